From an optimization exercise on the open Yosys and OpenROAD flow, aimed at small area and few clock cycles per item; shortcuts taken in it are not production practice.
RTL that was checked went through simulation tests only; none was proved equivalent to the original.
The runs stand in the order in which they began. Some may have run side by side, so a run need not build on the results above it, and the first need not be the original design.
The series may have gaps, and a smaller design here may also do less where the tests do not look.
Function not checked in run 2: the RTL went through the layout flow alone.
Power figures rest on the tool's default switching activity, not on a simulated workload.

==> flow/design.v <==
`timescale 1ns / 1ps
module twiddle_rom (
    input      [7:0]  index,
    output reg [15:0] w_real,
    output reg [15:0] w_imag
);
    always @(*) begin
        case (index)
            8'd0: begin w_real = 16'h7FFF; w_imag = 16'h0000; end
            8'd1: begin w_real = 16'h7FF6; w_imag = 16'hFCDC; end
            8'd2: begin w_real = 16'h7FD8; w_imag = 16'hF9B9; end
            8'd3: begin w_real = 16'h7FA7; w_imag = 16'hF696; end
            8'd4: begin w_real = 16'h7F62; w_imag = 16'hF375; end
            8'd5: begin w_real = 16'h7F09; w_imag = 16'hF055; end
            8'd6: begin w_real = 16'h7E9D; w_imag = 16'hED38; end
            8'd7: begin w_real = 16'h7E1D; w_imag = 16'hEA1E; end
            8'd8: begin w_real = 16'h7D8A; w_imag = 16'hE708; end
            8'd9: begin w_real = 16'h7CE3; w_imag = 16'hE3F5; end
            8'd10: begin w_real = 16'h7C29; w_imag = 16'hE0E7; end
            8'd11: begin w_real = 16'h7B5D; w_imag = 16'hDDDD; end
            8'd12: begin w_real = 16'h7A7D; w_imag = 16'hDAD8; end
            8'd13: begin w_real = 16'h798A; w_imag = 16'hD7DA; end
            8'd14: begin w_real = 16'h7884; w_imag = 16'hD4E1; end
            8'd15: begin w_real = 16'h776C; w_imag = 16'hD1EF; end
            8'd16: begin w_real = 16'h7641; w_imag = 16'hCF05; end
            8'd17: begin w_real = 16'h7504; w_imag = 16'hCC22; end
            8'd18: begin w_real = 16'h73B5; w_imag = 16'hC946; end
            8'd19: begin w_real = 16'h7255; w_imag = 16'hC674; end
            8'd20: begin w_real = 16'h70E2; w_imag = 16'hC3AA; end
            8'd21: begin w_real = 16'h6F5F; w_imag = 16'hC0E9; end
            8'd22: begin w_real = 16'h6DCA; w_imag = 16'hBE32; end
            8'd23: begin w_real = 16'h6C24; w_imag = 16'hBB86; end
            8'd24: begin w_real = 16'h6A6D; w_imag = 16'hB8E4; end
            8'd25: begin w_real = 16'h68A6; w_imag = 16'hB64C; end
            8'd26: begin w_real = 16'h66CF; w_imag = 16'hB3C1; end
            8'd27: begin w_real = 16'h64E8; w_imag = 16'hB141; end
            8'd28: begin w_real = 16'h62F2; w_imag = 16'hAECD; end
            8'd29: begin w_real = 16'h60EC; w_imag = 16'hAC65; end
            8'd30: begin w_real = 16'h5ED7; w_imag = 16'hAA0B; end
            8'd31: begin w_real = 16'h5CB4; w_imag = 16'hA7BE; end
            8'd32: begin w_real = 16'h5A82; w_imag = 16'hA57E; end
            8'd33: begin w_real = 16'h5842; w_imag = 16'hA34C; end
            8'd34: begin w_real = 16'h55F5; w_imag = 16'hA129; end
            8'd35: begin w_real = 16'h539B; w_imag = 16'h9F14; end
            8'd36: begin w_real = 16'h5133; w_imag = 16'h9D0E; end
            8'd37: begin w_real = 16'h4EBF; w_imag = 16'h9B18; end
            8'd38: begin w_real = 16'h4C3F; w_imag = 16'h9931; end
            8'd39: begin w_real = 16'h49B4; w_imag = 16'h975A; end
            8'd40: begin w_real = 16'h471C; w_imag = 16'h9593; end
            8'd41: begin w_real = 16'h447A; w_imag = 16'h93DC; end
            8'd42: begin w_real = 16'h41CE; w_imag = 16'h9236; end
            8'd43: begin w_real = 16'h3F17; w_imag = 16'h90A1; end
            8'd44: begin w_real = 16'h3C56; w_imag = 16'h8F1E; end
            8'd45: begin w_real = 16'h398C; w_imag = 16'h8DAB; end
            8'd46: begin w_real = 16'h36BA; w_imag = 16'h8C4B; end
            8'd47: begin w_real = 16'h33DE; w_imag = 16'h8AFC; end
            8'd48: begin w_real = 16'h30FB; w_imag = 16'h89BF; end
            8'd49: begin w_real = 16'h2E11; w_imag = 16'h8894; end
            8'd50: begin w_real = 16'h2B1F; w_imag = 16'h877C; end
            8'd51: begin w_real = 16'h2826; w_imag = 16'h8676; end
            8'd52: begin w_real = 16'h2528; w_imag = 16'h8583; end
            8'd53: begin w_real = 16'h2223; w_imag = 16'h84A3; end
            8'd54: begin w_real = 16'h1F19; w_imag = 16'h83D7; end
            8'd55: begin w_real = 16'h1C0B; w_imag = 16'h831D; end
            8'd56: begin w_real = 16'h18F8; w_imag = 16'h8276; end
            8'd57: begin w_real = 16'h15E2; w_imag = 16'h81E3; end
            8'd58: begin w_real = 16'h12C8; w_imag = 16'h8163; end
            8'd59: begin w_real = 16'h0FAB; w_imag = 16'h80F7; end
            8'd60: begin w_real = 16'h0C8B; w_imag = 16'h809E; end
            8'd61: begin w_real = 16'h096A; w_imag = 16'h8059; end
            8'd62: begin w_real = 16'h0647; w_imag = 16'h8028; end
            8'd63: begin w_real = 16'h0324; w_imag = 16'h800A; end
            8'd64: begin w_real = 16'h0000; w_imag = 16'h8000; end
            8'd65: begin w_real = 16'hFCDC; w_imag = 16'h800A; end
            8'd66: begin w_real = 16'hF9B9; w_imag = 16'h8028; end
            8'd67: begin w_real = 16'hF696; w_imag = 16'h8059; end
            8'd68: begin w_real = 16'hF375; w_imag = 16'h809E; end
            8'd69: begin w_real = 16'hF055; w_imag = 16'h80F7; end
            8'd70: begin w_real = 16'hED38; w_imag = 16'h8163; end
            8'd71: begin w_real = 16'hEA1E; w_imag = 16'h81E3; end
            8'd72: begin w_real = 16'hE708; w_imag = 16'h8276; end
            8'd73: begin w_real = 16'hE3F5; w_imag = 16'h831D; end
            8'd74: begin w_real = 16'hE0E7; w_imag = 16'h83D7; end
            8'd75: begin w_real = 16'hDDDD; w_imag = 16'h84A3; end
            8'd76: begin w_real = 16'hDAD8; w_imag = 16'h8583; end
            8'd77: begin w_real = 16'hD7DA; w_imag = 16'h8676; end
            8'd78: begin w_real = 16'hD4E1; w_imag = 16'h877C; end
            8'd79: begin w_real = 16'hD1EF; w_imag = 16'h8894; end
            8'd80: begin w_real = 16'hCF05; w_imag = 16'h89BF; end
            8'd81: begin w_real = 16'hCC22; w_imag = 16'h8AFC; end
            8'd82: begin w_real = 16'hC946; w_imag = 16'h8C4B; end
            8'd83: begin w_real = 16'hC674; w_imag = 16'h8DAB; end
            8'd84: begin w_real = 16'hC3AA; w_imag = 16'h8F1E; end
            8'd85: begin w_real = 16'hC0E9; w_imag = 16'h90A1; end
            8'd86: begin w_real = 16'hBE32; w_imag = 16'h9236; end
            8'd87: begin w_real = 16'hBB86; w_imag = 16'h93DC; end
            8'd88: begin w_real = 16'hB8E4; w_imag = 16'h9593; end
            8'd89: begin w_real = 16'hB64C; w_imag = 16'h975A; end
            8'd90: begin w_real = 16'hB3C1; w_imag = 16'h9931; end
            8'd91: begin w_real = 16'hB141; w_imag = 16'h9B18; end
            8'd92: begin w_real = 16'hAECD; w_imag = 16'h9D0E; end
            8'd93: begin w_real = 16'hAC65; w_imag = 16'h9F14; end
            8'd94: begin w_real = 16'hAA0B; w_imag = 16'hA129; end
            8'd95: begin w_real = 16'hA7BE; w_imag = 16'hA34C; end
            8'd96: begin w_real = 16'hA57E; w_imag = 16'hA57E; end
            8'd97: begin w_real = 16'hA34C; w_imag = 16'hA7BE; end
            8'd98: begin w_real = 16'hA129; w_imag = 16'hAA0B; end
            8'd99: begin w_real = 16'h9F14; w_imag = 16'hAC65; end
            8'd100: begin w_real = 16'h9D0E; w_imag = 16'hAECD; end
            8'd101: begin w_real = 16'h9B18; w_imag = 16'hB141; end
            8'd102: begin w_real = 16'h9931; w_imag = 16'hB3C1; end
            8'd103: begin w_real = 16'h975A; w_imag = 16'hB64C; end
            8'd104: begin w_real = 16'h9593; w_imag = 16'hB8E4; end
            8'd105: begin w_real = 16'h93DC; w_imag = 16'hBB86; end
            8'd106: begin w_real = 16'h9236; w_imag = 16'hBE32; end
            8'd107: begin w_real = 16'h90A1; w_imag = 16'hC0E9; end
            8'd108: begin w_real = 16'h8F1E; w_imag = 16'hC3AA; end
            8'd109: begin w_real = 16'h8DAB; w_imag = 16'hC674; end
            8'd110: begin w_real = 16'h8C4B; w_imag = 16'hC946; end
            8'd111: begin w_real = 16'h8AFC; w_imag = 16'hCC22; end
            8'd112: begin w_real = 16'h89BF; w_imag = 16'hCF05; end
            8'd113: begin w_real = 16'h8894; w_imag = 16'hD1EF; end
            8'd114: begin w_real = 16'h877C; w_imag = 16'hD4E1; end
            8'd115: begin w_real = 16'h8676; w_imag = 16'hD7DA; end
            8'd116: begin w_real = 16'h8583; w_imag = 16'hDAD8; end
            8'd117: begin w_real = 16'h84A3; w_imag = 16'hDDDD; end
            8'd118: begin w_real = 16'h83D7; w_imag = 16'hE0E7; end
            8'd119: begin w_real = 16'h831D; w_imag = 16'hE3F5; end
            8'd120: begin w_real = 16'h8276; w_imag = 16'hE708; end
            8'd121: begin w_real = 16'h81E3; w_imag = 16'hEA1E; end
            8'd122: begin w_real = 16'h8163; w_imag = 16'hED38; end
            8'd123: begin w_real = 16'h80F7; w_imag = 16'hF055; end
            8'd124: begin w_real = 16'h809E; w_imag = 16'hF375; end
            8'd125: begin w_real = 16'h8059; w_imag = 16'hF696; end
            8'd126: begin w_real = 16'h8028; w_imag = 16'hF9B9; end
            8'd127: begin w_real = 16'h800A; w_imag = 16'hFCDC; end
            8'd128: begin w_real = 16'h8000; w_imag = 16'h0000; end
            8'd129: begin w_real = 16'h800A; w_imag = 16'h0324; end
            8'd130: begin w_real = 16'h8028; w_imag = 16'h0647; end
            8'd131: begin w_real = 16'h8059; w_imag = 16'h096A; end
            8'd132: begin w_real = 16'h809E; w_imag = 16'h0C8B; end
            8'd133: begin w_real = 16'h80F7; w_imag = 16'h0FAB; end
            8'd134: begin w_real = 16'h8163; w_imag = 16'h12C8; end
            8'd135: begin w_real = 16'h81E3; w_imag = 16'h15E2; end
            8'd136: begin w_real = 16'h8276; w_imag = 16'h18F8; end
            8'd137: begin w_real = 16'h831D; w_imag = 16'h1C0B; end
            8'd138: begin w_real = 16'h83D7; w_imag = 16'h1F19; end
            8'd139: begin w_real = 16'h84A3; w_imag = 16'h2223; end
            8'd140: begin w_real = 16'h8583; w_imag = 16'h2528; end
            8'd141: begin w_real = 16'h8676; w_imag = 16'h2826; end
            8'd142: begin w_real = 16'h877C; w_imag = 16'h2B1F; end
            8'd143: begin w_real = 16'h8894; w_imag = 16'h2E11; end
            8'd144: begin w_real = 16'h89BF; w_imag = 16'h30FB; end
            8'd145: begin w_real = 16'h8AFC; w_imag = 16'h33DE; end
            8'd146: begin w_real = 16'h8C4B; w_imag = 16'h36BA; end
            8'd147: begin w_real = 16'h8DAB; w_imag = 16'h398C; end
            8'd148: begin w_real = 16'h8F1E; w_imag = 16'h3C56; end
            8'd149: begin w_real = 16'h90A1; w_imag = 16'h3F17; end
            8'd150: begin w_real = 16'h9236; w_imag = 16'h41CE; end
            8'd151: begin w_real = 16'h93DC; w_imag = 16'h447A; end
            8'd152: begin w_real = 16'h9593; w_imag = 16'h471C; end
            8'd153: begin w_real = 16'h975A; w_imag = 16'h49B4; end
            8'd154: begin w_real = 16'h9931; w_imag = 16'h4C3F; end
            8'd155: begin w_real = 16'h9B18; w_imag = 16'h4EBF; end
            8'd156: begin w_real = 16'h9D0E; w_imag = 16'h5133; end
            8'd157: begin w_real = 16'h9F14; w_imag = 16'h539B; end
            8'd158: begin w_real = 16'hA129; w_imag = 16'h55F5; end
            8'd159: begin w_real = 16'hA34C; w_imag = 16'h5842; end
            8'd160: begin w_real = 16'hA57E; w_imag = 16'h5A82; end
            8'd161: begin w_real = 16'hA7BE; w_imag = 16'h5CB4; end
            8'd162: begin w_real = 16'hAA0B; w_imag = 16'h5ED7; end
            8'd163: begin w_real = 16'hAC65; w_imag = 16'h60EC; end
            8'd164: begin w_real = 16'hAECD; w_imag = 16'h62F2; end
            8'd165: begin w_real = 16'hB141; w_imag = 16'h64E8; end
            8'd166: begin w_real = 16'hB3C1; w_imag = 16'h66CF; end
            8'd167: begin w_real = 16'hB64C; w_imag = 16'h68A6; end
            8'd168: begin w_real = 16'hB8E4; w_imag = 16'h6A6D; end
            8'd169: begin w_real = 16'hBB86; w_imag = 16'h6C24; end
            8'd170: begin w_real = 16'hBE32; w_imag = 16'h6DCA; end
            8'd171: begin w_real = 16'hC0E9; w_imag = 16'h6F5F; end
            8'd172: begin w_real = 16'hC3AA; w_imag = 16'h70E2; end
            8'd173: begin w_real = 16'hC674; w_imag = 16'h7255; end
            8'd174: begin w_real = 16'hC946; w_imag = 16'h73B5; end
            8'd175: begin w_real = 16'hCC22; w_imag = 16'h7504; end
            8'd176: begin w_real = 16'hCF05; w_imag = 16'h7641; end
            8'd177: begin w_real = 16'hD1EF; w_imag = 16'h776C; end
            8'd178: begin w_real = 16'hD4E1; w_imag = 16'h7884; end
            8'd179: begin w_real = 16'hD7DA; w_imag = 16'h798A; end
            8'd180: begin w_real = 16'hDAD8; w_imag = 16'h7A7D; end
            8'd181: begin w_real = 16'hDDDD; w_imag = 16'h7B5D; end
            8'd182: begin w_real = 16'hE0E7; w_imag = 16'h7C29; end
            8'd183: begin w_real = 16'hE3F5; w_imag = 16'h7CE3; end
            8'd184: begin w_real = 16'hE708; w_imag = 16'h7D8A; end
            8'd185: begin w_real = 16'hEA1E; w_imag = 16'h7E1D; end
            8'd186: begin w_real = 16'hED38; w_imag = 16'h7E9D; end
            8'd187: begin w_real = 16'hF055; w_imag = 16'h7F09; end
            8'd188: begin w_real = 16'hF375; w_imag = 16'h7F62; end
            8'd189: begin w_real = 16'hF696; w_imag = 16'h7FA7; end
            8'd190: begin w_real = 16'hF9B9; w_imag = 16'h7FD8; end
            8'd191: begin w_real = 16'hFCDC; w_imag = 16'h7FF6; end
            8'd192: begin w_real = 16'h0000; w_imag = 16'h7FFF; end
            8'd193: begin w_real = 16'h0324; w_imag = 16'h7FF6; end
            8'd194: begin w_real = 16'h0647; w_imag = 16'h7FD8; end
            8'd195: begin w_real = 16'h096A; w_imag = 16'h7FA7; end
            8'd196: begin w_real = 16'h0C8B; w_imag = 16'h7F62; end
            8'd197: begin w_real = 16'h0FAB; w_imag = 16'h7F09; end
            8'd198: begin w_real = 16'h12C8; w_imag = 16'h7E9D; end
            8'd199: begin w_real = 16'h15E2; w_imag = 16'h7E1D; end
            8'd200: begin w_real = 16'h18F8; w_imag = 16'h7D8A; end
            8'd201: begin w_real = 16'h1C0B; w_imag = 16'h7CE3; end
            8'd202: begin w_real = 16'h1F19; w_imag = 16'h7C29; end
            8'd203: begin w_real = 16'h2223; w_imag = 16'h7B5D; end
            8'd204: begin w_real = 16'h2528; w_imag = 16'h7A7D; end
            8'd205: begin w_real = 16'h2826; w_imag = 16'h798A; end
            8'd206: begin w_real = 16'h2B1F; w_imag = 16'h7884; end
            8'd207: begin w_real = 16'h2E11; w_imag = 16'h776C; end
            8'd208: begin w_real = 16'h30FB; w_imag = 16'h7641; end
            8'd209: begin w_real = 16'h33DE; w_imag = 16'h7504; end
            8'd210: begin w_real = 16'h36BA; w_imag = 16'h73B5; end
            8'd211: begin w_real = 16'h398C; w_imag = 16'h7255; end
            8'd212: begin w_real = 16'h3C56; w_imag = 16'h70E2; end
            8'd213: begin w_real = 16'h3F17; w_imag = 16'h6F5F; end
            8'd214: begin w_real = 16'h41CE; w_imag = 16'h6DCA; end
            8'd215: begin w_real = 16'h447A; w_imag = 16'h6C24; end
            8'd216: begin w_real = 16'h471C; w_imag = 16'h6A6D; end
            8'd217: begin w_real = 16'h49B4; w_imag = 16'h68A6; end
            8'd218: begin w_real = 16'h4C3F; w_imag = 16'h66CF; end
            8'd219: begin w_real = 16'h4EBF; w_imag = 16'h64E8; end
            8'd220: begin w_real = 16'h5133; w_imag = 16'h62F2; end
            8'd221: begin w_real = 16'h539B; w_imag = 16'h60EC; end
            8'd222: begin w_real = 16'h55F5; w_imag = 16'h5ED7; end
            8'd223: begin w_real = 16'h5842; w_imag = 16'h5CB4; end
            8'd224: begin w_real = 16'h5A82; w_imag = 16'h5A82; end
            8'd225: begin w_real = 16'h5CB4; w_imag = 16'h5842; end
            8'd226: begin w_real = 16'h5ED7; w_imag = 16'h55F5; end
            8'd227: begin w_real = 16'h60EC; w_imag = 16'h539B; end
            8'd228: begin w_real = 16'h62F2; w_imag = 16'h5133; end
            8'd229: begin w_real = 16'h64E8; w_imag = 16'h4EBF; end
            8'd230: begin w_real = 16'h66CF; w_imag = 16'h4C3F; end
            8'd231: begin w_real = 16'h68A6; w_imag = 16'h49B4; end
            8'd232: begin w_real = 16'h6A6D; w_imag = 16'h471C; end
            8'd233: begin w_real = 16'h6C24; w_imag = 16'h447A; end
            8'd234: begin w_real = 16'h6DCA; w_imag = 16'h41CE; end
            8'd235: begin w_real = 16'h6F5F; w_imag = 16'h3F17; end
            8'd236: begin w_real = 16'h70E2; w_imag = 16'h3C56; end
            8'd237: begin w_real = 16'h7255; w_imag = 16'h398C; end
            8'd238: begin w_real = 16'h73B5; w_imag = 16'h36BA; end
            8'd239: begin w_real = 16'h7504; w_imag = 16'h33DE; end
            8'd240: begin w_real = 16'h7641; w_imag = 16'h30FB; end
            8'd241: begin w_real = 16'h776C; w_imag = 16'h2E11; end
            8'd242: begin w_real = 16'h7884; w_imag = 16'h2B1F; end
            8'd243: begin w_real = 16'h798A; w_imag = 16'h2826; end
            8'd244: begin w_real = 16'h7A7D; w_imag = 16'h2528; end
            8'd245: begin w_real = 16'h7B5D; w_imag = 16'h2223; end
            8'd246: begin w_real = 16'h7C29; w_imag = 16'h1F19; end
            8'd247: begin w_real = 16'h7CE3; w_imag = 16'h1C0B; end
            8'd248: begin w_real = 16'h7D8A; w_imag = 16'h18F8; end
            8'd249: begin w_real = 16'h7E1D; w_imag = 16'h15E2; end
            8'd250: begin w_real = 16'h7E9D; w_imag = 16'h12C8; end
            8'd251: begin w_real = 16'h7F09; w_imag = 16'h0FAB; end
            8'd252: begin w_real = 16'h7F62; w_imag = 16'h0C8B; end
            8'd253: begin w_real = 16'h7FA7; w_imag = 16'h096A; end
            8'd254: begin w_real = 16'h7FD8; w_imag = 16'h0647; end
            8'd255: begin w_real = 16'h7FF6; w_imag = 16'h0324; end
        endcase
    end
endmodule
`timescale 1ns/1ps
module butterfly #(
    parameter   WIDTH = 32
)(
    input signed [WIDTH-1:0] ar, ai, br, bi,
    input signed [WIDTH/2-1:0] wr, wi,
    output signed [WIDTH-1:0] out1r, out1i, out2r, out2i
);
    wire signed [2*WIDTH-1:0] mr = br * wr - bi * wi;
    wire signed [2*WIDTH-1:0] mi = br * wi + bi * wr;
    assign out1r = ar + mr[WIDTH/2 + WIDTH-2 : WIDTH/2-1];
    assign out1i = ai + mi[WIDTH/2 + WIDTH-2 : WIDTH/2-1];
    assign out2r = ar - mr[WIDTH/2 + WIDTH-2 : WIDTH/2-1];
    assign out2i = ai - mi[WIDTH/2 + WIDTH-2 : WIDTH/2-1];
endmodule
module DelayBuffer #(
    parameter   DEPTH = 32,
    parameter   WIDTH = 32
)(
    input               clock,  
    input   [WIDTH-1:0] input_real,  
    input   [WIDTH-1:0] input_imag,  
    output  [WIDTH-1:0] out_real, 
    output  [WIDTH-1:0] out_imag   
);
reg [WIDTH-1:0] buf_re[0:DEPTH-1];
reg [WIDTH-1:0] buf_im[0:DEPTH-1];
integer n;
always @(posedge clock) begin
    for (n = DEPTH-1; n > 0; n = n - 1) begin
        buf_re[n] <= buf_re[n-1];
        buf_im[n] <= buf_im[n-1];
    end
    buf_re[0] <= input_real;
    buf_im[0] <= input_imag; 
end
assign  out_real = buf_re[DEPTH-1];
assign  out_imag = buf_im[DEPTH-1];
endmodule
module SdfUnit2 #(
    parameter   WIDTH = 32,  
    parameter   STAGE_NUM = 1,    
    parameter   N = 16  
)(
    input                   clock,   
    input                   reset,   
    input                   input_en,   
    input       [WIDTH-1:0] input_real,   
    input       [WIDTH-1:0] input_imag,   
    output  reg             output_en,   
    output  reg [WIDTH-1:0] output_real,   
    output  reg [WIDTH-1:0] output_imag    
);
localparam M = (1 << STAGE_NUM)/2;  
wire [$clog2(N)-1:0] twiddle_index;
reg [STAGE_NUM-1:0] butterfly_en;
reg [STAGE_NUM-1:0] flush_count;
wire [WIDTH-1:0] x0_re, x0_im, y0_re, y0_im;
wire [WIDTH-1:0] x1_re, x1_im, y1_re, y1_im;
wire [WIDTH-1:0] delay_in_real, delay_in_imag, delay_out_real, delay_out_imag;
wire [WIDTH-1:0] output_real_reg, output_imag_reg;
wire [WIDTH/2 - 1:0] w_real, w_imag;
reg start_out;
twiddle_rom rom0 (.index(twiddle_index), .w_real(w_real), .w_imag(w_imag));
always @(posedge clock or posedge reset) begin
    if (reset) begin
        butterfly_en <= 1'b0;
        flush_count <= 1'b0;
    end else begin
        if(input_en) begin
            butterfly_en <= butterfly_en + 1'b1;
            flush_count <= M;
        end else begin
            butterfly_en <=  1'b0;
            if (flush_count == 0) begin
                flush_count <= 0;
            end else begin
                flush_count <= flush_count - 1'b1;
            end
        end
    end
end
assign twiddle_index = (STAGE_NUM == 1) ? 3'b0 : (butterfly_en[STAGE_NUM-2:0] * (N/(2 * M)));
assign x0_re = delay_out_real;  
assign x0_im = delay_out_imag;  
assign x1_re = input_real;  
assign x1_im = input_imag;  
butterfly #(
    .WIDTH(WIDTH)
) b0 (
    .ar(x0_re), .ai(x0_im),
    .br(x1_re), .bi(x1_im),
    .wr(w_real), .wi(w_imag),
    .out1r(y0_re), .out1i(y0_im),
    .out2r(y1_re), .out2i(y1_im)
);
DelayBuffer #(
    .DEPTH(M),
    .WIDTH(WIDTH)
) db0 (
    .clock(clock),
    .input_real(delay_in_real),
    .input_imag(delay_in_imag),
    .out_real(delay_out_real),
    .out_imag(delay_out_imag)
);
assign delay_in_real = (butterfly_en[STAGE_NUM-1] == 1'b1) ? y1_re : input_real;
assign delay_in_imag = (butterfly_en[STAGE_NUM-1] == 1'b1) ? y1_im : input_imag;
assign output_real_reg = (butterfly_en[STAGE_NUM-1] == 1'b1) ? y0_re : delay_out_real;
assign output_imag_reg = (butterfly_en[STAGE_NUM-1] == 1'b1) ? y0_im : delay_out_imag;
always @(posedge clock or posedge reset) begin
    if (reset) begin
        output_en <= 1'b0;
        start_out <= 1'b0;
    end else begin
        if(input_en && (butterfly_en[STAGE_NUM-1] == 1'b1)) begin
            output_en <= 1'b1;
            start_out <= 1'b1;
        end else if(!input_en && flush_count > 0) begin
            output_en <= 1'b1;
            start_out <= 1'b0;
        end else if (input_en && start_out) begin
            output_en <= 1'b1;
            start_out <= 1'b1;
        end else begin
            output_en <= 1'b0;
            start_out <= 1'b0;
        end
    end
end
always @(posedge clock or posedge reset) begin
    if (reset) begin
        output_real <= {WIDTH{1'b0}};
        output_imag <= {WIDTH{1'b0}};
    end else begin
        output_real <= output_real_reg;
        output_imag <= output_imag_reg;
    end
end
endmodule
module fft_256_top #(
    parameter WIDTH = 32,
    parameter N = 256
)(
    input                   clock,
    input                   reset,
    input                   input_en,
    input       [WIDTH-1:0] input_real,
    input       [WIDTH-1:0] input_imag,
    output                  output_en,
    output      [WIDTH-1:0] output_real,
    output      [WIDTH-1:0] output_imag
);
wire stage1_output_en;
wire [WIDTH-1:0] stage1_output_real;
wire [WIDTH-1:0] stage1_output_imag;
wire stage2_output_en;
wire [WIDTH-1:0] stage2_output_real;
wire [WIDTH-1:0] stage2_output_imag;
wire stage3_output_en;
wire [WIDTH-1:0] stage3_output_real;
wire [WIDTH-1:0] stage3_output_imag;
wire stage4_output_en;
wire [WIDTH-1:0] stage4_output_real;
wire [WIDTH-1:0] stage4_output_imag;
wire stage5_output_en;
wire [WIDTH-1:0] stage5_output_real;
wire [WIDTH-1:0] stage5_output_imag;
wire stage6_output_en;
wire [WIDTH-1:0] stage6_output_real;
wire [WIDTH-1:0] stage6_output_imag;
wire stage7_output_en;
wire [WIDTH-1:0] stage7_output_real;
wire [WIDTH-1:0] stage7_output_imag;
SdfUnit2 #(
    .WIDTH(WIDTH),
    .STAGE_NUM(1),
    .N(N)
) stage1 (
    .clock(clock),
    .reset(reset),
    .input_en(input_en),
    .input_real(input_real),
    .input_imag(input_imag),
    .output_en(stage1_output_en),
    .output_real(stage1_output_real),
    .output_imag(stage1_output_imag)
);
SdfUnit2 #(
    .WIDTH(WIDTH),
    .STAGE_NUM(2),
    .N(N)
) stage2 (
    .clock(clock),
    .reset(reset),
    .input_en(stage1_output_en),
    .input_real(stage1_output_real),
    .input_imag(stage1_output_imag),
    .output_en(stage2_output_en),
    .output_real(stage2_output_real),
    .output_imag(stage2_output_imag)
);
SdfUnit2 #(
    .WIDTH(WIDTH),
    .STAGE_NUM(3),
    .N(N)
) stage3 (
    .clock(clock),
    .reset(reset),
    .input_en(stage2_output_en),
    .input_real(stage2_output_real),
    .input_imag(stage2_output_imag),
    .output_en(stage3_output_en),
    .output_real(stage3_output_real),
    .output_imag(stage3_output_imag)
);
SdfUnit2 #(
    .WIDTH(WIDTH),
    .STAGE_NUM(4),
    .N(N)
) stage4 (
    .clock(clock),
    .reset(reset),
    .input_en(stage3_output_en),
    .input_real(stage3_output_real),
    .input_imag(stage3_output_imag),
    .output_en(stage4_output_en),
    .output_real(stage4_output_real),
    .output_imag(stage4_output_imag)
);
SdfUnit2 #(
    .WIDTH(WIDTH),
    .STAGE_NUM(5),
    .N(N)
) stage5 (
    .clock(clock),
    .reset(reset),
    .input_en(stage4_output_en),
    .input_real(stage4_output_real),
    .input_imag(stage4_output_imag),
    .output_en(stage5_output_en),
    .output_real(stage5_output_real),
    .output_imag(stage5_output_imag)
);
SdfUnit2 #(
    .WIDTH(WIDTH),
    .STAGE_NUM(6),
    .N(N)
) stage6 (
    .clock(clock),
    .reset(reset),
    .input_en(stage5_output_en),
    .input_real(stage5_output_real),
    .input_imag(stage5_output_imag),
    .output_en(stage6_output_en),
    .output_real(stage6_output_real),
    .output_imag(stage6_output_imag)
);
SdfUnit2 #(
    .WIDTH(WIDTH),
    .STAGE_NUM(7),
    .N(N)
) stage7 (
    .clock(clock),
    .reset(reset),
    .input_en(stage6_output_en),
    .input_real(stage6_output_real),
    .input_imag(stage6_output_imag),
    .output_en(stage7_output_en),
    .output_real(stage7_output_real),
    .output_imag(stage7_output_imag)
);
SdfUnit2 #(
    .WIDTH(WIDTH),
    .STAGE_NUM(8),
    .N(N)
) stage8 (
    .clock(clock),
    .reset(reset),
    .input_en(stage7_output_en),
    .input_real(stage7_output_real),
    .input_imag(stage7_output_imag),
    .output_en(output_en),
    .output_real(output_real),
    .output_imag(output_imag)
);
endmodule
==> flow/run.sh <==
#!/bin/bash
# synth_recipe.tcl (not shown) runs the flow's synth.tcl, then flattens the netlist and writes it again
# the make line also repeats each setting of config.mk as NAME=value (left out here)
make -C /OpenROAD-flow-scripts/flow DESIGN_CONFIG=/design/flow/config.mk WORK_HOME=/design/flow/orfs CLKGATE_MAP_FILE= SYNTH_SCRIPT=/design/flow/synth_recipe.tcl finish
==> flow/config.mk <==
export PLATFORM = sky130hd
export DESIGN_NAME = fft_256_top
export DESIGN_NICKNAME = fft_256_top
export VERILOG_FILES = /design/flow/design.v
export SDC_FILE = /design/flow/constraint.sdc
export NUM_CORES = 8
export LEC_CHECK = 0
export CAP_MARGIN = 20
export CORE_MARGIN = 2
export CORE_UTILIZATION = 40
export SLEW_MARGIN = 20
export SYNTH_MEMORY_MAX_BITS = 131072
==> flow/constraint.sdc <==
create_clock -name core_clock -period 14.0 [get_ports {clock}]
set_input_delay 2.8000 -clock core_clock [delete_from_list [all_inputs] [get_ports {clock}]]
set_output_delay 2.8000 -clock core_clock [all_outputs]
set_load 0.01 [all_outputs]
==> run summary, run 1 <==
Status
The run finished with no timing, DRC or antenna violations.

STA
Setup violations remaining at the end of the flow were counted as 0. The post-route fraction of the period consumed by the critical path is 0.967. Measured against its own limit, the worst slew margin works out to 0.187. Static timing analysis puts the maximum clock frequency at 73.8 MHz. For the finished layout, the period the worst path requires is 13.54 ns. The final max-slew violation count is 0. For the pin with the worst max-slew slack, the measured transition is 1.21 ns. The setup skew after layout is 0.153 ns. The final-report hold violation count is 0. After layout, the worst setup slack is 0.457 ns.

Drt
In the routed design, unresolved DRC markers number 0. The detail-routed net length per standard cell is 19.8 um. The iteration count of the initial detailed-routing pass is 6.

After the first detailed-routing iteration, the DRC count stood at 25821. The via total after detailed routing is 477083. The mean number of vias per cell is 4.58. The residual antenna-violating net count after detailed routing is 0. The final layout contains routed wiring with a total length of 2070000 um.

Layout
The layout overhead on the synthesized area is 12.5%. The largest registers in the layout are stage8.db0.buf_im (4096), stage8.db0.buf_re (4096). In the layout the commonest cells are sky130_fd_sc_hd__dfxtp_1, sky130_fd_sc_hd__inv_1, sky130_fd_sc_hd__fa_1, sky130_fd_sc_hd__nand2_1, sky130_fd_sc_hd__ha_1. The final net count is 92379. The final standard cell utilization of the core is 0.451. The fraction of layout cells with a size suffix above 1 is 0.0846. After routing the design area is 947000 um^2. Leaving out fill and tap cells, the most frequent cell in the layout is sky130_fd_sc_hd__dfxtp_1.

Critical path
The endpoint kind of the worst setup timing path is a flop. Tracing the worst setup path back leads to its startpoint at stage5.butterfly_en[2]$_DFF_PP0_. The buffer and inverter count on the worst path is 12. The worst reg2reg path startpoint is stage5.butterfly_en[2]$_DFF_PP0_.

The largest single stage delay on the critical path is 1.02 ns. The master of the slowest instance on the critical path is sky130_fd_sc_hd__dfrtp_2. The cell family contributing the most delay on the critical path is adder cells. The type of the worst setup path is reg -> reg.

The most used cell along the critical path is sky130_fd_sc_hd__fa_1. The worst setup path is launched from a flop. The maximum net fanout on the critical path is 56. The endpoint required time on the critical path is 15.27 ns. The worst endpoint data arrival time is 14.81 ns.

Global route
Entering global routing, the biggest net connects 122 pins. The aggregate global routing overflow is 0. The number of global-route vias before repair is 522911.

The number of antenna violations at the first check in global routing is 196. The first-pass GRT wire length is 3180000 um. In the global route stage, overall resource usage came out at 0.197.

Job
The max-capacitance violation count is 0.

Clock network
After clock tree synthesis, the flow added hold-fix buffers numbering 0. The clock tree from TritonCTS is yes. CTS built an H-tree with a depth of 7. The clock latency at the later pin of the worst-skew pair is 1.38 ns. The clock transition at the registers of the reported paths is 0.06 ns. The clock tree buffer depth is 6. The tree built by TritonCTS fans out to 16920 sinks.

The clock buffer count from CTS is 1580. The library cell used as clock root buffer is sky130_fd_sc_hd__clkbuf_16.

Synth
In this run the cell area of the synthesized design comes to 841000 um^2. The share of synthesized flip-flops with an asynchronous set or reset is 0.0355. The dominant synthesized flop cell is sky130_fd_sc_hd__dfxtp_1.

A synthesized cell averages 11.6 um^2. In this run, synthesis inferred 0 flip-flops with an integrated enable. The gate count after technology mapping is 72552. Counting distinct cell types in the post-synthesis netlist gives 103.

The part of the Yosys area used for sequential elements is 0.406. Yosys printed 33 warnings. Synthesis inferred 16920 register bits.

Floorplan
The core region is 2100000 um^2. The die extent in x is 1450 um. The die outline height is 1450 um. The overall die area is 2120000 um^2.

132 I/O pins were placed. After floorplanning, the core was divided into 532 placement rows. For this configuration, the core starts out at a cell density of 0.401.

Place
Before CTS, the worst setup slack after placement is -0.516 ns. The count of buffers added on input and output ports is 131. The HPWL after detailed placement is 1630000 um. Summing all placed instances gives a cell area of 891000 um^2. Routability-driven placement finished with a final weighted congestion of 0.922.

Worst hold path
The worst hold path belongs to the class reg -> reg. The hold path startpoint is stage7.db0.buf_re[38][30]$_DFF_P_.
through the flow:
stage          std cells  setup TNS (ns)  hold slack [ns]
2_1_floorplan      72553               0            0.310
3_3_place_gp      100958           -8.09            0.309
3_5_place_dp      100960           -3.86            0.312
4_1_cts           103826               0            0.196
5_1_grt           104002         -0.0271            0.209
6_report          104081               0            0.195
worst paths after layout:
kind                       cells after the start  slack [ns]                                end
setup / recovery                              48        0.46   stage5.db0.buf_re[0][29]$_DFF_P_
hold / removal                                 0        0.19  stage7.db0.buf_re[39][30]$_DFF_P_
setup reg to reg                              48        0.46   stage5.db0.buf_re[0][29]$_DFF_P_
hold reg to reg                                0        0.19  stage7.db0.buf_re[39][30]$_DFF_P_
max in group asynchronous                      5        9.35   stage1.output_real[19]$_DFF_PP0_
min in group asynchronous                      3        2.53    stage7.output_real[3]$_DFF_PP0_
area by class of cell:
cell class	instances	area, um^2
antenna	234	586
multi-input combinational	37827	435000
sequential	16920	342000
clock buffer	2243	45900
inverter	15331	57600
fill	193647	1150000
tap	28035	35100
timing repair buffer	2868	22900
clock inverter	623	8020
cell usage after synthesis, drive strengths merged (60+ instances only):
| cell | instances | area share |
|---|---|---|
| or2 | 237 | 0.0018 |
| o211ai | 95 | 0.00085 |
| a21o | 292 | 0.0026 |
| dfrtp | 600 | 0.018 |
| o21a | 136 | 0.0012 |
| o31ai | 89 | 0.00080 |
| a211oi | 107 | 0.00097 |
| nand2 | 6212 | 0.028 |
| nor2b | 402 | 0.0030 |
| and3 | 83 | 0.00062 |
| a21oi | 1711 | 0.010 |
| mux2i | 60 | 0.00071 |
| nor3 | 274 | 0.0016 |
| nand2b | 538 | 0.0040 |
| mux2 | 472 | 0.0063 |
| fa | 13209 | 0.31 |
| and2 | 3221 | 0.024 |
| xor2 | 362 | 0.0038 |
| or3 | 93 | 0.00069 |
| nand4 | 76 | 0.00057 |
| nor2 | 2155 | 0.0096 |
| o21ai | 663 | 0.0039 |
| o21bai | 270 | 0.0024 |
| ha | 4575 | 0.068 |
| a31oi | 132 | 0.00098 |
| xnor2 | 1525 | 0.016 |
| buf | 113 | 0.00054 |
| dfxtp | 16320 | 0.39 |
| nand3 | 205 | 0.0012 |
| clkbuf | 2364 | 0.011 |
| inv | 15324 | 0.068 |
cells by family (layout without fill, tap and decap cells):
logic type,count (synthesis),count (layout),share of synthesized area
buffers and inverters,17808,21065,0.0795
adder cells (fa/ha/maj),17785,17785,0.382
flip-flops,16920,16920,0.406
AND/OR/NAND/NOR,13623,13623,0.0759
AO/OA/AOI/OAI,3984,3986,0.0292
XOR/XNOR,1889,1889,0.0197
multiplexers,542,542,0.00730
other,1,236,0.00000446
timing repair:
item / CTS / global route
endpoints found under the hold margin: 0 / 0
setup buffers: 0 / 18
gates resized for setup: 8 / 93
endpoints found under the setup margin: 19 / 66
gates cloned: 0 / 2
pin swaps: 0 / 13
worst register-to-register path: cells and delay by family (launching register included):
| family | cells | cell delay [ns] |
|---|---|---|
| buf+inv | 12 | 1.61 |
| simple gates | 10 | 2.57 |
| compound gates | 13 | 2.50 |
| fa+ha+maj | 10 | 4.90 |
| mux | 1 | 0.30 |
| flops | 1 | 1.02 |
| xor+xnor | 2 | 0.60 |
metal layers:
layer	global-route usage	part of all wire	vias up
met5	0	0.00014	-
met4	0.0843	0.050	46
met3	0.0308	0.054	4386
met2	0.336	0.48	11899
met1	0.250	0.42	243516
li1	-	-	217236
Testbench counts, summed over its fixed seeds: cycles 18,480, frames 64.
Power of run 1 is left out: the tool's default activity adds up to more than one toggle a clock period on the data nets, which glitch-free logic cannot reach.
==> run 2: too many edits to list; what changed since run 1 <==
flow/design.v: 554 -> 10394 lines; modules unchanged: 0
  TwiddleDigits2: new, 16 lines
  TwiddleDigits3: new, 20 lines
  TwiddleDigits4: new, 28 lines
  TwiddleDigits5: new, 44 lines
  TwiddleDigits6: new, 76 lines
  TwiddleDigits7: new, 140 lines
  FA: new, 10 lines
  HA: new, 9 lines
  DelayBuffer: edited, 24 -> 24 lines
  SdfStage0: new, 587 lines, not shown
  SdfStage1: new, 625 lines, not shown
  SdfStage2: new, 1240 lines, not shown
  SdfStage3: new, 1392 lines, not shown
  SdfStage4: new, 1531 lines, not shown
  SdfStage5: new, 1531 lines, not shown
  SdfStage6: new, 1531 lines, not shown
  SdfStage7: new, 1531 lines, shown in part
  fft_256_top: edited, 147 -> 59 lines
  removed: twiddle_rom, butterfly, SdfUnit2
  code outside the modules changed too, not shown
==> module TwiddleDigits2 as of run 2 <==
module TwiddleDigits2 (
    input             en,
    input      [1:0] p,
    output reg [18:0] d
);
    always @(*) begin
        case (p)
            2'd0: d = 19'h805;
            2'd1: d = 19'h7e75a;
            2'd2: d = 19'h40000;
            2'd3: d = 19'h7faae;
            default: d = 19'h0;
        endcase
        if (!en) d = 19'h0;
    end
endmodule
==> module TwiddleDigits3 as of run 2 <==
module TwiddleDigits3 (
    input             en,
    input      [2:0] p,
    output reg [33:0] d
);
    always @(*) begin
        case (p)
            3'd0: d = 34'h40005;
            3'd1: d = 34'h154943621;
            3'd2: d = 34'h2ba62adc2;
            3'd3: d = 34'h22953411d;
            3'd4: d = 34'h200000000;
            3'd5: d = 34'h2295a4509;
            3'd6: d = 34'h2ba6b8946;
            3'd7: d = 34'h1549c12a5;
            default: d = 34'h0;
        endcase
        if (!en) d = 34'h0;
    end
endmodule
==> module TwiddleDigits4 as of run 2 <==
module TwiddleDigits4 (
    input             en,
    input      [3:0] p,
    output reg [43:0] d
);
    always @(*) begin
        case (p)
            4'd0: d = 44'h400005;
            4'd1: d = 44'h3d410406c12;
            4'd2: d = 44'h51409436201;
            4'd3: d = 44'h4c4c856dd69;
            4'd4: d = 44'h7da062adc02;
            4'd5: d = 44'h95a2d2150a8;
            4'd6: d = 44'h8490534102d;
            4'd7: d = 44'h836b6051030;
            4'd8: d = 44'h80000000000;
            4'd9: d = 44'h836b6175010;
            4'd10: d = 44'h84905a45009;
            4'd11: d = 44'h95a2da31188;
            4'd12: d = 44'h7da06b89406;
            4'd13: d = 44'h4c4c8c4944d;
            4'd14: d = 44'h51409c12a05;
            4'd15: d = 44'h3d410c02436;
            default: d = 44'h0;
        endcase
        if (!en) d = 44'h0;
    end
endmodule
==> module TwiddleDigits5 as of run 2 <==
module TwiddleDigits5 (
    input             en,
    input      [4:0] p,
    output reg [46:0] d
);
    always @(*) begin
        case (p)
            5'd0: d = 47'h400005;
            5'd1: d = 47'h148d49400d82;
            5'd2: d = 47'h175010406c12;
            5'd3: d = 47'h1ad1b042dc29;
            5'd4: d = 47'h245009436201;
            5'd5: d = 47'h208b6e541182;
            5'd6: d = 47'h23118856dd69;
            5'd7: d = 47'h345a6928d142;
            5'd8: d = 47'h3894062adc02;
            5'd9: d = 47'h3a904624134d;
            5'd10: d = 47'h44944d2150a8;
            5'd11: d = 47'h44508622824a;
            5'd12: d = 47'h412a0534102d;
            5'd13: d = 47'h40940d089090;
            5'd14: d = 47'h402436051030;
            5'd15: d = 47'h40048606846d;
            5'd16: d = 47'h400000000000;
            5'd17: d = 47'h400486148d49;
            5'd18: d = 47'h402436175010;
            5'd19: d = 47'h40940d1ad1b0;
            5'd20: d = 47'h412a05a45009;
            5'd21: d = 47'h445086a08b6e;
            5'd22: d = 47'h44944da31188;
            5'd23: d = 47'h3a9046b45a69;
            5'd24: d = 47'h389406b89406;
            5'd25: d = 47'h345a69ba9046;
            5'd26: d = 47'h231188c4944d;
            5'd27: d = 47'h208b6ec45086;
            5'd28: d = 47'h245009c12a05;
            5'd29: d = 47'h1ad1b0c0940d;
            5'd30: d = 47'h175010c02436;
            5'd31: d = 47'h148d49c00486;
            default: d = 47'h0;
        endcase
        if (!en) d = 47'h0;
    end
endmodule
==> module TwiddleDigits6 as of run 2 <==
module TwiddleDigits6 (
    input             en,
    input      [5:0] p,
    output reg [46:0] d
);
    always @(*) begin
        case (p)
            6'd0: d = 47'h400005;
            6'd1: d = 47'h2ea314001b0;
            6'd2: d = 47'h148d49400d82;
            6'd3: d = 47'h169230405ba9;
            6'd4: d = 47'h175010406c12;
            6'd5: d = 47'h181175428091;
            6'd6: d = 47'h1ad1b042dc29;
            6'd7: d = 47'h249181430408;
            6'd8: d = 47'h245009436201;
            6'd9: d = 47'h21120a548b49;
            6'd10: d = 47'h208b6e541182;
            6'd11: d = 47'h206342546a12;
            6'd12: d = 47'h23118856dd69;
            6'd13: d = 47'h348a01575a45;
            6'd14: d = 47'h345a6928d142;
            6'd15: d = 47'h36e06d2851b5;
            6'd16: d = 47'h3894062adc02;
            6'd17: d = 47'h38109124a149;
            6'd18: d = 47'h3a904624134d;
            6'd19: d = 47'h451341268205;
            6'd20: d = 47'h44944d2150a8;
            6'd21: d = 47'h442236202a46;
            6'd22: d = 47'h44508622824a;
            6'd23: d = 47'h46826d235a2e;
            6'd24: d = 47'h412a0534102d;
            6'd25: d = 47'h410c2836d085;
            6'd26: d = 47'h40940d089090;
            6'd27: d = 47'h4081b5085051;
            6'd28: d = 47'h402436051030;
            6'd29: d = 47'h40128d04da10;
            6'd30: d = 47'h40048606846d;
            6'd31: d = 47'h40009000a215;
            6'd32: d = 47'h400000000000;
            6'd33: d = 47'h40009002ea31;
            6'd34: d = 47'h400486148d49;
            6'd35: d = 47'h40128d169230;
            6'd36: d = 47'h402436175010;
            6'd37: d = 47'h4081b5181175;
            6'd38: d = 47'h40940d1ad1b0;
            6'd39: d = 47'h410c28a49181;
            6'd40: d = 47'h412a05a45009;
            6'd41: d = 47'h46826da1120a;
            6'd42: d = 47'h445086a08b6e;
            6'd43: d = 47'h442236a06342;
            6'd44: d = 47'h44944da31188;
            6'd45: d = 47'h451341b48a01;
            6'd46: d = 47'h3a9046b45a69;
            6'd47: d = 47'h381091b6e06d;
            6'd48: d = 47'h389406b89406;
            6'd49: d = 47'h36e06db81091;
            6'd50: d = 47'h345a69ba9046;
            6'd51: d = 47'h348a01c51341;
            6'd52: d = 47'h231188c4944d;
            6'd53: d = 47'h206342c42236;
            6'd54: d = 47'h208b6ec45086;
            6'd55: d = 47'h21120ac6826d;
            6'd56: d = 47'h245009c12a05;
            6'd57: d = 47'h249181c10c28;
            6'd58: d = 47'h1ad1b0c0940d;
            6'd59: d = 47'h181175c081b5;
            6'd60: d = 47'h175010c02436;
            6'd61: d = 47'h169230c0128d;
            6'd62: d = 47'h148d49c00486;
            6'd63: d = 47'h2ea31c00090;
            default: d = 47'h0;
        endcase
        if (!en) d = 47'h0;
    end
endmodule
==> module TwiddleDigits7 as of run 2 <==
module TwiddleDigits7 (
    input             en,
    input      [6:0] p,
    output reg [46:0] d
);
    always @(*) begin
        case (p)
            7'd0: d = 47'h400005;
            7'd1: d = 47'h291a8400036;
            7'd2: d = 47'h2ea314001b0;
            7'd3: d = 47'h35c4a400b75;
            7'd4: d = 47'h148d49400d82;
            7'd5: d = 47'h140249405011;
            7'd6: d = 47'h169230405ba9;
            7'd7: d = 47'h16e0864060a9;
            7'd8: d = 47'h175010406c12;
            7'd9: d = 47'h18814942918d;
            7'd10: d = 47'h181175428091;
            7'd11: d = 47'h1861a9428da9;
            7'd12: d = 47'h1ad1b042dc29;
            7'd13: d = 47'h1b01ae431412;
            7'd14: d = 47'h249181430408;
            7'd15: d = 47'h242145430d68;
            7'd16: d = 47'h245009436201;
            7'd17: d = 47'h268082549008;
            7'd18: d = 47'h21120a548b49;
            7'd19: d = 47'h215d48542249;
            7'd20: d = 47'h208b6e541182;
            7'd21: d = 47'h201171540d85;
            7'd22: d = 47'h206342546a12;
            7'd23: d = 47'h228c0a568088;
            7'd24: d = 47'h23118856dd69;
            7'd25: d = 47'h23626857048a;
            7'd26: d = 47'h348a01575a45;
            7'd27: d = 47'h341201289170;
            7'd28: d = 47'h345a6928d142;
            7'd29: d = 47'h368289281168;
            7'd30: d = 47'h36e06d2851b5;
            7'd31: d = 47'h370a062a9b48;
            7'd32: d = 47'h3894062adc02;
            7'd33: d = 47'h38d268250202;
            7'd34: d = 47'h38109124a149;
            7'd35: d = 47'h385048248bad;
            7'd36: d = 47'h3a904624134d;
            7'd37: d = 47'h3ad050245a05;
            7'd38: d = 47'h451341268205;
            7'd39: d = 47'h450dae212b48;
            7'd40: d = 47'h44944d2150a8;
            7'd41: d = 47'h4481a820842e;
            7'd42: d = 47'h442236202a46;
            7'd43: d = 47'h440481205055;
            7'd44: d = 47'h44508622824a;
            7'd45: d = 47'h446b6d231468;
            7'd46: d = 47'h46826d235a2e;
            7'd47: d = 47'h46d028348186;
            7'd48: d = 47'h412a0534102d;
            7'd49: d = 47'h410448346041;
            7'd50: d = 47'h410c2836d085;
            7'd51: d = 47'h415c3609008a;
            7'd52: d = 47'h40940d089090;
            7'd53: d = 47'h40848d08208d;
            7'd54: d = 47'h4081b5085051;
            7'd55: d = 47'h40d0a90a806d;
            7'd56: d = 47'h402436051030;
            7'd57: d = 47'h40218d04a182;
            7'd58: d = 47'h40128d04da10;
            7'd59: d = 47'h401035040b6d;
            7'd60: d = 47'h40048606846d;
            7'd61: d = 47'h40025101156e;
            7'd62: d = 47'h40009000a215;
            7'd63: d = 47'h40001200d088;
            7'd64: d = 47'h400000000000;
            7'd65: d = 47'h4000120291a8;
            7'd66: d = 47'h40009002ea31;
            7'd67: d = 47'h400251035c4a;
            7'd68: d = 47'h400486148d49;
            7'd69: d = 47'h401035140249;
            7'd70: d = 47'h40128d169230;
            7'd71: d = 47'h40218d16e086;
            7'd72: d = 47'h402436175010;
            7'd73: d = 47'h40d0a9188149;
            7'd74: d = 47'h4081b5181175;
            7'd75: d = 47'h40848d1861a9;
            7'd76: d = 47'h40940d1ad1b0;
            7'd77: d = 47'h415c361b01ae;
            7'd78: d = 47'h410c28a49181;
            7'd79: d = 47'h410448a42145;
            7'd80: d = 47'h412a05a45009;
            7'd81: d = 47'h46d028a68082;
            7'd82: d = 47'h46826da1120a;
            7'd83: d = 47'h446b6da15d48;
            7'd84: d = 47'h445086a08b6e;
            7'd85: d = 47'h440481a01171;
            7'd86: d = 47'h442236a06342;
            7'd87: d = 47'h4481a8a28c0a;
            7'd88: d = 47'h44944da31188;
            7'd89: d = 47'h450daea36268;
            7'd90: d = 47'h451341b48a01;
            7'd91: d = 47'h3ad050b41201;
            7'd92: d = 47'h3a9046b45a69;
            7'd93: d = 47'h385048b68289;
            7'd94: d = 47'h381091b6e06d;
            7'd95: d = 47'h38d268b70a06;
            7'd96: d = 47'h389406b89406;
            7'd97: d = 47'h370a06b8d268;
            7'd98: d = 47'h36e06db81091;
            7'd99: d = 47'h368289b85048;
            7'd100: d = 47'h345a69ba9046;
            7'd101: d = 47'h341201bad050;
            7'd102: d = 47'h348a01c51341;
            7'd103: d = 47'h236268c50dae;
            7'd104: d = 47'h231188c4944d;
            7'd105: d = 47'h228c0ac481a8;
            7'd106: d = 47'h206342c42236;
            7'd107: d = 47'h201171c40481;
            7'd108: d = 47'h208b6ec45086;
            7'd109: d = 47'h215d48c46b6d;
            7'd110: d = 47'h21120ac6826d;
            7'd111: d = 47'h268082c6d028;
            7'd112: d = 47'h245009c12a05;
            7'd113: d = 47'h242145c10448;
            7'd114: d = 47'h249181c10c28;
            7'd115: d = 47'h1b01aec15c36;
            7'd116: d = 47'h1ad1b0c0940d;
            7'd117: d = 47'h1861a9c0848d;
            7'd118: d = 47'h181175c081b5;
            7'd119: d = 47'h188149c0d0a9;
            7'd120: d = 47'h175010c02436;
            7'd121: d = 47'h16e086c0218d;
            7'd122: d = 47'h169230c0128d;
            7'd123: d = 47'h140249c01035;
            7'd124: d = 47'h148d49c00486;
            7'd125: d = 47'h35c4ac00251;
            7'd126: d = 47'h2ea31c00090;
            7'd127: d = 47'h291a8c00012;
            default: d = 47'h0;
        endcase
        if (!en) d = 47'h0;
    end
endmodule
==> module FA as of run 2 <==
module FA (
    input  a,
    input  b,
    input  c,
    output s,
    output co
);
    assign s  = a ^ b ^ c;
    assign co = (a & b) | (a & c) | (b & c);
endmodule
==> module HA as of run 2 <==
module HA (
    input  a,
    input  b,
    output s,
    output co
);
    assign s  = a ^ b;
    assign co = a & b;
endmodule
==> module DelayBuffer as of run 2 <==
module DelayBuffer #(
    parameter   DEPTH = 32,
    parameter   WIDTH = 32
)(
    input               clock,
    input   [WIDTH-1:0] input_real,
    input   [WIDTH-1:0] input_imag,
    output  [WIDTH-1:0] out_real,
    output  [WIDTH-1:0] out_imag
);
reg [WIDTH-1:0] buf_re[0:DEPTH-1];
reg [WIDTH-1:0] buf_im[0:DEPTH-1];
integer n;
always @(posedge clock) begin
    for (n = DEPTH-1; n > 0; n = n - 1) begin
        buf_re[n] <= buf_re[n-1];
        buf_im[n] <= buf_im[n-1];
    end
    buf_re[0] <= input_real;
    buf_im[0] <= input_imag;
end
assign  out_real = buf_re[DEPTH-1];
assign  out_imag = buf_im[DEPTH-1];
endmodule
==> module SdfStage7 as of run 2, first 58 of 1531 lines <==
module SdfStage7 (
    input             clock,
    input             reset,
    input             input_en,
    input      [31:0] input_real,
    input      [31:0] input_imag,
    output reg        output_en,
    output reg [31:0] output_real,
    output reg [31:0] output_imag
);
    reg [7:0] cnt;
    reg [7:0] flush_count;
    reg       start_out;
    always @(posedge clock or posedge reset) begin
        if (reset) begin
            cnt <= 0;
            flush_count <= 0;
        end else if (input_en) begin
            cnt <= cnt + 1'b1;
            flush_count <= 128;
        end else begin
            cnt <= 0;
            if (flush_count != 0)
                flush_count <= flush_count - 1'b1;
        end
    end
    always @(posedge clock or posedge reset) begin
        if (reset) begin
            output_en <= 1'b0;
            start_out <= 1'b0;
        end else if (input_en && cnt[7]) begin
            output_en <= 1'b1;
            start_out <= 1'b1;
        end else if (!input_en && flush_count != 0) begin
            output_en <= 1'b1;
            start_out <= 1'b0;
        end else if (input_en && start_out) begin
            output_en <= 1'b1;
            start_out <= 1'b1;
        end else begin
            output_en <= 1'b0;
            start_out <= 1'b0;
        end
    end
    wire        bf = cnt[7];
    reg         bfd;
    wire [7:0] cnt_next = input_en ? cnt + 1'b1 : 8'd0;
    wire [46:0] dg_next;
    reg  [46:0] dg;
    TwiddleDigits7 rom (.en(cnt_next[7]), .p(cnt_next[6:0]), .d(dg_next));
    wire [31:0] B_re = input_real;
    wire [31:0] B_im = input_imag;
    wire [31:0] A_re, A_im;
    wire [31:0] y1_re, y1_im;
    wire [31:0] d1_re, d1_im;
    reg  [31:0] d0_re, d0_im;
    always @(posedge clock) begin
        dg <= dg_next;
==> module fft_256_top as of run 2 <==
module fft_256_top (
    input         clock,
    input         reset,
    input         input_en,
    input  [31:0] input_real,
    input  [31:0] input_imag,
    output        output_en,
    output [31:0] output_real,
    output [31:0] output_imag
);
    wire        s0_en;
    wire [31:0] s0_re, s0_im;
    wire        s1_en;
    wire [31:0] s1_re, s1_im;
    wire        s2_en;
    wire [31:0] s2_re, s2_im;
    wire        s3_en;
    wire [31:0] s3_re, s3_im;
    wire        s4_en;
    wire [31:0] s4_re, s4_im;
    wire        s5_en;
    wire [31:0] s5_re, s5_im;
    wire        s6_en;
    wire [31:0] s6_re, s6_im;
    wire        s7_en;
    wire [31:0] s7_re, s7_im;
    wire        s8_en;
    wire [31:0] s8_re, s8_im;
    assign s0_en = input_en;
    assign s0_re = input_real;
    assign s0_im = input_imag;
    SdfStage0 stage1 (.clock(clock), .reset(reset),
        .input_en(s0_en), .input_real(s0_re), .input_imag(s0_im),
        .output_en(s1_en), .output_real(s1_re), .output_imag(s1_im));
    SdfStage1 stage2 (.clock(clock), .reset(reset),
        .input_en(s1_en), .input_real(s1_re), .input_imag(s1_im),
        .output_en(s2_en), .output_real(s2_re), .output_imag(s2_im));
    SdfStage2 stage3 (.clock(clock), .reset(reset),
        .input_en(s2_en), .input_real(s2_re), .input_imag(s2_im),
        .output_en(s3_en), .output_real(s3_re), .output_imag(s3_im));
    SdfStage3 stage4 (.clock(clock), .reset(reset),
        .input_en(s3_en), .input_real(s3_re), .input_imag(s3_im),
        .output_en(s4_en), .output_real(s4_re), .output_imag(s4_im));
    SdfStage4 stage5 (.clock(clock), .reset(reset),
        .input_en(s4_en), .input_real(s4_re), .input_imag(s4_im),
        .output_en(s5_en), .output_real(s5_re), .output_imag(s5_im));
    SdfStage5 stage6 (.clock(clock), .reset(reset),
        .input_en(s5_en), .input_real(s5_re), .input_imag(s5_im),
        .output_en(s6_en), .output_real(s6_re), .output_imag(s6_im));
    SdfStage6 stage7 (.clock(clock), .reset(reset),
        .input_en(s6_en), .input_real(s6_re), .input_imag(s6_im),
        .output_en(s7_en), .output_real(s7_re), .output_imag(s7_im));
    SdfStage7 stage8 (.clock(clock), .reset(reset),
        .input_en(s7_en), .input_real(s7_re), .input_imag(s7_im),
        .output_en(s8_en), .output_real(s8_re), .output_imag(s8_im));
    assign output_en = s8_en;
    assign output_real = s8_re;
    assign output_imag = s8_im;
endmodule
--- a/flow/config.mk
+++ b/flow/config.mk
@@ -9,4 +9,6 @@
 export CORE_MARGIN = 2
-export CORE_UTILIZATION = 40
+export CORE_UTILIZATION = 55
 export SLEW_MARGIN = 20
+export SYNTH_HIERARCHICAL = 1
 export SYNTH_MEMORY_MAX_BITS = 131072
+export SYNTH_MINIMUM_KEEP_SIZE = 0
==> run 2 against run 1 <==
Die area shrank 46%; routed wire length shrank 12%; global-route usage grew 12 points; non-clock buffer count decreased by 1633; sequential share of layout area rose by 14 points; sequential cell count is 245 higher; hold slack lost 0.015 ns; critical endpoint is now stage8.db0.buf_im[0][28]$_DFF_P_; largest cell class is now flip-flops and latches; highest routed layer unchanged.
==> run summary, run 2 <==
STA
For the final database, setup skew stands at 0.186 ns. The top achievable clock speed is 85.8 MHz. The final-report hold violation count is 0. Setup repair after global routing left no endpoint under its margin. The final-report setup violation count is 0. The final max-slew violation count is 0. The total negative slack for setup checks is 0 ns. After layout, the worst setup slack is 2.34 ns. The post-route fraction of the period consumed by the critical path is 0.833. The shortest clock period the worst path allows after layout is 11.66 ns. At the pin with the least slew margin, the transition time is 1.29 ns. The max-slew headroom at the worst pin is 0.141.

Critical path
The buffer and inverter count on the worst path is 1. The worst endpoint data arrival time is 12.81 ns. The worst setup path startpoint is stage8.bfd$_DFF_P_.

The worst setup slack for register-to-register paths is 2.34 ns. The most numerous cell type found on the critical path is sky130_fd_sc_hd__fa_1. The worst reg2reg path startpoint is stage8.bfd$_DFF_P_. The cell family contributing the most delay on the critical path is adder cells.

The endpoint kind of the worst setup timing path is a flop. In this run the worst setup path terminates at stage8.db0.buf_im[0][28]$_DFF_P_. The critical path is of the reg -> reg type. The endpoint required time on the critical path is 15.15 ns. The critical path launch point type is a flop. The maximum net fanout on the critical path is 35. The maximum single-stage delay on the critical path is 0.63 ns.

The number of cells on the worst reg-to-reg path is 26. The endpoint identified for the worst register-to-register timing path is stage8.db0.buf_im[0][28]$_DFF_P_. In this run the number of cells on the critical path is 26. The largest individual stage delay along the critical path comes from the cell sky130_fd_sc_hd__fa_1.

Floorplan
The floorplan core area is 1130000 um^2. The initial utilization of the core area, before any placement, comes to 0.551. The total number of placement rows is 390. The floorplan step set the die width to 1070 um. The overall die area is 1140000 um^2. Pin placement for this block handled 132 I/O pins. Measured along the y axis, the die boundary spans 1070 um.

Global route
The number of global-route vias before repair came to 361814. Summed over all layers, the global routing overflow is 0. The first global-routing pass estimated 2580000 um of wire. Entering global routing, the biggest net connects 88 pins. Across every metal layer, demand over resource in global routing totals 0.315. The number of antenna violations at the first check in global routing is 284.

Synth
The part of the Yosys area used for sequential elements is 0.554. During synthesis, Yosys emitted a total of 38 warnings. The leading area contributor after synthesis is sky130_fd_sc_hd__dfxtp_1.

The most frequently used cell type in the post-synthesis netlist is sky130_fd_sc_hd__dfxtp_1. The share of synthesized flip-flops with an asynchronous set or reset is 0.00513. The number of synthesized flops with an enable pin is 0. Synthesis produced 43572 cells. The count of distinct cell types in the synthesized netlist is 107. The total of flip-flops plus latches after synthesis is 17165. The commonest cells after synthesis are sky130_fd_sc_hd__dfxtp_1, sky130_fd_sc_hd__fa_1, sky130_fd_sc_hd__a22oi_1. The average instance in the mapped netlist occupies 14.3 um^2.

The share of synthesized area in the top cell type comes to 0.551. After synthesis, the cell types taking the most area are sky130_fd_sc_hd__dfxtp_1, sky130_fd_sc_hd__fa_1, sky130_fd_sc_hd__xnor2_1. Among all flip-flop cells after synthesis, the most frequent one is sky130_fd_sc_hd__dfxtp_1.

Summing every instance area after synthesis gives 621000 um^2.

Place
The post-placement setup slack is 2.23 ns. The placer's final routability congestion estimate is 0.949. Once detailed placement completed, the half-perimeter wirelength came to 1200000 um. The placed standard-cell area is 636000 um^2. The number of port buffers is 131.

Clock network
The tree built by TritonCTS fans out to 17165 sinks. The number of hold buffers added after CTS was 0. The tree is rooted in a sky130_fd_sc_hd__clkbuf_16. At the later pin of the worst-skew pair, clock insertion delay measures 1.33 ns. The clock buffer count from CTS is 1589.

The clock transition at the registers of the reported paths is 0.06 ns. The H-tree depth is 7. TritonCTS built the clock tree. The clock tree buffer depth is 6. The post-CTS setup repair buffer count is 0. The total of cells resized after clock tree synthesis is 0.

Worst hold path
The hold path startpoint is stage7.db0.buf_im[48][28]$_DFF_P_. The type of the tightest min-delay check is reg -> reg.

Drt
After detailed routing, the number of remaining DRC violations is 0. Dividing the detail-routed via count by the number of cells gives 5.79. In this run the remaining antenna-violating nets after routing total 0.

The detail-routed net length per standard cell is 30.5 um. The overall routed net length is 1820000 um. The count of routing violations after the opening detailed-route iteration is 38716. The iteration count of the initial detailed-routing pass is 7. Across all layers, the routed design uses 344409 vias.

Layout
Of the cells placed in the final design, the portion with a size suffix greater than 1 is 0.112. The finished cells cover 690000 um^2. The total of fill cells in the finished design is 84848.

The final net count is 50854. The largest registers in the layout are stage8.db0.buf_im (4064), stage8.db0.buf_re (4064). Leaving out fill and tap cells, the most frequent cells in the layout are sky130_fd_sc_hd__dfxtp_1, sky130_fd_sc_hd__fa_1, sky130_fd_sc_hd__a22oi_1, sky130_fd_sc_hd__xnor2_1, sky130_fd_sc_hd__clkbuf_16. The layout overhead on the synthesized area is 11.1%. The most common cell after layout, fill and taps aside is sky130_fd_sc_hd__dfxtp_1.

Pwr
The leakage power summed over all cells is 266 nW. Overall power consumption after layout is estimated at 171 mW. Dividing total power by cell area gives a power density of 248 nW/um^2.

IR analysis of the VDD net gives a maximum drop of 1.12 mV.

Status
The flow ran to the end and the layout has no timing, DRC or antenna violations.

Job
Max-cap violations in this run came to 0.
-- run 2: cells by family after synthesis --
logic type,synth area share
multiplexers,0.0188
XOR/XNOR,0.0656
AO/OA/AOI/OAI,0.0724
buffers and inverters,0.0282
AND/OR/NAND/NOR,0.0185
adder cells (fa/ha/maj),0.242
flip-flops,0.554
-- run 2: where the power goes --
group          total (mW)  internal, mW  switching (mW)
Combinational        68.5          28.2            40.4
Sequential           59.5          56.1            3.41
Clock                42.9          25.2            17.8
-- run 2: worst register-to-register path, delay by kind of cell, from the launching register on --
family | cells | cell delay [ns]
and+or+nand+nor | 1 | 0.19
adders and majority gates | 23 | 10.04
DFF | 1 | 0.42
buffers and inverters | 1 | 0.58
muxes | 1 | 0.39
-- run 2: layout make-up --
| type | count | area [um^2] | share of cell area |
|---|---|---|---|
| Sequential cell | 17165 | 345000 | 0.500 |
| Clock buffer | 2239 | 45900 | 0.0665 |
| Antenna cell | 400 | 1000 | 0.00145 |
| Timing Repair Buffer | 1235 | 9900 | 0.0143 |
| Clock inverter | 577 | 7000 | 0.0101 |
| Inverter | 931 | 3500 | 0.00508 |
| Multi-Input combinational cell | 22070 | 259000 | 0.376 |
| Tap cell | 14896 | 18600 | 0.0270 |
-- run 2: worst min path at each step --
| stage | endpoint | slack (ns) | depth (start not counted) |
|---|---|---|---|
| 2_1_floorplan | stage3.db0.buf_im[1][0]$_DFF_P_ | 0.31 | 0 |
| 3_3_place_gp | stage6.db0.buf_re[26][22]$_DFF_P_ | 0.31 | 0 |
| 3_5_place_dp | stage8.db0.buf_im[123][25]$_DFF_P_ | 0.31 | 0 |
| 4_1_cts | stage7.db0.buf_im[49][28]$_DFF_P_ | 0.14 | 0 |
| 5_1_grt | stage7.db0.buf_im[49][28]$_DFF_P_ | 0.14 | 0 |
| 6_report | stage7.db0.buf_im[49][28]$_DFF_P_ | 0.18 | 0 |
-- run 2: Yosys stat by module, one instance, submodules excluded, a selection --
module	cell area (um^2)	times used
SdfStage7	26100	1
SdfStage6	25900	1
SdfStage5	25900	1
SdfStage4	24100	1
SdfStage3	20000	1
SdfStage2	13600	1
SdfStage1	7070	1
TwiddleDigits7	4460	1
TwiddleDigits6	2820	1
TwiddleDigits5	1850	1
TwiddleDigits4	902	1
TwiddleDigits3	384	1
HA	12.5	524
-- run 2: metrics by stage --
| step | hold slack (ns) | std cells | utilization |
|---|---|---|---|
| floorplan | 0.310 | 43572 | - |
| global placement | 0.310 | 56292 | 0.564 |
| detailed placement | 0.312 | 56295 | 0.565 |
| CTS | 0.136 | 59111 | 0.612 |
| global route | 0.142 | 59186 | 0.612 |
| finish | 0.180 | 59513 | 0.612 |
-- run 2: routing by layer --
metal | up-vias | global-route usage | share of wire
met5 | - | 0.00899 | 0.0017
met4 | 178 | 0.149 | 0.054
met3 | 5885 | 0.131 | 0.13
met2 | 21826 | 0.431 | 0.40
met1 | 175193 | 0.433 | 0.42
li1 | 141327 | - | -
--- run 3: outline of the changes from run 2 ---
flow/design.v: 10394 -> 10128 lines; modules unchanged: 11
  SdfStage0: edited, 587 -> 451 lines
  SdfStage2: edited, 1240 -> 1222 lines, not shown
  SdfStage3: edited, 1392 -> 1371 lines, not shown
  SdfStage4: edited, 1531 -> 1506 lines, not shown
  SdfStage5: edited, 1531 -> 1509 lines, not shown
  SdfStage6: edited, 1531 -> 1509 lines, not shown
  SdfStage7: edited, 1531 -> 1509 lines, shown in part
==> module SdfStage0 as of run 3 <==
module SdfStage0 (
    input             clock,
    input             reset,
    input             input_en,
    input      [31:0] input_real,
    input      [31:0] input_imag,
    output reg        output_en,
    output reg [31:0] output_real,
    output reg [31:0] output_imag
);
    reg [0:0] cnt;
    reg [0:0] flush_count;
    reg       start_out;
    always @(posedge clock or posedge reset) begin
        if (reset) begin
            cnt <= 0;
            flush_count <= 0;
        end else if (input_en) begin
            cnt <= cnt + 1'b1;
            flush_count <= 1;
        end else begin
            cnt <= 0;
            if (flush_count != 0)
                flush_count <= flush_count - 1'b1;
        end
    end
    always @(posedge clock or posedge reset) begin
        if (reset) begin
            output_en <= 1'b0;
            start_out <= 1'b0;
        end else if (input_en && cnt[0]) begin
            output_en <= 1'b1;
            start_out <= 1'b1;
        end else if (!input_en && flush_count != 0) begin
            output_en <= 1'b1;
            start_out <= 1'b0;
        end else if (input_en && start_out) begin
            output_en <= 1'b1;
            start_out <= 1'b1;
        end else begin
            output_en <= 1'b0;
            start_out <= 1'b0;
        end
    end
    wire        bf = cnt[0];
    reg         bfd;
    wire [31:0] B_re = input_real;
    wire [31:0] B_im = input_imag;
    reg  [31:0] A_re, A_im;
    wire [31:0] y1_re, y1_im;
    always @(posedge clock) begin
        bfd <= bf;
        A_re <= bf ? {A_re[30:0], 1'b0} : B_re;
        A_im <= bf ? {A_im[30:0], 1'b0} : B_im;
        output_real <= y1_re;
        output_imag <= y1_im;
    end
wire [611:0] w;
assign w[0] = bf ? ~|B_re[14:0] : 1'b1;
assign w[1] = bf ? B_re[0] : ~(bfd & output_real[0]);
assign w[2] = bf & ~B_re[15];
assign w[3] = bf ? B_re[1] : ~(bfd & output_real[1]);
assign w[4] = bf & ~B_re[16];
assign w[5] = bf ? B_re[2] : ~(bfd & output_real[2]);
assign w[6] = bf & ~B_re[17];
assign w[7] = bf ? B_re[3] : ~(bfd & output_real[3]);
assign w[8] = bf & ~B_re[18];
assign w[9] = bf ? B_re[4] : ~(bfd & output_real[4]);
assign w[10] = bf & ~B_re[19];
assign w[11] = bf ? B_re[5] : ~(bfd & output_real[5]);
assign w[12] = bf & ~B_re[20];
assign w[13] = bf ? B_re[6] : ~(bfd & output_real[6]);
assign w[14] = bf & ~B_re[21];
assign w[15] = bf ? B_re[7] : ~(bfd & output_real[7]);
assign w[16] = bf & ~B_re[22];
assign w[17] = bf ? B_re[8] : ~(bfd & output_real[8]);
assign w[18] = bf & ~B_re[23];
assign w[19] = bf ? B_re[9] : ~(bfd & output_real[9]);
assign w[20] = bf & ~B_re[24];
assign w[21] = bf ? B_re[10] : ~(bfd & output_real[10]);
assign w[22] = bf & ~B_re[25];
assign w[23] = bf ? B_re[11] : ~(bfd & output_real[11]);
assign w[24] = bf & ~B_re[26];
assign w[25] = bf ? B_re[12] : ~(bfd & output_real[12]);
assign w[26] = bf & ~B_re[27];
assign w[27] = bf ? B_re[13] : ~(bfd & output_real[13]);
assign w[28] = bf & ~B_re[28];
assign w[29] = bf ? B_re[14] : ~(bfd & output_real[14]);
assign w[30] = bf & ~B_re[29];
assign w[31] = bf ? B_re[15] : ~(bfd & output_real[15]);
assign w[32] = bf & ~B_re[30];
assign w[33] = bf ? B_re[16] : ~(bfd & output_real[16]);
assign w[34] = bf & ~B_re[31];
assign w[35] = bf ? B_re[17] : ~(bfd & output_real[17]);
assign w[36] = bf & ~B_re[31];
assign w[37] = bf ? B_re[18] : ~(bfd & output_real[18]);
assign w[38] = bf & ~B_re[31];
assign w[39] = bf ? B_re[19] : ~(bfd & output_real[19]);
assign w[40] = bf & ~B_re[31];
assign w[41] = bf ? B_re[20] : ~(bfd & output_real[20]);
assign w[42] = bf & ~B_re[31];
assign w[43] = bf ? B_re[21] : ~(bfd & output_real[21]);
assign w[44] = bf & ~B_re[31];
assign w[45] = bf ? B_re[22] : ~(bfd & output_real[22]);
assign w[46] = bf & ~B_re[31];
assign w[47] = bf ? B_re[23] : ~(bfd & output_real[23]);
assign w[48] = bf & ~B_re[31];
assign w[49] = bf ? B_re[24] : ~(bfd & output_real[24]);
assign w[50] = bf & ~B_re[31];
assign w[51] = bf ? B_re[25] : ~(bfd & output_real[25]);
assign w[52] = bf & ~B_re[31];
assign w[53] = bf ? B_re[26] : ~(bfd & output_real[26]);
assign w[54] = bf & ~B_re[31];
assign w[55] = bf ? B_re[27] : ~(bfd & output_real[27]);
assign w[56] = bf & ~B_re[31];
assign w[57] = bf ? B_re[28] : ~(bfd & output_real[28]);
assign w[58] = bf & ~B_re[31];
assign w[59] = bf ? B_re[29] : ~(bfd & output_real[29]);
assign w[60] = bf & ~B_re[31];
assign w[61] = bf ? B_re[30] : ~(bfd & output_real[30]);
assign w[62] = bf & ~B_re[31];
assign w[63] = bf ? B_re[31] : ~(bfd & output_real[31]);
assign w[64] = bf & ~B_re[31];
HA h1(A_re[0],w[1],w[65],w[66]);
HA h2(A_re[1],w[3],w[67],w[68]);
HA h3(A_re[2],w[5],w[69],w[70]);
HA h4(A_re[3],w[7],w[71],w[72]);
HA h5(A_re[4],w[9],w[73],w[74]);
HA h6(A_re[5],w[11],w[75],w[76]);
HA h7(A_re[6],w[13],w[77],w[78]);
HA h8(A_re[7],w[15],w[79],w[80]);
HA h9(A_re[8],w[17],w[81],w[82]);
HA h10(A_re[9],w[19],w[83],w[84]);
HA h11(A_re[10],w[21],w[85],w[86]);
HA h12(A_re[11],w[23],w[87],w[88]);
HA h13(A_re[12],w[25],w[89],w[90]);
HA h14(A_re[13],w[27],w[91],w[92]);
HA h15(A_re[14],w[29],w[93],w[94]);
HA h16(A_re[15],w[31],w[95],w[96]);
HA h17(A_re[16],w[33],w[97],w[98]);
HA h18(A_re[17],w[35],w[99],w[100]);
HA h19(A_re[18],w[37],w[101],w[102]);
HA h20(A_re[19],w[39],w[103],w[104]);
HA h21(A_re[20],w[41],w[105],w[106]);
HA h22(A_re[21],w[43],w[107],w[108]);
HA h23(A_re[22],w[45],w[109],w[110]);
HA h24(A_re[23],w[47],w[111],w[112]);
HA h25(A_re[24],w[49],w[113],w[114]);
HA h26(A_re[25],w[51],w[115],w[116]);
HA h27(A_re[26],w[53],w[117],w[118]);
HA h28(A_re[27],w[55],w[119],w[120]);
HA h29(A_re[28],w[57],w[121],w[122]);
HA h30(A_re[29],w[59],w[123],w[124]);
HA h31(A_re[30],w[61],w[125],w[126]);
HA h32(A_re[31],w[63],w[127],w[128]);
HA h33(w[65],w[2],w[129],w[130]);
FA f34(w[67],w[4],w[66],w[131],w[132]);
FA f35(w[69],w[6],w[68],w[133],w[134]);
FA f36(w[71],w[8],w[70],w[135],w[136]);
FA f37(w[73],w[10],w[72],w[137],w[138]);
FA f38(w[75],w[12],w[74],w[139],w[140]);
FA f39(w[77],w[14],w[76],w[141],w[142]);
FA f40(w[79],w[16],w[78],w[143],w[144]);
FA f41(w[81],w[18],w[80],w[145],w[146]);
FA f42(w[83],w[20],w[82],w[147],w[148]);
FA f43(w[85],w[22],w[84],w[149],w[150]);
FA f44(w[87],w[24],w[86],w[151],w[152]);
FA f45(w[89],w[26],w[88],w[153],w[154]);
FA f46(w[91],w[28],w[90],w[155],w[156]);
FA f47(w[93],w[30],w[92],w[157],w[158]);
FA f48(w[95],w[32],w[94],w[159],w[160]);
FA f49(w[97],w[34],w[96],w[161],w[162]);
FA f50(w[99],w[36],w[98],w[163],w[164]);
FA f51(w[101],w[38],w[100],w[165],w[166]);
FA f52(w[103],w[40],w[102],w[167],w[168]);
FA f53(w[105],w[42],w[104],w[169],w[170]);
FA f54(w[107],w[44],w[106],w[171],w[172]);
FA f55(w[109],w[46],w[108],w[173],w[174]);
FA f56(w[111],w[48],w[110],w[175],w[176]);
FA f57(w[113],w[50],w[112],w[177],w[178]);
FA f58(w[115],w[52],w[114],w[179],w[180]);
FA f59(w[117],w[54],w[116],w[181],w[182]);
FA f60(w[119],w[56],w[118],w[183],w[184]);
FA f61(w[121],w[58],w[120],w[185],w[186]);
FA f62(w[123],w[60],w[122],w[187],w[188]);
FA f63(w[125],w[62],w[124],w[189],w[190]);
FA f64(w[127],w[64],w[126],w[191],w[192]);
HA h65(w[129],w[0],w[193],w[194]);
FA f66(w[131],w[130],w[194],w[195],w[196]);
FA f67(w[133],w[132],w[196],w[197],w[198]);
FA f68(w[135],w[134],w[198],w[199],w[200]);
FA f69(w[137],w[136],w[200],w[201],w[202]);
FA f70(w[139],w[138],w[202],w[203],w[204]);
FA f71(w[141],w[140],w[204],w[205],w[206]);
FA f72(w[143],w[142],w[206],w[207],w[208]);
FA f73(w[145],w[144],w[208],w[209],w[210]);
FA f74(w[147],w[146],w[210],w[211],w[212]);
FA f75(w[149],w[148],w[212],w[213],w[214]);
FA f76(w[151],w[150],w[214],w[215],w[216]);
FA f77(w[153],w[152],w[216],w[217],w[218]);
FA f78(w[155],w[154],w[218],w[219],w[220]);
FA f79(w[157],w[156],w[220],w[221],w[222]);
FA f80(w[159],w[158],w[222],w[223],w[224]);
HA h81(w[161],w[160],w[225],w[226]);
FA f82(w[163],w[162],w[226],w[227],w[228]);
FA f83(w[165],w[164],w[228],w[229],w[230]);
FA f84(w[167],w[166],w[230],w[231],w[232]);
FA f85(w[169],w[168],w[232],w[233],w[234]);
FA f86(w[171],w[170],w[234],w[235],w[236]);
FA f87(w[173],w[172],w[236],w[237],w[238]);
FA f88(w[175],w[174],w[238],w[239],w[240]);
FA f89(w[177],w[176],w[240],w[241],w[242]);
FA f90(w[179],w[178],w[242],w[243],w[244]);
FA f91(w[181],w[180],w[244],w[245],w[246]);
FA f92(w[183],w[182],w[246],w[247],w[248]);
FA f93(w[185],w[184],w[248],w[249],w[250]);
FA f94(w[187],w[186],w[250],w[251],w[252]);
FA f95(w[189],w[188],w[252],w[253],w[254]);
FA f96(w[191],w[190],w[254],w[255],w[256]);
assign w[257] = ~(w[161] ^ w[160]);
assign w[258] = w[161] | w[160];
FA f97(w[163],w[162],w[258],w[259],w[260]);
FA f98(w[165],w[164],w[260],w[261],w[262]);
FA f99(w[167],w[166],w[262],w[263],w[264]);
FA f100(w[169],w[168],w[264],w[265],w[266]);
FA f101(w[171],w[170],w[266],w[267],w[268]);
FA f102(w[173],w[172],w[268],w[269],w[270]);
FA f103(w[175],w[174],w[270],w[271],w[272]);
FA f104(w[177],w[176],w[272],w[273],w[274]);
FA f105(w[179],w[178],w[274],w[275],w[276]);
FA f106(w[181],w[180],w[276],w[277],w[278]);
FA f107(w[183],w[182],w[278],w[279],w[280]);
FA f108(w[185],w[184],w[280],w[281],w[282]);
FA f109(w[187],w[186],w[282],w[283],w[284]);
FA f110(w[189],w[188],w[284],w[285],w[286]);
FA f111(w[191],w[190],w[286],w[287],w[288]);
assign w[289] = w[224] ? w[257] : w[225];
assign w[290] = w[224] ? w[259] : w[227];
assign w[291] = w[224] ? w[261] : w[229];
assign w[292] = w[224] ? w[263] : w[231];
assign w[293] = w[224] ? w[265] : w[233];
assign w[294] = w[224] ? w[267] : w[235];
assign w[295] = w[224] ? w[269] : w[237];
assign w[296] = w[224] ? w[271] : w[239];
assign w[297] = w[224] ? w[273] : w[241];
assign w[298] = w[224] ? w[275] : w[243];
assign w[299] = w[224] ? w[277] : w[245];
assign w[300] = w[224] ? w[279] : w[247];
assign w[301] = w[224] ? w[281] : w[249];
assign w[302] = w[224] ? w[283] : w[251];
assign w[303] = w[224] ? w[285] : w[253];
assign w[304] = w[224] ? w[287] : w[255];
assign w[305] = w[224] ? w[288] : w[256];
assign y1_re = {w[304], w[303], w[302], w[301], w[300], w[299], w[298], w[297], w[296], w[295], w[294], w[293], w[292], w[291], w[290], w[289], w[223], w[221], w[219], w[217], w[215], w[213], w[211], w[209], w[207], w[205], w[203], w[201], w[199], w[197], w[195], w[193]};
assign w[306] = bf ? ~|B_im[14:0] : 1'b1;
assign w[307] = bf ? B_im[0] : ~(bfd & output_imag[0]);
assign w[308] = bf & ~B_im[15];
assign w[309] = bf ? B_im[1] : ~(bfd & output_imag[1]);
assign w[310] = bf & ~B_im[16];
assign w[311] = bf ? B_im[2] : ~(bfd & output_imag[2]);
assign w[312] = bf & ~B_im[17];
assign w[313] = bf ? B_im[3] : ~(bfd & output_imag[3]);
assign w[314] = bf & ~B_im[18];
assign w[315] = bf ? B_im[4] : ~(bfd & output_imag[4]);
assign w[316] = bf & ~B_im[19];
assign w[317] = bf ? B_im[5] : ~(bfd & output_imag[5]);
assign w[318] = bf & ~B_im[20];
assign w[319] = bf ? B_im[6] : ~(bfd & output_imag[6]);
assign w[320] = bf & ~B_im[21];
assign w[321] = bf ? B_im[7] : ~(bfd & output_imag[7]);
assign w[322] = bf & ~B_im[22];
assign w[323] = bf ? B_im[8] : ~(bfd & output_imag[8]);
assign w[324] = bf & ~B_im[23];
assign w[325] = bf ? B_im[9] : ~(bfd & output_imag[9]);
assign w[326] = bf & ~B_im[24];
assign w[327] = bf ? B_im[10] : ~(bfd & output_imag[10]);
assign w[328] = bf & ~B_im[25];
assign w[329] = bf ? B_im[11] : ~(bfd & output_imag[11]);
assign w[330] = bf & ~B_im[26];
assign w[331] = bf ? B_im[12] : ~(bfd & output_imag[12]);
assign w[332] = bf & ~B_im[27];
assign w[333] = bf ? B_im[13] : ~(bfd & output_imag[13]);
assign w[334] = bf & ~B_im[28];
assign w[335] = bf ? B_im[14] : ~(bfd & output_imag[14]);
assign w[336] = bf & ~B_im[29];
assign w[337] = bf ? B_im[15] : ~(bfd & output_imag[15]);
assign w[338] = bf & ~B_im[30];
assign w[339] = bf ? B_im[16] : ~(bfd & output_imag[16]);
assign w[340] = bf & ~B_im[31];
assign w[341] = bf ? B_im[17] : ~(bfd & output_imag[17]);
assign w[342] = bf & ~B_im[31];
assign w[343] = bf ? B_im[18] : ~(bfd & output_imag[18]);
assign w[344] = bf & ~B_im[31];
assign w[345] = bf ? B_im[19] : ~(bfd & output_imag[19]);
assign w[346] = bf & ~B_im[31];
assign w[347] = bf ? B_im[20] : ~(bfd & output_imag[20]);
assign w[348] = bf & ~B_im[31];
assign w[349] = bf ? B_im[21] : ~(bfd & output_imag[21]);
assign w[350] = bf & ~B_im[31];
assign w[351] = bf ? B_im[22] : ~(bfd & output_imag[22]);
assign w[352] = bf & ~B_im[31];
assign w[353] = bf ? B_im[23] : ~(bfd & output_imag[23]);
assign w[354] = bf & ~B_im[31];
assign w[355] = bf ? B_im[24] : ~(bfd & output_imag[24]);
assign w[356] = bf & ~B_im[31];
assign w[357] = bf ? B_im[25] : ~(bfd & output_imag[25]);
assign w[358] = bf & ~B_im[31];
assign w[359] = bf ? B_im[26] : ~(bfd & output_imag[26]);
assign w[360] = bf & ~B_im[31];
assign w[361] = bf ? B_im[27] : ~(bfd & output_imag[27]);
assign w[362] = bf & ~B_im[31];
assign w[363] = bf ? B_im[28] : ~(bfd & output_imag[28]);
assign w[364] = bf & ~B_im[31];
assign w[365] = bf ? B_im[29] : ~(bfd & output_imag[29]);
assign w[366] = bf & ~B_im[31];
assign w[367] = bf ? B_im[30] : ~(bfd & output_imag[30]);
assign w[368] = bf & ~B_im[31];
assign w[369] = bf ? B_im[31] : ~(bfd & output_imag[31]);
assign w[370] = bf & ~B_im[31];
HA h112(A_im[0],w[307],w[371],w[372]);
HA h113(A_im[1],w[309],w[373],w[374]);
HA h114(A_im[2],w[311],w[375],w[376]);
HA h115(A_im[3],w[313],w[377],w[378]);
HA h116(A_im[4],w[315],w[379],w[380]);
HA h117(A_im[5],w[317],w[381],w[382]);
HA h118(A_im[6],w[319],w[383],w[384]);
HA h119(A_im[7],w[321],w[385],w[386]);
HA h120(A_im[8],w[323],w[387],w[388]);
HA h121(A_im[9],w[325],w[389],w[390]);
HA h122(A_im[10],w[327],w[391],w[392]);
HA h123(A_im[11],w[329],w[393],w[394]);
HA h124(A_im[12],w[331],w[395],w[396]);
HA h125(A_im[13],w[333],w[397],w[398]);
HA h126(A_im[14],w[335],w[399],w[400]);
HA h127(A_im[15],w[337],w[401],w[402]);
HA h128(A_im[16],w[339],w[403],w[404]);
HA h129(A_im[17],w[341],w[405],w[406]);
HA h130(A_im[18],w[343],w[407],w[408]);
HA h131(A_im[19],w[345],w[409],w[410]);
HA h132(A_im[20],w[347],w[411],w[412]);
HA h133(A_im[21],w[349],w[413],w[414]);
HA h134(A_im[22],w[351],w[415],w[416]);
HA h135(A_im[23],w[353],w[417],w[418]);
HA h136(A_im[24],w[355],w[419],w[420]);
HA h137(A_im[25],w[357],w[421],w[422]);
HA h138(A_im[26],w[359],w[423],w[424]);
HA h139(A_im[27],w[361],w[425],w[426]);
HA h140(A_im[28],w[363],w[427],w[428]);
HA h141(A_im[29],w[365],w[429],w[430]);
HA h142(A_im[30],w[367],w[431],w[432]);
HA h143(A_im[31],w[369],w[433],w[434]);
HA h144(w[371],w[308],w[435],w[436]);
FA f145(w[373],w[310],w[372],w[437],w[438]);
FA f146(w[375],w[312],w[374],w[439],w[440]);
FA f147(w[377],w[314],w[376],w[441],w[442]);
FA f148(w[379],w[316],w[378],w[443],w[444]);
FA f149(w[381],w[318],w[380],w[445],w[446]);
FA f150(w[383],w[320],w[382],w[447],w[448]);
FA f151(w[385],w[322],w[384],w[449],w[450]);
FA f152(w[387],w[324],w[386],w[451],w[452]);
FA f153(w[389],w[326],w[388],w[453],w[454]);
FA f154(w[391],w[328],w[390],w[455],w[456]);
FA f155(w[393],w[330],w[392],w[457],w[458]);
FA f156(w[395],w[332],w[394],w[459],w[460]);
FA f157(w[397],w[334],w[396],w[461],w[462]);
FA f158(w[399],w[336],w[398],w[463],w[464]);
FA f159(w[401],w[338],w[400],w[465],w[466]);
FA f160(w[403],w[340],w[402],w[467],w[468]);
FA f161(w[405],w[342],w[404],w[469],w[470]);
FA f162(w[407],w[344],w[406],w[471],w[472]);
FA f163(w[409],w[346],w[408],w[473],w[474]);
FA f164(w[411],w[348],w[410],w[475],w[476]);
FA f165(w[413],w[350],w[412],w[477],w[478]);
FA f166(w[415],w[352],w[414],w[479],w[480]);
FA f167(w[417],w[354],w[416],w[481],w[482]);
FA f168(w[419],w[356],w[418],w[483],w[484]);
FA f169(w[421],w[358],w[420],w[485],w[486]);
FA f170(w[423],w[360],w[422],w[487],w[488]);
FA f171(w[425],w[362],w[424],w[489],w[490]);
FA f172(w[427],w[364],w[426],w[491],w[492]);
FA f173(w[429],w[366],w[428],w[493],w[494]);
FA f174(w[431],w[368],w[430],w[495],w[496]);
FA f175(w[433],w[370],w[432],w[497],w[498]);
HA h176(w[435],w[306],w[499],w[500]);
FA f177(w[437],w[436],w[500],w[501],w[502]);
FA f178(w[439],w[438],w[502],w[503],w[504]);
FA f179(w[441],w[440],w[504],w[505],w[506]);
FA f180(w[443],w[442],w[506],w[507],w[508]);
FA f181(w[445],w[444],w[508],w[509],w[510]);
FA f182(w[447],w[446],w[510],w[511],w[512]);
FA f183(w[449],w[448],w[512],w[513],w[514]);
FA f184(w[451],w[450],w[514],w[515],w[516]);
FA f185(w[453],w[452],w[516],w[517],w[518]);
FA f186(w[455],w[454],w[518],w[519],w[520]);
FA f187(w[457],w[456],w[520],w[521],w[522]);
FA f188(w[459],w[458],w[522],w[523],w[524]);
FA f189(w[461],w[460],w[524],w[525],w[526]);
FA f190(w[463],w[462],w[526],w[527],w[528]);
FA f191(w[465],w[464],w[528],w[529],w[530]);
HA h192(w[467],w[466],w[531],w[532]);
FA f193(w[469],w[468],w[532],w[533],w[534]);
FA f194(w[471],w[470],w[534],w[535],w[536]);
FA f195(w[473],w[472],w[536],w[537],w[538]);
FA f196(w[475],w[474],w[538],w[539],w[540]);
FA f197(w[477],w[476],w[540],w[541],w[542]);
FA f198(w[479],w[478],w[542],w[543],w[544]);
FA f199(w[481],w[480],w[544],w[545],w[546]);
FA f200(w[483],w[482],w[546],w[547],w[548]);
FA f201(w[485],w[484],w[548],w[549],w[550]);
FA f202(w[487],w[486],w[550],w[551],w[552]);
FA f203(w[489],w[488],w[552],w[553],w[554]);
FA f204(w[491],w[490],w[554],w[555],w[556]);
FA f205(w[493],w[492],w[556],w[557],w[558]);
FA f206(w[495],w[494],w[558],w[559],w[560]);
FA f207(w[497],w[496],w[560],w[561],w[562]);
assign w[563] = ~(w[467] ^ w[466]);
assign w[564] = w[467] | w[466];
FA f208(w[469],w[468],w[564],w[565],w[566]);
FA f209(w[471],w[470],w[566],w[567],w[568]);
FA f210(w[473],w[472],w[568],w[569],w[570]);
FA f211(w[475],w[474],w[570],w[571],w[572]);
FA f212(w[477],w[476],w[572],w[573],w[574]);
FA f213(w[479],w[478],w[574],w[575],w[576]);
FA f214(w[481],w[480],w[576],w[577],w[578]);
FA f215(w[483],w[482],w[578],w[579],w[580]);
FA f216(w[485],w[484],w[580],w[581],w[582]);
FA f217(w[487],w[486],w[582],w[583],w[584]);
FA f218(w[489],w[488],w[584],w[585],w[586]);
FA f219(w[491],w[490],w[586],w[587],w[588]);
FA f220(w[493],w[492],w[588],w[589],w[590]);
FA f221(w[495],w[494],w[590],w[591],w[592]);
FA f222(w[497],w[496],w[592],w[593],w[594]);
assign w[595] = w[530] ? w[563] : w[531];
assign w[596] = w[530] ? w[565] : w[533];
assign w[597] = w[530] ? w[567] : w[535];
assign w[598] = w[530] ? w[569] : w[537];
assign w[599] = w[530] ? w[571] : w[539];
assign w[600] = w[530] ? w[573] : w[541];
assign w[601] = w[530] ? w[575] : w[543];
assign w[602] = w[530] ? w[577] : w[545];
assign w[603] = w[530] ? w[579] : w[547];
assign w[604] = w[530] ? w[581] : w[549];
assign w[605] = w[530] ? w[583] : w[551];
assign w[606] = w[530] ? w[585] : w[553];
assign w[607] = w[530] ? w[587] : w[555];
assign w[608] = w[530] ? w[589] : w[557];
assign w[609] = w[530] ? w[591] : w[559];
assign w[610] = w[530] ? w[593] : w[561];
assign w[611] = w[530] ? w[594] : w[562];
assign y1_im = {w[610], w[609], w[608], w[607], w[606], w[605], w[604], w[603], w[602], w[601], w[600], w[599], w[598], w[597], w[596], w[595], w[529], w[527], w[525], w[523], w[521], w[519], w[517], w[515], w[513], w[511], w[509], w[507], w[505], w[503], w[501], w[499]};
endmodule
==> module SdfStage7 as of run 3, first 58 of 1509 lines <==
module SdfStage7 (
    input             clock,
    input             reset,
    input             input_en,
    input      [31:0] input_real,
    input      [31:0] input_imag,
    output reg        output_en,
    output reg [31:0] output_real,
    output reg [31:0] output_imag
);
    reg [7:0] cnt;
    reg [7:0] flush_count;
    reg       start_out;
    always @(posedge clock or posedge reset) begin
        if (reset) begin
            cnt <= 0;
            flush_count <= 0;
        end else if (input_en) begin
            cnt <= cnt + 1'b1;
            flush_count <= 128;
        end else begin
            cnt <= 0;
            if (flush_count != 0)
                flush_count <= flush_count - 1'b1;
        end
    end
    always @(posedge clock or posedge reset) begin
        if (reset) begin
            output_en <= 1'b0;
            start_out <= 1'b0;
        end else if (input_en && cnt[7]) begin
            output_en <= 1'b1;
            start_out <= 1'b1;
        end else if (!input_en && flush_count != 0) begin
            output_en <= 1'b1;
            start_out <= 1'b0;
        end else if (input_en && start_out) begin
            output_en <= 1'b1;
            start_out <= 1'b1;
        end else begin
            output_en <= 1'b0;
            start_out <= 1'b0;
        end
    end
    wire        bf = cnt[7];
    reg         bfd;
    wire [7:0] cnt_next = input_en ? cnt + 1'b1 : 8'd0;
    wire [46:0] dg_next;
    reg  [46:0] dg;
    TwiddleDigits7 rom (.en(cnt_next[7]), .p(cnt_next[6:0]), .d(dg_next));
    wire [31:0] B_re = input_real;
    wire [31:0] B_im = input_imag;
    wire [31:0] A_re, A_im;
    wire [31:0] y1_re, y1_im;
    wire [31:0] d1_re, d1_im;
    reg  [31:0] d0_re, d0_im;
    always @(posedge clock) begin
        dg <= dg_next;
--- a/flow/config.mk
+++ b/flow/config.mk
@@ -9,3 +9,6 @@
 export CORE_MARGIN = 2
-export CORE_UTILIZATION = 55
+export CORE_UTILIZATION = 50
+export CTS_BUF_LIST = sky130_fd_sc_hd__clkbuf_16
+export CTS_CLUSTER_DIAMETER = 100
+export CTS_CLUSTER_SIZE = 30
 export SLEW_MARGIN = 20
==> run 3 against run 2 <==
Still clean on timing, DRC and antenna; via count down 4.8%; critical path depth up 3; fmax down 6.9%; final cell count down 2.5%; critical path type unchanged; critical endpoint is now stage5.output_real[29]$_DFF_P_; largest cell class unchanged; largest power group is now registers; highest routed layer unchanged.
==> run summary, run 3 <==
Status
The run finished with no timing, DRC or antenna violations.

Critical path
The most used cell along the critical path is sky130_fd_sc_hd__fa_1. The endpoint kind of the worst setup timing path is a flop. Among cell families on the critical path, the largest total delay comes from adder cells. STA classifies the critical path startpoint as a flop. For this run, the slowest stage of the critical path takes 0.74 ns. The master of the slowest instance on the critical path is sky130_fd_sc_hd__dfrtp_1.

The capture instance of the worst register-to-register path is stage5.output_real[29]$_DFF_P_. In this run the worst path has a maximum fanout of 16. The logic depth of the worst register-to-register path is 29. The type of the worst setup path is reg -> reg. The endpoint required time on the critical path is 15.08 ns. Data arrives at the worst endpoint at 13.61 ns. The worst setup slack for register-to-register paths is 1.47 ns. The buffer and inverter count on the worst path is 1.

The worst reg2reg path startpoint is stage5.cnt[1]$_DFF_PP0_.

Drt
The count of nets left with antenna violations once routing finished came out at 0. The count of routing violations after the opening detailed-route iteration is 36423. The mean number of vias per cell is 5.65. The via total after detailed routing is 327927. The detail-routed net length per standard cell is 29.7 um. The overall routed net length is 1720000 um. The first detailed-routing pass took 12 iterations. For this run, design rule violations remaining after detail routing come to 0.

Place
Including well taps, the total number of placed cells is 56945. The placer's final routability congestion estimate is 0.923. The HPWL after detailed placement is 1130000 um. Buffers placed on the I/O ports in this run total 131. The post-placement setup slack is 1.57 ns.

Global route
The number of antenna violations at the first check in global routing is 197. The maximum number of pins on one net before global-route repair is 203. The number of global-route vias before repair came to 344929.

The first global-routing pass estimated 2460000 um of wire. In the global route stage, overall resource usage came out at 0.275. Summed over all layers, the global routing overflow is 0.

Layout
The final net count is 48847. In the final layout, the share of cells above drive strength 1 is 0.0807. The largest registers in the layout are stage8.db0.buf_im (4064), stage8.db0.buf_re (4064).

For this run, the number of standard cells in the final layout without fillers is 58010. The most common cell after layout, fill and taps aside is sky130_fd_sc_hd__dfxtp_1. From synthesis to final layout, the design area changed by 6.43%. Leaving out fill and tap cells, the most frequent cells in the layout are sky130_fd_sc_hd__dfxtp_1, sky130_fd_sc_hd__fa_1, sky130_fd_sc_hd__a22oi_1, sky130_fd_sc_hd__xnor2_1, sky130_fd_sc_hd__nand2_1.

Synth
After synthesis, the mean cell area works out to 14.3 um^2. The total of flip-flops plus latches after synthesis is 17069. The most frequently used cell type in the post-synthesis netlist is sky130_fd_sc_hd__dfxtp_1. The gate count after technology mapping is 42820. By area the synthesized netlist is led by sky130_fd_sc_hd__dfxtp_1, sky130_fd_sc_hd__fa_1, sky130_fd_sc_hd__xnor2_1. The count of distinct cell types in the synthesized netlist is 110. Counting instances in the post-synthesis netlist gives the leading cell types as sky130_fd_sc_hd__dfxtp_1, sky130_fd_sc_hd__fa_1, sky130_fd_sc_hd__a22oi_1.

The part of the Yosys area used for sequential elements is 0.560. The dominant synthesized flop cell is sky130_fd_sc_hd__dfxtp_1. sky130_fd_sc_hd__dfxtp_1 takes more of the synthesized area than any other cell.

During synthesis, Yosys emitted a total of 38 warnings. Of the post-synthesis cell area, the dominant cell type holds 0.556. The number of synthesized flops with an enable pin is 0. After synthesis, the share of flip-flops with an asynchronous set or reset is 0.00516. The cell area that synthesis handed to floorplanning was 611000 um^2.

Worst hold path
The path with the worst hold slack has its endpoint at stage4.db0.buf_im[5][29]$_DFF_P_. The cell depth of the worst min-delay path is 0. The type of the tightest min-delay check is reg -> reg. The hold path startpoint is stage4.db0.buf_im[4][29]$_DFF_P_.

Clock network
TritonCTS built the clock tree. The number of clock sinks is 17069. The clock transition at the registers of the reported paths is 0.11 ns. The number of setup buffers added after CTS is 0.

The cell sitting at the root of the clock tree is a sky130_fd_sc_hd__clkbuf_16. In this run the deepest clock path goes through 5 buffers. The H-tree depth is 6.

The clock buffer count from CTS is 725. The number of hold buffers added after CTS was 0. The later pin in the worst-skew pair is clocked with a latency of 1.22 ns. The total of cells resized after clock tree synthesis is 0.

STA
The final max-slew violation count was 0. The transition time at the pin with the least slew margin is 1.18 ns. The setup skew after layout is 0.153 ns.

The shortest clock period the worst path allows after layout is 12.53 ns. The final worst-path setup slack is 1.47 ns. Static timing analysis puts the maximum clock frequency at 79.8 MHz.

In this run the tightest slew margin relative to its limit is 0.212. In the finished design, the share of the clock period the worst path needs comes to 0.895. The final-report hold violation count is 0. For the final routed database, the setup TNS stands at 0 ns. Setup repair after global routing left no endpoint under its margin. Setup violations remaining at the end of the flow were counted as 0. The worst hold margin is 0.251 ns.

Pwr
Internal power comes to 91.3 mW. The completed layout was analyzed and its total power is 143 mW. Of the total power, combinational logic draws 0.411.

The share of total power dissipated in the clock network is 0.173. The net switching share of the total power is 0.361. The sequential group share of total power is 0.416. The power density normalized to cell area is 220 nW/um^2. The leakage power summed over all cells is 245 nW. The largest vdd supply drop is 0.853 mV.

In this run the power spent charging and discharging nets is 51.7 mW.

Floorplan
For this design the top-level I/O count stands at 132. The floorplan step set the die width to 1110 um. The die covers 1230000 um^2. The floorplan step set the die height to 1110 um. Row generation in the floorplan step produced 406 rows. For this configuration, the core starts out at a cell density of 0.501. The total area inside the core boundary comes to 1220000 um^2.

Job
Across the run, the number of max-cap violations was 0.
[run 3: worst max path at each step]
stage | endpoint | cells past startpoint | from
2_1_floorplan | stage1.output_real[31]$_DFF_P_ | 21 | input_real[31]
3_3_place_gp | stage5.output_real[29]$_DFF_P_ | 29 | stage5.cnt[1]$_DFF_PP0_
4_1_cts | stage5.output_real[29]$_DFF_P_ | 29 | stage5.cnt[1]$_DFF_PP0_
6_report | stage5.output_real[29]$_DFF_P_ | 29 | stage5.cnt[1]$_DFF_PP0_
5_1_grt | stage5.output_real[27]$_DFF_P_ | 29 | stage5.cnt[1]$_DFF_PP0_
3_5_place_dp | stage5.output_real[27]$_DFF_P_ | 29 | stage5.cnt[1]$_DFF_PP0_
[run 3: kinds of logic (layout without fill, tap and decap cells)]
kind of cell / Yosys count / count (layout) / synth area share
other: 0 / 139 / 0
AND/OR/NAND/NOR: 2431 / 2431 / 0.0187
buffers and inverters: 4108 / 2839 / 0.0271
flip-flops: 17069 / 17069 / 0.560
AO/OA/AOI/OAI: 6091 / 6091 / 0.0734
adder cells (fa/ha/maj): 7446 / 7446 / 0.235
multiplexers: 1010 / 1010 / 0.0193
XOR/XNOR: 4665 / 4665 / 0.0668
[run 3: per-module statistics from Yosys, one instance, submodules excluded, a selection]
module          flip-flops and latches  cells inside  copies in the design  area, um^2
SdfStage2                          137          1827                     1       13300
TwiddleDigits2                       0            25                     1         196
TwiddleDigits6                       0           444                     1        2820
SdfStage6                          192          3282                     1       25900
TwiddleDigits4                       0           137                     1         902
TwiddleDigits5                       0           289                     1        1850
SdfStage5                          190          3271                     1       25800
HA                                   0             1                   467        12.5
SdfStage1                          199           599                     1        7070
[run 3: power by group through the flow]
| stage | Sequential [mW] | Combinational [mW] | Clock, mW |
|---|---|---|---|
| 2_1_floorplan | 58.4 | 39.7 | 0 |
| 3_3_place_gp | 60.5 | 57.4 | 0 |
| 3_5_place_dp | 60.6 | 58.1 | 0 |
| 4_1_cts | 59.5 | 58.7 | 25.5 |
| 5_1_grt | 60.1 | 65.1 | 27.2 |
| 6_report | 59.5 | 58.8 | 24.8 |
[run 3: layout make-up]
type | instances | area [um^2]
well taps | 16320 | 20400
clock buffers | 730 | 18300
flip-flops and latches | 17069 | 343000
multi-input cells | 21643 | 253000
repair buffers | 1196 | 9600
diodes | 139 | 348
fillers | 100077 | 570000
inverters | 718 | 2710
clock inverters | 195 | 3460
[run 3: stage by stage]
step | instance area [um^2] | utilization
global route | 650000 | 0.533
detailed placement | 628000 | 0.515
floorplan | 611000 | -
global placement | 628000 | 0.515
CTS | 650000 | 0.533
finish | 651000 | 0.533
[run 3: per-layer routing]
| layer | vias to the layer above | GRT usage | routed length [um] |
|---|---|---|---|
| met3 | 5029 | 0.0985 | 203000 |
| met1 | 167896 | 0.390 | 747000 |
| met2 | 18920 | 0.381 | 687000 |
| met4 | 140 | 0.114 | 84600 |
| li1 | 135942 | - | - |
| met5 | - | 0.00166 | 1160 |
Testbench counts for the RTL of run 3, summed over its fixed seeds: cycles 18,480, frames 64.
==> inputs of run 4 (changes only) <==
--- a/flow/design.v
+++ b/flow/design.v
@@ -7,9 +7,9 @@
         case (p)
-            2'd0: d = 19'h805;
-            2'd1: d = 19'h7e75a;
-            2'd2: d = 19'h40000;
-            2'd3: d = 19'h7faae;
-            default: d = 19'h0;
+            2'd0: d = 19'h7e6fe;
+            2'd1: d = 19'h9a1;
+            2'd2: d = 19'h3eefb;
+            2'd3: d = 19'h1455;
+            default: d = 19'h7eefb;
         endcase
-        if (!en) d = 19'h0;
+        if (!en) d = 19'h7eefb;
     end
@@ -23,13 +23,13 @@
         case (p)
-            3'd0: d = 34'h40005;
-            3'd1: d = 34'h154943621;
-            3'd2: d = 34'h2ba62adc2;
-            3'd3: d = 34'h22953411d;
-            3'd4: d = 34'h200000000;
-            3'd5: d = 34'h2295a4509;
-            3'd6: d = 34'h2ba6b8946;
-            3'd7: d = 34'h1549c12a5;
-            default: d = 34'h0;
+            3'd0: d = 34'h3efb2db6e;
+            3'd1: d = 34'h2bb22ed4a;
+            3'd2: d = 34'h155d476a9;
+            3'd3: d = 34'h1c6e59a76;
+            3'd4: d = 34'h1efb6db6b;
+            3'd5: d = 34'h1c6ec9e62;
+            3'd6: d = 34'h155dd522d;
+            3'd7: d = 34'h2bb2ac9ce;
+            default: d = 34'h3efb6db6b;
         endcase
-        if (!en) d = 34'h0;
+        if (!en) d = 34'h3efb6db6b;
     end
@@ -43,21 +43,21 @@
         case (p)
-            4'd0: d = 44'h400005;
-            4'd1: d = 44'h3d410406c12;
-            4'd2: d = 44'h51409436201;
-            4'd3: d = 44'h4c4c856dd69;
-            4'd4: d = 44'h7da062adc02;
-            4'd5: d = 44'h95a2d2150a8;
-            4'd6: d = 44'h8490534102d;
-            4'd7: d = 44'h836b6051030;
-            4'd8: d = 44'h80000000000;
-            4'd9: d = 44'h836b6175010;
-            4'd10: d = 44'h84905a45009;
-            4'd11: d = 44'h95a2da31188;
-            4'd12: d = 44'h7da06b89406;
-            4'd13: d = 44'h4c4c8c4944d;
-            4'd14: d = 44'h51409c12a05;
-            4'd15: d = 44'h3d410c02436;
-            default: d = 44'h0;
+            4'd0: d = 44'hd6f7b2db6de;
+            4'd1: d = 44'hebb6b2ddac9;
+            4'd2: d = 44'h87b722ed4da;
+            4'd3: d = 44'h9abb33b6bb2;
+            4'd4: d = 44'hab57d476ad9;
+            4'd5: d = 44'h435564ce673;
+            4'd6: d = 44'h5267e59a6f6;
+            4'd7: d = 44'h559cd68a6eb;
+            4'd8: d = 44'h56f7b6db6db;
+            4'd9: d = 44'h559cd7ae6cb;
+            4'd10: d = 44'h5267ec9e6d2;
+            4'd11: d = 44'h43556cea753;
+            4'd12: d = 44'hab57dd522dd;
+            4'd13: d = 44'h9abb3a92296;
+            4'd14: d = 44'h87b72ac9cde;
+            4'd15: d = 44'hebb6bad92ed;
+            default: d = 44'hd6f7b6db6db;
         endcase
-        if (!en) d = 44'h0;
+        if (!en) d = 44'hd6f7b6db6db;
     end
@@ -65,260 +65,160 @@
 module TwiddleDigits5 (
-    input             en,
-    input      [4:0] p,
-    output reg [46:0] d
+    input         en,
+    input  [4:0] p,
+    output [46:0] d
 );
+    wire       flip = p[4] & |p[3:0];
+    wire [4:0] q = flip ? -p : p;
+    reg  [46:0] r;
     always @(*) begin
-        case (p)
-            5'd0: d = 47'h400005;
-            5'd1: d = 47'h148d49400d82;
-            5'd2: d = 47'h175010406c12;
-            5'd3: d = 47'h1ad1b042dc29;
-            5'd4: d = 47'h245009436201;
-            5'd5: d = 47'h208b6e541182;
-            5'd6: d = 47'h23118856dd69;
-            5'd7: d = 47'h345a6928d142;
-            5'd8: d = 47'h3894062adc02;
-            5'd9: d = 47'h3a904624134d;
-            5'd10: d = 47'h44944d2150a8;
-            5'd11: d = 47'h44508622824a;
-            5'd12: d = 47'h412a0534102d;
-            5'd13: d = 47'h40940d089090;
-            5'd14: d = 47'h402436051030;
-            5'd15: d = 47'h40048606846d;
-            5'd16: d = 47'h400000000000;
-            5'd17: d = 47'h400486148d49;
-            5'd18: d = 47'h402436175010;
-            5'd19: d = 47'h40940d1ad1b0;
-            5'd20: d = 47'h412a05a45009;
-            5'd21: d = 47'h445086a08b6e;
-            5'd22: d = 47'h44944da31188;
-            5'd23: d = 47'h3a9046b45a69;
-            5'd24: d = 47'h389406b89406;
-            5'd25: d = 47'h345a69ba9046;
-            5'd26: d = 47'h231188c4944d;
-            5'd27: d = 47'h208b6ec45086;
-            5'd28: d = 47'h245009c12a05;
-            5'd29: d = 47'h1ad1b0c0940d;
-            5'd30: d = 47'h175010c02436;
-            5'd31: d = 47'h148d49c00486;
-            default: d = 47'h0;
+        case (q)
+            5'd0: r = 47'h6db6db2db6de;
+            5'd1: r = 47'h793b922dbb59;
+            5'd2: r = 47'h7ae6cb2ddac9;
+            5'd3: r = 47'h77676b2f6af2;
+            5'd4: r = 47'h49e6d22ed4da;
+            5'd5: r = 47'h4d3db539a759;
+            5'd6: r = 47'h4ea7533b6bb2;
+            5'd7: r = 47'h59ecb2456799;
+            5'd8: r = 47'h5522dd476ad9;
+            5'd9: r = 47'h57269d49a596;
+            5'd10: r = 47'h2922964ce673;
+            5'd11: r = 47'h29e65d4f3491;
+            5'd12: r = 47'h2c9cde59a6f6;
+            5'd13: r = 47'h2d22d665264b;
+            5'd14: r = 47'h2d92ed68a6eb;
+            5'd15: r = 47'h2db25d6b32b6;
+            5'd16: r = 47'h2db6db6db6db;
+            default: r = 47'h6db6db6db6db;
         endcase
-        if (!en) d = 47'h0;
     end
+    assign d = en ? (r ^ (flip ? 47'h924924 : 47'h0)) : 47'h6db6db6db6db;
 endmodule
 module TwiddleDigits6 (
-    input             en,
-    input      [5:0] p,
-    output reg [46:0] d
+    input         en,
+    input  [5:0] p,
+    output [46:0] d
 );
+    wire       flip = p[5] & |p[4:0];
+    wire [5:0] q = flip ? -p : p;
+    reg  [46:0] r;
     always @(*) begin
-        case (p)
-            6'd0: d = 47'h400005;
-            6'd1: d = 47'h2ea314001b0;
-            6'd2: d = 47'h148d49400d82;
-            6'd3: d = 47'h169230405ba9;
-            6'd4: d = 47'h175010406c12;
-            6'd5: d = 47'h181175428091;
-            6'd6: d = 47'h1ad1b042dc29;
-            6'd7: d = 47'h249181430408;
-            6'd8: d = 47'h245009436201;
-            6'd9: d = 47'h21120a548b49;
-            6'd10: d = 47'h208b6e541182;
-            6'd11: d = 47'h206342546a12;
-            6'd12: d = 47'h23118856dd69;
-            6'd13: d = 47'h348a01575a45;
-            6'd14: d = 47'h345a6928d142;
-            6'd15: d = 47'h36e06d2851b5;
-            6'd16: d = 47'h3894062adc02;
-            6'd17: d = 47'h38109124a149;
-            6'd18: d = 47'h3a904624134d;
-            6'd19: d = 47'h451341268205;
-            6'd20: d = 47'h44944d2150a8;
-            6'd21: d = 47'h442236202a46;
-            6'd22: d = 47'h44508622824a;
-            6'd23: d = 47'h46826d235a2e;
-            6'd24: d = 47'h412a0534102d;
-            6'd25: d = 47'h410c2836d085;
-            6'd26: d = 47'h40940d089090;
-            6'd27: d = 47'h4081b5085051;
-            6'd28: d = 47'h402436051030;
-            6'd29: d = 47'h40128d04da10;
-            6'd30: d = 47'h40048606846d;
-            6'd31: d = 47'h40009000a215;
-            6'd32: d = 47'h400000000000;
-            6'd33: d = 47'h40009002ea31;
-            6'd34: d = 47'h400486148d49;
-            6'd35: d = 47'h40128d169230;
-            6'd36: d = 47'h402436175010;
-            6'd37: d = 47'h4081b5181175;
-            6'd38: d = 47'h40940d1ad1b0;
-            6'd39: d = 47'h410c28a49181;
-            6'd40: d = 47'h412a05a45009;
-            6'd41: d = 47'h46826da1120a;
-            6'd42: d = 47'h445086a08b6e;
-            6'd43: d = 47'h442236a06342;
-            6'd44: d = 47'h44944da31188;
-            6'd45: d = 47'h451341b48a01;
-            6'd46: d = 47'h3a9046b45a69;
-            6'd47: d = 47'h381091b6e06d;
-            6'd48: d = 47'h389406b89406;
-            6'd49: d = 47'h36e06db81091;
-            6'd50: d = 47'h345a69ba9046;
-            6'd51: d = 47'h348a01c51341;
-            6'd52: d = 47'h231188c4944d;
-            6'd53: d = 47'h206342c42236;
-            6'd54: d = 47'h208b6ec45086;
-            6'd55: d = 47'h21120ac6826d;
-            6'd56: d = 47'h245009c12a05;
-            6'd57: d = 47'h249181c10c28;
-            6'd58: d = 47'h1ad1b0c0940d;
-            6'd59: d = 47'h181175c081b5;
-            6'd60: d = 47'h175010c02436;
-            6'd61: d = 47'h169230c0128d;
-            6'd62: d = 47'h148d49c00486;
-            6'd63: d = 47'h2ea31c00090;
-            default: d = 47'h0;
+        case (q)
+            6'd0: r = 47'h6db6db2db6de;
+            6'd1: r = 47'h6f5cea2db76b;
+            6'd2: r = 47'h793b922dbb59;
+            6'd3: r = 47'h7b24eb2ded72;
+            6'd4: r = 47'h7ae6cb2ddac9;
+            6'd5: r = 47'h75a7ae2f364a;
+            6'd6: r = 47'h77676b2f6af2;
+            6'd7: r = 47'h49275a2eb2d3;
+            6'd8: r = 47'h49e6d22ed4da;
+            6'd9: r = 47'h4ca4d1393d92;
+            6'd10: r = 47'h4d3db539a759;
+            6'd11: r = 47'h4dd59939dcc9;
+            6'd12: r = 47'h4ea7533b6bb2;
+            6'd13: r = 47'h593cda3aec9e;
+            6'd14: r = 47'h59ecb2456799;
+            6'd15: r = 47'h5b56b645e76e;
+            6'd16: r = 47'h5522dd476ad9;
+            6'd17: r = 47'h55a64a491792;
+            6'd18: r = 47'h57269d49a596;
+            6'd19: r = 47'h28a59a4b34de;
+            6'd20: r = 47'h2922964ce673;
+            6'd21: r = 47'h2994ed4d9c9d;
+            6'd22: r = 47'h29e65d4f3491;
+            6'd23: r = 47'h2b34b64eecf5;
+            6'd24: r = 47'h2c9cde59a6f6;
+            6'd25: r = 47'h2cbaf35b665e;
+            6'd26: r = 47'h2d22d665264b;
+            6'd27: r = 47'h2d376e65e68a;
+            6'd28: r = 47'h2d92ed68a6eb;
+            6'd29: r = 47'h2da456696ccb;
+            6'd30: r = 47'h2db25d6b32b6;
+            6'd31: r = 47'h2db64b6d14ce;
+            6'd32: r = 47'h2db6db6db6db;
+            default: r = 47'h6db6db6db6db;
         endcase
-        if (!en) d = 47'h0;
     end
+    assign d = en ? (r ^ (flip ? 47'h924924 : 47'h0)) : 47'h6db6db6db6db;
 endmodule
 module TwiddleDigits7 (
-    input             en,
-    input      [6:0] p,
-    output reg [46:0] d
+    input         en,
+    input  [6:0] p,
+    output [46:0] d
 );
+    wire       flip = p[6] & |p[5:0];
+    wire [6:0] q = flip ? -p : p;
+    reg  [46:0] r;
     always @(*) begin
-        case (p)
-            7'd0: d = 47'h400005;
-            7'd1: d = 47'h291a8400036;
-            7'd2: d = 47'h2ea314001b0;
-            7'd3: d = 47'h35c4a400b75;
-            7'd4: d = 47'h148d49400d82;
-            7'd5: d = 47'h140249405011;
-            7'd6: d = 47'h169230405ba9;
-            7'd7: d = 47'h16e0864060a9;
-            7'd8: d = 47'h175010406c12;
-            7'd9: d = 47'h18814942918d;
-            7'd10: d = 47'h181175428091;
-            7'd11: d = 47'h1861a9428da9;
-            7'd12: d = 47'h1ad1b042dc29;
-            7'd13: d = 47'h1b01ae431412;
-            7'd14: d = 47'h249181430408;
-            7'd15: d = 47'h242145430d68;
-            7'd16: d = 47'h245009436201;
-            7'd17: d = 47'h268082549008;
-            7'd18: d = 47'h21120a548b49;
-            7'd19: d = 47'h215d48542249;
-            7'd20: d = 47'h208b6e541182;
-            7'd21: d = 47'h201171540d85;
-            7'd22: d = 47'h206342546a12;
-            7'd23: d = 47'h228c0a568088;
-            7'd24: d = 47'h23118856dd69;
-            7'd25: d = 47'h23626857048a;
-            7'd26: d = 47'h348a01575a45;
-            7'd27: d = 47'h341201289170;
-            7'd28: d = 47'h345a6928d142;
-            7'd29: d = 47'h368289281168;
-            7'd30: d = 47'h36e06d2851b5;
-            7'd31: d = 47'h370a062a9b48;
-            7'd32: d = 47'h3894062adc02;
-            7'd33: d = 47'h38d268250202;
-            7'd34: d = 47'h38109124a149;
-            7'd35: d = 47'h385048248bad;
-            7'd36: d = 47'h3a904624134d;
-            7'd37: d = 47'h3ad050245a05;
-            7'd38: d = 47'h451341268205;
-            7'd39: d = 47'h450dae212b48;
-            7'd40: d = 47'h44944d2150a8;
-            7'd41: d = 47'h4481a820842e;
-            7'd42: d = 47'h442236202a46;
-            7'd43: d = 47'h440481205055;
-            7'd44: d = 47'h44508622824a;
-            7'd45: d = 47'h446b6d231468;
-            7'd46: d = 47'h46826d235a2e;
-            7'd47: d = 47'h46d028348186;
-            7'd48: d = 47'h412a0534102d;
-            7'd49: d = 47'h410448346041;
-            7'd50: d = 47'h410c2836d085;
-            7'd51: d = 47'h415c3609008a;
-            7'd52: d = 47'h40940d089090;
-            7'd53: d = 47'h40848d08208d;
-            7'd54: d = 47'h4081b5085051;
-            7'd55: d = 47'h40d0a90a806d;
-            7'd56: d = 47'h402436051030;
-            7'd57: d = 47'h40218d04a182;
-            7'd58: d = 47'h40128d04da10;
-            7'd59: d = 47'h401035040b6d;
-            7'd60: d = 47'h40048606846d;
-            7'd61: d = 47'h40025101156e;
-            7'd62: d = 47'h40009000a215;
-            7'd63: d = 47'h40001200d088;
-            7'd64: d = 47'h400000000000;
-            7'd65: d = 47'h4000120291a8;
-            7'd66: d = 47'h40009002ea31;
-            7'd67: d = 47'h400251035c4a;
-            7'd68: d = 47'h400486148d49;
-            7'd69: d = 47'h401035140249;
-            7'd70: d = 47'h40128d169230;
-            7'd71: d = 47'h40218d16e086;
-            7'd72: d = 47'h402436175010;
-            7'd73: d = 47'h40d0a9188149;
-            7'd74: d = 47'h4081b5181175;
-            7'd75: d = 47'h40848d1861a9;
-            7'd76: d = 47'h40940d1ad1b0;
-            7'd77: d = 47'h415c361b01ae;
-            7'd78: d = 47'h410c28a49181;
-            7'd79: d = 47'h410448a42145;
-            7'd80: d = 47'h412a05a45009;
-            7'd81: d = 47'h46d028a68082;
-            7'd82: d = 47'h46826da1120a;
-            7'd83: d = 47'h446b6da15d48;
-            7'd84: d = 47'h445086a08b6e;
-            7'd85: d = 47'h440481a01171;
-            7'd86: d = 47'h442236a06342;
-            7'd87: d = 47'h4481a8a28c0a;
-            7'd88: d = 47'h44944da31188;
-            7'd89: d = 47'h450daea36268;
-            7'd90: d = 47'h451341b48a01;
-            7'd91: d = 47'h3ad050b41201;
-            7'd92: d = 47'h3a9046b45a69;
-            7'd93: d = 47'h385048b68289;
-            7'd94: d = 47'h381091b6e06d;
-            7'd95: d = 47'h38d268b70a06;
-            7'd96: d = 47'h389406b89406;
-            7'd97: d = 47'h370a06b8d268;
-            7'd98: d = 47'h36e06db81091;
-            7'd99: d = 47'h368289b85048;
-            7'd100: d = 47'h345a69ba9046;
-            7'd101: d = 47'h341201bad050;
-            7'd102: d = 47'h348a01c51341;
-            7'd103: d = 47'h236268c50dae;
-            7'd104: d = 47'h231188c4944d;
-            7'd105: d = 47'h228c0ac481a8;
-            7'd106: d = 47'h206342c42236;
-            7'd107: d = 47'h201171c40481;
-            7'd108: d = 47'h208b6ec45086;
-            7'd109: d = 47'h215d48c46b6d;
-            7'd110: d = 47'h21120ac6826d;
-            7'd111: d = 47'h268082c6d028;
-            7'd112: d = 47'h245009c12a05;
-            7'd113: d = 47'h242145c10448;
-            7'd114: d = 47'h249181c10c28;
-            7'd115: d = 47'h1b01aec15c36;
-            7'd116: d = 47'h1ad1b0c0940d;
-            7'd117: d = 47'h1861a9c0848d;
-            7'd118: d = 47'h181175c081b5;
-            7'd119: d = 47'h188149c0d0a9;
-            7'd120: d = 47'h175010c02436;
-            7'd121: d = 47'h16e086c0218d;
-            7'd122: d = 47'h169230c0128d;
-            7'd123: d = 47'h140249c01035;
-            7'd124: d = 47'h148d49c00486;
-            7'd125: d = 47'h35c4ac00251;
-            7'd126: d = 47'h2ea31c00090;
-            7'd127: d = 47'h291a8c00012;
-            default: d = 47'h0;
+        case (q)
+            7'd0: r = 47'h6db6db2db6de;
+            7'd1: r = 47'h6f27732db6ed;
+            7'd2: r = 47'h6f5cea2db76b;
+            7'd3: r = 47'h6eea912dbdae;
+            7'd4: r = 47'h793b922dbb59;
+            7'd5: r = 47'h79b4922de6ca;
+            7'd6: r = 47'h7b24eb2ded72;
+            7'd7: r = 47'h7b565d2dd672;
+            7'd8: r = 47'h7ae6cb2ddac9;
+            7'd9: r = 47'h7537922f2756;
+            7'd10: r = 47'h75a7ae2f364a;
+            7'd11: r = 47'h75d7722f3b72;
+            7'd12: r = 47'h77676b2f6af2;
+            7'd13: r = 47'h76b7752ea2c9;
+            7'd14: r = 47'h49275a2eb2d3;
+            7'd15: r = 47'h49979e2ebbb3;
+            7'd16: r = 47'h49e6d22ed4da;
+            7'd17: r = 47'h4b36593926d3;
+            7'd18: r = 47'h4ca4d1393d92;
+            7'd19: r = 47'h4ceb93399492;
+            7'd20: r = 47'h4d3db539a759;
+            7'd21: r = 47'h4da7aa39bb5e;
+            7'd22: r = 47'h4dd59939dcc9;
+            7'd23: r = 47'h4f3ad13b3653;
+            7'd24: r = 47'h4ea7533b6bb2;
+            7'd25: r = 47'h4ed4b33ab251;
+            7'd26: r = 47'h593cda3aec9e;
+            7'd27: r = 47'h59a4da4527ab;
+            7'd28: r = 47'h59ecb2456799;
+            7'd29: r = 47'h5b345245a7b3;
+            7'd30: r = 47'h5b56b645e76e;
+            7'd31: r = 47'h5abcdd472d93;
+            7'd32: r = 47'h5522dd476ad9;
+            7'd33: r = 47'h5564b348b4d9;
+            7'd34: r = 47'h55a64a491792;
+            7'd35: r = 47'h55e693493d76;
+            7'd36: r = 47'h57269d49a596;
+            7'd37: r = 47'h57668b49ecde;
+            7'd38: r = 47'h28a59a4b34de;
+            7'd39: r = 47'h28bb754c9d93;
+            7'd40: r = 47'h2922964ce673;
+            7'd41: r = 47'h2937734d32f5;
+            7'd42: r = 47'h2994ed4d9c9d;
+            7'd43: r = 47'h29b25a4de68e;
+            7'd44: r = 47'h29e65d4f3491;
+            7'd45: r = 47'h29ddb64ea2b3;
+            7'd46: r = 47'h2b34b64eecf5;
+            7'd47: r = 47'h2b66f359375d;
+            7'd48: r = 47'h2c9cde59a6f6;
+            7'd49: r = 47'h2cb29359d69a;
+            7'd50: r = 47'h2cbaf35b665e;
+            7'd51: r = 47'h2ceaed64b651;
+            7'd52: r = 47'h2d22d665264b;
+            7'd53: r = 47'h2d3256659656;
+            7'd54: r = 47'h2d376e65e68a;
+            7'd55: r = 47'h2d66726736b6;
+            7'd56: r = 47'h2d92ed68a6eb;
+            7'd57: r = 47'h2d9756691759;
+            7'd58: r = 47'h2da456696ccb;
+            7'd59: r = 47'h2da6ee69bdb6;
+            7'd60: r = 47'h2db25d6b32b6;
+            7'd61: r = 47'h2db48a6ca3b5;
+            7'd62: r = 47'h2db64b6d14ce;
+            7'd63: r = 47'h2db6c96d6653;
+            7'd64: r = 47'h2db6db6db6db;
+            default: r = 47'h6db6db6db6db;
         endcase
-        if (!en) d = 47'h0;
     end
+    assign d = en ? (r ^ (flip ? 47'h924924 : 47'h0)) : 47'h6db6db6db6db;
 endmodule
@@ -1493,2 +1393,4 @@
     wire [31:0] B_im = input_imag;
+    wire [31:0] B_re_n = ~input_real;
+    wire [31:0] B_im_n = ~input_imag;
     wire [31:0] A_re, A_im;
@@ -1510,14 +1412,14 @@
 wire [2017:0] w;
-wire [32:0] pp1 = (({33{dg[0]}} & {B_re[31], B_re}) | ({33{dg[1]}} & {B_re, 1'b0})) ^ {33{dg[2]}} ^ 33'h100000000;
-wire [32:0] pp2 = (({33{dg[3]}} & {B_re, 1'b0})) ^ 33'hffffffff;
-wire [32:0] pp3 = (({33{dg[4]}} & {B_re[31], B_re}) | ({33{dg[5]}} & {B_re, 1'b0})) ^ 33'hffffffff;
-wire [32:0] pp4 = (({33{dg[6]}} & {B_re[31], B_re}) | ({33{dg[7]}} & {B_re, 1'b0})) ^ {33{dg[8]}} ^ 33'h100000000;
-wire [32:0] pp5 = (({33{dg[9]}} & {B_re, 1'b0})) ^ 33'h100000000;
-wire [32:0] pp6 = (({33{dg[10]}} & {B_re[31], B_re}) | ({33{dg[11]}} & {B_re, 1'b0})) ^ {33{dg[12]}} ^ 33'h100000000;
-wire [32:0] pp7 = (({33{dg[13]}} & {B_im, 1'b0})) ^ 33'h100000000;
-wire [32:0] pp8 = (({33{dg[14]}} & {B_im, 1'b0})) ^ 33'h100000000;
-wire [32:0] pp9 = (({33{dg[15]}} & {B_im, 1'b0})) ^ 33'h100000000;
-wire [32:0] pp10 = (({33{dg[16]}} & {B_im, 1'b0})) ^ 33'hffffffff;
-wire [32:0] pp11 = (({33{dg[17]}} & {B_im, 1'b0})) ^ 33'hffffffff;
-wire [32:0] pp12 = (({33{dg[18]}} & {B_im, 1'b0})) ^ 33'h100000000;
+wire [32:0] pp1 = (~(({33{dg[0]}} | {B_re_n[31], B_re_n}) & ({33{dg[1]}} | {B_re_n, 1'b1}))) ^ {33{dg[2]}} ^ 33'h100000000;
+wire [32:0] pp2 = (~(({33{dg[3]}} | {B_re_n, 1'b1}))) ^ 33'hffffffff;
+wire [32:0] pp3 = (~(({33{dg[4]}} | {B_re_n[31], B_re_n}) & ({33{dg[5]}} | {B_re_n, 1'b1}))) ^ 33'hffffffff;
+wire [32:0] pp4 = (~(({33{dg[6]}} | {B_re_n[31], B_re_n}) & ({33{dg[7]}} | {B_re_n, 1'b1}))) ^ {33{dg[8]}} ^ 33'h100000000;
+wire [32:0] pp5 = (~(({33{dg[9]}} | {B_re_n, 1'b1}))) ^ 33'h100000000;
+wire [32:0] pp6 = (~(({33{dg[10]}} | {B_re_n[31], B_re_n}) & ({33{dg[11]}} | {B_re_n, 1'b1}))) ^ {33{dg[12]}} ^ 33'h100000000;
+wire [32:0] pp7 = (~(({33{dg[13]}} | {B_im_n, 1'b1}))) ^ 33'h100000000;
+wire [32:0] pp8 = (~(({33{dg[14]}} | {B_im_n, 1'b1}))) ^ 33'h100000000;
+wire [32:0] pp9 = (~(({33{dg[15]}} | {B_im_n, 1'b1}))) ^ 33'h100000000;
+wire [32:0] pp10 = (~(({33{dg[16]}} | {B_im_n, 1'b1}))) ^ 33'hffffffff;
+wire [32:0] pp11 = (~(({33{dg[17]}} | {B_im_n, 1'b1}))) ^ 33'hffffffff;
+wire [32:0] pp12 = (~(({33{dg[18]}} | {B_im_n, 1'b1}))) ^ 33'h100000000;
 FA f1(pp1[13],pp2[7],pp3[5],w[0],w[1]);
@@ -1991,14 +1893,14 @@
 assign w[864] = w[823] ? w[855] : w[839];
-wire [32:0] pp13 = (({33{dg[13]}} & {B_re, 1'b0})) ^ 33'hffffffff;
-wire [32:0] pp14 = (({33{dg[14]}} & {B_re, 1'b0})) ^ 33'hffffffff;
-wire [32:0] pp15 = (({33{dg[15]}} & {B_re, 1'b0})) ^ 33'hffffffff;
-wire [32:0] pp16 = (({33{dg[16]}} & {B_re, 1'b0})) ^ 33'h100000000;
-wire [32:0] pp17 = (({33{dg[17]}} & {B_re, 1'b0})) ^ 33'h100000000;
-wire [32:0] pp18 = (({33{dg[18]}} & {B_re, 1'b0})) ^ 33'hffffffff;
-wire [32:0] pp19 = (({33{dg[0]}} & {B_im[31], B_im}) | ({33{dg[1]}} & {B_im, 1'b0})) ^ {33{dg[2]}} ^ 33'h100000000;
-wire [32:0] pp20 = (({33{dg[3]}} & {B_im, 1'b0})) ^ 33'hffffffff;
-wire [32:0] pp21 = (({33{dg[4]}} & {B_im[31], B_im}) | ({33{dg[5]}} & {B_im, 1'b0})) ^ 33'hffffffff;
-wire [32:0] pp22 = (({33{dg[6]}} & {B_im[31], B_im}) | ({33{dg[7]}} & {B_im, 1'b0})) ^ {33{dg[8]}} ^ 33'h100000000;
-wire [32:0] pp23 = (({33{dg[9]}} & {B_im, 1'b0})) ^ 33'h100000000;
-wire [32:0] pp24 = (({33{dg[10]}} & {B_im[31], B_im}) | ({33{dg[11]}} & {B_im, 1'b0})) ^ {33{dg[12]}} ^ 33'h100000000;
+wire [32:0] pp13 = (~(({33{dg[13]}} | {B_re_n, 1'b1}))) ^ 33'hffffffff;
+wire [32:0] pp14 = (~(({33{dg[14]}} | {B_re_n, 1'b1}))) ^ 33'hffffffff;
+wire [32:0] pp15 = (~(({33{dg[15]}} | {B_re_n, 1'b1}))) ^ 33'hffffffff;
+wire [32:0] pp16 = (~(({33{dg[16]}} | {B_re_n, 1'b1}))) ^ 33'h100000000;
+wire [32:0] pp17 = (~(({33{dg[17]}} | {B_re_n, 1'b1}))) ^ 33'h100000000;
+wire [32:0] pp18 = (~(({33{dg[18]}} | {B_re_n, 1'b1}))) ^ 33'hffffffff;
+wire [32:0] pp19 = (~(({33{dg[0]}} | {B_im_n[31], B_im_n}) & ({33{dg[1]}} | {B_im_n, 1'b1}))) ^ {33{dg[2]}} ^ 33'h100000000;
+wire [32:0] pp20 = (~(({33{dg[3]}} | {B_im_n, 1'b1}))) ^ 33'hffffffff;
+wire [32:0] pp21 = (~(({33{dg[4]}} | {B_im_n[31], B_im_n}) & ({33{dg[5]}} | {B_im_n, 1'b1}))) ^ 33'hffffffff;
+wire [32:0] pp22 = (~(({33{dg[6]}} | {B_im_n[31], B_im_n}) & ({33{dg[7]}} | {B_im_n, 1'b1}))) ^ {33{dg[8]}} ^ 33'h100000000;
+wire [32:0] pp23 = (~(({33{dg[9]}} | {B_im_n, 1'b1}))) ^ 33'h100000000;
+wire [32:0] pp24 = (~(({33{dg[10]}} | {B_im_n[31], B_im_n}) & ({33{dg[11]}} | {B_im_n, 1'b1}))) ^ {33{dg[12]}} ^ 33'h100000000;
 HA h397(pp13[15],pp14[9],w[865],w[866]);
@@ -2715,2 +2617,4 @@
     wire [31:0] B_im = input_imag;
+    wire [31:0] B_re_n = ~input_real;
+    wire [31:0] B_im_n = ~input_imag;
     wire [31:0] A_re, A_im;
@@ -2732,16 +2636,16 @@
 wire [2311:0] w;
-wire [32:0] pp1 = (({33{dg[0]}} & {B_re[31], B_re}) | ({33{dg[1]}} & {B_re, 1'b0})) ^ {33{dg[2]}} ^ 33'h100000000;
-wire [32:0] pp2 = (({33{dg[3]}} & {B_re[31], B_re})) ^ {33{dg[4]}} ^ 33'h100000000;
-wire [32:0] pp3 = (({33{dg[5]}} & {B_re[31], B_re}) | ({33{dg[6]}} & {B_re, 1'b0})) ^ {33{dg[7]}} ^ 33'h100000000;
-wire [32:0] pp4 = (({33{dg[8]}} & {B_re[31], B_re}) | ({33{dg[9]}} & {B_re, 1'b0})) ^ {33{dg[10]}} ^ 33'h100000000;
-wire [32:0] pp5 = (({33{dg[11]}} & {B_re[31], B_re}) | ({33{dg[12]}} & {B_re, 1'b0})) ^ {33{dg[13]}} ^ 33'h100000000;
-wire [32:0] pp6 = (({33{dg[14]}} & {B_re[31], B_re}) | ({33{dg[15]}} & {B_re, 1'b0})) ^ {33{dg[16]}} ^ 33'h100000000;
-wire [32:0] pp7 = (({33{dg[17]}} & {B_re[31], B_re}) | ({33{dg[18]}} & {B_re, 1'b0})) ^ {33{dg[19]}} ^ 33'h100000000;
-wire [32:0] pp8 = (({33{dg[20]}} & {B_im[31], B_im}) | ({33{dg[21]}} & {B_im, 1'b0})) ^ {33{~dg[22]}} ^ 33'h100000000;
-wire [32:0] pp9 = (({33{dg[23]}} & {B_im[31], B_im})) ^ 33'hffffffff;
-wire [32:0] pp10 = (({33{dg[24]}} & {B_im[31], B_im}) | ({33{dg[25]}} & {B_im, 1'b0})) ^ 33'h100000000;
-wire [32:0] pp11 = (({33{dg[26]}} & {B_im[31], B_im}) | ({33{dg[27]}} & {B_im, 1'b0})) ^ {33{~dg[28]}} ^ 33'h100000000;
-wire [32:0] pp12 = (({33{dg[29]}} & {B_im, 1'b0})) ^ 33'hffffffff;
-wire [32:0] pp13 = (({33{dg[30]}} & {B_im[31], B_im}) | ({33{dg[31]}} & {B_im, 1'b0})) ^ 33'hffffffff;
-wire [32:0] pp14 = (({33{dg[32]}} & {B_im[31], B_im}) | ({33{dg[33]}} & {B_im, 1'b0})) ^ 33'h100000000;
+wire [32:0] pp1 = (~(({33{dg[0]}} | {B_re_n[31], B_re_n}) & ({33{dg[1]}} | {B_re_n, 1'b1}))) ^ {33{dg[2]}} ^ 33'h100000000;
+wire [32:0] pp2 = (~(({33{dg[3]}} | {B_re_n[31], B_re_n}))) ^ {33{dg[4]}} ^ 33'h100000000;
+wire [32:0] pp3 = (~(({33{dg[5]}} | {B_re_n[31], B_re_n}) & ({33{dg[6]}} | {B_re_n, 1'b1}))) ^ {33{dg[7]}} ^ 33'h100000000;
+wire [32:0] pp4 = (~(({33{dg[8]}} | {B_re_n[31], B_re_n}) & ({33{dg[9]}} | {B_re_n, 1'b1}))) ^ {33{dg[10]}} ^ 33'h100000000;
+wire [32:0] pp5 = (~(({33{dg[11]}} | {B_re_n[31], B_re_n}) & ({33{dg[12]}} | {B_re_n, 1'b1}))) ^ {33{dg[13]}} ^ 33'h100000000;
+wire [32:0] pp6 = (~(({33{dg[14]}} | {B_re_n[31], B_re_n}) & ({33{dg[15]}} | {B_re_n, 1'b1}))) ^ {33{dg[16]}} ^ 33'h100000000;
+wire [32:0] pp7 = (~(({33{dg[17]}} | {B_re_n[31], B_re_n}) & ({33{dg[18]}} | {B_re_n, 1'b1}))) ^ {33{dg[19]}} ^ 33'h100000000;
+wire [32:0] pp8 = (~(({33{dg[20]}} | {B_im_n[31], B_im_n}) & ({33{dg[21]}} | {B_im_n, 1'b1}))) ^ {33{~dg[22]}} ^ 33'h100000000;
+wire [32:0] pp9 = (~(({33{dg[23]}} | {B_im_n[31], B_im_n}))) ^ 33'hffffffff;
+wire [32:0] pp10 = (~(({33{dg[24]}} | {B_im_n[31], B_im_n}) & ({33{dg[25]}} | {B_im_n, 1'b1}))) ^ 33'h100000000;
+wire [32:0] pp11 = (~(({33{dg[26]}} | {B_im_n[31], B_im_n}) & ({33{dg[27]}} | {B_im_n, 1'b1}))) ^ {33{~dg[28]}} ^ 33'h100000000;
+wire [32:0] pp12 = (~(({33{dg[29]}} | {B_im_n, 1'b1}))) ^ 33'hffffffff;
+wire [32:0] pp13 = (~(({33{dg[30]}} | {B_im_n[31], B_im_n}) & ({33{dg[31]}} | {B_im_n, 1'b1}))) ^ 33'hffffffff;
+wire [32:0] pp14 = (~(({33{dg[32]}} | {B_im_n[31], B_im_n}) & ({33{dg[33]}} | {B_im_n, 1'b1}))) ^ 33'h100000000;
 HA h1(pp1[12],pp2[10],w[0],w[1]);
@@ -3300,16 +3204,16 @@
 assign w[1036] = w[995] ? w[1027] : w[1011];
-wire [32:0] pp15 = (({33{dg[20]}} & {B_re[31], B_re}) | ({33{dg[21]}} & {B_re, 1'b0})) ^ {33{dg[22]}} ^ 33'h100000000;
-wire [32:0] pp16 = (({33{dg[23]}} & {B_re[31], B_re})) ^ 33'h100000000;
-wire [32:0] pp17 = (({33{dg[24]}} & {B_re[31], B_re}) | ({33{dg[25]}} & {B_re, 1'b0})) ^ 33'hffffffff;
-wire [32:0] pp18 = (({33{dg[26]}} & {B_re[31], B_re}) | ({33{dg[27]}} & {B_re, 1'b0})) ^ {33{dg[28]}} ^ 33'h100000000;
-wire [32:0] pp19 = (({33{dg[29]}} & {B_re, 1'b0})) ^ 33'h100000000;
-wire [32:0] pp20 = (({33{dg[30]}} & {B_re[31], B_re}) | ({33{dg[31]}} & {B_re, 1'b0})) ^ 33'h100000000;
-wire [32:0] pp21 = (({33{dg[32]}} & {B_re[31], B_re}) | ({33{dg[33]}} & {B_re, 1'b0})) ^ 33'hffffffff;
-wire [32:0] pp22 = (({33{dg[0]}} & {B_im[31], B_im}) | ({33{dg[1]}} & {B_im, 1'b0})) ^ {33{dg[2]}} ^ 33'h100000000;
-wire [32:0] pp23 = (({33{dg[3]}} & {B_im[31], B_im})) ^ {33{dg[4]}} ^ 33'h100000000;
-wire [32:0] pp24 = (({33{dg[5]}} & {B_im[31], B_im}) | ({33{dg[6]}} & {B_im, 1'b0})) ^ {33{dg[7]}} ^ 33'h100000000;
-wire [32:0] pp25 = (({33{dg[8]}} & {B_im[31], B_im}) | ({33{dg[9]}} & {B_im, 1'b0})) ^ {33{dg[10]}} ^ 33'h100000000;
-wire [32:0] pp26 = (({33{dg[11]}} & {B_im[31], B_im}) | ({33{dg[12]}} & {B_im, 1'b0})) ^ {33{dg[13]}} ^ 33'h100000000;
-wire [32:0] pp27 = (({33{dg[14]}} & {B_im[31], B_im}) | ({33{dg[15]}} & {B_im, 1'b0})) ^ {33{dg[16]}} ^ 33'h100000000;
-wire [32:0] pp28 = (({33{dg[17]}} & {B_im[31], B_im}) | ({33{dg[18]}} & {B_im, 1'b0})) ^ {33{dg[19]}} ^ 33'h100000000;
+wire [32:0] pp15 = (~(({33{dg[20]}} | {B_re_n[31], B_re_n}) & ({33{dg[21]}} | {B_re_n, 1'b1}))) ^ {33{dg[22]}} ^ 33'h100000000;
+wire [32:0] pp16 = (~(({33{dg[23]}} | {B_re_n[31], B_re_n}))) ^ 33'h100000000;
+wire [32:0] pp17 = (~(({33{dg[24]}} | {B_re_n[31], B_re_n}) & ({33{dg[25]}} | {B_re_n, 1'b1}))) ^ 33'hffffffff;
+wire [32:0] pp18 = (~(({33{dg[26]}} | {B_re_n[31], B_re_n}) & ({33{dg[27]}} | {B_re_n, 1'b1}))) ^ {33{dg[28]}} ^ 33'h100000000;
+wire [32:0] pp19 = (~(({33{dg[29]}} | {B_re_n, 1'b1}))) ^ 33'h100000000;
+wire [32:0] pp20 = (~(({33{dg[30]}} | {B_re_n[31], B_re_n}) & ({33{dg[31]}} | {B_re_n, 1'b1}))) ^ 33'h100000000;
+wire [32:0] pp21 = (~(({33{dg[32]}} | {B_re_n[31], B_re_n}) & ({33{dg[33]}} | {B_re_n, 1'b1}))) ^ 33'hffffffff;
+wire [32:0] pp22 = (~(({33{dg[0]}} | {B_im_n[31], B_im_n}) & ({33{dg[1]}} | {B_im_n, 1'b1}))) ^ {33{dg[2]}} ^ 33'h100000000;
+wire [32:0] pp23 = (~(({33{dg[3]}} | {B_im_n[31], B_im_n}))) ^ {33{dg[4]}} ^ 33'h100000000;
+wire [32:0] pp24 = (~(({33{dg[5]}} | {B_im_n[31], B_im_n}) & ({33{dg[6]}} | {B_im_n, 1'b1}))) ^ {33{dg[7]}} ^ 33'h100000000;
+wire [32:0] pp25 = (~(({33{dg[8]}} | {B_im_n[31], B_im_n}) & ({33{dg[9]}} | {B_im_n, 1'b1}))) ^ {33{dg[10]}} ^ 33'h100000000;
+wire [32:0] pp26 = (~(({33{dg[11]}} | {B_im_n[31], B_im_n}) & ({33{dg[12]}} | {B_im_n, 1'b1}))) ^ {33{dg[13]}} ^ 33'h100000000;
+wire [32:0] pp27 = (~(({33{dg[14]}} | {B_im_n[31], B_im_n}) & ({33{dg[15]}} | {B_im_n, 1'b1}))) ^ {33{dg[16]}} ^ 33'h100000000;
+wire [32:0] pp28 = (~(({33{dg[17]}} | {B_im_n[31], B_im_n}) & ({33{dg[18]}} | {B_im_n, 1'b1}))) ^ {33{dg[19]}} ^ 33'h100000000;
 FA f484(pp15[14],pp16[12],pp17[8],w[1037],w[1038]);
@@ -4086,2 +3990,4 @@
     wire [31:0] B_im = input_imag;
+    wire [31:0] B_re_n = ~input_real;
+    wire [31:0] B_im_n = ~input_imag;
     wire [31:0] A_re, A_im;
@@ -4103,18 +4009,18 @@
 wire [2581:0] w;
-wire [32:0] pp1 = (({33{dg[0]}} & {B_re[31], B_re}) | ({33{dg[1]}} & {B_re, 1'b0})) ^ {33{dg[2]}} ^ 33'h100000000;
-wire [32:0] pp2 = (({33{dg[3]}} & {B_re[31], B_re}) | ({33{dg[4]}} & {B_re, 1'b0})) ^ {33{dg[5]}} ^ 33'h100000000;
-wire [32:0] pp3 = (({33{dg[6]}} & {B_re[31], B_re}) | ({33{dg[7]}} & {B_re, 1'b0})) ^ {33{dg[8]}} ^ 33'h100000000;
-wire [32:0] pp4 = (({33{dg[9]}} & {B_re[31], B_re}) | ({33{dg[10]}} & {B_re, 1'b0})) ^ {33{dg[11]}} ^ 33'h100000000;
-wire [32:0] pp5 = (({33{dg[12]}} & {B_re[31], B_re}) | ({33{dg[13]}} & {B_re, 1'b0})) ^ {33{dg[14]}} ^ 33'h100000000;
-wire [32:0] pp6 = (({33{dg[15]}} & {B_re[31], B_re}) | ({33{dg[16]}} & {B_re, 1'b0})) ^ {33{dg[17]}} ^ 33'h100000000;
-wire [32:0] pp7 = (({33{dg[18]}} & {B_re[31], B_re}) | ({33{dg[19]}} & {B_re, 1'b0})) ^ {33{dg[20]}} ^ 33'h100000000;
-wire [32:0] pp8 = (({33{dg[21]}} & {B_re[31], B_re}) | ({33{dg[22]}} & {B_re, 1'b0})) ^ {33{dg[23]}} ^ 33'h100000000;
-wire [32:0] pp9 = (({33{dg[24]}} & {B_im[31], B_im}) | ({33{dg[25]}} & {B_im, 1'b0})) ^ {33{~dg[26]}} ^ 33'h100000000;
-wire [32:0] pp10 = (({33{dg[27]}} & {B_im[31], B_im}) | ({33{dg[28]}} & {B_im, 1'b0})) ^ 33'hffffffff;
-wire [32:0] pp11 = (({33{dg[29]}} & {B_im[31], B_im}) | ({33{dg[30]}} & {B_im, 1'b0})) ^ {33{~dg[31]}} ^ 33'h100000000;
-wire [32:0] pp12 = (({33{dg[32]}} & {B_im[31], B_im}) | ({33{dg[33]}} & {B_im, 1'b0})) ^ 33'h100000000;
-wire [32:0] pp13 = (({33{dg[34]}} & {B_im[31], B_im}) | ({33{dg[35]}} & {B_im, 1'b0})) ^ {33{~dg[36]}} ^ 33'h100000000;
-wire [32:0] pp14 = (({33{dg[37]}} & {B_im[31], B_im}) | ({33{dg[38]}} & {B_im, 1'b0})) ^ {33{~dg[39]}} ^ 33'h100000000;
-wire [32:0] pp15 = (({33{dg[40]}} & {B_im[31], B_im})) ^ {33{~dg[41]}} ^ 33'h100000000;
-wire [32:0] pp16 = (({33{dg[42]}} & {B_im[31], B_im}) | ({33{dg[43]}} & {B_im, 1'b0})) ^ 33'h100000000;
+wire [32:0] pp1 = (~(({33{dg[0]}} | {B_re_n[31], B_re_n}) & ({33{dg[1]}} | {B_re_n, 1'b1}))) ^ {33{dg[2]}} ^ 33'h100000000;
+wire [32:0] pp2 = (~(({33{dg[3]}} | {B_re_n[31], B_re_n}) & ({33{dg[4]}} | {B_re_n, 1'b1}))) ^ {33{dg[5]}} ^ 33'h100000000;
+wire [32:0] pp3 = (~(({33{dg[6]}} | {B_re_n[31], B_re_n}) & ({33{dg[7]}} | {B_re_n, 1'b1}))) ^ {33{dg[8]}} ^ 33'h100000000;
+wire [32:0] pp4 = (~(({33{dg[9]}} | {B_re_n[31], B_re_n}) & ({33{dg[10]}} | {B_re_n, 1'b1}))) ^ {33{dg[11]}} ^ 33'h100000000;
+wire [32:0] pp5 = (~(({33{dg[12]}} | {B_re_n[31], B_re_n}) & ({33{dg[13]}} | {B_re_n, 1'b1}))) ^ {33{dg[14]}} ^ 33'h100000000;
+wire [32:0] pp6 = (~(({33{dg[15]}} | {B_re_n[31], B_re_n}) & ({33{dg[16]}} | {B_re_n, 1'b1}))) ^ {33{dg[17]}} ^ 33'h100000000;
+wire [32:0] pp7 = (~(({33{dg[18]}} | {B_re_n[31], B_re_n}) & ({33{dg[19]}} | {B_re_n, 1'b1}))) ^ {33{dg[20]}} ^ 33'h100000000;
+wire [32:0] pp8 = (~(({33{dg[21]}} | {B_re_n[31], B_re_n}) & ({33{dg[22]}} | {B_re_n, 1'b1}))) ^ {33{dg[23]}} ^ 33'h100000000;
+wire [32:0] pp9 = (~(({33{dg[24]}} | {B_im_n[31], B_im_n}) & ({33{dg[25]}} | {B_im_n, 1'b1}))) ^ {33{~dg[26]}} ^ 33'h100000000;
+wire [32:0] pp10 = (~(({33{dg[27]}} | {B_im_n[31], B_im_n}) & ({33{dg[28]}} | {B_im_n, 1'b1}))) ^ 33'hffffffff;
+wire [32:0] pp11 = (~(({33{dg[29]}} | {B_im_n[31], B_im_n}) & ({33{dg[30]}} | {B_im_n, 1'b1}))) ^ {33{~dg[31]}} ^ 33'h100000000;
+wire [32:0] pp12 = (~(({33{dg[32]}} | {B_im_n[31], B_im_n}) & ({33{dg[33]}} | {B_im_n, 1'b1}))) ^ 33'h100000000;
+wire [32:0] pp13 = (~(({33{dg[34]}} | {B_im_n[31], B_im_n}) & ({33{dg[35]}} | {B_im_n, 1'b1}))) ^ {33{~dg[36]}} ^ 33'h100000000;
+wire [32:0] pp14 = (~(({33{dg[37]}} | {B_im_n[31], B_im_n}) & ({33{dg[38]}} | {B_im_n, 1'b1}))) ^ {33{~dg[39]}} ^ 33'h100000000;
+wire [32:0] pp15 = (~(({33{dg[40]}} | {B_im_n[31], B_im_n}))) ^ {33{~dg[41]}} ^ 33'h100000000;
+wire [32:0] pp16 = (~(({33{dg[42]}} | {B_im_n[31], B_im_n}) & ({33{dg[43]}} | {B_im_n, 1'b1}))) ^ 33'h100000000;
 HA h1(pp1[10],pp2[8],w[0],w[1]);
@@ -4735,18 +4641,18 @@
 assign w[1166] = w[1125] ? w[1157] : w[1141];
-wire [32:0] pp17 = (({33{dg[24]}} & {B_re[31], B_re}) | ({33{dg[25]}} & {B_re, 1'b0})) ^ {33{dg[26]}} ^ 33'h100000000;
-wire [32:0] pp18 = (({33{dg[27]}} & {B_re[31], B_re}) | ({33{dg[28]}} & {B_re, 1'b0})) ^ 33'h100000000;
-wire [32:0] pp19 = (({33{dg[29]}} & {B_re[31], B_re}) | ({33{dg[30]}} & {B_re, 1'b0})) ^ {33{dg[31]}} ^ 33'h100000000;
-wire [32:0] pp20 = (({33{dg[32]}} & {B_re[31], B_re}) | ({33{dg[33]}} & {B_re, 1'b0})) ^ 33'hffffffff;
-wire [32:0] pp21 = (({33{dg[34]}} & {B_re[31], B_re}) | ({33{dg[35]}} & {B_re, 1'b0})) ^ {33{dg[36]}} ^ 33'h100000000;
-wire [32:0] pp22 = (({33{dg[37]}} & {B_re[31], B_re}) | ({33{dg[38]}} & {B_re, 1'b0})) ^ {33{dg[39]}} ^ 33'h100000000;
-wire [32:0] pp23 = (({33{dg[40]}} & {B_re[31], B_re})) ^ {33{dg[41]}} ^ 33'h100000000;
-wire [32:0] pp24 = (({33{dg[42]}} & {B_re[31], B_re}) | ({33{dg[43]}} & {B_re, 1'b0})) ^ 33'hffffffff;
-wire [32:0] pp25 = (({33{dg[0]}} & {B_im[31], B_im}) | ({33{dg[1]}} & {B_im, 1'b0})) ^ {33{dg[2]}} ^ 33'h100000000;
-wire [32:0] pp26 = (({33{dg[3]}} & {B_im[31], B_im}) | ({33{dg[4]}} & {B_im, 1'b0})) ^ {33{dg[5]}} ^ 33'h100000000;
-wire [32:0] pp27 = (({33{dg[6]}} & {B_im[31], B_im}) | ({33{dg[7]}} & {B_im, 1'b0})) ^ {33{dg[8]}} ^ 33'h100000000;
-wire [32:0] pp28 = (({33{dg[9]}} & {B_im[31], B_im}) | ({33{dg[10]}} & {B_im, 1'b0})) ^ {33{dg[11]}} ^ 33'h100000000;
-wire [32:0] pp29 = (({33{dg[12]}} & {B_im[31], B_im}) | ({33{dg[13]}} & {B_im, 1'b0})) ^ {33{dg[14]}} ^ 33'h100000000;
-wire [32:0] pp30 = (({33{dg[15]}} & {B_im[31], B_im}) | ({33{dg[16]}} & {B_im, 1'b0})) ^ {33{dg[17]}} ^ 33'h100000000;
-wire [32:0] pp31 = (({33{dg[18]}} & {B_im[31], B_im}) | ({33{dg[19]}} & {B_im, 1'b0})) ^ {33{dg[20]}} ^ 33'h100000000;
-wire [32:0] pp32 = (({33{dg[21]}} & {B_im[31], B_im}) | ({33{dg[22]}} & {B_im, 1'b0})) ^ {33{dg[23]}} ^ 33'h100000000;
+wire [32:0] pp17 = (~(({33{dg[24]}} | {B_re_n[31], B_re_n}) & ({33{dg[25]}} | {B_re_n, 1'b1}))) ^ {33{dg[26]}} ^ 33'h100000000;
+wire [32:0] pp18 = (~(({33{dg[27]}} | {B_re_n[31], B_re_n}) & ({33{dg[28]}} | {B_re_n, 1'b1}))) ^ 33'h100000000;
+wire [32:0] pp19 = (~(({33{dg[29]}} | {B_re_n[31], B_re_n}) & ({33{dg[30]}} | {B_re_n, 1'b1}))) ^ {33{dg[31]}} ^ 33'h100000000;
+wire [32:0] pp20 = (~(({33{dg[32]}} | {B_re_n[31], B_re_n}) & ({33{dg[33]}} | {B_re_n, 1'b1}))) ^ 33'hffffffff;
+wire [32:0] pp21 = (~(({33{dg[34]}} | {B_re_n[31], B_re_n}) & ({33{dg[35]}} | {B_re_n, 1'b1}))) ^ {33{dg[36]}} ^ 33'h100000000;
+wire [32:0] pp22 = (~(({33{dg[37]}} | {B_re_n[31], B_re_n}) & ({33{dg[38]}} | {B_re_n, 1'b1}))) ^ {33{dg[39]}} ^ 33'h100000000;
+wire [32:0] pp23 = (~(({33{dg[40]}} | {B_re_n[31], B_re_n}))) ^ {33{dg[41]}} ^ 33'h100000000;
+wire [32:0] pp24 = (~(({33{dg[42]}} | {B_re_n[31], B_re_n}) & ({33{dg[43]}} | {B_re_n, 1'b1}))) ^ 33'hffffffff;
+wire [32:0] pp25 = (~(({33{dg[0]}} | {B_im_n[31], B_im_n}) & ({33{dg[1]}} | {B_im_n, 1'b1}))) ^ {33{dg[2]}} ^ 33'h100000000;
+wire [32:0] pp26 = (~(({33{dg[3]}} | {B_im_n[31], B_im_n}) & ({33{dg[4]}} | {B_im_n, 1'b1}))) ^ {33{dg[5]}} ^ 33'h100000000;
+wire [32:0] pp27 = (~(({33{dg[6]}} | {B_im_n[31], B_im_n}) & ({33{dg[7]}} | {B_im_n, 1'b1}))) ^ {33{dg[8]}} ^ 33'h100000000;
+wire [32:0] pp28 = (~(({33{dg[9]}} | {B_im_n[31], B_im_n}) & ({33{dg[10]}} | {B_im_n, 1'b1}))) ^ {33{dg[11]}} ^ 33'h100000000;
+wire [32:0] pp29 = (~(({33{dg[12]}} | {B_im_n[31], B_im_n}) & ({33{dg[13]}} | {B_im_n, 1'b1}))) ^ {33{dg[14]}} ^ 33'h100000000;
+wire [32:0] pp30 = (~(({33{dg[15]}} | {B_im_n[31], B_im_n}) & ({33{dg[16]}} | {B_im_n, 1'b1}))) ^ {33{dg[17]}} ^ 33'h100000000;
+wire [32:0] pp31 = (~(({33{dg[18]}} | {B_im_n[31], B_im_n}) & ({33{dg[19]}} | {B_im_n, 1'b1}))) ^ {33{dg[20]}} ^ 33'h100000000;
+wire [32:0] pp32 = (~(({33{dg[21]}} | {B_im_n[31], B_im_n}) & ({33{dg[22]}} | {B_im_n, 1'b1}))) ^ {33{dg[23]}} ^ 33'h100000000;
 HA h552(pp17[10],pp18[8],w[1167],w[1168]);
@@ -5594,2 +5500,4 @@
     wire [31:0] B_im = input_imag;
+    wire [31:0] B_re_n = ~input_real;
+    wire [31:0] B_im_n = ~input_imag;
     wire [31:0] A_re, A_im;
@@ -5612,18 +5520,18 @@
 wire [2585:0] w;
-wire [32:0] pp1 = (({33{dg[0]}} & {B_re[31], B_re}) | ({33{dg[1]}} & {B_re, 1'b0})) ^ {33{dg[2]}} ^ 33'h100000000;
-wire [32:0] pp2 = (({33{dg[3]}} & {B_re[31], B_re}) | ({33{dg[4]}} & {B_re, 1'b0})) ^ {33{dg[5]}} ^ 33'h100000000;
-wire [32:0] pp3 = (({33{dg[6]}} & {B_re[31], B_re}) | ({33{dg[7]}} & {B_re, 1'b0})) ^ {33{dg[8]}} ^ 33'h100000000;
-wire [32:0] pp4 = (({33{dg[9]}} & {B_re[31], B_re}) | ({33{dg[10]}} & {B_re, 1'b0})) ^ {33{dg[11]}} ^ 33'h100000000;
-wire [32:0] pp5 = (({33{dg[12]}} & {B_re[31], B_re}) | ({33{dg[13]}} & {B_re, 1'b0})) ^ {33{dg[14]}} ^ 33'h100000000;
-wire [32:0] pp6 = (({33{dg[15]}} & {B_re[31], B_re}) | ({33{dg[16]}} & {B_re, 1'b0})) ^ {33{dg[17]}} ^ 33'h100000000;
-wire [32:0] pp7 = (({33{dg[18]}} & {B_re[31], B_re}) | ({33{dg[19]}} & {B_re, 1'b0})) ^ {33{dg[20]}} ^ 33'h100000000;
-wire [32:0] pp8 = (({33{dg[21]}} & {B_re[31], B_re}) | ({33{dg[22]}} & {B_re, 1'b0})) ^ {33{dg[23]}} ^ 33'h100000000;
-wire [32:0] pp9 = (({33{dg[24]}} & {B_im[31], B_im}) | ({33{dg[25]}} & {B_im, 1'b0})) ^ {33{~dg[26]}} ^ 33'h100000000;
-wire [32:0] pp10 = (({33{dg[27]}} & {B_im[31], B_im}) | ({33{dg[28]}} & {B_im, 1'b0})) ^ {33{~dg[29]}} ^ 33'h100000000;
-wire [32:0] pp11 = (({33{dg[30]}} & {B_im[31], B_im}) | ({33{dg[31]}} & {B_im, 1'b0})) ^ {33{~dg[32]}} ^ 33'h100000000;
-wire [32:0] pp12 = (({33{dg[33]}} & {B_im[31], B_im}) | ({33{dg[34]}} & {B_im, 1'b0})) ^ {33{~dg[35]}} ^ 33'h100000000;
-wire [32:0] pp13 = (({33{dg[36]}} & {B_im[31], B_im}) | ({33{dg[37]}} & {B_im, 1'b0})) ^ {33{~dg[38]}} ^ 33'h100000000;
-wire [32:0] pp14 = (({33{dg[39]}} & {B_im[31], B_im}) | ({33{dg[40]}} & {B_im, 1'b0})) ^ {33{~dg[41]}} ^ 33'h100000000;
-wire [32:0] pp15 = (({33{dg[42]}} & {B_im[31], B_im}) | ({33{dg[43]}} & {B_im, 1'b0})) ^ {33{~dg[44]}} ^ 33'h100000000;
-wire [32:0] pp16 = (({33{dg[45]}} & {B_im[31], B_im}) | ({33{dg[46]}} & {B_im, 1'b0})) ^ 33'h100000000;
+wire [32:0] pp1 = (~(({33{dg[0]}} | {B_re_n[31], B_re_n}) & ({33{dg[1]}} | {B_re_n, 1'b1}))) ^ {33{dg[2]}} ^ 33'h100000000;
+wire [32:0] pp2 = (~(({33{dg[3]}} | {B_re_n[31], B_re_n}) & ({33{dg[4]}} | {B_re_n, 1'b1}))) ^ {33{dg[5]}} ^ 33'h100000000;
+wire [32:0] pp3 = (~(({33{dg[6]}} | {B_re_n[31], B_re_n}) & ({33{dg[7]}} | {B_re_n, 1'b1}))) ^ {33{dg[8]}} ^ 33'h100000000;
+wire [32:0] pp4 = (~(({33{dg[9]}} | {B_re_n[31], B_re_n}) & ({33{dg[10]}} | {B_re_n, 1'b1}))) ^ {33{dg[11]}} ^ 33'h100000000;
+wire [32:0] pp5 = (~(({33{dg[12]}} | {B_re_n[31], B_re_n}) & ({33{dg[13]}} | {B_re_n, 1'b1}))) ^ {33{dg[14]}} ^ 33'h100000000;
+wire [32:0] pp6 = (~(({33{dg[15]}} | {B_re_n[31], B_re_n}) & ({33{dg[16]}} | {B_re_n, 1'b1}))) ^ {33{dg[17]}} ^ 33'h100000000;
+wire [32:0] pp7 = (~(({33{dg[18]}} | {B_re_n[31], B_re_n}) & ({33{dg[19]}} | {B_re_n, 1'b1}))) ^ {33{dg[20]}} ^ 33'h100000000;
+wire [32:0] pp8 = (~(({33{dg[21]}} | {B_re_n[31], B_re_n}) & ({33{dg[22]}} | {B_re_n, 1'b1}))) ^ {33{dg[23]}} ^ 33'h100000000;
+wire [32:0] pp9 = (~(({33{dg[24]}} | {B_im_n[31], B_im_n}) & ({33{dg[25]}} | {B_im_n, 1'b1}))) ^ {33{~dg[26]}} ^ 33'h100000000;
+wire [32:0] pp10 = (~(({33{dg[27]}} | {B_im_n[31], B_im_n}) & ({33{dg[28]}} | {B_im_n, 1'b1}))) ^ {33{~dg[29]}} ^ 33'h100000000;
+wire [32:0] pp11 = (~(({33{dg[30]}} | {B_im_n[31], B_im_n}) & ({33{dg[31]}} | {B_im_n, 1'b1}))) ^ {33{~dg[32]}} ^ 33'h100000000;
+wire [32:0] pp12 = (~(({33{dg[33]}} | {B_im_n[31], B_im_n}) & ({33{dg[34]}} | {B_im_n, 1'b1}))) ^ {33{~dg[35]}} ^ 33'h100000000;
+wire [32:0] pp13 = (~(({33{dg[36]}} | {B_im_n[31], B_im_n}) & ({33{dg[37]}} | {B_im_n, 1'b1}))) ^ {33{~dg[38]}} ^ 33'h100000000;
+wire [32:0] pp14 = (~(({33{dg[39]}} | {B_im_n[31], B_im_n}) & ({33{dg[40]}} | {B_im_n, 1'b1}))) ^ {33{~dg[41]}} ^ 33'h100000000;
+wire [32:0] pp15 = (~(({33{dg[42]}} | {B_im_n[31], B_im_n}) & ({33{dg[43]}} | {B_im_n, 1'b1}))) ^ {33{~dg[44]}} ^ 33'h100000000;
+wire [32:0] pp16 = (~(({33{dg[45]}} | {B_im_n[31], B_im_n}) & ({33{dg[46]}} | {B_im_n, 1'b1}))) ^ 33'h100000000;
 HA h1(pp1[10],pp2[8],w[0],w[1]);
@@ -6245,18 +6153,18 @@
 assign w[1170] = w[1129] ? w[1161] : w[1145];
-wire [32:0] pp17 = (({33{dg[24]}} & {B_re[31], B_re}) | ({33{dg[25]}} & {B_re, 1'b0})) ^ {33{dg[26]}} ^ 33'h100000000;
-wire [32:0] pp18 = (({33{dg[27]}} & {B_re[31], B_re}) | ({33{dg[28]}} & {B_re, 1'b0})) ^ {33{dg[29]}} ^ 33'h100000000;
-wire [32:0] pp19 = (({33{dg[30]}} & {B_re[31], B_re}) | ({33{dg[31]}} & {B_re, 1'b0})) ^ {33{dg[32]}} ^ 33'h100000000;
-wire [32:0] pp20 = (({33{dg[33]}} & {B_re[31], B_re}) | ({33{dg[34]}} & {B_re, 1'b0})) ^ {33{dg[35]}} ^ 33'h100000000;
-wire [32:0] pp21 = (({33{dg[36]}} & {B_re[31], B_re}) | ({33{dg[37]}} & {B_re, 1'b0})) ^ {33{dg[38]}} ^ 33'h100000000;
-wire [32:0] pp22 = (({33{dg[39]}} & {B_re[31], B_re}) | ({33{dg[40]}} & {B_re, 1'b0})) ^ {33{dg[41]}} ^ 33'h100000000;
-wire [32:0] pp23 = (({33{dg[42]}} & {B_re[31], B_re}) | ({33{dg[43]}} & {B_re, 1'b0})) ^ {33{dg[44]}} ^ 33'h100000000;
-wire [32:0] pp24 = (({33{dg[45]}} & {B_re[31], B_re}) | ({33{dg[46]}} & {B_re, 1'b0})) ^ 33'hffffffff;
-wire [32:0] pp25 = (({33{dg[0]}} & {B_im[31], B_im}) | ({33{dg[1]}} & {B_im, 1'b0})) ^ {33{dg[2]}} ^ 33'h100000000;
-wire [32:0] pp26 = (({33{dg[3]}} & {B_im[31], B_im}) | ({33{dg[4]}} & {B_im, 1'b0})) ^ {33{dg[5]}} ^ 33'h100000000;
-wire [32:0] pp27 = (({33{dg[6]}} & {B_im[31], B_im}) | ({33{dg[7]}} & {B_im, 1'b0})) ^ {33{dg[8]}} ^ 33'h100000000;
-wire [32:0] pp28 = (({33{dg[9]}} & {B_im[31], B_im}) | ({33{dg[10]}} & {B_im, 1'b0})) ^ {33{dg[11]}} ^ 33'h100000000;
-wire [32:0] pp29 = (({33{dg[12]}} & {B_im[31], B_im}) | ({33{dg[13]}} & {B_im, 1'b0})) ^ {33{dg[14]}} ^ 33'h100000000;
-wire [32:0] pp30 = (({33{dg[15]}} & {B_im[31], B_im}) | ({33{dg[16]}} & {B_im, 1'b0})) ^ {33{dg[17]}} ^ 33'h100000000;
-wire [32:0] pp31 = (({33{dg[18]}} & {B_im[31], B_im}) | ({33{dg[19]}} & {B_im, 1'b0})) ^ {33{dg[20]}} ^ 33'h100000000;
-wire [32:0] pp32 = (({33{dg[21]}} & {B_im[31], B_im}) | ({33{dg[22]}} & {B_im, 1'b0})) ^ {33{dg[23]}} ^ 33'h100000000;
+wire [32:0] pp17 = (~(({33{dg[24]}} | {B_re_n[31], B_re_n}) & ({33{dg[25]}} | {B_re_n, 1'b1}))) ^ {33{dg[26]}} ^ 33'h100000000;
+wire [32:0] pp18 = (~(({33{dg[27]}} | {B_re_n[31], B_re_n}) & ({33{dg[28]}} | {B_re_n, 1'b1}))) ^ {33{dg[29]}} ^ 33'h100000000;
+wire [32:0] pp19 = (~(({33{dg[30]}} | {B_re_n[31], B_re_n}) & ({33{dg[31]}} | {B_re_n, 1'b1}))) ^ {33{dg[32]}} ^ 33'h100000000;
+wire [32:0] pp20 = (~(({33{dg[33]}} | {B_re_n[31], B_re_n}) & ({33{dg[34]}} | {B_re_n, 1'b1}))) ^ {33{dg[35]}} ^ 33'h100000000;
+wire [32:0] pp21 = (~(({33{dg[36]}} | {B_re_n[31], B_re_n}) & ({33{dg[37]}} | {B_re_n, 1'b1}))) ^ {33{dg[38]}} ^ 33'h100000000;
+wire [32:0] pp22 = (~(({33{dg[39]}} | {B_re_n[31], B_re_n}) & ({33{dg[40]}} | {B_re_n, 1'b1}))) ^ {33{dg[41]}} ^ 33'h100000000;
+wire [32:0] pp23 = (~(({33{dg[42]}} | {B_re_n[31], B_re_n}) & ({33{dg[43]}} | {B_re_n, 1'b1}))) ^ {33{dg[44]}} ^ 33'h100000000;
+wire [32:0] pp24 = (~(({33{dg[45]}} | {B_re_n[31], B_re_n}) & ({33{dg[46]}} | {B_re_n, 1'b1}))) ^ 33'hffffffff;
+wire [32:0] pp25 = (~(({33{dg[0]}} | {B_im_n[31], B_im_n}) & ({33{dg[1]}} | {B_im_n, 1'b1}))) ^ {33{dg[2]}} ^ 33'h100000000;
+wire [32:0] pp26 = (~(({33{dg[3]}} | {B_im_n[31], B_im_n}) & ({33{dg[4]}} | {B_im_n, 1'b1}))) ^ {33{dg[5]}} ^ 33'h100000000;
+wire [32:0] pp27 = (~(({33{dg[6]}} | {B_im_n[31], B_im_n}) & ({33{dg[7]}} | {B_im_n, 1'b1}))) ^ {33{dg[8]}} ^ 33'h100000000;
+wire [32:0] pp28 = (~(({33{dg[9]}} | {B_im_n[31], B_im_n}) & ({33{dg[10]}} | {B_im_n, 1'b1}))) ^ {33{dg[11]}} ^ 33'h100000000;
+wire [32:0] pp29 = (~(({33{dg[12]}} | {B_im_n[31], B_im_n}) & ({33{dg[13]}} | {B_im_n, 1'b1}))) ^ {33{dg[14]}} ^ 33'h100000000;
+wire [32:0] pp30 = (~(({33{dg[15]}} | {B_im_n[31], B_im_n}) & ({33{dg[16]}} | {B_im_n, 1'b1}))) ^ {33{dg[17]}} ^ 33'h100000000;
+wire [32:0] pp31 = (~(({33{dg[18]}} | {B_im_n[31], B_im_n}) & ({33{dg[19]}} | {B_im_n, 1'b1}))) ^ {33{dg[20]}} ^ 33'h100000000;
+wire [32:0] pp32 = (~(({33{dg[21]}} | {B_im_n[31], B_im_n}) & ({33{dg[22]}} | {B_im_n, 1'b1}))) ^ {33{dg[23]}} ^ 33'h100000000;
 HA h555(pp17[10],pp18[8],w[1171],w[1172]);
@@ -7103,2 +7011,4 @@
     wire [31:0] B_im = input_imag;
+    wire [31:0] B_re_n = ~input_real;
+    wire [31:0] B_im_n = ~input_imag;
     wire [31:0] A_re, A_im;
@@ -7121,18 +7031,18 @@
 wire [2585:0] w;
-wire [32:0] pp1 = (({33{dg[0]}} & {B_re[31], B_re}) | ({33{dg[1]}} & {B_re, 1'b0})) ^ {33{dg[2]}} ^ 33'h100000000;
-wire [32:0] pp2 = (({33{dg[3]}} & {B_re[31], B_re}) | ({33{dg[4]}} & {B_re, 1'b0})) ^ {33{dg[5]}} ^ 33'h100000000;
-wire [32:0] pp3 = (({33{dg[6]}} & {B_re[31], B_re}) | ({33{dg[7]}} & {B_re, 1'b0})) ^ {33{dg[8]}} ^ 33'h100000000;
-wire [32:0] pp4 = (({33{dg[9]}} & {B_re[31], B_re}) | ({33{dg[10]}} & {B_re, 1'b0})) ^ {33{dg[11]}} ^ 33'h100000000;
-wire [32:0] pp5 = (({33{dg[12]}} & {B_re[31], B_re}) | ({33{dg[13]}} & {B_re, 1'b0})) ^ {33{dg[14]}} ^ 33'h100000000;
-wire [32:0] pp6 = (({33{dg[15]}} & {B_re[31], B_re}) | ({33{dg[16]}} & {B_re, 1'b0})) ^ {33{dg[17]}} ^ 33'h100000000;
-wire [32:0] pp7 = (({33{dg[18]}} & {B_re[31], B_re}) | ({33{dg[19]}} & {B_re, 1'b0})) ^ {33{dg[20]}} ^ 33'h100000000;
-wire [32:0] pp8 = (({33{dg[21]}} & {B_re[31], B_re}) | ({33{dg[22]}} & {B_re, 1'b0})) ^ {33{dg[23]}} ^ 33'h100000000;
-wire [32:0] pp9 = (({33{dg[24]}} & {B_im[31], B_im}) | ({33{dg[25]}} & {B_im, 1'b0})) ^ {33{~dg[26]}} ^ 33'h100000000;
-wire [32:0] pp10 = (({33{dg[27]}} & {B_im[31], B_im}) | ({33{dg[28]}} & {B_im, 1'b0})) ^ {33{~dg[29]}} ^ 33'h100000000;
-wire [32:0] pp11 = (({33{dg[30]}} & {B_im[31], B_im}) | ({33{dg[31]}} & {B_im, 1'b0})) ^ {33{~dg[32]}} ^ 33'h100000000;
-wire [32:0] pp12 = (({33{dg[33]}} & {B_im[31], B_im}) | ({33{dg[34]}} & {B_im, 1'b0})) ^ {33{~dg[35]}} ^ 33'h100000000;
-wire [32:0] pp13 = (({33{dg[36]}} & {B_im[31], B_im}) | ({33{dg[37]}} & {B_im, 1'b0})) ^ {33{~dg[38]}} ^ 33'h100000000;
-wire [32:0] pp14 = (({33{dg[39]}} & {B_im[31], B_im}) | ({33{dg[40]}} & {B_im, 1'b0})) ^ {33{~dg[41]}} ^ 33'h100000000;
-wire [32:0] pp15 = (({33{dg[42]}} & {B_im[31], B_im}) | ({33{dg[43]}} & {B_im, 1'b0})) ^ {33{~dg[44]}} ^ 33'h100000000;
-wire [32:0] pp16 = (({33{dg[45]}} & {B_im[31], B_im}) | ({33{dg[46]}} & {B_im, 1'b0})) ^ 33'h100000000;
+wire [32:0] pp1 = (~(({33{dg[0]}} | {B_re_n[31], B_re_n}) & ({33{dg[1]}} | {B_re_n, 1'b1}))) ^ {33{dg[2]}} ^ 33'h100000000;
+wire [32:0] pp2 = (~(({33{dg[3]}} | {B_re_n[31], B_re_n}) & ({33{dg[4]}} | {B_re_n, 1'b1}))) ^ {33{dg[5]}} ^ 33'h100000000;
+wire [32:0] pp3 = (~(({33{dg[6]}} | {B_re_n[31], B_re_n}) & ({33{dg[7]}} | {B_re_n, 1'b1}))) ^ {33{dg[8]}} ^ 33'h100000000;
+wire [32:0] pp4 = (~(({33{dg[9]}} | {B_re_n[31], B_re_n}) & ({33{dg[10]}} | {B_re_n, 1'b1}))) ^ {33{dg[11]}} ^ 33'h100000000;
+wire [32:0] pp5 = (~(({33{dg[12]}} | {B_re_n[31], B_re_n}) & ({33{dg[13]}} | {B_re_n, 1'b1}))) ^ {33{dg[14]}} ^ 33'h100000000;
+wire [32:0] pp6 = (~(({33{dg[15]}} | {B_re_n[31], B_re_n}) & ({33{dg[16]}} | {B_re_n, 1'b1}))) ^ {33{dg[17]}} ^ 33'h100000000;
+wire [32:0] pp7 = (~(({33{dg[18]}} | {B_re_n[31], B_re_n}) & ({33{dg[19]}} | {B_re_n, 1'b1}))) ^ {33{dg[20]}} ^ 33'h100000000;
+wire [32:0] pp8 = (~(({33{dg[21]}} | {B_re_n[31], B_re_n}) & ({33{dg[22]}} | {B_re_n, 1'b1}))) ^ {33{dg[23]}} ^ 33'h100000000;
+wire [32:0] pp9 = (~(({33{dg[24]}} | {B_im_n[31], B_im_n}) & ({33{dg[25]}} | {B_im_n, 1'b1}))) ^ {33{~dg[26]}} ^ 33'h100000000;
+wire [32:0] pp10 = (~(({33{dg[27]}} | {B_im_n[31], B_im_n}) & ({33{dg[28]}} | {B_im_n, 1'b1}))) ^ {33{~dg[29]}} ^ 33'h100000000;
+wire [32:0] pp11 = (~(({33{dg[30]}} | {B_im_n[31], B_im_n}) & ({33{dg[31]}} | {B_im_n, 1'b1}))) ^ {33{~dg[32]}} ^ 33'h100000000;
+wire [32:0] pp12 = (~(({33{dg[33]}} | {B_im_n[31], B_im_n}) & ({33{dg[34]}} | {B_im_n, 1'b1}))) ^ {33{~dg[35]}} ^ 33'h100000000;
+wire [32:0] pp13 = (~(({33{dg[36]}} | {B_im_n[31], B_im_n}) & ({33{dg[37]}} | {B_im_n, 1'b1}))) ^ {33{~dg[38]}} ^ 33'h100000000;
+wire [32:0] pp14 = (~(({33{dg[39]}} | {B_im_n[31], B_im_n}) & ({33{dg[40]}} | {B_im_n, 1'b1}))) ^ {33{~dg[41]}} ^ 33'h100000000;
+wire [32:0] pp15 = (~(({33{dg[42]}} | {B_im_n[31], B_im_n}) & ({33{dg[43]}} | {B_im_n, 1'b1}))) ^ {33{~dg[44]}} ^ 33'h100000000;
+wire [32:0] pp16 = (~(({33{dg[45]}} | {B_im_n[31], B_im_n}) & ({33{dg[46]}} | {B_im_n, 1'b1}))) ^ 33'h100000000;
 HA h1(pp1[10],pp2[8],w[0],w[1]);
@@ -7754,18 +7664,18 @@
 assign w[1170] = w[1129] ? w[1161] : w[1145];
-wire [32:0] pp17 = (({33{dg[24]}} & {B_re[31], B_re}) | ({33{dg[25]}} & {B_re, 1'b0})) ^ {33{dg[26]}} ^ 33'h100000000;
-wire [32:0] pp18 = (({33{dg[27]}} & {B_re[31], B_re}) | ({33{dg[28]}} & {B_re, 1'b0})) ^ {33{dg[29]}} ^ 33'h100000000;
-wire [32:0] pp19 = (({33{dg[30]}} & {B_re[31], B_re}) | ({33{dg[31]}} & {B_re, 1'b0})) ^ {33{dg[32]}} ^ 33'h100000000;
-wire [32:0] pp20 = (({33{dg[33]}} & {B_re[31], B_re}) | ({33{dg[34]}} & {B_re, 1'b0})) ^ {33{dg[35]}} ^ 33'h100000000;
-wire [32:0] pp21 = (({33{dg[36]}} & {B_re[31], B_re}) | ({33{dg[37]}} & {B_re, 1'b0})) ^ {33{dg[38]}} ^ 33'h100000000;
-wire [32:0] pp22 = (({33{dg[39]}} & {B_re[31], B_re}) | ({33{dg[40]}} & {B_re, 1'b0})) ^ {33{dg[41]}} ^ 33'h100000000;
-wire [32:0] pp23 = (({33{dg[42]}} & {B_re[31], B_re}) | ({33{dg[43]}} & {B_re, 1'b0})) ^ {33{dg[44]}} ^ 33'h100000000;
-wire [32:0] pp24 = (({33{dg[45]}} & {B_re[31], B_re}) | ({33{dg[46]}} & {B_re, 1'b0})) ^ 33'hffffffff;
-wire [32:0] pp25 = (({33{dg[0]}} & {B_im[31], B_im}) | ({33{dg[1]}} & {B_im, 1'b0})) ^ {33{dg[2]}} ^ 33'h100000000;
-wire [32:0] pp26 = (({33{dg[3]}} & {B_im[31], B_im}) | ({33{dg[4]}} & {B_im, 1'b0})) ^ {33{dg[5]}} ^ 33'h100000000;
-wire [32:0] pp27 = (({33{dg[6]}} & {B_im[31], B_im}) | ({33{dg[7]}} & {B_im, 1'b0})) ^ {33{dg[8]}} ^ 33'h100000000;
-wire [32:0] pp28 = (({33{dg[9]}} & {B_im[31], B_im}) | ({33{dg[10]}} & {B_im, 1'b0})) ^ {33{dg[11]}} ^ 33'h100000000;
-wire [32:0] pp29 = (({33{dg[12]}} & {B_im[31], B_im}) | ({33{dg[13]}} & {B_im, 1'b0})) ^ {33{dg[14]}} ^ 33'h100000000;
-wire [32:0] pp30 = (({33{dg[15]}} & {B_im[31], B_im}) | ({33{dg[16]}} & {B_im, 1'b0})) ^ {33{dg[17]}} ^ 33'h100000000;
-wire [32:0] pp31 = (({33{dg[18]}} & {B_im[31], B_im}) | ({33{dg[19]}} & {B_im, 1'b0})) ^ {33{dg[20]}} ^ 33'h100000000;
-wire [32:0] pp32 = (({33{dg[21]}} & {B_im[31], B_im}) | ({33{dg[22]}} & {B_im, 1'b0})) ^ {33{dg[23]}} ^ 33'h100000000;
+wire [32:0] pp17 = (~(({33{dg[24]}} | {B_re_n[31], B_re_n}) & ({33{dg[25]}} | {B_re_n, 1'b1}))) ^ {33{dg[26]}} ^ 33'h100000000;
+wire [32:0] pp18 = (~(({33{dg[27]}} | {B_re_n[31], B_re_n}) & ({33{dg[28]}} | {B_re_n, 1'b1}))) ^ {33{dg[29]}} ^ 33'h100000000;
+wire [32:0] pp19 = (~(({33{dg[30]}} | {B_re_n[31], B_re_n}) & ({33{dg[31]}} | {B_re_n, 1'b1}))) ^ {33{dg[32]}} ^ 33'h100000000;
+wire [32:0] pp20 = (~(({33{dg[33]}} | {B_re_n[31], B_re_n}) & ({33{dg[34]}} | {B_re_n, 1'b1}))) ^ {33{dg[35]}} ^ 33'h100000000;
+wire [32:0] pp21 = (~(({33{dg[36]}} | {B_re_n[31], B_re_n}) & ({33{dg[37]}} | {B_re_n, 1'b1}))) ^ {33{dg[38]}} ^ 33'h100000000;
+wire [32:0] pp22 = (~(({33{dg[39]}} | {B_re_n[31], B_re_n}) & ({33{dg[40]}} | {B_re_n, 1'b1}))) ^ {33{dg[41]}} ^ 33'h100000000;
+wire [32:0] pp23 = (~(({33{dg[42]}} | {B_re_n[31], B_re_n}) & ({33{dg[43]}} | {B_re_n, 1'b1}))) ^ {33{dg[44]}} ^ 33'h100000000;
+wire [32:0] pp24 = (~(({33{dg[45]}} | {B_re_n[31], B_re_n}) & ({33{dg[46]}} | {B_re_n, 1'b1}))) ^ 33'hffffffff;
+wire [32:0] pp25 = (~(({33{dg[0]}} | {B_im_n[31], B_im_n}) & ({33{dg[1]}} | {B_im_n, 1'b1}))) ^ {33{dg[2]}} ^ 33'h100000000;
+wire [32:0] pp26 = (~(({33{dg[3]}} | {B_im_n[31], B_im_n}) & ({33{dg[4]}} | {B_im_n, 1'b1}))) ^ {33{dg[5]}} ^ 33'h100000000;
+wire [32:0] pp27 = (~(({33{dg[6]}} | {B_im_n[31], B_im_n}) & ({33{dg[7]}} | {B_im_n, 1'b1}))) ^ {33{dg[8]}} ^ 33'h100000000;
+wire [32:0] pp28 = (~(({33{dg[9]}} | {B_im_n[31], B_im_n}) & ({33{dg[10]}} | {B_im_n, 1'b1}))) ^ {33{dg[11]}} ^ 33'h100000000;
+wire [32:0] pp29 = (~(({33{dg[12]}} | {B_im_n[31], B_im_n}) & ({33{dg[13]}} | {B_im_n, 1'b1}))) ^ {33{dg[14]}} ^ 33'h100000000;
+wire [32:0] pp30 = (~(({33{dg[15]}} | {B_im_n[31], B_im_n}) & ({33{dg[16]}} | {B_im_n, 1'b1}))) ^ {33{dg[17]}} ^ 33'h100000000;
+wire [32:0] pp31 = (~(({33{dg[18]}} | {B_im_n[31], B_im_n}) & ({33{dg[19]}} | {B_im_n, 1'b1}))) ^ {33{dg[20]}} ^ 33'h100000000;
+wire [32:0] pp32 = (~(({33{dg[21]}} | {B_im_n[31], B_im_n}) & ({33{dg[22]}} | {B_im_n, 1'b1}))) ^ {33{dg[23]}} ^ 33'h100000000;
 HA h555(pp17[10],pp18[8],w[1171],w[1172]);
@@ -8612,2 +8522,4 @@
     wire [31:0] B_im = input_imag;
+    wire [31:0] B_re_n = ~input_real;
+    wire [31:0] B_im_n = ~input_imag;
     wire [31:0] A_re, A_im;
@@ -8630,18 +8542,18 @@
 wire [2585:0] w;
-wire [32:0] pp1 = (({33{dg[0]}} & {B_re[31], B_re}) | ({33{dg[1]}} & {B_re, 1'b0})) ^ {33{dg[2]}} ^ 33'h100000000;
-wire [32:0] pp2 = (({33{dg[3]}} & {B_re[31], B_re}) | ({33{dg[4]}} & {B_re, 1'b0})) ^ {33{dg[5]}} ^ 33'h100000000;
-wire [32:0] pp3 = (({33{dg[6]}} & {B_re[31], B_re}) | ({33{dg[7]}} & {B_re, 1'b0})) ^ {33{dg[8]}} ^ 33'h100000000;
-wire [32:0] pp4 = (({33{dg[9]}} & {B_re[31], B_re}) | ({33{dg[10]}} & {B_re, 1'b0})) ^ {33{dg[11]}} ^ 33'h100000000;
-wire [32:0] pp5 = (({33{dg[12]}} & {B_re[31], B_re}) | ({33{dg[13]}} & {B_re, 1'b0})) ^ {33{dg[14]}} ^ 33'h100000000;
-wire [32:0] pp6 = (({33{dg[15]}} & {B_re[31], B_re}) | ({33{dg[16]}} & {B_re, 1'b0})) ^ {33{dg[17]}} ^ 33'h100000000;
-wire [32:0] pp7 = (({33{dg[18]}} & {B_re[31], B_re}) | ({33{dg[19]}} & {B_re, 1'b0})) ^ {33{dg[20]}} ^ 33'h100000000;
-wire [32:0] pp8 = (({33{dg[21]}} & {B_re[31], B_re}) | ({33{dg[22]}} & {B_re, 1'b0})) ^ {33{dg[23]}} ^ 33'h100000000;
-wire [32:0] pp9 = (({33{dg[24]}} & {B_im[31], B_im}) | ({33{dg[25]}} & {B_im, 1'b0})) ^ {33{~dg[26]}} ^ 33'h100000000;
-wire [32:0] pp10 = (({33{dg[27]}} & {B_im[31], B_im}) | ({33{dg[28]}} & {B_im, 1'b0})) ^ {33{~dg[29]}} ^ 33'h100000000;
-wire [32:0] pp11 = (({33{dg[30]}} & {B_im[31], B_im}) | ({33{dg[31]}} & {B_im, 1'b0})) ^ {33{~dg[32]}} ^ 33'h100000000;
-wire [32:0] pp12 = (({33{dg[33]}} & {B_im[31], B_im}) | ({33{dg[34]}} & {B_im, 1'b0})) ^ {33{~dg[35]}} ^ 33'h100000000;
-wire [32:0] pp13 = (({33{dg[36]}} & {B_im[31], B_im}) | ({33{dg[37]}} & {B_im, 1'b0})) ^ {33{~dg[38]}} ^ 33'h100000000;
-wire [32:0] pp14 = (({33{dg[39]}} & {B_im[31], B_im}) | ({33{dg[40]}} & {B_im, 1'b0})) ^ {33{~dg[41]}} ^ 33'h100000000;
-wire [32:0] pp15 = (({33{dg[42]}} & {B_im[31], B_im}) | ({33{dg[43]}} & {B_im, 1'b0})) ^ {33{~dg[44]}} ^ 33'h100000000;
-wire [32:0] pp16 = (({33{dg[45]}} & {B_im[31], B_im}) | ({33{dg[46]}} & {B_im, 1'b0})) ^ 33'h100000000;
+wire [32:0] pp1 = (~(({33{dg[0]}} | {B_re_n[31], B_re_n}) & ({33{dg[1]}} | {B_re_n, 1'b1}))) ^ {33{dg[2]}} ^ 33'h100000000;
+wire [32:0] pp2 = (~(({33{dg[3]}} | {B_re_n[31], B_re_n}) & ({33{dg[4]}} | {B_re_n, 1'b1}))) ^ {33{dg[5]}} ^ 33'h100000000;
+wire [32:0] pp3 = (~(({33{dg[6]}} | {B_re_n[31], B_re_n}) & ({33{dg[7]}} | {B_re_n, 1'b1}))) ^ {33{dg[8]}} ^ 33'h100000000;
+wire [32:0] pp4 = (~(({33{dg[9]}} | {B_re_n[31], B_re_n}) & ({33{dg[10]}} | {B_re_n, 1'b1}))) ^ {33{dg[11]}} ^ 33'h100000000;
+wire [32:0] pp5 = (~(({33{dg[12]}} | {B_re_n[31], B_re_n}) & ({33{dg[13]}} | {B_re_n, 1'b1}))) ^ {33{dg[14]}} ^ 33'h100000000;
+wire [32:0] pp6 = (~(({33{dg[15]}} | {B_re_n[31], B_re_n}) & ({33{dg[16]}} | {B_re_n, 1'b1}))) ^ {33{dg[17]}} ^ 33'h100000000;
+wire [32:0] pp7 = (~(({33{dg[18]}} | {B_re_n[31], B_re_n}) & ({33{dg[19]}} | {B_re_n, 1'b1}))) ^ {33{dg[20]}} ^ 33'h100000000;
+wire [32:0] pp8 = (~(({33{dg[21]}} | {B_re_n[31], B_re_n}) & ({33{dg[22]}} | {B_re_n, 1'b1}))) ^ {33{dg[23]}} ^ 33'h100000000;
+wire [32:0] pp9 = (~(({33{dg[24]}} | {B_im_n[31], B_im_n}) & ({33{dg[25]}} | {B_im_n, 1'b1}))) ^ {33{~dg[26]}} ^ 33'h100000000;
+wire [32:0] pp10 = (~(({33{dg[27]}} | {B_im_n[31], B_im_n}) & ({33{dg[28]}} | {B_im_n, 1'b1}))) ^ {33{~dg[29]}} ^ 33'h100000000;
+wire [32:0] pp11 = (~(({33{dg[30]}} | {B_im_n[31], B_im_n}) & ({33{dg[31]}} | {B_im_n, 1'b1}))) ^ {33{~dg[32]}} ^ 33'h100000000;
+wire [32:0] pp12 = (~(({33{dg[33]}} | {B_im_n[31], B_im_n}) & ({33{dg[34]}} | {B_im_n, 1'b1}))) ^ {33{~dg[35]}} ^ 33'h100000000;
+wire [32:0] pp13 = (~(({33{dg[36]}} | {B_im_n[31], B_im_n}) & ({33{dg[37]}} | {B_im_n, 1'b1}))) ^ {33{~dg[38]}} ^ 33'h100000000;
+wire [32:0] pp14 = (~(({33{dg[39]}} | {B_im_n[31], B_im_n}) & ({33{dg[40]}} | {B_im_n, 1'b1}))) ^ {33{~dg[41]}} ^ 33'h100000000;
+wire [32:0] pp15 = (~(({33{dg[42]}} | {B_im_n[31], B_im_n}) & ({33{dg[43]}} | {B_im_n, 1'b1}))) ^ {33{~dg[44]}} ^ 33'h100000000;
+wire [32:0] pp16 = (~(({33{dg[45]}} | {B_im_n[31], B_im_n}) & ({33{dg[46]}} | {B_im_n, 1'b1}))) ^ 33'h100000000;
 HA h1(pp1[10],pp2[8],w[0],w[1]);
@@ -9263,18 +9175,18 @@
 assign w[1170] = w[1129] ? w[1161] : w[1145];
-wire [32:0] pp17 = (({33{dg[24]}} & {B_re[31], B_re}) | ({33{dg[25]}} & {B_re, 1'b0})) ^ {33{dg[26]}} ^ 33'h100000000;
-wire [32:0] pp18 = (({33{dg[27]}} & {B_re[31], B_re}) | ({33{dg[28]}} & {B_re, 1'b0})) ^ {33{dg[29]}} ^ 33'h100000000;
-wire [32:0] pp19 = (({33{dg[30]}} & {B_re[31], B_re}) | ({33{dg[31]}} & {B_re, 1'b0})) ^ {33{dg[32]}} ^ 33'h100000000;
-wire [32:0] pp20 = (({33{dg[33]}} & {B_re[31], B_re}) | ({33{dg[34]}} & {B_re, 1'b0})) ^ {33{dg[35]}} ^ 33'h100000000;
-wire [32:0] pp21 = (({33{dg[36]}} & {B_re[31], B_re}) | ({33{dg[37]}} & {B_re, 1'b0})) ^ {33{dg[38]}} ^ 33'h100000000;
-wire [32:0] pp22 = (({33{dg[39]}} & {B_re[31], B_re}) | ({33{dg[40]}} & {B_re, 1'b0})) ^ {33{dg[41]}} ^ 33'h100000000;
-wire [32:0] pp23 = (({33{dg[42]}} & {B_re[31], B_re}) | ({33{dg[43]}} & {B_re, 1'b0})) ^ {33{dg[44]}} ^ 33'h100000000;
-wire [32:0] pp24 = (({33{dg[45]}} & {B_re[31], B_re}) | ({33{dg[46]}} & {B_re, 1'b0})) ^ 33'hffffffff;
-wire [32:0] pp25 = (({33{dg[0]}} & {B_im[31], B_im}) | ({33{dg[1]}} & {B_im, 1'b0})) ^ {33{dg[2]}} ^ 33'h100000000;
-wire [32:0] pp26 = (({33{dg[3]}} & {B_im[31], B_im}) | ({33{dg[4]}} & {B_im, 1'b0})) ^ {33{dg[5]}} ^ 33'h100000000;
-wire [32:0] pp27 = (({33{dg[6]}} & {B_im[31], B_im}) | ({33{dg[7]}} & {B_im, 1'b0})) ^ {33{dg[8]}} ^ 33'h100000000;
-wire [32:0] pp28 = (({33{dg[9]}} & {B_im[31], B_im}) | ({33{dg[10]}} & {B_im, 1'b0})) ^ {33{dg[11]}} ^ 33'h100000000;
-wire [32:0] pp29 = (({33{dg[12]}} & {B_im[31], B_im}) | ({33{dg[13]}} & {B_im, 1'b0})) ^ {33{dg[14]}} ^ 33'h100000000;
-wire [32:0] pp30 = (({33{dg[15]}} & {B_im[31], B_im}) | ({33{dg[16]}} & {B_im, 1'b0})) ^ {33{dg[17]}} ^ 33'h100000000;
-wire [32:0] pp31 = (({33{dg[18]}} & {B_im[31], B_im}) | ({33{dg[19]}} & {B_im, 1'b0})) ^ {33{dg[20]}} ^ 33'h100000000;
-wire [32:0] pp32 = (({33{dg[21]}} & {B_im[31], B_im}) | ({33{dg[22]}} & {B_im, 1'b0})) ^ {33{dg[23]}} ^ 33'h100000000;
+wire [32:0] pp17 = (~(({33{dg[24]}} | {B_re_n[31], B_re_n}) & ({33{dg[25]}} | {B_re_n, 1'b1}))) ^ {33{dg[26]}} ^ 33'h100000000;
+wire [32:0] pp18 = (~(({33{dg[27]}} | {B_re_n[31], B_re_n}) & ({33{dg[28]}} | {B_re_n, 1'b1}))) ^ {33{dg[29]}} ^ 33'h100000000;
+wire [32:0] pp19 = (~(({33{dg[30]}} | {B_re_n[31], B_re_n}) & ({33{dg[31]}} | {B_re_n, 1'b1}))) ^ {33{dg[32]}} ^ 33'h100000000;
+wire [32:0] pp20 = (~(({33{dg[33]}} | {B_re_n[31], B_re_n}) & ({33{dg[34]}} | {B_re_n, 1'b1}))) ^ {33{dg[35]}} ^ 33'h100000000;
+wire [32:0] pp21 = (~(({33{dg[36]}} | {B_re_n[31], B_re_n}) & ({33{dg[37]}} | {B_re_n, 1'b1}))) ^ {33{dg[38]}} ^ 33'h100000000;
+wire [32:0] pp22 = (~(({33{dg[39]}} | {B_re_n[31], B_re_n}) & ({33{dg[40]}} | {B_re_n, 1'b1}))) ^ {33{dg[41]}} ^ 33'h100000000;
+wire [32:0] pp23 = (~(({33{dg[42]}} | {B_re_n[31], B_re_n}) & ({33{dg[43]}} | {B_re_n, 1'b1}))) ^ {33{dg[44]}} ^ 33'h100000000;
+wire [32:0] pp24 = (~(({33{dg[45]}} | {B_re_n[31], B_re_n}) & ({33{dg[46]}} | {B_re_n, 1'b1}))) ^ 33'hffffffff;
+wire [32:0] pp25 = (~(({33{dg[0]}} | {B_im_n[31], B_im_n}) & ({33{dg[1]}} | {B_im_n, 1'b1}))) ^ {33{dg[2]}} ^ 33'h100000000;
+wire [32:0] pp26 = (~(({33{dg[3]}} | {B_im_n[31], B_im_n}) & ({33{dg[4]}} | {B_im_n, 1'b1}))) ^ {33{dg[5]}} ^ 33'h100000000;
+wire [32:0] pp27 = (~(({33{dg[6]}} | {B_im_n[31], B_im_n}) & ({33{dg[7]}} | {B_im_n, 1'b1}))) ^ {33{dg[8]}} ^ 33'h100000000;
+wire [32:0] pp28 = (~(({33{dg[9]}} | {B_im_n[31], B_im_n}) & ({33{dg[10]}} | {B_im_n, 1'b1}))) ^ {33{dg[11]}} ^ 33'h100000000;
+wire [32:0] pp29 = (~(({33{dg[12]}} | {B_im_n[31], B_im_n}) & ({33{dg[13]}} | {B_im_n, 1'b1}))) ^ {33{dg[14]}} ^ 33'h100000000;
+wire [32:0] pp30 = (~(({33{dg[15]}} | {B_im_n[31], B_im_n}) & ({33{dg[16]}} | {B_im_n, 1'b1}))) ^ {33{dg[17]}} ^ 33'h100000000;
+wire [32:0] pp31 = (~(({33{dg[18]}} | {B_im_n[31], B_im_n}) & ({33{dg[19]}} | {B_im_n, 1'b1}))) ^ {33{dg[20]}} ^ 33'h100000000;
+wire [32:0] pp32 = (~(({33{dg[21]}} | {B_im_n[31], B_im_n}) & ({33{dg[22]}} | {B_im_n, 1'b1}))) ^ {33{dg[23]}} ^ 33'h100000000;
 HA h555(pp17[10],pp18[8],w[1171],w[1172]);
==> run 4 against run 3 <==
Critical endpoint is now stage5.output_real[26]$_DFF_P_; combinational power is 14% higher; fmax rose by 2.0%; largest cell class unchanged; hold slack lost 0.0099 ns; setup slack better by 0.24 ns; first-iteration DRC count grew 2.1%; still clean; sequential power about the same; synthesized cell count rose by 0.92%.
==> run summary, run 4 <==
Global route
Entering global routing, the biggest net connects 151 pins. Across every metal layer, demand over resource in global routing totals 0.277. The number of antenna violations at the first check in global routing is 181. Global routing finished with a remaining overflow of 0. The first-pass GRT wire length is 2440000 um.

The number of global-route vias before repair is 343839.

Place
The placer's final routability congestion estimate is 0.957. Detailed placement finished with a half-perimeter wire length of 1170000 um. During placement, the flow inserted port buffers numbering 131. The placed standard-cell area is 622000 um^2.

Synth
The gate count after technology mapping is 43213. The total of flip-flops plus latches after synthesis is 17069. Of the synthesized area, sequential elements account for 0.567.

The combined area of all synthesized cells is 604000 um^2. Sorting the synthesized cells by how often they occur yields sky130_fd_sc_hd__dfxtp_1, sky130_fd_sc_hd__fa_1, sky130_fd_sc_hd__o22ai_1. The Yosys step of the flow raised 38 warnings. The count of distinct cell types in the synthesized netlist is 124. The dominant synthesized flop cell is sky130_fd_sc_hd__dfxtp_1.

The largest total area in the synthesized netlist belongs to sky130_fd_sc_hd__dfxtp_1. The number of synthesized flops with an enable pin is 0. The area fraction of the dominant cell type after synthesis is 0.563. By area the synthesized netlist is led by sky130_fd_sc_hd__dfxtp_1, sky130_fd_sc_hd__fa_1, sky130_fd_sc_hd__o22ai_1. The most frequently used cell type in the post-synthesis netlist is sky130_fd_sc_hd__dfxtp_1. In the synthesized netlist the async set-or-reset flop fraction comes to 0.00516. The mean cell area of the mapped netlist is 14.0 um^2.

Critical path
The cell that appears most often on the critical path is sky130_fd_sc_hd__fa_1. The worst endpoint data arrival time is 13.29 ns. The type of the worst setup path is reg -> reg.

Of all nets on the critical path, the largest fanout is 31. The critical path launch point type is a flop. For this run, the slowest stage of the critical path takes 0.73 ns. The master of the slowest instance on the critical path is sky130_fd_sc_hd__dfrtp_1.

STA puts the critical path data required time at 15.00 ns. STA classifies the critical path endpoint as a flop.

Worst hold path
In this run the worst hold path is classified as reg -> reg.

Clock network
The clock latency at the later pin of the worst-skew pair is 1.20 ns. The clock tree from TritonCTS is yes. The H-tree generated during clock tree synthesis spans 6 levels. For this design, the sink count on the clock tree is 17069. The total of cells resized after clock tree synthesis is 0. The clock transition at the registers of the reported paths is 0.10 ns. The library cell used as clock root buffer is sky130_fd_sc_hd__clkbuf_16.

The clock buffer count from CTS is 705. The clock tree buffer depth is 5. The post-CTS setup repair buffer count is 0. The number of hold buffers added after CTS was 0.

Floorplan
The total area inside the core boundary comes to 1200000 um^2. The total number of placement rows is 403. The I/O pin total is 132. The effective utilization at floorplan is 0.501. The floorplan step defined a die boundary enclosing 1220000 um^2. From bottom edge to top edge, the die measures 1100 um. The die is 1100 um wide.

STA
Between clock sinks in the finished design, the worst skew comes to 0.131 ns. Setup repair after global routing left no endpoint under its margin. The final max-slew violation count is 0. The top achievable clock speed is 81.4 MHz.

Setup violations remaining at the end of the flow were counted as 0. The total negative slack for setup checks is 0 ns. The post-route fraction of the period consumed by the critical path is 0.878.

The final-report hold violation count is 0. The max-slew headroom at the worst pin is 0.0338. The shortest clock period the worst path allows after layout is 12.29 ns. The transition time at the pin with the least slew margin is 1.45 ns.

Status
The flow ran to the end and the layout has no timing, DRC or antenna violations.

Drt
The post-route DRC violation count is 0. The count of routing violations after the opening detailed-route iteration is 37206. The overall routed net length is 1710000 um. The via total after detailed routing is 330736. In this run the remaining antenna-violating nets after routing total 0. Dividing the detail-routed wire length by the instance count gives 29.2 um.

For this run, the detailed router's first-pass iteration total came to 10. The mean number of vias per cell is 5.64.

Pwr
The leakage power summed over all cells is 264 nW. The power density normalized to cell area is 233 nW/um^2. The largest vdd supply drop is 1.27 mV.

Layout
The most common cell after layout, fill and taps aside is sky130_fd_sc_hd__dfxtp_1. After routing the design area is 644000 um^2. The final net count is 49586. From synthesis to final layout, the design area changed by 6.62%.

In the final layout, the registers with the most flip-flops are stage8.db0.buf_im (4064), stage8.db0.buf_re (4064). The layout has 99142 filler cells. The fraction of layout cells with a size suffix above 1 is 0.0706. Leaving out fill and tap cells, the most frequent cells in the layout are sky130_fd_sc_hd__dfxtp_1, sky130_fd_sc_hd__fa_1, sky130_fd_sc_hd__o22ai_1, sky130_fd_sc_hd__xor2_1, sky130_fd_sc_hd__xnor2_1.

Job
The max-capacitance violation count is 0.
==> run 4: changes by cell type in the layout (fill, tap and decap cells not counted), sizes merged, moves of 346 or more <==
cell	delta
mux2	-371
a22oi	-4208
nand2b	+372
nor2	+448
xnor2	-2402
o22ai	+4458
xor2	+2408
inv	+346
==> run 4: per-layer routing <==
metal	global-route usage	wire length [um]	vias up
met3	0.114	216000	4947
met5	0.0159	2120	-
met2	0.385	685000	19478
met4	0.104	77900	143
li1	-	-	138146
met1	0.385	732000	168022
==> run 4: worst paths after layout <==
path	start	to	slack (ns)	depth (start not counted)
max in group asynchronous	reset	stage6.cnt[5]$_DFF_PP0_	10.61	4
worst min register to register	stage8.db0.buf_re[22][0]$_DFF_P_	stage8.db0.buf_re[23][0]$_DFF_P_	0.24	0
min in group asynchronous	reset	stage7.flush_count[3]$_DFFE_PP0P_	2.33	3
worst max register to register	stage5.cnt[1]$_DFF_PP0_	stage5.output_real[26]$_DFF_P_	1.71	31
worst min-delay path	stage8.db0.buf_re[22][0]$_DFF_P_	stage8.db0.buf_re[23][0]$_DFF_P_	0.24	0
worst max-delay path	stage5.cnt[1]$_DFF_PP0_	stage5.output_real[26]$_DFF_P_	1.71	31
==> run 4: layout make-up <==
cell class              count  area [um^2]  area share
repair buffers           1182         9590      0.0149
multi-input cells       22009       246000       0.382
clock inverters           160         2720     0.00422
well taps               15997        20000      0.0311
clock buffers             715        17900      0.0278
diodes                    392          981     0.00152
flip-flops and latches  17069       343000       0.532
inverters                1121         4220     0.00655
==> run 4: per-stage QoR <==
step           hold slack, ns  std cells  power (mW)   util  setup WS, ns
6_report                0.241      58645         150  0.535          1.71
5_1_grt                 0.218      58328         160  0.534          1.33
4_1_cts                 0.201      58251         150  0.534          1.88
3_5_place_dp            0.312      57376         126  0.517          1.94
3_3_place_gp            0.309      57375         125  0.517          1.71
2_1_floorplan           0.310      43213         103      -          2.87
==> run 4: critical path, delay by kind of cell (launching register included) <==
kind	cells	cell delay [ns]
buffers and inverters	6	1.18
AOI/OAI and AO/OA	3	0.81
adders and majority gates	15	7.08
DFF	1	0.73
and+or+nand+nor	3	0.73
muxes	4	1.57
==> run 4: kinds of logic after synthesis <==
group / Yosys count / share of synthesized area
adders and majority gates: 7451 / 0.238
muxes: 636 / 0.0126
xor gates and xnor gates: 4672 / 0.0678
and+or+nand+nor: 2989 / 0.0224
buffers and inverters: 4135 / 0.0272
AOI/OAI and AO/OA: 6261 / 0.0655
DFF: 17069 / 0.567
==> run 4: per-module statistics from Yosys (local to each module, per instance), excerpt <==
module	cell area (um^2)	times used	cells inside	flip-flops and latches
SdfStage5	24500	1	3359	190
SdfStage4	22000	1	3124	141
SdfStage3	18500	1	2623	139
SdfStage1	7070	1	599	199
SdfStage0	4760	1	380	133
TwiddleDigits7	3950	1	665	0
TwiddleDigits5	1570	1	266	0
TwiddleDigits4	1010	1	156	0
TwiddleDigits2	186	1	25	0
FA	20.0	6718	1	0
HA	12.5	467	1	0
==> run 4: power breakdown <==
part,switching (mW),total (mW),internal (mW)
logic,38.0,66.8,28.9
clock network,14.4,24.0,9.63
registers,3.59,59.3,55.7
total,56.0,150,94.2
Testbench counts for the RTL of run 4, summed over its fixed seeds: cycles 18,480, frames 64.
--- run 5: outline of the changes from run 4 ---
flow/design.v: 10040 -> 9932 lines; modules unchanged: 10
  SdfStage0: edited, 451 -> 447 lines
  SdfStage1: edited, 625 -> 617 lines, not shown
  SdfStage2: edited, 1224 -> 1208 lines, not shown
  SdfStage3: edited, 1373 -> 1357 lines, not shown
  SdfStage4: edited, 1508 -> 1492 lines, not shown
  SdfStage5: edited, 1511 -> 1495 lines, not shown
  SdfStage6: edited, 1511 -> 1495 lines, not shown
  SdfStage7: edited, 1511 -> 1495 lines, shown in part
==> module SdfStage0 as of run 5 <==
module SdfStage0 (
    input             clock,
    input             reset,
    input             input_en,
    input      [31:0] input_real,
    input      [31:0] input_imag,
    output reg        output_en,
    output reg [31:0] output_real,
    output reg [31:0] output_imag
);
    reg [0:0] cnt;
    reg [0:0] flush_count;
    reg       start_out;
    always @(posedge clock or posedge reset) begin
        if (reset) begin
            cnt <= 0;
            flush_count <= 0;
        end else if (input_en) begin
            cnt <= cnt + 1'b1;
            flush_count <= 1;
        end else begin
            cnt <= 0;
            if (flush_count != 0)
                flush_count <= flush_count - 1'b1;
        end
    end
    always @(posedge clock or posedge reset) begin
        if (reset) begin
            output_en <= 1'b0;
            start_out <= 1'b0;
        end else if (input_en && cnt[0]) begin
            output_en <= 1'b1;
            start_out <= 1'b1;
        end else if (!input_en && flush_count != 0) begin
            output_en <= 1'b1;
            start_out <= 1'b0;
        end else if (input_en && start_out) begin
            output_en <= 1'b1;
            start_out <= 1'b1;
        end else begin
            output_en <= 1'b0;
            start_out <= 1'b0;
        end
    end
    wire        bf = cnt[0];
    reg         bfd;
    wire [31:0] B_re = input_real;
    wire [31:0] B_im = input_imag;
    reg  [31:0] A_re, A_im;
    wire [31:0] y1_re, y1_im;
    always @(posedge clock) begin
        bfd <= bf;
        A_re <= bf ? {A_re[30:0], 1'b0} : B_re;
        A_im <= bf ? {A_im[30:0], 1'b0} : B_im;
        output_real <= y1_re;
        output_imag <= y1_im;
    end
wire [577:0] w;
assign w[0] = bf ? ~|B_re[14:0] : 1'b1;
assign w[1] = bf ? B_re[0] : ~(bfd & output_real[0]);
assign w[2] = bf & ~B_re[15];
assign w[3] = bf ? B_re[1] : ~(bfd & output_real[1]);
assign w[4] = bf & ~B_re[16];
assign w[5] = bf ? B_re[2] : ~(bfd & output_real[2]);
assign w[6] = bf & ~B_re[17];
assign w[7] = bf ? B_re[3] : ~(bfd & output_real[3]);
assign w[8] = bf & ~B_re[18];
assign w[9] = bf ? B_re[4] : ~(bfd & output_real[4]);
assign w[10] = bf & ~B_re[19];
assign w[11] = bf ? B_re[5] : ~(bfd & output_real[5]);
assign w[12] = bf & ~B_re[20];
assign w[13] = bf ? B_re[6] : ~(bfd & output_real[6]);
assign w[14] = bf & ~B_re[21];
assign w[15] = bf ? B_re[7] : ~(bfd & output_real[7]);
assign w[16] = bf & ~B_re[22];
assign w[17] = bf ? B_re[8] : ~(bfd & output_real[8]);
assign w[18] = bf & ~B_re[23];
assign w[19] = bf ? B_re[9] : ~(bfd & output_real[9]);
assign w[20] = bf & ~B_re[24];
assign w[21] = bf ? B_re[10] : ~(bfd & output_real[10]);
assign w[22] = bf & ~B_re[25];
assign w[23] = bf ? B_re[11] : ~(bfd & output_real[11]);
assign w[24] = bf & ~B_re[26];
assign w[25] = bf ? B_re[12] : ~(bfd & output_real[12]);
assign w[26] = bf & ~B_re[27];
assign w[27] = bf ? B_re[13] : ~(bfd & output_real[13]);
assign w[28] = bf & ~B_re[28];
assign w[29] = bf ? B_re[14] : ~(bfd & output_real[14]);
assign w[30] = bf & ~B_re[29];
assign w[31] = bf ? B_re[15] : ~(bfd & output_real[15]);
assign w[32] = bf & ~B_re[30];
assign w[33] = bf ? B_re[16] : ~(bfd & output_real[16]);
assign w[34] = bf & ~B_re[31];
assign w[35] = bf ? B_re[17] : ~(bfd & output_real[17]);
assign w[36] = bf & ~B_re[31];
assign w[37] = bf ? B_re[18] : ~(bfd & output_real[18]);
assign w[38] = bf & ~B_re[31];
assign w[39] = bf ? B_re[19] : ~(bfd & output_real[19]);
assign w[40] = bf & ~B_re[31];
assign w[41] = bf ? B_re[20] : ~(bfd & output_real[20]);
assign w[42] = bf & ~B_re[31];
assign w[43] = bf ? B_re[21] : ~(bfd & output_real[21]);
assign w[44] = bf & ~B_re[31];
assign w[45] = bf ? B_re[22] : ~(bfd & output_real[22]);
assign w[46] = bf & ~B_re[31];
assign w[47] = bf ? B_re[23] : ~(bfd & output_real[23]);
assign w[48] = bf & ~B_re[31];
assign w[49] = bf ? B_re[24] : ~(bfd & output_real[24]);
assign w[50] = bf & ~B_re[31];
assign w[51] = bf ? B_re[25] : ~(bfd & output_real[25]);
assign w[52] = bf & ~B_re[31];
assign w[53] = bf ? B_re[26] : ~(bfd & output_real[26]);
assign w[54] = bf & ~B_re[31];
assign w[55] = bf ? B_re[27] : ~(bfd & output_real[27]);
assign w[56] = bf & ~B_re[31];
assign w[57] = bf ? B_re[28] : ~(bfd & output_real[28]);
assign w[58] = bf & ~B_re[31];
assign w[59] = bf ? B_re[29] : ~(bfd & output_real[29]);
assign w[60] = bf & ~B_re[31];
assign w[61] = bf ? B_re[30] : ~(bfd & output_real[30]);
assign w[62] = bf & ~B_re[31];
assign w[63] = bf ? B_re[31] : ~(bfd & output_real[31]);
assign w[64] = bf & ~B_re[31];
HA h1(A_re[0],w[1],w[65],w[66]);
HA h2(A_re[1],w[3],w[67],w[68]);
HA h3(A_re[2],w[5],w[69],w[70]);
HA h4(A_re[3],w[7],w[71],w[72]);
HA h5(A_re[4],w[9],w[73],w[74]);
HA h6(A_re[5],w[11],w[75],w[76]);
HA h7(A_re[6],w[13],w[77],w[78]);
HA h8(A_re[7],w[15],w[79],w[80]);
HA h9(A_re[8],w[17],w[81],w[82]);
HA h10(A_re[9],w[19],w[83],w[84]);
HA h11(A_re[10],w[21],w[85],w[86]);
HA h12(A_re[11],w[23],w[87],w[88]);
HA h13(A_re[12],w[25],w[89],w[90]);
HA h14(A_re[13],w[27],w[91],w[92]);
HA h15(A_re[14],w[29],w[93],w[94]);
HA h16(A_re[15],w[31],w[95],w[96]);
HA h17(A_re[16],w[33],w[97],w[98]);
HA h18(A_re[17],w[35],w[99],w[100]);
HA h19(A_re[18],w[37],w[101],w[102]);
HA h20(A_re[19],w[39],w[103],w[104]);
HA h21(A_re[20],w[41],w[105],w[106]);
HA h22(A_re[21],w[43],w[107],w[108]);
HA h23(A_re[22],w[45],w[109],w[110]);
HA h24(A_re[23],w[47],w[111],w[112]);
HA h25(A_re[24],w[49],w[113],w[114]);
HA h26(A_re[25],w[51],w[115],w[116]);
HA h27(A_re[26],w[53],w[117],w[118]);
HA h28(A_re[27],w[55],w[119],w[120]);
HA h29(A_re[28],w[57],w[121],w[122]);
HA h30(A_re[29],w[59],w[123],w[124]);
HA h31(A_re[30],w[61],w[125],w[126]);
HA h32(A_re[31],w[63],w[127],w[128]);
HA h33(w[65],w[2],w[129],w[130]);
FA f34(w[67],w[4],w[66],w[131],w[132]);
FA f35(w[69],w[6],w[68],w[133],w[134]);
FA f36(w[71],w[8],w[70],w[135],w[136]);
FA f37(w[73],w[10],w[72],w[137],w[138]);
FA f38(w[75],w[12],w[74],w[139],w[140]);
FA f39(w[77],w[14],w[76],w[141],w[142]);
FA f40(w[79],w[16],w[78],w[143],w[144]);
FA f41(w[81],w[18],w[80],w[145],w[146]);
FA f42(w[83],w[20],w[82],w[147],w[148]);
FA f43(w[85],w[22],w[84],w[149],w[150]);
FA f44(w[87],w[24],w[86],w[151],w[152]);
FA f45(w[89],w[26],w[88],w[153],w[154]);
FA f46(w[91],w[28],w[90],w[155],w[156]);
FA f47(w[93],w[30],w[92],w[157],w[158]);
FA f48(w[95],w[32],w[94],w[159],w[160]);
FA f49(w[97],w[34],w[96],w[161],w[162]);
FA f50(w[99],w[36],w[98],w[163],w[164]);
FA f51(w[101],w[38],w[100],w[165],w[166]);
FA f52(w[103],w[40],w[102],w[167],w[168]);
FA f53(w[105],w[42],w[104],w[169],w[170]);
FA f54(w[107],w[44],w[106],w[171],w[172]);
FA f55(w[109],w[46],w[108],w[173],w[174]);
FA f56(w[111],w[48],w[110],w[175],w[176]);
FA f57(w[113],w[50],w[112],w[177],w[178]);
FA f58(w[115],w[52],w[114],w[179],w[180]);
FA f59(w[117],w[54],w[116],w[181],w[182]);
FA f60(w[119],w[56],w[118],w[183],w[184]);
FA f61(w[121],w[58],w[120],w[185],w[186]);
FA f62(w[123],w[60],w[122],w[187],w[188]);
FA f63(w[125],w[62],w[124],w[189],w[190]);
FA f64(w[127],w[64],w[126],w[191],w[192]);
HA h65(w[129],w[0],w[193],w[194]);
FA f66(w[131],w[130],w[194],w[195],w[196]);
FA f67(w[133],w[132],w[196],w[197],w[198]);
FA f68(w[135],w[134],w[198],w[199],w[200]);
FA f69(w[137],w[136],w[200],w[201],w[202]);
FA f70(w[139],w[138],w[202],w[203],w[204]);
FA f71(w[141],w[140],w[204],w[205],w[206]);
FA f72(w[143],w[142],w[206],w[207],w[208]);
FA f73(w[145],w[144],w[208],w[209],w[210]);
FA f74(w[147],w[146],w[210],w[211],w[212]);
FA f75(w[149],w[148],w[212],w[213],w[214]);
FA f76(w[151],w[150],w[214],w[215],w[216]);
FA f77(w[153],w[152],w[216],w[217],w[218]);
FA f78(w[155],w[154],w[218],w[219],w[220]);
FA f79(w[157],w[156],w[220],w[221],w[222]);
FA f80(w[159],w[158],w[222],w[223],w[224]);
HA h81(w[161],w[160],w[225],w[226]);
FA f82(w[163],w[162],w[226],w[227],w[228]);
FA f83(w[165],w[164],w[228],w[229],w[230]);
FA f84(w[167],w[166],w[230],w[231],w[232]);
FA f85(w[169],w[168],w[232],w[233],w[234]);
FA f86(w[171],w[170],w[234],w[235],w[236]);
FA f87(w[173],w[172],w[236],w[237],w[238]);
FA f88(w[175],w[174],w[238],w[239],w[240]);
FA f89(w[177],w[176],w[240],w[241],w[242]);
FA f90(w[179],w[178],w[242],w[243],w[244]);
FA f91(w[181],w[180],w[244],w[245],w[246]);
FA f92(w[183],w[182],w[246],w[247],w[248]);
FA f93(w[185],w[184],w[248],w[249],w[250]);
FA f94(w[187],w[186],w[250],w[251],w[252]);
FA f95(w[189],w[188],w[252],w[253],w[254]);
FA f96(w[191],w[190],w[254],w[255],w[256]);
assign w[257] = w[225] ^ w[224];
assign w[258] = w[227] ^ (w[224] & w[225]);
assign w[259] = w[225] & w[227];
assign w[260] = w[229] ^ (w[224] & w[259]);
assign w[261] = w[259] & w[229];
assign w[262] = w[231] ^ (w[224] & w[261]);
assign w[263] = w[261] & w[231];
assign w[264] = w[233] ^ (w[224] & w[263]);
assign w[265] = w[263] & w[233];
assign w[266] = w[235] ^ (w[224] & w[265]);
assign w[267] = w[265] & w[235];
assign w[268] = w[237] ^ (w[224] & w[267]);
assign w[269] = w[267] & w[237];
assign w[270] = w[239] ^ (w[224] & w[269]);
assign w[271] = w[269] & w[239];
assign w[272] = w[241] ^ (w[224] & w[271]);
assign w[273] = w[271] & w[241];
assign w[274] = w[243] ^ (w[224] & w[273]);
assign w[275] = w[273] & w[243];
assign w[276] = w[245] ^ (w[224] & w[275]);
assign w[277] = w[275] & w[245];
assign w[278] = w[247] ^ (w[224] & w[277]);
assign w[279] = w[277] & w[247];
assign w[280] = w[249] ^ (w[224] & w[279]);
assign w[281] = w[279] & w[249];
assign w[282] = w[251] ^ (w[224] & w[281]);
assign w[283] = w[281] & w[251];
assign w[284] = w[253] ^ (w[224] & w[283]);
assign w[285] = w[283] & w[253];
assign w[286] = w[255] ^ (w[224] & w[285]);
assign w[287] = w[285] & w[255];
assign w[288] = w[256] | (w[224] & w[287]);
assign y1_re = {w[286], w[284], w[282], w[280], w[278], w[276], w[274], w[272], w[270], w[268], w[266], w[264], w[262], w[260], w[258], w[257], w[223], w[221], w[219], w[217], w[215], w[213], w[211], w[209], w[207], w[205], w[203], w[201], w[199], w[197], w[195], w[193]};
assign w[289] = bf ? ~|B_im[14:0] : 1'b1;
assign w[290] = bf ? B_im[0] : ~(bfd & output_imag[0]);
assign w[291] = bf & ~B_im[15];
assign w[292] = bf ? B_im[1] : ~(bfd & output_imag[1]);
assign w[293] = bf & ~B_im[16];
assign w[294] = bf ? B_im[2] : ~(bfd & output_imag[2]);
assign w[295] = bf & ~B_im[17];
assign w[296] = bf ? B_im[3] : ~(bfd & output_imag[3]);
assign w[297] = bf & ~B_im[18];
assign w[298] = bf ? B_im[4] : ~(bfd & output_imag[4]);
assign w[299] = bf & ~B_im[19];
assign w[300] = bf ? B_im[5] : ~(bfd & output_imag[5]);
assign w[301] = bf & ~B_im[20];
assign w[302] = bf ? B_im[6] : ~(bfd & output_imag[6]);
assign w[303] = bf & ~B_im[21];
assign w[304] = bf ? B_im[7] : ~(bfd & output_imag[7]);
assign w[305] = bf & ~B_im[22];
assign w[306] = bf ? B_im[8] : ~(bfd & output_imag[8]);
assign w[307] = bf & ~B_im[23];
assign w[308] = bf ? B_im[9] : ~(bfd & output_imag[9]);
assign w[309] = bf & ~B_im[24];
assign w[310] = bf ? B_im[10] : ~(bfd & output_imag[10]);
assign w[311] = bf & ~B_im[25];
assign w[312] = bf ? B_im[11] : ~(bfd & output_imag[11]);
assign w[313] = bf & ~B_im[26];
assign w[314] = bf ? B_im[12] : ~(bfd & output_imag[12]);
assign w[315] = bf & ~B_im[27];
assign w[316] = bf ? B_im[13] : ~(bfd & output_imag[13]);
assign w[317] = bf & ~B_im[28];
assign w[318] = bf ? B_im[14] : ~(bfd & output_imag[14]);
assign w[319] = bf & ~B_im[29];
assign w[320] = bf ? B_im[15] : ~(bfd & output_imag[15]);
assign w[321] = bf & ~B_im[30];
assign w[322] = bf ? B_im[16] : ~(bfd & output_imag[16]);
assign w[323] = bf & ~B_im[31];
assign w[324] = bf ? B_im[17] : ~(bfd & output_imag[17]);
assign w[325] = bf & ~B_im[31];
assign w[326] = bf ? B_im[18] : ~(bfd & output_imag[18]);
assign w[327] = bf & ~B_im[31];
assign w[328] = bf ? B_im[19] : ~(bfd & output_imag[19]);
assign w[329] = bf & ~B_im[31];
assign w[330] = bf ? B_im[20] : ~(bfd & output_imag[20]);
assign w[331] = bf & ~B_im[31];
assign w[332] = bf ? B_im[21] : ~(bfd & output_imag[21]);
assign w[333] = bf & ~B_im[31];
assign w[334] = bf ? B_im[22] : ~(bfd & output_imag[22]);
assign w[335] = bf & ~B_im[31];
assign w[336] = bf ? B_im[23] : ~(bfd & output_imag[23]);
assign w[337] = bf & ~B_im[31];
assign w[338] = bf ? B_im[24] : ~(bfd & output_imag[24]);
assign w[339] = bf & ~B_im[31];
assign w[340] = bf ? B_im[25] : ~(bfd & output_imag[25]);
assign w[341] = bf & ~B_im[31];
assign w[342] = bf ? B_im[26] : ~(bfd & output_imag[26]);
assign w[343] = bf & ~B_im[31];
assign w[344] = bf ? B_im[27] : ~(bfd & output_imag[27]);
assign w[345] = bf & ~B_im[31];
assign w[346] = bf ? B_im[28] : ~(bfd & output_imag[28]);
assign w[347] = bf & ~B_im[31];
assign w[348] = bf ? B_im[29] : ~(bfd & output_imag[29]);
assign w[349] = bf & ~B_im[31];
assign w[350] = bf ? B_im[30] : ~(bfd & output_imag[30]);
assign w[351] = bf & ~B_im[31];
assign w[352] = bf ? B_im[31] : ~(bfd & output_imag[31]);
assign w[353] = bf & ~B_im[31];
HA h97(A_im[0],w[290],w[354],w[355]);
HA h98(A_im[1],w[292],w[356],w[357]);
HA h99(A_im[2],w[294],w[358],w[359]);
HA h100(A_im[3],w[296],w[360],w[361]);
HA h101(A_im[4],w[298],w[362],w[363]);
HA h102(A_im[5],w[300],w[364],w[365]);
HA h103(A_im[6],w[302],w[366],w[367]);
HA h104(A_im[7],w[304],w[368],w[369]);
HA h105(A_im[8],w[306],w[370],w[371]);
HA h106(A_im[9],w[308],w[372],w[373]);
HA h107(A_im[10],w[310],w[374],w[375]);
HA h108(A_im[11],w[312],w[376],w[377]);
HA h109(A_im[12],w[314],w[378],w[379]);
HA h110(A_im[13],w[316],w[380],w[381]);
HA h111(A_im[14],w[318],w[382],w[383]);
HA h112(A_im[15],w[320],w[384],w[385]);
HA h113(A_im[16],w[322],w[386],w[387]);
HA h114(A_im[17],w[324],w[388],w[389]);
HA h115(A_im[18],w[326],w[390],w[391]);
HA h116(A_im[19],w[328],w[392],w[393]);
HA h117(A_im[20],w[330],w[394],w[395]);
HA h118(A_im[21],w[332],w[396],w[397]);
HA h119(A_im[22],w[334],w[398],w[399]);
HA h120(A_im[23],w[336],w[400],w[401]);
HA h121(A_im[24],w[338],w[402],w[403]);
HA h122(A_im[25],w[340],w[404],w[405]);
HA h123(A_im[26],w[342],w[406],w[407]);
HA h124(A_im[27],w[344],w[408],w[409]);
HA h125(A_im[28],w[346],w[410],w[411]);
HA h126(A_im[29],w[348],w[412],w[413]);
HA h127(A_im[30],w[350],w[414],w[415]);
HA h128(A_im[31],w[352],w[416],w[417]);
HA h129(w[354],w[291],w[418],w[419]);
FA f130(w[356],w[293],w[355],w[420],w[421]);
FA f131(w[358],w[295],w[357],w[422],w[423]);
FA f132(w[360],w[297],w[359],w[424],w[425]);
FA f133(w[362],w[299],w[361],w[426],w[427]);
FA f134(w[364],w[301],w[363],w[428],w[429]);
FA f135(w[366],w[303],w[365],w[430],w[431]);
FA f136(w[368],w[305],w[367],w[432],w[433]);
FA f137(w[370],w[307],w[369],w[434],w[435]);
FA f138(w[372],w[309],w[371],w[436],w[437]);
FA f139(w[374],w[311],w[373],w[438],w[439]);
FA f140(w[376],w[313],w[375],w[440],w[441]);
FA f141(w[378],w[315],w[377],w[442],w[443]);
FA f142(w[380],w[317],w[379],w[444],w[445]);
FA f143(w[382],w[319],w[381],w[446],w[447]);
FA f144(w[384],w[321],w[383],w[448],w[449]);
FA f145(w[386],w[323],w[385],w[450],w[451]);
FA f146(w[388],w[325],w[387],w[452],w[453]);
FA f147(w[390],w[327],w[389],w[454],w[455]);
FA f148(w[392],w[329],w[391],w[456],w[457]);
FA f149(w[394],w[331],w[393],w[458],w[459]);
FA f150(w[396],w[333],w[395],w[460],w[461]);
FA f151(w[398],w[335],w[397],w[462],w[463]);
FA f152(w[400],w[337],w[399],w[464],w[465]);
FA f153(w[402],w[339],w[401],w[466],w[467]);
FA f154(w[404],w[341],w[403],w[468],w[469]);
FA f155(w[406],w[343],w[405],w[470],w[471]);
FA f156(w[408],w[345],w[407],w[472],w[473]);
FA f157(w[410],w[347],w[409],w[474],w[475]);
FA f158(w[412],w[349],w[411],w[476],w[477]);
FA f159(w[414],w[351],w[413],w[478],w[479]);
FA f160(w[416],w[353],w[415],w[480],w[481]);
HA h161(w[418],w[289],w[482],w[483]);
FA f162(w[420],w[419],w[483],w[484],w[485]);
FA f163(w[422],w[421],w[485],w[486],w[487]);
FA f164(w[424],w[423],w[487],w[488],w[489]);
FA f165(w[426],w[425],w[489],w[490],w[491]);
FA f166(w[428],w[427],w[491],w[492],w[493]);
FA f167(w[430],w[429],w[493],w[494],w[495]);
FA f168(w[432],w[431],w[495],w[496],w[497]);
FA f169(w[434],w[433],w[497],w[498],w[499]);
FA f170(w[436],w[435],w[499],w[500],w[501]);
FA f171(w[438],w[437],w[501],w[502],w[503]);
FA f172(w[440],w[439],w[503],w[504],w[505]);
FA f173(w[442],w[441],w[505],w[506],w[507]);
FA f174(w[444],w[443],w[507],w[508],w[509]);
FA f175(w[446],w[445],w[509],w[510],w[511]);
FA f176(w[448],w[447],w[511],w[512],w[513]);
HA h177(w[450],w[449],w[514],w[515]);
FA f178(w[452],w[451],w[515],w[516],w[517]);
FA f179(w[454],w[453],w[517],w[518],w[519]);
FA f180(w[456],w[455],w[519],w[520],w[521]);
FA f181(w[458],w[457],w[521],w[522],w[523]);
FA f182(w[460],w[459],w[523],w[524],w[525]);
FA f183(w[462],w[461],w[525],w[526],w[527]);
FA f184(w[464],w[463],w[527],w[528],w[529]);
FA f185(w[466],w[465],w[529],w[530],w[531]);
FA f186(w[468],w[467],w[531],w[532],w[533]);
FA f187(w[470],w[469],w[533],w[534],w[535]);
FA f188(w[472],w[471],w[535],w[536],w[537]);
FA f189(w[474],w[473],w[537],w[538],w[539]);
FA f190(w[476],w[475],w[539],w[540],w[541]);
FA f191(w[478],w[477],w[541],w[542],w[543]);
FA f192(w[480],w[479],w[543],w[544],w[545]);
assign w[546] = w[514] ^ w[513];
assign w[547] = w[516] ^ (w[513] & w[514]);
assign w[548] = w[514] & w[516];
assign w[549] = w[518] ^ (w[513] & w[548]);
assign w[550] = w[548] & w[518];
assign w[551] = w[520] ^ (w[513] & w[550]);
assign w[552] = w[550] & w[520];
assign w[553] = w[522] ^ (w[513] & w[552]);
assign w[554] = w[552] & w[522];
assign w[555] = w[524] ^ (w[513] & w[554]);
assign w[556] = w[554] & w[524];
assign w[557] = w[526] ^ (w[513] & w[556]);
assign w[558] = w[556] & w[526];
assign w[559] = w[528] ^ (w[513] & w[558]);
assign w[560] = w[558] & w[528];
assign w[561] = w[530] ^ (w[513] & w[560]);
assign w[562] = w[560] & w[530];
assign w[563] = w[532] ^ (w[513] & w[562]);
assign w[564] = w[562] & w[532];
assign w[565] = w[534] ^ (w[513] & w[564]);
assign w[566] = w[564] & w[534];
assign w[567] = w[536] ^ (w[513] & w[566]);
assign w[568] = w[566] & w[536];
assign w[569] = w[538] ^ (w[513] & w[568]);
assign w[570] = w[568] & w[538];
assign w[571] = w[540] ^ (w[513] & w[570]);
assign w[572] = w[570] & w[540];
assign w[573] = w[542] ^ (w[513] & w[572]);
assign w[574] = w[572] & w[542];
assign w[575] = w[544] ^ (w[513] & w[574]);
assign w[576] = w[574] & w[544];
assign w[577] = w[545] | (w[513] & w[576]);
assign y1_im = {w[575], w[573], w[571], w[569], w[567], w[565], w[563], w[561], w[559], w[557], w[555], w[553], w[551], w[549], w[547], w[546], w[512], w[510], w[508], w[506], w[504], w[502], w[500], w[498], w[496], w[494], w[492], w[490], w[488], w[486], w[484], w[482]};
endmodule
==> module SdfStage7 as of run 5, first 57 of 1495 lines <==
module SdfStage7 (
    input             clock,
    input             reset,
    input             input_en,
    input      [31:0] input_real,
    input      [31:0] input_imag,
    output reg        output_en,
    output reg [31:0] output_real,
    output reg [31:0] output_imag
);
    reg [7:0] cnt;
    reg [7:0] flush_count;
    reg       start_out;
    always @(posedge clock or posedge reset) begin
        if (reset) begin
            cnt <= 0;
            flush_count <= 0;
        end else if (input_en) begin
            cnt <= cnt + 1'b1;
            flush_count <= 128;
        end else begin
            cnt <= 0;
            if (flush_count != 0)
                flush_count <= flush_count - 1'b1;
        end
    end
    always @(posedge clock or posedge reset) begin
        if (reset) begin
            output_en <= 1'b0;
            start_out <= 1'b0;
        end else if (input_en && cnt[7]) begin
            output_en <= 1'b1;
            start_out <= 1'b1;
        end else if (!input_en && flush_count != 0) begin
            output_en <= 1'b1;
            start_out <= 1'b0;
        end else if (input_en && start_out) begin
            output_en <= 1'b1;
            start_out <= 1'b1;
        end else begin
            output_en <= 1'b0;
            start_out <= 1'b0;
        end
    end
    wire        bf = cnt[7];
    reg         bfd;
    wire [7:0] cnt_next = input_en ? cnt + 1'b1 : 8'd0;
    wire [46:0] dg_next;
    reg  [46:0] dg;
    TwiddleDigits7 rom (.en(cnt_next[7]), .p(cnt_next[6:0]), .d(dg_next));
    wire [31:0] B_re = input_real;
    wire [31:0] B_im = input_imag;
    wire [31:0] B_re_n = ~input_real;
    wire [31:0] B_im_n = ~input_imag;
    wire [31:0] A_re, A_im;
    wire [31:0] y1_re, y1_im;
    wire [31:0] d1_re, d1_im;
==> run 5 against run 4 <==
Non-clock buffer count rose by 7; first-iteration DRC count fell by 5.6%; final cell count fell by 0.86%; hold slack improved by 0.019 ns; largest power group unchanged.
==> run summary, run 5 <==
STA
The shortest clock period the worst path allows after layout is 12.41 ns. The post-route fraction of the period consumed by the critical path is 0.886. The max-slew headroom at the worst pin is 0.102. The transition time at the pin with the least slew margin is 1.35 ns.

The final max-slew violation count is 0. The total negative slack for setup checks is 0 ns. The top achievable clock speed is 80.6 MHz.

Setup repair after global routing left no endpoint under its margin. Clock skew on the completed layout was measured at 0.134 ns. Setup violations remaining at the end of the flow were counted as 0. The final-report hold violation count came to 0. The worst hold margin is 0.261 ns.

Critical path
The worst setup path is launched from a flop. The worst endpoint data arrival time is 13.50 ns. The most used cell along the critical path is sky130_fd_sc_hd__fa_1.

STA classifies the critical path endpoint as a flop. Among all stages on the critical path, the largest delay is contributed by sky130_fd_sc_hd__o21a_4. The cell family contributing the most delay on the critical path is adder cells. The number of buffers and inverters on the critical path is 1. The endpoint required time on the critical path is 15.09 ns. The maximum net fanout on the critical path is 20. The type of the worst setup path is reg -> reg. The largest single stage delay on the critical path is 0.59 ns.

Floorplan
The total number of placement rows is 400. The floorplan core area is 1190000 um^2. For this configuration, the core starts out at a cell density of 0.502.

The I/O pin total is 132. The die extent in x is 1100 um. The overall die area is 1200000 um^2. The die outline height is 1100 um.

Place
Routability-driven placement finished with a final weighted congestion of 0.963. Port buffering added 131 buffers. The HPWL after detailed placement is 1160000 um.

Clock network
The number of clock sinks is 17069. Once the clock tree was built, the resizer swapped 0 gates to a different size. TritonCTS built the clock tree. After clock tree synthesis, the clock-pin slew on the worst setup and hold paths is 0.11 ns. The library cell used as clock root buffer is sky130_fd_sc_hd__clkbuf_16.

Counting along the longest clock path gives a buffer depth of 5. The clock latency at the later pin of the worst-skew pair is 1.22 ns. The hold-fix buffer count after cts is 0.

The clock buffer count from CTS is 702. The H-tree depth is 6. The post-CTS setup repair buffer count is 0.

Status
The flow ran to the end and the layout has no timing, DRC or antenna violations.

Layout
Leaving out fill and tap cells, the most frequent cell in the layout is sky130_fd_sc_hd__dfxtp_1. The layout overhead on the synthesized area is 6.67%. The fraction of layout cells with a size suffix above 1 is 0.0628. At the end of the flow, the number of nets in the layout was 49048. The largest registers in the layout are stage8.db0.buf_im (4064), stage8.db0.buf_re (4064). In the layout the commonest cells are sky130_fd_sc_hd__dfxtp_1, sky130_fd_sc_hd__fa_1, sky130_fd_sc_hd__o22ai_1, sky130_fd_sc_hd__xor2_1, sky130_fd_sc_hd__xnor2_1.

Synth
The count of distinct cell types in the synthesized netlist is 137. By area the synthesized netlist is led by sky130_fd_sc_hd__dfxtp_1, sky130_fd_sc_hd__fa_1, sky130_fd_sc_hd__o22ai_1. Synthesis handed over a netlist of 43052 instances. The number of synthesized flops with an enable pin is 0.

The mapped netlist covers 596000 um^2. Of the post-synthesis cell area, the dominant cell type holds 0.571. The part of the Yosys area used for sequential elements is 0.574. Yosys instantiated no cell more often than sky130_fd_sc_hd__dfxtp_1. The most used flip-flop cell after synthesis is sky130_fd_sc_hd__dfxtp_1.

After synthesis, the most frequently instantiated cells are sky130_fd_sc_hd__dfxtp_1, sky130_fd_sc_hd__fa_1, sky130_fd_sc_hd__o22ai_1. The leading area contributor after synthesis is sky130_fd_sc_hd__dfxtp_1. The mean cell area of the mapped netlist is 13.8 um^2. The share of synthesized flip-flops with an asynchronous set or reset is 0.00516.

In this run, synthesis produced a sequential element count of 17069. Yosys printed 38 warnings.

Worst hold path
The tightest min-delay check is of the reg -> reg type.

Drt
The overall routed net length is 1690000 um. Before antenna repair, the detailed router went through 7 iterations. The count of routing violations after the opening detailed-route iteration is 35139. The post-route DRC violation count is 0.

In the routed layout, each cell is associated on average with a via count of 5.62. After detailed routing, the average wire length per cell comes to 29.1 um. The via total after detailed routing is 326948.

The detail route stage leaves a number of antenna-violating nets equal to 0.

Pwr
Of the total power, the share spent switching nets is 0.374. The sequential group share of total power is 0.414. In this run the power spent charging and discharging nets is 53.7 mW. The combinational power share is 0.418. The internal power of the cells totals 89.9 mW. The share of total power dissipated in the clock network is 0.167. The power density normalized to cell area is 226 nW/um^2. The leakage power summed over all cells is 261 nW.

Across the VDD grid, the largest voltage drop is 1.33 mV.

Global route
Entering global routing, the biggest net connects 160 pins. In the global route stage, overall resource usage came out at 0.278. The first global-routing pass estimated 2420000 um of wire. The number of antenna violations at the first check in global routing is 193. Global routing finished with a remaining overflow of 0. The number of global-route vias before repair is 339469.

Job
Max-cap violations in this run came to 0.
## run 5: worst paths after layout
| check | from | cells after the start | slack (ns) | endpoint |
|---|---|---|---|---|
| setup / recovery | stage5.cnt[1]$_DFF_PP0_ | 34 | 1.59 | stage5.output_real[30]$_DFF_P_ |
| hold / removal | stage5.db0.buf_re[2][2]$_DFF_P_ | 0 | 0.26 | stage5.db0.buf_re[3][2]$_DFF_P_ |
| setup reg to reg | stage5.cnt[1]$_DFF_PP0_ | 34 | 1.59 | stage5.output_real[30]$_DFF_P_ |
| hold reg to reg | stage5.db0.buf_re[2][2]$_DFF_P_ | 0 | 0.26 | stage5.db0.buf_re[3][2]$_DFF_P_ |
| max in group asynchronous | reset | 3 | 10.87 | stage8.cnt[7]$_DFF_PP0_ |
| min in group asynchronous | reset | 3 | 2.12 | stage1.cnt$_DFF_PP0_ |
## run 5: through the flow
step	utilization	cells	cell area, um^2	power [mW]	setup WS [ns]
finish	0.535	58142	635000	144	1.59
global route	0.535	58016	635000	152	1.19
CTS	0.535	58002	635000	144	1.59
detailed placement	0.518	57134	614000	120	1.72
global placement	0.518	57134	614000	119	1.53
floorplan	-	43052	596000	99.1	2.96
## run 5: kinds of logic after synthesis
family                   Yosys count  share of synthesized area
flip-flops                     17069                      0.574
AND/OR/NAND/NOR                 3466                     0.0277
buffers and inverters           3958                     0.0255
XOR/XNOR                        5078                     0.0748
adder cells (fa/ha/maj)         7040                      0.227
AO/OA/AOI/OAI                   6269                     0.0670
multiplexers                     172                    0.00332
## run 5: area by class of cell
| cell class | count | area (um^2) |
|---|---|---|
| Fill cell | 98196 | 552000 |
| Sequential cell | 17069 | 343000 |
| Multi-Input combinational cell | 22025 | 239000 |
| Tap cell | 15879 | 19900 |
| Clock buffer | 708 | 17700 |
| Timing Repair Buffer | 1189 | 9550 |
| Inverter | 973 | 3660 |
| Clock inverter | 160 | 2860 |
| Antenna cell | 139 | 348 |
## run 5: per-layer routing
metal | track usage | vias to the layer above | part of all wire
met3 | 0.109 | 4656 | 0.12
met5 | 0.000593 | - | 0.00070
li1 | - | 137530 | -
met4 | 0.110 | 150 | 0.047
met1 | 0.392 | 166092 | 0.44
met2 | 0.383 | 18520 | 0.40
## run 5: power by group through the flow
stage	clock network [mW]	logic [mW]	registers (mW)
6_report	24.0	60.1	59.5
5_1_grt	26.5	65.5	60.1
4_1_cts	24.8	59.2	59.5
3_5_place_dp	0	58.9	60.6
3_3_place_gp	0	58.5	60.5
2_1_floorplan	0	40.4	58.8
## run 5: per-module statistics from Yosys (local to each module, per instance), excerpt
module / flip-flops and latches / area [um^2] / times used / cells
SdfStage1: 199 / 6840 / 1 / 631
SdfStage7: 194 / 24700 / 1 / 3412
TwiddleDigits6: 0 / 2400 / 1 / 406
SdfStage5: 190 / 24500 / 1 / 3388
SdfStage6: 192 / 24500 / 1 / 3384
SdfStage3: 139 / 18500 / 1 / 2646
SdfStage0: 133 / 4830 / 1 / 443
SdfStage4: 141 / 22100 / 1 / 3153
FA: 0 / 20.0 / 6308 / 1
TwiddleDigits4: 0 / 1010 / 1 / 156
TwiddleDigits7: 0 / 3950 / 1 / 665
Testbench counts for the RTL of run 5, summed over its fixed seeds: cycles 18,480, frames 64.
==> inputs of run 6 (changes only) <==
==> flow/flow/run.sh (new file) <==
#!/bin/bash
# Layout flow: the standard layout (standard.sh), with clock tree synthesis
# run without dummy loads. Every tool's output goes to a log file in this folder.
set -euo pipefail
export CTS_ARGS="-sink_clustering_enable -repair_clock_nets -sink_clustering_size 30 -sink_clustering_max_diameter 100 -buf_list sky130_fd_sc_hd__clkbuf_16 -dont_use_dummy_load"
bash standard.sh > flow_standard.log 2>&1
==> flow/standard.sh (new file) <==
#!/bin/bash
# synth_recipe.tcl (not shown) runs the flow's synth.tcl, then flattens the netlist and writes it again
# the make line also repeats each setting of config.mk as NAME=value (left out here)
make -C /OpenROAD-flow-scripts/flow DESIGN_CONFIG=/design/flow/config.mk WORK_HOME=/design/flow/orfs CLKGATE_MAP_FILE= SYNTH_SCRIPT=/design/flow/synth_recipe.tcl "${@:-finish}"
removed: flow/run.sh
==> run 6 against run 5 <==
Still clean on timing, DRC and antenna; register-to-register slack barely moved; routed wire length about the same; largest power group unchanged; combinational power barely moved; die area did not move; critical path type unchanged; hold slack worse by 0.054 ns; sequential cell count is the same; final cell count decreased by 0.23%; synthesized cell count did not move; sequential share of layout area increased by 0.24 points.
==> run summary, run 6 <==
Clock network
The cell sitting at the root of the clock tree is a sky130_fd_sc_hd__clkbuf_16. TritonCTS built the clock tree. After clock tree synthesis, the flow added hold-fix buffers numbering 0.

Clock-pin slew was measured on the worst setup and hold paths at 0.11 ns. Once the clock tree was built, the setup fixing pass inserted 0 buffers. The clock drives 17069 sinks.

The longest clock path from root to sink contains 5 buffers. The clock tree synthesis step divided the H-tree into 6 levels. The total of cells resized after clock tree synthesis is 0. Clock latency on the worst-skew pair, taken at its later pin, is 1.19 ns. The clock buffer count from CTS is 702.

Pwr
The switching power is 52.8 mW. Summed over all cells, the static leakage comes to 260 nW. Power spread over the standard cell area amounts to 225 nW/um^2. The internal power component is 89.3 mW.

The largest vdd supply drop is 1.32 mV. Of the total power, the clock network draws 0.158. The net switching share of the total power is 0.372.

The combinational power share is 0.423. The sequential group share of total power is 0.419.

Synth
The largest total area in the synthesized netlist belongs to sky130_fd_sc_hd__dfxtp_1. After synthesis, the largest family of logic cells by area is adder cells. Measured against the total synthesized area, the mux share comes to 0.00332. The adder-cell share of the synthesized area is 0.227. Synthesis handed over a netlist of 43052 instances. After synthesis, the netlist uses 137 different library cells. The mapped netlist covers 596000 um^2. The share of synthesized area in the top cell type comes to 0.571. The share of the synthesized area in compound gates (AO/OA/AOI/OAI) is 0.0670. After synthesis, the cell types taking the most area are sky130_fd_sc_hd__dfxtp_1, sky130_fd_sc_hd__fa_1, sky130_fd_sc_hd__o22ai_1. Yosys printed 38 warnings.

Averaged over all synthesized cells, the footprint is 13.8 um^2. The area share of xor/xnor cells in the synthesized design is 0.0748. In the post-synthesis netlist, the cell with the most instances is sky130_fd_sc_hd__dfxtp_1. The post-synthesis simple-gate area fraction is 0.0277.

The total of flip-flops plus latches after synthesis is 17069. Sorting the synthesized cells by how often they occur yields sky130_fd_sc_hd__dfxtp_1, sky130_fd_sc_hd__fa_1, sky130_fd_sc_hd__o22ai_1. The share of synthesized flip-flops with an asynchronous set or reset is 0.00516. The dominant synthesized flop cell is sky130_fd_sc_hd__dfxtp_1. The part of the Yosys area used for sequential elements is 0.574. The number of synthesized flops with an enable pin is 0.

Layout
In the final layout, the share of cells above drive strength 1 is 0.0597. After the last flow step, the layout net total stands at 49052. Fill cells in the final layout number 98482. The finished layout cell area is 633000 um^2. Compared with the post-synthesis result, the final layout area differs by 6.19%. In the final layout, the registers with the most flip-flops are stage8.db0.buf_im (4064), stage8.db0.buf_re (4064). The most common cell after layout, fill and taps aside is sky130_fd_sc_hd__dfxtp_1. In the layout the commonest cells are sky130_fd_sc_hd__dfxtp_1, sky130_fd_sc_hd__fa_1, sky130_fd_sc_hd__o22ai_1, sky130_fd_sc_hd__xor2_1, sky130_fd_sc_hd__xnor2_1.

STA
The transition time at the pin with the least slew margin is 1.39 ns. The max-slew headroom at the worst pin is 0.0759. Setup repair after global routing left no endpoint under its margin. The post-route fraction of the period consumed by the critical path is 0.886. The final max-slew violation count is 0. Static timing analysis puts the maximum clock frequency at 80.6 MHz. The final-report hold violation count was 0. Setup violations remaining at the end of the flow were counted as 0. The routed design could run at a clock period as short as 12.41 ns. The total negative slack for setup checks is 0 ns.

The setup skew after layout is 0.181 ns.

Critical path
The maximum single-stage delay on the critical path is 0.59 ns. The slowest stage of the critical path is the sky130_fd_sc_hd__o21a_4 cell. The most critical setup path has its startpoint at stage5.cnt[1]$_DFF_PP0_. STA classifies the critical path endpoint as a flop.

At the worst endpoint, the arrival time is 13.47 ns. The buffer and inverter count on the worst path is 2. STA classifies the critical path startpoint as a flop. Grouping stages by cell kind, the critical path spends the most delay in adder cells. The critical path is of the reg -> reg type. The maximum net fanout on the critical path is 20. The startpoint identified for the worst register-to-register timing path is stage5.cnt[1]$_DFF_PP0_.

The number of gates on the worst path with buffers counted is 35. The most used cell along the critical path is sky130_fd_sc_hd__fa_1. The endpoint required time on the critical path is 15.06 ns. The worst register-to-register path has a depth of 35.

Drt
The count of nets left with antenna violations once routing finished came out at 0. The count of routing violations after the opening detailed-route iteration is 35548. The detail-routed net length per standard cell is 29.2 um. The overall routed net length is 1690000 um. Using the TritonRoute via totals, the vias-per-cell ratio works out to 5.63. The iteration count of the initial detailed-routing pass is 9.

The post-route DRC violation count is 0. The routed layout has 326363 vias.

Job
The tool flagged a number of max-cap violations equal to 0.

Place
The HPWL after detailed placement is 1160000 um. Once placement finished, the instance area stood at 614000 um^2. The number of port buffers is 131. The placer's final routability congestion estimate is 0.963.

Floorplan
In this run the count of I/O pins placed on the die edge is 132. The die covers 1200000 um^2. In this run the standard cell core region covers 1190000 um^2. The initial utilization of the core area, before any placement, comes to 0.502. The die outline height is 1100 um. The total number of placement rows is 400.

The die extent in x is 1100 um.

Global route
The maximum number of pins on one net before global-route repair is 160. The number of antenna violations at the first check in global routing is 185. The aggregate global routing overflow is 0. Across every metal layer, demand over resource in global routing totals 0.278.

The first-pass GRT wire length is 2420000 um. The number of global-route vias before repair came to 338841.

Status
The flow ran to the end and the layout has no timing, DRC or antenna violations.

Worst hold path
The type of the tightest min-delay check is reg -> reg. The cell depth of the worst min-delay path is 0. The hold path startpoint is stage5.db0.buf_re[1][26]$_DFF_P_.
## run 6: area by class of cell
type | count | area, um^2 | area share
Antenna cell | 168 | 420 | 0.000665
Clock buffer | 702 | 17600 | 0.0278
Inverter | 973 | 3660 | 0.00578
Multi-Input combinational cell | 22025 | 239000 | 0.377
Sequential cell | 17069 | 343000 | 0.542
Tap cell | 15879 | 19900 | 0.0314
Timing Repair Buffer | 1193 | 9620 | 0.0152
## run 6: worst reg2reg max path: cells and delay by family (launching register included)
kind	cells	cell delay, ns
AOI/OAI and AO/OA	8	2.44
and+or+nand+nor	9	2.02
buffers and inverters	2	0.53
DFF	1	0.51
xor gates and xnor gates	2	0.35
adders and majority gates	14	6.50
## run 6: metrics by stage
stage / std cells / hold slack [ns] / util / total power, mW / setup WS [ns]
after floorplan: 43052 / 0.310 / - / 99.1 / 2.96
after global placement: 57134 / 0.309 / 0.518 / 119 / 1.53
after detailed placement: 57134 / 0.312 / 0.518 / 120 / 1.72
after CTS: 57836 / 0.160 / 0.532 / 142 / 1.63
after global routing: 57852 / 0.166 / 0.532 / 151 / 1.22
final: 58009 / 0.206 / 0.533 / 142 / 1.59
## run 6: kinds of logic after synthesis
family / count (synthesis)
flip-flops: 17069
XOR/XNOR: 5078
multiplexers: 172
AND/OR/NAND/NOR: 3466
adder cells (fa/ha/maj): 7040
AO/OA/AOI/OAI: 6269
buffers and inverters: 3958
## run 6: final timing paths
kind	to	slack [ns]
max	stage5.output_real[30]$_DFF_P_	1.59
min	stage5.db0.buf_re[2][26]$_DFF_P_	0.21
max reg2reg	stage5.output_real[30]$_DFF_P_	1.59
min reg2reg	stage5.db0.buf_re[2][26]$_DFF_P_	0.21
max in group asynchronous	stage8.cnt[7]$_DFF_PP0_	10.84
min in group asynchronous	stage1.cnt$_DFF_PP0_	2.16
## run 6: Yosys stat by module, one instance, submodules excluded, a selection
module	flip-flops and latches	area [um^2]	copies in the design	cells inside
SdfStage7	194	24700	1	3412
SdfStage5	190	24500	1	3388
SdfStage0	133	4830	1	443
TwiddleDigits5	0	1570	1	266
TwiddleDigits2	0	186	1	25
FA	0	20.0	6308	1
HA	0	12.5	467	1
## run 6: metal layers
layer  GRT usage  part of all wire
met1       0.391              0.43
met2       0.383              0.39
met3       0.111              0.12
met4       0.110             0.048
met5   0.0000396           0.00091
## run 6: power by group through the flow
stage / Clock, mW / Combinational [mW] / Sequential (mW)
floorplan: 0 / 40.4 / 58.8
global placement: 0 / 58.5 / 60.5
detailed placement: 0 / 58.9 / 60.6
CTS: 23.3 / 59.2 / 59.5
global route: 24.9 / 65.5 / 60.1
finish: 22.5 / 60.1 / 59.5
==> inputs of run 7 (changes only) <==
--- a/flow/design.v
+++ b/flow/design.v
@@ -278,4 +278,6 @@
     reg [0:0] cnt;
-    reg [0:0] flush_count;
+    reg       fl;
     reg       start_out;
+    wire      run = input_en | (1'b0);
+    wire [0:0] cnt_next = run ? cnt + 1'b1 : 1'd0;
     always @(posedge clock or posedge reset) begin
@@ -283,10 +285,6 @@
             cnt <= 0;
-            flush_count <= 0;
-        end else if (input_en) begin
-            cnt <= cnt + 1'b1;
-            flush_count <= 1;
+            fl <= 1'b0;
         end else begin
-            cnt <= 0;
-            if (flush_count != 0)
-                flush_count <= flush_count - 1'b1;
+            cnt <= cnt_next;
+            fl <= input_en | (1'b0);
         end
@@ -300,3 +298,3 @@
             start_out <= 1'b1;
-        end else if (!input_en && flush_count != 0) begin
+        end else if (!input_en && fl) begin
             output_en <= 1'b1;
@@ -725,4 +723,6 @@
     reg [1:0] cnt;
-    reg [1:0] flush_count;
+    reg       fl;
     reg       start_out;
+    wire      run = input_en | (fl & ~&cnt[0:0]);
+    wire [1:0] cnt_next = run ? cnt + 1'b1 : 2'd0;
     always @(posedge clock or posedge reset) begin
@@ -730,10 +730,6 @@
             cnt <= 0;
-            flush_count <= 0;
-        end else if (input_en) begin
-            cnt <= cnt + 1'b1;
-            flush_count <= 2;
+            fl <= 1'b0;
         end else begin
-            cnt <= 0;
-            if (flush_count != 0)
-                flush_count <= flush_count - 1'b1;
+            cnt <= cnt_next;
+            fl <= input_en | (fl & ~&cnt[0:0]);
         end
@@ -747,3 +743,3 @@
             start_out <= 1'b1;
-        end else if (!input_en && flush_count != 0) begin
+        end else if (!input_en && fl) begin
             output_en <= 1'b1;
@@ -1342,4 +1338,6 @@
     reg [2:0] cnt;
-    reg [2:0] flush_count;
+    reg       fl;
     reg       start_out;
+    wire      run = input_en | (fl & ~&cnt[1:0]);
+    wire [2:0] cnt_next = run ? cnt + 1'b1 : 3'd0;
     always @(posedge clock or posedge reset) begin
@@ -1347,10 +1345,6 @@
             cnt <= 0;
-            flush_count <= 0;
-        end else if (input_en) begin
-            cnt <= cnt + 1'b1;
-            flush_count <= 4;
+            fl <= 1'b0;
         end else begin
-            cnt <= 0;
-            if (flush_count != 0)
-                flush_count <= flush_count - 1'b1;
+            cnt <= cnt_next;
+            fl <= input_en | (fl & ~&cnt[1:0]);
         end
@@ -1364,3 +1358,3 @@
             start_out <= 1'b1;
-        end else if (!input_en && flush_count != 0) begin
+        end else if (!input_en && fl) begin
             output_en <= 1'b1;
@@ -2550,4 +2544,6 @@
     reg [3:0] cnt;
-    reg [3:0] flush_count;
+    reg       fl;
     reg       start_out;
+    wire      run = input_en | (fl & ~&cnt[2:0]);
+    wire [3:0] cnt_next = run ? cnt + 1'b1 : 4'd0;
     always @(posedge clock or posedge reset) begin
@@ -2555,10 +2551,6 @@
             cnt <= 0;
-            flush_count <= 0;
-        end else if (input_en) begin
-            cnt <= cnt + 1'b1;
-            flush_count <= 8;
+            fl <= 1'b0;
         end else begin
-            cnt <= 0;
-            if (flush_count != 0)
-                flush_count <= flush_count - 1'b1;
+            cnt <= cnt_next;
+            fl <= input_en | (fl & ~&cnt[2:0]);
         end
@@ -2572,3 +2564,3 @@
             start_out <= 1'b1;
-        end else if (!input_en && flush_count != 0) begin
+        end else if (!input_en && fl) begin
             output_en <= 1'b1;
@@ -3907,4 +3899,6 @@
     reg [4:0] cnt;
-    reg [4:0] flush_count;
+    reg       fl;
     reg       start_out;
+    wire      run = input_en | (fl & ~&cnt[3:0]);
+    wire [4:0] cnt_next = run ? cnt + 1'b1 : 5'd0;
     always @(posedge clock or posedge reset) begin
@@ -3912,10 +3906,6 @@
             cnt <= 0;
-            flush_count <= 0;
-        end else if (input_en) begin
-            cnt <= cnt + 1'b1;
-            flush_count <= 16;
+            fl <= 1'b0;
         end else begin
-            cnt <= 0;
-            if (flush_count != 0)
-                flush_count <= flush_count - 1'b1;
+            cnt <= cnt_next;
+            fl <= input_en | (fl & ~&cnt[3:0]);
         end
@@ -3929,3 +3919,3 @@
             start_out <= 1'b1;
-        end else if (!input_en && flush_count != 0) begin
+        end else if (!input_en && fl) begin
             output_en <= 1'b1;
@@ -5399,4 +5389,6 @@
     reg [5:0] cnt;
-    reg [5:0] flush_count;
+    reg       fl;
     reg       start_out;
+    wire      run = input_en | (fl & ~&cnt[4:0]);
+    wire [5:0] cnt_next = run ? cnt + 1'b1 : 6'd0;
     always @(posedge clock or posedge reset) begin
@@ -5404,10 +5396,6 @@
             cnt <= 0;
-            flush_count <= 0;
-        end else if (input_en) begin
-            cnt <= cnt + 1'b1;
-            flush_count <= 32;
+            fl <= 1'b0;
         end else begin
-            cnt <= 0;
-            if (flush_count != 0)
-                flush_count <= flush_count - 1'b1;
+            cnt <= cnt_next;
+            fl <= input_en | (fl & ~&cnt[4:0]);
         end
@@ -5421,3 +5409,3 @@
             start_out <= 1'b1;
-        end else if (!input_en && flush_count != 0) begin
+        end else if (!input_en && fl) begin
             output_en <= 1'b1;
@@ -5434,3 +5422,2 @@
     reg         bfd;
-    wire [5:0] cnt_next = input_en ? cnt + 1'b1 : 6'd0;
     wire [46:0] dg_next;
@@ -6894,4 +6881,6 @@
     reg [6:0] cnt;
-    reg [6:0] flush_count;
+    reg       fl;
     reg       start_out;
+    wire      run = input_en | (fl & ~&cnt[5:0]);
+    wire [6:0] cnt_next = run ? cnt + 1'b1 : 7'd0;
     always @(posedge clock or posedge reset) begin
@@ -6899,10 +6888,6 @@
             cnt <= 0;
-            flush_count <= 0;
-        end else if (input_en) begin
-            cnt <= cnt + 1'b1;
-            flush_count <= 64;
+            fl <= 1'b0;
         end else begin
-            cnt <= 0;
-            if (flush_count != 0)
-                flush_count <= flush_count - 1'b1;
+            cnt <= cnt_next;
+            fl <= input_en | (fl & ~&cnt[5:0]);
         end
@@ -6916,3 +6901,3 @@
             start_out <= 1'b1;
-        end else if (!input_en && flush_count != 0) begin
+        end else if (!input_en && fl) begin
             output_en <= 1'b1;
@@ -6929,3 +6914,2 @@
     reg         bfd;
-    wire [6:0] cnt_next = input_en ? cnt + 1'b1 : 7'd0;
     wire [46:0] dg_next;
@@ -8389,4 +8373,6 @@
     reg [7:0] cnt;
-    reg [7:0] flush_count;
+    reg       fl;
     reg       start_out;
+    wire      run = input_en | (fl & ~&cnt[6:0]);
+    wire [7:0] cnt_next = run ? cnt + 1'b1 : 8'd0;
     always @(posedge clock or posedge reset) begin
@@ -8394,10 +8380,6 @@
             cnt <= 0;
-            flush_count <= 0;
-        end else if (input_en) begin
-            cnt <= cnt + 1'b1;
-            flush_count <= 128;
+            fl <= 1'b0;
         end else begin
-            cnt <= 0;
-            if (flush_count != 0)
-                flush_count <= flush_count - 1'b1;
+            cnt <= cnt_next;
+            fl <= input_en | (fl & ~&cnt[6:0]);
         end
@@ -8411,3 +8393,3 @@
             start_out <= 1'b1;
-        end else if (!input_en && flush_count != 0) begin
+        end else if (!input_en && fl) begin
             output_en <= 1'b1;
@@ -8424,3 +8406,2 @@
     reg         bfd;
-    wire [7:0] cnt_next = input_en ? cnt + 1'b1 : 8'd0;
     wire [46:0] dg_next;
==> flow/run.sh (new file) <==
#!/bin/bash
# synth_recipe.tcl (not shown) runs the flow's synth.tcl, then flattens the netlist and writes it again
# the make line also repeats each setting of config.mk as NAME=value (left out here)
make -C /OpenROAD-flow-scripts/flow DESIGN_CONFIG=/design/flow/config.mk WORK_HOME=/design/flow/orfs CLKGATE_MAP_FILE= SYNTH_SCRIPT=/design/flow/synth_recipe.tcl finish
removed: flow/flow/run.sh
removed: flow/standard.sh
==> run 7 against run 6 <==
Still clean; clock-buffer cell count is 5 higher; routed wire length decreased by 0.82%; register-to-register slack worse by 0.09 ns; sequential share of layout area is 0.22 points lower; cell area rose by 0.20%; sequential cell count down 28; clock skew shrank 0.018 ns; utilization is 0.20 points higher; first-iteration DRC count up 0.42%; critical path depth is 3 lower; fmax down 0.70%; critical path type unchanged; highest routed layer unchanged.
==> run summary, run 7 <==
Status
The flow ran to the end and the layout has no timing, DRC or antenna violations.

Synth
After synthesis, the largest family of logic cells by area is adder cells. The cell count after synthesis came out at 42918. The share of synthesized area in the top cell type comes to 0.572.

The adder-cell share of the synthesized area is 0.228. Of the total synthesized cell area, the portion taken by XOR and XNOR cells is 0.0747. Of all flip-flops after synthesis, the portion carrying an async set or reset was 0.00352. The mapped netlist covers 594000 um^2. In this run, synthesis inferred 0 flip-flops with an integrated enable.

In the post-synthesis netlist, the cell with the most instances is sky130_fd_sc_hd__dfxtp_1. The commonest cells after synthesis are sky130_fd_sc_hd__dfxtp_1, sky130_fd_sc_hd__fa_1, sky130_fd_sc_hd__o22ai_1. The post-synthesis simple-gate area fraction is 0.0270. The dominant synthesized flop cell is sky130_fd_sc_hd__dfxtp_1.

The netlist uses 134 different library cells. By area the synthesized netlist is led by sky130_fd_sc_hd__dfxtp_1, sky130_fd_sc_hd__fa_1, sky130_fd_sc_hd__o22ai_1. A synthesized cell averages 13.8 um^2. For this run, the number of Yosys warnings is 38. The share of the synthesized area in compound gates (AO/OA/AOI/OAI) was 0.0667. The total of flip-flops plus latches after synthesis is 17041. The part of the Yosys area used for sequential elements is 0.575.

Of the post-synthesis cell area, the part taken by muxes is 0.00324. The biggest area contributor in the post-synthesis netlist is sky130_fd_sc_hd__dfxtp_1.

Global route
For met1 alone, demand over resource in global routing was 0.387. The first-pass GRT wire length is 2400000 um. The met3 usage is 0.114. In this run the most used layer during global routing was met1. For this run, global-route usage on met2 was measured as 0.378. The number of antenna violations at the first check in global routing is 205. The maximum number of pins on one net before global-route repair is 144.

Global routing finished with a remaining overflow of 0. The global-route usage over all layers is 0.275. The number of global-route vias before repair was 337905.

STA
For the pin with the worst max-slew slack, the measured transition is 1.47 ns. Setup repair after global routing left no endpoint under its margin. The final-report hold violation count is 0. The setup skew after layout is 0.163 ns. In the finished design, the share of the clock period the worst path needs comes to 0.893. The shortest clock period the worst path allows after layout is 12.50 ns. Setup slack closes at 1.50 ns. The total negative slack for setup checks is 0 ns. The tightest hold path in the finished design has a slack of 0.219 ns.

The final-report setup violation count is 0. The top achievable clock speed is 80.0 MHz. The final max-slew violation count was 0. The worst pin sits at a relative slew slack of 0.0221.

Clock network
The clock buffer count from CTS is 702. The post-CTS setup repair buffer count is 0. The clock tree buffer depth is 5.

Counting every sink on the clock net gives 17041. After clock tree synthesis, the clock-pin slew on the worst setup and hold paths is 0.11 ns. The clock latency at the later pin of the worst-skew pair is 1.26 ns. The library cell used as clock root buffer is sky130_fd_sc_hd__clkbuf_16.

Gates resized during post-CTS repair numbered 0. The clock tree from TritonCTS is yes. The hold-fix buffer count after cts is 0. The H-tree depth is 6.

Critical path
The critical path launch point type is a flop. Setup slack on the worst reg-to-reg path comes out at 1.50 ns. The worst register-to-register path begins at stage5.cnt[1]$_DFF_PP0_. The endpoint kind of the worst setup timing path is a flop. The capture instance of the worst register-to-register path is stage5.output_real[27]$_DFF_P_.

The worst endpoint data arrival time is 13.58 ns. The worst setup path startpoint is stage5.cnt[1]$_DFF_PP0_. Counting cells, the worst reg-to-reg path comes to 32. The slowest stage of the critical path belongs to the cell sky130_fd_sc_hd__dfrtp_1. By startpoint and endpoint, the worst setup path is classified as reg -> reg. The most used cell along the critical path is sky130_fd_sc_hd__fa_1.

STA puts the critical path data required time at 15.09 ns. The largest single stage delay on the critical path is 0.73 ns. In this run the worst path has a maximum fanout of 25.

Floorplan
The effective utilization at floorplan is 0.501. The I/O pin total is 132. After floorplanning, the core was divided into 400 placement rows. The die outline height is 1090 um. The die covers 1200000 um^2. The floorplan step set the die width to 1090 um.

The floorplan core area is 1190000 um^2.

Layout
The top cell types in the final layout, fill and taps aside, are sky130_fd_sc_hd__dfxtp_1, sky130_fd_sc_hd__fa_1, sky130_fd_sc_hd__o22ai_1, sky130_fd_sc_hd__xor2_1, sky130_fd_sc_hd__xnor2_1. The final layout contains 48888 nets. The layout overhead on the synthesized area is 6.70%. Leaving out fill and tap cells, the most frequent cell in the layout is sky130_fd_sc_hd__dfxtp_1. The largest registers in the layout are stage8.db0.buf_im (4064), stage8.db0.buf_re (4064). The fraction of layout cells with a size suffix above 1 is 0.0623.

The finished cells cover 634000 um^2.

Drt
The residual antenna-violating net count after detailed routing is 0. Before antenna repair, the detailed router went through 8 iterations. After detailed routing, the average wire length per cell comes to 29.0 um. The mean number of vias per cell is 5.63. The routed layout has 325966 vias. For this block, the routed nets add up to 1680000 um of wire. The post-route DRC violation count is 0.

After the first detailed-routing iteration, the DRC count stood at 35699.

Place
Once placement finished, the instance area stood at 612000 um^2. Before CTS, the worst setup slack after placement is 1.66 ns. The placer's final routability congestion estimate is 0.960. After legalization and detailed placement, the total HPWL measured 1150000 um. Buffers placed on the I/O ports in this run total 131.

Worst hold path
In this run the worst hold path is classified as reg -> reg. The hold path startpoint is stage7.db0.buf_im[28][25]$_DFF_P_. The endpoint of the worst hold path is stage7.db0.buf_im[29][25]$_DFF_P_.

The cell depth of the worst min-delay path is 0.

Job
The tool flagged a number of max-cap violations equal to 0.
-- run 7: cell families after synthesis --
kind of cell / Yosys count
multiplexers: 167
AND/OR/NAND/NOR: 3417
buffers and inverters: 3959
AO/OA/AOI/OAI: 6245
flip-flops: 17041
XOR/XNOR: 5060
adder cells (fa/ha/maj): 7029
-- run 7: per-module statistics from Yosys, one instance, submodules excluded, excerpt --
| module | flip-flops and latches | copies in the design |
|---|---|---|
| FA | 0 | 6308 |
| HA | 0 | 467 |
| SdfStage0 | 133 | 1 |
| SdfStage1 | 198 | 1 |
| SdfStage2 | 135 | 1 |
| SdfStage3 | 136 | 1 |
| SdfStage4 | 137 | 1 |
| SdfStage6 | 186 | 1 |
| SdfStage7 | 187 | 1 |
| TwiddleDigits2 | 0 | 1 |
| TwiddleDigits3 | 0 | 1 |
| TwiddleDigits4 | 0 | 1 |
| TwiddleDigits5 | 0 | 1 |
| TwiddleDigits6 | 0 | 1 |
| TwiddleDigits7 | 0 | 1 |
-- run 7: worst max-delay path: cells and delay by family, from the launching register on --
family / cells / cell delay, ns
buffers and inverters: 2 / 1.13
AND/OR/NAND/NOR: 7 / 1.29
AO/OA/AOI/OAI: 6 / 1.58
XOR/XNOR: 2 / 0.46
adder cells (fa/ha/maj): 15 / 7.25
flip-flops: 1 / 0.73
-- run 7: worst max-delay path by stage --
stage | endpoint | slack (ns) | depth (start not counted)
finish | stage5.output_real[27]$_DFF_P_ | 1.50 | 32
global route | stage5.output_real[29]$_DFF_P_ | 1.16 | 32
CTS | stage5.output_real[31]$_DFF_P_ | 1.64 | 32
detailed placement | stage5.output_real[31]$_DFF_P_ | 1.66 | 32
global placement | stage5.output_real[27]$_DFF_P_ | 1.55 | 34
floorplan | stage1.output_real[31]$_DFF_P_ | 2.96 | 19
-- run 7: layout make-up --
class                           count  area, um^2
Antenna cell                      275         688
Clock buffer                      707       17700
Clock inverter                    165        3020
Fill cell                       98149      551000
Inverter                          972        3660
Multi-Input combinational cell  21918      238000
Sequential cell                 17041      342000
Tap cell                        15678       19600
Timing Repair Buffer             1176        9480
-- run 7: metal layers --
layer  vias to the layer above  wire length [um]
met4                       162             78600
met3                      4718            209000
li1                     137159                 -
met5                         -              1390
met2                     18572            664000
met1                    165355            724000
-- run 7: per-stage QoR --
step                utilization  cells
floorplan                     -  42918
global placement          0.517  56783
detailed placement        0.517  56783
CTS                       0.534  57655
global route              0.534  57743
finish                    0.535  57932
Testbench counts for the RTL of run 7, summed over its fixed seeds: cycles 18,480, frames 64.
Power of run 7 is left out: the tool's default activity adds up to more than one toggle a clock period on the data nets, which glitch-free logic cannot reach.
==> inputs of run 8 (changes only) <==
==> flow/flow/run.sh (new file) <==
#!/bin/bash
# Layout flow: the standard layout (standard.sh), with clock tree synthesis
# run without dummy loads. Every tool's output goes to a log file in this folder.
set -euo pipefail
export CTS_ARGS="-sink_clustering_enable -repair_clock_nets -sink_clustering_size 30 -sink_clustering_max_diameter 100 -buf_list sky130_fd_sc_hd__clkbuf_16 -dont_use_dummy_load"
bash standard.sh > flow_standard.log 2>&1
==> flow/standard.sh (new file) <==
#!/bin/bash
# synth_recipe.tcl (not shown) runs the flow's synth.tcl, then flattens the netlist and writes it again
# the make line also repeats each setting of config.mk as NAME=value (left out here)
make -C /OpenROAD-flow-scripts/flow DESIGN_CONFIG=/design/flow/config.mk WORK_HOME=/design/flow/orfs CLKGATE_MAP_FILE= SYNTH_SCRIPT=/design/flow/synth_recipe.tcl "${@:-finish}"
removed: flow/run.sh
==> run 8 against run 7 <==
Still clean on timing, DRC and antenna; utilization shrank 0.26 points; via count shrank 0.19%; fmax shrank 0.10%; first-iteration DRC count grew 0.30%; cell area shrank 0.48%; setup slack lost 0.013 ns; synthesized cell count is the same; sequential cell count is the same; synthesized area is the same; clock skew grew 0.023 ns; largest cell class unchanged.
==> run summary, run 8 <==
Synth
The dominant synthesized flop cell is sky130_fd_sc_hd__dfxtp_1. After synthesis, the share of flip-flops with an asynchronous set or reset is 0.00352. Of the total synthesized cell area, the portion taken by full adders, half adders and majority gates is 0.228.

The most frequently used cell type in the post-synthesis netlist is sky130_fd_sc_hd__dfxtp_1. The synthesized design spends more area on one cell type than any other, namely sky130_fd_sc_hd__dfxtp_1. The share of the Yosys chip area taken by registers is 0.575. By area, the combinational part of the netlist is dominated by adder cells. The number of synthesized flops with an enable pin is 0.

The total of flip-flops plus latches after synthesis is 17041. After synthesis, the mean cell area works out to 13.8 um^2. After synthesis, the share of cell area in mux cells is 0.00324. Summing every instance area after synthesis gives 594000 um^2. Sorting the synthesized cells by how often they occur yields sky130_fd_sc_hd__dfxtp_1, sky130_fd_sc_hd__fa_1, sky130_fd_sc_hd__o22ai_1.

Of the total synthesized cell area, the portion taken by AND, OR, NAND and NOR gates is 0.0270. Yosys attributes the largest share of cell area to sky130_fd_sc_hd__dfxtp_1, sky130_fd_sc_hd__fa_1, sky130_fd_sc_hd__o22ai_1. The count of distinct cell types in the synthesized netlist is 134. The area share of xor/xnor cells in the synthesized design is 0.0747. The share of synthesized area in the top cell type comes to 0.572. The share of the synthesized area in compound gates (AO/OA/AOI/OAI) came to 0.0667. The Yosys step of the flow raised 38 warnings. The gate count after technology mapping is 42918.

STA
The max-slew headroom at the worst pin is 0.0531. The final-report hold violation count was 0. Setup violations remaining at the end of the flow were counted as 0. For the pin with the worst max-slew slack, the measured transition is 1.42 ns. The setup skew after layout is 0.186 ns. The final max-slew violation count came to 0.

The total negative slack for setup checks is 0 ns. Of the available clock period, the critical path in the final layout requires 0.893. The shortest clock period the worst path allows after layout is 12.51 ns. Static timing analysis puts the maximum clock frequency at 79.9 MHz. Setup repair after global routing left no endpoint under its margin.

Drt
The detailed router placed 325361 vias in this run. The residual antenna-violating net count after detailed routing is 0. The overall routed net length is 1680000 um. The pre-antenna-repair detailed-routing pass consisted of 9 iterations.

In this run, the number of DRC markers left after iteration 0 of detailed routing was 35805. For this run, design rule violations remaining after detail routing come to 0. Dividing the detail-routed via count by the number of cells gives 5.63. Dividing the detail-routed wire length by the instance count gives 29.0 um.

Worst hold path
The endpoint of the worst hold path is stage8.db0.buf_re[111][20]$_DFF_P_. The type of the tightest min-delay check is reg -> reg. The hold path startpoint is stage8.db0.buf_re[110][20]$_DFF_P_. The worst hold path passes through 0 cells.

Layout
From synthesis to final layout, the design area changed by 6.18%. The final standard cell utilization of the core is 0.532. Summing all non-filler instances in the final layout gives an area of 631000 um^2. The most common cell after layout, fill and taps aside is sky130_fd_sc_hd__dfxtp_1. The number of standard cells in the final layout excluding fillers is 57794. The largest registers in the layout are stage8.db0.buf_im (4064), stage8.db0.buf_re (4064). The final net count is 48888.

Of the cells placed in the final design, the portion with a size suffix greater than 1 is 0.0588. The library cells used most frequently in the layout, excluding fill and tap cells, are sky130_fd_sc_hd__dfxtp_1, sky130_fd_sc_hd__fa_1, sky130_fd_sc_hd__o22ai_1, sky130_fd_sc_hd__xor2_1, sky130_fd_sc_hd__xnor2_1. Fill cells in the final layout number 98406.

Clock network
In this run the deepest clock path goes through 5 buffers. In this run the post-CTS setup repair buffer count came out at 0. TritonCTS built the clock tree. The H-tree was split into 6 levels. The clock transition at the registers of the reported paths is 0.10 ns. The library cell used as clock root buffer is sky130_fd_sc_hd__clkbuf_16.

For this design, the CTS-stage hold fixing added 0 buffers. The clock latency at the later pin of the worst-skew pair is 1.25 ns. The clock buffer count from CTS is 702. The tree built by TritonCTS fans out to 17041 sinks. Gates resized during post-CTS repair numbered 0.

Global route
The maximum number of pins on one net before global-route repair is 144. The number of global-route vias before repair is 337071. The first-pass GRT wire length is 2400000 um. The number of antenna violations at the first check in global routing is 197. The global-route usage over all layers is 0.275. The aggregate global routing overflow is 0.

Critical path
Data arrives at the worst endpoint at 13.59 ns. The slowest stage of the critical path is the sky130_fd_sc_hd__dfrtp_1 cell. The endpoint identified for the worst register-to-register timing path is stage5.output_real[27]$_DFF_P_.

The logic depth of the worst register-to-register path is 32. The endpoint kind of the worst setup timing path is a flop. The critical path launch point type is a flop.

Among the stages of the critical path, the cell type that occurs most often is sky130_fd_sc_hd__fa_1. Of all nets on the critical path, the largest fanout is 25. The worst setup path startpoint is stage5.cnt[1]$_DFF_PP0_.

Across all register-to-register paths, the minimum setup slack is 1.49 ns. In this run the critical register-to-register path is launched from stage5.cnt[1]$_DFF_PP0_. The critical path is of the reg -> reg type.

The endpoint required time on the critical path is 15.08 ns. The maximum single-stage delay on the critical path is 0.72 ns.

Job
The max-capacitance violation count is 0.

Floorplan
The die extent in x is 1090 um. The die covers 1200000 um^2. The total number of placement rows is 400.

The floorplan core area is 1190000 um^2. For this configuration, the core starts out at a cell density of 0.501. The I/O pin total is 132.

The die outline height is 1090 um.

Place
Input and output buffers added on the ports amount to 131. The HPWL after detailed placement is 1150000 um. The placer's final routability congestion estimate is 0.960.

The placed standard-cell area is 612000 um^2. Including well taps, the total number of placed cells is 56783.

Status
The flow ran to the end and the layout has no timing, DRC or antenna violations.
-- run 8: changes by cell type in the layout (fill, tap and decap cells not counted), moves of 14 or more --
cell / change
sky130_fd_sc_hd__inv_16: -19
sky130_fd_sc_hd__clkinv_8: -25
sky130_fd_sc_hd__diode_2: +32
sky130_fd_sc_hd__inv_1: -14
sky130_fd_sc_hd__inv_6: -19
sky130_fd_sc_hd__clkinv_16: -52
-- run 8: how the worst max path moves through the flow --
| stage | cells after the start | endpoint | slack (ns) |
|---|---|---|---|
| after floorplan | 19 | stage1.output_real[31]$_DFF_P_ | 2.96 |
| after global placement | 34 | stage5.output_real[27]$_DFF_P_ | 1.55 |
| after detailed placement | 32 | stage5.output_real[31]$_DFF_P_ | 1.66 |
| after CTS | 32 | stage5.output_real[31]$_DFF_P_ | 1.65 |
| after global routing | 32 | stage5.output_real[29]$_DFF_P_ | 1.18 |
| final | 32 | stage5.output_real[27]$_DFF_P_ | 1.49 |
-- run 8: Yosys stat by module, one instance, submodules excluded, a selection --
| module | area (um^2) | copies in the design |
|---|---|---|
| SdfStage4 | 21800 | 1 |
| SdfStage7 | 24200 | 1 |
| SdfStage2 | 12700 | 1 |
| TwiddleDigits7 | 3950 | 1 |
| TwiddleDigits3 | 428 | 1 |
| TwiddleDigits6 | 2400 | 1 |
| SdfStage1 | 6780 | 1 |
| SdfStage3 | 18400 | 1 |
| TwiddleDigits5 | 1570 | 1 |
| TwiddleDigits4 | 1010 | 1 |
| HA | 12.5 | 467 |
| FA | 20.0 | 6308 |
| TwiddleDigits2 | 186 | 1 |
| SdfStage5 | 24200 | 1 |
| SdfStage6 | 24200 | 1 |
-- run 8: critical path: cells and delay by family, from the launching register on --
| family | cells | cell delay [ns] |
|---|---|---|
| AO/OA/AOI/OAI | 6 | 1.56 |
| XOR/XNOR | 2 | 0.48 |
| adder cells (fa/ha/maj) | 15 | 7.25 |
| buffers and inverters | 2 | 1.12 |
| flip-flops | 1 | 0.72 |
| AND/OR/NAND/NOR | 7 | 1.28 |
-- run 8: stage by stage --
| stage | setup WS [ns] | hold slack [ns] |
|---|---|---|
| final | 1.49 | 0.185 |
| after global routing | 1.18 | 0.159 |
| after CTS | 1.65 | 0.144 |
| after detailed placement | 1.66 | 0.312 |
| after global placement | 1.55 | 0.310 |
| after floorplan | 2.96 | 0.310 |
-- run 8: cell type report --
type | instances | area (um^2) | share of cell area
timing repair buffer | 1176 | 9480 | 0.0150
multi-input combinational | 21918 | 238000 | 0.377
tap | 15678 | 19600 | 0.0311
sequential | 17041 | 342000 | 0.542
clock buffer | 702 | 17600 | 0.0279
antenna | 307 | 768 | 0.00122
inverter | 972 | 3660 | 0.00580
-- run 8: kinds of logic after synthesis --
kind of cell	count (synthesis)
flip-flops	17041
AO/OA/AOI/OAI	6245
buffers and inverters	3959
XOR/XNOR	5060
multiplexers	167
adder cells (fa/ha/maj)	7029
AND/OR/NAND/NOR	3417
-- run 8: per-layer routing --
metal / vias up / track usage / routed length [um]
met2: 18599 / 0.378 / 663000
met4: 144 / 0.108 / 78300
met5: - / 0 / 1000
met1: 164925 / 0.388 / 725000
met3: 4616 / 0.112 / 209000
li1: 137077 / - / -
Power of run 8 is left out for the same reason.
==> run 9: too many edits to list; what changed since run 8 <==
flow/design.v: 9913 -> 10183 lines; modules unchanged: 16
  SdfStage2: edited, 1206 -> 1492 lines, shown in part
  removed: TwiddleDigits2
==> module SdfStage2, changes in run 9, first 33 of 2581 lines <==
@@ -43,9 +43,9 @@
     wire        bf = cnt[2];
+    wire        g0 = bf & (cnt[1:0] == 2'd0);
+    wire        g2 = bf & (cnt[1:0] == 2'd2);
+    wire        g3 = bf & (cnt[1:0] == 2'd3);
+    wire        h  = bf & cnt[0];
     reg         bfd;
-    wire [18:0] dg;
-    TwiddleDigits2 rom (.en(bf), .p(cnt[1:0]), .d(dg));
     wire [31:0] B_re = input_real;
     wire [31:0] B_im = input_imag;
-    wire [31:0] B_re_n = ~input_real;
-    wire [31:0] B_im_n = ~input_imag;
     wire [31:0] A_re, A_im;
@@ -66,1141 +66,1427 @@
     );
-wire [1945:0] w;
-wire [32:0] pp1 = (~(({33{dg[0]}} | {B_re_n[31], B_re_n}) & ({33{dg[1]}} | {B_re_n, 1'b1}))) ^ {33{dg[2]}} ^ 33'h100000000;
-wire [32:0] pp2 = (~(({33{dg[3]}} | {B_re_n, 1'b1}))) ^ 33'hffffffff;
-wire [32:0] pp3 = (~(({33{dg[4]}} | {B_re_n[31], B_re_n}) & ({33{dg[5]}} | {B_re_n, 1'b1}))) ^ 33'hffffffff;
-wire [32:0] pp4 = (~(({33{dg[6]}} | {B_re_n[31], B_re_n}) & ({33{dg[7]}} | {B_re_n, 1'b1}))) ^ {33{dg[8]}} ^ 33'h100000000;
-wire [32:0] pp5 = (~(({33{dg[9]}} | {B_re_n, 1'b1}))) ^ 33'h100000000;
-wire [32:0] pp6 = (~(({33{dg[10]}} | {B_re_n[31], B_re_n}) & ({33{dg[11]}} | {B_re_n, 1'b1}))) ^ {33{dg[12]}} ^ 33'h100000000;
-wire [32:0] pp7 = (~(({33{dg[13]}} | {B_im_n, 1'b1}))) ^ 33'h100000000;
-wire [32:0] pp8 = (~(({33{dg[14]}} | {B_im_n, 1'b1}))) ^ 33'h100000000;
-wire [32:0] pp9 = (~(({33{dg[15]}} | {B_im_n, 1'b1}))) ^ 33'h100000000;
-wire [32:0] pp10 = (~(({33{dg[16]}} | {B_im_n, 1'b1}))) ^ 33'hffffffff;
-wire [32:0] pp11 = (~(({33{dg[17]}} | {B_im_n, 1'b1}))) ^ 33'hffffffff;
-wire [32:0] pp12 = (~(({33{dg[18]}} | {B_im_n, 1'b1}))) ^ 33'h100000000;
-FA f1(pp1[13],pp2[7],pp3[5],w[0],w[1]);
-FA f2(pp1[14],pp2[8],pp3[6],w[2],w[3]);
-FA f3(pp4[4],pp5[2],pp6[0],w[4],w[5]);
-FA f4(pp1[15],pp2[9],pp3[7],w[6],w[7]);
==> run 9 against run 8 <==
Now fails the layout checks on antenna rules; synthesized area down 1.3%; routed wire length down 1.2%; via count is 2.5% lower; utilization is 0.12 points higher; die area decreased by 1.2%; critical path type unchanged; critical endpoint is now stage5.output_real[28]$_DFF_P_.
==> run summary, run 9 <==
Status
The run finished, with violations left. The violated checks flagged are antenna rules.

Clock network
The H-tree depth is 6. The clock tree from TritonCTS is yes. The number of clock buffers added by TritonCTS is 703. The clock transition at the registers of the reported paths is 0.10 ns.

The later pin in the worst-skew pair is clocked with a latency of 1.20 ns. In this run the clock root is driven by a sky130_fd_sc_hd__clkbuf_16. The hold-fix buffer count after cts is 0.

No sink is reached through more buffers than the 5 on the longest clock path. The total of cells resized after clock tree synthesis is 0. In this run the post-CTS setup repair buffer count came out at 0. For this design, the sink count on the clock tree is 17041.

STA
The tightest hold path in the finished design has a slack of 0.203 ns. The routed design could run at a clock period as short as 12.58 ns. The total negative slack for setup checks is 0 ns. The transition time at the pin with the least slew margin is 1.28 ns. The final-report hold violation count is 0.

The top achievable clock speed is 79.5 MHz. Setup repair after global routing left no endpoint under its margin. The post-route fraction of the period consumed by the critical path is 0.899. Setup violations remaining at the end of the flow were counted as 0. The final max-slew violation count is 0. Headroom to the max-slew limit came out at 0.144. The clock arrives with 0.170 ns of skew.

Worst hold path
In this run the most critical hold path is launched from stage4.db0.buf_im[2][15]$_DFF_P_. The min-delay analysis places its worst path in the category reg -> reg. The endpoint of the worst hold path is stage4.db0.buf_im[3][15]$_DFF_P_. Along the worst hold path, the cell count comes to 0.

Synth
Of the post-synthesis cell area, the dominant cell type holds 0.580. The leading area contributor after synthesis is sky130_fd_sc_hd__dfxtp_1. Yosys mapped the design onto 132 distinct sky130hd cell types.

Yosys attributes the largest share of cell area to sky130_fd_sc_hd__dfxtp_1, sky130_fd_sc_hd__fa_1, sky130_fd_sc_hd__o22ai_1. Counting flops with an async set or reset pin after synthesis yields a share of 0.00352. The most frequently used cell type in the post-synthesis netlist is sky130_fd_sc_hd__dfxtp_1. For this run, the leading register cell type out of synthesis is sky130_fd_sc_hd__dfxtp_1. The mean cell area of the mapped netlist is 14.0 um^2. The mapped netlist covers 587000 um^2. Of the synthesized area, sequential elements account for 0.582.

By count the netlist is led by sky130_fd_sc_hd__dfxtp_1, sky130_fd_sc_hd__fa_1, sky130_fd_sc_hd__o22ai_1. The gate count after technology mapping is 41982. The count of yosys warnings during synthesis is 37. The total of flip-flops plus latches after synthesis is 17041. The number of synthesized flops with an enable pin is 0.

Critical path
The critical path in this run is classified as reg -> reg. The master of the slowest instance on the critical path is sky130_fd_sc_hd__dfrtp_1. The worst register-to-register path has a depth of 33.

The most used cell along the critical path is sky130_fd_sc_hd__fa_1. The worst reg2reg path startpoint is stage5.cnt[1]$_DFF_PP0_. The maximum single-stage delay on the critical path is 0.69 ns. The capture instance of the worst register-to-register path is stage5.output_real[28]$_DFF_P_. The worst setup path is launched from a flop. The worst endpoint data arrival time is 13.56 ns. The endpoint kind of the worst setup timing path is a flop. In this run the worst path has a maximum fanout of 24. At the worst endpoint, the required time is 14.98 ns. Across all register-to-register paths, the minimum setup slack is 1.42 ns.

Layout
In the layout the commonest cells are sky130_fd_sc_hd__dfxtp_1, sky130_fd_sc_hd__fa_1, sky130_fd_sc_hd__o22ai_1, sky130_fd_sc_hd__xor2_1, sky130_fd_sc_hd__xnor2_1. Of the cells placed in the final design, the portion with a size suffix greater than 1 is 0.0604. The final net count is 47973. The library cell used most frequently in the layout, excluding fill and tap cells, is sky130_fd_sc_hd__dfxtp_1.

The area growth from synthesis to layout is 6.29%. The count of cells in the finished layout, fillers not included, comes to 56804. Fill cells in the final layout number 96307.

The largest registers in the layout are stage8.db0.buf_im (4064), stage8.db0.buf_re (4064).

Global route
The global-route usage over all layers is 0.276. The number of antenna violations at the first check in global routing is 167. The first global-routing pass estimated 2370000 um of wire.

The number of global-route vias before repair came to 330968. Summed over all layers, the global routing overflow is 0. The maximum number of pins on one net before global-route repair is 118.

Floorplan
The die outline height is 1090 um. The floorplan has 397 rows. The floorplan step defined a die boundary enclosing 1180000 um^2.

The I/O pin total is 132. The die extent in x is 1090 um. The floorplan core area is 1170000 um^2. The effective utilization at floorplan is 0.502.

Job
The max-capacitance violation count is 0.

Drt
The mean number of vias per cell is 5.59. The residual antenna-violating net count after detailed routing is 1. The count of routing violations after the opening detailed-route iteration is 32948. The iteration count of the initial detailed-routing pass is 9. The post-route DRC violation count is 0. After detailed routing, the average wire length per cell comes to 29.2 um. Wires add up to 1660000 um.

The via total after detailed routing is 317362.

Place
The wire-length estimate of the detail-placed layout is 1140000 um. The placer's final routability congestion estimate is 0.954. In this run the tool buffered the top-level ports with 131 buffer cells.

The number of placed instances, taps included is 55877.
## run 9: cell count changes after synthesis, moves of 54 or more
| cell | previous run | this run |
|---|---|---|
| sky130_fd_sc_hd__clkbuf_1 | 2167 | 2052 |
| sky130_fd_sc_hd__nor2_1 | 740 | 484 |
| sky130_fd_sc_hd__xnor2_1 | 2262 | 2189 |
| sky130_fd_sc_hd__nand2b_1 | 468 | 241 |
| sky130_fd_sc_hd__fa_1 | 6308 | 6160 |
| sky130_fd_sc_hd__o22ai_1 | 4523 | 4339 |
| sky130_fd_sc_hd__nand2_1 | 1458 | 1537 |
| sky130_fd_sc_hd__a22oi_1 | 366 | 309 |
| sky130_fd_sc_hd__inv_1 | 861 | 993 |
| sky130_fd_sc_hd__xor2_1 | 2794 | 2740 |
## run 9: metal layers
| layer | routed length (um) | track usage | vias up |
|---|---|---|---|
| li1 | - | - | 134073 |
| met1 | 711000 | 0.385 | 160757 |
| met2 | 658000 | 0.380 | 17787 |
| met3 | 208000 | 0.115 | 4613 |
| met4 | 77700 | 0.109 | 132 |
| met5 | 1830 | 0.00252 | - |
## run 9: worst max path at each step
stage	startpoint	slack, ns	to
floorplan	stage3.cnt[1]$_DFF_PP0_	2.14	stage3.output_imag[25]$_DFF_P_
global placement	stage3.cnt[0]$_DFF_PP0_	1.19	stage3.output_real[25]$_DFF_P_
detailed placement	stage3.cnt[0]$_DFF_PP0_	1.37	stage3.output_real[27]$_DFF_P_
CTS	stage3.cnt[0]$_DFF_PP0_	1.32	stage3.output_real[25]$_DFF_P_
global route	stage3.cnt[0]$_DFF_PP0_	0.96	stage3.output_real[27]$_DFF_P_
finish	stage5.cnt[1]$_DFF_PP0_	1.42	stage5.output_real[28]$_DFF_P_
## run 9: logic make-up (layout without fill, tap and decap cells)
kind of cell	Yosys count	in the layout	synth area share
flops	17041	17041	0.582
fa+ha+maj	6905	6905	0.226
compound gates	5999	5999	0.0649
xor+xnor	4933	4933	0.0737
buf+inv	3900	2939	0.0256
simple gates	3005	3005	0.0237
mux	199	199	0.00390
other cells	0	222	0
## run 9: critical path: cells and delay by family (launching register included)
kind	cells	cell delay (ns)
AOI/OAI and AO/OA	7	1.59
xor gates and xnor gates	1	0.13
adders and majority gates	14	6.60
buffers and inverters	3	0.99
DFF	1	0.69
muxes	1	0.54
and+or+nand+nor	7	1.81
## run 9: per-module statistics from Yosys (local to each module, per instance), excerpt
| module | area [um^2] | cells inside |
|---|---|---|
| FA | 20.0 | 1 |
| HA | 12.5 | 1 |
| SdfStage2 | 8360 | 1142 |
| SdfStage4 | 21800 | 3128 |
| SdfStage5 | 24200 | 3363 |
| SdfStage7 | 24200 | 3359 |
| TwiddleDigits4 | 1010 | 156 |
| TwiddleDigits5 | 1570 | 266 |
| TwiddleDigits6 | 2400 | 406 |
| TwiddleDigits7 | 3950 | 665 |
## run 9: layout make-up
cell class	instances	area [um^2]	area share
flip-flops and latches	17041	342000	0.548
multi-input cells	21041	231000	0.370
well taps	15561	19500	0.0312
clock buffers	703	17600	0.0282
repair buffers	1166	9340	0.0150
inverters	1070	4020	0.00645
diodes	222	556	0.000891
## run 9: through the flow
| stage | worst slack (ns) | util | instance area [um^2] |
|---|---|---|---|
| 2_1_floorplan | 2.14 | - | 587000 |
| 3_3_place_gp | 1.19 | 0.518 | 605000 |
| 3_5_place_dp | 1.37 | 0.518 | 605000 |
| 4_1_cts | 1.32 | 0.533 | 623000 |
| 5_1_grt | 0.962 | 0.533 | 623000 |
| 6_report | 1.42 | 0.533 | 623000 |
Testbench counts for the RTL of run 9, summed over its fixed seeds: cycles 18,480, frames 64.
Power of run 9 is left out for the same reason.
==> inputs of run 10 (changes only) <==
==> flow/run.sh (new file) <==
#!/bin/bash
# synth_recipe.tcl (not shown) runs the flow's synth.tcl, then flattens the netlist and writes it again
# the make line also repeats each setting of config.mk as NAME=value (left out here)
make -C /OpenROAD-flow-scripts/flow DESIGN_CONFIG=/design/flow/config.mk WORK_HOME=/design/flow/orfs CLKGATE_MAP_FILE= SYNTH_SCRIPT=/design/flow/synth_recipe.tcl finish
removed: flow/flow/run.sh
removed: flow/standard.sh
==> run 10 against run 9 <==
Now clean on timing, DRC and antenna; first-iteration DRC count increased by 2.3%; sequential share of layout area decreased by 0.28 points; fmax decreased by 0.61%; die area unchanged; critical path depth unchanged; routed wire length about the same; setup slack got worse by 0.077 ns; synthesized area unchanged; critical path type unchanged; highest routed layer unchanged; final cell count increased by 0.39%; sequential cell count unchanged; via count increased by 0.22%.
==> run summary, run 10 <==
Status
The run finished with no timing, DRC or antenna violations.

Global route
The number of global-route vias before repair was 331561. The aggregate global routing overflow is 0. The maximum number of pins on one net before global-route repair is 118.

The number of antenna violations at the first check in global routing is 177. The first-pass GRT wire length is 2370000 um. Across every metal layer, demand over resource in global routing totals 0.276.

Worst hold path
The endpoint of the worst hold path is stage6.db0.buf_re[4][22]$_DFF_P_. Counting instances, the worst hold path has a depth of 0. The path class of the tightest hold or removal check is reg -> reg. The worst hold path begins at stage6.db0.buf_re[3][22]$_DFF_P_.

STA
The final-report hold violation count is 0. The final max-slew violation count is 0. Setup total negative slack on the finished layout was measured at 0 ns. Derived from the worst setup path, the maximum achievable clock frequency is 79.0 MHz.

The final worst-path setup slack is 1.34 ns. Between clock sinks in the finished design, the worst skew comes to 0.129 ns. The shortest clock period the worst path allows after layout is 12.66 ns. The worst pin sits at a relative slew slack of 0.0692. In the finished design, the share of the clock period the worst path needs comes to 0.904. Setup violations remaining at the end of the flow were counted as 0. Setup repair after global routing left no endpoint under its margin. The transition time at the pin with the least slew margin is 1.39 ns.

Job
Across the run, the number of max-cap violations was 0.

Synth
The leading area contributor after synthesis is sky130_fd_sc_hd__dfxtp_1. The share of the synthesized area in compound gates (AO/OA/AOI/OAI) is 0.0649. By instance count, the leading cell after synthesis is sky130_fd_sc_hd__dfxtp_1. The commonest cells after synthesis are sky130_fd_sc_hd__dfxtp_1, sky130_fd_sc_hd__fa_1, sky130_fd_sc_hd__o22ai_1. Of the total synthesized cell area, the portion taken by AND, OR, NAND and NOR gates is 0.0237. Synthesis produced 41982 cells. Yosys printed 37 warnings.

The combined area of all synthesized cells is 587000 um^2. The area fraction of the dominant cell type after synthesis is 0.580. The adder-cell share of the synthesized area is 0.226.

After synthesis, the share of flip-flops with an asynchronous set or reset is 0.00352. The share of cell area taken by muxes after synthesis is 0.00390. After synthesis the netlist holds a flip-flop and latch count of 17041. Of the total synthesized cell area, the portion taken by XOR and XNOR cells is 0.0737. A synthesized cell averages 14.0 um^2. The number of synthesized flops with an enable pin is 0. After synthesis, the cell types taking the most area are sky130_fd_sc_hd__dfxtp_1, sky130_fd_sc_hd__fa_1, sky130_fd_sc_hd__o22ai_1. The combinational family with the most area after synthesis is adder cells. The most used flip-flop cell after synthesis is sky130_fd_sc_hd__dfxtp_1. The synthesized netlist contains 132 unique library cells.

Of the synthesized area, sequential elements account for 0.582.

Drt
After detailed routing, the wire length on met1 is 713000 um. The detail-routed net length per standard cell is 29.1 um. The highest metal layer with signal wires is met5. The iteration count of the initial detailed-routing pass is 7.

The routed design has 1660000 um of wire. The post-route DRC violation count is 0. The total met3 wirelength after detailed routing is 206000 um. The via total after detailed routing is 318067. The amount of wire on met2 after detailed routing is 660000 um.

The residual antenna-violating net count after detailed routing is 0. The count of routing violations after the opening detailed-route iteration is 33700. The mean number of vias per cell is 5.58.

Layout
The most common cell after layout, fill and taps aside is sky130_fd_sc_hd__dfxtp_1. Across the whole layout, storage elements account for 342000 um^2. Relative to the synthesized area, the layout overhead comes to 6.84%. The layout has 96006 filler cells. The area of the multi-input gates is 231000 um^2.

In the layout the commonest cells are sky130_fd_sc_hd__dfxtp_1, sky130_fd_sc_hd__fa_1, sky130_fd_sc_hd__o22ai_1, sky130_fd_sc_hd__xor2_1, sky130_fd_sc_hd__xnor2_1. At the end of the flow, the number of nets in the layout was 47973. The largest registers in the layout are stage8.db0.buf_im (4064), stage8.db0.buf_re (4064). Of the cells placed in the final design, the portion with a size suffix greater than 1 is 0.0640. Excluding fillers, the count of instances in the completed layout stands at 57023.

Critical path
The worst setup slack for register-to-register paths is 1.34 ns. In this design, the stage delay of the slowest critical-path cell is 0.72 ns. The endpoint kind of the worst setup timing path is a flop. The master of the slowest instance on the critical path is sky130_fd_sc_hd__dfrtp_1. STA puts the critical path data required time at 15.03 ns. Of all nets on the critical path, the largest fanout is 24.

The worst setup path is launched from a flop. The critical path is of the reg -> reg type. Tracing the worst setup path back leads to its startpoint at stage5.cnt[1]$_DFF_PP0_.

The worst reg2reg path startpoint is stage5.cnt[1]$_DFF_PP0_. The capture instance of the worst register-to-register path is stage5.output_real[28]$_DFF_P_. The worst endpoint data arrival time is 13.69 ns. The most used cell along the critical path is sky130_fd_sc_hd__fa_1. The logic depth of the worst register-to-register path is 33.

Clock network
TritonCTS built the clock tree. After clock tree synthesis, the clock-pin slew on the worst setup and hold paths is 0.11 ns. The clock buffer count from CTS is 703. No sink is reached through more buffers than the 5 on the longest clock path. The clock latency at the later pin of the worst-skew pair is 1.20 ns.

The library cell used as clock root buffer is sky130_fd_sc_hd__clkbuf_16. The H-tree was split into 6 levels. The post-CTS setup repair buffer count is 0. The total of cells resized after clock tree synthesis is 0. CTS saw 17041 sinks.

The hold-fix buffer count after cts is 0.

Place
The post-placement setup slack is 1.37 ns. The number of placed instances, taps included is 55877. The placer's final routability congestion estimate is 0.954. The HPWL after detailed placement is 1140000 um.

Port buffering added 131 buffers.

Floorplan
The initial utilization of the core area, before any placement, comes to 0.502. Pin placement for this block handled 132 I/O pins. The die covers 1180000 um^2. Measured along the x axis, the die boundary spans 1090 um.

In this run the vertical extent of the chip is 1090 um. The total number of placement rows is 397. The floorplan core area is 1170000 um^2.
-- run 10: changes by cell type in the layout (fill, tap and decap cells not counted), moves of 6 or more --
cell                        previous run  this run
sky130_fd_sc_hd__bufinv_16             0         6
sky130_fd_sc_hd__inv_16                0        26
sky130_fd_sc_hd__diode_2             222       273
sky130_fd_sc_hd__inv_6                 0        21
sky130_fd_sc_hd__clkinv_2              1         8
sky130_fd_sc_hd__inv_8                 0         8
sky130_fd_sc_hd__clkinv_8              0        23
sky130_fd_sc_hd__clkbuf_16           703       709
sky130_fd_sc_hd__inv_12                0        12
sky130_fd_sc_hd__inv_1               852       860
sky130_fd_sc_hd__clkinv_16             0        42
-- run 10: area by class of cell --
class | count | share of cell area
Antenna cell | 273 | 0.00109
Clock buffer | 709 | 0.0283
Clock inverter | 162 | 0.00468
Inverter | 1070 | 0.00642
Multi-Input combinational cell | 21041 | 0.368
Sequential cell | 17041 | 0.546
Tap cell | 15561 | 0.0311
Timing Repair Buffer | 1166 | 0.0149
-- run 10: stage by stage --
| stage | area (um^2) | utilization | hold WS (ns) |
|---|---|---|---|
| after floorplan | 587000 | - | 0.310 |
| after global placement | 605000 | 0.518 | 0.309 |
| after detailed placement | 605000 | 0.518 | 0.312 |
| after CTS | 626000 | 0.535 | 0.184 |
| after global routing | 626000 | 0.536 | 0.194 |
| final | 627000 | 0.536 | 0.216 |
-- run 10: cells by family after synthesis --
family,count (synthesis)
buf+inv,3900
xor+xnor,4933
fa+ha+maj,6905
mux,199
compound gates,5999
simple gates,3005
flops,17041
-- run 10: how the worst max path moves through the flow --
stage / depth (start not counted) / endpoint
after floorplan: 36 / stage3.output_imag[25]$_DFF_P_
after global placement: 34 / stage3.output_real[25]$_DFF_P_
after detailed placement: 34 / stage3.output_real[27]$_DFF_P_
after CTS: 35 / stage3.output_real[25]$_DFF_P_
after global routing: 34 / stage3.output_real[27]$_DFF_P_
final: 33 / stage5.output_real[28]$_DFF_P_
-- run 10: critical path, delay by kind of cell, from the launching register on --
| kind | cells | cell delay, ns |
|---|---|---|
| AO/OA/AOI/OAI | 7 | 1.58 |
| XOR/XNOR | 1 | 0.14 |
| adder cells (fa/ha/maj) | 14 | 6.63 |
| buffers and inverters | 3 | 1.01 |
| flip-flops | 1 | 0.72 |
| multiplexers | 1 | 0.54 |
| AND/OR/NAND/NOR | 7 | 1.84 |
-- run 10: modules after synthesis, one instance, submodules excluded, a selection --
module	cells inside	copies in the design	area, um^2	flops+latches
SdfStage4	3128	1	21800	137
SdfStage0	443	1	4830	133
SdfStage1	628	1	6780	198
TwiddleDigits7	665	1	3950	0
TwiddleDigits6	406	1	2400	0
HA	1	472	12.5	0
-- run 10: layer usage --
metal | track usage | vias up
li1 | - | 134300
met1 | 0.385 | 161057
met2 | 0.380 | 17952
met3 | 0.116 | 4624
met4 | 0.110 | 134
met5 | 0.00252 | -
Power of run 10 is left out for the same reason.
==> inputs of run 11 (changes only) <==
==> flow/flow/run.sh (new file) <==
#!/bin/bash
# Layout flow: the standard layout (standard.sh), with clock tree synthesis
# run without dummy loads.
# Every tool's output goes to a log file in this folder (flow_standard.log here,
# the per-step logs under orfs/logs/).
set -euo pipefail
export CTS_ARGS="-sink_clustering_enable -repair_clock_nets -sink_clustering_size 28 -sink_clustering_max_diameter 100 -buf_list sky130_fd_sc_hd__clkbuf_16 -dont_use_dummy_load"
bash standard.sh > flow_standard.log 2>&1
==> flow/standard.sh (new file) <==
#!/bin/bash
# synth_recipe.tcl (not shown) runs the flow's synth.tcl, then flattens the netlist and writes it again
# the make line also repeats each setting of config.mk as NAME=value (left out here)
make -C /OpenROAD-flow-scripts/flow DESIGN_CONFIG=/design/flow/config.mk WORK_HOME=/design/flow/orfs CLKGATE_MAP_FILE= SYNTH_SCRIPT=/design/flow/synth_recipe.tcl "${@:-finish}"
--- a/flow/config.mk
+++ b/flow/config.mk
@@ -12,3 +12,3 @@
 export CTS_CLUSTER_DIAMETER = 100
-export CTS_CLUSTER_SIZE = 30
+export CTS_CLUSTER_SIZE = 28
 export SLEW_MARGIN = 20
removed: flow/run.sh
==> run 11 against run 10 <==
Now fails the layout checks on capacitance limit, slew limit; utilization decreased by 0.18 points; register-to-register slack improved by 0.07 ns; sequential share of layout area grew 0.18 points; setup slack improved by 0.074 ns; die area unchanged; critical path type unchanged; synthesized cell count did not move; global-route usage is essentially flat; routed wire length about the same.
==> run summary, run 11 <==
Status
The run finished, with violations left. The layout checks failed on capacitance limit, slew limit.

Layout
The area used by sequential logic in the layout is 342000 um^2. The library cells used most frequently in the layout, excluding fill and tap cells, are sky130_fd_sc_hd__dfxtp_1, sky130_fd_sc_hd__fa_1, sky130_fd_sc_hd__o22ai_1, sky130_fd_sc_hd__xor2_1, sky130_fd_sc_hd__xnor2_1. The area of the multi-input gates is 231000 um^2. The largest registers in the layout are stage8.db0.buf_im (4064), stage8.db0.buf_re (4064).

Fill cells in the final layout number 96187. The layout overhead on the synthesized area is 6.48%. The final net count is 48011. Leaving out fill and tap cells, the most frequent cell in the layout is sky130_fd_sc_hd__dfxtp_1.

The fraction of layout cells with a size suffix above 1 is 0.0612.

Critical path
The master of the slowest instance on the critical path is sky130_fd_sc_hd__fa_1. The capture instance of the worst register-to-register path is stage3.output_real[24]$_DFF_P_. The worst endpoint data arrival time is 13.56 ns.

The worst reg2reg path startpoint is stage3.cnt[0]$_DFF_PP0_. The worst setup path is captured at a flop. Across all register-to-register paths, the minimum setup slack is 1.41 ns. The most used cell along the critical path is sky130_fd_sc_hd__fa_1. The type of the worst setup path is reg -> reg. The maximum single-stage delay on the critical path is 0.56 ns. The worst setup path is launched from a flop. The logic depth of the worst register-to-register path is 33.

The maximum net fanout on the critical path is 50. The endpoint required time on the critical path is 14.97 ns.

STA
Measured against its own limit, the worst slew margin works out to -0.122. Setup repair after global routing left no endpoint under its margin. Setup total negative slack on the finished layout was measured at 0 ns. Of the available clock period, the critical path in the final layout requires 0.899. Counting I/O delays and the setup requirement, the final critical path takes 12.59 ns. The final max-slew violation count is 56. The final-report hold violation count is 0.

Derived from the worst setup path, the maximum achievable clock frequency is 79.4 MHz. For the pin with the worst max-slew slack, the measured transition is 1.68 ns. Setup violations remaining at the end of the flow were counted as 0. Clock skew on the completed layout was measured at 0.194 ns.

Synth
In this run, synthesis produced a sequential element count of 17041. The mean cell area of the mapped netlist is 14.0 um^2. The most frequently used cell type in the post-synthesis netlist is sky130_fd_sc_hd__dfxtp_1.

Of the post-synthesis cell area, the dominant cell type holds 0.580. The leading area contributor after synthesis is sky130_fd_sc_hd__dfxtp_1. The gate count after technology mapping is 41982. In this run the cell area of the synthesized design comes to 587000 um^2.

By count the netlist is led by sky130_fd_sc_hd__dfxtp_1, sky130_fd_sc_hd__fa_1, sky130_fd_sc_hd__o22ai_1. By area the synthesized netlist is led by sky130_fd_sc_hd__dfxtp_1, sky130_fd_sc_hd__fa_1, sky130_fd_sc_hd__o22ai_1. The dominant synthesized flop cell is sky130_fd_sc_hd__dfxtp_1. The share of synthesized flip-flops with an asynchronous set or reset is 0.00352.

The Yosys step of the flow raised 37 warnings. The count of distinct cell types in the synthesized netlist is 132. The number of synthesized flops with an enable pin is 0. The part of the Yosys area used for sequential elements is 0.582.

Global route
The total overflow left after global routing is 0. Entering global routing, the biggest net connects 118 pins. The global-route usage over all layers is 0.276. The number of antenna violations at the first check in global routing is 173.

The first global-routing pass estimated 2370000 um of wire. The number of global-route vias before repair is 331719.

Clock network
The clock transition at the registers of the reported paths is 0.10 ns. Post-CTS timing repair inserted 0 buffers for setup. TritonCTS built the clock tree. The hold-fix buffer count after cts is 0. In this run, post-CTS repair resized a total of 0 instances. The H-tree was split into 6 levels. The clock reaches the later pin of the worst-skew pair after 1.21 ns.

In this run the deepest clock path goes through 5 buffers. The number of clock sinks is 17041. The library cell used as clock root buffer is sky130_fd_sc_hd__clkbuf_16. Clock tree synthesis inserted a total of 741 buffers.

Floorplan
The effective utilization at floorplan is 0.502. The die outline height is 1090 um. The total number of placement rows is 397.

The die is 1090 um wide. The die covers 1180000 um^2. Pin placement for this block handled 132 I/O pins.

The total area inside the core boundary comes to 1170000 um^2.

Drt
Summed over all layers, the routed wires come to 1660000 um. In the routed layout, each cell is associated on average with a via count of 5.59. After detailed routing, the number of remaining DRC violations is 0. The via total after detailed routing is 317959.

Once detail routing completed, the nets flagged for antenna violations numbered 0. In the final routed layout, each cell accounts on average for 29.1 um. The first detailed-routing pass ran for 9 iterations.

The count of routing violations after the opening detailed-route iteration is 33612.

Place
After legalization and detailed placement, the total HPWL measured 1140000 um. The placer's final routability congestion estimate is 0.954. Input and output buffers added on the ports amount to 131.

Worst hold path
The endpoint of the worst hold path is stage8.db0.buf_im[18][7]$_DFF_P_. The type of the tightest min-delay check is reg -> reg. The cell depth of the worst min-delay path is 0. The worst hold path begins at stage8.db0.buf_im[17][7]$_DFF_P_.

Job
The max-capacitance violation count is 1.
[run 11: cell counts after synthesis]
No cell type changed its count.
[run 11: Yosys stat by module, one instance, submodules excluded, a selection]
module          times used  area, um^2
FA                    6160        20.0
HA                     472        12.5
SdfStage0                1        4830
SdfStage1                1        6780
SdfStage2                1        8360
SdfStage3                1       18400
SdfStage4                1       21800
SdfStage5                1       24200
SdfStage6                1       24200
SdfStage7                1       24200
TwiddleDigits3           1         428
TwiddleDigits4           1        1010
TwiddleDigits5           1        1570
TwiddleDigits6           1        2400
TwiddleDigits7           1        3950
[run 11: final cells by class]
class	instances	share of cell area
sequential	17041	0.547
multi-input combinational	21041	0.369
tap	15561	0.0312
clock buffer	741	0.0297
timing repair buffer	1166	0.0149
inverter	1070	0.00644
antenna	282	0.00113
[run 11: how the worst max path moves through the flow]
stage                                 start                              to  cells after the start
finish              stage3.cnt[0]$_DFF_PP0_  stage3.output_real[24]$_DFF_P_                     33
global placement    stage3.cnt[0]$_DFF_PP0_  stage3.output_real[25]$_DFF_P_                     34
detailed placement  stage3.cnt[0]$_DFF_PP0_  stage3.output_real[27]$_DFF_P_                     34
CTS                 stage3.cnt[0]$_DFF_PP0_  stage3.output_real[25]$_DFF_P_                     35
global route        stage3.cnt[0]$_DFF_PP0_  stage3.output_real[29]$_DFF_P_                     34
floorplan           stage3.cnt[1]$_DFF_PP0_  stage3.output_imag[25]$_DFF_P_                     36
[run 11: metal layers]
metal  up-vias  track usage  wire length (um)
li1     134186            -                 -
met1    160925        0.385            713000
met2     17985        0.381            658000
met3      4725        0.114            205000
met4       138        0.110             79200
met5         -      0.00974              2050
[run 11: cells by family after synthesis]
logic type,after synthesis,synth area share
fa+ha+maj,6905,0.226
mux,199,0.00390
xor+xnor,4933,0.0737
compound gates,5999,0.0649
buf+inv,3900,0.0256
flops,17041,0.582
simple gates,3005,0.0237
[run 11: metrics by stage]
step                hold slack, ns  utilization  cell area (um^2)  setup slack [ns]  std cells
finish                       0.173        0.534            624000              1.41      56902
CTS                          0.135        0.534            624000              1.36      56618
detailed placement           0.312        0.518            605000              1.37      55877
global placement             0.309        0.518            605000              1.19      55877
floorplan                    0.310            -            587000              2.14      41982
global route                 0.146        0.534            624000             0.980      56722
[run 11: critical path, delay by kind of cell (launching register included)]
family / cells / cell delay (ns)
compound gates: 2 / 0.56
xor+xnor: 1 / 0.12
fa+ha+maj: 24 / 9.74
buf+inv: 4 / 1.01
flops: 1 / 0.52
simple gates: 2 / 0.47
Power of run 11 is left out for the same reason.

## what the ideal ports hide
In the flow no input, the clock included, has a driving cell. The finished layouts below were timed again as built, in two steps.
Step 1 sets driving cells, clkbuf_16 on the clock port and buf_2 on the other inputs (assumed; they add their load-dependent delay and slew).
Step 2 moves the port delays by t, midway between the first and last clock arrival at a register: inputs arrive t later, outputs are due t later. That takes back most of the time a late clock gives input paths.
a / b / c = no drivers / after step 1 / after step 2; a / b = the first two.
| run | t, ns | setup WS [ns] | worst setup path after step 2 | worst data-port slew with drivers (ns) |
|---|---|---|---|---|
| run 1 | 1.540 | 0.457 / 0.457 / 0.378 | input to register | 0.11 |
| run 2 | 1.407 | 2.340 / 2.340 / 2.278 | input to register | 0.18 |
| run 3 | 1.322 | 1.471 / 1.471 / 1.471 | register to register | 0.08 |
| run 4 | 1.306 | 1.712 / 1.712 / 1.712 | register to register | 0.13 |
| run 5 | 1.318 | 1.593 / 1.593 / 1.593 | register to register | 0.07 |
| run 6 | 1.273 | 1.592 / 1.592 / 1.592 | register to register | 0.07 |
| run 7 | 1.332 | 1.505 / 1.505 / 1.505 | register to register | 0.09 |
| run 8 | 1.307 | 1.492 / 1.492 / 1.492 | register to register | 0.09 |
| run 9 | 1.269 | 1.415 / 1.415 / 1.415 | register to register | 0.07 |
| run 10 | 1.304 | 1.338 / 1.338 / 1.338 | register to register | 0.07 |
| run 11 | 1.276 | 1.412 / 1.412 / 1.412 | register to register | 0.07 |
For run 1, which loses most, drivers alone change the setup slack by 0.000 ns; drivers and shift together by -0.079 ns.
